From an optimization exercise on the open Yosys and OpenROAD flow, aimed at small area; shortcuts taken in it are not production practice.
Where RTL was checked, it was by simulation tests only, not by an equivalence proof against the original.
Order is by start time. A run may have started before the one above it ended, and the first run may already hold edits.
The series may have gaps, and a smaller design here may also do less where the tests do not look.
For runs 2, 3, 7 to 12, 17, 19, 22 to 28, 30 to 34, 37 to 50, 52, 54 and 56 to 61, only the layout was checked, not whether the RTL still works.
In runs 6 to 17 and 19 to 61 the design's own scripts or RTL, not TritonCTS, make the clock network.
No driver is modelled on the clock port, so clock power and skew are understated where the tree is cut down; a real chip needs a root buffer or a tree.
Power figures rest on the tool's default switching activity, not on a simulated workload.

[flow/config.mk]
export PLATFORM = sky130hd
export DESIGN_NAME = FSM_LightStand
export DESIGN_NICKNAME = FSM_LightStand
export VERILOG_FILES = /design/flow/design.v
export SDC_FILE = /design/flow/constraint.sdc
export NUM_CORES = 4
export LEC_CHECK = 0
export CAP_MARGIN = 20
export CORE_MARGIN = 2
export CORE_UTILIZATION = 40
export SLEW_MARGIN = 20
[flow/constraint.sdc]
create_clock -name core_clock -period 10.0 [get_ports {i_clk}]
set_input_delay 2.0000 -clock core_clock [delete_from_list [all_inputs] [get_ports {i_clk}]]
set_output_delay 2.0000 -clock core_clock [all_outputs]
set_load 0.01 [all_outputs]
[flow/design.v]
`timescale 1ns / 1ps
module ClockDivider(
    input i_clk,
    input i_reset,
    output o_clk,
    output o_tick
    );
    reg r_clk;
    reg [5:0] r_counter;
    assign o_clk = r_clk;
    assign o_tick = (r_counter == 49) && !r_clk;
    always @(posedge i_clk or posedge i_reset) begin
        if(i_reset) begin
            r_clk <= 1'b0;
            r_counter <= 0;
        end
        else begin
            if(r_counter == 49) begin
                r_clk <= ~r_clk;
                r_counter <= 0;
            end
            else begin
                r_counter <= r_counter + 1;
            end
        end
    end
endmodule
`timescale 1ns / 1ps
module Counter(
    input i_clk,
    input i_reset,
    input i_en,
    output [9:0] o_counter
    );
    reg [9:0] r_counter;
    assign o_counter = r_counter;
    always @(posedge i_clk or posedge i_reset) begin
        if(i_reset) begin
            r_counter <= 0;
        end
        else if (i_en) begin
            if(r_counter == 999) begin
                r_counter <= 0;
            end
            else begin
                r_counter <= r_counter + 1;
            end
        end
    end
endmodule
`timescale 1ns / 1ps
module Comparator(
    input [9:0] i_counter,
    output o_light_0, o_light_1, o_light_2, o_light_3, o_light_4
    );
    assign o_light_0 = (i_counter < 0)   ? 1'b1 : 1'b0;
    assign o_light_1 = (i_counter < 100) ? 1'b1 : 1'b0;
    assign o_light_2 = (i_counter < 400) ? 1'b1 : 1'b0;
    assign o_light_3 = (i_counter < 700) ? 1'b1 : 1'b0;
    assign o_light_4 = (i_counter < 999) ? 1'b1 : 1'b0;
endmodule
`timescale 1ns / 1ps
module ButtonController(
    input i_clk,
    input i_reset,
    input i_button,
    output o_button
    );
    parameter   PUSHED = 1'b1,
                RELEASED = 1'b0,
                TRUE = 1'b1,
                FALSE = 1'b0;
    parameter   DEBOUNCE = 1_000_000;
    reg r_prevState; 
    reg r_button;
    reg [31:0] r_counter;
    assign o_button = r_button;
    always @(posedge i_clk or posedge i_reset) begin
        if(i_reset) begin
            r_prevState <= RELEASED;
            r_button <= FALSE;
            r_counter <= 0;
        end
        else begin
            if (i_button == PUSHED && r_prevState == RELEASED && r_counter < DEBOUNCE) begin
                r_counter <= r_counter + 1;
                r_button <= FALSE;
            end
            else if (i_button == PUSHED && r_prevState == RELEASED && r_counter == DEBOUNCE) begin
                r_counter <= 0;
                r_prevState <= PUSHED;
                r_button <= FALSE;
            end
            else if (i_button == RELEASED && r_prevState == PUSHED && r_counter < DEBOUNCE) begin
                r_counter <= r_counter + 1;
                r_button <= FALSE;
            end
            else if (i_button == RELEASED && r_prevState == PUSHED && r_counter == DEBOUNCE) begin
                r_counter <= 0;
                r_prevState <= RELEASED;
                r_button <= TRUE;
            end
            else begin
                r_button <= FALSE;
            end
        end
    end
endmodule
`timescale 1ns / 1ps
module FSM_Light(
    input i_clk,
    input i_reset,
    input [2:0] i_button,
    output [2:0] o_lightState
    );
    parameter   LIGHT_0 = 3'd0,
                LIGHT_1 = 3'd1,
                LIGHT_2 = 3'd2,
                LIGHT_3 = 3'd3,
                LIGHT_4 = 3'd4;
    reg [2:0] r_curState, r_nextState;
    reg [2:0] r_lightState;
    assign o_lightState = r_lightState;
    always @(posedge i_clk or posedge i_reset) begin
        if (i_reset)    r_curState <= LIGHT_0;
        else            r_curState <= r_nextState;
    end
    always @(r_curState, i_button) begin
        r_nextState <= LIGHT_0;
        case (r_curState)
            LIGHT_0 : begin
                if(i_button[0])         r_nextState <= LIGHT_1;
                else                    r_nextState <= LIGHT_0;
            end
            LIGHT_1 : begin
                if(i_button[0])         r_nextState <= LIGHT_2;
                else if(i_button[1])    r_nextState <= LIGHT_0;
                else if(i_button[2])    r_nextState <= LIGHT_0;
                else                    r_nextState <= LIGHT_1;
            end
            LIGHT_2 : begin
                if(i_button[0])         r_nextState <= LIGHT_3;
                else if(i_button[1])    r_nextState <= LIGHT_1;
                else if(i_button[2])    r_nextState <= LIGHT_0;
                else                    r_nextState <= LIGHT_2;
            end
            LIGHT_3 : begin
                if(i_button[0])         r_nextState <= LIGHT_4;
                else if(i_button[1])    r_nextState <= LIGHT_2;
                else if(i_button[2])    r_nextState <= LIGHT_0;
                else                    r_nextState <= LIGHT_3;
            end
            LIGHT_4 : begin
                if(i_button[1])         r_nextState <= LIGHT_3;
                else if(i_button[2])    r_nextState <= LIGHT_0;
                else                    r_nextState <= LIGHT_4;
            end
        endcase
    end
    always @(r_curState) begin
        r_lightState <= 3'b000;
        case(r_curState)
            LIGHT_0 : r_lightState <= 3'd0;
            LIGHT_1 : r_lightState <= 3'd1;
            LIGHT_2 : r_lightState <= 3'd2;
            LIGHT_3 : r_lightState <= 3'd3;
            LIGHT_4 : r_lightState <= 3'd4;
        endcase
    end
endmodule
`timescale 1ns / 1ps
module MUX(
    input [4:0] i_x,
    input [2:0] sel,
    output o_y
    );
    reg r_y;
    assign o_y = r_y;
    always @(*) begin
        r_y = 1'b0;
        case (sel)
            3'd0 : r_y = i_x[0];
            3'd1 : r_y = i_x[1];
            3'd2 : r_y = i_x[2];
            3'd3 : r_y = i_x[3];
            3'd4 : r_y = i_x[4];
        endcase
    end
endmodule
`timescale 1ns / 1ps
module FSM_LightStand(
    input i_clk,
    input i_reset,
    input [2:0] i_button,
    output o_pwm_light
    );
    wire w_clk;
    wire w_tick;
    ClockDivider clkdiv(
        .i_clk(i_clk),
        .i_reset(i_reset),
        .o_clk(w_clk),
        .o_tick(w_tick)
    );
    wire [9:0] w_counter;
    Counter count(
        .i_clk(i_clk),
        .i_reset(i_reset),
        .i_en(w_tick),
        .o_counter(w_counter)
    );
    wire [4:0] w_light;
    Comparator comp(
        .i_counter(w_counter),
        .o_light_0(w_light[0]),
        .o_light_1(w_light[1]), 
        .o_light_2(w_light[2]), 
        .o_light_3(w_light[3]), 
        .o_light_4(w_light[4])
    );
    wire [2:0] w_button;
    ButtonController UpBTN(
        .i_clk(i_clk),
        .i_reset(i_reset),
        .i_button(i_button[0]),
        .o_button(w_button[0])
    );
    ButtonController DownBTN(
        .i_clk(i_clk),
        .i_reset(i_reset),
        .i_button(i_button[1]),
        .o_button(w_button[1])
    );
    ButtonController OffBTN(
        .i_clk(i_clk),
        .i_reset(i_reset),
        .i_button(i_button[2]),
        .o_button(w_button[2])
    );
    wire [2:0] w_lightState;
    FSM_Light fsm_led(
        .i_clk(i_clk),
        .i_reset(i_reset),
        .i_button(w_button),
        .o_lightState(w_lightState)
    );
    MUX pwmsel(
        .i_x(w_light),
        .sel(w_lightState),
        .o_y(o_pwm_light)
    );
endmodule
[flow/run.sh]
#!/bin/bash
# synth_recipe.tcl (not shown) runs the flow's synth.tcl, then flattens the netlist and writes it again
# the make line also repeats each setting of config.mk as NAME=value (left out here)
make -C /OpenROAD-flow-scripts/flow DESIGN_CONFIG=/design/flow/config.mk WORK_HOME=/design/flow/orfs CLKGATE_MAP_FILE= SYNTH_SCRIPT=/design/flow/synth_recipe.tcl finish
==> results of run 1 <==
per-layer routing:
| metal | global-route usage [%] | vias up |
|---|---|---|
| met1 | 19.1 | 1904 |
| met4 | 7.54 | 0 |
| met2 | 23.3 | 47 |
| li1 | - | 1921 |
| met3 | 4.37 | 17 |
| met5 | 0 | - |
state kept, by name, summed over array words and instances (netlist names), 3 cells and up:
signal              flops
clkdiv.r_counter        6
count.r_counter        10
OffBTN.r_counter       32
UpBTN.r_counter        32
DownBTN.r_counter      32
fsm_led.r_curState      3
stage by stage:
step                instance area, sq um  hold WS (ns)  utilization [%]  power, W
floorplan                           5640         0.429                -  0.000654
global placement                    5770         0.365             41.7  0.000681
detailed placement                  5770         0.366             41.7  0.000687
CTS                                 6380         0.379             46.2   0.00132
global route                        6380         0.384             46.2   0.00136
finish                              6380         0.374             46.2   0.00130
power groups by stage:
stage	clock network (W)	logic (W)	registers, W
floorplan	0	0.0000811	0.000573
global placement	0	0.0000970	0.000584
detailed placement	0	0.000101	0.000585
CTS	0.000642	0.000102	0.000577
global route	0.000664	0.000113	0.000584
finish	0.000628	0.0000994	0.000577
worst reg2reg max path, delay by kind of cell (launching register included):
| kind | cells | cell delay [ns] |
|---|---|---|
| simple gates | 3 | 1.05 |
| mux | 1 | 0.32 |
| flops | 1 | 0.41 |
| compound gates | 1 | 0.42 |
logic make-up (layout without fill, tap and decap cells):
| logic type | after synthesis | after routing | share of synthesized area, % |
|---|---|---|---|
| xor+xnor | 47 | 47 | 7.29 |
| fa+ha+maj | 9 | 9 | 2.00 |
| compound gates | 69 | 69 | 8.25 |
| simple gates | 225 | 225 | 22.2 |
| flops | 122 | 122 | 54.1 |
| mux | 10 | 10 | 1.88 |
| buf+inv | 64 | 60 | 4.28 |
cell type report:
class,instances,area share (%)
clock buffer,18,6.88
clock inverter,14,2.71
inverter,22,1.33
multi-input combinational,360,36.8
sequential,122,47.8
tap,180,3.53
timing repair buffer,6,0.902
path summary, 6_finish.rpt:
| check | from | endpoint | slack [ns] |
|---|---|---|---|
| setup / recovery | count.r_counter[2]$_DFFE_PP0P_ | o_pwm_light | 5.57 |
| setup reg to reg | UpBTN.r_counter[11]$_DFFE_PP0P_ | UpBTN.r_counter[2]$_DFFE_PP0P_ | 7.67 |
| hold / removal | UpBTN.r_counter[30]$_DFFE_PP0P_ | UpBTN.r_counter[30]$_DFFE_PP0P_ | 0.37 |
| min in group asynchronous | i_reset | UpBTN.r_counter[1]$_DFFE_PP0P_ | 2.08 |
| max in group asynchronous | i_reset | DownBTN.r_counter[13]$_DFFE_PP0P_ | 6.69 |
| hold reg to reg | UpBTN.r_counter[30]$_DFFE_PP0P_ | UpBTN.r_counter[30]$_DFFE_PP0P_ | 0.37 |
cell usage in the layout (no fill, tap or decap), drive strengths merged, types with 6 or more instances in the layout:
cell,synthesis,layout
inv,22,23
xor2,24,24
nand2,40,40
clkbuf,41,18
nor3b,6,6
o21ai,21,21
dfrtp,122,122
nor2,38,38
nand4,25,25
nor4,17,17
a21oi,13,13
and4,10,10
xnor2,23,23
ha,9,9
nor3,14,14
clkinv,0,8
o31ai,6,6
and3,13,13
nand3,30,30
==> results.sh, run 1 <==
export IMPL_finalCritPeriodShare_pct=44.3
export IMPL_synthesis_nets=560
export IMPL_crit_required_ns=8.00
export IMPL_fin_cells=722
export IMPL_worstPathArrival_ns=2.43
export IMPL_min_period_ns=4.43
export IMPL_numClockSinks=122
export IMPL_synth_area_leaders="dfrtp_1 (54%), xor2_1 (3.7%), xnor2_1 (3.6%), nand4_1 (2.8%), clkbuf_1 (2.7%)"
export IMPL_fmax_ghz=0.226
export IMPL_worstPathCellList="o311ai_0 -> a21oi_1 -> nor3b_1 -> a21oi_1 -> o31ai_1 -> clkdlybuf4s50_1"
export IMPL_num_vias=3889
export IMPL_synth_cells=546
export IMPL_wl_met1_mm=4.78
export IMPL_wl_met2_mm=4.71
export IMPL_place_ws_ns=5.96
export IMPL_status="complete, no violations"
export IMPL_fin_setup_tns_ns=0
export IMPL_worst_setup_path_end_kind="output port"
export IMPL_cap_viol_max_count=0
export IMPL_crit_family="compound AO/OA/AOI/OAI gates"
export IMPL_internal_power_w=0.000975
export IMPL_hold_violations=0
export IMPL_path_common_cell="a21oi_1"
export IMPL_die_x_um=123
export IMPL_cts_resized=0
export IMPL_synth_async_reset_ratio_pct=100
export IMPL_clk_path_buf_depth=2
export IMPL_hp_class="flip-flop to flip-flop"
export IMPL_io_buffer_count=5
export IMPL_ys_seq_elements=122
export IMPL_synth_seq_area_share_pct=54.1
export IMPL_synth_area_leader_cell="dfrtp_1"
export IMPL_synth_common_cells="dfrtp_1 (122), clkbuf_1 (41), nand2_1 (40)"
export IMPL_place_congestion=0.859
export IMPL_drv_slew=0
export IMPL_hpwl_mm=6.77
export IMPL_setup_slack_ns=5.57
export IMPL_synth_most_common_cell="dfrtp_1"
export IMPL_syn_to_final_growth_pct=13.1
export IMPL_drt_wirelength_per_cell_um=13.9
export IMPL_worstRegToRegCells=5
export IMPL_cts_buffers=17
export IMPL_tritoncts="yes"
export IMPL_multiInputGateArea_sq_mm=0.00235
export IMPL_met3WireLength_um=304
export IMPL_netlist_area_leader_share_pct=54.1
export IMPL_syn_area_sq_mm=0.00564
export IMPL_ys_types=52
export IMPL_cts_setup_buffers=0
export IMPL_antenna_found_initial=0
export IMPL_crit_path_max_incr_delay_ns=0.58
export IMPL_io_pin_count=6
export IMPL_ctsHoldBuffers=0
export IMPL_synth_warnings=5
export IMPL_start_util_pct=40.8
export IMPL_clkPwrFrac_pct=48.1
export IMPL_die_area_sq_mm=0.0151
export IMPL_p_per_area_mw_per_mm2=204
export IMPL_regArea_sq_mm=0.00305
export IMPL_vias_per_cell=5.39
export IMPL_n_fill_cell=1241
export IMPL_worstSetupPathType="flip-flop to output port"
export IMPL_setup_viol=0
export IMPL_numPlacedInstances=690
export IMPL_path_clk_slew_ns=0.06
export IMPL_drive_gt1_share_pct=7.75
export IMPL_grt_pass1_vias=3762
export IMPL_cp_depth=6
export IMPL_post_route_drc_count=0
export IMPL_cp_slowest_cell="clkdlybuf4s50_1"
export IMPL_cp_max_fo=6
export IMPL_avgSynthCellArea_sq_um=10.3
export IMPL_slew_limit_headroom_pct=37.6
export IMPL_rows=43
export IMPL_core_area_sq_mm=0.0138
export IMPL_top_layer="met4"
export IMPL_grt_overflow_total=0
export IMPL_die_h_um=123
export IMPL_ir_worst_vdd_mv=0.129
export IMPL_first_pass_iters=4
export IMPL_finalWirelength_mm=10.0
export IMPL_skew_ns=0.00670
export IMPL_p_switching_w=0.000330
export IMPL_tightest_slew_ns=0.930
export IMPL_p_comb_share_pct=7.6
export IMPL_clk_latency_ns=0.42
export IMPL_gr_usage_all_layers_pct=15.0
export IMPL_antenna_cells=0
export IMPL_total_leakage_power_nw=2.88
export IMPL_hold_depth=0
export IMPL_grt_pass1_wl_mm=17.6
export IMPL_switching_share_pct=25.3
export IMPL_synth_top_flop_cell="dfrtp_1"
export IMPL_htree_num_levels=4
export IMPL_fin_nets=543
export IMPL_grt_max_degree=63
export IMPL_seq_power_share_pct=44.2
export IMPL_synth_edff_count=0
export IMPL_rsz0062_at_grt="false"
export IMPL_cts_root_buf="clkbuf_16"
export IMPL_detail_route_antenna_nets=0
export IMPL_critPathLaunchType="flip-flop"
export IMPL_drt_iter0_drc=276
export IMPL_crit_buf_inv=1
--- run 2: outline of the changes from run 1 ---
flow/design.v: 252 -> 189 lines; modules unchanged: 0
  ClockDivider: edited, 26 -> 18 lines, not shown
  Counter: edited, 22 -> 28 lines, not shown
  Comparator: edited, 10 -> 10 lines
  ButtonController: edited, 46 -> 25 lines, not shown
  FSM_Light: edited, 61 -> 19 lines, not shown
  MUX: edited, 18 -> 16 lines, not shown
  FSM_LightStand: edited, 62 -> 66 lines, shown in part
==> module Comparator as of run 2 <==
module Comparator(
    input [3:0] i_hi,
    input i_last,
    output o_light_1, o_light_2, o_light_3, o_light_4
    );
    assign o_light_1 = (i_hi == 4'd0);
    assign o_light_2 = (i_hi < 4'd4);
    assign o_light_3 = (i_hi < 4'd7);
    assign o_light_4 = ~i_last;
endmodule
==> module FSM_LightStand, changes in run 2, first 13 of 85 lines <==
@@ -4,59 +4,63 @@
     input [2:0] i_button,
     output o_pwm_light
     );
-    wire w_clk;
-    wire w_tick;
+    wire w_wrap, w_pre_last;
     ClockDivider clkdiv(
         .i_clk(i_clk),
         .i_reset(i_reset),
-        .o_clk(w_clk),
-        .o_tick(w_tick)
+        .o_wrap(w_wrap),
==> run 2 against run 1 <==
Against the previous run:
- die area down 36%
- critical endpoint is now fsm_led.r_level[3]$_DFFE_PP0P_
- clock power decreased by 56%
- largest cell class unchanged
- worst setup slack better by 1.0 ns
- sequential power grew 4.7%
- cell area fell by 37%
- sequential cell count is 35 lower
- final cell count fell by 48%
==> results.sh, run 2 <==
export IMPL_start_util_pct=41.1
export IMPL_crit_required_ns=10.22
export IMPL_hold_violations=0
export IMPL_drv_slew=0
export IMPL_rsz0062_at_grt="false"
export IMPL_grt_pass1_wl_mm=9.09
export IMPL_whs_endpoint="clkdiv.r_lo[8]$_DFF_PP1_"
export IMPL_netlist_area_leader_share_pct=37.1
export IMPL_synth_common_cells="mux2_2 (59), dfrtp_1 (53), dfstp_2 (34)"
export IMPL_detail_route_antenna_nets=0
export IMPL_fin_setup_tns_ns=0
export IMPL_synth_seq_area_share_pct=62.2
export IMPL_cts_root_buf="clkbuf_8"
export IMPL_critPathLaunchType="input port"
export IMPL_die_x_um=98.5
export IMPL_finalCritPeriodShare_pct=34.1
export IMPL_min_period_ns=3.41
export IMPL_synth_edff_count=0
export IMPL_hpwl_mm=3.33
export IMPL_rows=34
export IMPL_die_area_sq_mm=0.00970
export IMPL_fin_total_pwr_w=0.00107
export IMPL_place_congestion=0.710
export IMPL_skew_ns=0.00950
export IMPL_regArea_sq_mm=0.00222
export IMPL_grt_pass1_vias=1883
export IMPL_synth_cells=251
export IMPL_ctsHoldBuffers=0
export IMPL_cp_max_fo=4
export IMPL_num_vias=1907
export IMPL_core_area_sq_mm=0.00868
export IMPL_numPlacedInstances=357
export IMPL_cts_buffers=9
export IMPL_rr_startpoint="UpBTN.r_lfsr[12]$_DFFE_PP1N_"
export IMPL_cts_setup_buffers=0
export IMPL_status="complete, no violations"
export IMPL_grt_overflow_total=0
export IMPL_r2r_setup_slack_ns=7.95
export IMPL_numClockSinks=87
export IMPL_final_common_cell="mux2_2"
export IMPL_clk_path_buf_depth=2
export IMPL_htree_num_levels=3
export IMPL_synth_top_flop_cell="dfrtp_1"
export IMPL_n_fill_cell=825
export IMPL_endpoint="fsm_led.r_level[3]$_DFFE_PP0P_"
export IMPL_synth_warnings=5
export IMPL_antenna_cells=0
export IMPL_worst_setup_path_end_kind="flip-flop"
export IMPL_hold_depth=0
export IMPL_synth_most_common_cell="mux2_2"
export IMPL_fmax_ghz=0.293
export IMPL_syn_area_sq_mm=0.00357
export IMPL_ir_worst_vdd_mv=0.0968
export IMPL_hp_class="flip-flop to flip-flop"
export IMPL_clk_latency_ns=0.34
export IMPL_gr_usage_all_layers_pct=11.7
export IMPL_cts_resized=0
export IMPL_busiest_layer="met2"
export IMPL_vias_per_cell=5.11
export IMPL_ys_seq_elements=87
export IMPL_reg_largest_list="DownBTN.r_lfsr: 20 flops, OffBTN.r_lfsr: 20 flops, UpBTN.r_lfsr: 20 flops"
export IMPL_die_h_um=98.5
export IMPL_worstPathArrival_ns=3.63
export IMPL_grt_max_degree=60
export IMPL_fin_cells=373
export IMPL_holdWs_ns=0.367
export IMPL_synth_async_reset_ratio_pct=100
export IMPL_synthesis_nets=258
export IMPL_final_cell_mix="mux2_2 (59), dfrtp_1 (53), dfstp_2 (34)"
export IMPL_global_route_usage_met2_pct=16.9
export IMPL_tightest_slew_ns=0.731
==> run 2: cell types whose count changed in the layout (fill, tap and decap cells not counted), sizes merged, moves of 24 or more <==
| cell | previous run | this run |
|---|---|---|
| dfrtp | 122 | 53 |
| mux2 | 5 | 60 |
| dfstp | 0 | 34 |
| nand2 | 40 | 8 |
| nor2 | 38 | 10 |
| nand3 | 30 | 6 |
==> run 2: cell families (layout without fill, tap and decap cells) <==
group | Yosys count | after routing | share of synthesized area, %
fa+ha+maj | 2 | 2 | 0.701
flops | 87 | 87 | 62.2
xor+xnor | 7 | 7 | 1.72
simple gates | 59 | 59 | 10.6
mux | 60 | 60 | 18.9
buf+inv | 15 | 29 | 1.86
compound gates | 21 | 21 | 4.03
==> run 2: critical path: stages <==
cell and delay [ns]:
clkdlybuf4s50_1 0.51, and3b_1 0.27, nor4b_1 0.21, o2bb2a_1 0.31, a22oi_1 0.25, a21oi_2 0.08
==> run 2: metal layers <==
metal  routed length, um  share of wire (%)
met3                 173                3.3
met2                2330                 45
met4                  43               0.83
met5                   0                  0
met1                2630                 51
==> run 2: per-stage QoR <==
step | instance area, sq um | setup slack (ns)
after floorplan | 3570 | 5.81
after global placement | 3750 | 6.07
after detailed placement | 3750 | 6.05
after CTS | 3980 | 6.43
after global routing | 4020 | 6.52
final | 4020 | 6.59
==> run 2: report_power, final <==
group / switching, W / internal [W] / total (W)
Combinational: 0.0000620 / 0.000127 / 0.000189
Clock: 0.000115 / 0.000161 / 0.000276
Sequential: 0.0000887 / 0.000515 / 0.000604
==> run 2: layout make-up <==
| class | count | area share (%) |
|---|---|---|
| clock buffer | 13 | 4.21 |
| timing repair buffer | 6 | 1.43 |
| tap | 108 | 3.37 |
| clock inverter | 3 | 1.62 |
| multi-input combinational | 149 | 33.4 |
| inverter | 7 | 0.686 |
| sequential | 87 | 55.3 |
==> inputs of run 3 (changes only) <==
==> flow/flow/run.sh (new file) <==
#!/bin/bash
# Standard synthesis and layout, with three layout changes:
#  - CTS without dummy loads, with small clock buffers
#  - port buffers of the smallest buffer cell
#  - no cap/slew margins in repair
set -euo pipefail
bash standard.sh \
  "CTS_ARGS=-sink_clustering_enable -repair_clock_nets -dont_use_dummy_load -buf_list sky130_fd_sc_hd__clkbuf_4 -sink_clustering_size 20" \
  "BUFFER_PORTS_ARGS=-buffer_cell sky130_fd_sc_hd__buf_1" \
  CAP_MARGIN=0 SLEW_MARGIN=0 CORE_UTILIZATION=60 \
  finish > flow_run.log 2>&1
==> flow/standard.sh (new file) <==
#!/bin/bash
# synth_recipe.tcl (not shown) runs the flow's synth.tcl, then flattens the netlist and writes it again
# the make line also repeats each setting of config.mk as NAME=value (left out here)
make -C /OpenROAD-flow-scripts/flow DESIGN_CONFIG=/design/flow/config.mk WORK_HOME=/design/flow/orfs CLKGATE_MAP_FILE= SYNTH_SCRIPT=/design/flow/synth_recipe.tcl "${@:-finish}"
removed: flow/run.sh
==> run 3 against run 2 <==
Against the previous run:
- synthesized cell count unchanged
- sequential cell count unchanged
- utilization increased by 18 points
- die area is 32% lower
- critical path type unchanged
==> results.sh, run 3 <==
export IMPL_status="complete, no violations"
export IMPL_fmax_ghz=0.320
export IMPL_cp_depth=3
export IMPL_rows=28
export IMPL_grt_pass1_wl_mm=9.16
export IMPL_setup_slack_ns=6.88
export IMPL_fin_setup_tns_ns=0
export IMPL_synth_cells=251
export IMPL_fin_total_pwr_w=0.000933
export IMPL_antenna_cells=0
export IMPL_detail_route_antenna_nets=0
export IMPL_hpwl_mm=3.51
export IMPL_clk_latency_ns=0.41
export IMPL_endpoint="DownBTN.r_lfsr[2]$_DFFE_PP0N_"
export IMPL_grt_overflow_total=0
export IMPL_p_comb_share_pct=20.4
export IMPL_grt_pass1_vias=2041
export IMPL_vias_per_cell=5.80
export IMPL_cts_setup_buffers=0
export IMPL_synth_seq_area_share_pct=62.2
export IMPL_holdWs_ns=0.358
export IMPL_place_ws_ns=6.48
export IMPL_numPlacedInstances=325
export IMPL_place_congestion=0.828
export IMPL_final_cell_mix="mux2_2 (59), dfrtp_1 (53), dfstp_2 (34)"
export IMPL_met3WireLength_um=162
export IMPL_worst_setup_path_end_kind="flip-flop"
export IMPL_drv_slew=0
export IMPL_synth_async_reset_ratio_pct=100
export IMPL_syn_area_sq_mm=0.00357
export IMPL_power_leader="registers"
export IMPL_start_util_pct=61.0
export IMPL_skew_ns=0.0275
export IMPL_cts_resized=0
export IMPL_critPathLaunchType="input port"
export IMPL_ys_seq_elements=87
export IMPL_netlist_area_leader_share_pct=37.1
export IMPL_gr_usage_all_layers_pct=18.7
export IMPL_cp_slowest_cell="xnor2_2"
export IMPL_pg_seq_w=0.000605
export IMPL_finalCritPeriodShare_pct=31.2
export IMPL_ir_worst_vdd_mv=0.157
export IMPL_switching_share_pct=26.9
export IMPL_crit_path_max_incr_delay_ns=0.85
export IMPL_hold_violations=0
export IMPL_htree_num_levels=3
export IMPL_cts_buffers=9
export IMPL_r2r_setup_slack_ns=7.91
export IMPL_crit_buf_inv=1
export IMPL_die_x_um=81.1
export IMPL_worstPathArrival_ns=3.40
export IMPL_die_area_sq_mm=0.00658
export IMPL_min_period_ns=3.12
export IMPL_ctsHoldBuffers=0
export IMPL_rr_startpoint="UpBTN.r_lfsr[12]$_DFFE_PP1N_"
export IMPL_p_comb_w=0.000190
export IMPL_internal_power_w=0.000682
export IMPL_numClockSinks=87
export IMPL_reg_largest_list="DownBTN.r_lfsr: 20 flops, OffBTN.r_lfsr: 20 flops, UpBTN.r_lfsr: 20 flops"
export IMPL_postPlaceCellArea_sq_mm=0.00367
export IMPL_cp_max_fo=22
export IMPL_clkPwrFrac_pct=14.7
export IMPL_wl_met1_mm=2.28
export IMPL_grt_max_degree=88
export IMPL_fin_cells=334
export IMPL_final_common_cell="mux2_2"
export IMPL_crit_required_ns=10.28
export IMPL_synth_edff_count=0
export IMPL_top_layer="met4"
export IMPL_clk_power_w=0.000138
export IMPL_synth_top_flop_cell="dfrtp_1"
## run 3: cell count changes in the layout (fill, tap and decap cells not counted), sizes merged
cell           delta
clkdlybuf4s50     -5
clkinv            -1
buf               +6
clkbuf            -4
bufinv            -2
## run 3: cells by family (layout without fill, tap and decap cells)
| group | count (synthesis) | after routing | share of synthesized area, % |
|---|---|---|---|
| muxes | 60 | 60 | 18.9 |
| AOI/OAI and AO/OA | 21 | 21 | 4.03 |
| adders and majority gates | 2 | 2 | 0.701 |
| xor gates and xnor gates | 7 | 7 | 1.72 |
| buffers and inverters | 15 | 23 | 1.86 |
| DFF | 87 | 87 | 62.2 |
| and+or+nand+nor | 59 | 59 | 10.6 |
## run 3: per-layer routing
| metal | global-route usage, % | vias to the layer above |
|---|---|---|
| met5 | 0 | - |
| met3 | 6.67 | 9 |
| li1 | - | 917 |
| met1 | 22.9 | 990 |
| met2 | 30.7 | 20 |
| met4 | 7.12 | 0 |
## run 3: worst min path at each step
stage / startpoint / endpoint / slack [ns] / depth (start not counted)
6_report: clkdiv.r_lo[11]$_DFF_PP1_ / clkdiv.r_lo[12]$_DFF_PP1_ / 0.36 / 0
4_1_cts: clkdiv.r_lo[11]$_DFF_PP1_ / clkdiv.r_lo[12]$_DFF_PP1_ / 0.36 / 0
3_5_place_dp: clkdiv.r_lo[11]$_DFF_PP1_ / clkdiv.r_lo[12]$_DFF_PP1_ / 0.36 / 0
2_1_floorplan: clkdiv.r_lo[11]$_DFF_PP1_ / clkdiv.r_lo[12]$_DFF_PP1_ / 0.35 / 0
3_3_place_gp: clkdiv.r_lo[11]$_DFF_PP1_ / clkdiv.r_lo[12]$_DFF_PP1_ / 0.35 / 0
5_1_grt: clkdiv.r_lo[11]$_DFF_PP1_ / clkdiv.r_lo[12]$_DFF_PP1_ / 0.37 / 0
## run 3: final cells by class
cell class	instances	area, sq um
inverters	7	27.5
flip-flops and latches	87	2220
multi-input cells	149	1300
fillers	413	2110
clock buffers	9	67.6
well taps	75	93.8
repair buffers	7	33.8
==> inputs of run 4 (changes only) <==
--- a/flow/design.v
+++ b/flow/design.v
@@ -23,39 +23,28 @@
     input i_reset,
     input i_wrap,
     input i_pre_last,
-    output [3:0] o_hi,
-    output o_last
+    output [3:0] o_hi
     );
     reg [3:0] r_hi;
-    reg r_last;
     assign o_hi = r_hi;
-    assign o_last = r_last;
-    wire w_hi9 = r_hi[3] & r_hi[0];
+    wire w_hi9  = r_hi[3] & r_hi[0];    
+    wire w_hi10 = r_hi[3] & r_hi[1];
     always @(posedge i_clk or posedge i_reset) begin
-        if (i_reset) begin
+        if (i_reset)
             r_hi <= 4'd0;
-            r_last <= 1'b0;
-        end
-        else begin
-            if (i_wrap)
-                r_hi <= w_hi9 ? 4'd0 : r_hi + 4'd1;
-            if (i_wrap)
-                r_last <= 1'b0;
-            else if (i_pre_last & w_hi9)
-                r_last <= 1'b1;
-        end
+        else if (w_hi9 ? i_pre_last : i_wrap)
+            r_hi <= w_hi10 ? 4'd0 : r_hi + 4'd1;
     end
 endmodule
 `timescale 1ns / 1ps
 module Comparator(
     input [3:0] i_hi,
-    input i_last,
     output o_light_1, o_light_2, o_light_3, o_light_4
     );
     assign o_light_1 = (i_hi == 4'd0);
     assign o_light_2 = (i_hi < 4'd4);
     assign o_light_3 = (i_hi < 4'd7);
-    assign o_light_4 = ~i_last;
+    assign o_light_4 = ~(i_hi[3] & i_hi[1]);
 endmodule
 `timescale 1ns / 1ps
 module ButtonController(
@@ -135,19 +124,16 @@
         .o_pre_last(w_pre_last)
     );
     wire [3:0] w_hi;
-    wire w_last;
     Counter count(
         .i_clk(i_clk),
         .i_reset(i_reset),
         .i_wrap(w_wrap),
         .i_pre_last(w_pre_last),
-        .o_hi(w_hi),
-        .o_last(w_last)
+        .o_hi(w_hi)
     );
     wire [4:1] w_light;
     Comparator comp(
         .i_hi(w_hi),
-        .i_last(w_last),
         .o_light_1(w_light[1]),
         .o_light_2(w_light[2]),
         .o_light_3(w_light[3]),
==> flow/flow/run.sh (replaced) <==
#!/bin/bash
set -euo pipefail
bash standard.sh \
  "CTS_ARGS=-sink_clustering_enable -repair_clock_nets -dont_use_dummy_load -root_buf sky130_fd_sc_hd__clkbuf_16 -buf_list sky130_fd_sc_hd__clkbuf_16 -sink_clustering_size 100 -sink_clustering_max_diameter 500" \
  "BUFFER_PORTS_ARGS=-buffer_cell sky130_fd_sc_hd__buf_1" \
  CAP_MARGIN=0 SLEW_MARGIN=0 CORE_UTILIZATION=70 \
  finish > flow_run.log 2>&1
==> run 4 against run 3 <==
Against the previous run:
- area after synthesis barely moved
- register-to-register slack improved by 0.21 ns
- sequential share of layout area fell by 2.9 points
- largest power group unchanged
- cell area rose by 3.9%
- sequential power barely moved
- clock power rose by 94%
- combinational power barely moved
==> results.sh, run 4 <==
export IMPL_crit_required_ns=10.20
export IMPL_grt_pass1_vias=1961
export IMPL_fin_nets=270
export IMPL_cts_resized=0
export IMPL_antenna_found_initial=0
export IMPL_fin_total_pwr_w=0.00106
export IMPL_detail_route_antenna_nets=0
export IMPL_synth_top_flop_cell="dfrtp_1"
export IMPL_die_x_um=75.4
export IMPL_power_leader="registers"
export IMPL_status="complete, no violations"
export IMPL_worstPathCellList="buf_1 -> xnor2_2 -> mux2_2"
export IMPL_cts_buffers=9
export IMPL_synth_edff_count=0
export IMPL_final_common_cell="mux2_2"
export IMPL_place_congestion=0.810
export IMPL_min_period_ns=3.25
export IMPL_htree_num_levels=3
export IMPL_die_area_sq_mm=0.00569
export IMPL_clkPwrFrac_pct=25.2
export IMPL_final_cell_mix="mux2_2 (59), dfrtp_1 (52), dfstp_2 (34)"
export IMPL_setup_slack_ns=6.75
export IMPL_ctsHoldBuffers=0
export IMPL_antenna_cells=0
export IMPL_cts_setup_buffers=0
export IMPL_numPlacedInstances=319
export IMPL_postPlaceCellArea_sq_mm=0.00366
export IMPL_synth_async_reset_ratio_pct=100
export IMPL_crit_buf_inv=1
export IMPL_internal_power_w=0.000796
export IMPL_hold_violations=0
export IMPL_drv_slew=0
export IMPL_finalCritPeriodShare_pct=32.5
export IMPL_switching_share_pct=25.2
export IMPL_rows=25
export IMPL_n_fill_cell=274
export IMPL_grt_overflow_total=0
export IMPL_ir_worst_vdd_mv=0.208
export IMPL_holdWs_ns=0.355
export IMPL_p_comb_w=0.000189
export IMPL_fmax_ghz=0.308
export IMPL_fin_setup_tns_ns=0
export IMPL_ys_seq_elements=86
export IMPL_place_ws_ns=6.44
export IMPL_cts_root_buf="clkbuf_16"
export IMPL_clk_path_buf_depth=2
export IMPL_worst_setup_path_end_kind="flip-flop"
export IMPL_grt_max_degree=87
export IMPL_synth_seq_area_share_pct=61.5
export IMPL_critPathLaunchType="input port"
export IMPL_cp_max_fo=22
export IMPL_clk_latency_ns=0.33
export IMPL_p_comb_share_pct=17.7
export IMPL_gr_usage_all_layers_pct=21.9
export IMPL_synth_cells=254
export IMPL_netlist_area_leader_share_pct=36.5
export IMPL_vias_per_cell=6.05
export IMPL_cp_slowest_cell="xnor2_2"
export IMPL_drt_wirelength_per_cell_um=16.5
export IMPL_worstPathArrival_ns=3.44
export IMPL_seq_power_share_pct=57.1
export IMPL_grt_pass1_wl_mm=9.11
export IMPL_fin_cells=328
export IMPL_start_util_pct=74.1
export IMPL_hpwl_mm=3.27
export IMPL_crit_path_max_incr_delay_ns=0.89
export IMPL_synth_warnings=5
export IMPL_clk_power_w=0.000268
export IMPL_skew_ns=0.0175
export IMPL_reg_largest_list="DownBTN.r_lfsr: 20 flops, OffBTN.r_lfsr: 20 flops, UpBTN.r_lfsr: 20 flops"
export IMPL_numClockSinks=86
## run 4: cell count changes after synthesis, moves of 3 or more
cell      before  now
a21oi_1        3    7
a22oi_1        3    0
and4b_1        0    3
buf_2          2    6
clkbuf_1       3    0
nand3_1        5   10
nor4b_1        5    0
## run 4: worst register-to-register path: stages, from the launching register on
cell and delay (ns):
dfrtp_1 0.41, xnor2_2 0.92, mux2_2 0.43
## run 4: kinds of logic (layout without fill, tap and decap cells)
kind of cell / after synthesis / after routing / synth area share, %
buffers and inverters: 14 / 21 / 1.72
adders and majority gates: 2 / 2 / 0.701
and+or+nand+nor: 65 / 65 / 12.0
muxes: 59 / 59 / 18.6
AOI/OAI and AO/OA: 22 / 22 / 4.00
xor gates and xnor gates: 6 / 6 / 1.47
DFF: 86 / 86 / 61.5
## run 4: routing by layer
layer / routed length [um] / global-route usage (%)
met1: 2500 / 28.7
met2: 2660 / 34.5
met3: 154 / 6.75
met4: 92 / 8.77
met5: 0 / 0
## run 4: cell type report
cell class	count	area, sq um	share of cell area (%)
Sequential cell	86	2190	56.4
Inverter	6	23.8	0.611
Tap cell	67	83.8	2.16
Clock buffer	9	225	5.79
Timing Repair Buffer	6	26.3	0.675
Multi-Input combinational cell	154	1340	34.4
## run 4: final timing paths
check | to | startpoint | slack [ns] | cells past startpoint
min | clkdiv.r_lo[7]$_DFF_PP1_ | clkdiv.r_lo[6]$_DFF_PP1_ | 0.35 | 0
max in group asynchronous | DownBTN.r_lfsr[19]$_DFFE_PP0N_ | i_reset | 7.39 | 3
max | DownBTN.r_lfsr[19]$_DFFE_PP0N_ | i_button[1] | 6.75 | 3
min reg2reg | clkdiv.r_lo[7]$_DFF_PP1_ | clkdiv.r_lo[6]$_DFF_PP1_ | 0.35 | 0
min in group asynchronous | UpBTN.r_lfsr[2]$_DFFE_PP0N_ | i_reset | 1.97 | 3
max reg2reg | DownBTN.r_lfsr[19]$_DFFE_PP0N_ | DownBTN.r_prevState$_DFFE_PP0P_ | 8.12 | 2
==> inputs of run 5 (changes only) <==
==> flow/flow/run.sh (replaced) <==
#!/bin/bash
set -euo pipefail
bash standard.sh \
  "CTS_ARGS=-sink_clustering_enable -repair_clock_nets -dont_use_dummy_load -root_buf sky130_fd_sc_hd__clkbuf_8 -buf_list sky130_fd_sc_hd__clkbuf_8 -sink_clustering_size 50 -sink_clustering_max_diameter 300" \
  "BUFFER_PORTS_ARGS=-buffer_cell sky130_fd_sc_hd__buf_1" \
  CAP_MARGIN=0 SLEW_MARGIN=0 CORE_UTILIZATION=70 \
  finish > flow_run.log 2>&1
==> run 5 against run 4 <==
Against the previous run:
- still clean on timing, DRC and antenna
- combinational power about the same
- sequential power decreased by 0.8%
- sequential cell count unchanged
- global-route usage decreased by 1.3 points
- sequential share of layout area increased by 1.5 points
- die area unchanged
- final cell count unchanged
- via count decreased by 2.2%
- critical path depth unchanged
- clock power decreased by 33%
- synthesized cell count unchanged
- utilization decreased by 2.1 points
- highest routed layer unchanged
==> results.sh, run 5 <==
export IMPL_synth_most_common_cell="mux2_2"
export IMPL_crit_required_ns=10.22
export IMPL_rows=25
export IMPL_cp_max_fo=22
export IMPL_io_buffer_count=5
export IMPL_place_congestion=0.810
export IMPL_crit_buf_inv=1
export IMPL_place_ws_ns=6.44
export IMPL_synth_cells=254
export IMPL_worst_setup_path_end_kind="flip-flop"
export IMPL_synth_top_flop_cell="dfrtp_1"
export IMPL_synth_async_reset_ratio_pct=100
export IMPL_cts_resized=0
export IMPL_slew_limit_headroom_pct=25.4
export IMPL_syn_area_sq_mm=0.00357
export IMPL_numClockSinks=86
export IMPL_grt_overflow_total=0
export IMPL_cp_slowest_cell="xnor2_2"
export IMPL_clk_path_buf_depth=2
export IMPL_crit_path_max_incr_delay_ns=0.86
export IMPL_fin_nets=270
export IMPL_clk_latency_ns=0.35
export IMPL_cts_buffers=9
export IMPL_status="complete, no violations"
export IMPL_die_x_um=75.4
export IMPL_antenna_cells=0
export IMPL_drv_slew=0
export IMPL_cap_viol_max_count=0
export IMPL_design_area_sq_mm=0.00379
export IMPL_die_area_sq_mm=0.00569
export IMPL_antenna_found_initial=0
export IMPL_fmax_ghz=0.313
export IMPL_ir_worst_vdd_mv=0.192
export IMPL_ctsHoldBuffers=0
export IMPL_reg_largest_list="DownBTN.r_lfsr: 20 flops, OffBTN.r_lfsr: 20 flops, UpBTN.r_lfsr: 20 flops"
export IMPL_numPlacedInstances=319
export IMPL_hold_violations=0
export IMPL_final_cell_mix="mux2_2 (59), dfrtp_1 (52), dfstp_2 (34)"
export IMPL_synth_common_cells="mux2_2 (59), dfrtp_1 (52), dfstp_2 (34)"
export IMPL_netlist_area_leader_share_pct=36.5
export IMPL_drt_iter0_drc=113
export IMPL_final_common_cell="mux2_2"
export IMPL_finalCritPeriodShare_pct=31.9
export IMPL_synth_seq_area_share_pct=61.5
export IMPL_skew_ns=0.0253
export IMPL_synth_warnings=5
export IMPL_min_period_ns=3.19
export IMPL_gr_usage_all_layers_pct=20.6
export IMPL_worstSetupPathType="input port to flip-flop"
export IMPL_synth_area_leaders="dfrtp_1 (36%), dfstp_2 (25%), mux2_2 (19%), nand3_1 (1.4%), nor4bb_1 (1.4%)"
export IMPL_fin_cells=328
export IMPL_setup_viol=0
export IMPL_cts_setup_buffers=0
export IMPL_cts_root_buf="clkbuf_8"
export IMPL_setup_slack_ns=6.81
export IMPL_fin_setup_tns_ns=0
export IMPL_worstPathCellList="buf_1 -> xnor2_2 -> mux2_2"
export IMPL_synth_edff_count=0
export IMPL_worstPathArrival_ns=3.41
export IMPL_hpwl_mm=3.27
export IMPL_ys_seq_elements=86
export IMPL_grt_pass1_vias=1925
export IMPL_critPathLaunchType="input port"
export IMPL_vias_per_cell=5.92
export IMPL_postPlaceCellArea_sq_mm=0.00366
export IMPL_htree_num_levels=3
export IMPL_holdWs_ns=0.347
export IMPL_grt_max_degree=87
export IMPL_drt_wirelength_per_cell_um=15.1
export IMPL_grt_pass1_wl_mm=8.62
export IMPL_fin_total_pwr_w=0.000968
==> run 5: cells by family (layout without fill, tap and decap cells) <==
| group | count (synthesis) | in the layout | synth area share [%] |
|---|---|---|---|
| multiplexers | 59 | 59 | 18.6 |
| adder cells (fa/ha/maj) | 2 | 2 | 0.701 |
| flip-flops | 86 | 86 | 61.5 |
| AO/OA/AOI/OAI | 22 | 22 | 4.00 |
| AND/OR/NAND/NOR | 65 | 65 | 12.0 |
| XOR/XNOR | 6 | 6 | 1.47 |
| buffers and inverters | 14 | 21 | 1.72 |
==> run 5: path summary, 6_finish.rpt <==
| check | startpoint | end | slack [ns] | cells after the start |
|---|---|---|---|---|
| max | i_button[1] | DownBTN.r_lfsr[11]$_DFFE_PP0N_ | 6.81 | 3 |
| min | clkdiv.r_lo[6]$_DFF_PP1_ | clkdiv.r_lo[7]$_DFF_PP1_ | 0.35 | 0 |
| max reg2reg | OffBTN.r_prevState$_DFFE_PP0P_ | OffBTN.r_lfsr[19]$_DFFE_PP0N_ | 8.16 | 2 |
| min reg2reg | clkdiv.r_lo[6]$_DFF_PP1_ | clkdiv.r_lo[7]$_DFF_PP1_ | 0.35 | 0 |
| max in group asynchronous | i_reset | fsm_led.r_level[1]$_DFFE_PP0P_ | 7.41 | 3 |
| min in group asynchronous | i_reset | UpBTN.r_lfsr[2]$_DFFE_PP0N_ | 1.93 | 3 |
==> run 5: layer usage <==
metal / track usage (%) / up-vias / share of wire, %
met2: 31.9 / 27 / 47
met3: 7.14 / 4 / 3.6
li1: - / 946 / -
met1: 27.5 / 965 / 48
met5: 0 / - / 0
met4: 7.02 / 0 / 0.95
==> run 5: cell type report <==
type / instances / area, sq um
sequential: 86 / 2190
fill: 292 / 1030
clock buffer: 9 / 124
multi-input combinational: 154 / 1340
tap: 67 / 83.8
inverter: 6 / 23.8
timing repair buffer: 6 / 26.3
==> run 5: report_power, final <==
group          internal (W)  switching, W
Sequential         0.000512     0.0000901
Combinational      0.000125     0.0000615
Clock             0.0000804     0.0000988
Total              0.000717      0.000250
==> inputs of run 6 (changes only) <==
==> flow/flow/run.sh (replaced) <==
#!/bin/bash
# The standard synthesis and layout, with these layout changes:
#  - the clock tree is one level of 4 clock buffers clkbuf_8 (flow/pre_cts.tcl)
#  - port buffers are the smallest buffer cell
#  - repair_design aims at the library's cap and slew limits (no margin)
set -euo pipefail
export FLOW_CLK_BUF=sky130_fd_sc_hd__clkbuf_8
export FLOW_CLK_K=4
bash standard.sh \
  "PRE_CTS_TCL=$PWD/flow/pre_cts.tcl" \
  "BUFFER_PORTS_ARGS=-buffer_cell sky130_fd_sc_hd__buf_1" \
  CAP_MARGIN=0 SLEW_MARGIN=0 CORE_UTILIZATION=70  \
  finish > flow_run.log 2>&1
==> flow/flow/pre_cts.tcl (new file) <==
proc clock_tree_synthesis { args } {
  set block [ord::get_db_block]
  set net [$block findNet i_clk]
  set k $::env(FLOW_CLK_K)
  set pins {}
  set xs {}
  set ys {}
  foreach it [$net getITerms] {
    set b [[$it getInst] getBBox]
    lappend pins "[[$it getInst] getName]/[[$it getMTerm] getName]"
    lappend xs [expr { ([$b xMin] + [$b xMax]) / 2.0 }]
    lappend ys [expr { ([$b yMin] + [$b yMax]) / 2.0 }]
  }
  set n [llength $pins]
  # initial centres: sinks spread along the sorted x+y order
  set order [lsort -real -indices [lmap x $xs y $ys { expr { $x + 0.7 * $y } }]]
  set cx {}
  set cy {}
  for { set c 0 } { $c < $k } { incr c } {
    set i [lindex $order [expr { int(($c + 0.5) * $n / $k) }]]
    lappend cx [lindex $xs $i]
    lappend cy [lindex $ys $i]
  }
  # k-means with at most ceil(n/k) sinks per group: each round assigns
  # the sink-group pairs in order of distance, skipping full groups
  set cap [expr { ($n + $k - 1) / $k }]
  for { set iter 0 } { $iter < 30 } { incr iter } {
    set pairs {}
    set i 0
    foreach x $xs y $ys {
      for { set c 0 } { $c < $k } { incr c } {
        lappend pairs [list [expr { abs($x - [lindex $cx $c]) + abs($y - [lindex $cy $c]) }] $i $c]
      }
      incr i
    }
    set assign [lrepeat $n -1]
    set fill [lrepeat $k 0]
    foreach p [lsort -real -index 0 $pairs] {
      lassign $p d i c
      if { [lindex $assign $i] >= 0 || [lindex $fill $c] >= $cap } { continue }
      lset assign $i $c
      lset fill $c [expr { [lindex $fill $c] + 1 }]
    }
    set ncx {}
    set ncy {}
    for { set c 0 } { $c < $k } { incr c } {
      set sx 0.0
      set sy 0.0
      set m 0
      foreach a $assign x $xs y $ys {
        if { $a == $c } {
          set sx [expr { $sx + $x }]
          set sy [expr { $sy + $y }]
          incr m
        }
      }
      if { $m > 0 } {
        lappend ncx [expr { $sx / $m }]
        lappend ncy [expr { $sy / $m }]
      } else {
        lappend ncx [lindex $cx $c]
        lappend ncy [lindex $cy $c]
      }
    }
    set cx $ncx
    set cy $ncy
  }
  for { set c 0 } { $c < $k } { incr c } {
    set loads {}
    foreach a $assign p $pins {
      if { $a == $c } { lappend loads [get_pins $p] }
    }
    if { [llength $loads] == 0 } { continue }
    set x [ord::dbu_to_microns [expr { int([lindex $cx $c]) }]]
    set y [ord::dbu_to_microns [expr { int([lindex $cy $c]) }]]
    puts "clock buffer $c: [llength $loads] sinks at $x $y"
    insert_buffer -buffer_cell $::env(FLOW_CLK_BUF) -net i_clk -load_pins $loads \
      -location [list $x $y] -buffer_name clkbuf_$c -net_name clk_$c
  }
  set_propagated_clock [all_clocks]
}
==> run 6 against run 5 <==
Against the previous run:
- still clean on timing, DRC and antenna
- cell area fell by 1.8%
- clock power fell by 35%
- sequential cell count did not move
- fmax fell by 4.6%
- clock skew fell by 0.015 ns
- routed wire length fell by 4.4%
- register-to-register slack barely moved
- synthesized cell count did not move
- die area did not move
- combinational power barely moved
- worst setup slack got worse by 0.15 ns
- critical endpoint is now OffBTN.r_lfsr[10]$_DFFE_PP0N_
- largest cell class unchanged
- highest routed layer unchanged
==> results.sh, run 6 <==
export IMPL_status="complete, no violations"
export IMPL_seq_power_share_pct=66.5
export IMPL_p_switching_w=0.000230
export IMPL_gr_usage_all_layers_pct=17.9
export IMPL_worst_setup_path_end_kind="flip-flop"
export IMPL_grt_pass1_vias=1820
export IMPL_synth_seq_area_share_pct=61.5
export IMPL_synth_cells=254
export IMPL_crit_family="XOR/XNOR gates"
export IMPL_io_buffer_count=5
export IMPL_synth_area_leaders="dfrtp_1 (36%), dfstp_2 (25%), mux2_2 (19%), nand3_1 (1.4%), nor4bb_1 (1.4%)"
export IMPL_cp_slowest_cell="xnor2_2"
export IMPL_clkPwrFrac_pct=12.9
export IMPL_grt_pass1_wl_mm=8.22
export IMPL_worstSetupPathType="input port to flip-flop"
export IMPL_whs_endpoint="clkdiv.r_lo[13]$_DFF_PP1_"
export IMPL_cts_resized=0
export IMPL_n_fill_cell=299
export IMPL_final_common_cell="mux2_2"
export IMPL_critPathLaunchType="input port"
export IMPL_antenna_cells=0
export IMPL_hold_depth=0
export IMPL_clk_latency_ns=0.17
export IMPL_internal_power_w=0.000673
export IMPL_worstRegToRegCells=2
export IMPL_worstPathArrival_ns=3.41
export IMPL_endpoint="OffBTN.r_lfsr[10]$_DFFE_PP0N_"
export IMPL_switching_share_pct=25.5
export IMPL_grt_max_degree=87
export IMPL_syn_area_sq_mm=0.00357
export IMPL_worstPathCellList="buf_1 -> xnor2_2 -> mux2_2"
export IMPL_slew_limit_headroom_pct=25.9
export IMPL_die_area_sq_mm=0.00569
export IMPL_synth_top_flop_cell="dfrtp_1"
export IMPL_ctsHoldBuffers=0
export IMPL_finalCritPeriodShare_pct=33.5
export IMPL_cp_depth=3
export IMPL_vias_per_cell=5.92
export IMPL_drv_slew=0
export IMPL_place_congestion=0.810
export IMPL_synth_warnings=5
export IMPL_cts_setup_buffers=0
export IMPL_synth_common_cells="mux2_2 (59), dfrtp_1 (52), dfstp_2 (34)"
export IMPL_netlist_area_leader_share_pct=36.5
export IMPL_synth_edff_count=0
export IMPL_crit_path_max_incr_delay_ns=0.86
export IMPL_cap_viol_max_count=0
export IMPL_skew_ns=0.0108
export IMPL_rr_startpoint="OffBTN.r_prevState$_DFFE_PP0P_"
export IMPL_die_x_um=75.4
export IMPL_reg_largest_list="DownBTN.r_lfsr: 20 flops, OffBTN.r_lfsr: 20 flops, UpBTN.r_lfsr: 20 flops"
export IMPL_synthesis_nets=261
export IMPL_final_cell_mix="mux2_2 (59), dfrtp_1 (52), dfstp_2 (34)"
export IMPL_setup_viol=0
export IMPL_ir_worst_vdd_mv=0.184
export IMPL_rows=25
export IMPL_final_util_pct=77.2
export IMPL_reg2reg_to="OffBTN.r_lfsr[10]$_DFFE_PP0N_"
export IMPL_p_comb_share_pct=20.6
export IMPL_crit_required_ns=10.06
export IMPL_synth_async_reset_ratio_pct=100
export IMPL_fin_setup_tns_ns=0
export IMPL_fmax_ghz=0.299
export IMPL_crit_start="i_button[2]"
export IMPL_fin_nets=265
export IMPL_ys_seq_elements=86
export IMPL_antenna_found_initial=0
export IMPL_drt_wirelength_per_cell_um=14.6
export IMPL_hpwl_mm=3.27
export IMPL_crit_buf_inv=1
export IMPL_synth_most_common_cell="mux2_2"
==> run 6: cell counts after synthesis <==
No cell type changed its count.
==> run 6: cells by family (layout without fill, tap and decap cells) <==
family                   Yosys count  count (layout)  share of synthesized area (%)
flip-flops                        86              86                           61.5
AND/OR/NAND/NOR                   65              65                           12.0
multiplexers                      59              59                           18.6
AO/OA/AOI/OAI                     22              22                           4.00
buffers and inverters             14              16                           1.72
XOR/XNOR                           6               6                           1.47
adder cells (fa/ha/maj)            2               2                          0.701
==> run 6: area by class of cell, without the clock buffers <==
cell class                      instances  area (sq um)  area share (%)
Timing Repair Buffer                    6          26.3           0.706
Multi-Input combinational cell        154          1340            35.9
Inverter                                6          23.8           0.639
Sequential cell                        86          2190            59.0
Tap cell                               67          83.8            2.25
==> run 6: power by group through the flow <==
stage	logic, W	clock network (W)	registers [W]
floorplan	0.000167	0	0.000576
global placement	0.000179	0	0.000603
detailed placement	0.000189	0	0.000610
CTS	0.000189	0.000120	0.000603
global route	0.000206	0.000133	0.000622
finish	0.000186	0.000117	0.000601
==> run 6: metal layers <==
| metal | vias up | part of all wire, % | GRT usage, % |
|---|---|---|---|
| li1 | 936 | - | - |
| met5 | - | 0 | 0 |
| met4 | 0 | 1.2 | 1.75 |
| met2 | 12 | 46 | 30.2 |
| met1 | 958 | 51 | 27.0 |
| met3 | 7 | 1.8 | 1.32 |
==> run 6: per-stage QoR <==
step	worst slack [ns]	power, W	instances	cell area [sq um]	hold WS (ns)
final	6.65	0.000903	323	3720	0.374
after global routing	6.52	0.000961	323	3720	0.382
after CTS	6.63	0.000912	323	3720	0.374
after detailed placement	6.44	0.000799	319	3660	0.357
after global placement	6.47	0.000782	319	3660	0.355
after floorplan	5.83	0.000744	254	3570	0.354
--- run 7: outline of the changes from run 6 ---
flow/design.v: 175 -> 182 lines; modules unchanged: 4
  ClockDivider: edited, 18 -> 18 lines, not shown
  ButtonController: edited, 25 -> 25 lines, not shown
  FSM_Light: edited, 19 -> 26 lines, shown in part
==> module FSM_Light, changes in run 7, first 7 of 32 lines <==
@@ -4,16 +4,23 @@
     input [2:0] i_button,
     output [4:1] o_level
     );
-    reg [4:1] r_level;
-    assign o_level = r_level;
+    reg [2:0] r_level;
==> flow/flow/run.sh (replaced) <==
#!/bin/bash
# The standard synthesis and layout, with these layout changes:
#  - the clock tree is one level of 3 clock buffers clkbuf_16 (flow/pre_cts.tcl)
#  - port buffers are the smallest buffer cell
#  - repair_design aims at the library's cap and slew limits (no margin)
set -euo pipefail
export FLOW_CLK_BUF=sky130_fd_sc_hd__clkbuf_16
export FLOW_CLK_K=3
bash standard.sh \
  "PRE_CTS_TCL=$PWD/flow/pre_cts.tcl" \
  "BUFFER_PORTS_ARGS=-buffer_cell sky130_fd_sc_hd__buf_1" \
  CAP_MARGIN=0 SLEW_MARGIN=0 CORE_UTILIZATION=70  \
  finish > flow_run.log 2>&1
==> run 7 against run 6 <==
Against the previous run:
- clock power up 16%
- critical path depth is 1 higher
- sequential power barely moved
- highest routed layer unchanged
==> results.sh, run 7 <==
export IMPL_post_route_drc_count=0
export IMPL_reg2reg_to="OffBTN.r_prevState$_DFFE_PP0P_"
export IMPL_antenna_cells=0
export IMPL_gr_usage_all_layers_pct=20.1
export IMPL_core_area_sq_mm=0.00479
export IMPL_ys_seq_elements=85
export IMPL_io_pin_count=6
export IMPL_endpoint="OffBTN.r_lfsr[11]$_DFFE_PP0N_"
export IMPL_start_util_pct=73.8
export IMPL_grt_max_degree=86
export IMPL_setup_viol=0
export IMPL_ctsHoldBuffers=0
export IMPL_synth_cells=250
export IMPL_worst_setup_path_end_kind="flip-flop"
export IMPL_drv_slew=0
export IMPL_netlist_area_leader_share_pct=36.1
export IMPL_grt_pass1_wl_mm=9.02
export IMPL_hpwl_mm=3.68
export IMPL_fin_nets=265
export IMPL_grt_overflow_total=0
export IMPL_cts_resized=0
export IMPL_path_clk_slew_ns=0.11
export IMPL_skew_ns=0.0154
export IMPL_drt_iter0_drc=164
export IMPL_synth_area_leaders="dfrtp_1 (36%), dfstp_2 (25%), mux2_2 (19%), nor4b_1 (1.2%), xnor2_1 (1.2%)"
export IMPL_first_pass_iters=4
export IMPL_status="complete, no violations"
export IMPL_synth_area_leader_cell="dfrtp_1"
export IMPL_crit_required_ns=10.05
export IMPL_synthesis_nets=257
export IMPL_die_h_um=75.0
export IMPL_synth_async_reset_ratio_pct=100
export IMPL_worstPathArrival_ns=3.29
export IMPL_hp_class="flip-flop to flip-flop"
export IMPL_cp_max_fo=16
export IMPL_synth_top_flop_cell="dfrtp_1"
export IMPL_reg_largest_list="DownBTN.r_lfsr: 20 flops, OffBTN.r_lfsr: 20 flops, UpBTN.r_lfsr: 20 flops"
export IMPL_grt_pass1_vias=1958
export IMPL_final_common_cell="mux2_2"
export IMPL_die_area_sq_mm=0.00563
export IMPL_avgSynthCellArea_sq_um=14.1
export IMPL_rsz0062_at_grt="false"
export IMPL_synth_most_common_cell="mux2_2"
export IMPL_crit_start="i_button[2]"
export IMPL_whs_endpoint="clkdiv.r_lo[5]$_DFF_PP1_"
export IMPL_ys_types=45
export IMPL_drt_wirelength_per_cell_um=16.2
export IMPL_hold_violations=0
export IMPL_antenna_found_initial=0
export IMPL_n_fill_cell=289
export IMPL_io_buffer_count=5
export IMPL_fin_total_pwr_w=0.000913
export IMPL_critPathLaunchType="input port"
export IMPL_worstHoldStart="clkdiv.r_lo[4]$_DFF_PP1_"
export IMPL_min_period_ns=3.24
export IMPL_synth_seq_area_share_pct=61.4
export IMPL_rows=25
export IMPL_die_x_um=75.0
export IMPL_hold_depth=0
export IMPL_fmax_ghz=0.309
export IMPL_worstSetupPathType="input port to flip-flop"
export IMPL_synth_warnings=5
export IMPL_clk_latency_ns=0.17
export IMPL_tightest_slew_ns=0.993
export IMPL_rr_startpoint="OffBTN.r_lfsr[4]$_DFFE_PP1N_"
export IMPL_num_vias=1907
export IMPL_synth_edff_count=0
export IMPL_slew_limit_headroom_pct=33.8
export IMPL_worstRegToRegCells=4
export IMPL_finalCritPeriodShare_pct=32.4
export IMPL_total_leakage_power_nw=1.50
export IMPL_syn_area_sq_mm=0.00353
export IMPL_p_per_area_mw_per_mm2=246
export IMPL_drive_gt1_share_pct=41.0
export IMPL_final_cell_mix="mux2_2 (59), dfrtp_1 (51), dfstp_2 (34)"
export IMPL_syn_to_final_growth_pct=5.24
export IMPL_fin_setup_tns_ns=0
export IMPL_vias_per_cell=5.90
export IMPL_finalWirelength_mm=5.22
export IMPL_detail_route_antenna_nets=0
export IMPL_place_congestion=0.856
export IMPL_synth_common_cells="mux2_2 (59), dfrtp_1 (51), dfstp_2 (34)"
export IMPL_cts_setup_buffers=0
export IMPL_r2r_setup_slack_ns=7.92
export IMPL_ir_worst_vdd_mv=0.185
export IMPL_cap_viol_max_count=0
==> run 7: changes by cell type after synthesis, moves of 5 or more <==
cell / change
clkbuf_1: +6
nor4b_1: +5
nor4bb_1: -5
buf_2: -6
nand3_1: -5
==> run 7: area by class of cell, without the clock buffers <==
cell class | instances | area, sq um | share of cell area, %
sequential | 85 | 2170 | 58.4
timing repair buffer | 9 | 48.8 | 1.31
tap | 67 | 83.8 | 2.26
multi-input combinational | 153 | 1320 | 35.4
inverter | 6 | 22.5 | 0.606
==> run 7: power by group <==
| group | switching, W | total (W) | internal, W |
|---|---|---|---|
| Sequential | 0.0000931 | 0.000598 | 0.000505 |
| Combinational | 0.0000617 | 0.000179 | 0.000117 |
| Clock | 0.0000802 | 0.000136 | 0.0000554 |
| Total | 0.000235 | 0.000913 | 0.000678 |
==> run 7: through the flow <==
step                cells  util, %  area [sq um]  setup slack [ns]  hold slack [ns]
finish                323     77.6          3720              6.76            0.372
global route          323     77.6          3720              6.71            0.381
global placement      320     76.1          3640              6.70            0.354
CTS                   323     77.6          3720              6.77            0.374
detailed placement    320     76.1          3640              6.61            0.358
floorplan             250        -          3530              5.86            0.351
==> run 7: cells by family (layout without fill, tap and decap cells) <==
group                      after synthesis  count (layout)  synth area share (%)
muxes                                   61              61                  19.5
AOI/OAI and AO/OA                       20              20                  3.90
xor gates and xnor gates                 9               9                  2.23
buffers and inverters                   12              18                  1.28
DFF                                     85              85                  61.4
and+or+nand+nor                         61              61                  11.0
adders and majority gates                2               2                 0.709
==> run 7: layer usage <==
metal	global-route usage [%]	wire (um)	share of wire, %
met5	0	0	0
met4	2.18	55	1.1
met3	0.937	87	1.7
met2	34.3	2660	51
met1	30.0	2420	46
==> run 7: critical path: stages <==
cell and delay, ns:
buf_1 0.11, xnor2_1 0.47, buf_4 0.33, mux2_2 0.37
==> inputs of run 8 (changes only) <==
--- a/flow/design.v
+++ b/flow/design.v
@@ -5,13 +5,13 @@
     output o_wrap,
     output o_pre_last
     );
-    localparam [13:0] C_RESET = 14'b00111010110010;
-    localparam [13:0] C_9899  = 14'b00101010001010;
-    localparam [13:0] C_LAST  = 14'b11100011001110;
+    localparam [13:0] C_RESET = 14'b00010111100010;
+    localparam [13:0] C_9899  = 14'b11100110000000;
+    localparam [13:0] C_LAST  = 14'b01111010010101;
     reg [13:0] r_lo;
-    assign o_wrap     = &{r_lo[13], r_lo[12], r_lo[11], ~r_lo[10], r_lo[7], r_lo[6], ~r_lo[5], r_lo[3], r_lo[2], r_lo[1], ~r_lo[0]};
-    assign o_pre_last = &{~r_lo[12], r_lo[11], ~r_lo[10], r_lo[9], ~r_lo[8], r_lo[7], ~r_lo[6], ~r_lo[5], ~r_lo[4], r_lo[3], ~r_lo[2], ~r_lo[0]};
-    wire w_fb = ~(r_lo[13] ^ r_lo[1] ^ r_lo[3] ^ r_lo[12]) ^ o_wrap;
+    assign o_wrap     = &{~r_lo[13], r_lo[12], r_lo[11], r_lo[10], r_lo[9], r_lo[7], ~r_lo[6], ~r_lo[5], r_lo[4], ~r_lo[3], r_lo[2], r_lo[0]};
+    assign o_pre_last = &{r_lo[13], r_lo[11], ~r_lo[10], ~r_lo[9], r_lo[8], r_lo[7], ~r_lo[6], ~r_lo[5], ~r_lo[3], ~r_lo[2], ~r_lo[1]};
+    wire w_fb = ~(r_lo[13] ^ r_lo[0] ^ r_lo[5] ^ r_lo[7]) ^ o_wrap;
     always @(posedge i_clk or posedge i_reset) begin
         if (i_reset) r_lo <= C_RESET;
         else         r_lo <= {r_lo[12:0], w_fb};
==> run 8 against run 7 <==
Against the previous run:
- combinational power hardly changed
- critical path depth grew 2
- global-route usage up 0.61 points
- still clean on timing, DRC and antenna
- sequential cell count did not move
- via count rose by 2.0%
- routed wire length increased by 2.7%
- fmax fell by 5.7%
==> results.sh, run 8 <==
export IMPL_use_met3_pct=1.34
export IMPL_antenna_cells=0
export IMPL_switching_share_pct=25.8
export IMPL_rsz0062_at_grt="false"
export IMPL_worstPathCellList="buf_1 -> and4b_1 -> nand3_1 -> or2_2 -> a31oi_2 -> mux2_4"
export IMPL_synth_warnings=5
export IMPL_power_leader="registers"
export IMPL_hold_violations=0
export IMPL_die_x_um=75.1
export IMPL_synth_most_common_cell="mux2_2"
export IMPL_clkPwrFrac_pct=15.1
export IMPL_die_h_um=75.1
export IMPL_ys_seq_elements=85
export IMPL_seq_power_share_pct=65.5
export IMPL_path_clk_slew_ns=0.10
export IMPL_final_common_cell="mux2_2"
export IMPL_status="complete, no violations"
export IMPL_synthesis_nets=256
export IMPL_fin_setup_tns_ns=0
export IMPL_io_buffer_count=5
export IMPL_crit_buf_inv=1
export IMPL_multiInputGateArea_sq_mm=0.00135
export IMPL_detail_route_antenna_nets=0
export IMPL_netlist_area_leader_share_pct=36.7
export IMPL_numPlacedInstances=316
export IMPL_synth_edff_count=0
export IMPL_holdWs_ns=0.381
export IMPL_reg_largest_list="DownBTN.r_lfsr: 20 flops, OffBTN.r_lfsr: 20 flops, UpBTN.r_lfsr: 20 flops"
export IMPL_final_cell_mix="mux2_2 (60), dfrtp_1 (52), dfstp_2 (33)"
export IMPL_avgSynthCellArea_sq_um=14.2
export IMPL_cp_slowest_cell="or2_2"
export IMPL_vias_per_cell=6.10
export IMPL_syn_area_sq_mm=0.00354
export IMPL_fin_cells=319
export IMPL_synth_top_flop_cell="dfrtp_1"
export IMPL_grt_pass1_wl_mm=9.23
export IMPL_drive_gt1_share_pct=42.1
export IMPL_crit_required_ns=10.06
export IMPL_place_congestion=0.812
export IMPL_hp_class="flip-flop to flip-flop"
export IMPL_fmax_ghz=0.291
export IMPL_finalWirelength_mm=5.36
export IMPL_syn_to_final_growth_pct=5.23
export IMPL_drt_iter0_drc=76
export IMPL_cap_viol_max_count=0
export IMPL_hpwl_mm=3.66
export IMPL_start_util_pct=74.0
export IMPL_p_comb_w=0.000177
export IMPL_synth_seq_area_share_pct=61.2
export IMPL_skew_ns=0.0127
export IMPL_synth_area_leaders="dfrtp_1 (37%), dfstp_2 (24%), mux2_2 (19%), nor4b_1 (1.2%), xnor2_1 (1.2%)"
export IMPL_tightest_slew_ns=1.09
export IMPL_regArea_sq_mm=0.00217
export IMPL_worstSetupPathType="input port to flip-flop"
export IMPL_grt_pass1_vias=1978
export IMPL_internal_power_w=0.000677
export IMPL_drt_wirelength_per_cell_um=16.8
export IMPL_global_route_usage_met2_pct=34.6
export IMPL_gr_usage_all_layers_pct=20.7
export IMPL_fin_nets=261
export IMPL_ctsHoldBuffers=0
export IMPL_worstPathArrival_ns=3.49
export IMPL_cts_resized=0
export IMPL_post_route_drc_count=0
export IMPL_total_leakage_power_nw=1.48
export IMPL_rows=25
export IMPL_die_area_sq_mm=0.00565
export IMPL_busiest_layer="met2"
export IMPL_min_period_ns=3.43
export IMPL_drv_slew=0
export IMPL_p_comb_share_pct=19.4
## run 8: layout make-up, without the clock buffers
type | instances | area share (%)
Inverter | 7 | 0.705
Multi-Input combinational cell | 151 | 36.2
Sequential cell | 85 | 58.2
Tap cell | 67 | 2.25
Timing Repair Buffer | 6 | 0.705
## run 8: cells by family (layout without fill, tap and decap cells)
family	after synthesis	after routing	share of synthesized area, %
flip-flops	85	85	61.2
buffers and inverters	13	16	1.38
AO/OA/AOI/OAI	24	24	4.95
AND/OR/NAND/NOR	54	54	9.75
multiplexers	62	62	19.8
adder cells (fa/ha/maj)	2	2	0.706
XOR/XNOR	9	9	2.23
## run 8: worst register-to-register path: stages, from the launching register on
cell and delay, ns:
dfrtp_1 0.39, or4b_1 0.54, nor3_1 0.50, nand4_1 0.22
a31oi_2 0.31, mux2_4 0.33
## run 8: path summary, 6_finish.rpt
kind,endpoint,slack [ns],startpoint,cells past startpoint
min reg2reg,clkdiv.r_lo[7]$_DFF_PP1_,0.38,clkdiv.r_lo[6]$_DFF_PP1_,0
max in group asynchronous,OffBTN.r_lfsr[0]$_DFFE_PP0N_,7.28,i_reset,3
max,fsm_led.r_level[1]$_DFFE_PP0P_,6.57,i_button[0],6
min,clkdiv.r_lo[7]$_DFF_PP1_,0.38,clkdiv.r_lo[6]$_DFF_PP1_,0
max reg2reg,fsm_led.r_level[1]$_DFFE_PP0P_,7.60,DownBTN.r_lfsr[10]$_DFFE_PP0N_,5
min in group asynchronous,UpBTN.r_lfsr[19]$_DFFE_PP0N_,2.12,i_reset,3
## run 8: routing by layer
metal,share of wire [%],wire (um)
met5,0,0
met4,1.3,72
met3,2.7,146
met2,48,2590
met1,48,2560
## run 8: through the flow
stage | cell area [sq um] | setup WS, ns
after floorplan | 3540 | 5.86
final | 3730 | 6.57
after global placement | 3650 | 6.45
after global routing | 3730 | 6.52
after detailed placement | 3650 | 6.37
after CTS | 3730 | 6.57
--- run 9: outline of the changes from run 8 ---
flow/design.v: 182 -> 196 lines; modules unchanged: 3
  ClockDivider: edited, 18 -> 18 lines, shown in part
  Counter: edited, 18 -> 28 lines, not shown
  Comparator: edited, 9 -> 10 lines
  FSM_LightStand: edited, 63 -> 66 lines, not shown
==> module ClockDivider, changes in run 9, first 11 of 20 lines <==
@@ -4,13 +4,13 @@
     output o_wrap,
     output o_pre_last
     );
-    localparam [13:0] C_RESET = 14'b00010111100010;
-    localparam [13:0] C_9899  = 14'b11100110000000;
-    localparam [13:0] C_LAST  = 14'b01111010010101;
+    localparam [13:0] C_RESET = 14'b10101100110000;
+    localparam [13:0] C_9899  = 14'b00111000010011;
+    localparam [13:0] C_LAST  = 14'b11011001100011;
     reg [13:0] r_lo;
==> module Comparator as of run 9 <==
module Comparator(
    input [3:0] i_hi,
    input i_last,
    output o_light_1, o_light_2, o_light_3, o_light_4
    );
    assign o_light_1 = (i_hi == 4'd0);
    assign o_light_2 = (i_hi < 4'd4);
    assign o_light_3 = (i_hi < 4'd7);
    assign o_light_4 = ~i_last;
endmodule
==> run 9 against run 8 <==
Against the previous run:
- global-route usage grew 0.27 points
- sequential cell count rose by 1
- hold slack worse by 0.013 ns
- critical path depth down 3
- cell area rose by 0.20%
- fmax increased by 0.41%
- first-iteration DRC count is 30% lower
- combinational power is essentially flat
- synthesized cell count shrank 0.40%
- clock skew fell by 0.0052 ns
- critical path type unchanged
- critical endpoint is now DownBTN.r_lfsr[2]$_DFFE_PP0N_
- largest cell class unchanged
==> results.sh, run 9 <==
export IMPL_rows=25
export IMPL_post_route_drc_count=0
export IMPL_design_area_sq_mm=0.00373
export IMPL_avgSynthCellArea_sq_um=14.3
export IMPL_hold_depth=0
export IMPL_synth_compound_area_share_pct=4.09
export IMPL_worstRegToRegCells=4
export IMPL_synth_area_leaders="dfrtp_1 (37%), dfstp_2 (24%), mux2_2 (18%), xnor2_1 (2.0%), nor4b_1 (1.2%)"
export IMPL_worstPathArrival_ns=3.47
export IMPL_switching_share_pct=25.9
export IMPL_path_clk_slew_ns=0.10
export IMPL_numPlacedInstances=316
export IMPL_place_ws_ns=6.45
export IMPL_fmax_ghz=0.293
export IMPL_tightest_slew_ns=1.13
export IMPL_total_leakage_power_nw=1.50
export IMPL_holdWs_ns=0.368
export IMPL_gr_usage_all_layers_pct=20.9
export IMPL_grt_pass1_wl_mm=9.23
export IMPL_start_util_pct=73.7
export IMPL_fin_setup_tns_ns=0
export IMPL_hold_violations=0
export IMPL_cts_resized=0
export IMPL_cp_slowest_cell="xnor2_2"
export IMPL_worstSetupPathType="input port to flip-flop"
export IMPL_detail_route_antenna_nets=0
export IMPL_drv_slew=0
export IMPL_synth_most_common_cell="mux2_2"
export IMPL_ctsHoldBuffers=0
export IMPL_syn_area_sq_mm=0.00355
export IMPL_setup_slack_ns=6.58
export IMPL_fin_nets=261
export IMPL_ys_seq_elements=86
export IMPL_finalWirelength_mm=5.51
export IMPL_cap_viol_max_count=0
export IMPL_postPlaceCellArea_sq_mm=0.00366
export IMPL_netlist_area_leader_share_pct=37.4
export IMPL_min_period_ns=3.42
export IMPL_grt_pass1_vias=1964
export IMPL_place_congestion=0.768
export IMPL_internal_power_w=0.000681
export IMPL_vias_per_cell=5.96
export IMPL_status="complete, no violations"
export IMPL_synthSimpleGateAreaFrac_pct=10.2
export IMPL_synth_top_family_by_area="multiplexers"
export IMPL_synthesis_nets=255
export IMPL_rsz0062_at_grt="false"
export IMPL_die_area_sq_mm=0.00566
export IMPL_final_common_cell="mux2_2"
export IMPL_worstPathCellList="buf_1 -> xnor2_2 -> mux2_2"
export IMPL_synth_xor_area_share_pct=2.71
export IMPL_drive_gt1_share_pct=40.9
export IMPL_hpwl_mm=3.81
export IMPL_hp_class="flip-flop to flip-flop"
export IMPL_synth_edff_count=0
export IMPL_die_x_um=75.2
export IMPL_crit_required_ns=10.06
export IMPL_clkPwrFrac_pct=14.8
export IMPL_antenna_cells=0
export IMPL_final_cell_mix="mux2_2 (58), dfrtp_1 (53), dfstp_2 (33)"
export IMPL_synth_top_flop_cell="dfrtp_1"
export IMPL_reg_largest_list="DownBTN.r_lfsr: 20 flops, OffBTN.r_lfsr: 20 flops, UpBTN.r_lfsr: 20 flops"
export IMPL_seq_power_share_pct=65.6
export IMPL_synth_seq_area_share_pct=61.8
export IMPL_synth_warnings=5
export IMPL_p_comb_share_pct=19.6
export IMPL_synthAdderAreaFrac_pct=0.705
export IMPL_drt_wirelength_per_cell_um=17.3
export IMPL_io_buffer_count=5
export IMPL_muxShareOfSynthArea_pct=19.3
export IMPL_drt_iter0_drc=53
run 9: worst max-delay path, delay by kind of cell:
family                    cells  cell delay, ns
xor gates and xnor gates      1            0.89
muxes                         1            0.43
buffers and inverters         1            0.15
run 9: path summary, 6_finish.rpt:
path	startpoint	to	slack [ns]
worst max-delay path	i_button[1]	DownBTN.r_lfsr[2]$_DFFE_PP0N_	6.58
worst min-delay path	clkdiv.r_lo[2]$_DFF_PP0_	clkdiv.r_lo[3]$_DFF_PP0_	0.37
worst max register to register	OffBTN.r_lfsr[4]$_DFFE_PP1N_	OffBTN.r_prevState$_DFFE_PP0P_	7.89
worst min register to register	clkdiv.r_lo[2]$_DFF_PP0_	clkdiv.r_lo[3]$_DFF_PP0_	0.37
max in group asynchronous	i_reset	OffBTN.r_lfsr[0]$_DFFE_PP0N_	7.25
min in group asynchronous	i_reset	UpBTN.r_prevState$_DFFE_PP0P_	2.10
run 9: power by group through the flow:
stage	Combinational, W	Clock (W)	Sequential, W
floorplan	0.000156	0	0.000573
global placement	0.000166	0	0.000595
detailed placement	0.000181	0	0.000609
CTS	0.000183	0.000139	0.000605
global route	0.000199	0.000151	0.000624
finish	0.000180	0.000136	0.000602
run 9: final cells by class, without the clock buffers:
cell class / instances / area [sq um] / area share, %
Timing Repair Buffer: 7 / 33.8 / 0.905
Tap cell: 67 / 83.8 / 2.24
Inverter: 5 / 18.8 / 0.503
Sequential cell: 86 / 2190 / 58.7
Multi-Input combinational cell: 151 / 1330 / 35.6
run 9: routing by layer:
metal	routed length (um)	GRT usage, %	share of wire (%)	vias up
met5	0	0	0	-
met4	51	3.51	0.93	0
met3	131	1.87	2.4	8
met2	2950	38.6	54	26
met1	2370	27.7	43	966
li1	-	-	-	901
run 9: cell families after synthesis:
group | Yosys count
multiplexers | 61
adder cells (fa/ha/maj) | 2
XOR/XNOR | 11
flip-flops | 86
AND/OR/NAND/NOR | 56
AO/OA/AOI/OAI | 21
buffers and inverters | 11
--- run 10: outline of the changes from run 9 ---
flow/design.v: 196 -> 182 lines; modules unchanged: 3
  ClockDivider: edited, 18 -> 18 lines, shown in part
  Counter: edited, 28 -> 18 lines, not shown
  Comparator: edited, 10 -> 9 lines
  FSM_LightStand: edited, 66 -> 63 lines, not shown
==> module ClockDivider, changes in run 10, first 11 of 20 lines <==
@@ -4,13 +4,13 @@
     output o_wrap,
     output o_pre_last
     );
-    localparam [13:0] C_RESET = 14'b10101100110000;
-    localparam [13:0] C_9899  = 14'b00111000010011;
-    localparam [13:0] C_LAST  = 14'b11011001100011;
+    localparam [13:0] C_RESET = 14'b11101111000000;
+    localparam [13:0] C_9899  = 14'b00001011101111;
+    localparam [13:0] C_LAST  = 14'b00011011011001;
     reg [13:0] r_lo;
==> module Comparator as of run 10 <==
module Comparator(
    input [3:0] i_hi,
    output o_light_1, o_light_2, o_light_3, o_light_4
    );
    assign o_light_1 = (i_hi == 4'd0);
    assign o_light_2 = (i_hi < 4'd4);
    assign o_light_3 = (i_hi < 4'd7);
    assign o_light_4 = ~(i_hi[3] & i_hi[1]);
endmodule
==> run 10 against run 9 <==
Against the previous run:
- combinational power about the same
- clock skew up 0.0011 ns
- synthesized cell count is 2.4% higher
- still clean on timing, DRC and antenna
- final cell count is 1.6% higher
- power down 0.77%
- sequential power is 0.7% lower
- utilization is 0.13 points higher
- hold slack better by 0.0047 ns
- register-to-register slack got worse by 0.06 ns
- clock power about the same
- worst setup slack better by 0.040 ns
==> results.sh, run 10 <==
export IMPL_status="complete, no violations"
export IMPL_fin_total_pwr_w=0.000912
export IMPL_r2r_setup_slack_ns=7.83
export IMPL_hold_depth=0
export IMPL_start_util_pct=73.8
export IMPL_fin_setup_tns_ns=0
export IMPL_synth_seq_area_share_pct=61.0
export IMPL_synth_warnings=5
export IMPL_grt_pass1_vias=1905
export IMPL_hp_class="flip-flop to flip-flop"
export IMPL_grt_overflow_total=0
export IMPL_synthesis_nets=261
export IMPL_skew_ns=0.00857
export IMPL_clkPwrFrac_pct=14.8
export IMPL_place_ws_ns=6.43
export IMPL_drive_gt1_share_pct=42.0
export IMPL_design_area_sq_mm=0.00374
export IMPL_gr_usage_all_layers_pct=19.7
export IMPL_die_area_sq_mm=0.00566
export IMPL_cap_viol_max_count=0
export IMPL_crit_required_ns=10.06
export IMPL_ctsHoldBuffers=0
export IMPL_place_congestion=0.765
export IMPL_hpwl_mm=3.60
export IMPL_p_comb_share_pct=19.6
export IMPL_min_period_ns=3.38
export IMPL_post_route_drc_count=0
export IMPL_fmax_ghz=0.296
export IMPL_final_cell_mix="mux2_2 (60), dfrtp_1 (51), dfstp_2 (34)"
export IMPL_netlist_area_leader_share_pct=35.9
export IMPL_regArea_sq_mm=0.00217
export IMPL_critPathLaunchType="input port"
export IMPL_worstSetupPathType="input port to flip-flop"
export IMPL_path_clk_slew_ns=0.10
export IMPL_reg_largest_list="DownBTN.r_lfsr: 20 flops, OffBTN.r_lfsr: 20 flops, UpBTN.r_lfsr: 20 flops"
export IMPL_rsz0062_at_grt="false"
export IMPL_ys_seq_elements=85
export IMPL_synth_top_flop_cell="dfrtp_1"
export IMPL_synth_edff_count=0
export IMPL_pg_seq_w=0.000598
export IMPL_cts_resized=0
export IMPL_detail_route_antenna_nets=0
export IMPL_switching_share_pct=25.5
export IMPL_tightest_slew_ns=1.10
export IMPL_hold_violations=0
export IMPL_synth_area_leader_cell="dfrtp_1"
export IMPL_multiInputGateArea_sq_mm=0.00137
export IMPL_drv_slew=0
export IMPL_synth_most_common_cell="mux2_2"
export IMPL_drt_wirelength_per_cell_um=16.0
export IMPL_io_buffer_count=5
export IMPL_die_x_um=75.3
export IMPL_final_common_cell="mux2_2"
export IMPL_syn_area_sq_mm=0.00355
export IMPL_setup_slack_ns=6.62
export IMPL_avgSynthCellArea_sq_um=14.0
export IMPL_fin_nets=266
export IMPL_drt_iter0_drc=113
export IMPL_worstPathArrival_ns=3.44
export IMPL_clk_power_w=0.000135
export IMPL_internal_power_w=0.000679
export IMPL_rows=25
export IMPL_grt_pass1_wl_mm=8.78
export IMPL_p_comb_w=0.000178
export IMPL_setup_viol=0
export IMPL_postPlaceCellArea_sq_mm=0.00367
export IMPL_power_leader="registers"
export IMPL_synth_area_leaders="dfrtp_1 (36%), dfstp_2 (25%), mux2_2 (19%), nor4b_1 (1.5%), nand2_1 (1.4%)"
export IMPL_seq_power_share_pct=65.6
export IMPL_antenna_cells=0
export IMPL_total_leakage_power_nw=1.46
## run 10: stage by stage
step                      hold slack [ns]  utilization [%]  cells
final                               0.373             77.7    324
after global routing                0.380             77.7    324
after CTS                           0.374             77.7    324
after detailed placement            0.358             76.1    321
after global placement              0.357             76.1    321
after floorplan                     0.346                -    254
## run 10: cell type report, without the clock buffers
| type | count | share of cell area (%) |
|---|---|---|
| Multi-Input combinational cell | 159 | 36.6 |
| Tap cell | 67 | 2.24 |
| Timing Repair Buffer | 6 | 0.702 |
| Inverter | 4 | 0.435 |
| Sequential cell | 85 | 58.0 |
## run 10: layer usage
metal  global-route usage, %  wire length, um  up-vias
met5                       0                0        -
met4                    3.31              104        0
met3                   0.803               74        7
met2                    34.0             2600       11
met1                    28.8             2420      972
li1                        -                -      934
## run 10: worst max-delay path: stages
cell     delay (ns)
buf_1          0.13
xnor2_2        0.88
mux2_2         0.43
## run 10: kinds of logic (layout without fill, tap and decap cells)
| kind of cell | count (synthesis) | after routing | synth area share (%) |
|---|---|---|---|
| AOI/OAI and AO/OA | 18 | 18 | 3.84 |
| xor gates and xnor gates | 8 | 8 | 1.97 |
| adders and majority gates | 2 | 2 | 0.704 |
| buffers and inverters | 10 | 13 | 1.06 |
| DFF | 85 | 85 | 61.0 |
| muxes | 61 | 61 | 19.4 |
| and+or+nand+nor | 70 | 70 | 12.0 |
## run 10: path summary, 6_finish.rpt
check                                     startpoint                           end
max reg2reg                count.r_hi[3]$_DFFE_PP0P_     count.r_hi[3]$_DFFE_PP0P_
min                        clkdiv.r_lo[11]$_DFF_PP1_     clkdiv.r_lo[12]$_DFF_PP1_
min in group asynchronous                    i_reset   UpBTN.r_lfsr[1]$_DFFE_PP0N_
max                                      i_button[2]  OffBTN.r_lfsr[2]$_DFFE_PP0N_
max in group asynchronous                    i_reset      clkdiv.r_lo[4]$_DFF_PP0_
min reg2reg                clkdiv.r_lo[11]$_DFF_PP1_     clkdiv.r_lo[12]$_DFF_PP1_
--- run 11: outline of the changes from run 10 ---
flow/design.v: 182 -> 175 lines; modules unchanged: 4
  ClockDivider: edited, 18 -> 18 lines, not shown
  ButtonController: edited, 25 -> 25 lines, shown in part
  FSM_Light: edited, 26 -> 19 lines
==> module ButtonController, changes in run 11, first 10 of 18 lines <==
@@ -4,13 +4,13 @@
     input i_button,
     output o_release
     );
-    localparam [19:0] S_0   = 20'b01101011001000111000;
-    localparam [19:0] S_END = 20'b10110101100100011100;
+    localparam [19:0] S_0   = 20'b00111000100110101101;
+    localparam [19:0] S_END = 20'b00011100010011010110;
     reg r_prevState;
     reg [19:0] r_lfsr;
==> module FSM_Light as of run 11 <==
module FSM_Light(
    input i_clk,
    input i_reset,
    input [2:0] i_button,
    output [4:1] o_level
    );
    reg [4:1] r_level;
    assign o_level = r_level;
    always @(posedge i_clk or posedge i_reset) begin
        if (i_reset)
            r_level <= 4'b0000;
        else if (i_button[0])
            r_level <= {r_level[3:1], 1'b1};
        else if (i_button[1])
            r_level <= {1'b0, r_level[4:2]};
        else if (i_button[2])
            r_level <= 4'b0000;
    end
endmodule
==> run 11 against run 10 <==
Against the previous run:
- still clean on timing, DRC and antenna
- worst setup slack gained 0.081 ns
- sequential share of layout area rose by 0.78 points
- global-route usage down 0.31 points
- clock skew is 0.0012 ns lower
- critical endpoint is now fsm_led.r_level[2]$_DFFE_PP0P_
==> results.sh, run 11 <==
export IMPL_synth_most_common_cell="mux2_2"
export IMPL_holdWs_ns=0.369
export IMPL_post_route_drc_count=0
export IMPL_worstSetupPathType="input port to flip-flop"
export IMPL_setup_viol=0
export IMPL_crit_required_ns=10.05
export IMPL_drt_iter0_drc=64
export IMPL_hold_violations=0
export IMPL_worstPathArrival_ns=3.35
export IMPL_start_util_pct=73.8
export IMPL_gr_usage_all_layers_pct=19.4
export IMPL_rsz0062_at_grt="false"
export IMPL_critPathLaunchType="input port"
export IMPL_synth_edff_count=0
export IMPL_place_ws_ns=6.52
export IMPL_drt_wirelength_per_cell_um=16.9
export IMPL_worstPathCellList="buf_1 -> nor4b_1 -> mux2_2"
export IMPL_synth_area_leader_cell="dfrtp_1"
export IMPL_fin_nets=258
export IMPL_fin_cells=316
export IMPL_die_area_sq_mm=0.00566
export IMPL_cp_slowest_cell="nor4b_1"
export IMPL_path_clk_slew_ns=0.10
export IMPL_io_pin_count=6
export IMPL_place_congestion=0.769
export IMPL_total_leakage_power_nw=1.36
export IMPL_synth_common_cells="mux2_2 (65), dfrtp_1 (51), dfstp_2 (35)"
export IMPL_muxShareOfSynthArea_pct=20.6
export IMPL_cts_resized=0
export IMPL_grt_pass1_wl_mm=8.74
export IMPL_ctsHoldBuffers=0
export IMPL_synth_area_leaders="dfrtp_1 (36%), dfstp_2 (26%), mux2_2 (21%), xnor2_1 (2.2%), nor4b_1 (0.99%)"
export IMPL_postPlaceCellArea_sq_mm=0.00366
export IMPL_synth_top_family_by_area="multiplexers"
export IMPL_synth_warnings=5
export IMPL_rows=25
export IMPL_final_common_cell="mux2_2"
export IMPL_hp_class="flip-flop to flip-flop"
export IMPL_design_area_sq_mm=0.00374
export IMPL_cap_viol_max_count=0
export IMPL_die_x_um=75.3
export IMPL_status="complete, no violations"
export IMPL_worstHoldStart="clkdiv.r_lo[1]$_DFF_PP0_"
export IMPL_fmax_ghz=0.303
export IMPL_fin_total_pwr_w=0.000797
export IMPL_syn_area_sq_mm=0.00355
export IMPL_synthSimpleGateAreaFrac_pct=9.71
export IMPL_reg_largest_list="DownBTN.r_lfsr: 20 flops, OffBTN.r_lfsr: 20 flops, UpBTN.r_lfsr: 20 flops"
export IMPL_hpwl_mm=3.78
export IMPL_netlist_area_leader_share_pct=35.9
export IMPL_min_period_ns=3.30
export IMPL_multiInputGateArea_sq_mm=0.00132
export IMPL_crit_start="i_button[0]"
export IMPL_detail_route_antenna_nets=0
export IMPL_antenna_cells=0
export IMPL_synth_top_flop_cell="dfrtp_1"
export IMPL_fin_setup_tns_ns=0
export IMPL_synthAdderAreaFrac_pct=0.704
export IMPL_synthesis_nets=251
export IMPL_grt_pass1_vias=1943
export IMPL_synth_seq_area_share_pct=61.8
export IMPL_synth_compound_area_share_pct=3.10
export IMPL_regArea_sq_mm=0.00220
export IMPL_final_cell_mix="mux2_2 (65), dfrtp_1 (51), dfstp_2 (35)"
export IMPL_grt_overflow_total=0
export IMPL_drive_gt1_share_pct=45.0
export IMPL_setup_slack_ns=6.70
export IMPL_skew_ns=0.00742
export IMPL_crit_path_max_incr_delay_ns=0.81
export IMPL_final_util_pct=77.6
export IMPL_synth_xor_area_share_pct=2.96
run 11: changes by cell type in the layout (fill, tap and decap cells not counted), sizes merged, moves of 3 or more:
cell / before / now
buf: 6 / 9
mux2: 61 / 65
nand2: 14 / 9
nand3: 9 / 3
nor4bb: 0 / 3
o2111ai: 3 / 0
o21ai: 7 / 4
xnor2: 5 / 9
run 11: path summary, 6_finish.rpt:
check | to | slack (ns) | depth (start not counted)
max | fsm_led.r_level[2]$_DFFE_PP0P_ | 6.70 | 3
min | clkdiv.r_lo[2]$_DFF_PP0_ | 0.37 | 0
max reg2reg | fsm_led.r_level[2]$_DFFE_PP0P_ | 7.76 | 4
min reg2reg | clkdiv.r_lo[2]$_DFF_PP0_ | 0.37 | 0
max in group asynchronous | DownBTN.r_lfsr[6]$_DFFE_PP0N_ | 7.23 | 3
min in group asynchronous | OffBTN.r_lfsr[6]$_DFFE_PP0N_ | 2.11 | 3
run 11: cell type report, without the clock buffers:
| type | instances | area share, % |
|---|---|---|
| well taps | 67 | 2.24 |
| repair buffers | 9 | 1.31 |
| inverters | 4 | 0.402 |
| flip-flops and latches | 86 | 58.8 |
| multi-input cells | 147 | 35.3 |
run 11: layer usage:
| metal | vias to the layer above | GRT usage (%) | part of all wire [%] |
|---|---|---|---|
| met2 | 13 | 37.0 | 53 |
| met5 | - | 0 | 0 |
| met1 | 980 | 24.8 | 44 |
| li1 | 895 | - | - |
| met4 | 0 | 2.92 | 1.2 |
| met3 | 6 | 1.34 | 1.8 |
run 11: critical path, delay by kind of cell:
kind / cells / cell delay [ns]
and+or+nand+nor: 1 / 0.81
muxes: 1 / 0.41
buffers and inverters: 1 / 0.12
run 11: power breakdown:
group | total, W | internal [W] | switching, W | leakage [nW]
Combinational | 0.000133 | 0.0000875 | 0.0000455 | 0.386
Clock | 0.000135 | 0.0000554 | 0.0000800 | 0.0370
Sequential | 0.000528 | 0.000466 | 0.0000623 | 0.932
--- run 12: outline of the changes from run 11 ---
flow/design.v: 175 -> 198 lines; modules unchanged: 2
  ClockDivider: edited, 18 -> 18 lines, not shown
  Counter: edited, 18 -> 34 lines, not shown
  Comparator: edited, 9 -> 9 lines
  ButtonController: edited, 25 -> 25 lines, shown in part
  FSM_Light: edited, 19 -> 26 lines, not shown
==> module Comparator as of run 12 <==
module Comparator(
    input [3:0] i_hi,
    output o_light_1, o_light_2, o_light_3, o_light_4
    );
    assign o_light_1 = (i_hi == 4'b0000);
    assign o_light_2 = ~i_hi[3] & ~i_hi[2];
    assign o_light_3 = ~i_hi[3] & ~(i_hi[2] & ~i_hi[1] & ~i_hi[0]);
    assign o_light_4 = ~(i_hi[3] & i_hi[1]);
endmodule
==> module ButtonController, changes in run 12, first 9 of 18 lines <==
@@ -4,13 +4,13 @@
     input i_button,
     output o_release
     );
-    localparam [19:0] S_0   = 20'b00111000100110101101;
-    localparam [19:0] S_END = 20'b00011100010011010110;
+    localparam [19:0] S_0   = 20'b01101011001000111000;
+    localparam [19:0] S_END = 20'b10110101100100011100;
     reg r_prevState;
==> run 12 against run 11 <==
Against the previous run:
- still clean
- first-iteration DRC count down 9.4%
- clock skew about the same
- power up 16%
- fmax down 1.7%
- die area down 1.1%
- sequential cell count down 1
- via count down 0.63%
- final cell count up 1.3%
- global-route usage about the same
- cell area down 1.1%
- synthesized cell count up 2.0%
- register-to-register slack better by 0.10 ns
- critical path type unchanged
==> results.sh, run 12 <==
export IMPL_grt_overflow_total=0
export IMPL_total_leakage_power_nw=1.47
export IMPL_synth_edff_count=0
export IMPL_drive_gt1_share_pct=43.9
export IMPL_synth_seq_area_share_pct=61.8
export IMPL_cts_resized=0
export IMPL_global_route_usage_met2_pct=34.1
export IMPL_synth_most_common_cell="mux2_2"
export IMPL_n_fill_cell=270
export IMPL_grt_pass1_vias=1897
export IMPL_fmax_ghz=0.298
export IMPL_final_cell_mix="mux2_2 (60), dfrtp_1 (51), dfstp_2 (34)"
export IMPL_path_clk_slew_ns=0.09
export IMPL_final_common_cell="mux2_2"
export IMPL_fin_nets=261
export IMPL_final_util_pct=77.2
export IMPL_use_met3_pct=1.20
export IMPL_top_layer="met4"
export IMPL_worstPathArrival_ns=3.40
export IMPL_netlist_area_leader_share_pct=36.3
export IMPL_slew_limit_headroom_pct=28.4
export IMPL_place_ws_ns=6.48
export IMPL_synth_area_leader_cell="dfrtp_1"
export IMPL_hold_violations=0
export IMPL_gr_usage_all_layers_pct=19.4
export IMPL_antenna_cells=0
export IMPL_post_route_drc_count=0
export IMPL_met3WireLength_um=93
export IMPL_cap_viol_max_count=0
export IMPL_fin_cells=320
export IMPL_worstSetupPathType="input port to flip-flop"
export IMPL_reg_largest_list="DownBTN.r_lfsr: 20 flops, OffBTN.r_lfsr: 20 flops, UpBTN.r_lfsr: 20 flops"
export IMPL_place_congestion=0.807
export IMPL_skew_ns=0.00727
export IMPL_wl_met1_mm=2.45
export IMPL_die_x_um=74.8
export IMPL_synthesis_nets=255
export IMPL_setup_viol=0
export IMPL_die_area_sq_mm=0.00560
export IMPL_synth_area_leaders="dfrtp_1 (36%), dfstp_2 (25%), mux2_2 (19%), nand2_1 (1.8%), xnor2_1 (1.7%)"
export IMPL_fin_total_pwr_w=0.000924
export IMPL_busiest_layer="met2"
export IMPL_ctsHoldBuffers=0
export IMPL_fin_setup_tns_ns=0
export IMPL_holdWs_ns=0.372
export IMPL_status="complete, no violations"
export IMPL_antenna_found_initial=0
export IMPL_syn_area_sq_mm=0.00351
export IMPL_grtUsageMet1_pct=27.6
export IMPL_io_pin_count=6
export IMPL_crit_required_ns=10.05
export IMPL_min_period_ns=3.35
export IMPL_die_h_um=74.8
export IMPL_synth_common_cells="mux2_2 (60), dfrtp_1 (51), dfstp_2 (34)"
export IMPL_synth_warnings=5
export IMPL_critPathLaunchType="input port"
export IMPL_rows=25
export IMPL_hp_class="flip-flop to flip-flop"
export IMPL_wl_met2_mm=2.56
export IMPL_drt_wirelength_per_cell_um=16.1
export IMPL_postPlaceCellArea_sq_mm=0.00362
export IMPL_detail_route_antenna_nets=0
export IMPL_setup_slack_ns=6.65
export IMPL_start_util_pct=73.4
export IMPL_rsz0062_at_grt="false"
export IMPL_design_area_sq_mm=0.00369
export IMPL_hpwl_mm=3.63
export IMPL_synth_top_flop_cell="dfrtp_1"
export IMPL_avgSynthCellArea_sq_um=14.1
export IMPL_drt_iter0_drc=58
export IMPL_grt_pass1_wl_mm=8.71
-- run 12: cell count changes after synthesis, sizes merged, moves of 4 or more --
| cell | delta |
|---|---|
| buf | -5 |
| clkbuf | +5 |
| mux2 | -4 |
| nand2 | +8 |
| nor2 | +4 |
| nor3 | +4 |
-- run 12: logic make-up after synthesis --
logic type      Yosys count  synth area share, %
mux                      64                 20.5
buf+inv                  13                 1.39
xor+xnor                  9                 2.24
compound gates           19                 3.78
flops                    85                 61.8
fa+ha+maj                 1                0.356
simple gates             58                 9.94
-- run 12: worst max-delay path, stage by stage --
cell and delay, ns:
buf_1 0.12, xnor2_2 0.85, mux2_2 0.43
-- run 12: path summary, 6_finish.rpt --
| kind | start | to | slack (ns) | cells after the start |
|---|---|---|---|---|
| worst max-delay path | i_button[2] | OffBTN.r_lfsr[14]$_DFFE_PP0N_ | 6.65 | 3 |
| worst min-delay path | clkdiv.r_lo[11]$_DFF_PP1_ | clkdiv.r_lo[12]$_DFF_PP1_ | 0.37 | 0 |
| worst max register to register | UpBTN.r_lfsr[4]$_DFFE_PP1N_ | fsm_led.r_level[2]$_DFFE_PP0P_ | 7.86 | 6 |
| worst min register to register | clkdiv.r_lo[11]$_DFF_PP1_ | clkdiv.r_lo[12]$_DFF_PP1_ | 0.37 | 0 |
| max in group asynchronous | i_reset | clkdiv.r_lo[5]$_DFF_PP0_ | 7.27 | 3 |
| min in group asynchronous | i_reset | OffBTN.r_lfsr[16]$_DFFE_PP0N_ | 2.12 | 3 |
-- run 12: power breakdown --
part / internal [W] / switching (W)
clock network: 0.0000553 / 0.0000760
registers: 0.000507 / 0.0000933
logic: 0.000124 / 0.0000681
total: 0.000686 / 0.000237
-- run 12: cell type report, without the clock buffers --
cell class	count	area, sq um	share of cell area, %
Inverter	6	22.5	0.610
Multi-Input combinational cell	151	1300	35.2
Sequential cell	85	2170	58.7
Tap cell	67	83.8	2.27
Timing Repair Buffer	8	41.3	1.12
==> inputs of run 13 (changes only) <==
--- a/flow/design.v
+++ b/flow/design.v
@@ -5,13 +5,13 @@
     output o_wrap,
     output o_pre_last
     );
-    localparam [13:0] C_RESET = 14'b01101100010101;
-    localparam [13:0] C_9899  = 14'b10111110011110;
-    localparam [13:0] C_LAST  = 14'b00100010110011;
+    localparam [13:0] C_RESET = 14'b00111010110010;
+    localparam [13:0] C_9899  = 14'b00101010001010;
+    localparam [13:0] C_LAST  = 14'b11100011001110;
     reg [13:0] r_lo;
-    assign o_wrap     = &{~r_lo[13], ~r_lo[12], r_lo[11], ~r_lo[10], ~r_lo[8], r_lo[7], ~r_lo[6], r_lo[5], r_lo[4], ~r_lo[3], r_lo[1], r_lo[0]};
-    assign o_pre_last = &{r_lo[13], ~r_lo[12], r_lo[11], r_lo[10], r_lo[8], r_lo[7], ~r_lo[6], r_lo[4], r_lo[3], r_lo[2], ~r_lo[0]};
-    wire w_fb = ~(r_lo[13] ^ r_lo[0] ^ r_lo[3] ^ r_lo[7]) ^ o_wrap;
+    assign o_wrap     = &{r_lo[13], r_lo[12], r_lo[11], ~r_lo[10], r_lo[7], r_lo[6], ~r_lo[5], r_lo[3], r_lo[2], r_lo[1], ~r_lo[0]};
+    assign o_pre_last = &{~r_lo[12], r_lo[11], ~r_lo[10], r_lo[9], ~r_lo[8], r_lo[7], ~r_lo[6], ~r_lo[5], ~r_lo[4], r_lo[3], ~r_lo[2], ~r_lo[0]};
+    wire w_fb = ~(r_lo[13] ^ r_lo[1] ^ r_lo[3] ^ r_lo[12]) ^ o_wrap;
     always @(posedge i_clk or posedge i_reset) begin
         if (i_reset) r_lo <= C_RESET;
         else         r_lo <= {r_lo[12:0], w_fb};
@@ -95,24 +95,17 @@
     input [2:0] i_button,
     output [4:1] o_level
     );
-    reg [2:0] r_level;
-    wire w_top = r_level[2] & ~r_level[0];    
-    wire w_bot = ~r_level[1] & ~r_level[0];   
-    assign o_level[1] = r_level[1] | r_level[0];
-    assign o_level[2] = r_level[1];
-    assign o_level[3] = r_level[2];
-    assign o_level[4] = w_top;
+    reg [4:1] r_level;
+    assign o_level = r_level;
     always @(posedge i_clk or posedge i_reset) begin
         if (i_reset)
-            r_level <= 3'b000;
-        else if (i_button[0]) begin
-            if (!w_top) r_level <= {r_level[1:0], ~r_level[2]};
-        end
-        else if (i_button[1]) begin
-            if (!w_bot) r_level <= {~r_level[0], r_level[2:1]};
-        end
+            r_level <= 4'b0000;
+        else if (i_button[0])
+            r_level <= {r_level[3:1], 1'b1};
+        else if (i_button[1])
+            r_level <= {1'b0, r_level[4:2]};
         else if (i_button[2])
-            r_level <= 3'b000;
+            r_level <= 4'b0000;
     end
 endmodule
 `timescale 1ns / 1ps
==> run 13 against run 12 <==
Against the previous run:
- cell area decreased by 0.37%
- via count fell by 0.27%
- combinational power decreased by 3%
- final cell count is 0.94% lower
- first-iteration DRC count grew 52%
- global-route usage up 0.98 points
- critical path type is now input port to asynchronous set/reset pin
- critical endpoint is now UpBTN.r_lfsr[15]$_DFFE_PP1N_
- highest routed layer unchanged
==> results.sh, run 13 <==
export IMPL_detail_route_antenna_nets=0
export IMPL_hold_violations=0
export IMPL_slew_limit_headroom_pct=47.3
export IMPL_die_h_um=74.7
export IMPL_power_leader="registers"
export IMPL_worstPathArrival_ns=3.27
export IMPL_avgSynthCellArea_sq_um=14.3
export IMPL_fin_total_pwr_w=0.000923
export IMPL_clkPwrFrac_pct=14.8
export IMPL_die_x_um=74.7
export IMPL_synth_common_cells="mux2_2 (60), dfrtp_1 (52), dfstp_2 (34)"
export IMPL_p_comb_w=0.000187
export IMPL_postPlaceCellArea_sq_mm=0.00360
export IMPL_p_switching_w=0.000234
export IMPL_syn_area_sq_mm=0.00350
export IMPL_synth_top_flop_cell="dfrtp_1"
export IMPL_synthesis_nets=251
export IMPL_worstPathCellList="buf_1 -> inv_2 -> buf_4"
export IMPL_fin_cells=317
export IMPL_cts_resized=0
export IMPL_netlist_area_leader_share_pct=37.2
export IMPL_final_cell_mix="mux2_2 (60), dfrtp_1 (52), dfstp_2 (34)"
export IMPL_synth_area_leader_cell="dfrtp_1"
export IMPL_synthAdderAreaFrac_pct=0.358
export IMPL_p_comb_share_pct=20.2
export IMPL_status="complete, no violations"
export IMPL_switching_share_pct=25.3
export IMPL_grt_pass1_vias=1894
export IMPL_drive_gt1_share_pct=43.6
export IMPL_fmax_ghz=0.333
export IMPL_pg_seq_w=0.000600
export IMPL_synth_edff_count=0
export IMPL_synth_xor_area_share_pct=2.25
export IMPL_place_congestion=0.762
export IMPL_total_leakage_power_nw=1.45
export IMPL_synth_area_leaders="dfrtp_1 (37%), dfstp_2 (26%), mux2_2 (19%), xnor2_1 (2.0%), nand4b_1 (1.3%)"
export IMPL_gr_usage_all_layers_pct=20.4
export IMPL_crit_buf_inv=3
export IMPL_synth_compound_area_share_pct=4.04
export IMPL_reg_largest_list="DownBTN.r_lfsr: 20 flops, OffBTN.r_lfsr: 20 flops, UpBTN.r_lfsr: 20 flops"
export IMPL_cp_slowest_cell="buf_4"
export IMPL_antenna_cells=0
export IMPL_muxShareOfSynthArea_pct=19.6
export IMPL_drt_wirelength_per_cell_um=16.6
export IMPL_grt_pass1_wl_mm=8.94
export IMPL_path_clk_slew_ns=0.11
export IMPL_setup_viol=0
export IMPL_post_route_drc_count=0
export IMPL_drt_iter0_drc=88
export IMPL_synth_top_family_by_area="multiplexers"
export IMPL_ys_seq_elements=86
export IMPL_rsz0062_at_grt="false"
export IMPL_grt_overflow_total=0
export IMPL_rows=25
export IMPL_critPathLaunchType="input port"
export IMPL_crit_path_max_incr_delay_ns=0.59
export IMPL_die_area_sq_mm=0.00558
export IMPL_ctsHoldBuffers=0
export IMPL_crit_required_ns=10.27
export IMPL_seq_power_share_pct=65.0
export IMPL_synth_seq_area_share_pct=62.7
export IMPL_antenna_found_initial=0
export IMPL_internal_power_w=0.000689
export IMPL_numPlacedInstances=314
export IMPL_io_pin_count=6
export IMPL_synth_most_common_cell="mux2_2"
export IMPL_hpwl_mm=3.63
export IMPL_cap_viol_max_count=0
export IMPL_worstSetupPathType="input port to asynchronous set/reset pin"
export IMPL_fin_setup_tns_ns=0
export IMPL_synthSimpleGateAreaFrac_pct=9.62
==> run 13: cell count changes in the layout (fill, tap and decap cells not counted), moves of 3 or more <==
cell	change
a31oi_1	+3
nand2_1	-8
nand4_1	+3
nor2_1	-3
o21ai_0	+3
or4b_2	+3
==> run 13: through the flow <==
| step | worst slack, ns | utilization, % |
|---|---|---|
| floorplan | 5.83 | - |
| global placement | 6.81 | 75.3 |
| detailed placement | 6.74 | 75.3 |
| CTS | 6.93 | 76.9 |
| global route | 6.73 | 76.9 |
| finish | 7.00 | 76.9 |
==> run 13: routing by layer <==
| metal | up-vias | wire length, um | track usage [%] |
|---|---|---|---|
| li1 | 899 | - | - |
| met1 | 946 | 2400 | 28.6 |
| met3 | 12 | 122 | 1.87 |
| met5 | - | 0 | 0 |
| met4 | 0 | 113 | 4.37 |
| met2 | 20 | 2630 | 35.4 |
==> run 13: cell type report, without the clock buffers <==
class | instances | area, sq um
fill | 295 | 1110
inverter | 6 | 22.5
multi-input combinational | 146 | 1250
sequential | 86 | 2190
tap | 67 | 83.8
timing repair buffer | 9 | 48.8
==> run 13: path summary, 6_finish.rpt <==
kind,from,end,slack (ns),cells after the start
worst min-delay path,clkdiv.r_lo[9]$_DFF_PP1_,clkdiv.r_lo[10]$_DFF_PP1_,0.38,0
worst min register to register,clkdiv.r_lo[9]$_DFF_PP1_,clkdiv.r_lo[10]$_DFF_PP1_,0.38,0
worst max-delay path,i_reset,UpBTN.r_lfsr[15]$_DFFE_PP1N_,7.00,3
min in group asynchronous,i_reset,pwmsel.r_y$_DFF_PP0_,1.95,2
worst max register to register,OffBTN.r_lfsr[17]$_DFFE_PP1N_,fsm_led.r_level[3]$_DFFE_PP0P_,7.77,5
max in group core_clock,i_button[1],fsm_led.r_level[3]$_DFFE_PP0P_,7.02,4
==> run 13: worst register-to-register path, delay by kind of cell (launching register included) <==
family / cells / cell delay [ns]
AO/OA/AOI/OAI: 1 / 0.13
flip-flops: 1 / 0.54
AND/OR/NAND/NOR: 4 / 1.42
==> inputs of run 14 (changes only) <==
--- a/flow/flow/run.sh
+++ b/flow/flow/run.sh
@@ -9,5 +9,5 @@
 bash standard.sh \
   "PRE_CTS_TCL=$PWD/flow/pre_cts.tcl" \
   "BUFFER_PORTS_ARGS=-buffer_cell sky130_fd_sc_hd__buf_1" \
-  CAP_MARGIN=0 SLEW_MARGIN=0 CORE_UTILIZATION=70  \
+  CAP_MARGIN=0 SLEW_MARGIN=0 CORE_UTILIZATION=70 GPL_TIMING_DRIVEN=0  \
   finish > flow_run.log 2>&1
==> run 14 against run 13 <==
Against the previous run:
- fmax down 6.2%
- synthesized cell count unchanged
- worst setup slack worse by 0.20 ns
- area after synthesis unchanged
- die area unchanged
- clock power about the same
- routed wire length down 5.2%
- sequential share of layout area down 0.42 points
- global-route usage down 1.2 points
- first-iteration DRC count up 15%
- utilization up 0.55 points
==> results.sh, run 14 <==
export IMPL_status="complete, no violations"
export IMPL_reg_largest_list="DownBTN.r_lfsr: 20 flops, OffBTN.r_lfsr: 20 flops, UpBTN.r_lfsr: 20 flops"
export IMPL_cts_resized=0
export IMPL_place_congestion=0.767
export IMPL_min_period_ns=3.20
export IMPL_multi_input_area_share_pct=33.9
export IMPL_post_route_drc_count=0
export IMPL_synth_top_flop_cell="dfrtp_1"
export IMPL_antenna_found_initial=0
export IMPL_grt_overflow_total=0
export IMPL_synth_edff_count=0
export IMPL_inv_count=6
export IMPL_synth_common_cells="mux2_2 (60), dfrtp_1 (52), dfstp_2 (34)"
export IMPL_detail_route_antenna_nets=0
export IMPL_p_per_area_mw_per_mm2=249
export IMPL_synth_top_family_by_area="multiplexers"
export IMPL_ctsHoldBuffers=0
export IMPL_critPathLaunchType="input port"
export IMPL_worstPathArrival_ns=3.26
export IMPL_synthSimpleGateAreaFrac_pct=9.62
export IMPL_slew_limit_headroom_pct=61.6
export IMPL_regArea_sq_mm=0.00219
export IMPL_avgSynthCellArea_sq_um=14.3
export IMPL_drive_gt1_share_pct=41.7
export IMPL_rsz0062_at_grt="false"
export IMPL_drt_wirelength_per_cell_um=15.5
export IMPL_crit_required_ns=10.05
export IMPL_clk_latency_ns=0.16
export IMPL_final_cell_mix="mux2_2 (60), dfrtp_1 (52), dfstp_2 (34)"
export IMPL_dominant_cell_class="registers"
export IMPL_synth_xor_area_share_pct=2.25
export IMPL_synthAdderAreaFrac_pct=0.358
export IMPL_ys_seq_elements=86
export IMPL_worstSetupPathType="input port to flip-flop"
export IMPL_fin_total_pwr_w=0.000922
export IMPL_cp_slowest_cell="clkbuf_1"
export IMPL_cap_viol_max_count=0
export IMPL_total_leakage_power_nw=1.46
export IMPL_netlist_area_leader_share_pct=37.2
export IMPL_die_h_um=74.7
export IMPL_hp_class="flip-flop to flip-flop"
export IMPL_path_clk_slew_ns=0.10
export IMPL_io_pin_count=6
export IMPL_synthesis_nets=251
export IMPL_n_sequential_cell=86
export IMPL_drt_iter0_drc=101
export IMPL_multiInputGateArea_sq_mm=0.00125
export IMPL_crit_buf_inv=2
export IMPL_sh_seq_area_pct=59.2
export IMPL_hpwl_mm=3.36
export IMPL_antenna_cells=0
export IMPL_synth_area_leaders="dfrtp_1 (37%), dfstp_2 (26%), mux2_2 (19%), xnor2_1 (2.0%), nand4b_1 (1.3%)"
export IMPL_setup_viol=0
export IMPL_taps=67
export IMPL_multi_input_gates=146
export IMPL_n_fill_cell=305
export IMPL_muxShareOfSynthArea_pct=19.6
export IMPL_die_area_sq_mm=0.00558
export IMPL_fin_setup_tns_ns=0
export IMPL_worstPathCellList="buf_1 -> xnor2_1 -> clkbuf_1 -> mux2_2"
export IMPL_synth_most_common_cell="mux2_2"
export IMPL_synth_area_leader_cell="dfrtp_1"
export IMPL_synth_compound_area_share_pct=4.04
export IMPL_die_x_um=74.7
export IMPL_fmax_ghz=0.312
export IMPL_synth_seq_area_share_pct=62.7
export IMPL_grt_pass1_vias=1884
export IMPL_grt_pass1_wl_mm=8.58
export IMPL_rows=25
export IMPL_gr_usage_all_layers_pct=19.2
export IMPL_crit_path_max_incr_delay_ns=0.46
run 14: cell counts after synthesis:
No cell type changed its count.
run 14: where the power goes:
group | switching (W) | internal (W)
sequential | 0.0000896 | 0.000509
clock | 0.0000808 | 0.0000555
combinational | 0.0000624 | 0.000124
run 14: logic make-up (layout without fill, tap and decap cells):
family          Yosys count  count (layout)
flops                    86              86
buf+inv                  13              22
xor+xnor                  9               9
mux                      61              61
simple gates             54              54
fa+ha+maj                 1               1
compound gates           21              21
run 14: through the flow:
stage / setup WS (ns) / instance area, sq um / std cells / util, % / hold slack (ns)
detailed placement: 6.61 / 3630 / 318 / 75.9 / 0.355
floorplan: 5.83 / 3500 / 245 / - / 0.351
finish: 6.80 / 3710 / 321 / 77.4 / 0.368
global placement: 4.99 / 3600 / 317 / 75.2 / 0.352
global route: 6.71 / 3710 / 321 / 77.4 / 0.378
CTS: 6.78 / 3710 / 321 / 77.4 / 0.370
run 14: path summary, 6_finish.rpt:
path | start | depth (start not counted) | end | slack (ns)
min in group asynchronous | i_reset | 2 | pwmsel.r_y$_DFF_PP0_ | 1.86
max in group asynchronous | i_reset | 3 | DownBTN.r_lfsr[15]$_DFFE_PP1N_ | 7.51
min reg2reg | clkdiv.r_lo[9]$_DFF_PP1_ | 0 | clkdiv.r_lo[10]$_DFF_PP1_ | 0.37
max reg2reg | OffBTN.r_lfsr[17]$_DFFE_PP1N_ | 5 | fsm_led.r_level[1]$_DFFE_PP0P_ | 7.80
max | i_button[2] | 4 | OffBTN.r_lfsr[8]$_DFFE_PP0N_ | 6.80
min | clkdiv.r_lo[9]$_DFF_PP1_ | 0 | clkdiv.r_lo[10]$_DFF_PP1_ | 0.37
run 14: metal layers:
| layer | part of all wire [%] | vias to the layer above | global-route usage [%] |
|---|---|---|---|
| met4 | 1.4 | 0 | 2.78 |
| met3 | 1.4 | 7 | 1.20 |
| met5 | 0 | - | 0 |
| met2 | 48 | 10 | 34.0 |
| li1 | - | 909 | - |
| met1 | 49 | 947 | 27.3 |
==> inputs of run 15 (changes only) <==
--- a/flow/flow/run.sh
+++ b/flow/flow/run.sh
@@ -7,7 +7,7 @@
 export FLOW_CLK_BUF=sky130_fd_sc_hd__clkbuf_16
 export FLOW_CLK_K=3
 bash standard.sh \
-  "PRE_CTS_TCL=$PWD/flow/pre_cts.tcl" \
+  "PRE_CTS_TCL=$PWD/flow/pre_cts.tcl" "POST_CTS_TCL=$PWD/flow/post_cts.tcl" \
   "BUFFER_PORTS_ARGS=-buffer_cell sky130_fd_sc_hd__buf_1" \
-  CAP_MARGIN=0 SLEW_MARGIN=0 CORE_UTILIZATION=70 GPL_TIMING_DRIVEN=0  \
+  CAP_MARGIN=0 SLEW_MARGIN=0 CORE_UTILIZATION=70  \
   finish > flow_run.log 2>&1
==> flow/flow/post_cts.tcl (new file) <==
# After CTS and its timing repair: move each combinational cell and buffer
# to the smallest cell of the same function (same name but for the drive
# strength) that leaves no max-slew or max-capacitance violation and keeps
# setup and hold slack above a margin. Flip-flops and clock buffers keep
# their cells.
proc my_violations { } {
  set bad 0
  if { [sta::max_slew_violation_count] > 0 } { set bad 1 }
  if { [sta::max_capacitance_violation_count] > 0 } { set bad 1 }
  if { [worst_slack -max] < 1.0 } { set bad 1 }
  if { [worst_slack -min] < 0.1 } { set bad 1 }
  return $bad
}

proc my_downsize { } {
  estimate_parasitics -placement
  if { [my_violations] } {
    puts "my_downsize: violations before downsizing; skipped"
    return
  }
  set saved 0.0
  set n 0
  foreach inst [get_cells *] {
    set name [get_full_name $inst]
    set ref [get_property $inst ref_name]
    if { [string match clkbuf_* $name] } { continue }
    if { ![regexp {^(sky130_fd_sc_hd__[a-z0-9]+)_([0-9]+)$} $ref -> base size] } { continue }
    if { [regexp {__(df|sdf|edf|sedf|dl|tap|fill|decap|conb|diode)} $ref] } { continue }
    set cur_area [get_property [get_lib_cells $ref] area]
    set cands {}
    foreach lc [get_lib_cells ${base}_*] {
      set lname [get_name $lc]
      if { ![regexp {^sky130_fd_sc_hd__[a-z0-9]+_[0-9]+$} $lname] } { continue }
      if { [get_property $lc dont_use] } { continue }
      set a [get_property $lc area]
      if { $a < $cur_area - 1e-6 } { lappend cands [list $a $lname] }
    }
    foreach cand [lsort -real -index 0 $cands] {
      lassign $cand a lname
      replace_cell $inst $lname
      if { [my_violations] } {
        replace_cell $inst $ref
      } else {
        puts "my_downsize: $name $ref -> $lname"
        set saved [expr { $saved + $cur_area - $a }]
        incr n
        break
      }
    }
  }
  puts "my_downsize: $n cells, [format %.2f $saved] um2 saved"
}
my_downsize
==> run 15 against run 14 <==
Against the previous run:
- cell area shrank 1.5%
- utilization down 1.2 points
- largest cell class unchanged
- highest routed layer unchanged
- die area stayed put
- sequential share of layout area rose by 0.89 points
- combinational power about the same
- register-to-register slack worse by 0.47 ns
- synthesized cell count stayed put
- clock skew is 0.0075 ns higher
- hold slack improved by 0.0085 ns
- fmax is 6.9% lower
- first-iteration DRC count is 13% lower
- global-route usage is 1.2 points higher
- critical path type unchanged
==> results.sh, run 15 <==
export IMPL_top_layer="met4"
export IMPL_muxShareOfSynthArea_pct=19.6
export IMPL_wl_met1_mm=2.43
export IMPL_gr_usage_all_layers_pct=20.4
export IMPL_drive_gt1_share_pct=41.6
export IMPL_slew_limit_headroom_pct=31.0
export IMPL_use_met3_pct=1.87
export IMPL_crit_buf_inv=2
export IMPL_grt_max_degree=46
export IMPL_worstPathArrival_ns=3.49
export IMPL_setup_slack_ns=6.56
export IMPL_synth_common_cells="mux2_2 (60), dfrtp_1 (52), dfstp_2 (34)"
export IMPL_synth_top_family_by_area="multiplexers"
export IMPL_fin_setup_tns_ns=0
export IMPL_worstSetupPathType="input port to flip-flop"
export IMPL_grt_overflow_total=0
export IMPL_crit_path_max_incr_delay_ns=0.78
export IMPL_detail_route_antenna_nets=0
export IMPL_ys_seq_elements=86
export IMPL_clk_latency_ns=0.17
export IMPL_p_per_area_mw_per_mm2=253
export IMPL_drt_iter0_drc=88
export IMPL_synth_seq_area_share_pct=62.7
export IMPL_final_cell_mix="mux2_2 (60), dfrtp_1 (52), dfstp_2 (34)"
export IMPL_synth_area_leader_cell="dfrtp_1"
export IMPL_status="complete, no violations"
export IMPL_min_period_ns=3.44
export IMPL_reg_largest_list="DownBTN.r_lfsr: 20 flops, OffBTN.r_lfsr: 20 flops, UpBTN.r_lfsr: 20 flops"
export IMPL_worstPathCellList="buf_1 -> xnor2_1 -> buf_1 -> mux2_2"
export IMPL_synthSimpleGateAreaFrac_pct=9.62
export IMPL_synthesis_nets=251
export IMPL_wl_met2_mm=2.60
export IMPL_rows=25
export IMPL_drt_wirelength_per_cell_um=16.6
export IMPL_finalWirelength_mm=5.27
export IMPL_place_congestion=0.762
export IMPL_avgSynthCellArea_sq_um=14.3
export IMPL_grtUsageMet1_pct=28.6
export IMPL_synth_xor_area_share_pct=2.25
export IMPL_synth_area_leaders="dfrtp_1 (37%), dfstp_2 (26%), mux2_2 (19%), xnor2_1 (2.0%), nand4b_1 (1.3%)"
export IMPL_hp_class="flip-flop to flip-flop"
export IMPL_io_pin_count=6
export IMPL_global_route_usage_met2_pct=35.4
export IMPL_synth_compound_area_share_pct=4.04
export IMPL_netlist_area_leader_share_pct=37.2
export IMPL_path_clk_slew_ns=0.11
export IMPL_fmax_ghz=0.291
export IMPL_crit_required_ns=10.05
export IMPL_grt_pass1_vias=1901
export IMPL_synth_most_common_cell="mux2_2"
export IMPL_die_h_um=74.7
export IMPL_met3WireLength_um=130
export IMPL_total_leakage_power_nw=1.44
export IMPL_synthAdderAreaFrac_pct=0.358
export IMPL_grt_pass1_wl_mm=8.94
export IMPL_die_area_sq_mm=0.00558
export IMPL_antenna_found_initial=0
export IMPL_die_x_um=74.7
export IMPL_antenna_cells=0
export IMPL_rsz0062_at_grt="false"
export IMPL_final_common_cell="mux2_2"
export IMPL_cap_viol_max_count=0
export IMPL_cp_slowest_cell="buf_1"
export IMPL_synth_edff_count=0
export IMPL_post_route_drc_count=0
export IMPL_hpwl_mm=3.63
export IMPL_place_ws_ns=6.74
export IMPL_setup_viol=0
export IMPL_busiest_layer="met2"
export IMPL_critPathLaunchType="input port"
export IMPL_synth_top_flop_cell="dfrtp_1"
## run 15: cell counts after synthesis
Identical to the previous run, type by type.
## run 15: cell families (layout without fill, tap and decap cells)
logic type / after synthesis / count (layout)
AOI/OAI and AO/OA: 21 / 21
xor gates and xnor gates: 9 / 9
adders and majority gates: 1 / 1
DFF: 86 / 86
muxes: 61 / 61
and+or+nand+nor: 54 / 54
buffers and inverters: 13 / 18
## run 15: where the power goes
group	switching (W)	internal (W)	leakage, nW	total, W
Sequential	0.0000905	0.000509	0.999	0.000599
Combinational	0.0000624	0.000123	0.403	0.000186
Clock	0.0000812	0.0000555	0.0370	0.000137
## run 15: final cells by class, without the clock buffers
cell class	instances	area, sq um
Multi-Input combinational cell	146	1240
Inverter	6	22.5
Tap cell	67	83.8
Sequential cell	86	2190
Timing Repair Buffer	9	35.0
Fill cell	301	1130
## run 15: worst paths after layout
path | start | end | slack, ns | cells after the start
worst min-delay path | clkdiv.r_lo[10]$_DFF_PP1_ | clkdiv.r_lo[11]$_DFF_PP1_ | 0.38 | 0
min in group asynchronous | i_reset | pwmsel.r_y$_DFF_PP0_ | 1.95 | 2
worst max-delay path | i_button[2] | OffBTN.r_lfsr[6]$_DFFE_PP0N_ | 6.56 | 4
max in group asynchronous | i_reset | UpBTN.r_lfsr[0]$_DFFE_PP0N_ | 6.63 | 3
worst max register to register | clkdiv.r_lo[9]$_DFF_PP1_ | flip-flop | 7.33 | 5
worst min register to register | clkdiv.r_lo[10]$_DFF_PP1_ | clkdiv.r_lo[11]$_DFF_PP1_ | 0.38 | 0
## run 15: worst reg2reg max path, cell delays in order (launching register included)
cell and delay [ns]:
dfstp_2 0.55, or4b_1 0.41, or4_1 0.49, a21boi_0 0.65
o21ai_1 0.18, a32o_1 0.27
## run 15: stage by stage
stage                     area (sq um)  util, %  total power (W)  hold WS [ns]  instances
final                             3650     76.3         0.000922         0.377        317
after detailed placement          3600     75.3         0.000796         0.359        314
after global routing              3650     76.3         0.000977         0.379        317
after global placement            3600     75.3         0.000772         0.353        314
after floorplan                   3500        -         0.000738         0.351        245
==> inputs of run 16 (changes only) <==
--- a/flow/flow/run.sh
+++ b/flow/flow/run.sh
@@ -5,7 +5,8 @@
 #  - repair_design aims at the library's cap and slew limits (no margin)
 set -euo pipefail
 export FLOW_CLK_BUF=sky130_fd_sc_hd__clkbuf_16
-export FLOW_CLK_K=3
+export FLOW_CLK_K=4
+export FLOW_CLK_SLEW_PS=95
 bash standard.sh \
   "PRE_CTS_TCL=$PWD/flow/pre_cts.tcl" "POST_CTS_TCL=$PWD/flow/post_cts.tcl" \
   "BUFFER_PORTS_ARGS=-buffer_cell sky130_fd_sc_hd__buf_1" \
--- a/flow/flow/post_cts.tcl
+++ b/flow/flow/post_cts.tcl
@@ -51,3 +51,36 @@
   puts "my_downsize: $n cells, [format %.2f $saved] um2 saved"
 }
 my_downsize
+
+proc my_clk_pin_slew { buf } {
+  set worst 0.0
+  set net [get_nets -of_objects [get_pins [get_full_name $buf]/X]]
+  foreach pin [get_pins -of_objects $net -filter "direction == input"] {
+    foreach p {slew_max_rise slew_max_fall} {
+      set s [sta::time_ui_sta [get_property $pin $p]]
+      if { $s > $worst } { set worst $s }
+    }
+  }
+  return $worst
+}
+
+proc my_downsize_clock { } {
+  set limit [expr { $::env(FLOW_CLK_SLEW_PS) * 1e-12 }]
+  estimate_parasitics -placement
+  foreach buf [get_cells clkbuf_*] {
+    set ref [get_property $buf ref_name]
+    set s [my_clk_pin_slew $buf]
+    puts "my_downsize_clock: [get_full_name $buf] $ref slew [format %.1f [expr { $s * 1e12 }]] ps"
+    foreach cand {sky130_fd_sc_hd__clkbuf_4 sky130_fd_sc_hd__clkbuf_8} {
+      if { [get_property [get_lib_cells $cand] area] >= [get_property [get_lib_cells $ref] area] } { continue }
+      replace_cell $buf $cand
+      set s2 [my_clk_pin_slew $buf]
+      if { $s2 <= $limit && ![my_violations] } {
+        puts "my_downsize_clock: [get_full_name $buf] $ref -> $cand slew [format %.1f [expr { $s2 * 1e12 }]] ps"
+        break
+      }
+      replace_cell $buf $ref
+    }
+  }
+}
+if { [info exists ::env(FLOW_CLK_SLEW_PS)] } { my_downsize_clock }
==> run 16 against run 15 <==
Against the previous run:
- still clean on timing, DRC and antenna
- first-iteration DRC count is 30% higher
- power is 1.5% higher
- register-to-register slack worse by 0.02 ns
- critical endpoint is now OffBTN.r_lfsr[1]$_DFFE_PP0N_
==> results.sh, run 16 <==
export IMPL_p_switching_w=0.000231
export IMPL_syn_area_sq_mm=0.00350
export IMPL_synth_cells=245
export IMPL_synth_common_cells="mux2_2 (60), dfrtp_1 (52), dfstp_2 (34)"
export IMPL_setup_viol=0
export IMPL_path_clk_slew_ns=0.08
export IMPL_worst_setup_path_end_kind="flip-flop"
export IMPL_synth_async_reset_ratio_pct=100
export IMPL_critPathLaunchType="input port"
export IMPL_met3WireLength_um=127
export IMPL_final_cell_mix="mux2_2 (60), dfrtp_1 (52), dfstp_2 (34)"
export IMPL_final_common_cell="mux2_2"
export IMPL_worstSetupPathType="input port to flip-flop"
export IMPL_worstRegToRegCells=5
export IMPL_fin_cells=318
export IMPL_cp_max_fo=21
export IMPL_rsz0062_at_grt="false"
export IMPL_first_pass_iters=4
export IMPL_ir_worst_vdd_mv=0.185
export IMPL_drt_iter0_drc=114
export IMPL_numPlacedInstances=314
export IMPL_drt_wirelength_per_cell_um=16.7
export IMPL_finalWirelength_mm=5.31
export IMPL_fmax_ghz=0.287
export IMPL_detail_route_antenna_nets=0
export IMPL_power_leader="registers"
export IMPL_io_pin_count=6
export IMPL_status="complete, no violations"
export IMPL_fin_total_pwr_w=0.000936
export IMPL_syn_to_final_growth_pct=5.08
export IMPL_internal_power_w=0.000705
export IMPL_hpwl_mm=3.63
export IMPL_synth_warnings=5
export IMPL_finalCritPeriodShare_pct=34.9
export IMPL_core_area_sq_mm=0.00479
export IMPL_cap_viol_max_count=0
export IMPL_drive_gt1_share_pct=41.8
export IMPL_wl_met2_mm=2.66
export IMPL_die_h_um=74.7
export IMPL_drv_slew=0
export IMPL_gr_usage_all_layers_pct=20.3
export IMPL_switching_share_pct=24.6
export IMPL_place_congestion=0.762
export IMPL_ys_types=39
export IMPL_antenna_cells=0
export IMPL_reg_largest_list="DownBTN.r_lfsr: 20 flops, OffBTN.r_lfsr: 20 flops, UpBTN.r_lfsr: 20 flops"
export IMPL_grt_overflow_total=0
export IMPL_clkPwrFrac_pct=16.1
export IMPL_fin_setup_tns_ns=0
export IMPL_netlist_area_leader_share_pct=37.2
export IMPL_hold_violations=0
export IMPL_p_comb_share_pct=19.9
export IMPL_grt_max_degree=46
export IMPL_synth_top_flop_cell="dfrtp_1"
export IMPL_synth_seq_area_share_pct=62.7
export IMPL_p_comb_w=0.000186
export IMPL_hp_class="flip-flop to flip-flop"
export IMPL_p_per_area_mw_per_mm2=255
export IMPL_skew_ns=0.00723
export IMPL_slew_limit_headroom_pct=30.0
export IMPL_ys_seq_elements=86
export IMPL_final_util_pct=76.8
export IMPL_synth_area_leaders="dfrtp_1 (37%), dfstp_2 (26%), mux2_2 (19%), xnor2_1 (2.0%), nand4b_1 (1.3%)"
export IMPL_fin_nets=259
export IMPL_post_route_drc_count=0
export IMPL_die_area_sq_mm=0.00558
export IMPL_synth_most_common_cell="mux2_2"
export IMPL_design_area_sq_mm=0.00368
export IMPL_avgSynthCellArea_sq_um=14.3
export IMPL_pg_seq_w=0.000599
export IMPL_die_x_um=74.7
export IMPL_tightest_slew_ns=1.05
export IMPL_clk_power_w=0.000151
export IMPL_start_util_pct=73.1
export IMPL_total_leakage_power_nw=1.45
export IMPL_grt_pass1_vias=1924
export IMPL_num_vias=1914
export IMPL_grt_pass1_wl_mm=8.89
export IMPL_synth_area_leader_cell="dfrtp_1"
export IMPL_rows=25
export IMPL_top_layer="met4"
export IMPL_clk_latency_ns=0.15
export IMPL_worstPathArrival_ns=3.52
export IMPL_seq_power_share_pct=64.0
export IMPL_synth_edff_count=0
export IMPL_postPlaceCellArea_sq_mm=0.00360
export IMPL_antenna_found_initial=0
export IMPL_io_buffer_count=5
export IMPL_wl_met1_mm=2.40
export IMPL_hold_depth=0
export IMPL_crit_required_ns=10.03
export IMPL_min_period_ns=3.49
export IMPL_vias_per_cell=6.02
export IMPL_synthesis_nets=251
-- run 16: cell count changes in the layout (fill, tap and decap cells not counted) --
cell and change:
clkbuf_16 +1
-- run 16: metrics by stage --
stage | hold WS [ns] | worst slack (ns)
final | 0.373 | 6.51
after global routing | 0.377 | 6.23
after detailed placement | 0.359 | 6.74
after global placement | 0.353 | 6.81
after floorplan | 0.351 | 5.83
-- run 16: final cells by class, without the clock buffers --
class	instances	area, sq um
sequential	86	2190
multi-input combinational	146	1240
fill	289	1110
tap	67	83.8
timing repair buffer	9	35.0
inverter	6	22.5
-- run 16: metal layers --
metal / global-route usage [%] / up-vias
met4: 4.96 / 0
met1: 27.5 / 977
li1: - / 899
met5: 0 / -
met3: 2.01 / 12
met2: 36.0 / 26
-- run 16: cells by family (layout without fill, tap and decap cells) --
kind of cell	count (synthesis)	count (layout)	synth area share [%]
compound gates	21	21	4.04
xor+xnor	9	9	2.25
fa+ha+maj	1	1	0.358
buf+inv	13	19	1.39
flops	86	86	62.7
mux	61	61	19.6
simple gates	54	54	9.62
-- run 16: path summary, 6_finish.rpt --
kind,end,from,slack (ns)
hold reg to reg,clkdiv.r_lo[11]$_DFF_PP1_,clkdiv.r_lo[10]$_DFF_PP1_,0.37
max in group asynchronous,UpBTN.r_lfsr[14]$_DFFE_PP0N_,i_reset,6.59
min in group asynchronous,pwmsel.r_y$_DFF_PP0_,i_reset,1.99
setup reg to reg,flip-flop,clkdiv.r_lo[9]$_DFF_PP1_,7.31
setup / recovery,OffBTN.r_lfsr[1]$_DFFE_PP0N_,i_button[2],6.51
hold / removal,clkdiv.r_lo[11]$_DFF_PP1_,clkdiv.r_lo[10]$_DFF_PP1_,0.37
-- run 16: worst max-delay path, stage by stage --
cell	delay [ns]
buf_1	0.16
xnor2_1	0.13
buf_1	0.79
mux2_2	0.43
--- run 17: outline of the changes from run 16 ---
flow/design.v: 191 -> 198 lines; modules unchanged: 5
  ClockDivider: edited, 18 -> 18 lines, not shown
  FSM_Light: edited, 19 -> 26 lines, shown in part
==> module FSM_Light, changes in run 17, first 10 of 32 lines <==
@@ -4,16 +4,23 @@
     input [2:0] i_button,
     output [4:1] o_level
     );
-    reg [4:1] r_level;
-    assign o_level = r_level;
+    reg [2:0] r_level;
+    wire w_top = r_level[2] & ~r_level[0];    
+    wire w_bot = ~r_level[1] & ~r_level[0];   
+    assign o_level[1] = r_level[1] | r_level[0];
changed, not shown: flow/flow/post_cts.tcl
--- a/flow/flow/run.sh
+++ b/flow/flow/run.sh
@@ -5,8 +5,7 @@
 #  - repair_design aims at the library's cap and slew limits (no margin)
 set -euo pipefail
 export FLOW_CLK_BUF=sky130_fd_sc_hd__clkbuf_16
-export FLOW_CLK_K=4
-export FLOW_CLK_SLEW_PS=95
+export FLOW_CLK_K=3
 bash standard.sh \
   "PRE_CTS_TCL=$PWD/flow/pre_cts.tcl" "POST_CTS_TCL=$PWD/flow/post_cts.tcl" \
   "BUFFER_PORTS_ARGS=-buffer_cell sky130_fd_sc_hd__buf_1" \
==> run 17 against run 16 <==
Against the previous run:
- fmax increased by 1.2%
- power decreased by 1.6%
- register-to-register slack improved by 0.25 ns
- global-route usage decreased by 0.81 points
- final cell count increased by 0.63%
- via count decreased by 0.57%
- worst setup slack improved by 0.042 ns
- first-iteration DRC count decreased by 46%
- still clean on timing, DRC and antenna
- synthesized cell count increased by 1.6%
- clock skew increased by 0.0019 ns
- combinational power increased by 3%
- sequential power about the same
==> results.sh, run 17 <==
export IMPL_status="complete, no violations"
export IMPL_grt_max_degree=86
export IMPL_synth_edff_count=0
export IMPL_cap_viol_max_count=0
export IMPL_rsz0062_at_grt="false"
export IMPL_r2r_setup_slack_ns=7.56
export IMPL_setup_slack_ns=6.55
export IMPL_synth_warnings=5
export IMPL_syn_to_final_growth_pct=3.95
export IMPL_drive_gt1_share_pct=39.9
export IMPL_syn_area_sq_mm=0.00351
export IMPL_finalCritPeriodShare_pct=34.5
export IMPL_start_util_pct=73.4
export IMPL_fin_total_pwr_w=0.000921
export IMPL_place_ws_ns=6.48
export IMPL_hold_violations=0
export IMPL_synthesis_nets=255
export IMPL_vias_per_cell=5.95
export IMPL_core_area_sq_mm=0.00479
export IMPL_gr_usage_all_layers_pct=19.5
export IMPL_final_cell_mix="mux2_2 (60), dfrtp_1 (51), dfstp_2 (34)"
export IMPL_io_pin_count=6
export IMPL_drt_wirelength_per_cell_um=16.2
export IMPL_path_common_cell="buf_1"
export IMPL_holdWs_ns=0.373
export IMPL_ys_types=42
export IMPL_wl_met1_mm=2.40
export IMPL_grt_pass1_wl_mm=8.77
export IMPL_design_area_sq_mm=0.00365
export IMPL_fmax_ghz=0.290
export IMPL_antenna_cells=0
export IMPL_avgSynthCellArea_sq_um=14.1
export IMPL_worstPathCellList="buf_1 -> xor2_1 -> buf_1 -> mux2_2"
export IMPL_tightest_slew_ns=1.06
export IMPL_synth_area_leaders="dfrtp_1 (36%), dfstp_2 (25%), mux2_2 (19%), nand2_1 (1.8%), xnor2_1 (1.7%)"
export IMPL_worstHoldStart="clkdiv.r_lo[11]$_DFF_PP1_"
export IMPL_slew_limit_headroom_pct=29.1
export IMPL_ir_worst_vdd_mv=0.163
export IMPL_path_clk_slew_ns=0.10
export IMPL_crit_required_ns=10.05
export IMPL_hpwl_mm=3.63
export IMPL_die_h_um=74.8
export IMPL_p_per_area_mw_per_mm2=252
export IMPL_synth_area_leader_cell="dfrtp_1"
export IMPL_io_buffer_count=5
export IMPL_post_route_drc_count=0
export IMPL_ys_seq_elements=85
export IMPL_cp_slowest_cell="buf_1"
export IMPL_postPlaceCellArea_sq_mm=0.00362
export IMPL_rr_startpoint="UpBTN.r_lfsr[4]$_DFFE_PP1N_"
export IMPL_wl_met2_mm=2.57
export IMPL_synth_top_flop_cell="dfrtp_1"
export IMPL_drv_slew=0
export IMPL_synth_async_reset_ratio_pct=100
export IMPL_total_leakage_power_nw=1.45
export IMPL_place_congestion=0.807
export IMPL_synth_most_common_cell="mux2_2"
export IMPL_fin_nets=261
export IMPL_skew_ns=0.00913
export IMPL_finalWirelength_mm=5.19
export IMPL_grt_overflow_total=0
export IMPL_crit_start="i_button[1]"
export IMPL_netlist_area_leader_share_pct=36.3
export IMPL_synth_seq_area_share_pct=61.8
export IMPL_met3WireLength_um=158
export IMPL_num_vias=1903
export IMPL_antenna_found_initial=0
export IMPL_setup_viol=0
export IMPL_cp_max_fo=21
export IMPL_rows=25
export IMPL_worstPathArrival_ns=3.50
-- run 17: path summary, 6_finish.rpt --
path | cells after the start | endpoint
worst max-delay path | 4 | DownBTN.r_lfsr[8]$_DFFE_PP0N_
worst min-delay path | 0 | clkdiv.r_lo[12]$_DFF_PP1_
worst max register to register | 6 | fsm_led.r_level[2]$_DFFE_PP0P_
worst min register to register | 0 | clkdiv.r_lo[12]$_DFF_PP1_
max in group asynchronous | 3 | clkdiv.r_lo[5]$_DFF_PP0_
min in group asynchronous | 3 | OffBTN.r_lfsr[16]$_DFFE_PP0N_
-- run 17: layout make-up, without the clock buffers --
type | count | area (sq um)
Sequential cell | 85 | 2170
Multi-Input combinational cell | 151 | 1270
Fill cell | 282 | 1130
Tap cell | 67 | 83.8
Timing Repair Buffer | 8 | 33.8
Inverter | 6 | 22.5
-- run 17: logic make-up (layout without fill, tap and decap cells) --
logic type / count (synthesis) / in the layout / synth area share (%)
xor gates and xnor gates: 9 / 9 / 2.24
DFF: 85 / 85 / 61.8
adders and majority gates: 1 / 1 / 0.356
AOI/OAI and AO/OA: 19 / 19 / 3.78
and+or+nand+nor: 58 / 58 / 9.94
buffers and inverters: 13 / 17 / 1.39
muxes: 64 / 64 / 20.5
-- run 17: routing by layer --
metal  track usage [%]  vias up
li1                  -      904
met1              27.9      957
met2              33.9       35
met3              1.34        7
met4              3.37        0
met5                 0        -
-- run 17: metrics by stage --
| stage | cells | util [%] |
|---|---|---|
| 2_1_floorplan | 249 | - |
| 3_3_place_gp | 317 | 75.6 |
| 3_5_place_dp | 317 | 75.6 |
| 5_1_grt | 320 | 76.3 |
| 6_report | 320 | 76.3 |
-- run 17: power breakdown --
| part | internal (W) | switching [W] |
|---|---|---|
| Combinational | 0.000124 | 0.0000670 |
| Sequential | 0.000506 | 0.0000927 |
| Clock | 0.0000553 | 0.0000762 |
| Total | 0.000685 | 0.000236 |
-- run 17: critical path, delay by kind of cell --
kind / cells / cell delay (ns)
buffers and inverters: 2 / 0.91
xor gates and xnor gates: 1 / 0.16
muxes: 1 / 0.43
--- run 18: outline of the changes from run 17 ---
flow/design.v: 198 -> 191 lines; modules unchanged: 5
  ClockDivider: edited, 18 -> 18 lines, shown in part
  FSM_Light: edited, 26 -> 19 lines
==> module ClockDivider, changes in run 18, first 10 of 20 lines <==
@@ -4,13 +4,13 @@
     output o_wrap,
     output o_pre_last
     );
-    localparam [13:0] C_RESET = 14'b01101100010101;
-    localparam [13:0] C_9899  = 14'b10111110011110;
-    localparam [13:0] C_LAST  = 14'b00100010110011;
+    localparam [13:0] C_RESET = 14'b00111010110010;
+    localparam [13:0] C_9899  = 14'b00101010001010;
+    localparam [13:0] C_LAST  = 14'b11100011001110;
==> module FSM_Light as of run 18 <==
module FSM_Light(
    input i_clk,
    input i_reset,
    input [2:0] i_button,
    output [4:1] o_level
    );
    reg [4:1] r_level;
    assign o_level = r_level;
    always @(posedge i_clk or posedge i_reset) begin
        if (i_reset)
            r_level <= 4'b0000;
        else if (i_button[0])
            r_level <= {r_level[3:1], 1'b1};
        else if (i_button[1])
            r_level <= {1'b0, r_level[4:2]};
        else if (i_button[2])
            r_level <= 4'b0000;
    end
endmodule
changed, not shown: flow/flow/post_cts.tcl
==> run 18 against run 17 <==
Against the previous run:
- the run now fails in global routing (5_1_grt)
- area after synthesis down 0.39%
- synthesized cell count shrank 1.6%
==> results.sh, run 18 <==
export IMPL_syn_area_sq_mm=0.00350
export IMPL_start_util_pct=73.1
export IMPL_io_pin_count=6
export IMPL_ys_seq_elements=86
export IMPL_place_congestion=0.762
export IMPL_die_x_um=74.7
export IMPL_ys_types=39
export IMPL_synth_area_leader_cell="dfrtp_1"
export IMPL_netlist_area_leader_share_pct=37.2
export IMPL_synthesis_nets=251
export IMPL_synth_cells=245
export IMPL_firstError="[ERROR DRT-0073] No access point for load_slew21/A (sky130_fd_sc_hd__buf_2)."
export IMPL_synth_warnings=5
export IMPL_synth_async_reset_ratio_pct=100
export IMPL_synth_common_cells="mux2_2 (60), dfrtp_1 (52), dfstp_2 (34)"
export IMPL_stop_stage="global routing (5_1_grt)"
export IMPL_numPlacedInstances=314
export IMPL_synth_most_common_cell="mux2_2"
export IMPL_rows=25
export IMPL_synth_seq_area_share_pct=62.7
export IMPL_die_h_um=74.7
export IMPL_status="did not finish"
export IMPL_avgSynthCellArea_sq_um=14.3
export IMPL_hpwl_mm=3.63
export IMPL_synth_area_leaders="dfrtp_1 (37%), dfstp_2 (26%), mux2_2 (19%), xnor2_1 (2.0%), nand4b_1 (1.3%)"
export IMPL_io_buffer_count=5
export IMPL_synth_top_flop_cell="dfrtp_1"
export IMPL_synth_edff_count=0
## run 18: worst min path at each step
| stage | startpoint | end | slack [ns] | cells after the start |
|---|---|---|---|---|
| 2_1_floorplan | clkdiv.r_lo[8]$_DFF_PP0_ | clkdiv.r_lo[9]$_DFF_PP1_ | 0.35 | 0 |
| 3_3_place_gp | clkdiv.r_lo[9]$_DFF_PP1_ | clkdiv.r_lo[10]$_DFF_PP1_ | 0.35 | 0 |
| 3_5_place_dp | clkdiv.r_lo[4]$_DFF_PP1_ | clkdiv.r_lo[5]$_DFF_PP1_ | 0.36 | 0 |
## run 18: cells by family after synthesis
group                    share of synthesized area [%]
XOR/XNOR                                          2.25
multiplexers                                      19.6
flip-flops                                        62.7
AND/OR/NAND/NOR                                   9.62
buffers and inverters                             1.39
adder cells (fa/ha/maj)                          0.358
AO/OA/AOI/OAI                                     4.04
## run 18: power groups by stage
stage	Clock (W)	Combinational, W	Sequential, W
global placement	0	0.000177	0.000595
detailed placement	0	0.000189	0.000607
floorplan	0	0.000166	0.000572
## run 18: stage by stage
stage | instance area, sq um | setup slack, ns
3_5_place_dp | 3600 | 6.74
3_3_place_gp | 3600 | 6.81
2_1_floorplan | 3500 | 5.83
==> inputs of run 19 (changes only) <==
--- a/flow/design.v
+++ b/flow/design.v
@@ -69,13 +69,13 @@
     input i_button,
     output o_release
     );
-    localparam [19:0] S_0   = 20'b01101011001000111000;
-    localparam [19:0] S_END = 20'b10110101100100011100;
+    localparam [19:0] S_0   = 20'b00000001101011001000;
+    localparam [19:0] S_END = 20'b00000010110101100100;
     reg r_prevState;
     reg [19:0] r_lfsr;
     wire w_en   = i_button ^ r_prevState;
-    wire w_term = &{r_lfsr[19], ~r_lfsr[18], r_lfsr[17], r_lfsr[16], ~r_lfsr[15], r_lfsr[14], ~r_lfsr[13], r_lfsr[12], r_lfsr[11], ~r_lfsr[10], ~r_lfsr[9], r_lfsr[8], ~r_lfsr[7], ~r_lfsr[6], ~r_lfsr[5], r_lfsr[4], r_lfsr[3], r_lfsr[2], ~r_lfsr[1]};
-    wire w_fb   = ~(r_lfsr[19] ^ r_lfsr[2]) ^ w_term;
+    wire w_term = &{~r_lfsr[19], ~r_lfsr[18], ~r_lfsr[17], ~r_lfsr[16], ~r_lfsr[15], ~r_lfsr[14], ~r_lfsr[12], r_lfsr[11], r_lfsr[10], ~r_lfsr[9], r_lfsr[8], ~r_lfsr[7], r_lfsr[6], r_lfsr[5], ~r_lfsr[4], ~r_lfsr[3], r_lfsr[2], ~r_lfsr[1], ~r_lfsr[0]};
+    wire w_fb   = ~(r_lfsr[19] ^ r_lfsr[2]);
     assign o_release = w_en & w_term & r_prevState;
     always @(posedge i_clk or posedge i_reset) begin
         if (i_reset) begin
@@ -83,7 +83,7 @@
             r_lfsr <= S_0;
         end
         else if (w_en) begin
-            r_lfsr <= {r_lfsr[18:0], w_fb};
+            r_lfsr <= {r_lfsr[18:14], r_lfsr[13] ^ w_term, r_lfsr[12:0], w_fb};
             if (w_term) r_prevState <= ~r_prevState;
         end
     end
--- a/flow/flow/post_cts.tcl
+++ b/flow/flow/post_cts.tcl
@@ -50,29 +50,6 @@
   }
   puts "my_downsize: $n cells, [format %.2f $saved] um2 saved"
 }
-# Buffers that repair_design added inside the logic (not the port
-# buffers, not the clock buffers): remove each one whose removal leaves
-# no violation; put a buffer back with repair_design if one does.
-proc my_remove_buffers { } {
-  estimate_parasitics -placement
-  foreach inst [get_cells *] {
-    set name [get_full_name $inst]
-    set ref [get_property $inst ref_name]
-    if { ![regexp {__(buf|clkbuf)_[0-9]+$} $ref] } { continue }
-    if { [string match clkbuf_* $name] || [string match input* $name] || [string match output* $name] } { continue }
-    remove_buffers [list $inst]
-    estimate_parasitics -placement
-    if { [my_violations] } {
-      puts "my_remove_buffers: removing $name ($ref) left a violation; repair_design"
-      repair_design
-      estimate_parasitics -placement
-    } else {
-      puts "my_remove_buffers: removed $name ($ref)"
-    }
-  }
-}
-my_remove_buffers
-
 my_downsize
 
 proc my_clk_pin_slew { buf } {
@@ -107,3 +84,7 @@
   }
 }
 if { [info exists ::env(FLOW_CLK_SLEW_PS)] } { my_downsize_clock }
+
+# the cells changed in place; legalize again to be safe
+detailed_placement
+check_placement -verbose
==> run 19 against run 18 <==
Against the previous run:
- area after synthesis down 0.21%
- synthesized cell count up 2.4%
- now clean on timing, DRC and antenna
==> results.sh, run 19 <==
export IMPL_rsz0062_at_grt="false"
export IMPL_ir_worst_vdd_mv=0.165
export IMPL_synth_async_reset_ratio_pct=100
export IMPL_busiest_layer="met2"
export IMPL_rows=25
export IMPL_worst_setup_path_end_kind="flip-flop"
export IMPL_skew_ns=0.00770
export IMPL_fin_setup_tns_ns=0
export IMPL_avgSynthCellArea_sq_um=13.9
export IMPL_ys_seq_elements=86
export IMPL_vias_per_cell=5.76
export IMPL_grt_pass1_vias=1812
export IMPL_synth_top_flop_cell="dfrtp_1"
export IMPL_p_switching_w=0.000229
export IMPL_antenna_found_initial=0
export IMPL_worstPathArrival_ns=3.42
export IMPL_wl_met1_mm=2.43
export IMPL_critPathLaunchType="input port"
export IMPL_synth_common_cells="dfrtp_1 (61), mux2_2 (57), dfstp_2 (25)"
export IMPL_die_h_um=74.6
export IMPL_drive_gt1_share_pct=35.2
export IMPL_setup_slack_ns=6.64
export IMPL_p_comb_share_pct=19.2
export IMPL_cp_slowest_cell="xnor2_2"
export IMPL_synth_warnings=5
export IMPL_syn_area_sq_mm=0.00349
export IMPL_numPlacedInstances=317
export IMPL_die_x_um=74.6
export IMPL_num_vias=1844
export IMPL_synth_seq_area_share_pct=62.5
export IMPL_crit_path_max_incr_delay_ns=0.87
export IMPL_switching_share_pct=25.8
export IMPL_io_pin_count=6
export IMPL_cap_viol_max_count=0
export IMPL_gr_usage_all_layers_pct=19.3
export IMPL_synth_area_leader_cell="dfrtp_1"
export IMPL_reg_largest_list="DownBTN.r_lfsr: 20 flops, OffBTN.r_lfsr: 20 flops, UpBTN.r_lfsr: 20 flops"
export IMPL_fin_total_pwr_w=0.000891
export IMPL_synth_most_common_cell="dfrtp_1"
export IMPL_detail_route_antenna_nets=0
export IMPL_syn_to_final_growth_pct=4.77
export IMPL_holdWs_ns=0.378
export IMPL_final_cell_mix="dfrtp_1 (61), mux2_2 (57), dfstp_2 (25)"
export IMPL_netlist_area_leader_share_pct=43.7
export IMPL_p_per_area_mw_per_mm2=244
export IMPL_internal_power_w=0.000662
export IMPL_postPlaceCellArea_sq_mm=0.00360
export IMPL_place_congestion=0.825
export IMPL_clkPwrFrac_pct=15.4
export IMPL_final_util_pct=76.9
export IMPL_post_route_drc_count=0
export IMPL_final_common_cell="dfrtp_1"
export IMPL_fin_nets=261
export IMPL_crit_buf_inv=1
export IMPL_place_ws_ns=6.41
export IMPL_min_period_ns=3.36
export IMPL_met3WireLength_um=95
export IMPL_synth_area_leaders="dfrtp_1 (44%), dfstp_2 (19%), mux2_2 (18%), xnor2_1 (1.8%), o21ai_0 (1.4%)"
export IMPL_hpwl_mm=3.17
export IMPL_start_util_pct=73.4
export IMPL_tightest_slew_ns=1.12
export IMPL_global_route_usage_met2_pct=31.2
export IMPL_synth_edff_count=0
export IMPL_ys_types=36
export IMPL_io_buffer_count=5
export IMPL_synth_cells=251
export IMPL_seq_power_share_pct=65.4
export IMPL_drt_wirelength_per_cell_um=15.0
export IMPL_status="complete, no violations"
export IMPL_hold_violations=0
export IMPL_synthesis_nets=257
## run 19: changes by cell type after synthesis, moves of 3 or more
cell and change:
dfstp_2 -9, dfrtp_1 +9, mux2_2 -3, xor2_1 +4, o21ai_0 +3, or4b_2 -3
## run 19: kinds of logic (layout without fill, tap and decap cells)
family | count (synthesis) | in the layout | synth area share (%)
flops | 86 | 86 | 62.5
simple gates | 59 | 59 | 10.0
buf+inv | 12 | 14 | 1.29
mux | 58 | 58 | 18.7
xor+xnor | 12 | 12 | 3.01
compound gates | 23 | 23 | 4.09
fa+ha+maj | 1 | 1 | 0.358
## run 19: power groups by stage
stage,Combinational [W],Clock (W),Sequential [W]
3_3_place_gp,0.000166,0,0.000586
3_5_place_dp,0.000175,0,0.000590
5_1_grt,0.000193,0.000152,0.000605
6_report,0.000171,0.000138,0.000582
2_1_floorplan,0.000154,0,0.000560
## run 19: final timing paths
check,from,endpoint,slack (ns),cells after the start
hold reg to reg,clkdiv.r_lo[9]$_DFF_PP1_,clkdiv.r_lo[10]$_DFF_PP1_,0.38,0
hold / removal,clkdiv.r_lo[9]$_DFF_PP1_,clkdiv.r_lo[10]$_DFF_PP1_,0.38,0
setup reg to reg,clkdiv.r_lo[10]$_DFF_PP1_,flip-flop,7.84,5
max in group asynchronous,i_reset,UpBTN.r_lfsr[5]$_DFFE_PP0N_,7.25,3
setup / recovery,i_button[2],OffBTN.r_lfsr[8]$_DFFE_PP0N_,6.64,3
min in group asynchronous,i_reset,DownBTN.r_lfsr[14]$_DFFE_PP0N_,2.11,3
## run 19: final cells by class, without the clock buffers
| class | instances | area, sq um | share of cell area, % |
|---|---|---|---|
| Timing Repair Buffer | 6 | 26.3 | 0.718 |
| Inverter | 5 | 18.8 | 0.513 |
| Multi-Input combinational cell | 153 | 1270 | 34.7 |
| Sequential cell | 86 | 2180 | 59.7 |
| Tap cell | 67 | 83.8 | 2.29 |
==> inputs of run 20 (changes only) <==
--- a/flow/design.v
+++ b/flow/design.v
@@ -69,13 +69,13 @@
     input i_button,
     output o_release
     );
-    localparam [19:0] S_0   = 20'b00000001101011001000;
-    localparam [19:0] S_END = 20'b00000010110101100100;
+    localparam [19:0] S_0   = 20'b01101011001000111000;
+    localparam [19:0] S_END = 20'b10110101100100011100;
     reg r_prevState;
     reg [19:0] r_lfsr;
     wire w_en   = i_button ^ r_prevState;
-    wire w_term = &{~r_lfsr[19], ~r_lfsr[18], ~r_lfsr[17], ~r_lfsr[16], ~r_lfsr[15], ~r_lfsr[14], ~r_lfsr[12], r_lfsr[11], r_lfsr[10], ~r_lfsr[9], r_lfsr[8], ~r_lfsr[7], r_lfsr[6], r_lfsr[5], ~r_lfsr[4], ~r_lfsr[3], r_lfsr[2], ~r_lfsr[1], ~r_lfsr[0]};
-    wire w_fb   = ~(r_lfsr[19] ^ r_lfsr[2]);
+    wire w_term = &{r_lfsr[19], ~r_lfsr[18], r_lfsr[17], r_lfsr[16], ~r_lfsr[15], r_lfsr[14], ~r_lfsr[13], r_lfsr[12], r_lfsr[11], ~r_lfsr[10], ~r_lfsr[9], r_lfsr[8], ~r_lfsr[7], ~r_lfsr[6], ~r_lfsr[5], r_lfsr[4], r_lfsr[3], r_lfsr[2], ~r_lfsr[1]};
+    wire w_fb   = ~(r_lfsr[19] ^ r_lfsr[2]) ^ w_term;
     assign o_release = w_en & w_term & r_prevState;
     always @(posedge i_clk or posedge i_reset) begin
         if (i_reset) begin
@@ -83,7 +83,7 @@
             r_lfsr <= S_0;
         end
         else if (w_en) begin
-            r_lfsr <= {r_lfsr[18:14], r_lfsr[13] ^ w_term, r_lfsr[12:0], w_fb};
+            r_lfsr <= {r_lfsr[18:0], w_fb};
             if (w_term) r_prevState <= ~r_prevState;
         end
     end
--- a/flow/flow/run.sh
+++ b/flow/flow/run.sh
@@ -5,9 +5,10 @@
 #  - repair_design aims at the library's cap and slew limits (no margin)
 set -euo pipefail
 export FLOW_CLK_BUF=sky130_fd_sc_hd__clkbuf_16
-export FLOW_CLK_K=3
+export FLOW_CLK_K=4
+export FLOW_CLK_SLEW_PS=118
 bash standard.sh \
   "PRE_CTS_TCL=$PWD/flow/pre_cts.tcl" "POST_CTS_TCL=$PWD/flow/post_cts.tcl" \
   "BUFFER_PORTS_ARGS=-buffer_cell sky130_fd_sc_hd__buf_1" \
-  CAP_MARGIN=0 SLEW_MARGIN=0 CORE_UTILIZATION=70  \
+  CAP_MARGIN=0 SLEW_MARGIN=0 CORE_UTILIZATION=85  \
   finish > flow_run.log 2>&1
==> run 20 against run 19 <==
Against the previous run:
- still clean
- sequential cell count did not move
- routed wire length rose by 62%
- area after synthesis rose by 0.22%
- worst setup slack got worse by 0.16 ns
- sequential share of layout area rose by 0.43 points
- first-iteration DRC count rose to 3.1 times the previous value
- via count rose by 16%
- power rose by 11%
- utilization rose by 15 points
- combinational power rose by 25%
==> results.sh, run 20 <==
export IMPL_detail_route_antenna_nets=0
export IMPL_skew_ns=0.0124
export IMPL_rows=23
export IMPL_multi_input_area_share_pct=34.2
export IMPL_worstHoldStart="clkdiv.r_lo[4]$_DFF_PP1_"
export IMPL_ys_seq_elements=86
export IMPL_vias_per_cell=7.12
export IMPL_synth_cells=245
export IMPL_die_x_um=68.2
export IMPL_holdWs_ns=0.372
export IMPL_postPlaceCellArea_sq_mm=0.00358
export IMPL_p_per_area_mw_per_mm2=270
export IMPL_tightest_slew_ns=1.12
export IMPL_syn_area_sq_mm=0.00350
export IMPL_numPlacedInstances=296
export IMPL_synth_edff_count=0
export IMPL_start_util_pct=88.1
export IMPL_crit_path_max_incr_delay_ns=0.81
export IMPL_place_congestion=0.776
export IMPL_final_cell_mix="mux2_2 (60), dfrtp_1 (52), dfstp_2 (34)"
export IMPL_fin_nets=258
export IMPL_status="complete, no violations"
export IMPL_fin_total_pwr_w=0.000986
export IMPL_hpwl_mm=4.27
export IMPL_synth_top_flop_cell="dfrtp_1"
export IMPL_drt_wirelength_per_cell_um=25.9
export IMPL_synth_seq_area_share_pct=62.7
export IMPL_hold_violations=0
export IMPL_drive_gt1_share_pct=42.4
export IMPL_ys_types=39
export IMPL_n_sequential_cell=86
export IMPL_clkPwrFrac_pct=15.1
export IMPL_worstPathArrival_ns=3.56
export IMPL_hold_depth=0
export IMPL_r2r_setup_slack_ns=7.21
export IMPL_synth_area_leaders="dfrtp_1 (37%), dfstp_2 (26%), mux2_2 (19%), xnor2_1 (2.0%), nand4b_1 (1.3%)"
export IMPL_final_util_pct=91.9
export IMPL_ir_worst_vdd_mv=0.246
export IMPL_cp_slowest_cell="buf_1"
export IMPL_io_buffer_count=5
export IMPL_seq_power_share_pct=63.2
export IMPL_post_route_drc_count=0
export IMPL_dominant_cell_class="registers"
export IMPL_multi_input_gates=146
export IMPL_synthesis_nets=251
export IMPL_netlist_area_leader_share_pct=37.2
export IMPL_p_comb_share_pct=21.7
export IMPL_reg_largest_list="DownBTN.r_lfsr: 20 flops, OffBTN.r_lfsr: 20 flops, UpBTN.r_lfsr: 20 flops"
export IMPL_synth_area_leader_cell="dfrtp_1"
export IMPL_regArea_sq_mm=0.00219
export IMPL_crit_buf_inv=2
export IMPL_worstRegToRegCells=5
export IMPL_final_common_cell="mux2_2"
export IMPL_whs_endpoint="clkdiv.r_lo[5]$_DFF_PP1_"
export IMPL_cap_viol_max_count=0
export IMPL_taps=50
export IMPL_synth_most_common_cell="mux2_2"
export IMPL_place_ws_ns=6.44
export IMPL_critPathLaunchType="input port"
export IMPL_fin_setup_tns_ns=0
export IMPL_sh_seq_area_pct=60.1
export IMPL_num_vias=2135
export IMPL_synth_warnings=5
export IMPL_synth_async_reset_ratio_pct=100
export IMPL_io_pin_count=6
export IMPL_gr_usage_all_layers_pct=37.0
export IMPL_p_switching_w=0.000287
export IMPL_die_h_um=68.2
export IMPL_internal_power_w=0.000699
export IMPL_syn_to_final_growth_pct=4.33
export IMPL_avgSynthCellArea_sq_um=14.3
[run 20: cell types whose count changed in the layout (fill, tap and decap cells not counted), moves of 3 or more]
cell / delta
nor4_1: -3
o21ai_0: -4
dfrtp_1: -9
dfstp_2: +9
or4b_2: +3
mux2_2: +3
xor2_1: -4
xnor2_1: +3
[run 20: routing by layer]
metal	routed length, um	up-vias	global-route usage (%)
met1	2900	1084	46.5
met5	0	-	0
met4	270	0	11.3
met3	488	33	6.25
li1	-	891	-
met2	4100	127	66.0
[run 20: worst max path at each step]
stage | startpoint | to | slack [ns] | depth (start not counted)
6_report | i_button[1] | DownBTN.r_lfsr[1]$_DFFE_PP0N_ | 6.48 | 4
5_1_grt | i_button[1] | DownBTN.r_lfsr[1]$_DFFE_PP0N_ | 6.41 | 4
3_5_place_dp | i_button[0] | UpBTN.r_lfsr[16]$_DFFE_PP0N_ | 6.44 | 3
3_3_place_gp | i_button[0] | UpBTN.r_lfsr[10]$_DFFE_PP0N_ | 6.61 | 3
2_1_floorplan | i_reset | DownBTN.r_lfsr[0]$_DFFE_PP0N_ | 5.83 | 1
[run 20: power by group through the flow]
stage               Clock (W)  Combinational (W)  Sequential (W)
finish               0.000149           0.000214        0.000624
global route         0.000161           0.000229        0.000638
detailed placement          0           0.000198        0.000614
global placement            0           0.000174        0.000594
floorplan                   0           0.000166        0.000572
[run 20: kinds of logic (layout without fill, tap and decap cells)]
logic type                 Yosys count  count (layout)  synth area share, %
AOI/OAI and AO/OA                   21              21                 4.04
adders and majority gates            1               1                0.358
buffers and inverters               13              18                 1.39
muxes                               61              61                 19.6
DFF                                 86              86                 62.7
xor gates and xnor gates             9               9                 2.25
and+or+nand+nor                     54              54                 9.62
[run 20: worst register-to-register path, delay by kind of cell (launching register included)]
kind	cells	cell delay, ns
AND/OR/NAND/NOR	2	1.03
flip-flops	1	0.44
AO/OA/AOI/OAI	3	1.20
==> inputs of run 21 (changes only) <==
==> flow/flow/run.sh (replaced) <==
#!/bin/bash
# The standard synthesis and layout (standard.sh), with these changes
# to how the layout is made:
#  - clock tree: three clkbuf_16, each at the centre of an equal share of
#    the flip-flops, driven by the clock port (flow/pre_cts.tcl replaces
#    clock_tree_synthesis)
#  - after CTS, combinational cells and buffers go down to the smallest
#    drive strength that leaves no slew, cap or timing violation
#    (flow/post_cts.tcl)
#  - port buffers are buf_1; repair aims at the library's own cap and slew
#    limits; core utilization 70%
# ORFS writes each step's full log under orfs/logs/; this script's own
# output goes to flow_run.log.
set -euo pipefail
export FLOW_CLK_BUF=sky130_fd_sc_hd__clkbuf_16
export FLOW_CLK_K=3
bash standard.sh \
  "PRE_CTS_TCL=$PWD/flow/pre_cts.tcl" "POST_CTS_TCL=$PWD/flow/post_cts.tcl" \
  "BUFFER_PORTS_ARGS=-buffer_cell sky130_fd_sc_hd__buf_1" \
  CAP_MARGIN=0 SLEW_MARGIN=0 CORE_UTILIZATION=70 \
  finish > flow_run.log 2>&1
==> run 21 against run 20 <==
Against the previous run:
- hold slack improved by 0.0045 ns
- critical path depth unchanged
- cell area about the same
- routed wire length decreased by 32%
- utilization decreased by 16 points
- clock power decreased by 8%
- final cell count increased by 5.7%
- via count decreased by 11%
- combinational power decreased by 13%
- critical endpoint is now OffBTN.r_lfsr[6]$_DFFE_PP0N_
- highest routed layer unchanged
==> results.sh, run 21 <==
export IMPL_place_ws_ns=6.74
export IMPL_grt_pass1_vias=1901
export IMPL_gr_usage_all_layers_pct=20.4
export IMPL_synth_area_leaders="dfrtp_1 (37%), dfstp_2 (26%), mux2_2 (19%), xnor2_1 (2.0%), nand4b_1 (1.3%)"
export IMPL_ys_seq_elements=86
export IMPL_r2r_setup_slack_ns=7.33
export IMPL_cp_depth=4
export IMPL_synth_area_leader_cell="dfrtp_1"
export IMPL_synth_top_family_by_area="multiplexers"
export IMPL_internal_power_w=0.000688
export IMPL_start_util_pct=73.1
export IMPL_crit_path_max_incr_delay_ns=0.78
export IMPL_muxShareOfSynthArea_pct=19.6
export IMPL_io_buffer_count=5
export IMPL_p_comb_share_pct=20.2
export IMPL_place_congestion=0.762
export IMPL_synth_xor_area_share_pct=2.25
export IMPL_io_pin_count=6
export IMPL_netlist_area_leader_share_pct=37.2
export IMPL_switching_share_pct=25.4
export IMPL_crit_buf_inv=2
export IMPL_synth_warnings=5
export IMPL_tightest_slew_ns=1.03
export IMPL_finalCritPeriodShare_pct=34.4
export IMPL_final_util_pct=76.3
export IMPL_worstRegToRegCells=5
export IMPL_worst_setup_path_end_kind="flip-flop"
export IMPL_drv_slew=0
export IMPL_final_common_cell="mux2_2"
export IMPL_clkPwrFrac_pct=14.8
export IMPL_synth_edff_count=0
export IMPL_p_per_area_mw_per_mm2=253
export IMPL_synth_top_flop_cell="dfrtp_1"
export IMPL_crit_start="i_button[2]"
export IMPL_status="complete, no violations"
export IMPL_num_vias=1898
export IMPL_n_fill_cell=301
export IMPL_worstPathArrival_ns=3.49
export IMPL_syn_to_final_growth_pct=4.36
export IMPL_synth_async_reset_ratio_pct=100
export IMPL_fin_nets=258
export IMPL_crit_required_ns=10.05
export IMPL_critPathLaunchType="input port"
export IMPL_fin_setup_tns_ns=0
export IMPL_synthesis_nets=251
export IMPL_die_h_um=74.7
export IMPL_vias_per_cell=5.99
export IMPL_final_cell_mix="mux2_2 (60), dfrtp_1 (52), dfstp_2 (34)"
export IMPL_fmax_ghz=0.291
export IMPL_post_route_drc_count=0
export IMPL_drt_wirelength_per_cell_um=16.6
export IMPL_cap_viol_max_count=0
export IMPL_setup_slack_ns=6.56
export IMPL_synthSimpleGateAreaFrac_pct=9.62
export IMPL_endpoint="OffBTN.r_lfsr[6]$_DFFE_PP0N_"
export IMPL_synth_seq_area_share_pct=62.7
export IMPL_skew_ns=0.0141
export IMPL_synthAdderAreaFrac_pct=0.358
export IMPL_cp_slowest_cell="buf_1"
export IMPL_avgSynthCellArea_sq_um=14.3
export IMPL_synth_cells=245
export IMPL_ys_types=39
export IMPL_syn_area_sq_mm=0.00350
export IMPL_reg_largest_list="DownBTN.r_lfsr: 20 flops, OffBTN.r_lfsr: 20 flops, UpBTN.r_lfsr: 20 flops"
export IMPL_drive_gt1_share_pct=41.6
export IMPL_ir_worst_vdd_mv=0.205
export IMPL_detail_route_antenna_nets=0
export IMPL_rows=25
export IMPL_seq_power_share_pct=65.0
export IMPL_antenna_found_initial=0
export IMPL_hold_violations=0
## run 21: cell counts after synthesis
No cell type changed its count.
## run 21: cell type report, without the clock buffers
| cell class | count | area (sq um) | share of cell area [%] |
|---|---|---|---|
| flip-flops and latches | 86 | 2190 | 60.1 |
| multi-input cells | 146 | 1240 | 34.0 |
| well taps | 67 | 83.8 | 2.30 |
| repair buffers | 9 | 35.0 | 0.960 |
| inverters | 6 | 22.5 | 0.617 |
## run 21: through the flow
step	total power [W]	instance area, sq um	std cells	hold WS, ns
final	0.000922	3650	317	0.377
after detailed placement	0.000796	3600	314	0.359
after global placement	0.000772	3600	314	0.353
after global routing	0.000977	3650	317	0.379
after floorplan	0.000738	3500	245	0.351
## run 21: per-layer routing
metal	track usage [%]	share of wire, %
met5	0	0
met4	4.37	2.1
met3	1.87	2.5
met2	35.4	49
met1	28.6	46
## run 21: worst register-to-register path, cell delays in order, from the launching register on
cell and delay, ns:
dfstp_2 0.55, or4b_1 0.41, or4_1 0.49, a21boi_0 0.65, o21ai_1 0.18, a32o_1 0.27
## run 21: worst min path at each step
stage                         startpoint                   endpoint  depth (start not counted)
6_report       clkdiv.r_lo[10]$_DFF_PP1_  clkdiv.r_lo[11]$_DFF_PP1_                          0
5_1_grt        clkdiv.r_lo[10]$_DFF_PP1_  clkdiv.r_lo[11]$_DFF_PP1_                          0
3_5_place_dp    clkdiv.r_lo[4]$_DFF_PP1_   clkdiv.r_lo[5]$_DFF_PP1_                          0
2_1_floorplan   clkdiv.r_lo[8]$_DFF_PP0_   clkdiv.r_lo[9]$_DFF_PP1_                          0
3_3_place_gp    clkdiv.r_lo[9]$_DFF_PP1_  clkdiv.r_lo[10]$_DFF_PP1_                          0
## run 21: power groups by stage
stage	combinational [W]	sequential (W)	clock [W]
after floorplan	0.000166	0.000572	0
after global placement	0.000177	0.000595	0
after detailed placement	0.000189	0.000607	0
after global routing	0.000204	0.000621	0.000151
final	0.000186	0.000599	0.000137
==> inputs of run 22 (changes only) <==
--- a/flow/design.v
+++ b/flow/design.v
@@ -69,13 +69,13 @@
     input i_button,
     output o_release
     );
-    localparam [19:0] S_0   = 20'b01101011001000111000;
-    localparam [19:0] S_END = 20'b10110101100100011100;
+    localparam [19:0] S_0   = 20'b00000000110101100100;
+    localparam [19:0] S_END = 20'b10000001011010110010;
     reg r_prevState;
     reg [19:0] r_lfsr;
     wire w_en   = i_button ^ r_prevState;
-    wire w_term = &{r_lfsr[19], ~r_lfsr[18], r_lfsr[17], r_lfsr[16], ~r_lfsr[15], r_lfsr[14], ~r_lfsr[13], r_lfsr[12], r_lfsr[11], ~r_lfsr[10], ~r_lfsr[9], r_lfsr[8], ~r_lfsr[7], ~r_lfsr[6], ~r_lfsr[5], r_lfsr[4], r_lfsr[3], r_lfsr[2], ~r_lfsr[1]};
-    wire w_fb   = ~(r_lfsr[19] ^ r_lfsr[2]) ^ w_term;
+    wire w_term = &{r_lfsr[19], ~r_lfsr[18], ~r_lfsr[17], ~r_lfsr[16], ~r_lfsr[15], ~r_lfsr[14], ~r_lfsr[13], ~r_lfsr[11], r_lfsr[10], r_lfsr[9], ~r_lfsr[8], r_lfsr[7], ~r_lfsr[6], r_lfsr[5], r_lfsr[4], ~r_lfsr[3], ~r_lfsr[2], r_lfsr[1], ~r_lfsr[0]};
+    wire w_fb   = ~(r_lfsr[19] ^ r_lfsr[2]);
     assign o_release = w_en & w_term & r_prevState;
     always @(posedge i_clk or posedge i_reset) begin
         if (i_reset) begin
@@ -83,7 +83,7 @@
             r_lfsr <= S_0;
         end
         else if (w_en) begin
-            r_lfsr <= {r_lfsr[18:0], w_fb};
+            r_lfsr <= {r_lfsr[18:13], r_lfsr[12] ^ w_term, r_lfsr[11:0], w_fb};
             if (w_term) r_prevState <= ~r_prevState;
         end
     end
==> run 22 against run 21 <==
Against the previous run:
- still clean on timing, DRC and antenna
- critical path depth did not move
- critical path type unchanged
- routed wire length is 2.1% higher
- utilization grew 0.13 points
- first-iteration DRC count is 82% higher
- sequential power fell by 2%
- sequential cell count stayed put
- cell area increased by 0.17%
- clock power barely moved
- worst setup slack improved by 0.0076 ns
- clock skew down 0.00076 ns
- combinational power shrank 8%
==> results.sh, run 22 <==
export IMPL_status="complete, no violations"
export IMPL_busiest_layer="met2"
export IMPL_start_util_pct=73.5
export IMPL_path_common_cell="buf_1"
export IMPL_grt_max_degree=87
export IMPL_wl_met2_mm=2.69
export IMPL_syn_area_sq_mm=0.00352
export IMPL_final_cell_mix="dfrtp_1 (61), mux2_2 (57), dfstp_2 (25)"
export IMPL_crit_start="i_button[2]"
export IMPL_fmax_ghz=0.291
export IMPL_netlist_area_leader_share_pct=43.4
export IMPL_drv_slew=0
export IMPL_io_pin_count=6
export IMPL_num_vias=1914
export IMPL_rows=25
export IMPL_hold_violations=0
export IMPL_cp_slowest_cell="buf_1"
export IMPL_synth_cells=248
export IMPL_worst_setup_path_end_kind="flip-flop"
export IMPL_synth_edff_count=0
export IMPL_cap_viol_max_count=0
export IMPL_crit_required_ns=10.05
export IMPL_wl_met1_mm=2.49
export IMPL_reg_largest_list="DownBTN.r_lfsr: 20 flops, OffBTN.r_lfsr: 20 flops, UpBTN.r_lfsr: 20 flops"
export IMPL_synth_area_leader_cell="dfrtp_1"
export IMPL_finalWirelength_mm=5.38
export IMPL_final_common_cell="dfrtp_1"
export IMPL_worstPathArrival_ns=3.48
export IMPL_synth_top_flop_cell="dfrtp_1"
export IMPL_tightest_slew_ns=1.10
export IMPL_r2r_setup_slack_ns=7.84
export IMPL_drt_wirelength_per_cell_um=16.9
export IMPL_critPathLaunchType="input port"
export IMPL_place_congestion=0.765
export IMPL_detail_route_antenna_nets=0
export IMPL_fin_nets=259
export IMPL_fin_setup_tns_ns=0
export IMPL_drive_gt1_share_pct=35.5
export IMPL_synth_async_reset_ratio_pct=100
export IMPL_synth_area_leaders="dfrtp_1 (43%), dfstp_2 (19%), mux2_2 (18%), xnor2_1 (1.7%), o21ai_0 (1.4%)"
export IMPL_drt_iter0_drc=160
export IMPL_global_route_usage_met2_pct=36.6
export IMPL_post_route_drc_count=0
export IMPL_n_fill_cell=287
export IMPL_top_layer="met4"
export IMPL_met3WireLength_um=146
export IMPL_worstRegToRegCells=5
export IMPL_die_h_um=74.9
export IMPL_vias_per_cell=6.02
export IMPL_io_buffer_count=5
export IMPL_crit_path_max_incr_delay_ns=0.80
export IMPL_ys_types=38
export IMPL_synth_seq_area_share_pct=62.0
export IMPL_setup_slack_ns=6.57
export IMPL_grtUsageMet1_pct=30.8
export IMPL_gr_usage_all_layers_pct=21.2
export IMPL_grt_pass1_vias=1970
export IMPL_synthesis_nets=254
export IMPL_grt_overflow_total=0
export IMPL_skew_ns=0.0134
export IMPL_finalCritPeriodShare_pct=34.3
export IMPL_avgSynthCellArea_sq_um=14.2
export IMPL_synth_warnings=5
export IMPL_syn_to_final_growth_pct=3.91
export IMPL_endpoint="OffBTN.r_lfsr[14]$_DFFE_PP0N_"
export IMPL_ir_worst_vdd_mv=0.184
export IMPL_place_ws_ns=6.47
export IMPL_antenna_found_initial=0
export IMPL_ys_seq_elements=86
export IMPL_p_per_area_mw_per_mm2=246
export IMPL_use_met3_pct=1.74
-- run 22: through the flow --
stage               std cells  hold slack (ns)  instance area [sq um]  utilization, %  power [W]
global route              318            0.377                   3660            76.4   0.000955
floorplan                 248            0.351                   3520               -   0.000712
detailed placement        315            0.360                   3620            75.6   0.000767
finish                    318            0.376                   3660            76.4   0.000900
global placement          315            0.358                   3620            75.6   0.000740
-- run 22: report_power, final --
part	internal (W)	switching (W)
Sequential	0.000495	0.0000925
Combinational	0.000113	0.0000589
Clock	0.0000557	0.0000847
Total	0.000664	0.000236
-- run 22: kinds of logic after synthesis --
group                    Yosys count  synth area share (%)
XOR/XNOR                          12                  2.99
AO/OA/AOI/OAI                     23                  4.16
buffers and inverters             12                  1.49
flip-flops                        86                  62.0
multiplexers                      58                  18.5
AND/OR/NAND/NOR                   56                  10.5
adder cells (fa/ha/maj)            1                 0.355
-- run 22: worst min path at each step --
stage	startpoint	end	slack, ns	depth (start not counted)
after global placement	clkdiv.r_lo[10]$_DFF_PP1_	clkdiv.r_lo[11]$_DFF_PP1_	0.36	0
after floorplan	clkdiv.r_lo[4]$_DFF_PP1_	clkdiv.r_lo[5]$_DFF_PP1_	0.35	0
after global routing	clkdiv.r_lo[4]$_DFF_PP1_	clkdiv.r_lo[5]$_DFF_PP1_	0.38	0
after detailed placement	clkdiv.r_lo[10]$_DFF_PP1_	clkdiv.r_lo[11]$_DFF_PP1_	0.36	0
final	clkdiv.r_lo[4]$_DFF_PP1_	clkdiv.r_lo[5]$_DFF_PP1_	0.38	0
-- run 22: cell type report, without the clock buffers --
class | count | area [sq um] | area share [%]
flip-flops and latches | 86 | 2180 | 59.7
multi-input cells | 150 | 1270 | 34.6
well taps | 67 | 83.8 | 2.29
inverters | 5 | 18.8 | 0.513
repair buffers | 7 | 30.0 | 0.821
-- run 22: critical path: cells and delay by family --
family / cells / cell delay [ns]
multiplexers: 1 / 0.43
buffers and inverters: 2 / 0.90
XOR/XNOR: 1 / 0.15
==> inputs of run 23 (changes only) <==
--- a/flow/design.v
+++ b/flow/design.v
@@ -5,13 +5,13 @@
     output o_wrap,
     output o_pre_last
     );
-    localparam [13:0] C_RESET = 14'b00111010110010;
-    localparam [13:0] C_9899  = 14'b00101010001010;
-    localparam [13:0] C_LAST  = 14'b11100011001110;
+    localparam [13:0] C_RESET = 14'b11100100000010;
+    localparam [13:0] C_9899  = 14'b00001101111011;
+    localparam [13:0] C_LAST  = 14'b11101101101100;
     reg [13:0] r_lo;
-    assign o_wrap     = &{r_lo[13], r_lo[12], r_lo[11], ~r_lo[10], r_lo[7], r_lo[6], ~r_lo[5], r_lo[3], r_lo[2], r_lo[1], ~r_lo[0]};
-    assign o_pre_last = &{~r_lo[12], r_lo[11], ~r_lo[10], r_lo[9], ~r_lo[8], r_lo[7], ~r_lo[6], ~r_lo[5], ~r_lo[4], r_lo[3], ~r_lo[2], ~r_lo[0]};
-    wire w_fb = ~(r_lo[13] ^ r_lo[1] ^ r_lo[3] ^ r_lo[12]) ^ o_wrap;
+    assign o_wrap     = &{r_lo[13], r_lo[12], r_lo[11], ~r_lo[10], r_lo[9], r_lo[8], ~r_lo[7], r_lo[6], r_lo[5], ~r_lo[4], r_lo[2], ~r_lo[0]};
+    assign o_pre_last = &{~r_lo[13], ~r_lo[12], ~r_lo[11], ~r_lo[10], r_lo[9], r_lo[8], ~r_lo[7], r_lo[6], r_lo[5], r_lo[4], r_lo[3], ~r_lo[2]};
+    wire w_fb = ~(r_lo[13] ^ r_lo[2] ^ r_lo[9] ^ r_lo[10]) ^ o_wrap;
     always @(posedge i_clk or posedge i_reset) begin
         if (i_reset) r_lo <= C_RESET;
         else         r_lo <= {r_lo[12:0], w_fb};
@@ -69,12 +69,12 @@
     input i_button,
     output o_release
     );
-    localparam [19:0] S_0   = 20'b00000000110101100100;
-    localparam [19:0] S_END = 20'b10000001011010110010;
+    localparam [19:0] S_0   = 20'b00000001101011001000;
+    localparam [19:0] S_END = 20'b00000010110101100100;
     reg r_prevState;
     reg [19:0] r_lfsr;
     wire w_en   = i_button ^ r_prevState;
-    wire w_term = &{r_lfsr[19], ~r_lfsr[18], ~r_lfsr[17], ~r_lfsr[16], ~r_lfsr[15], ~r_lfsr[14], ~r_lfsr[13], ~r_lfsr[11], r_lfsr[10], r_lfsr[9], ~r_lfsr[8], r_lfsr[7], ~r_lfsr[6], r_lfsr[5], r_lfsr[4], ~r_lfsr[3], ~r_lfsr[2], r_lfsr[1], ~r_lfsr[0]};
+    wire w_term = &{~r_lfsr[19], ~r_lfsr[18], ~r_lfsr[17], ~r_lfsr[16], ~r_lfsr[15], ~r_lfsr[14], ~r_lfsr[12], r_lfsr[11], r_lfsr[10], ~r_lfsr[9], r_lfsr[8], ~r_lfsr[7], r_lfsr[6], r_lfsr[5], ~r_lfsr[4], ~r_lfsr[3], r_lfsr[2], ~r_lfsr[1], ~r_lfsr[0]};
     wire w_fb   = ~(r_lfsr[19] ^ r_lfsr[2]);
     assign o_release = w_en & w_term & r_prevState;
     always @(posedge i_clk or posedge i_reset) begin
@@ -83,7 +83,7 @@
             r_lfsr <= S_0;
         end
         else if (w_en) begin
-            r_lfsr <= {r_lfsr[18:13], r_lfsr[12] ^ w_term, r_lfsr[11:0], w_fb};
+            r_lfsr <= {r_lfsr[18:14], r_lfsr[13] ^ w_term, r_lfsr[12:0], w_fb};
             if (w_term) r_prevState <= ~r_prevState;
         end
     end
==> run 23 against run 22 <==
Against the previous run:
- final cell count is the same
- register-to-register slack improved by 0.06 ns
- largest power group unchanged
- via count is 2.5% lower
- critical path type unchanged
- sequential cell count is the same
- clock power fell by 4%
- area after synthesis increased by 0.14%
- largest cell class unchanged
==> results.sh, run 23 <==
export IMPL_fin_total_pwr_w=0.000898
export IMPL_worstPathArrival_ns=3.44
export IMPL_post_route_drc_count=0
export IMPL_synth_top_flop_cell="dfrtp_1"
export IMPL_worstSetupPathType="input port to flip-flop"
export IMPL_critPathLaunchType="input port"
export IMPL_finalCritPeriodShare_pct=33.9
export IMPL_die_x_um=75.0
export IMPL_worstRegToRegCells=5
export IMPL_ir_worst_vdd_mv=0.177
export IMPL_setup_viol=0
export IMPL_ys_seq_elements=86
export IMPL_synth_area_leaders="dfrtp_1 (45%), mux2_2 (18%), dfstp_2 (17%), xnor2_1 (1.5%), xor2_1 (1.5%)"
export IMPL_num_vias=1867
export IMPL_synth_area_leader_cell="dfrtp_1"
export IMPL_synth_seq_area_share_pct=61.9
export IMPL_start_util_pct=73.6
export IMPL_detail_route_antenna_nets=0
export IMPL_hold_violations=0
export IMPL_worst_setup_path_end_kind="flip-flop"
export IMPL_fin_setup_tns_ns=0
export IMPL_path_clk_slew_ns=0.10
export IMPL_avgSynthCellArea_sq_um=14.1
export IMPL_synth_async_reset_ratio_pct=100
export IMPL_first_pass_iters=4
export IMPL_io_buffer_count=5
export IMPL_place_congestion=0.741
export IMPL_crit_start="i_button[0]"
export IMPL_drive_gt1_share_pct=35.5
export IMPL_die_h_um=75.0
export IMPL_status="complete, no violations"
export IMPL_drv_slew=0
export IMPL_synthesis_nets=256
export IMPL_grt_pass1_wl_mm=9.04
export IMPL_final_cell_mix="dfrtp_1 (63), mux2_2 (57), dfstp_2 (23)"
export IMPL_skew_ns=0.0118
export IMPL_rsz0062_at_grt="false"
export IMPL_total_leakage_power_nw=1.49
export IMPL_p_per_area_mw_per_mm2=245
export IMPL_worstHoldStart="clkdiv.r_lo[0]$_DFF_PP0_"
export IMPL_slew_limit_headroom_pct=26.3
export IMPL_drt_iter0_drc=181
export IMPL_gr_usage_all_layers_pct=20.2
export IMPL_fin_nets=259
export IMPL_clk_latency_ns=0.17
export IMPL_syn_area_sq_mm=0.00352
export IMPL_drt_wirelength_per_cell_um=16.7
export IMPL_crit_required_ns=10.05
export IMPL_synth_edff_count=0
export IMPL_antenna_cells=0
export IMPL_syn_to_final_growth_pct=3.83
export IMPL_finalWirelength_mm=5.32
export IMPL_tightest_slew_ns=1.10
export IMPL_hp_class="flip-flop to flip-flop"
export IMPL_synth_most_common_cell="dfrtp_1"
export IMPL_synth_cells=250
export IMPL_antenna_found_initial=0
export IMPL_grt_pass1_vias=1928
export IMPL_netlist_area_leader_share_pct=44.7
export IMPL_cap_viol_max_count=0
export IMPL_synth_common_cells="dfrtp_1 (63), mux2_2 (57), dfstp_2 (23)"
export IMPL_ys_types=42
export IMPL_endpoint="UpBTN.r_lfsr[15]$_DFFE_PP0N_"
export IMPL_fmax_ghz=0.295
export IMPL_hpwl_mm=3.69
export IMPL_die_area_sq_mm=0.00562
export IMPL_min_period_ns=3.39
export IMPL_final_common_cell="dfrtp_1"
export IMPL_rr_startpoint="count.r_hi[3]$_DFFE_PP0P_"
export IMPL_rows=25
export IMPL_grt_overflow_total=0
export IMPL_reg_largest_list="DownBTN.r_lfsr: 20 flops, OffBTN.r_lfsr: 20 flops, UpBTN.r_lfsr: 20 flops"
export IMPL_vias_per_cell=5.87
export IMPL_core_area_sq_mm=0.00479
export IMPL_grt_max_degree=87
export IMPL_io_pin_count=6
export IMPL_synth_warnings=5
export IMPL_cp_max_fo=22
export IMPL_r2r_setup_slack_ns=7.90
[run 23: cells by family after synthesis]
family	count (synthesis)	synth area share, %
mux	58	18.5
fa+ha+maj	1	0.355
compound gates	25	4.76
flops	86	61.9
simple gates	54	10.0
xor+xnor	12	2.98
buf+inv	14	1.53
[run 23: worst min-delay path by stage]
stage                                            to  cells past startpoint
final                      clkdiv.r_lo[1]$_DFF_PP1_                      0
after global routing      clkdiv.r_lo[13]$_DFF_PP1_                      0
after detailed placement  clkdiv.r_lo[13]$_DFF_PP1_                      0
after global placement     clkdiv.r_lo[6]$_DFF_PP0_                      0
after floorplan            clkdiv.r_lo[4]$_DFF_PP0_                      0
[run 23: area by class of cell, without the clock buffers]
| cell class | count | area [sq um] |
|---|---|---|
| Sequential cell | 86 | 2180 |
| Tap cell | 67 | 83.8 |
| Multi-Input combinational cell | 150 | 1270 |
| Timing Repair Buffer | 6 | 26.3 |
| Fill cell | 300 | 1130 |
| Inverter | 6 | 22.5 |
[run 23: through the flow]
stage / utilization (%) / setup slack [ns] / std cells / hold slack, ns / area, sq um
global placement: 75.8 / 6.54 / 315 / 0.355 / 3630
finish: 76.5 / 6.61 / 318 / 0.386 / 3660
floorplan: - / 5.82 / 250 / 0.347 / 3520
detailed placement: 75.8 / 6.44 / 315 / 0.369 / 3630
global route: 76.5 / 6.48 / 318 / 0.395 / 3660
[run 23: per-layer routing]
| layer | global-route usage (%) | wire [um] |
|---|---|---|
| met5 | 0 | 0 |
| met4 | 1.98 | 53 |
| met3 | 1.61 | 93 |
| met2 | 35.2 | 2690 |
| met1 | 29.5 | 2490 |
[run 23: where the power goes]
part	internal, W	total [W]	switching, W
clock network	0.0000554	0.000135	0.0000795
logic	0.000115	0.000178	0.0000629
registers	0.000494	0.000585	0.0000913
[run 23: critical path, stage by stage]
cell and delay (ns):
buf_1 0.14, xnor2_2 0.87, mux2_2 0.42
--- run 24: outline of the changes from run 23 ---
flow/design.v: 191 -> 175 lines; modules unchanged: 3
  ClockDivider: edited, 18 -> 18 lines, not shown
  Counter: edited, 34 -> 18 lines, not shown
  Comparator: edited, 9 -> 9 lines
  ButtonController: edited, 25 -> 25 lines, shown in part
==> module Comparator as of run 24 <==
module Comparator(
    input [3:0] i_hi,
    output o_light_1, o_light_2, o_light_3, o_light_4
    );
    assign o_light_1 = (i_hi == 4'd0);
    assign o_light_2 = (i_hi < 4'd4);
    assign o_light_3 = (i_hi < 4'd7);
    assign o_light_4 = ~(i_hi[3] & i_hi[1]);
endmodule
==> module ButtonController, changes in run 24, first 11 of 25 lines <==
@@ -4,12 +4,12 @@
     input i_button,
     output o_release
     );
-    localparam [19:0] S_0   = 20'b00000001101011001000;
-    localparam [19:0] S_END = 20'b00000010110101100100;
+    localparam [19:0] S_0   = 20'b00000000110101100100;
+    localparam [19:0] S_END = 20'b10000001011010110010;
     reg r_prevState;
     reg [19:0] r_lfsr;
     wire w_en   = i_button ^ r_prevState;
==> run 24 against run 23 <==
Against the previous run:
- utilization rose by 0.42 points
- clock skew decreased by 0.0058 ns
- synthesized cell count is 1.2% lower
- power increased by 0.23%
- sequential share of layout area up 0.13 points
- clock power barely moved
- register-to-register slack got worse by 0.06 ns
- cell area is 0.10% lower
- critical path depth up 1
- sequential cell count did not move
- fmax is 2.7% lower
- largest cell class unchanged
- largest power group unchanged
==> results.sh, run 24 <==
export IMPL_status="complete, no violations"
export IMPL_drt_iter0_drc=101
export IMPL_core_area_sq_mm=0.00475
export IMPL_worst_setup_path_end_kind="flip-flop"
export IMPL_fin_total_pwr_w=0.000900
export IMPL_path_clk_slew_ns=0.10
export IMPL_synth_compound_area_share_pct=3.19
export IMPL_finalWirelength_mm=5.23
export IMPL_synth_top_family_by_area="multiplexers"
export IMPL_min_period_ns=3.48
export IMPL_multiInputGateArea_sq_mm=0.00126
export IMPL_postPlaceCellArea_sq_mm=0.00360
export IMPL_cap_viol_max_count=0
export IMPL_fin_nets=260
export IMPL_gr_usage_all_layers_pct=20.0
export IMPL_worstHoldStart="clkdiv.r_lo[4]$_DFF_PP1_"
export IMPL_hpwl_mm=3.71
export IMPL_io_pin_count=6
export IMPL_fin_cells=318
export IMPL_grt_overflow_total=0
export IMPL_ir_worst_vdd_mv=0.193
export IMPL_worstPathArrival_ns=3.53
export IMPL_ys_seq_elements=86
export IMPL_synth_most_common_cell="dfrtp_1"
export IMPL_vias_per_cell=5.92
export IMPL_cp_max_fo=22
export IMPL_final_common_cell="dfrtp_1"
export IMPL_syn_area_sq_mm=0.00350
export IMPL_detail_route_antenna_nets=0
export IMPL_ys_types=35
export IMPL_rr_startpoint="OffBTN.r_lfsr[14]$_DFFE_PP0N_"
export IMPL_synth_edff_count=0
export IMPL_syn_to_final_growth_pct=4.58
export IMPL_final_cell_mix="dfrtp_1 (61), mux2_2 (59), dfstp_2 (25)"
export IMPL_synthAdderAreaFrac_pct=0.716
export IMPL_p_per_area_mw_per_mm2=246
export IMPL_die_x_um=74.7
export IMPL_grt_pass1_wl_mm=8.85
export IMPL_reg_largest_list="DownBTN.r_lfsr: 20 flops, OffBTN.r_lfsr: 20 flops, UpBTN.r_lfsr: 20 flops"
export IMPL_synth_warnings=5
export IMPL_synth_cells=247
export IMPL_num_vias=1883
export IMPL_fmax_ghz=0.287
export IMPL_slew_limit_headroom_pct=26.7
export IMPL_rsz0062_at_grt="false"
export IMPL_tightest_slew_ns=1.09
export IMPL_drive_gt1_share_pct=35.9
export IMPL_synth_common_cells="dfrtp_1 (61), mux2_2 (59), dfstp_2 (25)"
export IMPL_design_area_sq_mm=0.00366
export IMPL_muxShareOfSynthArea_pct=19.3
export IMPL_numPlacedInstances=315
export IMPL_worstSetupPathType="input port to flip-flop"
export IMPL_die_h_um=74.7
export IMPL_hold_violations=0
export IMPL_netlist_area_leader_share_pct=43.7
export IMPL_synth_seq_area_share_pct=62.5
export IMPL_antenna_cells=0
export IMPL_place_congestion=0.800
export IMPL_final_util_pct=76.9
export IMPL_crit_start="i_button[1]"
export IMPL_grt_max_degree=66
export IMPL_regArea_sq_mm=0.00218
export IMPL_setup_viol=0
export IMPL_hp_class="flip-flop to flip-flop"
export IMPL_critPathLaunchType="input port"
export IMPL_synth_area_leader_cell="dfrtp_1"
export IMPL_fin_setup_tns_ns=0
export IMPL_post_route_drc_count=0
export IMPL_total_leakage_power_nw=1.49
export IMPL_synth_area_leaders="dfrtp_1 (44%), mux2_2 (19%), dfstp_2 (19%), nor4b_1 (1.5%), xnor2_1 (1.5%)"
export IMPL_n_fill_cell=275
run 24: critical path, cell delays in order:
cell	delay (ns)
buf_1	0.13
xor2_1	0.16
buf_1	0.80
mux2_2	0.43
run 24: per-stage QoR:
step | hold slack, ns | setup WS (ns)
2_1_floorplan | 0.351 | 5.82
3_3_place_gp | 0.355 | 6.55
3_5_place_dp | 0.358 | 6.46
5_1_grt | 0.381 | 6.44
6_report | 0.378 | 6.52
run 24: layer usage:
layer / GRT usage, % / up-vias / wire, um
li1: - / 897 / -
met1: 28.3 / 952 / 2350
met2: 36.1 / 26 / 2710
met3: 0.937 / 8 / 92
met4: 2.78 / 0 / 71
met5: 0 / - / 0
run 24: worst paths after layout:
path | depth (start not counted) | slack (ns) | end
hold / removal | 0 | 0.38 | clkdiv.r_lo[5]$_DFF_PP1_
hold reg to reg | 0 | 0.38 | clkdiv.r_lo[5]$_DFF_PP1_
setup / recovery | 4 | 6.52 | DownBTN.r_lfsr[7]$_DFFE_PP0N_
max in group asynchronous | 3 | 7.07 | DownBTN.r_lfsr[12]$_DFFE_PP0N_
setup reg to reg | 5 | 7.84 | fsm_led.r_level[2]$_DFFE_PP0P_
min in group asynchronous | 2 | 1.81 | OffBTN.r_prevState$_DFFE_PP0P_
run 24: cell type report, without the clock buffers:
class | count | area share [%]
Sequential cell | 86 | 59.7
Multi-Input combinational cell | 149 | 34.5
Tap cell | 67 | 2.29
Timing Repair Buffer | 8 | 0.924
Inverter | 5 | 0.513
run 24: where the power goes:
group / switching, W / total [W] / leakage [nW] / internal (W)
Combinational: 0.0000616 / 0.000177 / 0.444 / 0.000115
Sequential: 0.0000944 / 0.000590 / 1.01 / 0.000495
Clock: 0.0000780 / 0.000133 / 0.0370 / 0.0000553
Total: 0.000234 / 0.000900 / 1.49 / 0.000666
==> inputs of run 25 (changes only) <==
==> flow/design.v: back to that of run 7 <==
==> run 25 against run 24 <==
Against the previous run:
- clock power barely moved
- power rose by 0.74%
- clock skew barely moved
- utilization barely moved
- sequential cell count fell by 1
- die area rose by 0.94%
- cell area rose by 0.62%
- critical path type unchanged
- largest power group unchanged
==> results.sh, run 25 <==
export IMPL_worstPathArrival_ns=3.63
export IMPL_detail_route_antenna_nets=0
export IMPL_worstSetupPathType="input port to flip-flop"
export IMPL_path_clk_slew_ns=0.10
export IMPL_cp_slowest_cell="buf_1"
export IMPL_start_util_pct=73.8
export IMPL_r2r_setup_slack_ns=7.76
export IMPL_die_x_um=75.0
export IMPL_setup_viol=0
export IMPL_internal_power_w=0.000675
export IMPL_grt_pass1_wl_mm=9.05
export IMPL_synth_common_cells="mux2_2 (59), dfrtp_1 (51), dfstp_2 (34)"
export IMPL_vias_per_cell=5.90
export IMPL_final_util_pct=76.9
export IMPL_cap_viol_max_count=0
export IMPL_reg_largest_list="DownBTN.r_lfsr: 20 flops, OffBTN.r_lfsr: 20 flops, UpBTN.r_lfsr: 20 flops"
export IMPL_drive_gt1_share_pct=38.3
export IMPL_hpwl_mm=3.68
export IMPL_tightest_slew_ns=1.03
export IMPL_worstRegToRegCells=4
export IMPL_synth_cells=250
export IMPL_synth_warnings=5
export IMPL_ys_types=45
export IMPL_io_pin_count=6
export IMPL_p_switching_w=0.000231
export IMPL_final_common_cell="mux2_2"
export IMPL_ys_seq_elements=85
export IMPL_clkPwrFrac_pct=14.9
export IMPL_grt_max_degree=86
export IMPL_switching_share_pct=25.5
export IMPL_worst_setup_path_end_kind="flip-flop"
export IMPL_path_common_cell="buf_1"
export IMPL_place_congestion=0.856
export IMPL_design_area_sq_mm=0.00368
export IMPL_post_route_drc_count=0
export IMPL_worstPathCellList="buf_1 -> xnor2_1 -> buf_1 -> mux2_2"
export IMPL_p_per_area_mw_per_mm2=246
export IMPL_antenna_cells=0
export IMPL_gr_usage_all_layers_pct=20.1
export IMPL_critPathLaunchType="input port"
export IMPL_num_vias=1907
export IMPL_synth_seq_area_share_pct=61.4
export IMPL_postPlaceCellArea_sq_mm=0.00364
export IMPL_numPlacedInstances=320
export IMPL_min_period_ns=3.58
export IMPL_grt_overflow_total=0
export IMPL_cp_max_fo=16
export IMPL_fin_setup_tns_ns=0
export IMPL_hold_depth=0
export IMPL_synth_edff_count=0
export IMPL_finalWirelength_mm=5.23
export IMPL_hold_violations=0
export IMPL_crit_path_max_incr_delay_ns=0.64
export IMPL_core_area_sq_mm=0.00479
export IMPL_hp_class="flip-flop to flip-flop"
export IMPL_rr_startpoint="OffBTN.r_lfsr[4]$_DFFE_PP1N_"
export IMPL_reg2reg_to="OffBTN.r_prevState$_DFFE_PP0P_"
export IMPL_die_h_um=75.0
export IMPL_syn_area_sq_mm=0.00353
export IMPL_synth_most_common_cell="mux2_2"
export IMPL_seq_power_share_pct=65.9
export IMPL_fmax_ghz=0.279
export IMPL_endpoint="OffBTN.r_lfsr[11]$_DFFE_PP0N_"
export IMPL_fin_total_pwr_w=0.000907
export IMPL_synth_area_leader_cell="dfrtp_1"
export IMPL_final_cell_mix="mux2_2 (59), dfrtp_1 (51), dfstp_2 (34)"
export IMPL_status="complete, no violations"
export IMPL_drt_iter0_drc=167
export IMPL_fin_cells=323
export IMPL_total_leakage_power_nw=1.47
export IMPL_fin_nets=265
-- run 25: worst min-delay path by stage --
stage	from	endpoint	slack (ns)
after floorplan	clkdiv.r_lo[9]$_DFF_PP1_	clkdiv.r_lo[10]$_DFF_PP1_	0.35
after global placement	clkdiv.r_lo[9]$_DFF_PP1_	clkdiv.r_lo[10]$_DFF_PP1_	0.35
after detailed placement	clkdiv.r_lo[4]$_DFF_PP1_	clkdiv.r_lo[5]$_DFF_PP1_	0.36
after global routing	clkdiv.r_lo[10]$_DFF_PP1_	clkdiv.r_lo[11]$_DFF_PP1_	0.38
final	clkdiv.r_lo[9]$_DFF_PP1_	clkdiv.r_lo[10]$_DFF_PP1_	0.37
-- run 25: stage by stage --
stage	hold slack, ns	setup WS [ns]
after floorplan	0.351	5.86
after global placement	0.354	6.70
after detailed placement	0.358	6.61
after global routing	0.381	6.30
final	0.374	6.42
-- run 25: critical path, delay by kind of cell --
kind	cells	cell delay, ns
XOR/XNOR	1	0.46
buffers and inverters	2	0.75
multiplexers	1	0.42
-- run 25: layout make-up, without the clock buffers --
type / count / area [sq um]
sequential: 85 / 2170
multi-input combinational: 153 / 1290
fill: 295 / 1110
tap: 67 / 83.8
timing repair buffer: 9 / 37.5
inverter: 6 / 22.5
-- run 25: power groups by stage --
stage          Combinational [W]  Clock [W]  Sequential (W)
2_1_floorplan           0.000158          0        0.000569
3_3_place_gp            0.000169          0        0.000591
3_5_place_dp            0.000181          0        0.000605
5_1_grt                 0.000191   0.000152        0.000621
6_report                0.000174   0.000135        0.000597
-- run 25: cell families after synthesis --
kind of cell    Yosys count  synth area share [%]
buf+inv                  12                  1.28
compound gates           20                  3.90
simple gates             61                  11.0
xor+xnor                  9                  2.23
mux                      61                  19.5
fa+ha+maj                 2                 0.709
flops                    85                  61.4
-- run 25: routing by layer --
layer  up-vias  global-route usage, %  share of wire [%]
met1       965                   30.1                 46
li1        917                      -                  -
met5         -                      0                  0
met4         0                   1.98                1.3
met2        18                   34.5                 51
met3         7                  0.937                1.5
--- run 26: outline of the changes from run 25 ---
flow/design.v: 182 -> 196 lines; modules unchanged: 3
  ClockDivider: edited, 18 -> 18 lines, shown in part
  Counter: edited, 18 -> 28 lines, not shown
  Comparator: edited, 9 -> 10 lines
  FSM_LightStand: edited, 63 -> 66 lines, not shown
==> module ClockDivider, changes in run 26, first 11 of 20 lines <==
@@ -4,13 +4,13 @@
     output o_wrap,
     output o_pre_last
     );
-    localparam [13:0] C_RESET = 14'b00111010110010;
-    localparam [13:0] C_9899  = 14'b00101010001010;
-    localparam [13:0] C_LAST  = 14'b11100011001110;
+    localparam [13:0] C_RESET = 14'b11100100000010;
+    localparam [13:0] C_9899  = 14'b00001101111011;
+    localparam [13:0] C_LAST  = 14'b11101101101100;
     reg [13:0] r_lo;
==> module Comparator as of run 26 <==
module Comparator(
    input [3:0] i_hi,
    input i_last,
    output o_light_1, o_light_2, o_light_3, o_light_4
    );
    assign o_light_1 = (i_hi == 4'd0);
    assign o_light_2 = (i_hi < 4'd4);
    assign o_light_3 = (i_hi < 4'd7);
    assign o_light_4 = ~i_last;
endmodule
==> run 26 against run 25 <==
Against the previous run:
- still clean on timing, DRC and antenna
- cell area rose by 0.58%
- sequential share of layout area rose by 0.27 points
- final cell count unchanged
- utilization up 0.44 points
- sequential power is 1% higher
- power grew 1.3%
- synthesized cell count increased by 0.40%
- clock power hardly changed
- hold slack better by 0.0089 ns
- area after synthesis is 0.25% higher
- routed wire length shrank 2.7%
- worst setup slack lost 0.14 ns
- critical endpoint is now OffBTN.r_lfsr[10]$_DFFE_PP0N_
==> results.sh, run 26 <==
export IMPL_drive_gt1_share_pct=39.5
export IMPL_gr_usage_all_layers_pct=19.3
export IMPL_synth_seq_area_share_pct=61.9
export IMPL_finalCritPeriodShare_pct=37.2
export IMPL_worstPathArrival_ns=3.78
export IMPL_synth_cells=251
export IMPL_post_route_drc_count=0
export IMPL_rsz0062_at_grt="false"
export IMPL_crit_buf_inv=2
export IMPL_ys_types=34
export IMPL_final_util_pct=77.3
export IMPL_grt_pass1_vias=1959
export IMPL_holdWs_ns=0.383
export IMPL_die_x_um=75.1
export IMPL_die_area_sq_mm=0.00564
export IMPL_core_area_sq_mm=0.00479
export IMPL_final_common_cell="mux2_2"
export IMPL_start_util_pct=74.0
export IMPL_vias_per_cell=5.89
export IMPL_cp_slowest_cell="xnor2_1"
export IMPL_place_congestion=0.774
export IMPL_rows=25
export IMPL_hold_violations=0
export IMPL_grt_overflow_total=0
export IMPL_ys_seq_elements=86
export IMPL_fmax_ghz=0.269
export IMPL_avgSynthCellArea_sq_um=14.1
export IMPL_path_common_cell="buf_1"
export IMPL_synth_area_leaders="dfrtp_1 (38%), dfstp_2 (24%), mux2_2 (19%), xnor2_1 (1.5%), nand4_1 (1.4%)"
export IMPL_finalWirelength_mm=5.08
export IMPL_worst_setup_path_end_kind="flip-flop"
export IMPL_fin_setup_tns_ns=0
export IMPL_fin_nets=265
export IMPL_hpwl_mm=3.60
export IMPL_reg_largest_list="DownBTN.r_lfsr: 20 flops, OffBTN.r_lfsr: 20 flops, UpBTN.r_lfsr: 20 flops"
export IMPL_crit_required_ns=10.05
export IMPL_netlist_area_leader_share_pct=38.2
export IMPL_path_clk_slew_ns=0.10
export IMPL_p_per_area_mw_per_mm2=248
export IMPL_syn_to_final_growth_pct=4.52
export IMPL_synth_most_common_cell="mux2_2"
export IMPL_antenna_found_initial=0
export IMPL_clk_latency_ns=0.16
export IMPL_synth_async_reset_ratio_pct=100
export IMPL_fin_total_pwr_w=0.000918
export IMPL_tightest_slew_ns=1.19
export IMPL_syn_area_sq_mm=0.00354
export IMPL_slew_limit_headroom_pct=19.5
export IMPL_first_pass_iters=4
export IMPL_worstPathCellList="buf_1 -> xnor2_1 -> buf_1 -> mux2_2"
export IMPL_synth_edff_count=0
export IMPL_skew_ns=0.0103
export IMPL_crit_family="XOR/XNOR gates"
export IMPL_grt_max_degree=87
export IMPL_drt_wirelength_per_cell_um=15.7
export IMPL_antenna_cells=0
export IMPL_num_vias=1902
export IMPL_detail_route_antenna_nets=0
export IMPL_min_period_ns=3.72
export IMPL_n_fill_cell=309
export IMPL_drv_slew=0
export IMPL_synth_area_leader_cell="dfrtp_1"
export IMPL_crit_path_max_incr_delay_ns=0.76
export IMPL_place_ws_ns=6.28
export IMPL_synth_top_flop_cell="dfrtp_1"
export IMPL_die_h_um=75.1
export IMPL_cap_viol_max_count=0
export IMPL_io_buffer_count=5
export IMPL_grt_pass1_wl_mm=8.70
export IMPL_critPathLaunchType="input port"
export IMPL_synth_common_cells="mux2_2 (61), dfrtp_1 (54), dfstp_2 (32)"
export IMPL_drt_iter0_drc=107
export IMPL_cp_max_fo=11
export IMPL_worstSetupPathType="input port to flip-flop"
export IMPL_synthesis_nets=258
export IMPL_ir_worst_vdd_mv=0.205
export IMPL_io_pin_count=6
export IMPL_final_cell_mix="mux2_2 (61), dfrtp_1 (54), dfstp_2 (32)"
export IMPL_total_leakage_power_nw=1.48
export IMPL_status="complete, no violations"
export IMPL_synth_warnings=5
export IMPL_setup_slack_ns=6.28
export IMPL_setup_viol=0
export IMPL_hp_class="flip-flop to flip-flop"
[run 26: metrics by stage]
stage,instance area [sq um],instances
after floorplan,3540,251
after global placement,3650,320
after detailed placement,3650,320
after global routing,3700,323
final,3700,323
[run 26: cell families (layout without fill, tap and decap cells)]
logic type	Yosys count	in the layout	synth area share [%]
mux	61	61	19.4
flops	86	86	61.9
buf+inv	12	17	1.27
compound gates	17	17	3.04
xor+xnor	10	10	2.47
fa+ha+maj	2	2	0.707
simple gates	63	63	11.2
[run 26: routing by layer]
metal / vias up / part of all wire [%] / global-route usage [%]
li1: 917 / - / -
met1: 967 / 47 / 27.0
met2: 14 / 50 / 34.3
met3: 4 / 1.9 / 1.61
met4: 0 / 0.81 / 2.18
met5: - / 0 / 0
[run 26: worst paths after layout]
path                                                 from                            end  slack [ns]  depth (start not counted)
worst min register to register  clkdiv.r_lo[11]$_DFF_PP1_      clkdiv.r_lo[12]$_DFF_PP1_        0.38                          0
worst min-delay path            clkdiv.r_lo[11]$_DFF_PP1_      clkdiv.r_lo[12]$_DFF_PP1_        0.38                          0
worst max register to register   clkdiv.r_lo[8]$_DFF_PP1_      count.r_hi[3]$_DFFE_PP0P_        7.53                          5
max in group asynchronous                         i_reset       clkdiv.r_lo[4]$_DFF_PP0_        7.26                          3
min in group asynchronous                         i_reset   UpBTN.r_lfsr[19]$_DFFE_PP0N_        2.12                          3
worst max-delay path                          i_button[2]  OffBTN.r_lfsr[10]$_DFFE_PP0N_        6.28                          4
[run 26: report_power, final]
group | internal (W) | total [W] | switching (W)
Sequential | 0.000510 | 0.000604 | 0.0000939
Clock | 0.0000554 | 0.000134 | 0.0000788
Combinational | 0.000118 | 0.000180 | 0.0000623
[run 26: cell type report, without the clock buffers]
| class | instances | area, sq um | share of cell area [%] |
|---|---|---|---|
| flip-flops and latches | 86 | 2190 | 59.2 |
| multi-input cells | 153 | 1290 | 34.9 |
| repair buffers | 8 | 33.8 | 0.913 |
| inverters | 6 | 22.5 | 0.609 |
| well taps | 67 | 83.8 | 2.27 |
--- run 27: outline of the changes from run 26 ---
flow/design.v: 196 -> 175 lines; modules unchanged: 1
  ClockDivider: edited, 18 -> 18 lines, not shown
  Counter: edited, 28 -> 18 lines, not shown
  Comparator: edited, 10 -> 9 lines
  ButtonController: edited, 25 -> 25 lines, shown in part
  FSM_Light: edited, 26 -> 19 lines, not shown
  FSM_LightStand: edited, 66 -> 63 lines, not shown
==> module Comparator as of run 27 <==
module Comparator(
    input [3:0] i_hi,
    output o_light_1, o_light_2, o_light_3, o_light_4
    );
    assign o_light_1 = (i_hi == 4'd0);
    assign o_light_2 = (i_hi < 4'd4);
    assign o_light_3 = (i_hi < 4'd7);
    assign o_light_4 = ~(i_hi[3] & i_hi[1]);
endmodule
==> module ButtonController, changes in run 27, first 10 of 27 lines <==
@@ -4,13 +4,13 @@
     input i_button,
     output o_release
     );
-    localparam [19:0] S_0   = 20'b01101011001000111000;
-    localparam [19:0] S_END = 20'b10110101100100011100;
+    localparam [19:0] S_0   = 20'b00000001101011001000;
+    localparam [19:0] S_END = 20'b00000010110101100100;
     reg r_prevState;
     reg [19:0] r_lfsr;
==> run 27 against run 26 <==
Against the previous run:
- global-route usage up 0.76 points
- fmax up 1.4%
- register-to-register slack worse by 0.09 ns
- clock skew down 0.0041 ns
- clock power about the same
- power down 3.8%
- worst setup slack better by 0.053 ns
- sequential power down 3%
- area after synthesis down 0.21%
- utilization down 0.73 points
- sequential share of layout area up 0.33 points
- critical path type unchanged
- largest cell class unchanged
- largest power group unchanged
- highest routed layer unchanged
==> results.sh, run 27 <==
export IMPL_final_cell_mix="dfrtp_1 (61), mux2_1 (36), dfstp_2 (25)"
export IMPL_finalWirelength_mm=5.20
export IMPL_fin_nets=259
export IMPL_status="complete, no violations"
export IMPL_rr_startpoint="UpBTN.r_lfsr[6]$_DFFE_PP1N_"
export IMPL_avgSynthCellArea_sq_um=14.3
export IMPL_grt_pass1_wl_mm=9.02
export IMPL_wl_met1_mm=2.56
export IMPL_crit_start="i_button[1]"
export IMPL_synth_async_reset_ratio_pct=100
export IMPL_netlist_area_leader_share_pct=43.2
export IMPL_global_route_usage_met2_pct=35.2
export IMPL_min_period_ns=3.67
export IMPL_vias_per_cell=5.85
export IMPL_top_layer="met4"
export IMPL_use_met3_pct=1.20
export IMPL_met3WireLength_um=82
export IMPL_hpwl_mm=3.63
export IMPL_syn_area_sq_mm=0.00353
export IMPL_setup_viol=0
export IMPL_total_leakage_power_nw=1.49
export IMPL_wl_met2_mm=2.52
export IMPL_slew_limit_headroom_pct=24.7
export IMPL_grt_max_degree=87
export IMPL_ir_worst_vdd_mv=0.225
export IMPL_start_util_pct=73.8
export IMPL_crit_required_ns=10.06
export IMPL_synth_common_cells="dfrtp_1 (61), mux2_1 (36), dfstp_2 (25)"
export IMPL_syn_to_final_growth_pct=3.75
export IMPL_antenna_found_initial=0
export IMPL_die_h_um=75.0
export IMPL_drive_gt1_share_pct=22.0
export IMPL_core_area_sq_mm=0.00479
export IMPL_grtUsageMet1_pct=29.1
export IMPL_clk_latency_ns=0.16
export IMPL_grt_overflow_total=0
export IMPL_synth_cells=247
export IMPL_busiest_layer="met2"
export IMPL_worst_setup_path_end_kind="flip-flop"
export IMPL_ys_types=37
export IMPL_die_area_sq_mm=0.00563
export IMPL_finalCritPeriodShare_pct=36.7
export IMPL_synth_most_common_cell="dfrtp_1"
export IMPL_io_pin_count=6
export IMPL_final_util_pct=76.6
export IMPL_synth_edff_count=0
export IMPL_fin_cells=317
export IMPL_hp_class="flip-flop to flip-flop"
export IMPL_drv_slew=0
export IMPL_gr_usage_all_layers_pct=20.0
export IMPL_num_vias=1856
export IMPL_path_clk_slew_ns=0.10
export IMPL_cap_viol_max_count=0
export IMPL_worstHoldStart="clkdiv.r_lo[10]$_DFF_PP1_"
export IMPL_drt_iter0_drc=135
export IMPL_numPlacedInstances=314
export IMPL_first_pass_iters=4
export IMPL_rsz0062_at_grt="false"
export IMPL_reg_largest_list="DownBTN.r_lfsr: 20 flops, OffBTN.r_lfsr: 20 flops, UpBTN.r_lfsr: 20 flops"
export IMPL_antenna_cells=0
export IMPL_synthesis_nets=254
export IMPL_post_route_drc_count=0
export IMPL_die_x_um=75.0
export IMPL_cp_max_fo=22
export IMPL_rows=25
export IMPL_grt_pass1_vias=1942
export IMPL_fin_setup_tns_ns=0
export IMPL_worstSetupPathType="input port to flip-flop"
export IMPL_synth_seq_area_share_pct=61.8
export IMPL_synth_warnings=5
export IMPL_critPathLaunchType="input port"
export IMPL_ys_seq_elements=86
export IMPL_final_common_cell="dfrtp_1"
export IMPL_tightest_slew_ns=1.12
export IMPL_place_congestion=0.759
export IMPL_synth_area_leaders="dfrtp_1 (43%), dfstp_2 (19%), mux2_1 (11%), mux2_2 (7.7%), xnor2_1 (1.5%)"
export IMPL_io_buffer_count=5
export IMPL_fmax_ghz=0.273
export IMPL_synth_top_flop_cell="dfrtp_1"
export IMPL_detail_route_antenna_nets=0
export IMPL_synth_area_leader_cell="dfrtp_1"
export IMPL_p_per_area_mw_per_mm2=241
export IMPL_hold_violations=0
export IMPL_worstPathArrival_ns=3.72
export IMPL_drt_wirelength_per_cell_um=16.4
export IMPL_skew_ns=0.00626
[run 27: cell count changes in the layout (fill, tap and decap cells not counted), moves of 4 or more]
cell,previous run,this run
mux2_1,0,36
nand4_1,8,4
mux2_2,61,24
dfstp_2,32,25
dfrtp_1,54,61
o21ai_1,0,4
[run 27: worst paths after layout]
kind	end	slack (ns)	cells after the start
min in group asynchronous	UpBTN.r_prevState$_DFFE_PP0P_	2.12	3
hold / removal	clkdiv.r_lo[11]$_DFF_PP1_	0.37	0
setup reg to reg	fsm_led.r_level[2]$_DFFE_PP0P_	7.44	5
max in group asynchronous	OffBTN.r_lfsr[19]$_DFFE_PP0N_	7.24	3
hold reg to reg	clkdiv.r_lo[11]$_DFF_PP1_	0.37	0
setup / recovery	DownBTN.r_lfsr[13]$_DFFE_PP0N_	6.33	4
[run 27: logic make-up after synthesis]
family          after synthesis  synth area share, %
xor+xnor                     12                 2.98
compound gates               18                 3.22
buf+inv                      11                 1.17
mux                          61                 19.4
flops                        86                 61.8
fa+ha+maj                     2                0.708
simple gates                 57                 10.7
[run 27: power by group]
part	switching, W	internal, W
clock network	0.0000815	0.0000555
logic	0.0000602	0.0000989
registers	0.0000934	0.000494
[run 27: final cells by class, without the clock buffers]
cell class                      count  area [sq um]
Sequential cell                    86          2180
Multi-Input combinational cell    150          1280
Fill cell                         285          1120
Tap cell                           67          83.8
Timing Repair Buffer                7          30.0
Inverter                            4          15.0
[run 27: stage by stage]
step	hold slack (ns)	power, W	cell area, sq um	setup WS, ns
after detailed placement	0.359	0.000764	3640	6.43
after global placement	0.355	0.000739	3640	6.53
final	0.374	0.000883	3660	6.33
after global routing	0.382	0.000939	3660	6.26
after floorplan	0.351	0.000707	3530	5.82
[run 27: worst max-delay path: stages]
cell	delay (ns)
buf_1	0.21
xor2_1	0.24
buf_1	0.83
mux2_2	0.43
--- run 28: outline of the changes from run 27 ---
flow/design.v: 175 -> 189 lines; modules unchanged: 2
  ClockDivider: edited, 18 -> 18 lines, not shown
  Counter: edited, 18 -> 28 lines, not shown
  Comparator: edited, 9 -> 10 lines
  ButtonController: edited, 25 -> 25 lines, shown in part
  FSM_LightStand: edited, 63 -> 66 lines, not shown
==> module Comparator as of run 28 <==
module Comparator(
    input [3:0] i_hi,
    input i_last,
    output o_light_1, o_light_2, o_light_3, o_light_4
    );
    assign o_light_1 = (i_hi == 4'd0);
    assign o_light_2 = (i_hi < 4'd4);
    assign o_light_3 = (i_hi < 4'd7);
    assign o_light_4 = ~i_last;
endmodule
==> module ButtonController, changes in run 28, first 11 of 25 lines <==
@@ -4,12 +4,12 @@
     input i_button,
     output o_release
     );
-    localparam [19:0] S_0   = 20'b00000001101011001000;
-    localparam [19:0] S_END = 20'b00000010110101100100;
+    localparam [19:0] S_0   = 20'b00000000110101100100;
+    localparam [19:0] S_END = 20'b10000001011010110010;
     reg r_prevState;
     reg [19:0] r_lfsr;
     wire w_en   = i_button ^ r_prevState;
==> run 28 against run 27 <==
Against the previous run:
- routed wire length up 3.0%
- area after synthesis up 0.11%
- worst setup slack better by 0.17 ns
- sequential power up 0.7%
- synthesized cell count down 0.40%
==> results.sh, run 28 <==
export IMPL_status="complete, no violations"
export IMPL_final_common_cell="dfrtp_1"
export IMPL_die_h_um=75.1
export IMPL_ys_seq_elements=87
export IMPL_netlist_area_leader_share_pct=44.6
export IMPL_path_common_cell="buf_1"
export IMPL_total_leakage_power_nw=1.49
export IMPL_rsz0062_at_grt="false"
export IMPL_setup_viol=0
export IMPL_worstHoldStart="clkdiv.r_lo[6]$_DFF_PP1_"
export IMPL_ir_worst_vdd_mv=0.224
export IMPL_synth_warnings=5
export IMPL_crit_path_max_incr_delay_ns=0.82
export IMPL_worstRegToRegCells=5
export IMPL_reg2reg_to="fsm_led.r_level[2]$_DFFE_PP0P_"
export IMPL_fin_nets=259
export IMPL_finalWirelength_mm=5.36
export IMPL_die_area_sq_mm=0.00564
export IMPL_first_pass_iters=4
export IMPL_worst_setup_path_end_kind="flip-flop"
export IMPL_cap_viol_max_count=0
export IMPL_avgSynthCellArea_sq_um=14.4
export IMPL_drt_wirelength_per_cell_um=16.9
export IMPL_drv_slew=0
export IMPL_hp_class="flip-flop to flip-flop"
export IMPL_path_clk_slew_ns=0.11
export IMPL_hold_violations=0
export IMPL_core_area_sq_mm=0.00479
export IMPL_endpoint="DownBTN.r_lfsr[16]$_DFFE_PP0N_"
export IMPL_antenna_cells=0
export IMPL_reg_largest_list="DownBTN.r_lfsr: 20 flops, OffBTN.r_lfsr: 20 flops, UpBTN.r_lfsr: 20 flops"
export IMPL_fmax_ghz=0.286
export IMPL_ys_types=41
export IMPL_crit_required_ns=10.06
export IMPL_synth_async_reset_ratio_pct=100
export IMPL_grt_pass1_wl_mm=8.99
export IMPL_rows=25
export IMPL_n_fill_cell=291
export IMPL_skew_ns=0.0124
export IMPL_synth_area_leader_cell="dfrtp_1"
export IMPL_synth_edff_count=0
export IMPL_holdWs_ns=0.365
export IMPL_syn_to_final_growth_pct=3.82
export IMPL_post_route_drc_count=0
export IMPL_antenna_found_initial=0
export IMPL_drt_iter0_drc=112
export IMPL_synthesis_nets=253
export IMPL_clk_latency_ns=0.17
export IMPL_finalCritPeriodShare_pct=35.0
export IMPL_p_per_area_mw_per_mm2=246
export IMPL_synth_cells=246
export IMPL_synth_area_leaders="dfrtp_1 (45%), dfstp_2 (18%), mux2_2 (17%), xnor2_1 (1.7%), mux2_1 (1.6%)"
export IMPL_hpwl_mm=3.61
export IMPL_io_pin_count=6
export IMPL_final_cell_mix="dfrtp_1 (63), mux2_2 (52), dfstp_2 (24)"
export IMPL_io_buffer_count=5
export IMPL_grt_overflow_total=0
export IMPL_cp_slowest_cell="buf_1"
export IMPL_die_x_um=75.1
export IMPL_r2r_setup_slack_ns=7.69
export IMPL_whs_endpoint="clkdiv.r_lo[7]$_DFF_PP1_"
export IMPL_vias_per_cell=5.91
export IMPL_grt_max_degree=88
export IMPL_slew_limit_headroom_pct=24.6
export IMPL_start_util_pct=73.9
export IMPL_synth_most_common_cell="dfrtp_1"
export IMPL_gr_usage_all_layers_pct=20.0
export IMPL_worstPathCellList="buf_1 -> xor2_1 -> buf_1 -> mux2_2"
export IMPL_num_vias=1872
export IMPL_rr_startpoint="UpBTN.r_lfsr[5]$_DFFE_PP1N_"
export IMPL_hold_depth=0
export IMPL_worstSetupPathType="input port to flip-flop"
export IMPL_synth_seq_area_share_pct=62.4
export IMPL_detail_route_antenna_nets=0
export IMPL_min_period_ns=3.50
export IMPL_worstPathArrival_ns=3.55
export IMPL_place_congestion=0.785
export IMPL_cp_max_fo=22
export IMPL_synth_common_cells="dfrtp_1 (63), mux2_2 (52), dfstp_2 (24)"
export IMPL_tightest_slew_ns=1.12
export IMPL_syn_area_sq_mm=0.00354
export IMPL_fin_setup_tns_ns=0
export IMPL_drive_gt1_share_pct=33.6
export IMPL_critPathLaunchType="input port"
export IMPL_synth_top_flop_cell="dfrtp_1"
export IMPL_grt_pass1_vias=1999
export IMPL_crit_start="i_button[1]"
[run 28: cell families (layout without fill, tap and decap cells)]
logic type / count (synthesis) / after routing / synth area share [%]
DFF: 87 / 87 / 62.4
muxes: 58 / 58 / 18.6
and+or+nand+nor: 56 / 56 / 10.8
AOI/OAI and AO/OA: 18 / 18 / 3.01
xor gates and xnor gates: 13 / 13 / 3.22
buffers and inverters: 12 / 16 / 1.27
adders and majority gates: 2 / 2 / 0.708
[run 28: metal layers]
layer	routed length, um	global-route usage (%)	vias to the layer above
met5	0	0	-
met4	70	2.58	0
met3	128	1.61	9
met2	2700	36.0	26
met1	2460	27.7	953
li1	-	-	884
[run 28: per-stage QoR]
step	setup WS, ns	std cells	total power [W]	cell area [sq um]	util [%]
finish	6.50	317	0.000903	3670	76.7
global route	6.39	317	0.000957	3670	76.7
detailed placement	6.43	314	0.000781	3650	76.2
floorplan	5.79	246	0.000723	3540	-
global placement	6.55	314	0.000756	3650	76.2
[run 28: power breakdown]
part / switching (W) / total [W] / internal [W] / leakage, nW
Clock: 0.0000827 / 0.000138 / 0.0000556 / 0.0370
Combinational: 0.0000601 / 0.000174 / 0.000114 / 0.434
Sequential: 0.0000920 / 0.000591 / 0.000499 / 1.02
Total: 0.000235 / 0.000903 / 0.000668 / 1.49
[run 28: cell type report, without the clock buffers]
type	count	area, sq um	area share, %
Inverter	6	22.5	0.613
Multi-Input combinational cell	147	1250	34.1
Sequential cell	87	2210	60.1
Tap cell	67	83.8	2.28
Timing Repair Buffer	7	30.0	0.818
[run 28: worst max-delay path, delay by kind of cell]
kind / cells / cell delay (ns)
buffers and inverters: 2 / 0.96
muxes: 1 / 0.43
xor gates and xnor gates: 1 / 0.16
==> inputs of run 29 (changes only) <==
==> flow/design.v: back to that of run 13 <==
--- a/flow/flow/run.sh
+++ b/flow/flow/run.sh
@@ -12,7 +12,7 @@
 # ORFS writes each step's full log under orfs/logs/; this script's own
 # output goes to flow_run.log.
 set -euo pipefail
-export FLOW_CLK_BUF=sky130_fd_sc_hd__clkbuf_16
+export FLOW_CLK_BUF=sky130_fd_sc_hd__buf_12
 export FLOW_CLK_K=3
 bash standard.sh \
   "PRE_CTS_TCL=$PWD/flow/pre_cts.tcl" "POST_CTS_TCL=$PWD/flow/post_cts.tcl" \
==> run 29 against run 28 <==
Against the previous run:
- via count rose by 0.80%
- utilization fell by 0.73 points
- combinational power rose by 7%
- fmax rose by 0.88%
- sequential power rose by 1%
- routed wire length fell by 3.2%
- highest routed layer unchanged
- critical path type unchanged
- sequential cell count fell by 1
- worst setup slack improved by 0.030 ns
- clock power fell by 5%
==> results.sh, run 29 <==
export IMPL_synth_area_leaders="dfrtp_1 (37%), dfstp_2 (26%), mux2_2 (19%), xnor2_1 (2.0%), nand4b_1 (1.3%)"
export IMPL_gr_usage_all_layers_pct=20.1
export IMPL_final_util_pct=76.0
export IMPL_design_area_sq_mm=0.00364
export IMPL_vias_per_cell=5.95
export IMPL_fmax_ghz=0.289
export IMPL_io_pin_count=6
export IMPL_switching_share_pct=25.6
export IMPL_rsz0062_at_grt="false"
export IMPL_fin_cells=317
export IMPL_cap_viol_max_count=0
export IMPL_synth_seq_area_share_pct=62.7
export IMPL_synthesis_nets=251
export IMPL_die_area_sq_mm=0.00558
export IMPL_pg_seq_w=0.000599
export IMPL_drv_slew=0
export IMPL_first_pass_iters=4
export IMPL_io_buffer_count=5
export IMPL_avgSynthCellArea_sq_um=14.3
export IMPL_cp_max_fo=21
export IMPL_ys_types=39
export IMPL_netlist_area_leader_share_pct=37.2
export IMPL_finalWirelength_mm=5.19
export IMPL_drt_wirelength_per_cell_um=16.4
export IMPL_hpwl_mm=3.63
export IMPL_clk_power_w=0.000131
export IMPL_syn_area_sq_mm=0.00350
export IMPL_p_comb_w=0.000186
export IMPL_synth_async_reset_ratio_pct=100
export IMPL_clk_latency_ns=0.14
export IMPL_hold_depth=0
export IMPL_whs_endpoint="clkdiv.r_lo[11]$_DFF_PP1_"
export IMPL_worst_setup_path_end_kind="flip-flop"
export IMPL_grt_max_degree=46
export IMPL_hold_violations=0
export IMPL_clkPwrFrac_pct=14.3
export IMPL_path_clk_slew_ns=0.11
export IMPL_die_h_um=74.7
export IMPL_synth_top_flop_cell="dfrtp_1"
export IMPL_num_vias=1887
export IMPL_start_util_pct=73.1
export IMPL_antenna_cells=0
export IMPL_final_common_cell="mux2_2"
export IMPL_final_cell_mix="mux2_2 (60), dfrtp_1 (52), dfstp_2 (34)"
export IMPL_grt_pass1_vias=1868
export IMPL_finalCritPeriodShare_pct=34.7
export IMPL_crit_required_ns=10.03
export IMPL_numPlacedInstances=314
export IMPL_post_route_drc_count=0
export IMPL_p_per_area_mw_per_mm2=252
export IMPL_synth_warnings=5
export IMPL_worstHoldStart="clkdiv.r_lo[10]$_DFF_PP1_"
export IMPL_grt_overflow_total=0
export IMPL_total_leakage_power_nw=1.43
export IMPL_seq_power_share_pct=65.4
export IMPL_setup_viol=0
export IMPL_r2r_setup_slack_ns=7.33
export IMPL_worstRegToRegCells=5
export IMPL_syn_to_final_growth_pct=3.93
export IMPL_worstSetupPathType="input port to flip-flop"
export IMPL_slew_limit_headroom_pct=30.7
export IMPL_postPlaceCellArea_sq_mm=0.00360
export IMPL_min_period_ns=3.47
export IMPL_die_x_um=74.7
export IMPL_fin_nets=258
export IMPL_synth_common_cells="mux2_2 (60), dfrtp_1 (52), dfstp_2 (34)"
export IMPL_rows=25
export IMPL_drt_iter0_drc=94
export IMPL_skew_ns=0.0114
export IMPL_status="complete, no violations"
export IMPL_synth_edff_count=0
run 29: worst max path at each step:
stage	slack, ns	end	cells past startpoint	start
2_1_floorplan	5.83	DownBTN.r_lfsr[0]$_DFFE_PP0N_	1	i_reset
3_5_place_dp	6.74	UpBTN.r_lfsr[18]$_DFFE_PP1N_	3	i_reset
6_report	6.53	OffBTN.r_lfsr[19]$_DFFE_PP0N_	4	i_button[2]
3_3_place_gp	6.81	UpBTN.r_lfsr[3]$_DFFE_PP1N_	3	i_reset
5_1_grt	6.24	UpBTN.r_lfsr[14]$_DFFE_PP0N_	3	i_reset
run 29: critical path, cell delays in order:
cell and delay, ns:
buf_1 0.15, xnor2_1 0.13, buf_1 0.78, mux2_2 0.42
run 29: cells by family (layout without fill, tap and decap cells):
group	Yosys count	in the layout	synth area share [%]
flip-flops	86	86	62.7
multiplexers	61	61	19.6
AND/OR/NAND/NOR	54	54	9.62
AO/OA/AOI/OAI	21	21	4.04
buffers and inverters	13	18	1.39
XOR/XNOR	9	9	2.25
adder cells (fa/ha/maj)	1	1	0.358
run 29: layout make-up, without the clock buffers:
cell class / instances / area, sq um
Fill cell: 304 / 1150
Inverter: 6 / 22.5
Multi-Input combinational cell: 146 / 1240
Sequential cell: 86 / 2190
Tap cell: 67 / 83.8
Timing Repair Buffer: 9 / 35.0
run 29: stage by stage:
| step | total power, W | worst slack [ns] |
|---|---|---|
| final | 0.000917 | 6.53 |
| after global routing | 0.000971 | 6.24 |
| after detailed placement | 0.000796 | 6.74 |
| after global placement | 0.000772 | 6.81 |
| after floorplan | 0.000738 | 5.83 |
run 29: metal layers:
| layer | part of all wire, % | global-route usage [%] | wire length (um) |
|---|---|---|---|
| met4 | 1.6 | 2.38 | 85 |
| met1 | 47 | 29.3 | 2440 |
| met2 | 49 | 34.8 | 2540 |
| met3 | 2.3 | 1.61 | 121 |
| met5 | 0 | 0 | 0 |
--- run 30: outline of the changes from run 29 ---
flow/design.v: 191 -> 175 lines; modules unchanged: 3
  ClockDivider: edited, 18 -> 18 lines, not shown
  Counter: edited, 34 -> 18 lines, not shown
  Comparator: edited, 9 -> 9 lines, not shown
  ButtonController: edited, 25 -> 25 lines, shown in part
==> module ButtonController, changes in run 30, first 7 of 27 lines <==
@@ -4,13 +4,13 @@
     input i_button,
     output o_release
     );
-    localparam [19:0] S_0   = 20'b01101011001000111000;
-    localparam [19:0] S_END = 20'b10110101100100011100;
+    localparam [19:0] S_0   = 20'b00000000110101100100;
--- a/flow/flow/run.sh
+++ b/flow/flow/run.sh
@@ -12,7 +12,7 @@
 # ORFS writes each step's full log under orfs/logs/; this script's own
 # output goes to flow_run.log.
 set -euo pipefail
-export FLOW_CLK_BUF=sky130_fd_sc_hd__buf_12
+export FLOW_CLK_BUF=sky130_fd_sc_hd__clkbuf_16
 export FLOW_CLK_K=3
 bash standard.sh \
   "PRE_CTS_TCL=$PWD/flow/pre_cts.tcl" "POST_CTS_TCL=$PWD/flow/post_cts.tcl" \
==> run 30 against run 29 <==
Against the previous run:
- clock power increased by 5%
- routed wire length is 1.5% higher
- synthesized cell count is 2.0% higher
- sequential power down 1%
- critical endpoint is now DownBTN.r_lfsr[16]$_DFFE_PP0N_
- largest power group unchanged
==> results.sh, run 30 <==
export IMPL_antenna_cells=0
export IMPL_ys_types=43
export IMPL_path_clk_slew_ns=0.10
export IMPL_inv_count=6
export IMPL_drt_iter0_drc=112
export IMPL_synth_area_leaders="dfrtp_1 (45%), mux2_2 (18%), dfstp_2 (17%), xor2_1 (2.0%), nand2_1 (1.2%)"
export IMPL_multiInputGateArea_sq_mm=0.00127
export IMPL_clkPwrFrac_pct=15.0
export IMPL_gr_usage_all_layers_pct=20.0
export IMPL_worstPathCellList="buf_1 -> xor2_1 -> buf_1 -> mux2_2"
export IMPL_rsz0062_at_grt="false"
export IMPL_path_common_cell="buf_1"
export IMPL_synthesis_nets=257
export IMPL_num_vias=1890
export IMPL_io_buffer_count=5
export IMPL_setup_viol=0
export IMPL_final_common_cell="dfrtp_1"
export IMPL_cap_viol_max_count=0
export IMPL_final_util_pct=76.6
export IMPL_synth_top_flop_cell="dfrtp_1"
export IMPL_hpwl_mm=3.66
export IMPL_slew_limit_headroom_pct=25.6
export IMPL_total_leakage_power_nw=1.49
export IMPL_cp_max_fo=22
export IMPL_cp_slowest_cell="buf_1"
export IMPL_switching_share_pct=26.4
export IMPL_avgSynthCellArea_sq_um=14.2
export IMPL_fin_nets=263
export IMPL_final_cell_mix="dfrtp_1 (63), mux2_2 (56), dfstp_2 (23)"
export IMPL_die_h_um=75.1
export IMPL_skew_ns=0.00544
export IMPL_die_x_um=75.1
export IMPL_cp_depth=4
export IMPL_crit_family="buffers and inverters"
export IMPL_synth_async_reset_ratio_pct=100
export IMPL_crit_path_max_incr_delay_ns=0.82
export IMPL_synth_warnings=5
export IMPL_finalWirelength_mm=5.27
export IMPL_fmax_ghz=0.286
export IMPL_worstSetupPathType="input port to flip-flop"
export IMPL_grt_overflow_total=0
export IMPL_hold_violations=0
export IMPL_netlist_area_leader_share_pct=44.5
export IMPL_p_per_area_mw_per_mm2=249
export IMPL_multi_input_gates=152
export IMPL_n_fill_cell=296
export IMPL_syn_area_sq_mm=0.00354
export IMPL_multi_input_area_share_pct=34.7
export IMPL_crit_start="i_button[1]"
export IMPL_drt_wirelength_per_cell_um=16.4
export IMPL_dominant_cell_class="registers"
export IMPL_vias_per_cell=5.89
export IMPL_finalCritPeriodShare_pct=35.0
export IMPL_worst_setup_path_end_kind="flip-flop"
export IMPL_io_pin_count=6
export IMPL_post_route_drc_count=0
export IMPL_n_sequential_cell=86
export IMPL_grt_pass1_vias=1951
export IMPL_start_util_pct=74.0
export IMPL_crit_required_ns=10.06
export IMPL_endpoint="DownBTN.r_lfsr[16]$_DFFE_PP0N_"
export IMPL_grtUsageMet1_pct=27.8
export IMPL_rows=25
export IMPL_seq_power_share_pct=64.9
export IMPL_clk_latency_ns=0.16
export IMPL_status="complete, no violations"
export IMPL_crit_buf_inv=2
export IMPL_first_pass_iters=4
export IMPL_r2r_setup_slack_ns=7.84
export IMPL_sh_seq_area_pct=59.5
export IMPL_taps=67
## run 30: through the flow
stage	hold WS [ns]	setup slack (ns)	area (sq um)	total power, W	std cells
after floorplan	0.331	5.82	3540	0.000728	250
after global placement	0.345	6.52	3650	0.000759	318
after detailed placement	0.342	6.45	3650	0.000788	318
after global routing	0.377	6.36	3670	0.000965	321
final	0.360	6.50	3670	0.000911	321
## run 30: power by group through the flow
stage / registers, W / clock network, W / logic [W]
global route: 0.000611 / 0.000152 / 0.000201
global placement: 0.000585 / 0 / 0.000174
detailed placement: 0.000599 / 0 / 0.000189
floorplan: 0.000564 / 0 / 0.000164
finish: 0.000591 / 0.000137 / 0.000183
## run 30: worst min-delay path by stage
stage                                   from                  endpoint  depth (start not counted)
finish              clkdiv.r_lo[1]$_DFF_PP0_  clkdiv.r_lo[2]$_DFF_PP0_                          0
detailed placement  clkdiv.r_lo[1]$_DFF_PP0_  clkdiv.r_lo[2]$_DFF_PP0_                          0
global route        clkdiv.r_lo[1]$_DFF_PP0_  clkdiv.r_lo[2]$_DFF_PP0_                          0
global placement    clkdiv.r_lo[1]$_DFF_PP0_  clkdiv.r_lo[2]$_DFF_PP0_                          0
floorplan           clkdiv.r_lo[1]$_DFF_PP0_  clkdiv.r_lo[2]$_DFF_PP0_                          0
## run 30: logic make-up after synthesis
| kind of cell | count (synthesis) | synth area share (%) |
|---|---|---|
| simple gates | 59 | 11.1 |
| xor+xnor | 12 | 2.97 |
| buf+inv | 12 | 1.34 |
| flops | 86 | 61.6 |
| compound gates | 21 | 3.67 |
| fa+ha+maj | 2 | 0.706 |
| mux | 58 | 18.6 |
## run 30: worst register-to-register path, stage by stage, from the launching register on
cell and delay, ns:
dfrtp_1 0.39, or4_1 0.53, nor3_1 0.29, nand4b_1 0.34, or2_0 0.33, a31oi_1 0.20
## run 30: layer usage
layer  up-vias  wire [um]
met5         -          0
met1       966       2400
met3         4         83
met2        17       2730
li1        903          -
met4         0         47
==> inputs of run 31 (changes only) <==
--- a/flow/design.v
+++ b/flow/design.v
@@ -5,13 +5,13 @@
     output o_wrap,
     output o_pre_last
     );
-    localparam [13:0] C_RESET = 14'b10010100001001;
-    localparam [13:0] C_9899  = 14'b11010011110000;
-    localparam [13:0] C_LAST  = 14'b01101100101011;
+    localparam [13:0] C_RESET = 14'b10000101101001;
+    localparam [13:0] C_9899  = 14'b11100001101001;
+    localparam [13:0] C_LAST  = 14'b01010100101111;
     reg [13:0] r_lo;
-    assign o_wrap     = &{~r_lo[13], r_lo[12], r_lo[11], ~r_lo[10], r_lo[9], r_lo[8], ~r_lo[7], ~r_lo[6], r_lo[5], ~r_lo[4], r_lo[3], ~r_lo[2]};
-    assign o_pre_last = &{r_lo[13], r_lo[12], ~r_lo[11], r_lo[10], ~r_lo[9], ~r_lo[8], r_lo[7], r_lo[6], r_lo[5], r_lo[4], ~r_lo[3], ~r_lo[2]};
-    wire w_fb = ~(r_lo[13] ^ r_lo[2] ^ r_lo[7] ^ r_lo[12]) ^ o_wrap;
+    assign o_wrap     = &{~r_lo[13], r_lo[12], ~r_lo[11], r_lo[10], ~r_lo[7], ~r_lo[6], r_lo[5], ~r_lo[4], r_lo[3], r_lo[2], r_lo[1], r_lo[0]};
+    assign o_pre_last = &{r_lo[13], r_lo[12], r_lo[11], ~r_lo[10], ~r_lo[9], ~r_lo[8], r_lo[5], ~r_lo[4], r_lo[3], ~r_lo[2], ~r_lo[1], r_lo[0]};
+    wire w_fb = ~(r_lo[13] ^ r_lo[5] ^ r_lo[7] ^ r_lo[12]) ^ o_wrap;
     always @(posedge i_clk or posedge i_reset) begin
         if (i_reset) r_lo <= C_RESET;
         else         r_lo <= {r_lo[12:0], w_fb};
@@ -26,14 +26,30 @@
     output [3:0] o_hi
     );
     reg [3:0] r_hi;
+    reg [3:0] w_next;
     assign o_hi = r_hi;
-    wire w_hi9  = r_hi[3] & r_hi[0];    
+    wire w_hi9  = r_hi[3] & r_hi[0] & ~r_hi[1];
     wire w_hi10 = r_hi[3] & r_hi[1];
+    always @(*) begin
+        case (r_hi)
+            4'b0000: w_next = 4'b0001;
+            4'b0001: w_next = 4'b0011;
+            4'b0011: w_next = 4'b0010;
+            4'b0010: w_next = 4'b0110;
+            4'b0110: w_next = 4'b0111;
+            4'b0111: w_next = 4'b0101;
+            4'b0101: w_next = 4'b0100;
+            4'b0100: w_next = 4'b1100;
+            4'b1100: w_next = 4'b1101;
+            4'b1101: w_next = 4'b1111;
+            default: w_next = 4'b0000;
+        endcase
+    end
     always @(posedge i_clk or posedge i_reset) begin
         if (i_reset)
-            r_hi <= 4'd0;
+            r_hi <= 4'b0000;
         else if (w_hi9 ? i_pre_last : i_wrap)
-            r_hi <= w_hi10 ? 4'd0 : r_hi + 4'd1;
+            r_hi <= w_next;
     end
 endmodule
 `timescale 1ns / 1ps
@@ -41,9 +57,9 @@
     input [3:0] i_hi,
     output o_light_1, o_light_2, o_light_3, o_light_4
     );
-    assign o_light_1 = (i_hi == 4'd0);
-    assign o_light_2 = (i_hi < 4'd4);
-    assign o_light_3 = (i_hi < 4'd7);
+    assign o_light_1 = (i_hi == 4'b0000);
+    assign o_light_2 = ~i_hi[3] & ~i_hi[2];
+    assign o_light_3 = ~i_hi[3] & ~(i_hi[2] & ~i_hi[1] & ~i_hi[0]);
     assign o_light_4 = ~(i_hi[3] & i_hi[1]);
 endmodule
 `timescale 1ns / 1ps
==> run 31 against run 30 <==
Against the previous run:
- routed wire length decreased by 0.53%
- synthesized cell count unchanged
- sequential power down 0.8%
- final cell count decreased by 0.62%
- largest cell class unchanged
==> results.sh, run 31 <==
export IMPL_postPlaceCellArea_sq_mm=0.00363
export IMPL_ys_types=41
export IMPL_drive_gt1_share_pct=34.9
export IMPL_status="complete, no violations"
export IMPL_post_route_drc_count=0
export IMPL_design_area_sq_mm=0.00367
export IMPL_cp_max_fo=22
export IMPL_netlist_area_leader_share_pct=44.0
export IMPL_reg_largest_list="DownBTN.r_lfsr: 20 flops, OffBTN.r_lfsr: 20 flops, UpBTN.r_lfsr: 20 flops"
export IMPL_worstSetupPathType="input port to flip-flop"
export IMPL_grt_pass1_vias=1934
export IMPL_cap_viol_max_count=0
export IMPL_core_area_sq_mm=0.00479
export IMPL_synth_cells=250
export IMPL_detail_route_antenna_nets=0
export IMPL_fin_nets=260
export IMPL_fmax_ghz=0.295
export IMPL_place_congestion=0.781
export IMPL_numPlacedInstances=316
export IMPL_worstPathArrival_ns=3.44
export IMPL_grt_overflow_total=0
export IMPL_rsz0062_at_grt="false"
export IMPL_worst_setup_path_end_kind="flip-flop"
export IMPL_syn_to_final_growth_pct=4.15
export IMPL_ir_worst_vdd_mv=0.157
export IMPL_fin_total_pwr_w=0.000890
export IMPL_fin_cells=319
export IMPL_synth_async_reset_ratio_pct=100
export IMPL_synth_warnings=5
export IMPL_drt_wirelength_per_cell_um=16.4
export IMPL_avgSynthCellArea_sq_um=14.1
export IMPL_grt_max_degree=87
export IMPL_start_util_pct=73.7
export IMPL_die_x_um=75.0
export IMPL_antenna_found_initial=0
export IMPL_synthesis_nets=256
export IMPL_rr_startpoint="UpBTN.r_prevState$_DFFE_PP0P_"
export IMPL_die_h_um=75.0
export IMPL_tightest_slew_ns=1.15
export IMPL_r2r_setup_slack_ns=8.11
export IMPL_hpwl_mm=3.55
export IMPL_synth_most_common_cell="dfrtp_1"
export IMPL_num_vias=1906
export IMPL_gr_usage_all_layers_pct=19.6
export IMPL_fin_setup_tns_ns=0
export IMPL_die_area_sq_mm=0.00562
export IMPL_total_leakage_power_nw=1.54
export IMPL_drv_slew=0
export IMPL_ys_seq_elements=86
export IMPL_io_buffer_count=5
export IMPL_final_cell_mix="dfrtp_1 (62), mux2_2 (56), dfstp_2 (24)"
export IMPL_critPathLaunchType="input port"
export IMPL_finalWirelength_mm=5.24
export IMPL_grt_pass1_wl_mm=8.88
export IMPL_synth_area_leaders="dfrtp_1 (44%), dfstp_2 (18%), mux2_2 (18%), xnor2_1 (2.0%), nor4bb_1 (1.4%)"
export IMPL_p_per_area_mw_per_mm2=242
export IMPL_setup_viol=0
export IMPL_endpoint="UpBTN.r_lfsr[9]$_DFFE_PP0N_"
export IMPL_reg2reg_to="UpBTN.r_lfsr[9]$_DFFE_PP0N_"
export IMPL_slew_limit_headroom_pct=22.7
export IMPL_clk_latency_ns=0.16
export IMPL_antenna_cells=0
export IMPL_final_common_cell="dfrtp_1"
export IMPL_crit_required_ns=10.05
export IMPL_crit_start="i_button[0]"
export IMPL_path_clk_slew_ns=0.10
export IMPL_synth_seq_area_share_pct=61.9
export IMPL_synth_area_leader_cell="dfrtp_1"
export IMPL_hold_depth=0
export IMPL_synth_top_flop_cell="dfrtp_1"
export IMPL_io_pin_count=6
export IMPL_worstRegToRegCells=2
export IMPL_min_period_ns=3.39
export IMPL_rows=25
export IMPL_hold_violations=0
export IMPL_drt_iter0_drc=83
export IMPL_finalCritPeriodShare_pct=33.9
export IMPL_whs_endpoint="clkdiv.r_lo[5]$_DFF_PP1_"
export IMPL_skew_ns=0.00848
export IMPL_synth_common_cells="dfrtp_1 (62), mux2_2 (56), dfstp_2 (24)"
export IMPL_worstHoldStart="clkdiv.r_lo[4]$_DFF_PP0_"
export IMPL_vias_per_cell=5.97
export IMPL_first_pass_iters=6
export IMPL_synth_edff_count=0
export IMPL_syn_area_sq_mm=0.00353
export IMPL_hp_class="flip-flop to flip-flop"
-- run 31: kinds of logic (layout without fill, tap and decap cells) --
group	count (synthesis)	after routing	share of synthesized area (%)
and+or+nand+nor	58	58	10.9
DFF	86	86	61.9
buffers and inverters	12	14	1.42
muxes	58	58	18.5
AOI/OAI and AO/OA	23	23	4.01
xor gates and xnor gates	12	12	2.98
adders and majority gates	1	1	0.355
-- run 31: worst max-delay path, stage by stage --
cell     delay, ns
buf_1         0.12
xnor2_2       0.89
mux2_2        0.43
-- run 31: layer usage --
| layer | track usage [%] | wire [um] | up-vias |
|---|---|---|---|
| met5 | 0 | 0 | - |
| met4 | 1.98 | 46 | 0 |
| met3 | 1.20 | 132 | 3 |
| met2 | 33.7 | 2470 | 31 |
| met1 | 29.1 | 2590 | 961 |
| li1 | - | - | 911 |
-- run 31: power by group --
part           internal (W)  leakage (nW)  switching (W)
Clock             0.0000554        0.0370      0.0000803
Combinational      0.000112         0.476      0.0000561
Sequential         0.000494          1.03      0.0000917
Total              0.000662          1.54       0.000228
-- run 31: per-stage QoR --
stage | utilization [%] | hold slack, ns | setup slack, ns
finish | 76.8 | 0.398 | 6.61
global route | 76.8 | 0.403 | 6.50
detailed placement | 75.8 | 0.373 | 6.40
global placement | 75.8 | 0.360 | 6.55
floorplan | - | 0.348 | 5.82
-- run 31: cell type report, without the clock buffers --
type                       count  area [sq um]
multi-input combinational    152          1290
sequential                    86          2180
timing repair buffer           6          26.3
inverter                       5          18.8
tap                           67          83.8
fill                         300          1110
==> inputs of run 32 (changes only) <==
--- a/flow/design.v
+++ b/flow/design.v
@@ -5,13 +5,13 @@
     output o_wrap,
     output o_pre_last
     );
-    localparam [13:0] C_RESET = 14'b10000101101001;
-    localparam [13:0] C_9899  = 14'b11100001101001;
-    localparam [13:0] C_LAST  = 14'b01010100101111;
+    localparam [13:0] C_RESET = 14'b11100100000010;
+    localparam [13:0] C_9899  = 14'b00001101111011;
+    localparam [13:0] C_LAST  = 14'b11101101101100;
     reg [13:0] r_lo;
-    assign o_wrap     = &{~r_lo[13], r_lo[12], ~r_lo[11], r_lo[10], ~r_lo[7], ~r_lo[6], r_lo[5], ~r_lo[4], r_lo[3], r_lo[2], r_lo[1], r_lo[0]};
-    assign o_pre_last = &{r_lo[13], r_lo[12], r_lo[11], ~r_lo[10], ~r_lo[9], ~r_lo[8], r_lo[5], ~r_lo[4], r_lo[3], ~r_lo[2], ~r_lo[1], r_lo[0]};
-    wire w_fb = ~(r_lo[13] ^ r_lo[5] ^ r_lo[7] ^ r_lo[12]) ^ o_wrap;
+    assign o_wrap     = &{r_lo[13], r_lo[12], r_lo[11], ~r_lo[10], r_lo[9], r_lo[8], ~r_lo[7], r_lo[6], r_lo[5], ~r_lo[4], r_lo[2], ~r_lo[0]};
+    assign o_pre_last = &{~r_lo[13], ~r_lo[12], ~r_lo[11], ~r_lo[10], r_lo[9], r_lo[8], ~r_lo[7], r_lo[6], r_lo[5], r_lo[4], r_lo[3], ~r_lo[2]};
+    wire w_fb = ~(r_lo[13] ^ r_lo[2] ^ r_lo[9] ^ r_lo[10]) ^ o_wrap;
     always @(posedge i_clk or posedge i_reset) begin
         if (i_reset) r_lo <= C_RESET;
         else         r_lo <= {r_lo[12:0], w_fb};
==> run 32 against run 31 <==
Against the previous run:
- area after synthesis rose by 0.21%
- highest routed layer unchanged
- critical endpoint is now OffBTN.r_lfsr[12]$_DFFE_PP0N_
- power rose by 0.71%
- still clean
- sequential cell count did not move
==> results.sh, run 32 <==
export IMPL_slew_limit_headroom_pct=27.3
export IMPL_rr_startpoint="DownBTN.r_lfsr[5]$_DFFE_PP1N_"
export IMPL_fin_total_pwr_w=0.000896
export IMPL_io_pin_count=6
export IMPL_tightest_slew_ns=1.08
export IMPL_drv_slew=0
export IMPL_crit_required_ns=10.05
export IMPL_rows=25
export IMPL_grt_max_degree=87
export IMPL_crit_start="i_button[2]"
export IMPL_holdWs_ns=0.383
export IMPL_gr_usage_all_layers_pct=19.6
export IMPL_design_area_sq_mm=0.00367
export IMPL_postPlaceCellArea_sq_mm=0.00363
export IMPL_hpwl_mm=3.66
export IMPL_worstRegToRegCells=4
export IMPL_reg2reg_to="DownBTN.r_prevState$_DFFE_PP0P_"
export IMPL_critPathLaunchType="input port"
export IMPL_start_util_pct=73.9
export IMPL_netlist_area_leader_share_pct=44.6
export IMPL_setup_viol=0
export IMPL_reg_largest_list="DownBTN.r_lfsr: 20 flops, OffBTN.r_lfsr: 20 flops, UpBTN.r_lfsr: 20 flops"
export IMPL_antenna_found_initial=0
export IMPL_setup_slack_ns=6.59
export IMPL_io_buffer_count=5
export IMPL_grt_overflow_total=0
export IMPL_syn_to_final_growth_pct=3.82
export IMPL_hold_depth=0
export IMPL_die_area_sq_mm=0.00563
export IMPL_drt_iter0_drc=100
export IMPL_drive_gt1_share_pct=35.2
export IMPL_synth_edff_count=0
export IMPL_fin_setup_tns_ns=0
export IMPL_avgSynthCellArea_sq_um=14.1
export IMPL_antenna_cells=0
export IMPL_grt_pass1_wl_mm=8.71
export IMPL_place_ws_ns=6.42
export IMPL_ys_types=45
export IMPL_whs_endpoint="clkdiv.r_lo[12]$_DFF_PP1_"
export IMPL_die_h_um=75.1
export IMPL_cp_max_fo=22
export IMPL_drt_wirelength_per_cell_um=16.2
export IMPL_first_pass_iters=4
export IMPL_grt_pass1_vias=1892
export IMPL_place_congestion=0.831
export IMPL_worstPathArrival_ns=3.46
export IMPL_rsz0062_at_grt="false"
export IMPL_fmax_ghz=0.293
export IMPL_worstHoldStart="clkdiv.r_lo[11]$_DFF_PP1_"
export IMPL_synthesis_nets=257
export IMPL_path_clk_slew_ns=0.10
export IMPL_final_common_cell="dfrtp_1"
export IMPL_finalWirelength_mm=5.19
export IMPL_total_leakage_power_nw=1.50
export IMPL_p_per_area_mw_per_mm2=244
export IMPL_synth_cells=251
export IMPL_synth_seq_area_share_pct=61.7
export IMPL_clk_latency_ns=0.16
export IMPL_hp_class="flip-flop to flip-flop"
export IMPL_syn_area_sq_mm=0.00353
export IMPL_synth_common_cells="dfrtp_1 (63), mux2_2 (57), dfstp_2 (23)"
export IMPL_worstSetupPathType="input port to flip-flop"
export IMPL_final_cell_mix="dfrtp_1 (63), mux2_2 (57), dfstp_2 (23)"
export IMPL_fin_nets=261
export IMPL_num_vias=1894
export IMPL_ys_seq_elements=86
export IMPL_skew_ns=0.00725
export IMPL_die_x_um=75.1
export IMPL_synth_warnings=5
export IMPL_synth_area_leader_cell="dfrtp_1"
export IMPL_synth_async_reset_ratio_pct=100
export IMPL_post_route_drc_count=0
export IMPL_hold_violations=0
export IMPL_worst_setup_path_end_kind="flip-flop"
export IMPL_core_area_sq_mm=0.00479
export IMPL_cap_viol_max_count=0
export IMPL_ir_worst_vdd_mv=0.175
export IMPL_min_period_ns=3.41
export IMPL_synth_top_flop_cell="dfrtp_1"
export IMPL_vias_per_cell=5.92
export IMPL_synth_most_common_cell="dfrtp_1"
export IMPL_status="complete, no violations"
export IMPL_detail_route_antenna_nets=0
export IMPL_r2r_setup_slack_ns=7.91
export IMPL_synth_area_leaders="dfrtp_1 (45%), mux2_2 (18%), dfstp_2 (17%), xnor2_1 (1.7%), xor2_1 (1.2%)"
export IMPL_finalCritPeriodShare_pct=34.1
[run 32: layout make-up, without the clock buffers]
type	count	area, sq um
Sequential cell	86	2180
Multi-Input combinational cell	152	1280
Fill cell	298	1120
Tap cell	67	83.8
Timing Repair Buffer	7	30.0
Inverter	5	18.8
[run 32: logic make-up after synthesis]
logic type | after synthesis | synth area share (%)
buffers and inverters | 13 | 1.70
xor gates and xnor gates | 12 | 2.97
adders and majority gates | 1 | 0.354
muxes | 58 | 18.4
and+or+nand+nor | 57 | 10.2
AOI/OAI and AO/OA | 24 | 4.67
DFF | 86 | 61.7
[run 32: layer usage]
metal  global-route usage [%]  vias to the layer above  share of wire, %
li1                         -                      902                 -
met1                     27.1                      969                47
met2                     35.4                       16                50
met3                     1.07                        7               1.8
met4                     2.98                        0               1.4
met5                        0                        -                 0
[run 32: power breakdown]
group / switching, W / total, W / internal, W
clock: 0.0000805 / 0.000136 / 0.0000555
sequential: 0.0000918 / 0.000587 / 0.000495
combinational: 0.0000603 / 0.000173 / 0.000113
total: 0.000233 / 0.000896 / 0.000663
[run 32: worst max-delay path: stages]
cell and delay (ns):
buf_1 0.14, xnor2_1 0.13, buf_1 0.77, mux2_2 0.42
[run 32: metrics by stage]
step	utilization (%)	instances
after floorplan	-	251
after global placement	75.8	317
after detailed placement	75.8	317
after global routing	76.7	320
final	76.7	320
[run 32: how the worst max path moves through the flow]
stage | slack, ns | end | cells after the start
final | 6.59 | OffBTN.r_lfsr[12]$_DFFE_PP0N_ | 4
after floorplan | 5.82 | DownBTN.r_lfsr[0]$_DFFE_PP0N_ | 1
after detailed placement | 6.42 | UpBTN.r_lfsr[12]$_DFFE_PP0N_ | 3
after global routing | 6.46 | OffBTN.r_lfsr[7]$_DFFE_PP0N_ | 4
after global placement | 6.54 | DownBTN.r_lfsr[4]$_DFFE_PP0N_ | 3
==> inputs of run 33 (changes only) <==
--- a/flow/design.v
+++ b/flow/design.v
@@ -5,13 +5,13 @@
     output o_wrap,
     output o_pre_last
     );
-    localparam [13:0] C_RESET = 14'b11100100000010;
-    localparam [13:0] C_9899  = 14'b00001101111011;
-    localparam [13:0] C_LAST  = 14'b11101101101100;
+    localparam [13:0] C_RESET = 14'b10000001011110;
+    localparam [13:0] C_9899  = 14'b01100000111101;
+    localparam [13:0] C_LAST  = 14'b01100110100010;
     reg [13:0] r_lo;
-    assign o_wrap     = &{r_lo[13], r_lo[12], r_lo[11], ~r_lo[10], r_lo[9], r_lo[8], ~r_lo[7], r_lo[6], r_lo[5], ~r_lo[4], r_lo[2], ~r_lo[0]};
-    assign o_pre_last = &{~r_lo[13], ~r_lo[12], ~r_lo[11], ~r_lo[10], r_lo[9], r_lo[8], ~r_lo[7], r_lo[6], r_lo[5], r_lo[4], r_lo[3], ~r_lo[2]};
-    wire w_fb = ~(r_lo[13] ^ r_lo[2] ^ r_lo[9] ^ r_lo[10]) ^ o_wrap;
+    assign o_wrap     = &{~r_lo[13], r_lo[12], r_lo[11], ~r_lo[10], ~r_lo[9], r_lo[8], r_lo[7], ~r_lo[6], r_lo[5], ~r_lo[3], r_lo[1], ~r_lo[0]};
+    assign o_pre_last = &{~r_lo[13], r_lo[12], r_lo[11], ~r_lo[10], ~r_lo[9], ~r_lo[8], ~r_lo[7], ~r_lo[6], r_lo[5], r_lo[4], r_lo[3], ~r_lo[1]};
+    wire w_fb = ~(r_lo[13] ^ r_lo[5] ^ r_lo[9] ^ r_lo[12]) ^ o_wrap;
     always @(posedge i_clk or posedge i_reset) begin
         if (i_reset) r_lo <= C_RESET;
         else         r_lo <= {r_lo[12:0], w_fb};
==> run 33 against run 32 <==
Against the previous run:
- still clean on timing, DRC and antenna
- area after synthesis grew 0.21%
- fmax grew 1.3%
- synthesized cell count grew 0.80%
- global-route usage shrank 0.92 points
- hold slack lost 0.020 ns
- cell area grew 0.14%
- critical path depth shrank 1
- final cell count grew 0.94%
- clock skew grew 0.0025 ns
- via count shrank 1.9%
- highest routed layer unchanged
==> results.sh, run 33 <==
export IMPL_status="complete, no violations"
export IMPL_holdWs_ns=0.363
export IMPL_rows=25
export IMPL_crit_required_ns=10.05
export IMPL_die_area_sq_mm=0.00565
export IMPL_drive_gt1_share_pct=33.6
export IMPL_reg_largest_list="DownBTN.r_lfsr: 20 flops, OffBTN.r_lfsr: 20 flops, UpBTN.r_lfsr: 20 flops"
export IMPL_muxShareOfSynthArea_pct=18.4
export IMPL_crit_buf_inv=1
export IMPL_final_util_pct=76.8
export IMPL_netlist_area_leader_share_pct=43.8
export IMPL_min_period_ns=3.37
export IMPL_regArea_sq_mm=0.00218
export IMPL_synth_warnings=5
export IMPL_worstPathArrival_ns=3.42
export IMPL_synth_seq_area_share_pct=61.6
export IMPL_cp_slowest_cell="xnor2_2"
export IMPL_hp_class="flip-flop to flip-flop"
export IMPL_die_x_um=75.1
export IMPL_rsz0062_at_grt="false"
export IMPL_grt_max_degree=87
export IMPL_path_clk_slew_ns=0.10
export IMPL_slew_limit_headroom_pct=25.2
export IMPL_ys_seq_elements=86
export IMPL_core_area_sq_mm=0.00479
export IMPL_skew_ns=0.00972
export IMPL_num_vias=1858
export IMPL_n_fill_cell=305
export IMPL_synthSimpleGateAreaFrac_pct=11.5
export IMPL_multiInputGateArea_sq_mm=0.00128
export IMPL_setup_viol=0
export IMPL_final_cell_mix="dfrtp_1 (62), mux2_2 (55), dfstp_2 (24)"
export IMPL_grt_pass1_vias=1866
export IMPL_worst_setup_path_end_kind="flip-flop"
export IMPL_antenna_found_initial=0
export IMPL_syn_to_final_growth_pct=3.74
export IMPL_grt_pass1_wl_mm=8.44
export IMPL_synth_async_reset_ratio_pct=100
export IMPL_first_pass_iters=4
export IMPL_die_h_um=75.1
export IMPL_detail_route_antenna_nets=0
export IMPL_synthAdderAreaFrac_pct=0.353
export IMPL_clk_latency_ns=0.16
export IMPL_cp_max_fo=22
export IMPL_synth_xor_area_share_pct=2.72
export IMPL_synth_cells=253
export IMPL_synth_area_leaders="dfrtp_1 (44%), dfstp_2 (18%), mux2_2 (17%), xor2_1 (1.7%), o21ai_0 (1.6%)"
export IMPL_synth_top_family_by_area="multiplexers"
export IMPL_design_area_sq_mm=0.00367
export IMPL_fmax_ghz=0.297
export IMPL_finalCritPeriodShare_pct=33.7
export IMPL_synth_edff_count=0
export IMPL_worstSetupPathType="input port to flip-flop"
export IMPL_critPathLaunchType="input port"
export IMPL_antenna_cells=0
export IMPL_ir_worst_vdd_mv=0.202
export IMPL_cap_viol_max_count=0
export IMPL_crit_family="XOR/XNOR gates"
export IMPL_synthesis_nets=259
export IMPL_fin_cells=323
export IMPL_hold_violations=0
export IMPL_synth_most_common_cell="dfrtp_1"
export IMPL_tightest_slew_ns=1.12
export IMPL_finalWirelength_mm=4.88
export IMPL_grt_overflow_total=0
export IMPL_fin_nets=264
export IMPL_io_pin_count=6
export IMPL_final_common_cell="dfrtp_1"
export IMPL_worstPathCellList="buf_1 -> xnor2_2 -> mux2_2"
export IMPL_avgSynthCellArea_sq_um=14.0
export IMPL_fin_setup_tns_ns=0
## run 33: cell types whose count changed after synthesis, sizes merged, moves of 2 or more
cell	previous run	this run
a31oi	5	3
and4b	0	2
nor2	6	8
nor3	2	4
nand3	7	4
a21oi	3	1
nand4b	1	4
nand2	11	14
xor2	5	7
xnor2	7	4
nor4bb	2	0
o21ai	10	15
## run 33: final cells by class, without the clock buffers
type                    count  area share, %
inverters                   6          0.613
multi-input cells         155           35.0
flip-flops and latches     86           59.4
well taps                  67           2.28
repair buffers              6          0.715
## run 33: report_power, final
part           leakage, nW  total [W]  internal (W)  switching (W)
registers             1.02   0.000585      0.000497      0.0000885
clock network       0.0370   0.000138     0.0000555      0.0000821
logic                0.446   0.000178      0.000118      0.0000608
## run 33: path summary, 6_finish.rpt
path / cells after the start / slack (ns) / start / end
worst max-delay path: 3 / 6.63 / i_button[2] / OffBTN.r_lfsr[19]$_DFFE_PP0N_
worst min-delay path: 0 / 0.36 / clkdiv.r_lo[2]$_DFF_PP1_ / clkdiv.r_lo[3]$_DFF_PP1_
worst max register to register: 5 / 7.87 / DownBTN.r_lfsr[8]$_DFFE_PP1N_ / fsm_led.r_level[2]$_DFFE_PP0P_
worst min register to register: 0 / 0.36 / clkdiv.r_lo[2]$_DFF_PP1_ / clkdiv.r_lo[3]$_DFF_PP1_
max in group asynchronous: 3 / 7.23 / i_reset / DownBTN.r_lfsr[1]$_DFFE_PP0N_
min in group asynchronous: 3 / 2.10 / i_reset / OffBTN.r_lfsr[7]$_DFFE_PP0N_
## run 33: per-layer routing
metal  vias to the layer above  global-route usage [%]  part of all wire [%]
met2                        11                    31.0                    46
met5                         -                       0                     0
met4                         0                    2.53                   1.4
met3                         7                    1.07                   1.2
li1                        923                       -                     -
met1                       917                    28.5                    52
## run 33: kinds of logic after synthesis
logic type               after synthesis
adder cells (fa/ha/maj)                1
buffers and inverters                 12
AO/OA/AOI/OAI                         25
flip-flops                            86
AND/OR/NAND/NOR                       60
multiplexers                          58
XOR/XNOR                              11
--- run 34: outline of the changes from run 33 ---
flow/design.v: 191 -> 189 lines; modules unchanged: 3
  ClockDivider: edited, 18 -> 18 lines, shown in part
  Counter: edited, 34 -> 28 lines, not shown
  Comparator: edited, 9 -> 10 lines
  FSM_LightStand: edited, 63 -> 66 lines, not shown
==> module ClockDivider, changes in run 34, first 11 of 20 lines <==
@@ -4,13 +4,13 @@
     output o_wrap,
     output o_pre_last
     );
-    localparam [13:0] C_RESET = 14'b10000001011110;
-    localparam [13:0] C_9899  = 14'b01100000111101;
-    localparam [13:0] C_LAST  = 14'b01100110100010;
+    localparam [13:0] C_RESET = 14'b10000101101001;
+    localparam [13:0] C_9899  = 14'b11100001101001;
+    localparam [13:0] C_LAST  = 14'b01010100101111;
     reg [13:0] r_lo;
==> module Comparator as of run 34 <==
module Comparator(
    input [3:0] i_hi,
    input i_last,
    output o_light_1, o_light_2, o_light_3, o_light_4
    );
    assign o_light_1 = (i_hi == 4'd0);
    assign o_light_2 = (i_hi < 4'd4);
    assign o_light_3 = (i_hi < 4'd7);
    assign o_light_4 = ~i_last;
endmodule
==> run 34 against run 33 <==
Against the previous run:
- critical path depth rose by 2
- via count decreased by 0.86%
- power rose by 0.17%
- worst setup slack got worse by 0.12 ns
- utilization is 0.052 points lower
- register-to-register slack got worse by 0.22 ns
- clock skew rose by 0.0017 ns
- synthesized cell count shrank 3.6%
- sequential share of layout area is 0.72 points higher
- cell area barely moved
- clock power barely moved
- routed wire length rose by 9.2%
- critical path type unchanged
- critical endpoint is now fsm_led.r_level[2]$_DFFE_PP0P_
==> results.sh, run 34 <==
export IMPL_status="complete, no violations"
export IMPL_met3WireLength_um=78
export IMPL_worstPathArrival_ns=3.55
export IMPL_top_layer="met4"
export IMPL_fin_setup_tns_ns=0
export IMPL_finalCritPeriodShare_pct=34.9
export IMPL_core_area_sq_mm=0.00479
export IMPL_synthesis_nets=251
export IMPL_netlist_area_leader_share_pct=44.8
export IMPL_ys_seq_elements=87
export IMPL_io_pin_count=6
export IMPL_final_util_pct=76.7
export IMPL_die_x_um=74.9
export IMPL_hp_class="flip-flop to flip-flop"
export IMPL_drive_gt1_share_pct=36.3
export IMPL_antenna_cells=0
export IMPL_synth_cells=244
export IMPL_antenna_found_initial=0
export IMPL_fin_cells=315
export IMPL_slew_limit_headroom_pct=18.1
export IMPL_num_vias=1842
export IMPL_holdWs_ns=0.389
export IMPL_wl_met1_mm=2.37
export IMPL_min_period_ns=3.49
export IMPL_setup_viol=0
export IMPL_fin_nets=257
export IMPL_critPathLaunchType="input port"
export IMPL_die_area_sq_mm=0.00561
export IMPL_grt_pass1_wl_mm=9.07
export IMPL_skew_ns=0.0114
export IMPL_synth_common_cells="dfrtp_1 (63), mux2_2 (60), dfstp_2 (24)"
export IMPL_crit_family="simple AND/OR/NAND/NOR gates"
export IMPL_rsz0062_at_grt="false"
export IMPL_synth_edff_count=0
export IMPL_grt_pass1_vias=2016
export IMPL_finalWirelength_mm=5.33
export IMPL_synth_async_reset_ratio_pct=100
export IMPL_crit_buf_inv=1
export IMPL_cp_max_fo=4
export IMPL_hold_violations=0
export IMPL_worstPathCellList="buf_1 -> or4b_1 -> or3_1 -> a32o_1 -> mux2_2"
export IMPL_final_cell_mix="dfrtp_1 (63), mux2_2 (60), dfstp_2 (24)"
export IMPL_syn_to_final_growth_pct=4.37
export IMPL_p_per_area_mw_per_mm2=246
export IMPL_synth_warnings=5
export IMPL_crit_required_ns=10.06
export IMPL_cap_viol_max_count=0
export IMPL_worst_setup_path_end_kind="flip-flop"
export IMPL_tightest_slew_ns=1.22
export IMPL_synth_seq_area_share_pct=62.7
export IMPL_synth_most_common_cell="dfrtp_1"
export IMPL_die_h_um=74.9
export IMPL_clk_latency_ns=0.17
export IMPL_drv_slew=0
export IMPL_reg_largest_list="DownBTN.r_lfsr: 20 flops, OffBTN.r_lfsr: 20 flops, UpBTN.r_lfsr: 20 flops"
export IMPL_avgSynthCellArea_sq_um=14.4
export IMPL_design_area_sq_mm=0.00367
export IMPL_ir_worst_vdd_mv=0.150
export IMPL_cp_slowest_cell="or4b_1"
export IMPL_grt_max_degree=88
export IMPL_final_common_cell="dfrtp_1"
export IMPL_first_pass_iters=4
export IMPL_rows=25
export IMPL_detail_route_antenna_nets=0
export IMPL_path_clk_slew_ns=0.10
export IMPL_fmax_ghz=0.287
export IMPL_wl_met2_mm=2.80
export IMPL_drt_iter0_drc=123
export IMPL_synth_area_leaders="dfrtp_1 (45%), mux2_2 (19%), dfstp_2 (18%), xnor2_1 (1.7%), xor2_1 (1.5%)"
export IMPL_grt_overflow_total=0
export IMPL_worstSetupPathType="input port to flip-flop"
## run 34: cell count changes after synthesis, sizes merged, moves of 3 or more
cell,previous run,this run
nand2,14,9
mux2,57,60
or3,0,3
nand4b,4,1
o21ai,15,8
xnor2,4,7
nor4bb,0,4
## run 34: power by group
group / internal [W] / total (W) / switching (W)
combinational: 0.000115 / 0.000174 / 0.0000594
sequential: 0.000499 / 0.000590 / 0.0000912
clock: 0.0000556 / 0.000138 / 0.0000827
## run 34: cell type report, without the clock buffers
type                    count  area (sq um)
flip-flops and latches     87          2210
multi-input cells         146          1260
fillers                   299          1110
well taps                  67          83.8
repair buffers              7          30.0
inverters                   5          18.8
## run 34: path summary, 6_finish.rpt
kind / depth (start not counted) / startpoint / slack (ns) / endpoint
min in group asynchronous: 3 / i_reset / 2.12 / UpBTN.r_lfsr[3]$_DFFE_PP0N_
max in group asynchronous: 3 / i_reset / 7.24 / clkdiv.r_lo[7]$_DFF_PP0_
hold / removal: 0 / clkdiv.r_lo[9]$_DFF_PP0_ / 0.39 / clkdiv.r_lo[10]$_DFF_PP0_
setup / recovery: 5 / i_button[2] / 6.51 / fsm_led.r_level[2]$_DFFE_PP0P_
hold reg to reg: 0 / clkdiv.r_lo[9]$_DFF_PP0_ / 0.39 / clkdiv.r_lo[10]$_DFF_PP0_
setup reg to reg: 5 / clkdiv.r_lo[13]$_DFF_PP1_ / 7.65 / count.r_hi[2]$_DFFE_PP0P_
## run 34: cells by family (layout without fill, tap and decap cells)
family / Yosys count / in the layout / share of synthesized area [%]
adder cells (fa/ha/maj): 2 / 2 / 0.711
buffers and inverters: 11 / 15 / 1.17
XOR/XNOR: 13 / 13 / 3.24
flip-flops: 87 / 87 / 62.7
multiplexers: 60 / 60 / 19.2
AND/OR/NAND/NOR: 55 / 55 / 10.1
AO/OA/AOI/OAI: 16 / 16 / 2.81
## run 34: metal layers
layer	track usage, %	up-vias
li1	-	883
met1	26.8	935
met2	38.2	13
met3	1.47	11
met4	3.57	0
met5	0	-
==> inputs of run 35 (changes only) <==
==> flow/design.v: back to that of run 13 <==
--- a/flow/flow/run.sh
+++ b/flow/flow/run.sh
@@ -1,7 +1,7 @@
 #!/bin/bash
 # The standard synthesis and layout (standard.sh), with these changes
 # to how the layout is made:
-#  - clock tree: three clkbuf_16, each at the centre of an equal share of
+#  - clock tree: three buf_12, each at the centre of an equal share of
 #    the flip-flops, driven by the clock port (flow/pre_cts.tcl replaces
 #    clock_tree_synthesis)
 #  - after CTS, combinational cells and buffers go down to the smallest
@@ -12,7 +12,7 @@
 # ORFS writes each step's full log under orfs/logs/; this script's own
 # output goes to flow_run.log.
 set -euo pipefail
-export FLOW_CLK_BUF=sky130_fd_sc_hd__clkbuf_16
+export FLOW_CLK_BUF=sky130_fd_sc_hd__buf_12
 export FLOW_CLK_K=3
 bash standard.sh \
   "PRE_CTS_TCL=$PWD/flow/pre_cts.tcl" "POST_CTS_TCL=$PWD/flow/post_cts.tcl" \
==> run 35 against run 34 <==
Against the previous run:
- clock power decreased by 5%
- highest routed layer unchanged
- critical endpoint is now OffBTN.r_lfsr[19]$_DFFE_PP0N_
- fmax grew 0.66%
- power up 1.5%
- via count is 2.4% higher
- sequential power rose by 2%
==> results.sh, run 35 <==
export IMPL_status="complete, no violations"
export IMPL_grt_overflow_total=0
export IMPL_reg_largest_list="DownBTN.r_lfsr: 20 flops, OffBTN.r_lfsr: 20 flops, UpBTN.r_lfsr: 20 flops"
export IMPL_crit_required_ns=10.03
export IMPL_synth_async_reset_ratio_pct=100
export IMPL_synthAdderAreaFrac_pct=0.358
export IMPL_antenna_found_initial=0
export IMPL_regArea_sq_mm=0.00219
export IMPL_synth_common_cells="mux2_2 (60), dfrtp_1 (52), dfstp_2 (34)"
export IMPL_rows=25
export IMPL_drive_gt1_share_pct=41.6
export IMPL_finalCritPeriodShare_pct=34.7
export IMPL_synthSimpleGateAreaFrac_pct=9.62
export IMPL_die_h_um=74.7
export IMPL_min_period_ns=3.47
export IMPL_antenna_cells=0
export IMPL_fin_setup_tns_ns=0
export IMPL_synth_cells=245
export IMPL_cp_max_fo=21
export IMPL_cp_slowest_cell="buf_1"
export IMPL_r2r_setup_slack_ns=7.33
export IMPL_setup_viol=0
export IMPL_synth_area_leaders="dfrtp_1 (37%), dfstp_2 (26%), mux2_2 (19%), xnor2_1 (2.0%), nand4b_1 (1.3%)"
export IMPL_ir_worst_vdd_mv=0.202
export IMPL_finalWirelength_mm=5.19
export IMPL_avgSynthCellArea_sq_um=14.3
export IMPL_hold_violations=0
export IMPL_design_area_sq_mm=0.00364
export IMPL_drv_slew=0
export IMPL_clk_latency_ns=0.14
export IMPL_final_common_cell="mux2_2"
export IMPL_final_cell_mix="mux2_2 (60), dfrtp_1 (52), dfstp_2 (34)"
export IMPL_grt_pass1_vias=1868
export IMPL_io_pin_count=6
export IMPL_ys_seq_elements=86
export IMPL_worstSetupPathType="input port to flip-flop"
export IMPL_worstPathCellList="buf_1 -> xnor2_1 -> buf_1 -> mux2_2"
export IMPL_crit_buf_inv=2
export IMPL_n_fill_cell=304
export IMPL_num_vias=1887
export IMPL_fin_nets=258
export IMPL_slew_limit_headroom_pct=30.7
export IMPL_drt_iter0_drc=94
export IMPL_synth_compound_area_share_pct=4.04
export IMPL_first_pass_iters=4
export IMPL_synth_top_family_by_area="multiplexers"
export IMPL_synthesis_nets=251
export IMPL_netlist_area_leader_share_pct=37.2
export IMPL_grt_max_degree=46
export IMPL_synth_most_common_cell="mux2_2"
export IMPL_core_area_sq_mm=0.00479
export IMPL_rsz0062_at_grt="false"
export IMPL_tightest_slew_ns=1.04
export IMPL_synth_edff_count=0
export IMPL_crit_family="buffers and inverters"
export IMPL_p_per_area_mw_per_mm2=252
export IMPL_skew_ns=0.0114
export IMPL_worst_setup_path_end_kind="flip-flop"
export IMPL_worstPathArrival_ns=3.49
export IMPL_hp_class="flip-flop to flip-flop"
export IMPL_fmax_ghz=0.289
export IMPL_syn_to_final_growth_pct=3.93
export IMPL_path_common_cell="buf_1"
export IMPL_multiInputGateArea_sq_mm=0.00124
export IMPL_muxShareOfSynthArea_pct=19.6
export IMPL_die_x_um=74.7
export IMPL_synth_warnings=5
export IMPL_cap_viol_max_count=0
export IMPL_grt_pass1_wl_mm=8.84
export IMPL_detail_route_antenna_nets=0
export IMPL_critPathLaunchType="input port"
[run 35: cell count changes after synthesis, moves of 2 or more]
cell / change
nor4bb_1: -4
or2_2: +2
nor4_1: -3
dfstp_2: +10
nor2_1: -2
a31oi_1: +4
nand4b_1: +4
xor2_1: -5
dfrtp_1: -11
or4b_2: +3
nand4_1: +2
and4b_1: -2
[run 35: cell type report, without the clock buffers]
cell class	count	share of cell area [%]
Multi-Input combinational cell	146	34.1
Tap cell	67	2.31
Sequential cell	86	60.4
Timing Repair Buffer	9	0.964
Inverter	6	0.619
[run 35: path summary, 6_finish.rpt]
kind	from	depth (start not counted)	end
worst max register to register	clkdiv.r_lo[9]$_DFF_PP1_	5	flip-flop
max in group asynchronous	i_reset	3	UpBTN.r_lfsr[6]$_DFFE_PP0N_
worst min-delay path	clkdiv.r_lo[10]$_DFF_PP1_	0	clkdiv.r_lo[11]$_DFF_PP1_
worst max-delay path	i_button[2]	4	OffBTN.r_lfsr[19]$_DFFE_PP0N_
worst min register to register	clkdiv.r_lo[10]$_DFF_PP1_	0	clkdiv.r_lo[11]$_DFF_PP1_
min in group asynchronous	i_reset	2	UpBTN.r_lfsr[16]$_DFFE_PP0N_
[run 35: report_power, final]
part | switching (W) | internal (W) | leakage (nW)
clock network | 0.0000825 | 0.0000490 | 0.0282
registers | 0.0000903 | 0.000509 | 0.999
logic | 0.0000623 | 0.000123 | 0.403
total | 0.000235 | 0.000682 | 1.43
[run 35: per-layer routing]
metal	part of all wire (%)	vias up	track usage, %
met1	47	947	29.3
met2	49	29	34.8
met4	1.6	0	2.38
li1	-	902	-
met5	0	-	0
met3	2.3	9	1.61
[run 35: stage by stage]
step	util, %	hold slack (ns)	std cells	total power, W	setup WS, ns
floorplan	-	0.351	245	0.000738	5.83
global placement	75.3	0.353	314	0.000772	6.81
detailed placement	75.3	0.359	314	0.000796	6.74
global route	76.0	0.382	317	0.000971	6.24
finish	76.0	0.378	317	0.000917	6.53
==> inputs of run 36 (changes only) <==
--- a/flow/flow/run.sh
+++ b/flow/flow/run.sh
@@ -17,5 +17,5 @@
 bash standard.sh \
   "PRE_CTS_TCL=$PWD/flow/pre_cts.tcl" "POST_CTS_TCL=$PWD/flow/post_cts.tcl" \
   "BUFFER_PORTS_ARGS=-buffer_cell sky130_fd_sc_hd__buf_1" \
-  CAP_MARGIN=0 SLEW_MARGIN=0 CORE_UTILIZATION=70 \
+  CAP_MARGIN=0 SLEW_MARGIN=0 CORE_UTILIZATION=80 \
   finish > flow_run.log 2>&1
==> run 36 against run 35 <==
Against the previous run:
- power is 0.91% higher
- global-route usage is 3.9 points higher
- cell area is 0.45% lower
- worst setup slack hardly changed
- area after synthesis stayed put
- final cell count is 4.7% lower
- clock skew hardly changed
- critical endpoint is now UpBTN.r_lfsr[14]$_DFFE_PP0N_
- utilization is 8.3 points higher
==> results.sh, run 36 <==
export IMPL_status="complete, no violations"
export IMPL_internal_power_w=0.000682
export IMPL_synth_area_leaders="dfrtp_1 (37%), dfstp_2 (26%), mux2_2 (19%), xnor2_1 (2.0%), nand4b_1 (1.3%)"
export IMPL_clk_power_w=0.000133
export IMPL_crit_buf_inv=2
export IMPL_finalCritPeriodShare_pct=34.7
export IMPL_drt_iter0_drc=145
export IMPL_avgSynthCellArea_sq_um=14.3
export IMPL_num_vias=1922
export IMPL_grtUsageMet1_pct=33.9
export IMPL_top_layer="met4"
export IMPL_wl_met2_mm=2.86
export IMPL_p_per_area_mw_per_mm2=256
export IMPL_min_period_ns=3.47
export IMPL_synth_common_cells="mux2_2 (60), dfrtp_1 (52), dfstp_2 (34)"
export IMPL_p_comb_w=0.000189
export IMPL_finalWirelength_mm=5.47
export IMPL_hold_violations=0
export IMPL_ir_worst_vdd_mv=0.166
export IMPL_hp_class="flip-flop to flip-flop"
export IMPL_synthesis_nets=251
export IMPL_clkPwrFrac_pct=14.4
export IMPL_final_cell_mix="mux2_2 (60), dfrtp_1 (52), dfstp_2 (34)"
export IMPL_multiInputGateArea_sq_mm=0.00124
export IMPL_crit_required_ns=10.02
export IMPL_grt_overflow_total=0
export IMPL_grt_pass1_wl_mm=9.63
export IMPL_busiest_layer="met2"
export IMPL_cp_slowest_cell="buf_1"
export IMPL_syn_area_sq_mm=0.00350
export IMPL_cap_viol_max_count=0
export IMPL_die_x_um=70.1
export IMPL_syn_to_final_growth_pct=3.47
export IMPL_critPathLaunchType="input port"
export IMPL_drive_gt1_share_pct=41.6
export IMPL_fin_nets=258
export IMPL_antenna_found_initial=0
export IMPL_clk_latency_ns=0.14
export IMPL_synth_most_common_cell="mux2_2"
export IMPL_power_leader="registers"
export IMPL_synth_cells=245
export IMPL_regArea_sq_mm=0.00219
export IMPL_met3WireLength_um=171
export IMPL_ys_seq_elements=86
export IMPL_worstSetupPathType="input port to flip-flop"
export IMPL_synth_async_reset_ratio_pct=100
export IMPL_cp_max_fo=21
export IMPL_worst_setup_path_end_kind="flip-flop"
export IMPL_slew_limit_headroom_pct=30.2
export IMPL_grt_pass1_vias=2011
export IMPL_grt_max_degree=87
export IMPL_p_comb_share_pct=20.5
export IMPL_worstPathArrival_ns=3.49
export IMPL_detail_route_antenna_nets=0
export IMPL_wl_met1_mm=2.30
export IMPL_tightest_slew_ns=1.05
export IMPL_core_area_sq_mm=0.00429
export IMPL_path_common_cell="buf_1"
export IMPL_seq_power_share_pct=65.2
export IMPL_setup_viol=0
export IMPL_netlist_area_leader_share_pct=37.2
export IMPL_reg_largest_list="DownBTN.r_lfsr: 20 flops, OffBTN.r_lfsr: 20 flops, UpBTN.r_lfsr: 20 flops"
export IMPL_drt_wirelength_per_cell_um=18.1
export IMPL_crit_family="buffers and inverters"
export IMPL_global_route_usage_met2_pct=42.1
export IMPL_fin_setup_tns_ns=0
export IMPL_die_h_um=70.1
export IMPL_pg_seq_w=0.000603
export IMPL_drv_slew=0
export IMPL_final_common_cell="mux2_2"
export IMPL_fmax_ghz=0.289
==> run 36: cell count changes in the layout (fill, tap and decap cells not counted) <==
cell and change:
buf_2 -1, buf_4 +1
==> run 36: worst register-to-register path, delay by kind of cell (launching register included) <==
kind / cells / cell delay, ns
AOI/OAI and AO/OA: 3 / 1.18
and+or+nand+nor: 2 / 0.91
DFF: 1 / 0.54
==> run 36: cell families after synthesis <==
group,count (synthesis),share of synthesized area (%)
fa+ha+maj,1,0.358
buf+inv,13,1.39
mux,61,19.6
simple gates,54,9.62
compound gates,21,4.04
xor+xnor,9,2.25
flops,86,62.7
==> run 36: area by class of cell, without the clock buffers <==
type | count | share of cell area, %
flip-flops and latches | 86 | 60.6
multi-input cells | 146 | 34.3
well taps | 52 | 1.80
repair buffers | 9 | 1.04
inverters | 6 | 0.622
==> run 36: worst paths after layout <==
kind / startpoint / end / slack [ns] / cells past startpoint
worst max register to register: clkdiv.r_lo[9]$_DFF_PP1_ / flip-flop / 7.28 / 5
worst max-delay path: i_button[0] / UpBTN.r_lfsr[14]$_DFFE_PP0N_ / 6.53 / 4
max in group asynchronous: i_reset / clkdiv.r_lo[3]$_DFF_PP0_ / 7.25 / 3
worst min register to register: clkdiv.r_lo[9]$_DFF_PP1_ / clkdiv.r_lo[10]$_DFF_PP1_ / 0.37 / 0
worst min-delay path: clkdiv.r_lo[9]$_DFF_PP1_ / clkdiv.r_lo[10]$_DFF_PP1_ / 0.37 / 0
min in group asynchronous: i_reset / UpBTN.r_lfsr[1]$_DFFE_PP0N_ / 2.14 / 3
==> run 36: metrics by stage <==
stage                     setup slack [ns]  cells  total power, W  utilization (%)  instance area (sq um)
after global routing                  6.42    302        0.000976             84.3                   3620
after global placement                7.00    299        0.000771             83.5                   3590
after floorplan                       5.83    245        0.000738                -                   3500
after detailed placement              6.93    299        0.000802             83.5                   3590
final                                 6.53    302        0.000925             84.3                   3620
--- run 37: outline of the changes from run 36 ---
flow/design.v: 191 -> 175 lines; modules unchanged: 3
  ClockDivider: edited, 18 -> 18 lines, not shown
  Counter: edited, 34 -> 18 lines, not shown
  Comparator: edited, 9 -> 9 lines, not shown
  ButtonController: edited, 25 -> 25 lines, not shown
==> flow/flow/run.sh (replaced) <==
#!/bin/bash
# The standard synthesis and layout (standard.sh), with these changes
# to how the layout is made:
#  - clock tree: three clkbuf_16, each at the centre of an equal share of
#    the flip-flops, driven by the clock port (flow/pre_cts.tcl replaces
#    clock_tree_synthesis)
#  - after CTS, combinational cells and buffers go down to the smallest
#    drive strength that leaves no slew, cap or timing violation
#    (flow/post_cts.tcl)
#  - port buffers are buf_1; repair aims at the library's own cap and slew
#    limits; core utilization 70%
# ORFS writes each step's full log under orfs/logs/; this script's own
# output goes to flow_run.log.
set -euo pipefail
export FLOW_CLK_BUF=sky130_fd_sc_hd__clkbuf_16
export FLOW_CLK_K=3
bash standard.sh \
  "PRE_CTS_TCL=$PWD/flow/pre_cts.tcl" "POST_CTS_TCL=$PWD/flow/post_cts.tcl" \
  "BUFFER_PORTS_ARGS=-buffer_cell sky130_fd_sc_hd__buf_1" \
  CAP_MARGIN=0 SLEW_MARGIN=0 CORE_UTILIZATION=70 \
  finish > flow_run.log 2>&1
==> run 37 against run 36 <==
Against the previous run:
- still clean on timing, DRC and antenna
- sequential share of layout area decreased by 1.2 points
- clock power about the same
- fmax decreased by 3.0%
- hold slack improved by 0.013 ns
- critical path depth unchanged
- cell area increased by 1.5%
- combinational power decreased by 14%
- utilization decreased by 7.6 points
- first-iteration DRC count decreased by 19%
- area after synthesis increased by 1.2%
- clock skew decreased by 0.0068 ns
- power decreased by 3.8%
- critical path type unchanged
- critical endpoint is now DownBTN.r_lfsr[17]$_DFFE_PP0N_
- largest power group unchanged
==> results.sh, run 37 <==
export IMPL_status="complete, no violations"
export IMPL_finalWirelength_mm=5.52
export IMPL_postPlaceCellArea_sq_mm=0.00365
export IMPL_fin_nets=259
export IMPL_detail_route_antenna_nets=0
export IMPL_hp_class="flip-flop to flip-flop"
export IMPL_antenna_found_initial=0
export IMPL_ir_worst_vdd_mv=0.177
export IMPL_grtUsageMet1_pct=30.2
export IMPL_ys_types=40
export IMPL_crit_required_ns=10.05
export IMPL_cp_slowest_cell="buf_1"
export IMPL_syn_area_sq_mm=0.00354
export IMPL_final_common_cell="dfrtp_1"
export IMPL_design_area_sq_mm=0.00367
export IMPL_fin_setup_tns_ns=0
export IMPL_die_h_um=75.1
export IMPL_critPathLaunchType="input port"
export IMPL_worstPathArrival_ns=3.63
export IMPL_wl_met2_mm=2.77
export IMPL_core_area_sq_mm=0.00479
export IMPL_p_per_area_mw_per_mm2=242
export IMPL_grt_pass1_wl_mm=9.32
export IMPL_final_cell_mix="dfrtp_1 (63), mux2_1 (37), dfstp_2 (23), mux2_2 (23), nand2_1 (12)"
export IMPL_path_common_cell="buf_1"
export IMPL_drt_iter0_drc=118
export IMPL_die_x_um=75.1
export IMPL_tightest_slew_ns=1.15
export IMPL_setup_slack_ns=6.43
export IMPL_grt_pass1_vias=1958
export IMPL_busiest_layer="met2"
export IMPL_place_ws_ns=6.41
export IMPL_fin_total_pwr_w=0.000890
export IMPL_slew_limit_headroom_pct=22.6
export IMPL_met3WireLength_um=98
export IMPL_fmax_ghz=0.280
export IMPL_hold_violations=0
export IMPL_io_buffer_count=5
export IMPL_reg_largest_list="DownBTN.r_lfsr: 20 flops, OffBTN.r_lfsr: 20 flops, UpBTN.r_lfsr: 20 flops"
export IMPL_global_route_usage_met2_pct=36.5
export IMPL_wl_met1_mm=2.61
export IMPL_top_layer="met4"
export IMPL_worst_setup_path_end_kind="flip-flop"
export IMPL_num_vias=1918
export IMPL_setup_viol=0
export IMPL_min_period_ns=3.57
export IMPL_gr_usage_all_layers_pct=20.9
export IMPL_synth_common_cells="dfrtp_1 (63), mux2_1 (37), dfstp_2 (23), mux2_2 (23), nand2_1 (12)"
export IMPL_synthesis_nets=254
export IMPL_finalCritPeriodShare_pct=35.7
export IMPL_path_clk_slew_ns=0.10
export IMPL_grt_max_degree=87
export IMPL_final_util_pct=76.7
export IMPL_clk_latency_ns=0.16
export IMPL_drv_slew=0
export IMPL_synth_cells=247
export IMPL_total_leakage_power_nw=1.49
export IMPL_avgSynthCellArea_sq_um=14.3
export IMPL_synth_async_reset_ratio_pct=100
export IMPL_worstSetupPathType="input port to flip-flop"
export IMPL_synth_most_common_cell="dfrtp_1"
export IMPL_drive_gt1_share_pct=20.8
export IMPL_synth_area_leaders="dfrtp_1 (45%), dfstp_2 (17%), mux2_1 (12%), mux2_2 (7.3%), xnor2_1 (1.5%)"
export IMPL_netlist_area_leader_share_pct=44.5
export IMPL_drt_wirelength_per_cell_um=17.4
export IMPL_post_route_drc_count=0
export IMPL_ys_seq_elements=86
export IMPL_syn_to_final_growth_pct=3.75
export IMPL_cp_max_fo=22
export IMPL_cap_viol_max_count=0
export IMPL_grt_overflow_total=0
-- run 37: area by class of cell, without the clock buffers --
type | count | area [sq um]
flip-flops and latches | 86 | 2180
multi-input cells | 150 | 1290
fillers | 289 | 1110
well taps | 67 | 83.8
repair buffers | 7 | 30.0
inverters | 4 | 15.0
-- run 37: power breakdown --
part,switching [W],total [W],internal (W)
Sequential,0.0000981,0.000592,0.000494
Clock,0.0000809,0.000136,0.0000555
Combinational,0.0000631,0.000162,0.0000985
-- run 37: critical path, delay by kind of cell --
family | cells | cell delay (ns)
buffers and inverters | 2 | 1.04
muxes | 1 | 0.43
xor gates and xnor gates | 1 | 0.16
-- run 37: stage by stage --
step                cells  hold slack [ns]
floorplan             247            0.347
global placement      314            0.353
detailed placement    314            0.366
global route          317            0.393
finish                317            0.384
-- run 37: path summary, 6_finish.rpt --
path	cells after the start	start	end	slack, ns
max	4	i_button[1]	DownBTN.r_lfsr[17]$_DFFE_PP0N_	6.43
min	0	clkdiv.r_lo[6]$_DFF_PP0_	clkdiv.r_lo[7]$_DFF_PP0_	0.38
max reg2reg	5	UpBTN.r_lfsr[6]$_DFFE_PP1N_	fsm_led.r_level[2]$_DFFE_PP0P_	7.29
min reg2reg	0	clkdiv.r_lo[6]$_DFF_PP0_	clkdiv.r_lo[7]$_DFF_PP0_	0.38
max in group asynchronous	3	i_reset	count.r_hi[0]$_DFFE_PP0P_	7.27
min in group asynchronous	3	i_reset	UpBTN.r_prevState$_DFFE_PP0P_	2.11
-- run 37: kinds of logic after synthesis --
| kind of cell | synth area share [%] |
|---|---|
| AO/OA/AOI/OAI | 3.54 |
| XOR/XNOR | 2.97 |
| adder cells (fa/ha/maj) | 0.707 |
| buffers and inverters | 1.17 |
| flip-flops | 61.6 |
| multiplexers | 19.4 |
| AND/OR/NAND/NOR | 10.6 |
--- run 38: outline of the changes from run 37 ---
flow/design.v: 175 -> 189 lines; modules unchanged: 3
  ClockDivider: edited, 18 -> 18 lines, shown in part
  Counter: edited, 18 -> 28 lines, not shown
  Comparator: edited, 9 -> 10 lines
  FSM_LightStand: edited, 63 -> 66 lines, not shown
==> module ClockDivider, changes in run 38, first 11 of 20 lines <==
@@ -4,13 +4,13 @@
     output o_wrap,
     output o_pre_last
     );
-    localparam [13:0] C_RESET = 14'b11100100000010;
-    localparam [13:0] C_9899  = 14'b00001101111011;
-    localparam [13:0] C_LAST  = 14'b11101101101100;
+    localparam [13:0] C_RESET = 14'b10000101101001;
+    localparam [13:0] C_9899  = 14'b11100001101001;
+    localparam [13:0] C_LAST  = 14'b01010100101111;
     reg [13:0] r_lo;
==> module Comparator as of run 38 <==
module Comparator(
    input [3:0] i_hi,
    input i_last,
    output o_light_1, o_light_2, o_light_3, o_light_4
    );
    assign o_light_1 = (i_hi == 4'd0);
    assign o_light_2 = (i_hi < 4'd4);
    assign o_light_3 = (i_hi < 4'd7);
    assign o_light_4 = ~i_last;
endmodule
==> run 38 against run 37 <==
Against the previous run:
- cell area rose by 0.17%
- first-iteration DRC count rose by 66%
- global-route usage fell by 0.18 points
- hold slack improved by 0.0065 ns
- area after synthesis rose by 0.60%
- largest power group unchanged
==> results.sh, run 38 <==
export IMPL_grt_overflow_total=0
export IMPL_fin_setup_tns_ns=0
export IMPL_setup_slack_ns=6.54
export IMPL_syn_to_final_growth_pct=3.30
export IMPL_tightest_slew_ns=1.14
export IMPL_fmax_ghz=0.289
export IMPL_crit_buf_inv=2
export IMPL_synth_async_reset_ratio_pct=100
export IMPL_reg2reg_to="fsm_led.r_level[1]$_DFFE_PP0P_"
export IMPL_syn_area_sq_mm=0.00356
export IMPL_final_common_cell="dfrtp_1"
export IMPL_worstPathArrival_ns=3.51
export IMPL_finalCritPeriodShare_pct=34.6
export IMPL_finalWirelength_mm=5.41
export IMPL_io_buffer_count=5
export IMPL_worstHoldStart="clkdiv.r_lo[5]$_DFF_PP1_"
export IMPL_p_per_area_mw_per_mm2=246
export IMPL_holdWs_ns=0.390
export IMPL_postPlaceCellArea_sq_mm=0.00367
export IMPL_rr_startpoint="DownBTN.r_lfsr[15]$_DFFE_PP0N_"
export IMPL_die_h_um=75.3
export IMPL_clk_latency_ns=0.17
export IMPL_crit_family="buffers and inverters"
export IMPL_place_ws_ns=6.42
export IMPL_path_common_cell="buf_1"
export IMPL_min_period_ns=3.46
export IMPL_slew_limit_headroom_pct=23.9
export IMPL_r2r_setup_slack_ns=7.77
export IMPL_fin_nets=262
export IMPL_path_clk_slew_ns=0.11
export IMPL_drv_slew=0
export IMPL_synth_most_common_cell="dfrtp_1"
export IMPL_ys_seq_elements=87
export IMPL_grt_pass1_wl_mm=9.23
export IMPL_worstSetupPathType="input port to flip-flop"
export IMPL_hp_class="flip-flop to flip-flop"
export IMPL_worstRegToRegCells=5
export IMPL_gr_usage_all_layers_pct=20.7
export IMPL_grt_pass1_vias=2006
export IMPL_netlist_area_leader_share_pct=44.3
export IMPL_worstPathCellList="buf_1 -> xor2_1 -> buf_1 -> mux2_2"
export IMPL_detail_route_antenna_nets=0
export IMPL_cp_slowest_cell="buf_1"
export IMPL_num_vias=1902
export IMPL_core_area_sq_mm=0.00482
export IMPL_critPathLaunchType="input port"
export IMPL_final_cell_mix="dfrtp_1 (63), mux2_2 (56), dfstp_2 (24)"
export IMPL_synthesis_nets=256
export IMPL_grt_max_degree=88
export IMPL_hold_depth=0
export IMPL_total_leakage_power_nw=1.52
export IMPL_drt_wirelength_per_cell_um=16.9
export IMPL_cap_viol_max_count=0
export IMPL_reg_largest_list="DownBTN.r_lfsr: 20 flops, OffBTN.r_lfsr: 20 flops, UpBTN.r_lfsr: 20 flops"
export IMPL_drive_gt1_share_pct=35.2
export IMPL_whs_endpoint="clkdiv.r_lo[6]$_DFF_PP1_"
export IMPL_drt_iter0_drc=196
export IMPL_worst_setup_path_end_kind="flip-flop"
export IMPL_synth_common_cells="dfrtp_1 (63), mux2_2 (56), dfstp_2 (24)"
export IMPL_avgSynthCellArea_sq_um=14.3
export IMPL_final_util_pct=76.4
export IMPL_design_area_sq_mm=0.00368
export IMPL_die_x_um=75.3
export IMPL_synth_area_leaders="dfrtp_1 (44%), dfstp_2 (18%), mux2_2 (18%), xnor2_1 (2.0%), nand2_1 (1.3%)"
export IMPL_status="complete, no violations"
export IMPL_cp_max_fo=22
export IMPL_post_route_drc_count=0
export IMPL_antenna_found_initial=0
export IMPL_setup_viol=0
export IMPL_crit_required_ns=10.05
export IMPL_synth_cells=249
[run 38: changes by cell type after synthesis, sizes merged, moves of 3 or more]
cell	delta
mux2	-3
nor4	+3
a31oi	+3
buf	+4
clkbuf	-5
a21oi	-3
[run 38: report_power, final]
| part | leakage, nW | internal (W) | switching [W] |
|---|---|---|---|
| combinational | 0.460 | 0.000113 | 0.0000640 |
| sequential | 1.02 | 0.000498 | 0.0000936 |
| clock | 0.0370 | 0.0000555 | 0.0000822 |
| total | 1.52 | 0.000667 | 0.000240 |
[run 38: area by class of cell, without the clock buffers]
cell class,count,area (sq um)
Sequential cell,87,2210
Tap cell,67,83.8
Timing Repair Buffer,7,30.0
Fill cell,309,1140
Multi-Input combinational cell,150,1260
Inverter,6,22.5
[run 38: kinds of logic after synthesis]
family / count (synthesis) / share of synthesized area, %
buf+inv: 12 / 1.41
xor+xnor: 13 / 3.20
simple gates: 60 / 11.7
compound gates: 18 / 3.02
flops: 87 / 62.0
fa+ha+maj: 2 / 0.703
mux: 57 / 18.0
[run 38: through the flow]
| stage | instances | power, W |
|---|---|---|
| 3_5_place_dp | 317 | 0.000781 |
| 5_1_grt | 320 | 0.000959 |
| 6_report | 320 | 0.000907 |
| 2_1_floorplan | 249 | 0.000720 |
| 3_3_place_gp | 317 | 0.000749 |
[run 38: worst max-delay path by stage]
stage	start	endpoint	slack (ns)	depth (start not counted)
global route	i_button[1]	DownBTN.r_lfsr[1]$_DFFE_PP0N_	6.46	4
finish	i_button[1]	DownBTN.r_lfsr[5]$_DFFE_PP0N_	6.54	4
floorplan	i_reset	DownBTN.r_lfsr[0]$_DFFE_PP0N_	5.79	1
detailed placement	i_button[2]	OffBTN.r_lfsr[5]$_DFFE_PP0N_	6.42	3
global placement	i_button[2]	OffBTN.r_lfsr[4]$_DFFE_PP0N_	6.50	3
[run 38: per-layer routing]
layer	vias to the layer above	wire length, um	GRT usage, %
li1	895	-	-
met1	981	2440	28.6
met3	10	116	1.59
met5	-	0	0
met4	0	90	3.90
met2	16	2760	36.8
--- run 39: outline of the changes from run 38 ---
flow/design.v: 189 -> 194 lines; modules unchanged: 1
  ClockDivider: edited, 18 -> 18 lines, not shown
  Counter: edited, 28 -> 34 lines, not shown
  Comparator: edited, 10 -> 9 lines, not shown
  FSM_Light: edited, 19 -> 22 lines, not shown
  MUX: edited, 16 -> 16 lines, not shown
  FSM_LightStand: edited, 66 -> 63 lines, not shown
--- a/flow/flow/run.sh
+++ b/flow/flow/run.sh
@@ -1,7 +1,7 @@
 #!/bin/bash
 # The standard synthesis and layout (standard.sh), with these changes
 # to how the layout is made:
-#  - clock tree: three clkbuf_16, each at the centre of an equal share of
+#  - clock tree: three buf_12, each at the centre of an equal share of
 #    the flip-flops, driven by the clock port (flow/pre_cts.tcl replaces
 #    clock_tree_synthesis)
 #  - after CTS, combinational cells and buffers go down to the smallest
@@ -12,7 +12,7 @@
 # ORFS writes each step's full log under orfs/logs/; this script's own
 # output goes to flow_run.log.
 set -euo pipefail
-export FLOW_CLK_BUF=sky130_fd_sc_hd__clkbuf_16
+export FLOW_CLK_BUF=sky130_fd_sc_hd__buf_12
 export FLOW_CLK_K=3
 bash standard.sh \
   "PRE_CTS_TCL=$PWD/flow/pre_cts.tcl" "POST_CTS_TCL=$PWD/flow/post_cts.tcl" \
==> run 39 against run 38 <==
Against the previous run:
- still clean on timing, DRC and antenna
- hold slack worse by 0.012 ns
- critical path depth did not move
- final cell count grew 0.63%
- via count rose by 5.3%
- worst setup slack got worse by 0.28 ns
- clock power decreased by 5%
- cell area decreased by 1.0%
- sequential power barely moved
- critical endpoint is now OffBTN.r_lfsr[1]$_DFFE_PP0N_
==> results.sh, run 39 <==
export IMPL_hold_depth=0
export IMPL_setup_viol=0
export IMPL_path_clk_slew_ns=0.11
export IMPL_grt_max_degree=87
export IMPL_gr_usage_all_layers_pct=21.5
export IMPL_grt_overflow_total=0
export IMPL_avgSynthCellArea_sq_um=14.0
export IMPL_crit_required_ns=10.03
export IMPL_seq_power_share_pct=66.0
export IMPL_ys_seq_elements=86
export IMPL_cap_viol_max_count=0
export IMPL_synth_async_reset_ratio_pct=100
export IMPL_clkPwrFrac_pct=14.7
export IMPL_syn_area_sq_mm=0.00351
export IMPL_antenna_found_initial=0
export IMPL_slew_limit_headroom_pct=24.9
export IMPL_grt_pass1_vias=2066
export IMPL_die_x_um=74.8
export IMPL_internal_power_w=0.000654
export IMPL_n_fill_cell=325
export IMPL_core_area_sq_mm=0.00479
export IMPL_crit_buf_inv=2
export IMPL_drt_iter0_drc=154
export IMPL_multiInputGateArea_sq_mm=0.00127
export IMPL_holdWs_ns=0.378
export IMPL_p_comb_share_pct=19.3
export IMPL_clk_latency_ns=0.14
export IMPL_design_area_sq_mm=0.00364
export IMPL_path_common_cell="buf_1"
export IMPL_synth_common_cells="dfrtp_1 (61), mux2_2 (57), dfstp_2 (25)"
export IMPL_switching_share_pct=26.7
export IMPL_fmax_ghz=0.267
export IMPL_setup_slack_ns=6.26
export IMPL_numPlacedInstances=319
export IMPL_hp_class="flip-flop to flip-flop"
export IMPL_p_per_area_mw_per_mm2=245
export IMPL_final_cell_mix="dfrtp_1 (61), mux2_2 (57), dfstp_2 (25)"
export IMPL_hold_violations=0
export IMPL_status="complete, no violations"
export IMPL_post_route_drc_count=0
export IMPL_drive_gt1_share_pct=34.5
export IMPL_place_ws_ns=6.29
export IMPL_syn_to_final_growth_pct=3.71
export IMPL_synthesis_nets=257
export IMPL_grt_pass1_wl_mm=9.55
export IMPL_synth_area_leaders="dfrtp_1 (43%), dfstp_2 (19%), mux2_2 (18%), nand4_1 (1.2%), xnor2_1 (1.2%)"
export IMPL_critPathLaunchType="input port"
export IMPL_final_common_cell="dfrtp_1"
export IMPL_worstRegToRegCells=3
export IMPL_total_leakage_power_nw=1.48
export IMPL_final_util_pct=76.1
export IMPL_worstPathCellList="buf_1 -> xnor2_1 -> buf_1 -> mux2_2"
export IMPL_tightest_slew_ns=1.12
export IMPL_finalCritPeriodShare_pct=37.4
export IMPL_reg_largest_list="DownBTN.r_lfsr: 20 flops, OffBTN.r_lfsr: 20 flops, UpBTN.r_lfsr: 20 flops"
export IMPL_finalWirelength_mm=5.61
export IMPL_p_switching_w=0.000238
export IMPL_cp_max_fo=12
export IMPL_worstPathArrival_ns=3.77
export IMPL_synth_most_common_cell="dfrtp_1"
export IMPL_fin_setup_tns_ns=0
export IMPL_postPlaceCellArea_sq_mm=0.00361
export IMPL_fin_total_pwr_w=0.000892
export IMPL_num_vias=2003
export IMPL_crit_family="XOR/XNOR gates"
export IMPL_worstSetupPathType="input port to flip-flop"
export IMPL_first_pass_iters=4
export IMPL_detail_route_antenna_nets=0
export IMPL_min_period_ns=3.74
export IMPL_netlist_area_leader_share_pct=43.5
export IMPL_fin_cells=322
run 39: changes by cell type in the layout (fill, tap and decap cells not counted), sizes merged, moves of 3 or more:
cell	delta
nand2b	+5
a21oi	+5
xnor2	-3
nand4	+4
buf	+4
clkbuf	-3
nor4b	-3
run 39: worst paths after layout:
check | startpoint | endpoint | slack (ns)
max | i_button[2] | OffBTN.r_lfsr[1]$_DFFE_PP0N_ | 6.26
min reg2reg | clkdiv.r_lo[11]$_DFF_PP1_ | clkdiv.r_lo[12]$_DFF_PP1_ | 0.38
max in group asynchronous | i_reset | UpBTN.r_lfsr[18]$_DFFE_PP0N_ | 7.24
min in group asynchronous | i_reset | count.r_hi[0]$_DFFE_PP0P_ | 2.15
max reg2reg | OffBTN.r_prevState$_DFFE_PP0P_ | OffBTN.r_lfsr[1]$_DFFE_PP0N_ | 7.79
min | clkdiv.r_lo[11]$_DFF_PP1_ | clkdiv.r_lo[12]$_DFF_PP1_ | 0.38
run 39: area by class of cell, without the clock buffers:
cell class,count,area share [%]
inverters,3,0.309
multi-input cells,155,34.8
flip-flops and latches,86,60.0
well taps,67,2.30
repair buffers,8,0.928
run 39: cells by family (layout without fill, tap and decap cells):
group           Yosys count  in the layout  share of synthesized area, %
compound gates           23             23                          4.31
xor+xnor                 10             10                          2.49
fa+ha+maj                 1              1                         0.356
buf+inv                  10             14                          1.18
flops                    86             86                          62.2
mux                      58             58                          18.6
simple gates             63             63                          10.9
run 39: power by group through the flow:
| stage | sequential [W] | clock (W) | combinational, W |
|---|---|---|---|
| floorplan | 0.000561 | 0 | 0.000149 |
| global placement | 0.000580 | 0 | 0.000160 |
| detailed placement | 0.000597 | 0 | 0.000175 |
| global route | 0.000610 | 0.000143 | 0.000190 |
| finish | 0.000589 | 0.000131 | 0.000172 |
run 39: metal layers:
layer	GRT usage [%]	share of wire, %	up-vias
li1	-	-	925
met1	28.2	43	1036
met2	39.7	53	32
met3	1.20	1.9	10
met4	4.76	1.9	0
met5	0	0	-
--- run 40: outline of the changes from run 39 ---
flow/design.v: 194 -> 178 lines; modules unchanged: 3
  ClockDivider: edited, 18 -> 18 lines, not shown
  Counter: edited, 34 -> 18 lines, not shown
  Comparator: edited, 9 -> 9 lines
  ButtonController: edited, 25 -> 25 lines, shown in part
==> module Comparator as of run 40 <==
module Comparator(
    input [3:0] i_hi,
    output o_light_1, o_light_2, o_light_3, o_light_4
    );
    assign o_light_1 = (i_hi == 4'd0);
    assign o_light_2 = (i_hi < 4'd4);
    assign o_light_3 = (i_hi < 4'd7);
    assign o_light_4 = ~(i_hi[3] & i_hi[1]);
endmodule
==> module ButtonController, changes in run 40, first 11 of 25 lines <==
@@ -4,12 +4,12 @@
     input i_button,
     output o_release
     );
-    localparam [19:0] S_0   = 20'b00000001101011001000;
-    localparam [19:0] S_END = 20'b00000010110101100100;
+    localparam [19:0] S_0   = 20'b00000000110101100100;
+    localparam [19:0] S_END = 20'b10000001011010110010;
     reg r_prevState;
     reg [19:0] r_lfsr;
     wire w_en   = i_button ^ r_prevState;
==> run 40 against run 39 <==
Against the previous run:
- critical path type unchanged
- routed wire length shrank 7.5%
- first-iteration DRC count shrank 54%
- via count shrank 6.8%
- clock skew shrank 0.0039 ns
- clock power is essentially flat
- highest routed layer unchanged
- power shrank 0.25%
- fmax grew 2.2%
- largest cell class unchanged
- sequential power is essentially flat
- largest power group unchanged
- final cell count shrank 2.2%
- die area grew 0.17%
- still clean on timing, DRC and antenna
==> results.sh, run 40 <==
export IMPL_drive_gt1_share_pct=34.7
export IMPL_io_pin_count=6
export IMPL_worst_setup_path_end_kind="flip-flop"
export IMPL_tightest_slew_ns=1.10
export IMPL_critPathLaunchType="input port"
export IMPL_fin_nets=257
export IMPL_hp_class="flip-flop to flip-flop"
export IMPL_antenna_found_initial=0
export IMPL_synth_cells=244
export IMPL_worstRegToRegCells=5
export IMPL_setup_viol=0
export IMPL_path_clk_slew_ns=0.10
export IMPL_worstHoldStart="clkdiv.r_lo[1]$_DFF_PP0_"
export IMPL_syn_to_final_growth_pct=3.13
export IMPL_place_congestion=0.794
export IMPL_synth_edff_count=0
export IMPL_synth_area_leaders="dfrtp_1 (45%), mux2_2 (18%), dfstp_2 (17%), xnor2_1 (1.7%), nand2_1 (1.6%)"
export IMPL_worstSetupPathType="input port to flip-flop"
export IMPL_final_util_pct=75.8
export IMPL_hold_depth=0
export IMPL_grt_max_degree=87
export IMPL_numPlacedInstances=312
export IMPL_hpwl_mm=3.64
export IMPL_netlist_area_leader_share_pct=44.8
export IMPL_hold_violations=0
export IMPL_rsz0062_at_grt="false"
export IMPL_cp_max_fo=15
export IMPL_reg_largest_list="DownBTN.r_lfsr: 20 flops, OffBTN.r_lfsr: 20 flops, UpBTN.r_lfsr: 20 flops"
export IMPL_ys_seq_elements=86
export IMPL_p_per_area_mw_per_mm2=245
export IMPL_skew_ns=0.00701
export IMPL_clk_latency_ns=0.14
export IMPL_worstPathArrival_ns=3.69
export IMPL_drv_slew=0
export IMPL_drt_iter0_drc=71
export IMPL_slew_limit_headroom_pct=26.3
export IMPL_synthesis_nets=251
export IMPL_synth_async_reset_ratio_pct=100
export IMPL_synth_area_leader_cell="dfrtp_1"
export IMPL_reg2reg_to="fsm_led.r_level[1]$_DFF_PP0_"
export IMPL_core_area_sq_mm=0.00479
export IMPL_n_fill_cell=313
export IMPL_drt_wirelength_per_cell_um=16.5
export IMPL_grt_pass1_wl_mm=8.66
export IMPL_ys_types=41
export IMPL_rr_startpoint="DownBTN.r_lfsr[10]$_DFFE_PP1N_"
export IMPL_post_route_drc_count=0
export IMPL_synth_warnings=5
export IMPL_rows=25
export IMPL_synth_seq_area_share_pct=62.0
export IMPL_io_buffer_count=5
export IMPL_regArea_sq_mm=0.00218
export IMPL_ir_worst_vdd_mv=0.167
export IMPL_grt_overflow_total=0
export IMPL_fin_total_pwr_w=0.000890
export IMPL_whs_endpoint="clkdiv.r_lo[2]$_DFF_PP0_"
export IMPL_status="complete, no violations"
export IMPL_num_vias=1866
export IMPL_synth_most_common_cell="dfrtp_1"
export IMPL_detail_route_antenna_nets=0
export IMPL_grt_pass1_vias=1895
export IMPL_syn_area_sq_mm=0.00352
export IMPL_finalCritPeriodShare_pct=36.6
export IMPL_endpoint="DownBTN.r_lfsr[18]$_DFFE_PP0N_"
export IMPL_die_x_um=74.9
export IMPL_synth_top_flop_cell="dfrtp_1"
export IMPL_r2r_setup_slack_ns=7.61
export IMPL_finalWirelength_mm=5.19
export IMPL_first_pass_iters=4
export IMPL_die_h_um=74.9
export IMPL_antenna_cells=0
export IMPL_avgSynthCellArea_sq_um=14.4
export IMPL_synth_common_cells="dfrtp_1 (63), mux2_2 (57), dfstp_2 (23)"
export IMPL_die_area_sq_mm=0.00561
export IMPL_crit_required_ns=10.03
export IMPL_fin_cells=315
export IMPL_cap_viol_max_count=0
export IMPL_vias_per_cell=5.92
export IMPL_min_period_ns=3.66
export IMPL_fin_setup_tns_ns=0
export IMPL_final_cell_mix="dfrtp_1 (63), mux2_2 (57), dfstp_2 (23)"
export IMPL_crit_start="i_button[1]"
export IMPL_start_util_pct=73.5
export IMPL_gr_usage_all_layers_pct=19.3
export IMPL_final_common_cell="dfrtp_1"
export IMPL_total_leakage_power_nw=1.51
export IMPL_fmax_ghz=0.273
export IMPL_multiInputGateArea_sq_mm=0.00126
run 40: per-layer routing:
metal / up-vias / routed length [um] / GRT usage [%]
met5: - / 0 / 0
met4: 0 / 75 / 4.17
met3: 7 / 93 / 1.47
met2: 19 / 2560 / 31.9
met1: 953 / 2460 / 28.6
li1: 887 / - / -
run 40: worst max-delay path, stage by stage:
cell and delay [ns]:
buf_1 0.13, xor2_1 0.52, buf_1 0.62, mux2_2 0.42
run 40: cell families (layout without fill, tap and decap cells):
| family | count (synthesis) | after routing | share of synthesized area, % |
|---|---|---|---|
| buffers and inverters | 10 | 14 | 1.21 |
| adder cells (fa/ha/maj) | 2 | 2 | 0.711 |
| XOR/XNOR | 13 | 13 | 3.24 |
| AND/OR/NAND/NOR | 55 | 55 | 10.4 |
| AO/OA/AOI/OAI | 20 | 20 | 3.95 |
| multiplexers | 58 | 58 | 18.5 |
| flip-flops | 86 | 86 | 62.0 |
run 40: layout make-up, without the clock buffers:
type | count | area share (%)
inverters | 3 | 0.310
multi-input cells | 148 | 34.7
well taps | 67 | 2.31
flip-flops and latches | 86 | 60.1
repair buffers | 8 | 0.931
run 40: per-stage QoR:
step | hold slack [ns] | instance area (sq um) | setup WS (ns)
2_1_floorplan | 0.331 | 3520 | 5.82
5_1_grt | 0.384 | 3630 | 6.14
6_report | 0.376 | 3630 | 6.34
3_3_place_gp | 0.344 | 3620 | 6.55
3_5_place_dp | 0.343 | 3620 | 6.45
run 40: power breakdown:
part / switching [W] / internal, W / total [W]
combinational: 0.0000596 / 0.000112 / 0.000172
sequential: 0.0000942 / 0.000495 / 0.000590
clock: 0.0000792 / 0.0000490 / 0.000128
total: 0.000233 / 0.000656 / 0.000890
--- run 41: outline of the changes from run 40 ---
flow/design.v: 178 -> 192 lines; modules unchanged: 2
  ClockDivider: edited, 18 -> 18 lines, shown in part
  Counter: edited, 18 -> 28 lines, not shown
  Comparator: edited, 9 -> 10 lines, not shown
  MUX: edited, 16 -> 16 lines
  FSM_LightStand: edited, 63 -> 66 lines, not shown
==> module ClockDivider, changes in run 41, first 10 of 20 lines <==
@@ -4,13 +4,13 @@
     output o_wrap,
     output o_pre_last
     );
-    localparam [13:0] C_RESET = 14'b10010010110000;
-    localparam [13:0] C_9899  = 14'b10100001011011;
-    localparam [13:0] C_LAST  = 14'b01111111111101;
+    localparam [13:0] C_RESET = 14'b10000001011110;
+    localparam [13:0] C_9899  = 14'b01100000111101;
+    localparam [13:0] C_LAST  = 14'b01100110100010;
==> module MUX, changes in run 41 <==
@@ -11,6 +11,6 @@
         if (i_reset)
             r_y <= 1'b0;
         else
-            r_y <= |(i_level & i_x);
+            r_y <= i_level[1] & (i_x[1] | (i_level[2] & (i_x[2] | (i_level[3] & (i_x[3] | (i_level[4] & i_x[4]))))));
     end
 endmodule
==> run 41 against run 40 <==
Against the previous run:
- worst setup slack improved by 0.16 ns
- utilization increased by 0.31 points
- sequential share of layout area increased by 0.47 points
- die area decreased by 0.17%
- highest routed layer unchanged
- sequential cell count increased by 1
- clock power increased by 4%
- combinational power decreased by 4%
- register-to-register slack got worse by 0.37 ns
==> results.sh, run 41 <==
export IMPL_synth_edff_count=0
export IMPL_synth_async_reset_ratio_pct=100
export IMPL_synth_warnings=5
export IMPL_worstPathArrival_ns=3.53
export IMPL_grt_max_degree=88
export IMPL_antenna_found_initial=0
export IMPL_post_route_drc_count=0
export IMPL_setup_viol=0
export IMPL_syn_area_sq_mm=0.00351
export IMPL_p_comb_share_pct=18.6
export IMPL_ys_types=38
export IMPL_syn_to_final_growth_pct=3.74
export IMPL_p_per_area_mw_per_mm2=244
export IMPL_synth_cells=244
export IMPL_power_leader="registers"
export IMPL_synth_seq_area_share_pct=62.9
export IMPL_crit_start="i_button[1]"
export IMPL_synthesis_nets=251
export IMPL_pg_seq_w=0.000590
export IMPL_crit_path_max_incr_delay_ns=0.79
export IMPL_endpoint="DownBTN.r_lfsr[1]$_DFFE_PP0N_"
export IMPL_reg2reg_to="fsm_led.r_level[4]$_DFF_PP0_"
export IMPL_num_vias=1826
export IMPL_reg_largest_list="DownBTN.r_lfsr: 20 flops, OffBTN.r_lfsr: 20 flops, UpBTN.r_lfsr: 20 flops"
export IMPL_crit_required_ns=10.03
export IMPL_hp_class="flip-flop to flip-flop"
export IMPL_drv_slew=0
export IMPL_grt_pass1_wl_mm=8.65
export IMPL_rows=25
export IMPL_tightest_slew_ns=1.10
export IMPL_p_switching_w=0.000231
export IMPL_cp_slowest_cell="buf_1"
export IMPL_synth_area_leader_cell="dfrtp_1"
export IMPL_worstPathCellList="buf_1 -> xor2_1 -> buf_1 -> mux2_2"
export IMPL_avgSynthCellArea_sq_um=14.4
export IMPL_seq_power_share_pct=66.5
export IMPL_drt_iter0_drc=156
export IMPL_die_x_um=74.8
export IMPL_vias_per_cell=5.82
export IMPL_cp_max_fo=22
export IMPL_clk_power_w=0.000133
export IMPL_critPathLaunchType="input port"
export IMPL_status="complete, no violations"
export IMPL_grt_pass1_vias=1847
export IMPL_hpwl_mm=3.49
export IMPL_postPlaceCellArea_sq_mm=0.00362
export IMPL_fin_nets=256
export IMPL_worstSetupPathType="input port to flip-flop"
export IMPL_slew_limit_headroom_pct=26.3
export IMPL_r2r_setup_slack_ns=7.24
export IMPL_hold_violations=0
export IMPL_die_area_sq_mm=0.00560
export IMPL_die_h_um=74.8
export IMPL_total_leakage_power_nw=1.50
export IMPL_grt_overflow_total=0
export IMPL_path_clk_slew_ns=0.11
export IMPL_rr_startpoint="UpBTN.r_lfsr[0]$_DFFE_PP0N_"
export IMPL_worst_setup_path_end_kind="flip-flop"
export IMPL_ir_worst_vdd_mv=0.200
export IMPL_skew_ns=0.0131
export IMPL_design_area_sq_mm=0.00364
export IMPL_crit_buf_inv=2
export IMPL_cp_depth=4
export IMPL_first_pass_iters=4
export IMPL_place_congestion=0.809
export IMPL_holdWs_ns=0.370
export IMPL_synth_top_flop_cell="dfrtp_1"
export IMPL_io_buffer_count=5
export IMPL_synth_area_leaders="dfrtp_1 (45%), dfstp_2 (18%), mux2_2 (18%), xnor2_1 (2.0%), xor2_1 (1.2%)"
export IMPL_place_ws_ns=6.42
export IMPL_detail_route_antenna_nets=0
==> run 41: changes by cell type in the layout (fill, tap and decap cells not counted), moves of 2 or more <==
cell / before / now
mux2_2: 57 / 55
nor3_1: 5 / 2
mux2_1: 0 / 3
o21ai_1: 0 / 2
nor2_1: 5 / 9
inv_1: 2 / 4
and3_1: 0 / 2
and4b_1: 2 / 0
nand2_1: 15 / 8
==> run 41: worst min path at each step <==
stage	startpoint	endpoint	slack, ns	cells past startpoint
after global routing	clkdiv.r_lo[2]$_DFF_PP1_	clkdiv.r_lo[3]$_DFF_PP1_	0.37	0
after floorplan	clkdiv.r_lo[2]$_DFF_PP1_	clkdiv.r_lo[3]$_DFF_PP1_	0.35	0
after global placement	clkdiv.r_lo[2]$_DFF_PP1_	clkdiv.r_lo[3]$_DFF_PP1_	0.35	0
final	clkdiv.r_lo[2]$_DFF_PP1_	clkdiv.r_lo[3]$_DFF_PP1_	0.37	0
after detailed placement	clkdiv.r_lo[2]$_DFF_PP1_	clkdiv.r_lo[3]$_DFF_PP1_	0.35	0
==> run 41: final cells by class, without the clock buffers <==
class | instances | area (sq um)
Timing Repair Buffer | 7 | 30.0
Sequential cell | 87 | 2210
Tap cell | 67 | 83.8
Fill cell | 302 | 1140
Multi-Input combinational cell | 145 | 1240
Inverter | 5 | 18.8
==> run 41: per-layer routing <==
layer	vias up	part of all wire, %	track usage (%)	wire length, um
met5	-	0	0	0
met4	0	1.5	2.78	78
met3	5	1.6	0.937	82
met2	15	47	31.8	2420
met1	916	49	29.7	2530
li1	890	-	-	-
==> run 41: metrics by stage <==
stage | std cells | total power [W]
after floorplan | 244 | 0.000711
after global placement | 311 | 0.000743
after detailed placement | 311 | 0.000768
after global routing | 314 | 0.000943
final | 314 | 0.000888
==> run 41: logic make-up after synthesis <==
| kind of cell | share of synthesized area (%) |
|---|---|
| DFF | 62.9 |
| muxes | 18.6 |
| and+or+nand+nor | 9.02 |
| AOI/OAI and AO/OA | 4.28 |
| xor gates and xnor gates | 3.24 |
| buffers and inverters | 1.28 |
| adders and majority gates | 0.713 |
--- run 42: outline of the changes from run 41 ---
flow/design.v: 192 -> 194 lines; modules unchanged: 2
  ClockDivider: edited, 18 -> 18 lines, not shown
  Counter: edited, 28 -> 34 lines, not shown
  Comparator: edited, 10 -> 9 lines
  ButtonController: edited, 25 -> 25 lines, shown in part
  FSM_LightStand: edited, 66 -> 63 lines, not shown
==> module Comparator as of run 42 <==
module Comparator(
    input [3:0] i_hi,
    output o_light_1, o_light_2, o_light_3, o_light_4
    );
    assign o_light_1 = (i_hi == 4'b0000);
    assign o_light_2 = ~i_hi[3] & ~i_hi[2];
    assign o_light_3 = ~i_hi[3] & ~(i_hi[2] & ~i_hi[1] & ~i_hi[0]);
    assign o_light_4 = ~(i_hi[3] & i_hi[1]);
endmodule
==> module ButtonController, changes in run 42, first 9 of 25 lines <==
@@ -4,12 +4,12 @@
     input i_button,
     output o_release
     );
-    localparam [19:0] S_0   = 20'b00000000110101100100;
-    localparam [19:0] S_END = 20'b10000001011010110010;
+    localparam [19:0] S_0   = 20'b00000001101011001000;
+    localparam [19:0] S_END = 20'b00000010110101100100;
     reg r_prevState;
==> run 42 against run 41 <==
Against the previous run:
- power barely moved
- area after synthesis is 0.53% higher
- die area is 0.51% higher
- clock power about the same
- final cell count increased by 1.9%
- sequential share of layout area fell by 0.75 points
- sequential cell count down 1
- clock skew fell by 0.0026 ns
- via count up 5.6%
- synthesized cell count grew 2.5%
- combinational power is essentially flat
- first-iteration DRC count down 26%
- largest cell class unchanged
- largest power group unchanged
==> results.sh, run 42 <==
export IMPL_status="complete, no violations"
export IMPL_n_fill_cell=291
export IMPL_synth_seq_area_share_pct=61.8
export IMPL_path_clk_slew_ns=0.10
export IMPL_grt_overflow_total=0
export IMPL_setup_viol=0
export IMPL_avgSynthCellArea_sq_um=14.1
export IMPL_hold_depth=0
export IMPL_synth_top_family_by_area="multiplexers"
export IMPL_reg_largest_list="DownBTN.r_lfsr: 20 flops, OffBTN.r_lfsr: 20 flops, UpBTN.r_lfsr: 20 flops"
export IMPL_post_route_drc_count=0
export IMPL_fin_setup_tns_ns=0
export IMPL_slew_limit_headroom_pct=23.8
export IMPL_whs_endpoint="clkdiv.r_lo[2]$_DFF_PP1_"
export IMPL_place_congestion=0.775
export IMPL_critPathLaunchType="input port"
export IMPL_num_vias=1929
export IMPL_synth_top_flop_cell="dfrtp_1"
export IMPL_syn_area_sq_mm=0.00353
export IMPL_grt_max_degree=87
export IMPL_worstHoldStart="clkdiv.r_lo[1]$_DFF_PP1_"
export IMPL_r2r_setup_slack_ns=7.69
export IMPL_muxShareOfSynthArea_pct=18.1
export IMPL_synth_async_reset_ratio_pct=100
export IMPL_ys_types=41
export IMPL_synth_area_leader_cell="dfrtp_1"
export IMPL_hold_violations=0
export IMPL_fin_nets=261
export IMPL_cp_max_fo=22
export IMPL_skew_ns=0.0105
export IMPL_detail_route_antenna_nets=0
export IMPL_rows=25
export IMPL_ir_worst_vdd_mv=0.185
export IMPL_numPlacedInstances=317
export IMPL_drt_iter0_drc=116
export IMPL_syn_to_final_growth_pct=3.30
export IMPL_io_buffer_count=5
export IMPL_synthesis_nets=256
export IMPL_fin_cells=320
export IMPL_die_h_um=75.0
export IMPL_reg2reg_to="fsm_led.r_level[1]$_DFF_PP0_"
export IMPL_finalWirelength_mm=5.32
export IMPL_die_x_um=75.0
export IMPL_vias_per_cell=6.03
export IMPL_synth_xor_area_share_pct=3.23
export IMPL_synth_warnings=5
export IMPL_tightest_slew_ns=1.14
export IMPL_total_leakage_power_nw=1.49
export IMPL_design_area_sq_mm=0.00365
export IMPL_synth_area_leaders="dfrtp_1 (44%), dfstp_2 (18%), mux2_2 (18%), xnor2_1 (2.2%), o21ai_0 (1.6%)"
export IMPL_p_per_area_mw_per_mm2=243
export IMPL_rr_startpoint="DownBTN.r_lfsr[19]$_DFFE_PP0N_"
export IMPL_hp_class="flip-flop to flip-flop"
export IMPL_worstSetupPathType="input port to flip-flop"
export IMPL_first_pass_iters=4
export IMPL_antenna_found_initial=0
export IMPL_synth_cells=250
export IMPL_synth_edff_count=0
export IMPL_synth_compound_area_share_pct=4.86
export IMPL_grt_pass1_vias=2034
export IMPL_worst_setup_path_end_kind="flip-flop"
export IMPL_crit_required_ns=10.03
export IMPL_die_area_sq_mm=0.00563
export IMPL_grt_pass1_wl_mm=9.36
export IMPL_hpwl_mm=3.64
export IMPL_cap_viol_max_count=0
export IMPL_worstPathArrival_ns=3.50
export IMPL_synthAdderAreaFrac_pct=0.354
export IMPL_synthSimpleGateAreaFrac_pct=10.1
export IMPL_gr_usage_all_layers_pct=20.8
export IMPL_postPlaceCellArea_sq_mm=0.00363
[run 42: per-stage QoR]
step | util (%) | total power (W) | hold slack, ns | worst slack (ns)
floorplan | - | 0.000711 | 0.354 | 5.82
global placement | 75.9 | 0.000742 | 0.367 | 6.56
detailed placement | 75.9 | 0.000767 | 0.362 | 6.45
global route | 76.2 | 0.000942 | 0.387 | 6.43
finish | 76.2 | 0.000887 | 0.381 | 6.53
[run 42: report_power, final]
| part | internal [W] | switching, W |
|---|---|---|
| Sequential | 0.000494 | 0.0000940 |
| Clock | 0.0000490 | 0.0000834 |
| Combinational | 0.000110 | 0.0000570 |
| Total | 0.000653 | 0.000234 |
[run 42: logic make-up (layout without fill, tap and decap cells)]
group / after synthesis / in the layout
flip-flops: 86 / 86
multiplexers: 57 / 57
buffers and inverters: 13 / 16
AND/OR/NAND/NOR: 53 / 53
AO/OA/AOI/OAI: 27 / 27
XOR/XNOR: 13 / 13
adder cells (fa/ha/maj): 1 / 1
[run 42: final cells by class, without the clock buffers]
class | instances | area (sq um) | area share, %
Tap cell | 67 | 83.8 | 2.30
Sequential cell | 86 | 2180 | 59.8
Inverter | 6 | 22.5 | 0.618
Timing Repair Buffer | 7 | 30.0 | 0.824
Multi-Input combinational cell | 151 | 1270 | 34.8
[run 42: critical path: stages]
cell    delay (ns)
buf_1         0.14
xor2_1        0.15
buf_1         0.79
mux2_2        0.42
[run 42: worst max-delay path by stage]
stage / from / cells after the start / end
6_report: i_button[1] / 4 / DownBTN.r_lfsr[15]$_DFFE_PP0N_
3_3_place_gp: i_button[2] / 3 / OffBTN.r_lfsr[8]$_DFFE_PP0N_
3_5_place_dp: i_button[2] / 3 / OffBTN.r_lfsr[15]$_DFFE_PP0N_
2_1_floorplan: i_reset / 1 / DownBTN.r_lfsr[0]$_DFFE_PP0N_
5_1_grt: i_button[1] / 4 / DownBTN.r_lfsr[2]$_DFFE_PP0N_
[run 42: per-layer routing]
metal	GRT usage [%]	share of wire (%)
met5	0	0
met2	36.9	49
met3	1.20	2.4
met4	3.37	1.7
met1	29.3	47
--- run 43: outline of the changes from run 42 ---
flow/design.v: 194 -> 178 lines; modules unchanged: 3
  ClockDivider: edited, 18 -> 18 lines, shown in part
  Counter: edited, 34 -> 18 lines, not shown
  Comparator: edited, 9 -> 9 lines
  MUX: edited, 16 -> 16 lines, not shown
==> module ClockDivider, changes in run 43, first 11 of 20 lines <==
@@ -4,13 +4,13 @@
     output o_wrap,
     output o_pre_last
     );
-    localparam [13:0] C_RESET = 14'b01001000100111;
-    localparam [13:0] C_9899  = 14'b00110101111100;
-    localparam [13:0] C_LAST  = 14'b11001010110111;
+    localparam [13:0] C_RESET = 14'b10010010110000;
+    localparam [13:0] C_9899  = 14'b10100001011011;
+    localparam [13:0] C_LAST  = 14'b01111111111101;
     reg [13:0] r_lo;
==> module Comparator as of run 43 <==
module Comparator(
    input [3:0] i_hi,
    output o_light_1, o_light_2, o_light_3, o_light_4
    );
    assign o_light_1 = (i_hi == 4'd0);
    assign o_light_2 = (i_hi < 4'd4);
    assign o_light_3 = (i_hi < 4'd7);
    assign o_light_4 = ~(i_hi[3] & i_hi[1]);
endmodule
==> run 43 against run 42 <==
Against the previous run:
- still clean
- utilization is 0.052 points lower
- power is 0.25% higher
- first-iteration DRC count fell by 10%
- register-to-register slack got worse by 0.02 ns
- worst setup slack lost 0.035 ns
- die area fell by 0.31%
- critical endpoint is now OffBTN.r_lfsr[2]$_DFFE_PP0N_
==> results.sh, run 43 <==
export IMPL_setup_viol=0
export IMPL_synth_area_leader_cell="dfrtp_1"
export IMPL_grt_pass1_vias=1873
export IMPL_synth_top_flop_cell="dfrtp_1"
export IMPL_setup_slack_ns=6.49
export IMPL_wl_met1_mm=2.39
export IMPL_avgSynthCellArea_sq_um=14.4
export IMPL_fin_setup_tns_ns=0
export IMPL_p_per_area_mw_per_mm2=244
export IMPL_worst_setup_path_end_kind="flip-flop"
export IMPL_synth_seq_area_share_pct=62.0
export IMPL_path_clk_slew_ns=0.10
export IMPL_wl_met2_mm=2.59
export IMPL_place_ws_ns=6.83
export IMPL_p_switching_w=0.000233
export IMPL_status="complete, no violations"
export IMPL_switching_share_pct=26.1
export IMPL_met3WireLength_um=79
export IMPL_holdWs_ns=0.368
export IMPL_hp_class="flip-flop to flip-flop"
export IMPL_ys_types=37
export IMPL_numPlacedInstances=315
export IMPL_clkPwrFrac_pct=14.5
export IMPL_fin_total_pwr_w=0.000889
export IMPL_crit_required_ns=10.02
export IMPL_ir_worst_vdd_mv=0.164
export IMPL_p_comb_share_pct=19.8
export IMPL_synthesis_nets=252
export IMPL_antenna_found_initial=0
export IMPL_die_x_um=74.9
export IMPL_cap_viol_max_count=0
export IMPL_syn_to_final_growth_pct=3.56
export IMPL_n_fill_cell=308
export IMPL_fin_cells=318
export IMPL_num_vias=1877
export IMPL_place_congestion=0.797
export IMPL_slew_limit_headroom_pct=31.0
export IMPL_hold_violations=0
export IMPL_skew_ns=0.00837
export IMPL_final_util_pct=76.1
export IMPL_synth_edff_count=0
export IMPL_synth_area_leaders="dfrtp_1 (45%), mux2_2 (18%), dfstp_2 (17%), xnor2_1 (1.7%), nor4b_1 (1.5%)"
export IMPL_gr_usage_all_layers_pct=19.5
export IMPL_worstPathArrival_ns=3.53
export IMPL_critPathLaunchType="input port"
export IMPL_hpwl_mm=3.57
export IMPL_use_met3_pct=1.20
export IMPL_grtUsageMet1_pct=27.5
export IMPL_postPlaceCellArea_sq_mm=0.00363
export IMPL_post_route_drc_count=0
export IMPL_grt_max_degree=87
export IMPL_worstSetupPathType="input port to flip-flop"
export IMPL_fin_nets=260
export IMPL_syn_area_sq_mm=0.00352
export IMPL_first_pass_iters=4
export IMPL_io_buffer_count=5
export IMPL_detail_route_antenna_nets=0
export IMPL_tightest_slew_ns=1.03
export IMPL_top_layer="met4"
export IMPL_grt_overflow_total=0
export IMPL_regArea_sq_mm=0.00218
export IMPL_synth_warnings=5
export IMPL_rows=25
export IMPL_busiest_layer="met2"
export IMPL_die_area_sq_mm=0.00561
export IMPL_internal_power_w=0.000657
export IMPL_finalWirelength_mm=5.15
export IMPL_total_leakage_power_nw=1.50
export IMPL_seq_power_share_pct=65.7
export IMPL_vias_per_cell=5.90
export IMPL_die_h_um=74.9
run 43: path summary, 6_finish.rpt:
path | startpoint | to | slack [ns] | cells after the start
setup / recovery | i_button[2] | OffBTN.r_lfsr[2]$_DFFE_PP0N_ | 6.49 | 4
hold / removal | clkdiv.r_lo[1]$_DFF_PP0_ | clkdiv.r_lo[2]$_DFF_PP0_ | 0.37 | 0
setup reg to reg | DownBTN.r_lfsr[4]$_DFFE_PP0N_ | fsm_led.r_level[1]$_DFF_PP0_ | 7.67 | 5
hold reg to reg | clkdiv.r_lo[1]$_DFF_PP0_ | clkdiv.r_lo[2]$_DFF_PP0_ | 0.37 | 0
max in group asynchronous | i_reset | OffBTN.r_lfsr[19]$_DFFE_PP0N_ | 7.23 | 3
min in group asynchronous | i_reset | DownBTN.r_lfsr[5]$_DFFE_PP0N_ | 2.13 | 3
run 43: cell families (layout without fill, tap and decap cells):
kind of cell	Yosys count	after routing	synth area share [%]
multiplexers	58	58	18.5
flip-flops	86	86	62.0
buffers and inverters	9	15	0.996
AND/OR/NAND/NOR	60	60	11.2
AO/OA/AOI/OAI	17	17	3.38
adder cells (fa/ha/maj)	2	2	0.711
XOR/XNOR	13	13	3.24
run 43: power groups by stage:
stage / clock (W) / sequential, W / combinational (W)
after global routing: 0.000144 / 0.000606 / 0.000194
after detailed placement: 0 / 0.000595 / 0.000181
after global placement: 0 / 0.000583 / 0.000167
after floorplan: 0 / 0.000563 / 0.000155
final: 0.000129 / 0.000584 / 0.000176
run 43: worst max-delay path, cell delays in order:
cell and delay (ns):
buf_1 0.17, xnor2_1 0.15, buf_1 0.78, mux2_2 0.43
run 43: area by class of cell, without the clock buffers:
type                            instances  share of cell area [%]
Sequential cell                        86                    59.9
Multi-Input combinational cell        150                    34.9
Tap cell                               67                    2.30
Timing Repair Buffer                    9                    1.03
Inverter                                3                   0.309
--- run 44: outline of the changes from run 43 ---
flow/design.v: 178 -> 192 lines; modules unchanged: 3
  ClockDivider: edited, 18 -> 18 lines, shown in part
  Counter: edited, 18 -> 28 lines, not shown
  Comparator: edited, 9 -> 10 lines
  FSM_LightStand: edited, 63 -> 66 lines, not shown
==> module ClockDivider, changes in run 44, first 11 of 20 lines <==
@@ -4,13 +4,13 @@
     output o_wrap,
     output o_pre_last
     );
-    localparam [13:0] C_RESET = 14'b10010010110000;
-    localparam [13:0] C_9899  = 14'b10100001011011;
-    localparam [13:0] C_LAST  = 14'b01111111111101;
+    localparam [13:0] C_RESET = 14'b10001100100100;
+    localparam [13:0] C_9899  = 14'b10101110101011;
+    localparam [13:0] C_LAST  = 14'b11100011001101;
     reg [13:0] r_lo;
==> module Comparator as of run 44 <==
module Comparator(
    input [3:0] i_hi,
    input i_last,
    output o_light_1, o_light_2, o_light_3, o_light_4
    );
    assign o_light_1 = (i_hi == 4'd0);
    assign o_light_2 = (i_hi < 4'd4);
    assign o_light_3 = (i_hi < 4'd7);
    assign o_light_4 = ~i_last;
endmodule
==> run 44 against run 43 <==
Against the previous run:
- still clean
- register-to-register slack got worse by 0.12 ns
- hold slack improved by 0.021 ns
- critical path depth did not move
- sequential share of layout area up 0.69 points
- clock power barely moved
- combinational power down 2%
- final cell count up 0.31%
- global-route usage increased by 0.31 points
- worst setup slack got worse by 0.24 ns
- fmax decreased by 6.3%
- first-iteration DRC count fell by 38%
- routed wire length is 0.41% higher
- critical endpoint is now UpBTN.r_lfsr[17]$_DFFE_PP0N_
- largest power group unchanged
==> results.sh, run 44 <==
export IMPL_finalCritPeriodShare_pct=37.5
export IMPL_internal_power_w=0.000658
export IMPL_seq_power_share_pct=66.4
export IMPL_fin_nets=261
export IMPL_clkPwrFrac_pct=14.4
export IMPL_skew_ns=0.0110
export IMPL_worst_setup_path_end_kind="flip-flop"
export IMPL_slew_limit_headroom_pct=27.2
export IMPL_hold_violations=0
export IMPL_num_vias=1866
export IMPL_critPathLaunchType="input port"
export IMPL_fin_setup_tns_ns=0
export IMPL_die_h_um=74.9
export IMPL_worstSetupPathType="input port to flip-flop"
export IMPL_post_route_drc_count=0
export IMPL_rr_startpoint="DownBTN.r_lfsr[1]$_DFFE_PP0N_"
export IMPL_worstRegToRegCells=5
export IMPL_grt_max_degree=88
export IMPL_n_fill_cell=308
export IMPL_avgSynthCellArea_sq_um=14.3
export IMPL_crit_start="i_button[0]"
export IMPL_die_x_um=74.9
export IMPL_detail_route_antenna_nets=0
export IMPL_io_buffer_count=5
export IMPL_power_leader="registers"
export IMPL_synth_seq_area_share_pct=62.6
export IMPL_final_util_pct=76.1
export IMPL_crit_path_max_incr_delay_ns=0.71
export IMPL_min_period_ns=3.75
export IMPL_tightest_slew_ns=1.08
export IMPL_worstPathCellList="buf_1 -> xnor2_1 -> buf_1 -> mux2_2"
export IMPL_synth_edff_count=0
export IMPL_p_comb_share_pct=19.3
export IMPL_path_common_cell="buf_1"
export IMPL_antenna_found_initial=0
export IMPL_die_area_sq_mm=0.00562
export IMPL_drive_gt1_share_pct=34.1
export IMPL_worstPathArrival_ns=3.77
export IMPL_rows=25
export IMPL_synth_area_leaders="dfrtp_1 (45%), mux2_2 (19%), dfstp_2 (17%), xnor2_1 (2.2%), nor2_1 (1.4%)"
export IMPL_reg2reg_to="fsm_led.r_level[3]$_DFF_PP0_"
export IMPL_r2r_setup_slack_ns=7.55
export IMPL_total_leakage_power_nw=1.49
export IMPL_synth_top_flop_cell="dfrtp_1"
export IMPL_cp_max_fo=12
export IMPL_hp_class="flip-flop to flip-flop"
export IMPL_synth_warnings=5
export IMPL_ir_worst_vdd_mv=0.229
export IMPL_synth_area_leader_cell="dfrtp_1"
export IMPL_clk_power_w=0.000128
export IMPL_ys_types=32
export IMPL_switching_share_pct=26.2
export IMPL_crit_required_ns=10.02
export IMPL_synthesis_nets=254
export IMPL_fmax_ghz=0.267
export IMPL_p_per_area_mw_per_mm2=245
export IMPL_status="complete, no violations"
export IMPL_endpoint="UpBTN.r_lfsr[17]$_DFFE_PP0N_"
export IMPL_syn_area_sq_mm=0.00352
export IMPL_vias_per_cell=5.85
export IMPL_cp_slowest_cell="xnor2_1"
export IMPL_syn_to_final_growth_pct=3.45
export IMPL_grt_pass1_vias=1943
export IMPL_hpwl_mm=3.62
export IMPL_cap_viol_max_count=0
export IMPL_gr_usage_all_layers_pct=19.8
export IMPL_setup_viol=0
export IMPL_grt_overflow_total=0
export IMPL_p_comb_w=0.000172
export IMPL_p_switching_w=0.000233
export IMPL_first_pass_iters=4
[run 44: logic make-up (layout without fill, tap and decap cells)]
family	Yosys count	in the layout	synth area share, %
flops	87	87	62.6
mux	58	58	18.5
simple gates	56	56	10.1
compound gates	17	17	3.13
xor+xnor	14	14	3.48
buf+inv	13	18	1.39
fa+ha+maj	2	2	0.710
[run 44: routing by layer]
metal | global-route usage, % | vias up | share of wire (%)
li1 | - | 894 | -
met1 | 26.2 | 956 | 45
met2 | 36.7 | 9 | 53
met3 | 2.01 | 7 | 2.0
met4 | 1.98 | 0 | 0.93
met5 | 0 | - | 0
[run 44: metrics by stage]
step           cells  worst slack, ns  hold WS [ns]  cell area [sq um]  power [W]
5_1_grt          319             6.09         0.403               3640   0.000945
3_3_place_gp     316             6.43         0.358               3630   0.000751
6_report         319             6.25         0.389               3640   0.000891
2_1_floorplan    247             5.79         0.354               3520   0.000718
3_5_place_dp     316             6.32         0.364               3630   0.000776
[run 44: cell type report, without the clock buffers]
class / count / area [sq um] / share of cell area [%]
Sequential cell: 87 / 2210 / 60.5
Multi-Input combinational cell: 147 / 1230 / 33.9
Tap cell: 67 / 83.8 / 2.30
Timing Repair Buffer: 9 / 37.5 / 1.03
Inverter: 6 / 22.5 / 0.618
[run 44: worst min-delay path by stage]
stage                                          from                   endpoint  slack (ns)  cells after the start
after floorplan            clkdiv.r_lo[0]$_DFF_PP0_   clkdiv.r_lo[1]$_DFF_PP0_        0.35                      0
after global routing       clkdiv.r_lo[7]$_DFF_PP0_   clkdiv.r_lo[8]$_DFF_PP1_        0.40                      0
final                     clkdiv.r_lo[11]$_DFF_PP0_  clkdiv.r_lo[12]$_DFF_PP0_        0.39                      0
after detailed placement  clkdiv.r_lo[11]$_DFF_PP0_  clkdiv.r_lo[12]$_DFF_PP0_        0.36                      0
after global placement    clkdiv.r_lo[11]$_DFF_PP0_  clkdiv.r_lo[12]$_DFF_PP0_        0.36                      0
[run 44: worst max-delay path: cells and delay by family]
kind	cells	cell delay, ns
xor+xnor	1	0.71
buf+inv	2	0.64
mux	1	0.41
==> inputs of run 45 (changes only) <==
--- a/flow/design.v
+++ b/flow/design.v
@@ -5,13 +5,13 @@
     output o_wrap,
     output o_pre_last
     );
-    localparam [13:0] C_RESET = 14'b10001100100100;
-    localparam [13:0] C_9899  = 14'b10101110101011;
-    localparam [13:0] C_LAST  = 14'b11100011001101;
+    localparam [13:0] C_RESET = 14'b10010010110000;
+    localparam [13:0] C_9899  = 14'b10100001011011;
+    localparam [13:0] C_LAST  = 14'b01111111111101;
     reg [13:0] r_lo;
-    assign o_wrap     = &{r_lo[12], r_lo[11], ~r_lo[10], ~r_lo[9], ~r_lo[8], r_lo[6], ~r_lo[5], ~r_lo[4], r_lo[3], r_lo[2], ~r_lo[1], r_lo[0]};
-    assign o_pre_last = &{r_lo[13], ~r_lo[12], r_lo[11], ~r_lo[10], r_lo[9], r_lo[8], r_lo[7], ~r_lo[6], r_lo[5], ~r_lo[4], r_lo[3], r_lo[0]};
-    wire w_fb = ~(r_lo[13] ^ r_lo[4] ^ r_lo[5] ^ r_lo[8]) ^ o_wrap;
+    assign o_wrap     = &{~r_lo[13], r_lo[12], r_lo[11], r_lo[10], r_lo[9], r_lo[8], r_lo[7], r_lo[6], r_lo[5], r_lo[3], r_lo[2], r_lo[0]};
+    assign o_pre_last = &{r_lo[13], ~r_lo[12], r_lo[11], ~r_lo[10], ~r_lo[8], ~r_lo[7], r_lo[6], ~r_lo[5], r_lo[4], r_lo[3], ~r_lo[2], r_lo[0]};
+    wire w_fb = ~(r_lo[13] ^ r_lo[4] ^ r_lo[10] ^ r_lo[11]) ^ o_wrap;
     always @(posedge i_clk or posedge i_reset) begin
         if (i_reset) r_lo <= C_RESET;
         else         r_lo <= {r_lo[12:0], w_fb};
@@ -64,13 +64,13 @@
     input i_button,
     output o_release
     );
-    localparam [19:0] S_0   = 20'b00000001101011001000;
-    localparam [19:0] S_END = 20'b00000010110101100100;
+    localparam [19:0] S_0   = 20'b01101011001000111000;
+    localparam [19:0] S_END = 20'b10110101100100011100;
     reg r_prevState;
     reg [19:0] r_lfsr;
     wire w_en   = i_button ^ r_prevState;
-    wire w_term = &{~r_lfsr[19], ~r_lfsr[18], ~r_lfsr[17], ~r_lfsr[16], ~r_lfsr[15], ~r_lfsr[14], ~r_lfsr[12], r_lfsr[11], r_lfsr[10], ~r_lfsr[9], r_lfsr[8], ~r_lfsr[7], r_lfsr[6], r_lfsr[5], ~r_lfsr[4], ~r_lfsr[3], r_lfsr[2], ~r_lfsr[1], ~r_lfsr[0]};
-    wire w_fb   = ~(r_lfsr[19] ^ r_lfsr[2]);
+    wire w_term = &{r_lfsr[19], ~r_lfsr[18], r_lfsr[17], r_lfsr[16], ~r_lfsr[15], r_lfsr[14], ~r_lfsr[13], r_lfsr[12], r_lfsr[11], ~r_lfsr[10], ~r_lfsr[9], r_lfsr[8], ~r_lfsr[7], ~r_lfsr[6], ~r_lfsr[5], r_lfsr[4], r_lfsr[3], r_lfsr[2], ~r_lfsr[1]};
+    wire w_fb   = ~(r_lfsr[19] ^ r_lfsr[2]) ^ w_term;
     assign o_release = w_en & w_term & r_prevState;
     always @(posedge i_clk or posedge i_reset) begin
         if (i_reset) begin
@@ -78,7 +78,7 @@
             r_lfsr <= S_0;
         end
         else if (w_en) begin
-            r_lfsr <= {r_lfsr[18:14], r_lfsr[13] ^ w_term, r_lfsr[12:0], w_fb};
+            r_lfsr <= {r_lfsr[18:0], w_fb};
             if (w_term) r_prevState <= ~r_prevState;
         end
     end
==> run 45 against run 44 <==
Against the previous run:
- final cell count fell by 3.4%
- cell area about the same
- combinational power is essentially flat
- clock skew up 0.0072 ns
- sequential share of layout area rose by 0.29 points
- power increased by 1.8%
- critical path depth stayed put
- largest cell class unchanged
- highest routed layer unchanged
==> results.sh, run 45 <==
export IMPL_die_h_um=75.1
export IMPL_synth_seq_area_share_pct=62.6
export IMPL_p_per_area_mw_per_mm2=249
export IMPL_antenna_cells=0
export IMPL_hp_class="flip-flop to flip-flop"
export IMPL_grt_pass1_wl_mm=9.21
export IMPL_grtUsageMet1_pct=28.4
export IMPL_status="complete, no violations"
export IMPL_r2r_setup_slack_ns=7.49
export IMPL_global_route_usage_met2_pct=36.1
export IMPL_fin_nets=250
export IMPL_top_layer="met4"
export IMPL_num_vias=1849
export IMPL_core_area_sq_mm=0.00479
export IMPL_skew_ns=0.0182
export IMPL_cap_viol_max_count=0
export IMPL_fmax_ghz=0.260
export IMPL_antenna_found_initial=0
export IMPL_setup_slack_ns=6.15
export IMPL_netlist_area_leader_share_pct=38.9
export IMPL_synth_top_flop_cell="dfrtp_1"
export IMPL_wl_met1_mm=2.41
export IMPL_io_pin_count=6
export IMPL_cp_max_fo=11
export IMPL_met3WireLength_um=100
export IMPL_place_ws_ns=6.23
export IMPL_use_met3_pct=1.47
export IMPL_regArea_sq_mm=0.00222
export IMPL_synth_async_reset_ratio_pct=100
export IMPL_min_period_ns=3.85
export IMPL_grt_overflow_total=0
export IMPL_final_common_cell="mux2_2"
export IMPL_slew_limit_headroom_pct=21.8
export IMPL_synth_common_cells="mux2_2 (61), dfrtp_1 (55), dfstp_2 (32)"
export IMPL_crit_required_ns=10.03
export IMPL_syn_area_sq_mm=0.00354
export IMPL_multiInputGateArea_sq_mm=0.00122
export IMPL_finalWirelength_mm=5.31
export IMPL_hold_violations=0
export IMPL_grt_max_degree=88
export IMPL_synthesis_nets=242
export IMPL_synth_cells=235
export IMPL_worst_setup_path_end_kind="flip-flop"
export IMPL_vias_per_cell=6.00
export IMPL_design_area_sq_mm=0.00364
export IMPL_fin_setup_tns_ns=0
export IMPL_rsz0062_at_grt="false"
export IMPL_synth_warnings=5
export IMPL_wl_met2_mm=2.72
export IMPL_clk_latency_ns=0.15
export IMPL_drt_iter0_drc=132
export IMPL_rows=25
export IMPL_setup_viol=0
export IMPL_place_congestion=0.761
export IMPL_ir_worst_vdd_mv=0.203
export IMPL_drt_wirelength_per_cell_um=17.2
export IMPL_first_pass_iters=4
export IMPL_syn_to_final_growth_pct=2.97
export IMPL_tightest_slew_ns=1.16
export IMPL_die_area_sq_mm=0.00564
export IMPL_critPathLaunchType="input port"
export IMPL_final_cell_mix="mux2_2 (61), dfrtp_1 (55), dfstp_2 (32)"
export IMPL_total_leakage_power_nw=1.50
export IMPL_finalCritPeriodShare_pct=38.5
export IMPL_io_buffer_count=5
export IMPL_worstPathArrival_ns=3.88
export IMPL_detail_route_antenna_nets=0
export IMPL_n_fill_cell=298
export IMPL_grt_pass1_vias=1993
export IMPL_die_x_um=75.1
export IMPL_hpwl_mm=3.67
export IMPL_busiest_layer="met2"
export IMPL_post_route_drc_count=0
export IMPL_avgSynthCellArea_sq_um=15.1
export IMPL_worstSetupPathType="input port to flip-flop"
export IMPL_synth_most_common_cell="mux2_2"
export IMPL_gr_usage_all_layers_pct=20.4
export IMPL_synth_area_leader_cell="dfrtp_1"
export IMPL_path_clk_slew_ns=0.12
export IMPL_ys_seq_elements=87
export IMPL_drv_slew=0
export IMPL_synth_area_leaders="dfrtp_1 (39%), dfstp_2 (24%), mux2_2 (19%), xnor2_1 (1.7%), nand4_1 (1.4%)"
export IMPL_fin_total_pwr_w=0.000907
export IMPL_ys_types=39
export IMPL_postPlaceCellArea_sq_mm=0.00365
export IMPL_reg_largest_list="DownBTN.r_lfsr: 20 flops, OffBTN.r_lfsr: 20 flops, UpBTN.r_lfsr: 20 flops"
export IMPL_start_util_pct=74.0
export IMPL_drive_gt1_share_pct=40.7
export IMPL_synth_edff_count=0
## run 45: changes by cell type in the layout (fill, tap and decap cells not counted), sizes merged, moves of 4 or more
cell / before / now
dfrtp: 64 / 55
dfstp: 23 / 32
nor2: 13 / 4
nand2: 10 / 5
a21oi: 4 / 0
o21ai: 6 / 2
## run 45: path summary, 6_finish.rpt
check / depth (start not counted) / to / from
setup / recovery: 4 / DownBTN.r_lfsr[19]$_DFFE_PP0N_ / i_button[1]
hold / removal: 0 / clkdiv.r_lo[2]$_DFF_PP0_ / clkdiv.r_lo[1]$_DFF_PP0_
setup reg to reg: 5 / fsm_led.r_level[2]$_DFF_PP0_ / DownBTN.r_lfsr[1]$_DFFE_PP0N_
hold reg to reg: 0 / clkdiv.r_lo[2]$_DFF_PP0_ / clkdiv.r_lo[1]$_DFF_PP0_
max in group asynchronous: 3 / UpBTN.r_lfsr[11]$_DFFE_PP0N_ / i_reset
min in group asynchronous: 3 / UpBTN.r_lfsr[2]$_DFFE_PP0N_ / i_reset
## run 45: kinds of logic after synthesis
family / share of synthesized area, %
flip-flops: 62.6
multiplexers: 19.4
AND/OR/NAND/NOR: 9.26
AO/OA/AOI/OAI: 3.78
buffers and inverters: 1.48
XOR/XNOR: 2.72
adder cells (fa/ha/maj): 0.707
## run 45: per-stage QoR
step	hold WS (ns)	util [%]	instances
2_1_floorplan	0.331	-	235
3_3_place_gp	0.337	76.3	305
3_5_place_dp	0.338	76.3	305
5_1_grt	0.381	76.2	308
6_report	0.369	76.2	308
## run 45: cell type report, without the clock buffers
type	instances	area share, %
multi-input combinational	134	33.4
inverter	8	0.824
tap	67	2.30
sequential	87	60.8
timing repair buffer	9	1.03
## run 45: power breakdown
group / leakage (nW) / internal, W / switching [W]
Sequential: 1.01 / 0.000512 / 0.0000917
Clock: 0.0282 / 0.0000490 / 0.0000836
Combinational: 0.466 / 0.000112 / 0.0000588
Total: 1.50 / 0.000673 / 0.000234
## run 45: critical path, stage by stage
cell and delay (ns):
buf_1 0.11, xnor2_1 0.85, buf_1 0.52, mux2_2 0.40
==> inputs of run 46 (changes only) <==
--- a/flow/design.v
+++ b/flow/design.v
@@ -5,13 +5,13 @@
     output o_wrap,
     output o_pre_last
     );
-    localparam [13:0] C_RESET = 14'b10010010110000;
-    localparam [13:0] C_9899  = 14'b10100001011011;
-    localparam [13:0] C_LAST  = 14'b01111111111101;
+    localparam [13:0] C_RESET = 14'b11100100000010;
+    localparam [13:0] C_9899  = 14'b00001101111011;
+    localparam [13:0] C_LAST  = 14'b11101101101100;
     reg [13:0] r_lo;
-    assign o_wrap     = &{~r_lo[13], r_lo[12], r_lo[11], r_lo[10], r_lo[9], r_lo[8], r_lo[7], r_lo[6], r_lo[5], r_lo[3], r_lo[2], r_lo[0]};
-    assign o_pre_last = &{r_lo[13], ~r_lo[12], r_lo[11], ~r_lo[10], ~r_lo[8], ~r_lo[7], r_lo[6], ~r_lo[5], r_lo[4], r_lo[3], ~r_lo[2], r_lo[0]};
-    wire w_fb = ~(r_lo[13] ^ r_lo[4] ^ r_lo[10] ^ r_lo[11]) ^ o_wrap;
+    assign o_wrap     = &{r_lo[13], r_lo[12], r_lo[11], ~r_lo[10], r_lo[9], r_lo[8], ~r_lo[7], r_lo[6], r_lo[5], ~r_lo[4], r_lo[2], ~r_lo[0]};
+    assign o_pre_last = &{~r_lo[13], ~r_lo[12], ~r_lo[11], ~r_lo[10], r_lo[9], r_lo[8], ~r_lo[7], r_lo[6], r_lo[5], r_lo[4], r_lo[3], ~r_lo[2]};
+    wire w_fb = ~(r_lo[13] ^ r_lo[2] ^ r_lo[9] ^ r_lo[10]) ^ o_wrap;
     always @(posedge i_clk or posedge i_reset) begin
         if (i_reset) r_lo <= C_RESET;
         else         r_lo <= {r_lo[12:0], w_fb};
@@ -64,13 +64,13 @@
     input i_button,
     output o_release
     );
-    localparam [19:0] S_0   = 20'b01101011001000111000;
-    localparam [19:0] S_END = 20'b10110101100100011100;
+    localparam [19:0] S_0   = 20'b00000000110101100100;
+    localparam [19:0] S_END = 20'b10000001011010110010;
     reg r_prevState;
     reg [19:0] r_lfsr;
     wire w_en   = i_button ^ r_prevState;
-    wire w_term = &{r_lfsr[19], ~r_lfsr[18], r_lfsr[17], r_lfsr[16], ~r_lfsr[15], r_lfsr[14], ~r_lfsr[13], r_lfsr[12], r_lfsr[11], ~r_lfsr[10], ~r_lfsr[9], r_lfsr[8], ~r_lfsr[7], ~r_lfsr[6], ~r_lfsr[5], r_lfsr[4], r_lfsr[3], r_lfsr[2], ~r_lfsr[1]};
-    wire w_fb   = ~(r_lfsr[19] ^ r_lfsr[2]) ^ w_term;
+    wire w_term = &{r_lfsr[19], ~r_lfsr[18], ~r_lfsr[17], ~r_lfsr[16], ~r_lfsr[15], ~r_lfsr[14], ~r_lfsr[13], ~r_lfsr[11], r_lfsr[10], r_lfsr[9], ~r_lfsr[8], r_lfsr[7], ~r_lfsr[6], r_lfsr[5], r_lfsr[4], ~r_lfsr[3], ~r_lfsr[2], r_lfsr[1], ~r_lfsr[0]};
+    wire w_fb   = ~(r_lfsr[19] ^ r_lfsr[2]);
     assign o_release = w_en & w_term & r_prevState;
     always @(posedge i_clk or posedge i_reset) begin
         if (i_reset) begin
@@ -78,7 +78,7 @@
             r_lfsr <= S_0;
         end
         else if (w_en) begin
-            r_lfsr <= {r_lfsr[18:0], w_fb};
+            r_lfsr <= {r_lfsr[18:13], r_lfsr[12] ^ w_term, r_lfsr[11:0], w_fb};
             if (w_term) r_prevState <= ~r_prevState;
         end
     end
==> run 46 against run 45 <==
Against the previous run:
- register-to-register slack worse by 0.15 ns
- area after synthesis increased by 0.25%
- sequential share of layout area fell by 0.37 points
- clock power about the same
- worst setup slack improved by 0.26 ns
- die area grew 0.23%
- final cell count rose by 1.9%
- routed wire length decreased by 0.38%
- fmax grew 7.3%
==> results.sh, run 46 <==
export IMPL_status="complete, no violations"
export IMPL_synth_compound_area_share_pct=4.69
export IMPL_hp_class="flip-flop to flip-flop"
export IMPL_synthAdderAreaFrac_pct=0.705
export IMPL_synth_area_leader_cell="dfrtp_1"
export IMPL_total_leakage_power_nw=1.49
export IMPL_worstSetupPathType="input port to asynchronous set/reset pin"
export IMPL_drv_slew=0
export IMPL_seq_power_share_pct=66.4
export IMPL_n_fill_cell=309
export IMPL_internal_power_w=0.000658
export IMPL_drt_wirelength_per_cell_um=16.9
export IMPL_fin_total_pwr_w=0.000889
export IMPL_slew_limit_headroom_pct=19.8
export IMPL_ir_worst_vdd_mv=0.191
export IMPL_die_h_um=75.2
export IMPL_p_per_area_mw_per_mm2=244
export IMPL_first_pass_iters=4
export IMPL_pg_seq_w=0.000590
export IMPL_avgSynthCellArea_sq_um=14.5
export IMPL_crit_buf_inv=3
export IMPL_place_congestion=0.812
export IMPL_synth_top_flop_cell="dfrtp_1"
export IMPL_synth_seq_area_share_pct=62.2
export IMPL_p_comb_w=0.000168
export IMPL_clk_latency_ns=0.14
export IMPL_worstPathArrival_ns=3.67
export IMPL_worst_setup_path_end_kind="asynchronous set/reset pin"
export IMPL_ys_types=40
export IMPL_synth_top_family_by_area="multiplexers"
export IMPL_rsz0062_at_grt="false"
export IMPL_fmax_ghz=0.279
export IMPL_crit_path_max_incr_delay_ns=1.01
export IMPL_synthesis_nets=251
export IMPL_cp_slowest_cell="buf_2"
export IMPL_r2r_setup_slack_ns=7.34
export IMPL_grt_pass1_vias=1916
export IMPL_antenna_found_initial=0
export IMPL_setup_viol=0
export IMPL_crit_required_ns=10.08
export IMPL_drt_iter0_drc=210
export IMPL_syn_area_sq_mm=0.00355
export IMPL_cap_viol_max_count=0
export IMPL_grt_max_degree=57
export IMPL_num_vias=1875
export IMPL_gr_usage_all_layers_pct=20.4
export IMPL_synthSimpleGateAreaFrac_pct=9.56
export IMPL_finalWirelength_mm=5.29
export IMPL_multiInputGateArea_sq_mm=0.00125
export IMPL_p_switching_w=0.000231
export IMPL_skew_ns=0.0162
export IMPL_syn_to_final_growth_pct=2.82
export IMPL_synth_area_leaders="dfrtp_1 (45%), mux2_2 (18%), dfstp_2 (17%), xnor2_1 (2.0%), nand2_1 (1.3%)"
export IMPL_cp_max_fo=56
export IMPL_hpwl_mm=3.66
export IMPL_synth_xor_area_share_pct=3.21
export IMPL_antenna_cells=0
export IMPL_p_comb_share_pct=18.9
export IMPL_post_route_drc_count=0
export IMPL_grt_pass1_wl_mm=9.11
export IMPL_path_clk_slew_ns=0.10
export IMPL_grt_overflow_total=0
export IMPL_tightest_slew_ns=1.19
export IMPL_start_util_pct=73.7
export IMPL_finalCritPeriodShare_pct=35.8
export IMPL_worstPathCellList="buf_1 -> clkinv_1 -> buf_2"
export IMPL_hold_violations=0
export IMPL_min_period_ns=3.58
export IMPL_synth_async_reset_ratio_pct=100
export IMPL_detail_route_antenna_nets=0
export IMPL_muxShareOfSynthArea_pct=18.1
## run 46: cell types whose count changed after synthesis, moves of 3 or more
cell	before	now
a21oi_1	0	3
o21ai_0	2	6
nand4b_1	1	4
nand4_1	8	3
a22o_1	0	3
mux2_2	61	57
dfstp_2	32	23
a2111oi_0	3	0
dfrtp_1	55	64
o31ai_1	3	0
nand2_1	5	12
## run 46: kinds of logic (layout without fill, tap and decap cells)
family / after synthesis / in the layout
buffers and inverters: 13 / 16
DFF: 87 / 87
muxes: 57 / 57
xor gates and xnor gates: 13 / 13
adders and majority gates: 2 / 2
and+or+nand+nor: 48 / 48
AOI/OAI and AO/OA: 24 / 24
## run 46: cell type report, without the clock buffers
| class | count | share of cell area [%] |
|---|---|---|
| sequential | 87 | 60.5 |
| timing repair buffer | 7 | 0.754 |
| multi-input combinational | 144 | 34.2 |
| inverter | 6 | 0.617 |
| tap | 67 | 2.30 |
## run 46: through the flow
stage	utilization, %	cell area, sq um	worst slack, ns	hold slack (ns)
global placement	75.7	3650	6.54	0.352
finish	75.7	3650	6.42	0.382
floorplan	-	3550	5.79	0.346
global route	75.7	3650	6.02	0.386
detailed placement	75.7	3650	6.41	0.357
## run 46: path summary, 6_finish.rpt
check	start	to	depth (start not counted)
min in group asynchronous	i_reset	OffBTN.r_lfsr[9]$_DFFE_PP0N_	2
worst max-delay path	i_reset	DownBTN.r_lfsr[18]$_DFFE_PP0N_	3
max in group core_clock	i_button[0]	fsm_led.r_level[3]$_DFF_PP0_	4
worst min register to register	clkdiv.r_lo[12]$_DFF_PP1_	clkdiv.r_lo[13]$_DFF_PP1_	0
worst min-delay path	clkdiv.r_lo[12]$_DFF_PP1_	clkdiv.r_lo[13]$_DFF_PP1_	0
worst max register to register	UpBTN.r_lfsr[10]$_DFFE_PP1N_	fsm_led.r_level[3]$_DFF_PP0_	5
## run 46: routing by layer
layer  track usage, %  share of wire [%]  wire, um
met5                0                  0         0
met4             2.34                1.4        72
met3             1.47                2.5       131
met2             34.8                 50      2620
met1             30.4                 47      2470
--- run 47: outline of the changes from run 46 ---
flow/design.v: 192 -> 180 lines; modules unchanged: 1
  ClockDivider: edited, 18 -> 18 lines, not shown
  Counter: edited, 28 -> 18 lines, not shown
  Comparator: edited, 10 -> 9 lines
  ButtonController: edited, 25 -> 25 lines, shown in part
  FSM_Light: edited, 22 -> 24 lines, not shown
  FSM_LightStand: edited, 66 -> 63 lines, not shown
==> module Comparator as of run 47 <==
module Comparator(
    input [3:0] i_hi,
    output o_light_1, o_light_2, o_light_3, o_light_4
    );
    assign o_light_1 = (i_hi == 4'd0);
    assign o_light_2 = (i_hi < 4'd4);
    assign o_light_3 = (i_hi < 4'd7);
    assign o_light_4 = ~(i_hi[3] & i_hi[1]);
endmodule
==> module ButtonController, changes in run 47, first 10 of 25 lines <==
@@ -4,12 +4,12 @@
     input i_button,
     output o_release
     );
-    localparam [19:0] S_0   = 20'b00000000110101100100;
-    localparam [19:0] S_END = 20'b10000001011010110010;
+    localparam [19:0] S_0   = 20'b00000001101011001000;
+    localparam [19:0] S_END = 20'b00000010110101100100;
     reg r_prevState;
     reg [19:0] r_lfsr;
==> run 47 against run 46 <==
Against the previous run:
- still clean on timing, DRC and antenna
- sequential cell count decreased by 2
- utilization decreased by 0.13 points
- sequential power decreased by 0.8%
- worst setup slack improved by 0.071 ns
- power decreased by 1.3%
- highest routed layer unchanged
==> results.sh, run 47 <==
export IMPL_status="complete, no violations"
export IMPL_reg2reg_to="fsm_led.r_level[1]$_DFF_PP0_"
export IMPL_internal_power_w=0.000647
export IMPL_rr_startpoint="UpBTN.r_lfsr[11]$_DFFE_PP1N_"
export IMPL_gr_usage_all_layers_pct=20.7
export IMPL_worst_setup_path_end_kind="flip-flop"
export IMPL_antenna_cells=0
export IMPL_grt_pass1_vias=1939
export IMPL_r2r_setup_slack_ns=7.59
export IMPL_holdWs_ns=0.374
export IMPL_fin_total_pwr_w=0.000878
export IMPL_slew_limit_headroom_pct=24.1
export IMPL_rows=25
export IMPL_detail_route_antenna_nets=0
export IMPL_avgSynthCellArea_sq_um=14.3
export IMPL_whs_endpoint="clkdiv.r_lo[5]$_DFF_PP1_"
export IMPL_synth_top_flop_cell="dfrtp_1"
export IMPL_finalWirelength_mm=5.34
export IMPL_seq_power_share_pct=66.7
export IMPL_worstHoldStart="clkdiv.r_lo[4]$_DFF_PP1_"
export IMPL_io_pin_count=6
export IMPL_skew_ns=0.00929
export IMPL_syn_area_sq_mm=0.00353
export IMPL_setup_viol=0
export IMPL_worstRegToRegCells=5
export IMPL_synth_area_leader_cell="dfrtp_1"
export IMPL_clk_latency_ns=0.14
export IMPL_pg_seq_w=0.000585
export IMPL_grt_pass1_wl_mm=9.18
export IMPL_p_comb_share_pct=19.0
export IMPL_cap_viol_max_count=0
export IMPL_die_h_um=75.1
export IMPL_antenna_found_initial=0
export IMPL_busiest_layer="met2"
export IMPL_first_pass_iters=4
export IMPL_total_leakage_power_nw=1.47
export IMPL_grt_max_degree=86
export IMPL_post_route_drc_count=0
export IMPL_use_met3_pct=0.937
export IMPL_start_util_pct=73.9
export IMPL_synth_area_leaders="dfrtp_1 (42%), dfstp_2 (19%), mux2_2 (16%), mux2_1 (2.2%), nor4b_4 (2.0%)"
export IMPL_rsz0062_at_grt="false"
export IMPL_cp_max_fo=22
export IMPL_p_comb_w=0.000167
export IMPL_tightest_slew_ns=1.13
export IMPL_hold_depth=0
export IMPL_fmax_ghz=0.285
export IMPL_hold_violations=0
export IMPL_synthesis_nets=255
export IMPL_synth_async_reset_ratio_pct=100
export IMPL_p_per_area_mw_per_mm2=243
export IMPL_global_route_usage_met2_pct=36.8
export IMPL_place_congestion=0.754
export IMPL_grt_overflow_total=0
export IMPL_n_fill_cell=305
export IMPL_drt_wirelength_per_cell_um=16.7
export IMPL_num_vias=1889
export IMPL_grtUsageMet1_pct=29.0
export IMPL_worstPathArrival_ns=3.54
export IMPL_drv_slew=0
export IMPL_crit_required_ns=10.03
export IMPL_min_period_ns=3.51
export IMPL_p_switching_w=0.000231
export IMPL_hpwl_mm=3.81
export IMPL_ir_worst_vdd_mv=0.237
export IMPL_synth_seq_area_share_pct=61.1
export IMPL_worstSetupPathType="input port to flip-flop"
export IMPL_ys_types=42
export IMPL_hp_class="flip-flop to flip-flop"
export IMPL_finalCritPeriodShare_pct=35.1
export IMPL_drt_iter0_drc=95
-- run 47: changes by cell type after synthesis, moves of 3 or more --
cell      previous run  this run
buf_2                0         4
nand2_1             12         9
nand4b_1             4         0
nand3_1              0         4
a211oi_1             3         0
clkbuf_1             6         2
mux2_2              57        51
nor2_1               5        12
mux2_1               0         7
dfrtp_1             64        60
-- run 47: worst max-delay path, stage by stage --
cell and delay, ns:
buf_1 0.13, xor2_1 0.15, buf_1 0.82, mux2_2 0.43
-- run 47: cell families after synthesis --
family	count (synthesis)	synth area share (%)
AO/OA/AOI/OAI	21	3.72
XOR/XNOR	12	2.97
multiplexers	60	19.0
flip-flops	85	61.1
adder cells (fa/ha/maj)	2	0.708
AND/OR/NAND/NOR	54	10.9
buffers and inverters	14	1.63
-- run 47: worst max path at each step --
stage / cells past startpoint / startpoint / slack, ns / endpoint
3_5_place_dp: 3 / i_button[0] / 6.41 / UpBTN.r_lfsr[19]$_DFFE_PP0N_
3_3_place_gp: 3 / i_button[0] / 6.54 / UpBTN.r_lfsr[8]$_DFFE_PP0N_
6_report: 4 / i_button[1] / 6.49 / DownBTN.r_lfsr[16]$_DFFE_PP0N_
2_1_floorplan: 1 / i_reset / 5.85 / DownBTN.r_lfsr[0]$_DFFE_PP0N_
5_1_grt: 4 / i_button[1] / 6.40 / DownBTN.r_lfsr[2]$_DFFE_PP0N_
-- run 47: area by class of cell, without the clock buffers --
cell class	instances	area, sq um	area share, %
Inverter	8	30.0	0.830
Multi-Input combinational cell	149	1260	34.7
Sequential cell	85	2160	59.6
Tap cell	67	83.8	2.32
Timing Repair Buffer	7	30.0	0.830
-- run 47: layer usage --
| layer | wire [um] | share of wire (%) |
|---|---|---|
| met1 | 2410 | 45 |
| met2 | 2720 | 51 |
| met3 | 86 | 1.6 |
| met4 | 114 | 2.1 |
| met5 | 0 | 0 |
-- run 47: stage by stage --
stage	area (sq um)	setup WS (ns)	util, %
after global placement	3640	6.54	76.1
after global routing	3620	6.40	75.6
after detailed placement	3640	6.41	76.1
final	3620	6.49	75.6
after floorplan	3530	5.85	-
==> inputs of run 48 (changes only) <==
--- a/flow/design.v
+++ b/flow/design.v
@@ -26,14 +26,30 @@
     output [3:0] o_hi
     );
     reg [3:0] r_hi;
+    reg [3:0] w_next;
     assign o_hi = r_hi;
-    wire w_hi9  = r_hi[3] & r_hi[0];    
+    wire w_hi9  = r_hi[3] & r_hi[0] & ~r_hi[1];
     wire w_hi10 = r_hi[3] & r_hi[1];
+    always @(*) begin
+        case (r_hi)
+            4'b0000: w_next = 4'b0001;
+            4'b0001: w_next = 4'b0011;
+            4'b0011: w_next = 4'b0010;
+            4'b0010: w_next = 4'b0110;
+            4'b0110: w_next = 4'b0111;
+            4'b0111: w_next = 4'b0101;
+            4'b0101: w_next = 4'b0100;
+            4'b0100: w_next = 4'b1100;
+            4'b1100: w_next = 4'b1101;
+            4'b1101: w_next = 4'b1111;
+            default: w_next = 4'b0000;
+        endcase
+    end
     always @(posedge i_clk or posedge i_reset) begin
         if (i_reset)
-            r_hi <= 4'd0;
+            r_hi <= 4'b0000;
         else if (w_hi9 ? i_pre_last : i_wrap)
-            r_hi <= w_hi10 ? 4'd0 : r_hi + 4'd1;
+            r_hi <= w_next;
     end
 endmodule
 `timescale 1ns / 1ps
@@ -41,9 +57,9 @@
     input [3:0] i_hi,
     output o_light_1, o_light_2, o_light_3, o_light_4
     );
-    assign o_light_1 = (i_hi == 4'd0);
-    assign o_light_2 = (i_hi < 4'd4);
-    assign o_light_3 = (i_hi < 4'd7);
+    assign o_light_1 = (i_hi == 4'b0000);
+    assign o_light_2 = ~i_hi[3] & ~i_hi[2];
+    assign o_light_3 = ~i_hi[3] & ~(i_hi[2] & ~i_hi[1] & ~i_hi[0]);
     assign o_light_4 = ~(i_hi[3] & i_hi[1]);
 endmodule
 `timescale 1ns / 1ps
@@ -53,12 +69,12 @@
     input i_button,
     output o_release
     );
-    localparam [19:0] S_0   = 20'b00000001101011001000;
-    localparam [19:0] S_END = 20'b00000010110101100100;
+    localparam [19:0] S_0   = 20'b00000000110101100100;
+    localparam [19:0] S_END = 20'b10000001011010110010;
     reg r_prevState;
     reg [19:0] r_lfsr;
     wire w_en   = i_button ^ r_prevState;
-    wire w_term = &{~r_lfsr[19], ~r_lfsr[18], ~r_lfsr[17], ~r_lfsr[16], ~r_lfsr[15], ~r_lfsr[14], ~r_lfsr[12], r_lfsr[11], r_lfsr[10], ~r_lfsr[9], r_lfsr[8], ~r_lfsr[7], r_lfsr[6], r_lfsr[5], ~r_lfsr[4], ~r_lfsr[3], r_lfsr[2], ~r_lfsr[1], ~r_lfsr[0]};
+    wire w_term = &{r_lfsr[19], ~r_lfsr[18], ~r_lfsr[17], ~r_lfsr[16], ~r_lfsr[15], ~r_lfsr[14], ~r_lfsr[13], ~r_lfsr[11], r_lfsr[10], r_lfsr[9], ~r_lfsr[8], r_lfsr[7], ~r_lfsr[6], r_lfsr[5], r_lfsr[4], ~r_lfsr[3], ~r_lfsr[2], r_lfsr[1], ~r_lfsr[0]};
     wire w_fb   = ~(r_lfsr[19] ^ r_lfsr[2]);
     assign o_release = w_en & w_term & r_prevState;
     always @(posedge i_clk or posedge i_reset) begin
@@ -67,7 +83,7 @@
             r_lfsr <= S_0;
         end
         else if (w_en) begin
-            r_lfsr <= {r_lfsr[18:14], r_lfsr[13] ^ w_term, r_lfsr[12:0], w_fb};
+            r_lfsr <= {r_lfsr[18:13], r_lfsr[12] ^ w_term, r_lfsr[11:0], w_fb};
             if (w_term) r_prevState <= ~r_prevState;
         end
     end
==> run 48 against run 47 <==
Against the previous run:
- still clean
- largest power group unchanged
- first-iteration DRC count increased by 18%
- register-to-register slack improved by 0.33 ns
- routed wire length decreased by 4.5%
- worst setup slack got worse by 0.0091 ns
- sequential cell count unchanged
- via count increased by 0.21%
- clock skew about the same
- sequential share of layout area increased by 0.10 points
==> results.sh, run 48 <==
export IMPL_use_met3_pct=1.36
export IMPL_worstSetupPathType="input port to flip-flop"
export IMPL_rsz0062_at_grt="false"
export IMPL_skew_ns=0.00900
export IMPL_min_period_ns=3.52
export IMPL_grt_pass1_vias=1936
export IMPL_core_area_sq_mm=0.00475
export IMPL_rr_startpoint="count.r_hi[3]$_DFFE_PP0P_"
export IMPL_tightest_slew_ns=1.14
export IMPL_busiest_layer="met2"
export IMPL_path_clk_slew_ns=0.11
export IMPL_worstPathArrival_ns=3.54
export IMPL_holdWs_ns=0.371
export IMPL_worstHoldStart="clkdiv.r_lo[4]$_DFF_PP1_"
export IMPL_hp_class="flip-flop to flip-flop"
export IMPL_cp_max_fo=22
export IMPL_met3WireLength_um=112
export IMPL_clk_latency_ns=0.14
export IMPL_total_leakage_power_nw=1.47
export IMPL_avgSynthCellArea_sq_um=14.0
export IMPL_first_pass_iters=4
export IMPL_post_route_drc_count=0
export IMPL_wl_met2_mm=2.51
export IMPL_num_vias=1893
export IMPL_synth_seq_area_share_pct=62.1
export IMPL_final_util_pct=76.0
export IMPL_design_area_sq_mm=0.00361
export IMPL_synth_async_reset_ratio_pct=100
export IMPL_grt_pass1_wl_mm=8.70
export IMPL_top_layer="met4"
export IMPL_postPlaceCellArea_sq_mm=0.00358
export IMPL_io_pin_count=6
export IMPL_fmax_ghz=0.284
export IMPL_gr_usage_all_layers_pct=19.5
export IMPL_p_per_area_mw_per_mm2=246
export IMPL_synth_top_flop_cell="dfrtp_1"
export IMPL_hold_violations=0
export IMPL_grt_overflow_total=0
export IMPL_grt_max_degree=86
export IMPL_ys_types=40
export IMPL_start_util_pct=73.1
export IMPL_n_fill_cell=306
export IMPL_slew_limit_headroom_pct=23.8
export IMPL_antenna_found_initial=0
export IMPL_synth_area_leader_cell="dfrtp_1"
export IMPL_status="complete, no violations"
export IMPL_rows=25
export IMPL_place_congestion=0.767
export IMPL_ir_worst_vdd_mv=0.179
export IMPL_finalWirelength_mm=5.09
export IMPL_drive_gt1_share_pct=36.3
export IMPL_final_common_cell="dfrtp_1"
export IMPL_wl_met1_mm=2.41
export IMPL_grtUsageMet1_pct=28.1
export IMPL_crit_start="i_button[1]"
export IMPL_hpwl_mm=3.54
export IMPL_synth_area_leaders="dfrtp_1 (43%), dfstp_2 (19%), mux2_2 (18%), xnor2_1 (1.5%), xor2_1 (1.5%)"
export IMPL_cap_viol_max_count=0
export IMPL_crit_required_ns=10.02
export IMPL_worst_setup_path_end_kind="flip-flop"
export IMPL_detail_route_antenna_nets=0
export IMPL_fin_total_pwr_w=0.000889
export IMPL_drt_wirelength_per_cell_um=16.0
export IMPL_drt_iter0_drc=112
export IMPL_setup_viol=0
export IMPL_drv_slew=0
export IMPL_die_h_um=74.5
export IMPL_global_route_usage_met2_pct=34.0
export IMPL_synthesis_nets=254
export IMPL_finalCritPeriodShare_pct=35.2
export IMPL_antenna_cells=0
==> run 48: cell count changes in the layout (fill, tap and decap cells not counted), sizes merged, moves of 2 or more <==
cell    delta
inv        -3
nor4b      -7
and2       -2
nor4       +3
nor3       +3
nor2       -2
nand2b     +2
a21oi      +2
==> run 48: critical path, cell delays in order <==
cell    delay [ns]
buf_1         0.13
xor2_1        0.17
buf_1         0.81
mux2_2        0.43
==> run 48: area by class of cell, without the clock buffers <==
| type | count | area [sq um] | area share (%) |
|---|---|---|---|
| Sequential cell | 85 | 2160 | 59.8 |
| Multi-Input combinational cell | 151 | 1260 | 34.9 |
| Inverter | 5 | 18.8 | 0.520 |
| Timing Repair Buffer | 7 | 30.0 | 0.831 |
| Tap cell | 67 | 83.8 | 2.32 |
==> run 48: logic make-up (layout without fill, tap and decap cells) <==
family / count (synthesis) / in the layout / share of synthesized area [%]
buffers and inverters: 12 / 15 / 1.48
AND/OR/NAND/NOR: 54 / 54 / 9.28
multiplexers: 59 / 59 / 19.0
adder cells (fa/ha/maj): 1 / 1 / 0.360
XOR/XNOR: 12 / 12 / 3.02
flip-flops: 85 / 85 / 62.1
AO/OA/AOI/OAI: 25 / 25 / 4.75
==> run 48: report_power, final <==
part	internal (W)	switching, W
registers	0.000492	0.0000927
clock network	0.0000490	0.0000781
logic	0.000115	0.0000632
==> run 48: final timing paths <==
path                                                       end  slack (ns)  cells after the start
min in group asynchronous         fsm_led.r_level[1]$_DFF_PP0_        2.15                      3
max in group asynchronous       DownBTN.r_lfsr[19]$_DFFE_PP0N_        7.22                      3
worst max register to register                       flip-flop        7.92                      5
worst min-delay path                  clkdiv.r_lo[5]$_DFF_PP1_        0.37                      0
worst min register to register        clkdiv.r_lo[5]$_DFF_PP1_        0.37                      0
worst max-delay path             DownBTN.r_lfsr[1]$_DFFE_PP0N_        6.48                      4
==> run 48: per-stage QoR <==
step / worst slack (ns) / std cells
floorplan: 5.85 / 248
global placement: 6.54 / 315
finish: 6.48 / 318
detailed placement: 6.43 / 315
global route: 6.38 / 318
--- run 49: outline of the changes from run 48 ---
flow/design.v: 196 -> 180 lines; modules unchanged: 3
  ClockDivider: edited, 18 -> 18 lines, not shown
  Counter: edited, 34 -> 18 lines, not shown
  Comparator: edited, 9 -> 9 lines
  ButtonController: edited, 25 -> 25 lines, shown in part
==> module Comparator as of run 49 <==
module Comparator(
    input [3:0] i_hi,
    output o_light_1, o_light_2, o_light_3, o_light_4
    );
    assign o_light_1 = (i_hi == 4'd0);
    assign o_light_2 = (i_hi < 4'd4);
    assign o_light_3 = (i_hi < 4'd7);
    assign o_light_4 = ~(i_hi[3] & i_hi[1]);
endmodule
==> module ButtonController, changes in run 49, first 11 of 25 lines <==
@@ -4,12 +4,12 @@
     input i_button,
     output o_release
     );
-    localparam [19:0] S_0   = 20'b00000000110101100100;
-    localparam [19:0] S_END = 20'b10000001011010110010;
+    localparam [19:0] S_0   = 20'b00000001101011001000;
+    localparam [19:0] S_END = 20'b00000010110101100100;
     reg r_prevState;
     reg [19:0] r_lfsr;
     wire w_en   = i_button ^ r_prevState;
==> run 49 against run 48 <==
Against the previous run:
- register-to-register slack got worse by 0.32 ns
- power decreased by 11%
- synthesized cell count grew 16%
- die area up 0.71%
- final cell count increased by 12%
- combinational power fell by 24%
- critical path type unchanged
- critical endpoint is now OffBTN.r_lfsr[13]$_DFFE_PP0N_
- largest cell class unchanged
- largest power group unchanged
==> results.sh, run 49 <==
export IMPL_top_layer="met4"
export IMPL_synth_top_flop_cell="dfrtp_1"
export IMPL_crit_required_ns=10.03
export IMPL_p_per_area_mw_per_mm2=219
export IMPL_tightest_slew_ns=1.14
export IMPL_hp_class="flip-flop to flip-flop"
export IMPL_finalCritPeriodShare_pct=34.0
export IMPL_wl_met2_mm=2.42
export IMPL_grt_overflow_total=0
export IMPL_total_leakage_power_nw=1.57
export IMPL_drive_gt1_share_pct=23.8
export IMPL_antenna_cells=0
export IMPL_fin_cells=357
export IMPL_status="complete, no violations"
export IMPL_post_route_drc_count=0
export IMPL_synthesis_nets=294
export IMPL_met3WireLength_um=103
export IMPL_worstPathArrival_ns=3.42
export IMPL_wl_met1_mm=2.52
export IMPL_worstPathCellList="buf_1 -> xnor2_2 -> mux2_2"
export IMPL_holdWs_ns=0.367
export IMPL_drt_iter0_drc=80
export IMPL_finalWirelength_mm=5.09
export IMPL_avgSynthCellArea_sq_um=12.2
export IMPL_fin_total_pwr_w=0.000795
export IMPL_rsz0062_at_grt="false"
export IMPL_global_route_usage_met2_pct=33.4
export IMPL_busiest_layer="met2"
export IMPL_path_clk_slew_ns=0.10
export IMPL_synth_seq_area_share_pct=61.6
export IMPL_worst_setup_path_end_kind="flip-flop"
export IMPL_numPlacedInstances=354
export IMPL_synth_area_leader_cell="dfrtp_1"
export IMPL_gr_usage_all_layers_pct=19.6
export IMPL_hpwl_mm=3.45
export IMPL_fmax_ghz=0.294
export IMPL_antenna_found_initial=0
export IMPL_num_vias=2036
export IMPL_core_area_sq_mm=0.00479
export IMPL_drv_slew=0
export IMPL_first_pass_iters=4
export IMPL_grt_pass1_wl_mm=8.84
export IMPL_crit_path_max_incr_delay_ns=0.88
export IMPL_skew_ns=0.00536
export IMPL_synth_async_reset_ratio_pct=100
export IMPL_grt_max_degree=86
export IMPL_slew_limit_headroom_pct=23.6
export IMPL_final_util_pct=75.9
export IMPL_ys_seq_elements=85
export IMPL_rows=25
export IMPL_clk_latency_ns=0.14
export IMPL_cp_slowest_cell="xnor2_2"
export IMPL_synth_area_leaders="dfrtp_1 (44%), dfstp_2 (18%), mux2_2 (13%), nand2_1 (7.4%), xnor2_1 (1.7%)"
export IMPL_cp_max_fo=22
export IMPL_cap_viol_max_count=0
export IMPL_place_congestion=0.727
export IMPL_multiInputGateArea_sq_mm=0.00128
export IMPL_start_util_pct=73.2
export IMPL_grtUsageMet1_pct=29.5
export IMPL_ys_types=40
export IMPL_die_h_um=74.7
export IMPL_detail_route_antenna_nets=0
export IMPL_worstSetupPathType="input port to flip-flop"
export IMPL_io_pin_count=6
export IMPL_n_fill_cell=311
export IMPL_hold_violations=0
export IMPL_drt_wirelength_per_cell_um=14.3
export IMPL_use_met3_pct=1.34
export IMPL_regArea_sq_mm=0.00216
export IMPL_grt_pass1_vias=1957
export IMPL_min_period_ns=3.40
run 49: cell count changes after synthesis, sizes merged, moves of 2 or more:
cell    change
nand4       -3
nand2      +61
o31ai       +2
buf         -3
mux2       -18
nor3        -2
clkbuf      +4
mux2i       -2
nor4b       +6
a21oi       -3
nor3b       +2
nor2        -4
o21ai       +5
run 49: logic make-up after synthesis:
kind of cell / after synthesis / share of synthesized area (%)
simple gates: 111 / 16.2
flops: 85 / 61.6
mux: 39 / 12.5
compound gates: 26 / 4.57
xor+xnor: 12 / 3.00
buf+inv: 12 / 1.36
fa+ha+maj: 2 / 0.714
run 49: through the flow:
stage	area (sq um)	setup slack (ns)
after floorplan	3500	5.85
after global placement	3610	6.45
after detailed placement	3610	6.44
after global routing	3630	6.52
final	3630	6.60
run 49: where the power goes:
group | total (W) | switching [W] | internal, W
Clock | 0.000128 | 0.0000792 | 0.0000490
Sequential | 0.000532 | 0.0000728 | 0.000459
Combinational | 0.000135 | 0.0000521 | 0.0000830
Total | 0.000795 | 0.000204 | 0.000591
run 49: cell type report, without the clock buffers:
class	instances	share of cell area [%]
flip-flops and latches	85	59.4
multi-input cells	190	35.3
well taps	67	2.31
repair buffers	8	0.930
inverters	4	0.414
run 49: worst paths after layout:
check | from | endpoint | slack (ns) | cells after the start
worst max-delay path | i_button[2] | OffBTN.r_lfsr[13]$_DFFE_PP0N_ | 6.60 | 3
worst min-delay path | clkdiv.r_lo[2]$_DFF_PP1_ | clkdiv.r_lo[3]$_DFF_PP1_ | 0.37 | 0
worst max register to register | UpBTN.r_lfsr[11]$_DFFE_PP1N_ | fsm_led.r_level[0]$_DFF_PP0_ | 7.60 | 5
worst min register to register | clkdiv.r_lo[2]$_DFF_PP1_ | clkdiv.r_lo[3]$_DFF_PP1_ | 0.37 | 0
max in group asynchronous | i_reset | fsm_led.r_level[2]$_DFF_PP0_ | 7.22 | 3
min in group asynchronous | i_reset | UpBTN.r_lfsr[10]$_DFFE_PP0N_ | 2.13 | 3
--- run 50: outline of the changes from run 49 ---
flow/design.v: 180 -> 196 lines; modules unchanged: 3
  ClockDivider: edited, 18 -> 18 lines, not shown
  Counter: edited, 18 -> 34 lines, not shown
  Comparator: edited, 9 -> 9 lines
  ButtonController: edited, 25 -> 25 lines, shown in part
==> module Comparator as of run 50 <==
module Comparator(
    input [3:0] i_hi,
    output o_light_1, o_light_2, o_light_3, o_light_4
    );
    assign o_light_1 = (i_hi == 4'b0000);
    assign o_light_2 = ~i_hi[3] & ~i_hi[2];
    assign o_light_3 = ~i_hi[3] & ~(i_hi[2] & ~i_hi[1] & ~i_hi[0]);
    assign o_light_4 = ~(i_hi[3] & i_hi[1]);
endmodule
==> module ButtonController, changes in run 50, first 10 of 25 lines <==
@@ -4,12 +4,12 @@
     input i_button,
     output o_release
     );
-    localparam [19:0] S_0   = 20'b00000001101011001000;
-    localparam [19:0] S_END = 20'b00000010110101100100;
+    localparam [19:0] S_0   = 20'b00000000110101100100;
+    localparam [19:0] S_END = 20'b10000001011010110010;
     reg r_prevState;
     reg [19:0] r_lfsr;
==> run 50 against run 49 <==
Against the previous run:
- worst setup slack lost 0.11 ns
- fmax decreased by 3.1%
- cell area unchanged
- sequential power rose by about 10%
- first-iteration DRC count up 31%
- area after synthesis shrank 0.11%
- still clean
- final cell count fell by 11%
- clock power hardly changed
- die area shrank 0.11%
- via count down 6.4%
- utilization is the same
==> results.sh, run 50 <==
export IMPL_hold_violations=0
export IMPL_setup_slack_ns=6.50
export IMPL_postPlaceCellArea_sq_mm=0.00360
export IMPL_min_period_ns=3.50
export IMPL_holdWs_ns=0.382
export IMPL_final_util_pct=75.9
export IMPL_drv_slew=0
export IMPL_finalCritPeriodShare_pct=35.0
export IMPL_first_pass_iters=4
export IMPL_rows=25
export IMPL_fin_total_pwr_w=0.000892
export IMPL_grt_pass1_vias=1990
export IMPL_seq_power_share_pct=65.7
export IMPL_internal_power_w=0.000654
export IMPL_post_route_drc_count=0
export IMPL_worst_setup_path_end_kind="flip-flop"
export IMPL_p_switching_w=0.000237
export IMPL_synth_top_flop_cell="dfrtp_1"
export IMPL_finalWirelength_mm=5.36
export IMPL_start_util_pct=73.1
export IMPL_synth_area_leader_cell="dfrtp_1"
export IMPL_switching_share_pct=26.6
export IMPL_numPlacedInstances=314
export IMPL_drive_gt1_share_pct=36.0
export IMPL_synth_async_reset_ratio_pct=100
export IMPL_ys_seq_elements=85
export IMPL_tightest_slew_ns=1.09
export IMPL_p_comb_w=0.000178
export IMPL_synth_seq_area_share_pct=61.6
export IMPL_num_vias=1906
export IMPL_core_area_sq_mm=0.00479
export IMPL_detail_route_antenna_nets=0
export IMPL_path_clk_slew_ns=0.10
export IMPL_crit_path_max_incr_delay_ns=0.82
export IMPL_die_h_um=74.7
export IMPL_cp_max_fo=22
export IMPL_grt_max_degree=86
export IMPL_path_common_cell="buf_1"
export IMPL_design_area_sq_mm=0.00363
export IMPL_grt_pass1_wl_mm=9.26
export IMPL_power_leader="registers"
export IMPL_worstPathCellList="buf_1 -> xor2_1 -> buf_1 -> mux2_2"
export IMPL_clk_latency_ns=0.14
export IMPL_worstSetupPathType="input port to flip-flop"
export IMPL_hpwl_mm=3.76
export IMPL_place_congestion=0.729
export IMPL_clkPwrFrac_pct=14.3
export IMPL_worstPathArrival_ns=3.53
export IMPL_p_per_area_mw_per_mm2=246
export IMPL_avgSynthCellArea_sq_um=14.2
export IMPL_grt_overflow_total=0
export IMPL_pg_seq_w=0.000586
export IMPL_skew_ns=0.00350
export IMPL_cp_slowest_cell="buf_1"
export IMPL_fmax_ghz=0.285
export IMPL_hp_class="flip-flop to flip-flop"
export IMPL_crit_required_ns=10.03
export IMPL_io_pin_count=6
export IMPL_rsz0062_at_grt="false"
export IMPL_fin_cells=317
export IMPL_cap_viol_max_count=0
export IMPL_io_buffer_count=5
export IMPL_synth_area_leaders="dfrtp_1 (44%), mux2_2 (18%), dfstp_2 (18%), xnor2_1 (2.0%), xor2_1 (1.3%)"
export IMPL_antenna_cells=0
export IMPL_gr_usage_all_layers_pct=20.8
export IMPL_slew_limit_headroom_pct=26.8
export IMPL_synthesis_nets=253
export IMPL_clk_power_w=0.000127
export IMPL_place_ws_ns=6.44
export IMPL_status="complete, no violations"
export IMPL_p_comb_share_pct=20.0
-- run 50: changes by cell type in the layout (fill, tap and decap cells not counted), sizes merged, moves of 3 or more --
cell,delta
nor4b,-7
nor4,-3
o21ai,-6
nand2,-61
nor2,+3
mux2,+18
-- run 50: critical path: cells and delay by family --
family / cells / cell delay (ns)
buffers and inverters: 2 / 0.94
multiplexers: 1 / 0.43
XOR/XNOR: 1 / 0.15
-- run 50: cells by family after synthesis --
logic type | count (synthesis) | synth area share (%)
flip-flops | 85 | 61.6
AO/OA/AOI/OAI | 25 | 4.79
adder cells (fa/ha/maj) | 1 | 0.357
buffers and inverters | 11 | 1.22
AND/OR/NAND/NOR | 53 | 9.83
XOR/XNOR | 13 | 3.25
multiplexers | 59 | 18.9
-- run 50: final timing paths --
check,start,endpoint,slack (ns),cells after the start
hold reg to reg,clkdiv.r_lo[4]$_DFF_PP1_,clkdiv.r_lo[5]$_DFF_PP1_,0.38,0
min in group asynchronous,i_reset,OffBTN.r_lfsr[3]$_DFFE_PP0N_,2.14,3
setup / recovery,i_button[1],DownBTN.r_lfsr[1]$_DFFE_PP0N_,6.50,4
setup reg to reg,clkdiv.r_lo[11]$_DFF_PP1_,flip-flop,7.40,5
max in group asynchronous,i_reset,clkdiv.r_lo[1]$_DFF_PP0_,7.23,3
hold / removal,clkdiv.r_lo[4]$_DFF_PP1_,clkdiv.r_lo[5]$_DFF_PP1_,0.38,0
-- run 50: routing by layer --
| layer | share of wire [%] | up-vias | track usage (%) |
|---|---|---|---|
| met2 | 52 | 21 | 38.8 |
| met1 | 44 | 980 | 27.6 |
| met5 | 0 | - | 0 |
| met3 | 2.2 | 8 | 1.47 |
| li1 | - | 897 | - |
| met4 | 1.5 | 0 | 2.58 |
-- run 50: layout make-up, without the clock buffers --
cell class	instances	area (sq um)
fill	302	1150
inverter	4	15.0
multi-input combinational	151	1280
sequential	85	2160
tap	67	83.8
timing repair buffer	7	30.0
--- run 51: outline of the changes from run 50 ---
flow/design.v: 196 -> 191 lines; modules unchanged: 3
  ClockDivider: edited, 18 -> 18 lines, not shown
  ButtonController: edited, 25 -> 25 lines, shown in part
  FSM_Light: edited, 24 -> 19 lines, not shown
  MUX: edited, 16 -> 16 lines
==> module ButtonController, changes in run 51, first 11 of 27 lines <==
@@ -4,13 +4,13 @@
     input i_button,
     output o_release
     );
-    localparam [19:0] S_0   = 20'b00000000110101100100;
-    localparam [19:0] S_END = 20'b10000001011010110010;
+    localparam [19:0] S_0   = 20'b01101011001000111000;
+    localparam [19:0] S_END = 20'b10110101100100011100;
     reg r_prevState;
     reg [19:0] r_lfsr;
     wire w_en   = i_button ^ r_prevState;
==> module MUX, changes in run 51 <==
@@ -11,6 +11,6 @@
         if (i_reset)
             r_y <= 1'b0;
         else
-            r_y <= |(i_level & i_x);
+            r_y <= i_level[1] & (i_x[1] | (i_level[2] & (i_x[2] | (i_level[3] & (i_x[3] | (i_level[4] & i_x[4]))))));
     end
 endmodule
==> run 51 against run 50 <==
Against the previous run:
- highest routed layer unchanged
- sequential cell count is 1 higher
- cell area up 1.7%
- area after synthesis grew 1.6%
- sequential power increased by 3.8%
- worst setup slack lost 0.12 ns
- power increased by 2.5%
- first-iteration DRC count rose by 26%
- critical path depth did not move
- utilization up 0.81 points
- sequential share of layout area barely moved
- combinational power about the same
- final cell count is 0.63% higher
==> results.sh, run 51 <==
export IMPL_status="complete, no violations"
export IMPL_whs_endpoint="clkdiv.r_lo[5]$_DFF_PP1_"
export IMPL_grtUsageMet1_pct=30.3
export IMPL_clk_latency_ns=0.14
export IMPL_io_pin_count=6
export IMPL_synthesis_nets=254
export IMPL_first_pass_iters=4
export IMPL_top_layer="met4"
export IMPL_met3WireLength_um=99
export IMPL_place_congestion=0.780
export IMPL_tightest_slew_ns=1.11
export IMPL_numPlacedInstances=316
export IMPL_synth_seq_area_share_pct=61.7
export IMPL_cp_max_fo=17
export IMPL_worst_setup_path_end_kind="flip-flop"
export IMPL_antenna_cells=0
export IMPL_worstPathArrival_ns=3.65
export IMPL_post_route_drc_count=0
export IMPL_place_ws_ns=6.45
export IMPL_finalWirelength_mm=5.64
export IMPL_skew_ns=0.0107
export IMPL_path_clk_slew_ns=0.11
export IMPL_holdWs_ns=0.372
export IMPL_num_vias=1925
export IMPL_min_period_ns=3.62
export IMPL_drive_gt1_share_pct=40.9
export IMPL_synth_top_flop_cell="dfrtp_1"
export IMPL_wl_met2_mm=2.84
export IMPL_cap_viol_max_count=0
export IMPL_p_per_area_mw_per_mm2=247
export IMPL_grt_max_degree=87
export IMPL_hp_class="flip-flop to flip-flop"
export IMPL_finalCritPeriodShare_pct=36.2
export IMPL_hold_depth=0
export IMPL_worstSetupPathType="input port to flip-flop"
export IMPL_setup_slack_ns=6.38
export IMPL_rsz0062_at_grt="false"
export IMPL_final_util_pct=76.7
export IMPL_rows=25
export IMPL_path_common_cell="buf_1"
export IMPL_fin_total_pwr_w=0.000914
export IMPL_global_route_usage_met2_pct=38.1
export IMPL_grt_overflow_total=0
export IMPL_drv_slew=0
export IMPL_r2r_setup_slack_ns=7.32
export IMPL_rr_startpoint="clkdiv.r_lo[9]$_DFF_PP1_"
export IMPL_hpwl_mm=3.92
export IMPL_n_fill_cell=316
export IMPL_worstRegToRegCells=5
export IMPL_worstHoldStart="clkdiv.r_lo[4]$_DFF_PP1_"
export IMPL_crit_buf_inv=2
export IMPL_crit_required_ns=10.02
export IMPL_regArea_sq_mm=0.00219
export IMPL_crit_path_max_incr_delay_ns=0.72
export IMPL_fmax_ghz=0.276
export IMPL_detail_route_antenna_nets=0
export IMPL_die_h_um=75.3
export IMPL_hold_violations=0
export IMPL_busiest_layer="met2"
export IMPL_slew_limit_headroom_pct=25.7
export IMPL_grt_pass1_vias=1965
export IMPL_multiInputGateArea_sq_mm=0.00129
export IMPL_worstPathCellList="buf_1 -> xnor2_1 -> buf_1 -> mux2_2"
export IMPL_avgSynthCellArea_sq_um=14.3
export IMPL_fin_cells=319
export IMPL_use_met3_pct=1.34
export IMPL_io_buffer_count=5
export IMPL_design_area_sq_mm=0.00369
export IMPL_synth_area_leaders="dfrtp_1 (37%), dfstp_2 (25%), mux2_2 (19%), nor4bb_1 (1.4%), xnor2_1 (1.2%)"
export IMPL_synth_async_reset_ratio_pct=100
export IMPL_ys_seq_elements=86
==> run 51: cell types whose count changed after synthesis, sizes merged, moves of 2 or more <==
| cell | delta |
|---|---|
| dfstp | +10 |
| inv | +3 |
| xnor2 | -3 |
| nand3 | -3 |
| and4b | -2 |
| nor4bb | +3 |
| dfrtp | -9 |
| mux2 | +3 |
| nor3 | -3 |
| nand4 | +2 |
| a21oi | -3 |
| nand2 | -2 |
| o31ai | +2 |
| a211oi | +2 |
==> run 51: power breakdown <==
part           internal, W  switching [W]  leakage [nW]  total (W)
registers         0.000509      0.0000992         0.985   0.000608
logic             0.000118      0.0000588         0.459   0.000177
clock network    0.0000490      0.0000802        0.0282   0.000129
total             0.000676       0.000238          1.47   0.000914
==> run 51: how the worst max path moves through the flow <==
| stage | startpoint | endpoint | slack, ns | depth (start not counted) |
|---|---|---|---|---|
| final | i_button[1] | DownBTN.r_lfsr[16]$_DFFE_PP0N_ | 6.38 | 4 |
| after floorplan | i_reset | DownBTN.r_lfsr[0]$_DFFE_PP0N_ | 5.83 | 1 |
| after global routing | i_button[1] | DownBTN.r_lfsr[16]$_DFFE_PP0N_ | 6.31 | 4 |
| after detailed placement | i_button[1] | fsm_led.r_level[2]$_DFFE_PP0P_ | 6.45 | 5 |
| after global placement | i_button[1] | fsm_led.r_level[2]$_DFFE_PP0P_ | 6.54 | 5 |
==> run 51: layout make-up, without the clock buffers <==
class	count	area share (%)
Multi-Input combinational cell	148	35.1
Timing Repair Buffer	8	0.915
Sequential cell	86	59.4
Tap cell	67	2.27
Inverter	7	0.711
==> run 51: cell families (layout without fill, tap and decap cells) <==
| family | Yosys count | after routing | share of synthesized area (%) |
|---|---|---|---|
| buffers and inverters | 14 | 18 | 1.48 |
| AND/OR/NAND/NOR | 52 | 52 | 9.92 |
| multiplexers | 61 | 61 | 19.3 |
| AO/OA/AOI/OAI | 25 | 25 | 5.03 |
| XOR/XNOR | 9 | 9 | 2.22 |
| flip-flops | 86 | 86 | 61.7 |
| adder cells (fa/ha/maj) | 1 | 1 | 0.352 |
--- run 52: outline of the changes from run 51 ---
flow/design.v: 191 -> 181 lines; modules unchanged: 1
  ClockDivider: edited, 18 -> 18 lines, not shown
  Counter: edited, 34 -> 18 lines, not shown
  Comparator: edited, 9 -> 9 lines
  ButtonController: edited, 25 -> 25 lines, shown in part
  FSM_Light: edited, 19 -> 25 lines, not shown
  MUX: edited, 16 -> 16 lines, not shown
==> module Comparator as of run 52 <==
module Comparator(
    input [3:0] i_hi,
    output o_light_1, o_light_2, o_light_3, o_light_4
    );
    assign o_light_1 = (i_hi == 4'd0);
    assign o_light_2 = (i_hi < 4'd4);
    assign o_light_3 = (i_hi < 4'd7);
    assign o_light_4 = ~(i_hi[3] & i_hi[1]);
endmodule
==> module ButtonController, changes in run 52, first 10 of 27 lines <==
@@ -4,13 +4,13 @@
     input i_button,
     output o_release
     );
-    localparam [19:0] S_0   = 20'b01101011001000111000;
-    localparam [19:0] S_END = 20'b10110101100100011100;
+    localparam [19:0] S_0   = 20'b00000000110101100100;
+    localparam [19:0] S_END = 20'b10000001011010110010;
     reg r_prevState;
     reg [19:0] r_lfsr;
==> run 52 against run 51 <==
Against the previous run:
- first-iteration DRC count up 5.3%
- largest power group unchanged
- critical path depth down 1
- highest routed layer unchanged
- sequential share of layout area down 0.17 points
- sequential power down 12%
- global-route usage down 2.7 points
- clock power about the same
- combinational power down 25%
- sequential cell count down 1
- synthesized cell count up 17%
- hold slack worse by 0.0031 ns
- die area down 1.2%
- cell area down 1.5%
==> results.sh, run 52 <==
export IMPL_hold_violations=0
export IMPL_fin_setup_tns_ns=0
export IMPL_drive_gt1_share_pct=23.5
export IMPL_slew_limit_headroom_pct=24.8
export IMPL_worstSetupPathType="input port to flip-flop"
export IMPL_io_buffer_count=5
export IMPL_drv_slew=0
export IMPL_synth_area_leader_cell="dfrtp_1"
export IMPL_detail_route_antenna_nets=0
export IMPL_worstPathArrival_ns=3.43
export IMPL_first_pass_iters=4
export IMPL_finalCritPeriodShare_pct=33.9
export IMPL_multiInputGateArea_sq_mm=0.00129
export IMPL_synth_area_leaders="dfrtp_1 (44%), dfstp_2 (17%), mux2_2 (12%), nand2_1 (7.6%), xnor2_1 (2.0%)"
export IMPL_rows=25
export IMPL_start_util_pct=73.4
export IMPL_final_util_pct=76.0
export IMPL_setup_slack_ns=6.61
export IMPL_post_route_drc_count=0
export IMPL_synth_edff_count=0
export IMPL_avgSynthCellArea_sq_um=12.1
export IMPL_synthAdderAreaFrac_pct=0.713
export IMPL_grt_overflow_total=0
export IMPL_skew_ns=0.00831
export IMPL_num_vias=2000
export IMPL_hpwl_mm=3.41
export IMPL_cap_viol_max_count=0
export IMPL_status="complete, no violations"
export IMPL_ys_seq_elements=85
export IMPL_synth_top_family_by_area="simple AND/OR/NAND/NOR gates"
export IMPL_finalWirelength_mm=5.07
export IMPL_synth_compound_area_share_pct=3.46
export IMPL_regArea_sq_mm=0.00216
export IMPL_place_congestion=0.816
export IMPL_place_ws_ns=6.43
export IMPL_synthSimpleGateAreaFrac_pct=16.6
export IMPL_crit_family="XOR/XNOR gates"
export IMPL_synth_xor_area_share_pct=3.24
export IMPL_path_clk_slew_ns=0.11
export IMPL_synth_seq_area_share_pct=61.4
export IMPL_synth_top_flop_cell="dfrtp_1"
export IMPL_crit_buf_inv=1
export IMPL_cp_max_fo=22
export IMPL_io_pin_count=6
export IMPL_hp_class="flip-flop to flip-flop"
export IMPL_setup_viol=0
export IMPL_die_area_sq_mm=0.00560
export IMPL_muxShareOfSynthArea_pct=13.3
export IMPL_worst_setup_path_end_kind="flip-flop"
export IMPL_antenna_cells=0
export IMPL_grt_max_degree=86
export IMPL_clk_latency_ns=0.14
export IMPL_drt_wirelength_per_cell_um=14.0
export IMPL_min_period_ns=3.39
export IMPL_rsz0062_at_grt="false"
export IMPL_die_x_um=74.8
export IMPL_tightest_slew_ns=1.12
export IMPL_n_fill_cell=333
export IMPL_crit_path_max_incr_delay_ns=0.87
export IMPL_netlist_area_leader_share_pct=44.2
export IMPL_die_h_um=74.8
export IMPL_p_per_area_mw_per_mm2=219
export IMPL_fmax_ghz=0.295
export IMPL_grt_pass1_vias=1923
export IMPL_design_area_sq_mm=0.00364
export IMPL_total_leakage_power_nw=1.60
export IMPL_reg_largest_list="DownBTN.r_lfsr: 20 flops, OffBTN.r_lfsr: 20 flops, UpBTN.r_lfsr: 20 flops"
export IMPL_worstPathCellList="buf_1 -> xnor2_2 -> mux2_2"
export IMPL_crit_required_ns=10.04
export IMPL_synth_async_reset_ratio_pct=100
export IMPL_synthesis_nets=298
run 52: cell count changes in the layout (fill, tap and decap cells not counted), moves of 4 or more:
cell / change
dfrtp_1: +10
mux2_2: -22
nor4bb_1: -4
o21ai_0: +6
nand2_1: +66
dfstp_2: -11
run 52: area by class of cell, without the clock buffers:
class | count | area share, %
inverters | 5 | 0.516
repair buffers | 8 | 0.928
flip-flops and latches | 85 | 59.3
multi-input cells | 193 | 35.4
well taps | 67 | 2.30
run 52: per-stage QoR:
step,instances,hold slack [ns],total power [W]
global route,361,0.382,0.000843
finish,361,0.369,0.000798
floorplan,291,0.331,0.000633
global placement,358,0.338,0.000664
detailed placement,358,0.337,0.000677
run 52: where the power goes:
part           switching [W]  total [W]  leakage (nW)  internal (W)
Clock              0.0000826   0.000132        0.0282     0.0000490
Sequential         0.0000738   0.000534          1.01      0.000460
Combinational      0.0000499   0.000133         0.563     0.0000831
run 52: metal layers:
| metal | wire length [um] | vias to the layer above | global-route usage (%) | share of wire [%] |
|---|---|---|---|---|
| met5 | 0 | - | 0 | 0 |
| met1 | 2610 | 992 | 29.3 | 51 |
| met3 | 65 | 4 | 0.937 | 1.3 |
| li1 | - | 996 | - | - |
| met2 | 2370 | 8 | 31.2 | 47 |
| met4 | 25 | 0 | 1.39 | 0.49 |
run 52: path summary, 6_finish.rpt:
check | from | endpoint | slack, ns | depth (start not counted)
max | i_button[0] | UpBTN.r_lfsr[16]$_DFFE_PP0N_ | 6.61 | 3
min | clkdiv.r_lo[1]$_DFF_PP0_ | clkdiv.r_lo[2]$_DFF_PP0_ | 0.37 | 0
max reg2reg | DownBTN.r_lfsr[8]$_DFFE_PP1N_ | fsm_led.r_level[2]$_DFF_PP0_ | 7.57 | 5
min reg2reg | clkdiv.r_lo[1]$_DFF_PP0_ | clkdiv.r_lo[2]$_DFF_PP0_ | 0.37 | 0
max in group asynchronous | i_reset | fsm_led.r_level[0]$_DFF_PP0_ | 7.24 | 3
min in group asynchronous | i_reset | OffBTN.r_prevState$_DFFE_PP0P_ | 2.15 | 3
==> inputs of run 53 (changes only) <==
--- a/flow/design.v
+++ b/flow/design.v
@@ -5,13 +5,13 @@
     output o_wrap,
     output o_pre_last
     );
-    localparam [13:0] C_RESET = 14'b10010100001001;
-    localparam [13:0] C_9899  = 14'b11010011110000;
-    localparam [13:0] C_LAST  = 14'b01101100101011;
+    localparam [13:0] C_RESET = 14'b10101100110000;
+    localparam [13:0] C_9899  = 14'b00111000010011;
+    localparam [13:0] C_LAST  = 14'b11011001100011;
     reg [13:0] r_lo;
-    assign o_wrap     = &{~r_lo[13], r_lo[12], r_lo[11], ~r_lo[10], r_lo[9], r_lo[8], ~r_lo[7], ~r_lo[6], r_lo[5], ~r_lo[4], r_lo[3], ~r_lo[2]};
-    assign o_pre_last = &{r_lo[13], r_lo[12], ~r_lo[11], r_lo[10], ~r_lo[9], ~r_lo[8], r_lo[7], r_lo[6], r_lo[5], r_lo[4], ~r_lo[3], ~r_lo[2]};
-    wire w_fb = ~(r_lo[13] ^ r_lo[2] ^ r_lo[7] ^ r_lo[12]) ^ o_wrap;
+    assign o_wrap     = &{r_lo[13], r_lo[12], ~r_lo[11], r_lo[10], r_lo[9], ~r_lo[8], ~r_lo[7], r_lo[6], r_lo[5], ~r_lo[3], r_lo[1]};
+    assign o_pre_last = &{~r_lo[13], ~r_lo[12], r_lo[11], r_lo[10], r_lo[9], ~r_lo[8], ~r_lo[7], ~r_lo[6], ~r_lo[5], ~r_lo[3], r_lo[1], r_lo[0]};
+    wire w_fb = ~(r_lo[13] ^ r_lo[4] ^ r_lo[7] ^ r_lo[8]) ^ o_wrap;
     always @(posedge i_clk or posedge i_reset) begin
         if (i_reset) r_lo <= C_RESET;
         else         r_lo <= {r_lo[12:0], w_fb};
==> run 53 against run 52 <==
Against the previous run:
- fmax fell by 4.0%
- synthesized cell count fell by 15%
- clock skew rose by 0.0066 ns
- combinational power rose by 26%
- global-route usage rose by 1.6 points
- hold slack improved by 0.00093 ns
- power rose by 10%
- first-iteration DRC count fell by 6.5%
- highest routed layer unchanged
- area after synthesis fell by 0.89%
- routed wire length rose by 4.2%
- largest cell class unchanged
==> results.sh, run 53 <==
export IMPL_total_leakage_power_nw=1.47
export IMPL_fin_setup_tns_ns=0
export IMPL_drive_gt1_share_pct=37.2
export IMPL_status="complete, no violations"
export IMPL_start_util_pct=73.2
export IMPL_finalWirelength_mm=5.28
export IMPL_antenna_cells=0
export IMPL_rsz0062_at_grt="false"
export IMPL_worst_setup_path_end_kind="flip-flop"
export IMPL_avgSynthCellArea_sq_um=14.1
export IMPL_drv_slew=0
export IMPL_critPathLaunchType="input port"
export IMPL_grt_pass1_vias=1911
export IMPL_crit_required_ns=10.03
export IMPL_path_clk_slew_ns=0.11
export IMPL_synth_compound_area_share_pct=3.31
export IMPL_multiInputGateArea_sq_mm=0.00127
export IMPL_cp_max_fo=6
export IMPL_die_h_um=74.5
export IMPL_clk_latency_ns=0.14
export IMPL_tightest_slew_ns=1.13
export IMPL_synthesis_nets=253
export IMPL_synthAdderAreaFrac_pct=0.719
export IMPL_netlist_area_leader_share_pct=43.9
export IMPL_worstPathCellList="buf_1 -> or3b_2 -> nor4_1 -> or4b_2 -> nand2_1"
export IMPL_synth_area_leaders="dfrtp_1 (44%), mux2_2 (18%), dfstp_2 (18%), xnor2_1 (2.3%), o21ai_0 (1.3%)"
export IMPL_crit_buf_inv=1
export IMPL_die_x_um=74.5
export IMPL_antenna_found_initial=0
export IMPL_hpwl_mm=3.68
export IMPL_crit_path_max_incr_delay_ns=0.66
export IMPL_finalCritPeriodShare_pct=35.4
export IMPL_skew_ns=0.0149
export IMPL_min_period_ns=3.54
export IMPL_slew_limit_headroom_pct=24.4
export IMPL_num_vias=1888
export IMPL_setup_viol=0
export IMPL_crit_family="simple AND/OR/NAND/NOR gates"
export IMPL_grt_max_degree=86
export IMPL_post_route_drc_count=0
export IMPL_synth_async_reset_ratio_pct=100
export IMPL_muxShareOfSynthArea_pct=18.9
export IMPL_final_common_cell="dfrtp_1"
export IMPL_detail_route_antenna_nets=0
export IMPL_n_fill_cell=297
export IMPL_synth_seq_area_share_pct=62.0
export IMPL_synth_edff_count=0
export IMPL_synth_warnings=5
export IMPL_rows=25
export IMPL_reg_largest_list="DownBTN.r_lfsr: 20 flops, OffBTN.r_lfsr: 20 flops, UpBTN.r_lfsr: 20 flops"
export IMPL_hold_violations=0
export IMPL_regArea_sq_mm=0.00216
export IMPL_io_buffer_count=5
export IMPL_synth_xor_area_share_pct=3.27
export IMPL_synth_area_leader_cell="dfrtp_1"
export IMPL_synth_top_flop_cell="dfrtp_1"
export IMPL_fmax_ghz=0.283
export IMPL_worstSetupPathType="input port to flip-flop"
export IMPL_io_pin_count=6
export IMPL_first_pass_iters=4
export IMPL_grt_overflow_total=0
export IMPL_hp_class="flip-flop to flip-flop"
export IMPL_final_util_pct=76.1
export IMPL_p_per_area_mw_per_mm2=243
export IMPL_die_area_sq_mm=0.00555
export IMPL_ys_seq_elements=85
export IMPL_worstPathArrival_ns=3.57
export IMPL_synthSimpleGateAreaFrac_pct=10.8
export IMPL_synth_top_family_by_area="multiplexers"
export IMPL_place_congestion=0.804
export IMPL_drt_wirelength_per_cell_um=16.7
## run 53: logic make-up after synthesis
| family | Yosys count |
|---|---|
| flops | 85 |
| mux | 58 |
| xor+xnor | 13 |
| fa+ha+maj | 2 |
| simple gates | 60 |
| compound gates | 18 |
| buf+inv | 10 |
## run 53: final timing paths
kind | start | to | slack, ns | cells past startpoint
worst max register to register | clkdiv.r_lo[11]$_DFF_PP1_ | count.r_hi[3]$_DFFE_PP0P_ | 7.40 | 5
worst min register to register | clkdiv.r_lo[2]$_DFF_PP0_ | clkdiv.r_lo[3]$_DFF_PP0_ | 0.37 | 0
max in group asynchronous | i_reset | clkdiv.r_lo[1]$_DFF_PP0_ | 7.25 | 3
min in group asynchronous | i_reset | UpBTN.r_lfsr[0]$_DFFE_PP0N_ | 2.14 | 3
worst max-delay path | i_button[0] | fsm_led.r_level[2]$_DFF_PP0_ | 6.46 | 5
worst min-delay path | clkdiv.r_lo[2]$_DFF_PP0_ | clkdiv.r_lo[3]$_DFF_PP0_ | 0.37 | 0
## run 53: layout make-up, without the clock buffers
class | count | area share, %
inverters | 4 | 0.415
multi-input cells | 151 | 35.2
repair buffers | 7 | 0.830
well taps | 67 | 2.32
flip-flops and latches | 85 | 59.6
## run 53: per-layer routing
metal	track usage [%]	wire, um	vias up
met5	0	0	-
met4	2.98	64	0
met3	1.76	143	7
met2	35.0	2600	25
met1	29.5	2470	967
li1	-	-	889
## run 53: through the flow
step           hold slack [ns]  total power (W)  instance area, sq um  cells  setup slack (ns)
2_1_floorplan            0.331         0.000703                  3480    246              5.85
3_3_place_gp             0.344         0.000735                  3590    314              6.46
3_5_place_dp             0.336         0.000762                  3590    314              6.31
5_1_grt                  0.384         0.000933                  3620    317              6.39
6_report                 0.370         0.000879                  3620    317              6.46
## run 53: report_power, final
part	switching [W]	internal, W	total, W
registers	0.0000941	0.000491	0.000585
clock network	0.0000772	0.0000490	0.000126
logic	0.0000591	0.000109	0.000168
==> inputs of run 54 (changes only) <==
--- a/flow/design.v
+++ b/flow/design.v
@@ -5,13 +5,13 @@
     output o_wrap,
     output o_pre_last
     );
-    localparam [13:0] C_RESET = 14'b10101100110000;
-    localparam [13:0] C_9899  = 14'b00111000010011;
-    localparam [13:0] C_LAST  = 14'b11011001100011;
+    localparam [13:0] C_RESET = 14'b10000001011110;
+    localparam [13:0] C_9899  = 14'b01100000111101;
+    localparam [13:0] C_LAST  = 14'b01100110100010;
     reg [13:0] r_lo;
-    assign o_wrap     = &{r_lo[13], r_lo[12], ~r_lo[11], r_lo[10], r_lo[9], ~r_lo[8], ~r_lo[7], r_lo[6], r_lo[5], ~r_lo[3], r_lo[1]};
-    assign o_pre_last = &{~r_lo[13], ~r_lo[12], r_lo[11], r_lo[10], r_lo[9], ~r_lo[8], ~r_lo[7], ~r_lo[6], ~r_lo[5], ~r_lo[3], r_lo[1], r_lo[0]};
-    wire w_fb = ~(r_lo[13] ^ r_lo[4] ^ r_lo[7] ^ r_lo[8]) ^ o_wrap;
+    assign o_wrap     = &{~r_lo[13], r_lo[12], r_lo[11], ~r_lo[10], ~r_lo[9], r_lo[8], r_lo[7], ~r_lo[6], r_lo[5], ~r_lo[3], r_lo[1], ~r_lo[0]};
+    assign o_pre_last = &{~r_lo[13], r_lo[12], r_lo[11], ~r_lo[10], ~r_lo[9], ~r_lo[8], ~r_lo[7], ~r_lo[6], r_lo[5], r_lo[4], r_lo[3], ~r_lo[1]};
+    wire w_fb = ~(r_lo[13] ^ r_lo[5] ^ r_lo[9] ^ r_lo[12]) ^ o_wrap;
     always @(posedge i_clk or posedge i_reset) begin
         if (i_reset) r_lo <= C_RESET;
         else         r_lo <= {r_lo[12:0], w_fb};
==> run 54 against run 53 <==
Against the previous run:
- routed wire length down 2.7%
- sequential cell count unchanged
- sequential power about the same
- power down 0.57%
- via count up 0.79%
- hold slack worse by 0.0054 ns
- first-iteration DRC count down 6.2%
==> results.sh, run 54 <==
export IMPL_crit_required_ns=10.02
export IMPL_synth_area_leaders="dfrtp_1 (44%), dfstp_2 (18%), mux2_2 (18%), nand2_1 (1.5%), xnor2_1 (1.5%)"
export IMPL_antenna_cells=0
export IMPL_syn_to_final_growth_pct=3.80
export IMPL_cp_slowest_cell="buf_1"
export IMPL_use_met3_pct=1.20
export IMPL_worstPathCellList="buf_1 -> xor2_1 -> buf_1 -> mux2_2"
export IMPL_clk_latency_ns=0.14
export IMPL_post_route_drc_count=0
export IMPL_start_util_pct=73.4
export IMPL_core_area_sq_mm=0.00475
export IMPL_worstSetupPathType="input port to flip-flop"
export IMPL_busiest_layer="met2"
export IMPL_detail_route_antenna_nets=0
export IMPL_total_leakage_power_nw=1.48
export IMPL_ir_worst_vdd_mv=0.191
export IMPL_ys_types=41
export IMPL_syn_area_sq_mm=0.00349
export IMPL_global_route_usage_met2_pct=34.1
export IMPL_setup_viol=0
export IMPL_hpwl_mm=3.61
export IMPL_synth_warnings=5
export IMPL_drt_wirelength_per_cell_um=16.1
export IMPL_avgSynthCellArea_sq_um=14.1
export IMPL_synth_common_cells="dfrtp_1 (61), mux2_2 (56), dfstp_2 (24)"
export IMPL_crit_path_max_incr_delay_ns=0.81
export IMPL_cap_viol_max_count=0
export IMPL_worstPathArrival_ns=3.53
export IMPL_path_common_cell="buf_1"
export IMPL_p_per_area_mw_per_mm2=241
export IMPL_holdWs_ns=0.364
export IMPL_synth_top_flop_cell="dfrtp_1"
export IMPL_final_common_cell="dfrtp_1"
export IMPL_final_cell_mix="dfrtp_1 (61), mux2_2 (56), dfstp_2 (24)"
export IMPL_hold_violations=0
export IMPL_finalWirelength_mm=5.14
export IMPL_grt_pass1_vias=1921
export IMPL_ys_seq_elements=85
export IMPL_synth_edff_count=0
export IMPL_postPlaceCellArea_sq_mm=0.00360
export IMPL_drt_iter0_drc=122
export IMPL_slew_limit_headroom_pct=24.8
export IMPL_num_vias=1903
export IMPL_die_h_um=74.6
export IMPL_synth_cells=248
export IMPL_rows=25
export IMPL_netlist_area_leader_share_pct=43.7
export IMPL_grt_overflow_total=0
export IMPL_io_pin_count=6
export IMPL_cp_max_fo=22
export IMPL_synth_async_reset_ratio_pct=100
export IMPL_vias_per_cell=5.97
export IMPL_die_area_sq_mm=0.00557
export IMPL_finalCritPeriodShare_pct=35.0
export IMPL_grt_max_degree=86
export IMPL_rsz0062_at_grt="false"
export IMPL_fin_nets=261
export IMPL_gr_usage_all_layers_pct=19.6
export IMPL_die_x_um=74.6
export IMPL_grt_pass1_wl_mm=8.77
export IMPL_synth_area_leader_cell="dfrtp_1"
export IMPL_fin_setup_tns_ns=0
export IMPL_reg_largest_list="DownBTN.r_lfsr: 20 flops, OffBTN.r_lfsr: 20 flops, UpBTN.r_lfsr: 20 flops"
export IMPL_final_util_pct=76.2
export IMPL_path_clk_slew_ns=0.10
export IMPL_place_congestion=0.775
export IMPL_critPathLaunchType="input port"
export IMPL_synth_most_common_cell="dfrtp_1"
export IMPL_antenna_found_initial=0
export IMPL_status="complete, no violations"
export IMPL_drv_slew=0
export IMPL_worst_setup_path_end_kind="flip-flop"
export IMPL_r2r_setup_slack_ns=7.70
export IMPL_design_area_sq_mm=0.00362
export IMPL_fin_total_pwr_w=0.000874
export IMPL_synth_seq_area_share_pct=61.8
export IMPL_first_pass_iters=4
export IMPL_hp_class="flip-flop to flip-flop"
export IMPL_skew_ns=0.00849
export IMPL_min_period_ns=3.50
export IMPL_io_buffer_count=5
export IMPL_synthesis_nets=255
export IMPL_tightest_slew_ns=1.12
export IMPL_fmax_ghz=0.286
export IMPL_drive_gt1_share_pct=36.1
export IMPL_grtUsageMet1_pct=27.9
-- run 54: routing by layer --
layer | vias to the layer above | share of wire [%]
met5 | - | 0
met4 | 0 | 2.2
met3 | 9 | 1.6
met2 | 18 | 51
met1 | 969 | 45
li1 | 907 | -
-- run 54: path summary, 6_finish.rpt --
path                                                    from                        endpoint  depth (start not counted)
worst max-delay path                             i_button[1]  DownBTN.r_lfsr[16]$_DFFE_PP0N_                          4
worst min-delay path                clkdiv.r_lo[2]$_DFF_PP1_        clkdiv.r_lo[3]$_DFF_PP1_                          0
worst max register to register  UpBTN.r_lfsr[10]$_DFFE_PP1N_    fsm_led.r_level[1]$_DFF_PP0_                          5
worst min register to register      clkdiv.r_lo[2]$_DFF_PP1_        clkdiv.r_lo[3]$_DFF_PP1_                          0
max in group asynchronous                            i_reset    OffBTN.r_lfsr[1]$_DFFE_PP0N_                          3
min in group asynchronous                            i_reset       clkdiv.r_lo[11]$_DFF_PP0_                          3
-- run 54: power breakdown --
group	leakage, nW	internal, W	switching (W)
clock	0.0282	0.0000489	0.0000765
combinational	0.458	0.000109	0.0000567
sequential	0.995	0.000491	0.0000922
-- run 54: logic make-up after synthesis --
group | count (synthesis) | synth area share, %
compound gates | 25 | 4.19
xor+xnor | 11 | 2.76
fa+ha+maj | 2 | 0.716
buf+inv | 9 | 0.967
flops | 85 | 61.8
mux | 57 | 18.4
simple gates | 59 | 11.2
-- run 54: area by class of cell, without the clock buffers --
class | count | area [sq um]
fill | 296 | 1130
inverter | 3 | 11.3
multi-input combinational | 154 | 1280
sequential | 85 | 2160
tap | 67 | 83.8
timing repair buffer | 7 | 30.0
-- run 54: worst max-delay path, delay by kind of cell --
family | cells | cell delay [ns]
buf+inv | 2 | 0.94
xor+xnor | 1 | 0.16
mux | 1 | 0.42
-- run 54: metrics by stage --
step                setup WS (ns)  cells
floorplan                    5.85    248
global placement             6.56    316
detailed placement           6.48    316
global route                 6.42    319
finish                       6.50    319
==> inputs of run 55 (changes only) <==
--- a/flow/design.v
+++ b/flow/design.v
@@ -5,13 +5,13 @@
     output o_wrap,
     output o_pre_last
     );
-    localparam [13:0] C_RESET = 14'b10000001011110;
-    localparam [13:0] C_9899  = 14'b01100000111101;
-    localparam [13:0] C_LAST  = 14'b01100110100010;
+    localparam [13:0] C_RESET = 14'b00111010110010;
+    localparam [13:0] C_9899  = 14'b00101010001010;
+    localparam [13:0] C_LAST  = 14'b11100011001110;
     reg [13:0] r_lo;
-    assign o_wrap     = &{~r_lo[13], r_lo[12], r_lo[11], ~r_lo[10], ~r_lo[9], r_lo[8], r_lo[7], ~r_lo[6], r_lo[5], ~r_lo[3], r_lo[1], ~r_lo[0]};
-    assign o_pre_last = &{~r_lo[13], r_lo[12], r_lo[11], ~r_lo[10], ~r_lo[9], ~r_lo[8], ~r_lo[7], ~r_lo[6], r_lo[5], r_lo[4], r_lo[3], ~r_lo[1]};
-    wire w_fb = ~(r_lo[13] ^ r_lo[5] ^ r_lo[9] ^ r_lo[12]) ^ o_wrap;
+    assign o_wrap     = &{r_lo[13], r_lo[12], r_lo[11], ~r_lo[10], r_lo[7], r_lo[6], ~r_lo[5], r_lo[3], r_lo[2], r_lo[1], ~r_lo[0]};
+    assign o_pre_last = &{~r_lo[12], r_lo[11], ~r_lo[10], r_lo[9], ~r_lo[8], r_lo[7], ~r_lo[6], ~r_lo[5], ~r_lo[4], r_lo[3], ~r_lo[2], ~r_lo[0]};
+    wire w_fb = ~(r_lo[13] ^ r_lo[1] ^ r_lo[3] ^ r_lo[12]) ^ o_wrap;
     always @(posedge i_clk or posedge i_reset) begin
         if (i_reset) r_lo <= C_RESET;
         else         r_lo <= {r_lo[12:0], w_fb};
==> run 55 against run 54 <==
Against the previous run:
- sequential power is essentially flat
- clock skew grew 0.0029 ns
- hold slack gained 0.0012 ns
- routed wire length grew 2.1%
- power grew 1.1%
- area after synthesis shrank 0.25%
- global-route usage grew 0.82 points
- register-to-register slack lost 0.14 ns
- clock power grew 6%
- sequential cell count is the same
- critical path type unchanged
==> results.sh, run 55 <==
export IMPL_antenna_cells=0
export IMPL_die_x_um=74.5
export IMPL_post_route_drc_count=0
export IMPL_drt_iter0_drc=168
export IMPL_skew_ns=0.0114
export IMPL_synth_most_common_cell="dfrtp_1"
export IMPL_hold_violations=0
export IMPL_synth_seq_area_share_pct=62.0
export IMPL_finalCritPeriodShare_pct=35.2
export IMPL_finalWirelength_mm=5.25
export IMPL_final_cell_mix="dfrtp_1 (60), mux2_2 (57), dfstp_2 (25)"
export IMPL_synth_cells=245
export IMPL_r2r_setup_slack_ns=7.56
export IMPL_worstHoldStart="clkdiv.r_lo[4]$_DFF_PP1_"
export IMPL_fin_nets=260
export IMPL_clk_latency_ns=0.14
export IMPL_cp_depth=5
export IMPL_die_h_um=74.5
export IMPL_holdWs_ns=0.365
export IMPL_synthesis_nets=252
export IMPL_netlist_area_leader_share_pct=43.1
export IMPL_synth_async_reset_ratio_pct=100
export IMPL_synth_area_leader_cell="dfrtp_1"
export IMPL_gr_usage_all_layers_pct=20.4
export IMPL_drv_slew=0
export IMPL_grt_pass1_vias=1942
export IMPL_tightest_slew_ns=1.07
export IMPL_path_clk_slew_ns=0.11
export IMPL_status="complete, no violations"
export IMPL_grt_overflow_total=0
export IMPL_synth_top_flop_cell="dfrtp_1"
export IMPL_setup_viol=0
export IMPL_worstSetupPathType="input port to flip-flop"
export IMPL_worstRegToRegCells=5
export IMPL_cp_slowest_cell="or4b_2"
export IMPL_hpwl_mm=3.66
export IMPL_core_area_sq_mm=0.00475
export IMPL_reg_largest_list="DownBTN.r_lfsr: 20 flops, OffBTN.r_lfsr: 20 flops, UpBTN.r_lfsr: 20 flops"
export IMPL_first_pass_iters=4
export IMPL_reg2reg_to="count.r_hi[3]$_DFFE_PP0P_"
export IMPL_p_per_area_mw_per_mm2=245
export IMPL_die_area_sq_mm=0.00556
export IMPL_syn_area_sq_mm=0.00348
export IMPL_whs_endpoint="clkdiv.r_lo[5]$_DFF_PP1_"
export IMPL_rows=25
export IMPL_antenna_found_initial=0
export IMPL_ys_seq_elements=85
export IMPL_cap_viol_max_count=0
export IMPL_fin_setup_tns_ns=0
export IMPL_worstPathArrival_ns=3.51
export IMPL_synth_area_leaders="dfrtp_1 (43%), dfstp_2 (19%), mux2_2 (18%), xnor2_1 (1.5%), xor2_1 (1.5%)"
export IMPL_slew_limit_headroom_pct=28.9
export IMPL_num_vias=1866
export IMPL_worstPathCellList="buf_1 -> or4b_2 -> nor3_1 -> or3b_2 -> a22oi_1"
export IMPL_min_period_ns=3.52
export IMPL_drive_gt1_share_pct=36.7
export IMPL_ys_types=39
export IMPL_worst_setup_path_end_kind="flip-flop"
export IMPL_rsz0062_at_grt="false"
export IMPL_total_leakage_power_nw=1.47
export IMPL_grt_max_degree=86
export IMPL_grt_pass1_wl_mm=8.97
export IMPL_hold_depth=0
export IMPL_crit_buf_inv=1
export IMPL_syn_to_final_growth_pct=3.45
export IMPL_cp_max_fo=6
export IMPL_synth_common_cells="dfrtp_1 (60), mux2_2 (57), dfstp_2 (25)"
export IMPL_drt_wirelength_per_cell_um=16.5
export IMPL_crit_required_ns=9.99
export IMPL_synth_warnings=5
export IMPL_hp_class="flip-flop to flip-flop"
## run 55: stage by stage
stage	power [W]	instances	cell area [sq um]	utilization (%)	setup slack (ns)
after floorplan	0.000704	245	3480	-	5.85
after global placement	0.000736	315	3590	75.6	6.64
after detailed placement	0.000762	315	3590	75.6	6.54
after global routing	0.000936	318	3600	75.8	6.30
final	0.000883	318	3600	75.8	6.48
## run 55: layout make-up, without the clock buffers
| class | count | area [sq um] |
|---|---|---|
| Sequential cell | 85 | 2160 |
| Multi-Input combinational cell | 151 | 1250 |
| Fill cell | 317 | 1150 |
| Tap cell | 67 | 83.8 |
| Timing Repair Buffer | 9 | 37.5 |
| Inverter | 3 | 11.3 |
## run 55: kinds of logic (layout without fill, tap and decap cells)
family                     count (synthesis)  after routing  share of synthesized area (%)
AOI/OAI and AO/OA                         19             19                           3.45
buffers and inverters                      9             15                          0.970
muxes                                     58             58                           18.9
DFF                                       85             85                           62.0
and+or+nand+nor                           60             60                           11.0
xor gates and xnor gates                  12             12                           3.02
adders and majority gates                  2              2                          0.718
## run 55: routing by layer
| layer | track usage, % | vias up | part of all wire (%) |
|---|---|---|---|
| met1 | 29.4 | 947 | 46 |
| met5 | 0 | - | 0 |
| met2 | 35.7 | 20 | 51 |
| li1 | - | 895 | - |
| met3 | 1.36 | 4 | 2.0 |
| met4 | 2.38 | 0 | 0.69 |
## run 55: worst max-delay path by stage
stage / start / endpoint / slack [ns]
detailed placement: i_button[1] / fsm_led.r_level[1]$_DFF_PP0_ / 6.54
finish: i_button[1] / fsm_led.r_level[0]$_DFF_PP0_ / 6.48
floorplan: i_reset / DownBTN.r_lfsr[0]$_DFFE_PP0N_ / 5.85
global placement: i_button[1] / fsm_led.r_level[0]$_DFF_PP0_ / 6.64
global route: i_button[0] / fsm_led.r_level[1]$_DFF_PP0_ / 6.30
## run 55: power by group
group	switching, W	internal, W
clock	0.0000842	0.0000490
sequential	0.0000939	0.000491
combinational	0.0000572	0.000109
==> inputs of run 56 (changes only) <==
--- a/flow/design.v
+++ b/flow/design.v
@@ -26,14 +26,30 @@
     output [3:0] o_hi
     );
     reg [3:0] r_hi;
+    reg [3:0] w_next;
     assign o_hi = r_hi;
-    wire w_hi9  = r_hi[3] & r_hi[0];    
+    wire w_hi9  = r_hi[3] & r_hi[0] & ~r_hi[1];
     wire w_hi10 = r_hi[3] & r_hi[1];
+    always @(*) begin
+        case (r_hi)
+            4'b0000: w_next = 4'b0001;
+            4'b0001: w_next = 4'b0011;
+            4'b0011: w_next = 4'b0010;
+            4'b0010: w_next = 4'b0110;
+            4'b0110: w_next = 4'b0111;
+            4'b0111: w_next = 4'b0101;
+            4'b0101: w_next = 4'b0100;
+            4'b0100: w_next = 4'b1100;
+            4'b1100: w_next = 4'b1101;
+            4'b1101: w_next = 4'b1111;
+            default: w_next = 4'b0000;
+        endcase
+    end
     always @(posedge i_clk or posedge i_reset) begin
         if (i_reset)
-            r_hi <= 4'd0;
+            r_hi <= 4'b0000;
         else if (w_hi9 ? i_pre_last : i_wrap)
-            r_hi <= w_hi10 ? 4'd0 : r_hi + 4'd1;
+            r_hi <= w_next;
     end
 endmodule
 `timescale 1ns / 1ps
@@ -41,9 +57,9 @@
     input [3:0] i_hi,
     output o_light_1, o_light_2, o_light_3, o_light_4
     );
-    assign o_light_1 = (i_hi == 4'd0);
-    assign o_light_2 = (i_hi < 4'd4);
-    assign o_light_3 = (i_hi < 4'd7);
+    assign o_light_1 = (i_hi == 4'b0000);
+    assign o_light_2 = ~i_hi[3] & ~i_hi[2];
+    assign o_light_3 = ~i_hi[3] & ~(i_hi[2] & ~i_hi[1] & ~i_hi[0]);
     assign o_light_4 = ~(i_hi[3] & i_hi[1]);
 endmodule
 `timescale 1ns / 1ps
@@ -53,12 +69,12 @@
     input i_button,
     output o_release
     );
-    localparam [19:0] S_0   = 20'b00000000110101100100;
-    localparam [19:0] S_END = 20'b10000001011010110010;
+    localparam [19:0] S_0   = 20'b00000001101011001000;
+    localparam [19:0] S_END = 20'b00000010110101100100;
     reg r_prevState;
     reg [19:0] r_lfsr;
     wire w_en   = i_button ^ r_prevState;
-    wire w_term = &{r_lfsr[19], ~r_lfsr[18], ~r_lfsr[17], ~r_lfsr[16], ~r_lfsr[15], ~r_lfsr[14], ~r_lfsr[13], ~r_lfsr[11], r_lfsr[10], r_lfsr[9], ~r_lfsr[8], r_lfsr[7], ~r_lfsr[6], r_lfsr[5], r_lfsr[4], ~r_lfsr[3], ~r_lfsr[2], r_lfsr[1], ~r_lfsr[0]};
+    wire w_term = &{~r_lfsr[19], ~r_lfsr[18], ~r_lfsr[17], ~r_lfsr[16], ~r_lfsr[15], ~r_lfsr[14], ~r_lfsr[12], r_lfsr[11], r_lfsr[10], ~r_lfsr[9], r_lfsr[8], ~r_lfsr[7], r_lfsr[6], r_lfsr[5], ~r_lfsr[4], ~r_lfsr[3], r_lfsr[2], ~r_lfsr[1], ~r_lfsr[0]};
     wire w_fb   = ~(r_lfsr[19] ^ r_lfsr[2]);
     assign o_release = w_en & w_term & r_prevState;
     always @(posedge i_clk or posedge i_reset) begin
@@ -67,7 +83,7 @@
             r_lfsr <= S_0;
         end
         else if (w_en) begin
-            r_lfsr <= {r_lfsr[18:13], r_lfsr[12] ^ w_term, r_lfsr[11:0], w_fb};
+            r_lfsr <= {r_lfsr[18:14], r_lfsr[13] ^ w_term, r_lfsr[12:0], w_fb};
             if (w_term) r_prevState <= ~r_prevState;
         end
     end
==> run 56 against run 55 <==
Against the previous run:
- via count is 3.6% higher
- clock skew is 0.0055 ns lower
- cell area is 0.59% higher
- register-to-register slack better by 0.34 ns
- global-route usage hardly changed
- power hardly changed
- synthesized cell count is 2.0% higher
- fmax is 0.87% lower
- highest routed layer unchanged
==> results.sh, run 56 <==
export IMPL_worstSetupPathType="input port to flip-flop"
export IMPL_netlist_area_leader_share_pct=42.8
export IMPL_antenna_found_initial=0
export IMPL_synth_xor_area_share_pct=2.99
export IMPL_gr_usage_all_layers_pct=20.3
export IMPL_drt_iter0_drc=112
export IMPL_rows=25
export IMPL_grt_max_degree=86
export IMPL_p_comb_share_pct=19.3
export IMPL_postPlaceCellArea_sq_mm=0.00361
export IMPL_total_leakage_power_nw=1.46
export IMPL_pg_seq_w=0.000582
export IMPL_grt_pass1_wl_mm=9.18
export IMPL_holdWs_ns=0.373
export IMPL_synth_top_flop_cell="dfrtp_1"
export IMPL_switching_share_pct=26.2
export IMPL_design_area_sq_mm=0.00362
export IMPL_synth_area_leader_cell="dfrtp_1"
export IMPL_top_layer="met4"
export IMPL_finalCritPeriodShare_pct=35.5
export IMPL_synth_most_common_cell="dfrtp_1"
export IMPL_hold_violations=0
export IMPL_synth_common_cells="dfrtp_1 (60), mux2_2 (56), dfstp_2 (25)"
export IMPL_synth_top_family_by_area="multiplexers"
export IMPL_num_vias=1933
export IMPL_p_per_area_mw_per_mm2=244
export IMPL_worst_setup_path_end_kind="flip-flop"
export IMPL_worstPathArrival_ns=3.58
export IMPL_synth_async_reset_ratio_pct=100
export IMPL_clkPwrFrac_pct=14.8
export IMPL_hold_depth=0
export IMPL_synth_seq_area_share_pct=61.5
export IMPL_min_period_ns=3.55
export IMPL_fin_nets=261
export IMPL_internal_power_w=0.000652
export IMPL_final_cell_mix="dfrtp_1 (60), mux2_2 (56), dfstp_2 (25)"
export IMPL_synth_cells=250
export IMPL_synth_warnings=5
export IMPL_wl_met2_mm=2.56
export IMPL_synthesis_nets=256
export IMPL_drv_slew=0
export IMPL_cp_max_fo=22
export IMPL_status="complete, no violations"
export IMPL_path_clk_slew_ns=0.11
export IMPL_crit_required_ns=10.03
export IMPL_grt_overflow_total=0
export IMPL_met3WireLength_um=129
export IMPL_die_x_um=74.8
export IMPL_worstRegToRegCells=5
export IMPL_p_comb_w=0.000171
export IMPL_power_leader="registers"
export IMPL_slew_limit_headroom_pct=24.6
export IMPL_wl_met1_mm=2.52
export IMPL_grt_pass1_vias=2003
export IMPL_syn_to_final_growth_pct=3.24
export IMPL_skew_ns=0.00586
export IMPL_io_pin_count=6
export IMPL_ys_types=40
export IMPL_finalWirelength_mm=5.32
export IMPL_synthAdderAreaFrac_pct=0.356
export IMPL_drive_gt1_share_pct=34.8
export IMPL_hpwl_mm=3.68
export IMPL_start_util_pct=73.4
export IMPL_ys_seq_elements=85
export IMPL_tightest_slew_ns=1.13
export IMPL_seq_power_share_pct=65.9
export IMPL_clk_power_w=0.000130
export IMPL_vias_per_cell=6.04
export IMPL_p_switching_w=0.000232
export IMPL_cap_viol_max_count=0
export IMPL_setup_viol=0
[run 56: cell count changes after synthesis, moves of 3 or more]
cell     previous run  this run
or3b_2              3         0
a31oi_1             0         3
nand2_1            12         8
inv_1               3         8
nand4_1             6         2
nor2_1              6        10
[run 56: critical path: stages]
cell    delay, ns
buf_1        0.16
xor2_1       0.18
buf_1        0.82
mux2_2       0.43
[run 56: cell type report, without the clock buffers]
cell class / count / area [sq um]
flip-flops and latches: 85 / 2160
multi-input cells: 150 / 1260
fillers: 312 / 1160
well taps: 67 / 83.8
repair buffers: 7 / 30.0
inverters: 8 / 30.0
[run 56: per-layer routing]
layer  vias to the layer above  global-route usage [%]
met1                       993                    29.1
met2                        17                    34.6
met4                         0                    3.97
met5                         -                       0
li1                        912                       -
met3                        11                    1.87
[run 56: through the flow]
step	utilization [%]	power (W)	std cells	setup slack [ns]
after global placement	75.4	0.000740	317	6.52
after detailed placement	75.4	0.000763	317	6.45
after global routing	75.7	0.000937	320	6.36
after floorplan	-	0.000708	250	5.85
final	75.7	0.000883	320	6.45
[run 56: cells by family (layout without fill, tap and decap cells)]
group                      Yosys count  after routing
DFF                                 85             85
xor gates and xnor gates            12             12
adders and majority gates            1              1
muxes                               58             58
AOI/OAI and AO/OA                   26             26
and+or+nand+nor                     53             53
buffers and inverters               15             18
[run 56: final timing paths]
check | startpoint | end | slack [ns]
min in group asynchronous | i_reset | OffBTN.r_lfsr[5]$_DFFE_PP0N_ | 2.16
min | clkdiv.r_lo[9]$_DFF_PP1_ | clkdiv.r_lo[10]$_DFF_PP1_ | 0.37
max | i_button[1] | DownBTN.r_lfsr[17]$_DFFE_PP0N_ | 6.45
max reg2reg | count.r_hi[3]$_DFFE_PP0P_ | count.r_hi[3]$_DFFE_PP0P_ | 7.90
min reg2reg | clkdiv.r_lo[9]$_DFF_PP1_ | clkdiv.r_lo[10]$_DFF_PP1_ | 0.37
max in group asynchronous | i_reset | asynchronous set/reset pin | 7.24
==> inputs of run 57 (changes only) <==
--- a/flow/design.v
+++ b/flow/design.v
@@ -5,13 +5,13 @@
     output o_wrap,
     output o_pre_last
     );
-    localparam [13:0] C_RESET = 14'b00111010110010;
-    localparam [13:0] C_9899  = 14'b00101010001010;
-    localparam [13:0] C_LAST  = 14'b11100011001110;
+    localparam [13:0] C_RESET = 14'b10000101101001;
+    localparam [13:0] C_9899  = 14'b11100001101001;
+    localparam [13:0] C_LAST  = 14'b01010100101111;
     reg [13:0] r_lo;
-    assign o_wrap     = &{r_lo[13], r_lo[12], r_lo[11], ~r_lo[10], r_lo[7], r_lo[6], ~r_lo[5], r_lo[3], r_lo[2], r_lo[1], ~r_lo[0]};
-    assign o_pre_last = &{~r_lo[12], r_lo[11], ~r_lo[10], r_lo[9], ~r_lo[8], r_lo[7], ~r_lo[6], ~r_lo[5], ~r_lo[4], r_lo[3], ~r_lo[2], ~r_lo[0]};
-    wire w_fb = ~(r_lo[13] ^ r_lo[1] ^ r_lo[3] ^ r_lo[12]) ^ o_wrap;
+    assign o_wrap     = &{~r_lo[13], r_lo[12], ~r_lo[11], r_lo[10], ~r_lo[7], ~r_lo[6], r_lo[5], ~r_lo[4], r_lo[3], r_lo[2], r_lo[1], r_lo[0]};
+    assign o_pre_last = &{r_lo[13], r_lo[12], r_lo[11], ~r_lo[10], ~r_lo[9], ~r_lo[8], r_lo[5], ~r_lo[4], r_lo[3], ~r_lo[2], ~r_lo[1], r_lo[0]};
+    wire w_fb = ~(r_lo[13] ^ r_lo[5] ^ r_lo[7] ^ r_lo[12]) ^ o_wrap;
     always @(posedge i_clk or posedge i_reset) begin
         if (i_reset) r_lo <= C_RESET;
         else         r_lo <= {r_lo[12:0], w_fb};
==> run 57 against run 56 <==
Against the previous run:
- combinational power barely moved
- still clean on timing, DRC and antenna
- sequential cell count did not move
- register-to-register slack got worse by 0.46 ns
==> results.sh, run 57 <==
export IMPL_hold_violations=0
export IMPL_path_clk_slew_ns=0.10
export IMPL_design_area_sq_mm=0.00362
export IMPL_worstPathArrival_ns=3.74
export IMPL_fin_total_pwr_w=0.000876
export IMPL_fin_nets=258
export IMPL_grt_pass1_vias=1901
export IMPL_critPathLaunchType="input port"
export IMPL_slew_limit_headroom_pct=26.2
export IMPL_hold_depth=0
export IMPL_die_x_um=74.6
export IMPL_grt_pass1_wl_mm=8.52
export IMPL_postPlaceCellArea_sq_mm=0.00359
export IMPL_min_period_ns=3.71
export IMPL_setup_viol=0
export IMPL_antenna_found_initial=0
export IMPL_p_per_area_mw_per_mm2=242
export IMPL_final_common_cell="dfrtp_1"
export IMPL_status="complete, no violations"
export IMPL_total_leakage_power_nw=1.47
export IMPL_netlist_area_leader_share_pct=43.8
export IMPL_die_h_um=74.6
export IMPL_cp_max_fo=7
export IMPL_worstHoldStart="clkdiv.r_lo[9]$_DFF_PP0_"
export IMPL_syn_to_final_growth_pct=3.95
export IMPL_synth_most_common_cell="dfrtp_1"
export IMPL_final_util_pct=76.2
export IMPL_r2r_setup_slack_ns=7.44
export IMPL_finalWirelength_mm=5.00
export IMPL_synthesis_nets=252
export IMPL_hpwl_mm=3.51
export IMPL_crit_buf_inv=1
export IMPL_vias_per_cell=5.95
export IMPL_synth_area_leader_cell="dfrtp_1"
export IMPL_synth_seq_area_share_pct=61.9
export IMPL_synth_top_flop_cell="dfrtp_1"
export IMPL_tightest_slew_ns=1.10
export IMPL_reg2reg_to="fsm_led.r_level[1]$_DFF_PP0_"
export IMPL_ys_seq_elements=85
export IMPL_rr_startpoint="UpBTN.r_lfsr[6]$_DFFE_PP1N_"
export IMPL_synth_area_leaders="dfrtp_1 (44%), mux2_2 (18%), dfstp_2 (18%), xnor2_1 (1.8%), nor4bb_1 (1.4%)"
export IMPL_worstRegToRegCells=5
export IMPL_synth_async_reset_ratio_pct=100
export IMPL_ys_types=42
export IMPL_grt_max_degree=86
export IMPL_holdWs_ns=0.382
export IMPL_crit_required_ns=10.02
export IMPL_drive_gt1_share_pct=34.8
export IMPL_start_util_pct=73.3
export IMPL_drt_iter0_drc=73
export IMPL_cap_viol_max_count=0
export IMPL_drv_slew=0
export IMPL_whs_endpoint="clkdiv.r_lo[10]$_DFF_PP0_"
export IMPL_num_vias=1887
export IMPL_grt_overflow_total=0
export IMPL_multiInputGateArea_sq_mm=0.00127
export IMPL_io_pin_count=6
export IMPL_worstSetupPathType="input port to flip-flop"
export IMPL_skew_ns=0.0124
export IMPL_worstPathCellList="buf_1 -> nand2b_1 -> nor4_1 -> and3b_1 -> a221o_1"
export IMPL_synth_cells=246
export IMPL_crit_path_max_incr_delay_ns=0.93
export IMPL_finalCritPeriodShare_pct=37.1
export IMPL_cp_slowest_cell="nor4_1"
export IMPL_rows=25
export IMPL_rsz0062_at_grt="false"
export IMPL_regArea_sq_mm=0.00216
export IMPL_synth_warnings=5
export IMPL_fin_setup_tns_ns=0
export IMPL_crit_family="simple AND/OR/NAND/NOR gates"
export IMPL_synth_common_cells="dfrtp_1 (61), mux2_2 (57), dfstp_2 (24)"
run 57: cell count changes in the layout (fill, tap and decap cells not counted), moves of 2 or more:
cell and delta:
and3_1 -2, o21ai_0 -4, nand4b_1 -2, nor4bb_1 +4, a21o_1 +2, nor3_1 +4, nand3_1 -3, inv_1 -4
a32oi_1 -2, nor2b_1 +2
run 57: per-stage QoR:
step	cells	setup WS, ns
after floorplan	246	5.85
after global placement	314	6.47
after detailed placement	314	6.26
after global routing	317	6.22
final	317	6.29
run 57: cell families (layout without fill, tap and decap cells):
logic type,after synthesis,after routing,synth area share (%)
buffers and inverters,11,15,1.18
DFF,85,85,61.9
muxes,59,59,19.0
adders and majority gates,1,1,0.359
and+or+nand+nor,53,53,9.69
AOI/OAI and AO/OA,25,25,4.92
xor gates and xnor gates,12,12,3.01
run 57: area by class of cell, without the clock buffers:
| class | count | area share [%] |
|---|---|---|
| Inverter | 4 | 0.414 |
| Sequential cell | 85 | 59.5 |
| Timing Repair Buffer | 8 | 0.932 |
| Tap cell | 67 | 2.31 |
| Multi-Input combinational cell | 150 | 35.2 |
run 57: metal layers:
layer / share of wire, % / GRT usage (%) / vias to the layer above
met5: 0 / 0 / -
met4: 0.94 / 2.18 / 0
met3: 1.5 / 1.22 / 4
met2: 51 / 34.1 / 13
met1: 47 / 26.4 / 972
li1: - / - / 898
run 57: worst max path at each step:
stage                            from                            end  slack [ns]  cells past startpoint
final                     i_button[0]   fsm_led.r_level[1]$_DFF_PP0_        6.29                      5
after global routing      i_button[0]   fsm_led.r_level[1]$_DFF_PP0_        6.22                      5
after detailed placement  i_button[1]   fsm_led.r_level[1]$_DFF_PP0_        6.26                      5
after global placement    i_button[1]   fsm_led.r_level[1]$_DFF_PP0_        6.47                      5
after floorplan               i_reset  DownBTN.r_lfsr[0]$_DFFE_PP0N_        5.85                      1
run 57: power breakdown:
group	total, W	switching, W	internal [W]
Sequential	0.000581	0.0000910	0.000490
Clock	0.000125	0.0000765	0.0000489
Combinational	0.000169	0.0000564	0.000113
Total	0.000876	0.000224	0.000652
==> inputs of run 58 (changes only) <==
--- a/flow/design.v
+++ b/flow/design.v
@@ -5,13 +5,13 @@
     output o_wrap,
     output o_pre_last
     );
-    localparam [13:0] C_RESET = 14'b10000101101001;
-    localparam [13:0] C_9899  = 14'b11100001101001;
-    localparam [13:0] C_LAST  = 14'b01010100101111;
+    localparam [13:0] C_RESET = 14'b11100100000010;
+    localparam [13:0] C_9899  = 14'b00001101111011;
+    localparam [13:0] C_LAST  = 14'b11101101101100;
     reg [13:0] r_lo;
-    assign o_wrap     = &{~r_lo[13], r_lo[12], ~r_lo[11], r_lo[10], ~r_lo[7], ~r_lo[6], r_lo[5], ~r_lo[4], r_lo[3], r_lo[2], r_lo[1], r_lo[0]};
-    assign o_pre_last = &{r_lo[13], r_lo[12], r_lo[11], ~r_lo[10], ~r_lo[9], ~r_lo[8], r_lo[5], ~r_lo[4], r_lo[3], ~r_lo[2], ~r_lo[1], r_lo[0]};
-    wire w_fb = ~(r_lo[13] ^ r_lo[5] ^ r_lo[7] ^ r_lo[12]) ^ o_wrap;
+    assign o_wrap     = &{r_lo[13], r_lo[12], r_lo[11], ~r_lo[10], r_lo[9], r_lo[8], ~r_lo[7], r_lo[6], r_lo[5], ~r_lo[4], r_lo[2], ~r_lo[0]};
+    assign o_pre_last = &{~r_lo[13], ~r_lo[12], ~r_lo[11], ~r_lo[10], r_lo[9], r_lo[8], ~r_lo[7], r_lo[6], r_lo[5], r_lo[4], r_lo[3], ~r_lo[2]};
+    wire w_fb = ~(r_lo[13] ^ r_lo[2] ^ r_lo[9] ^ r_lo[10]) ^ o_wrap;
     always @(posedge i_clk or posedge i_reset) begin
         if (i_reset) r_lo <= C_RESET;
         else         r_lo <= {r_lo[12:0], w_fb};
@@ -26,30 +26,14 @@
     output [3:0] o_hi
     );
     reg [3:0] r_hi;
-    reg [3:0] w_next;
     assign o_hi = r_hi;
-    wire w_hi9  = r_hi[3] & r_hi[0] & ~r_hi[1];
+    wire w_hi9  = r_hi[3] & r_hi[0];    
     wire w_hi10 = r_hi[3] & r_hi[1];
-    always @(*) begin
-        case (r_hi)
-            4'b0000: w_next = 4'b0001;
-            4'b0001: w_next = 4'b0011;
-            4'b0011: w_next = 4'b0010;
-            4'b0010: w_next = 4'b0110;
-            4'b0110: w_next = 4'b0111;
-            4'b0111: w_next = 4'b0101;
-            4'b0101: w_next = 4'b0100;
-            4'b0100: w_next = 4'b1100;
-            4'b1100: w_next = 4'b1101;
-            4'b1101: w_next = 4'b1111;
-            default: w_next = 4'b0000;
-        endcase
-    end
     always @(posedge i_clk or posedge i_reset) begin
         if (i_reset)
-            r_hi <= 4'b0000;
+            r_hi <= 4'd0;
         else if (w_hi9 ? i_pre_last : i_wrap)
-            r_hi <= w_next;
+            r_hi <= w_hi10 ? 4'd0 : r_hi + 4'd1;
     end
 endmodule
 `timescale 1ns / 1ps
@@ -57,9 +41,9 @@
     input [3:0] i_hi,
     output o_light_1, o_light_2, o_light_3, o_light_4
     );
-    assign o_light_1 = (i_hi == 4'b0000);
-    assign o_light_2 = ~i_hi[3] & ~i_hi[2];
-    assign o_light_3 = ~i_hi[3] & ~(i_hi[2] & ~i_hi[1] & ~i_hi[0]);
+    assign o_light_1 = (i_hi == 4'd0);
+    assign o_light_2 = (i_hi < 4'd4);
+    assign o_light_3 = (i_hi < 4'd7);
     assign o_light_4 = ~(i_hi[3] & i_hi[1]);
 endmodule
 `timescale 1ns / 1ps
==> run 58 against run 57 <==
Against the previous run:
- via count fell by 2.2%
- still clean on timing, DRC and antenna
- clock power increased by 4%
- utilization decreased by 0.37 points
- register-to-register slack improved by 0.30 ns
- largest cell class unchanged
- highest routed layer unchanged
==> results.sh, run 58 <==
export IMPL_status="complete, no violations"
export IMPL_synth_area_leaders="dfrtp_1 (44%), mux2_2 (19%), dfstp_2 (17%), xnor2_1 (2.0%), nand2_1 (1.8%)"
export IMPL_p_per_area_mw_per_mm2=243
export IMPL_syn_to_final_growth_pct=3.72
export IMPL_synth_seq_area_share_pct=61.6
export IMPL_drt_iter0_drc=120
export IMPL_p_comb_share_pct=19.4
export IMPL_worstPathArrival_ns=3.52
export IMPL_rsz0062_at_grt="false"
export IMPL_synthAdderAreaFrac_pct=0.715
export IMPL_p_switching_w=0.000234
export IMPL_ir_worst_vdd_mv=0.184
export IMPL_cp_max_fo=6
export IMPL_synth_top_family_by_area="multiplexers"
export IMPL_num_vias=1845
export IMPL_synth_async_reset_ratio_pct=100
export IMPL_power_leader="registers"
export IMPL_muxShareOfSynthArea_pct=18.7
export IMPL_setup_viol=0
export IMPL_numPlacedInstances=314
export IMPL_ys_types=34
export IMPL_synthSimpleGateAreaFrac_pct=11.3
export IMPL_internal_power_w=0.000649
export IMPL_crit_required_ns=10.04
export IMPL_ys_seq_elements=85
export IMPL_synth_common_cells="dfrtp_1 (62), mux2_2 (58), dfstp_2 (23)"
export IMPL_drv_slew=0
export IMPL_synth_warnings=5
export IMPL_hpwl_mm=3.65
export IMPL_clk_power_w=0.000130
export IMPL_finalWirelength_mm=5.25
export IMPL_synth_most_common_cell="dfrtp_1"
export IMPL_final_common_cell="dfrtp_1"
export IMPL_worstSetupPathType="input port to flip-flop"
export IMPL_synth_cells=247
export IMPL_clkPwrFrac_pct=14.8
export IMPL_fin_setup_tns_ns=0
export IMPL_slew_limit_headroom_pct=27.6
export IMPL_setup_slack_ns=6.52
export IMPL_grt_pass1_vias=1919
export IMPL_holdWs_ns=0.380
export IMPL_final_util_pct=75.9
export IMPL_die_x_um=74.7
export IMPL_min_period_ns=3.48
export IMPL_seq_power_share_pct=65.9
export IMPL_synth_top_flop_cell="dfrtp_1"
export IMPL_io_pin_count=6
export IMPL_fin_cells=317
export IMPL_grt_pass1_wl_mm=9.05
export IMPL_grt_max_degree=86
export IMPL_netlist_area_leader_share_pct=44.3
export IMPL_synth_xor_area_share_pct=3.00
export IMPL_start_util_pct=73.2
export IMPL_pg_seq_w=0.000582
export IMPL_die_h_um=74.7
export IMPL_p_comb_w=0.000171
export IMPL_postPlaceCellArea_sq_mm=0.00361
export IMPL_fin_total_pwr_w=0.000883
export IMPL_design_area_sq_mm=0.00363
export IMPL_total_leakage_power_nw=1.49
export IMPL_tightest_slew_ns=1.08
export IMPL_grt_overflow_total=0
export IMPL_path_clk_slew_ns=0.11
export IMPL_switching_share_pct=26.5
export IMPL_synth_area_leader_cell="dfrtp_1"
export IMPL_synth_compound_area_share_pct=3.75
export IMPL_fin_nets=259
export IMPL_synthesis_nets=254
export IMPL_skew_ns=0.00504
export IMPL_vias_per_cell=5.82
export IMPL_rows=25
[run 58: cell count changes after synthesis, sizes merged, moves of 3 or more]
cell,delta
nand2,+9
nor2,-6
o21ai,+6
a31oi,-3
nor3,-3
nor4b,-3
or3b,+3
[run 58: path summary, 6_finish.rpt]
| check | startpoint | slack, ns | endpoint | cells past startpoint |
|---|---|---|---|---|
| worst max register to register | UpBTN.r_lfsr[11]$_DFFE_PP1N_ | 7.74 | fsm_led.r_level[2]$_DFF_PP0_ | 5 |
| worst min-delay path | clkdiv.r_lo[12]$_DFF_PP1_ | 0.38 | clkdiv.r_lo[13]$_DFF_PP1_ | 0 |
| max in group asynchronous | i_reset | 7.23 | OffBTN.r_lfsr[0]$_DFFE_PP0N_ | 3 |
| worst max-delay path | i_button[0] | 6.52 | fsm_led.r_level[2]$_DFF_PP0_ | 5 |
| worst min register to register | clkdiv.r_lo[12]$_DFF_PP1_ | 0.38 | clkdiv.r_lo[13]$_DFF_PP1_ | 0 |
| min in group asynchronous | i_reset | 2.15 | UpBTN.r_lfsr[1]$_DFFE_PP0N_ | 3 |
[run 58: worst max-delay path, cell delays in order]
cell and delay, ns:
buf_1 0.12, or3b_2 0.47, nor4_1 0.63, or4b_2 0.25
nand2_1 0.05
[run 58: logic make-up (layout without fill, tap and decap cells)]
family / Yosys count / after routing
AOI/OAI and AO/OA: 23 / 23
xor gates and xnor gates: 12 / 12
adders and majority gates: 2 / 2
buffers and inverters: 9 / 12
DFF: 85 / 85
muxes: 58 / 58
and+or+nand+nor: 58 / 58
[run 58: final cells by class, without the clock buffers]
cell class / instances / area (sq um)
Fill cell: 312 / 1150
Inverter: 3 / 11.3
Multi-Input combinational cell: 153 / 1290
Sequential cell: 85 / 2160
Tap cell: 67 / 83.8
Timing Repair Buffer: 6 / 26.3
[run 58: per-layer routing]
metal  share of wire [%]  GRT usage (%)
met5                   0              0
met4                 1.0           1.98
met3                 2.4           1.34
met2                  51           36.8
met1                  45           28.7
==> inputs of run 59 (changes only) <==
--- a/flow/design.v
+++ b/flow/design.v
@@ -5,13 +5,13 @@
     output o_wrap,
     output o_pre_last
     );
-    localparam [13:0] C_RESET = 14'b11100100000010;
-    localparam [13:0] C_9899  = 14'b00001101111011;
-    localparam [13:0] C_LAST  = 14'b11101101101100;
+    localparam [13:0] C_RESET = 14'b10000001011110;
+    localparam [13:0] C_9899  = 14'b01100000111101;
+    localparam [13:0] C_LAST  = 14'b01100110100010;
     reg [13:0] r_lo;
-    assign o_wrap     = &{r_lo[13], r_lo[12], r_lo[11], ~r_lo[10], r_lo[9], r_lo[8], ~r_lo[7], r_lo[6], r_lo[5], ~r_lo[4], r_lo[2], ~r_lo[0]};
-    assign o_pre_last = &{~r_lo[13], ~r_lo[12], ~r_lo[11], ~r_lo[10], r_lo[9], r_lo[8], ~r_lo[7], r_lo[6], r_lo[5], r_lo[4], r_lo[3], ~r_lo[2]};
-    wire w_fb = ~(r_lo[13] ^ r_lo[2] ^ r_lo[9] ^ r_lo[10]) ^ o_wrap;
+    assign o_wrap     = &{~r_lo[13], r_lo[12], r_lo[11], ~r_lo[10], ~r_lo[9], r_lo[8], r_lo[7], ~r_lo[6], r_lo[5], ~r_lo[3], r_lo[1], ~r_lo[0]};
+    assign o_pre_last = &{~r_lo[13], r_lo[12], r_lo[11], ~r_lo[10], ~r_lo[9], ~r_lo[8], ~r_lo[7], ~r_lo[6], r_lo[5], r_lo[4], r_lo[3], ~r_lo[1]};
+    wire w_fb = ~(r_lo[13] ^ r_lo[5] ^ r_lo[9] ^ r_lo[12]) ^ o_wrap;
     always @(posedge i_clk or posedge i_reset) begin
         if (i_reset) r_lo <= C_RESET;
         else         r_lo <= {r_lo[12:0], w_fb};
==> run 59 against run 58 <==
Against the previous run:
- cell area did not move
- combinational power barely moved
- sequential cell count did not move
- worst setup slack got worse by 0.027 ns
- largest cell class unchanged
- sequential share of layout area barely moved
- sequential power rose by 0.7%
- clock skew barely moved
- hold slack got worse by 0.016 ns
- die area did not move
- power rose by 0.27%
- global-route usage fell by 0.88 points
==> results.sh, run 59 <==
export IMPL_min_period_ns=3.51
export IMPL_rows=25
export IMPL_worstRegToRegCells=5
export IMPL_crit_required_ns=9.99
export IMPL_num_vias=1889
export IMPL_clk_latency_ns=0.14
export IMPL_fin_cells=318
export IMPL_hpwl_mm=3.62
export IMPL_die_h_um=74.7
export IMPL_total_leakage_power_nw=1.51
export IMPL_synth_async_reset_ratio_pct=100
export IMPL_antenna_found_initial=0
export IMPL_ys_types=39
export IMPL_rr_startpoint="UpBTN.r_lfsr[11]$_DFFE_PP1N_"
export IMPL_skew_ns=0.00502
export IMPL_grt_max_degree=86
export IMPL_slew_limit_headroom_pct=24.5
export IMPL_drv_slew=0
export IMPL_worstPathArrival_ns=3.50
export IMPL_finalWirelength_mm=5.29
export IMPL_path_clk_slew_ns=0.11
export IMPL_crit_family="simple AND/OR/NAND/NOR gates"
export IMPL_final_util_pct=75.9
export IMPL_setup_viol=0
export IMPL_syn_to_final_growth_pct=3.72
export IMPL_worstHoldStart="clkdiv.r_lo[2]$_DFF_PP1_"
export IMPL_hold_depth=0
export IMPL_synth_common_cells="dfrtp_1 (61), mux2_2 (57), dfstp_2 (24)"
export IMPL_netlist_area_leader_share_pct=43.6
export IMPL_start_util_pct=73.2
export IMPL_status="complete, no violations"
export IMPL_tightest_slew_ns=1.13
export IMPL_cp_slowest_cell="or4b_2"
export IMPL_worstSetupPathType="input port to flip-flop"
export IMPL_reg2reg_to="fsm_led.r_level[2]$_DFF_PP0_"
export IMPL_synth_warnings=5
export IMPL_fin_total_pwr_w=0.000886
export IMPL_ir_worst_vdd_mv=0.180
export IMPL_grt_overflow_total=0
export IMPL_drt_iter0_drc=86
export IMPL_design_area_sq_mm=0.00363
export IMPL_fin_nets=260
export IMPL_worstPathCellList="buf_1 -> or4b_2 -> nor3_1 -> or3b_2 -> a22oi_1"
export IMPL_p_per_area_mw_per_mm2=244
export IMPL_rsz0062_at_grt="false"
export IMPL_grt_pass1_wl_mm=8.81
export IMPL_vias_per_cell=5.94
export IMPL_postPlaceCellArea_sq_mm=0.00361
export IMPL_synth_seq_area_share_pct=61.6
export IMPL_setup_slack_ns=6.49
export IMPL_fin_setup_tns_ns=0
export IMPL_die_x_um=74.7
export IMPL_synth_cells=248
export IMPL_io_pin_count=6
export IMPL_final_common_cell="dfrtp_1"
export IMPL_synth_top_flop_cell="dfrtp_1"
export IMPL_holdWs_ns=0.364
export IMPL_cp_max_fo=6
export IMPL_synth_most_common_cell="dfrtp_1"
export IMPL_numPlacedInstances=315
export IMPL_crit_path_max_incr_delay_ns=0.64
export IMPL_grt_pass1_vias=1924
export IMPL_synth_area_leaders="dfrtp_1 (44%), mux2_2 (18%), dfstp_2 (18%), xnor2_1 (1.8%), nand2_1 (1.7%)"
export IMPL_ys_seq_elements=85
export IMPL_avgSynthCellArea_sq_um=14.1
export IMPL_synthesis_nets=255
export IMPL_synth_area_leader_cell="dfrtp_1"
export IMPL_whs_endpoint="clkdiv.r_lo[3]$_DFF_PP1_"
export IMPL_die_area_sq_mm=0.00558
export IMPL_crit_buf_inv=1
export IMPL_r2r_setup_slack_ns=7.75
run 59: changes by cell type after synthesis, moves of 2 or more:
| cell | delta |
|---|---|
| nand4bb_1 | -2 |
| nor4b_1 | +2 |
| nor3_1 | +2 |
| or4_1 | -2 |
run 59: metal layers:
layer | vias to the layer above | part of all wire [%] | global-route usage [%]
met5 | - | 0 | 0
met1 | 976 | 46 | 27.2
met3 | 5 | 1.2 | 1.07
li1 | 899 | - | -
met4 | 0 | 1.3 | 2.38
met2 | 9 | 51 | 35.3
run 59: cell type report, without the clock buffers:
| cell class | count | area (sq um) |
|---|---|---|
| sequential | 85 | 2160 |
| multi-input combinational | 154 | 1290 |
| fill | 318 | 1150 |
| tap | 67 | 83.8 |
| timing repair buffer | 6 | 26.3 |
| inverter | 3 | 11.3 |
run 59: worst reg2reg max path, delay by kind of cell (launching register included):
| kind | cells | cell delay (ns) |
|---|---|---|
| DFF | 1 | 0.55 |
| and+or+nand+nor | 5 | 1.59 |
run 59: how the worst max path moves through the flow:
stage,start,to,slack (ns),cells after the start
final,i_button[1],fsm_led.r_level[0]$_DFF_PP0_,6.49,5
after global routing,i_button[0],fsm_led.r_level[1]$_DFF_PP0_,6.32,5
after detailed placement,i_button[1],DownBTN.r_lfsr[4]$_DFFE_PP0N_,6.45,3
after global placement,i_button[2],OffBTN.r_lfsr[1]$_DFFE_PP0N_,6.56,3
after floorplan,i_reset,DownBTN.r_lfsr[0]$_DFFE_PP0N_,5.85,1
run 59: kinds of logic after synthesis:
logic type	Yosys count	synth area share [%]
flops	85	61.6
simple gates	59	11.4
mux	57	18.3
compound gates	25	4.18
xor+xnor	11	2.75
buf+inv	9	0.965
fa+ha+maj	2	0.715
run 59: where the power goes:
part           leakage, nW  total (W)  switching, W  internal (W)
Clock               0.0282   0.000130     0.0000810     0.0000490
Sequential            1.01   0.000586     0.0000957      0.000490
Combinational        0.475   0.000170     0.0000599      0.000110
--- run 60: outline of the changes from run 59 ---
flow/design.v: 181 -> 178 lines; modules unchanged: 4
  ClockDivider: edited, 18 -> 18 lines, not shown
  ButtonController: edited, 25 -> 25 lines, shown in part
  FSM_Light: edited, 25 -> 22 lines, not shown
==> module ButtonController, changes in run 60, first 12 of 25 lines <==
@@ -4,12 +4,12 @@
     input i_button,
     output o_release
     );
-    localparam [19:0] S_0   = 20'b00000001101011001000;
-    localparam [19:0] S_END = 20'b00000010110101100100;
+    localparam [19:0] S_0   = 20'b00000000110101100100;
+    localparam [19:0] S_END = 20'b10000001011010110010;
     reg r_prevState;
     reg [19:0] r_lfsr;
     wire w_en   = i_button ^ r_prevState;
-    wire w_term = &{~r_lfsr[19], ~r_lfsr[18], ~r_lfsr[17], ~r_lfsr[16], ~r_lfsr[15], ~r_lfsr[14], ~r_lfsr[12], r_lfsr[11], r_lfsr[10], ~r_lfsr[9], r_lfsr[8], ~r_lfsr[7], r_lfsr[6], r_lfsr[5], ~r_lfsr[4], ~r_lfsr[3], r_lfsr[2], ~r_lfsr[1], ~r_lfsr[0]};
==> run 60 against run 59 <==
Against the previous run:
- area after synthesis is 2.6% higher
- combinational power hardly changed
- critical path type unchanged
- worst setup slack better by 0.052 ns
- cell area is 1.8% higher
- die area is 2.5% higher
- sequential share of layout area is 0.31 points lower
- clock skew is 0.0071 ns higher
- hold slack better by 0.0093 ns
- global-route usage is 0.096 points lower
==> results.sh, run 60 <==
export IMPL_die_x_um=75.6
export IMPL_worstPathCellList="buf_1 -> xor2_1 -> buf_1 -> mux2_2"
export IMPL_crit_path_max_incr_delay_ns=0.78
export IMPL_detail_route_antenna_nets=0
export IMPL_fin_total_pwr_w=0.000900
export IMPL_syn_to_final_growth_pct=2.86
export IMPL_seq_power_share_pct=66.4
export IMPL_grt_pass1_wl_mm=8.83
export IMPL_synth_async_reset_ratio_pct=100
export IMPL_holdWs_ns=0.373
export IMPL_crit_buf_inv=2
export IMPL_drt_iter0_drc=97
export IMPL_status="complete, no violations"
export IMPL_final_util_pct=73.3
export IMPL_fin_setup_tns_ns=0
export IMPL_cp_slowest_cell="buf_1"
export IMPL_grt_pass1_vias=1914
export IMPL_min_period_ns=3.46
export IMPL_ir_worst_vdd_mv=0.166
export IMPL_clk_latency_ns=0.14
export IMPL_netlist_area_leader_share_pct=42.5
export IMPL_cp_max_fo=22
export IMPL_num_vias=1882
export IMPL_synthesis_nets=258
export IMPL_numPlacedInstances=322
export IMPL_rows=26
export IMPL_fin_cells=325
export IMPL_wl_met2_mm=2.47
export IMPL_setup_slack_ns=6.54
export IMPL_postPlaceCellArea_sq_mm=0.00370
export IMPL_synth_area_leader_cell="dfrtp_1"
export IMPL_final_common_cell="dfrtp_1"
export IMPL_wl_met1_mm=2.54
export IMPL_finalWirelength_mm=5.17
export IMPL_antenna_found_initial=0
export IMPL_setup_viol=0
export IMPL_hpwl_mm=3.48
export IMPL_design_area_sq_mm=0.00369
export IMPL_vias_per_cell=5.79
export IMPL_slew_limit_headroom_pct=26.0
export IMPL_grt_max_degree=87
export IMPL_finalCritPeriodShare_pct=34.6
export IMPL_ys_seq_elements=86
export IMPL_drv_slew=0
export IMPL_reg_largest_list="DownBTN.r_lfsr: 20 flops, OffBTN.r_lfsr: 20 flops, UpBTN.r_lfsr: 20 flops"
export IMPL_top_layer="met4"
export IMPL_p_switching_w=0.000242
export IMPL_fin_nets=264
export IMPL_synth_top_flop_cell="dfrtp_1"
export IMPL_io_pin_count=6
export IMPL_grt_overflow_total=0
export IMPL_worstSetupPathType="input port to flip-flop"
export IMPL_die_h_um=75.6
export IMPL_internal_power_w=0.000657
export IMPL_met3WireLength_um=91
export IMPL_crit_family="buffers and inverters"
export IMPL_skew_ns=0.0121
export IMPL_total_leakage_power_nw=1.49
export IMPL_switching_share_pct=26.9
export IMPL_p_comb_share_pct=18.9
export IMPL_clkPwrFrac_pct=14.7
export IMPL_avgSynthCellArea_sq_um=14.3
export IMPL_synth_area_leaders="dfrtp_1 (42%), dfstp_2 (18%), mux2_2 (18%), xnor2_1 (1.7%), nor4b_1 (1.5%)"
export IMPL_start_util_pct=71.2
export IMPL_rsz0062_at_grt="false"
export IMPL_p_per_area_mw_per_mm2=244
export IMPL_ys_types=41
export IMPL_synth_common_cells="dfrtp_1 (61), mux2_2 (58), dfstp_2 (25)"
export IMPL_synth_seq_area_share_pct=60.8
export IMPL_synth_most_common_cell="dfrtp_1"
export IMPL_synth_cells=251
==> run 60: power by group through the flow <==
stage | Clock (W) | Combinational (W) | Sequential [W]
final | 0.000132 | 0.000170 | 0.000597
after global routing | 0.000148 | 0.000187 | 0.000619
after detailed placement | 0 | 0.000176 | 0.000609
after global placement | 0 | 0.000166 | 0.000603
after floorplan | 0 | 0.000156 | 0.000573
==> run 60: area by class of cell, without the clock buffers <==
cell class,count,area [sq um]
multi-input cells,155,1320
well taps,70,87.6
flip-flops and latches,86,2180
fillers,354,1350
repair buffers,7,30.0
inverters,4,15.0
==> run 60: cells by family after synthesis <==
| family | count (synthesis) | synth area share [%] |
|---|---|---|
| fa+ha+maj | 2 | 0.697 |
| compound gates | 17 | 3.52 |
| flops | 86 | 60.8 |
| mux | 58 | 18.2 |
| simple gates | 66 | 12.6 |
| xor+xnor | 12 | 2.93 |
| buf+inv | 10 | 1.25 |
==> run 60: layer usage <==
layer / up-vias / GRT usage, %
met5: - / 0
met2: 12 / 33.5
met3: 5 / 1.06
li1: 922 / -
met1: 943 / 28.5
met4: 0 / 2.53
==> run 60: path summary, 6_finish.rpt <==
path / slack, ns / to / from / cells past startpoint
setup / recovery: 6.54 / DownBTN.r_lfsr[18]$_DFFE_PP0N_ / i_button[1] / 4
hold / removal: 0.37 / clkdiv.r_lo[11]$_DFF_PP1_ / clkdiv.r_lo[10]$_DFF_PP1_ / 0
setup reg to reg: 7.97 / OffBTN.r_prevState$_DFFE_PP0P_ / OffBTN.r_lfsr[10]$_DFFE_PP1N_ / 4
hold reg to reg: 0.37 / clkdiv.r_lo[11]$_DFF_PP1_ / clkdiv.r_lo[10]$_DFF_PP1_ / 0
max in group asynchronous: 7.21 / DownBTN.r_lfsr[15]$_DFFE_PP0N_ / i_reset / 3
min in group asynchronous: 2.14 / OffBTN.r_lfsr[1]$_DFFE_PP0N_ / i_reset / 3
==> inputs of run 61 (changes only) <==
--- a/flow/design.v
+++ b/flow/design.v
@@ -26,14 +26,30 @@
     output [3:0] o_hi
     );
     reg [3:0] r_hi;
+    reg [3:0] w_next;
     assign o_hi = r_hi;
-    wire w_hi9  = r_hi[3] & r_hi[0];    
+    wire w_hi9  = r_hi[3] & r_hi[0] & ~r_hi[1];
     wire w_hi10 = r_hi[3] & r_hi[1];
+    always @(*) begin
+        case (r_hi)
+            4'b0000: w_next = 4'b0001;
+            4'b0001: w_next = 4'b0011;
+            4'b0011: w_next = 4'b0010;
+            4'b0010: w_next = 4'b0110;
+            4'b0110: w_next = 4'b0111;
+            4'b0111: w_next = 4'b0101;
+            4'b0101: w_next = 4'b0100;
+            4'b0100: w_next = 4'b1100;
+            4'b1100: w_next = 4'b1101;
+            4'b1101: w_next = 4'b1111;
+            default: w_next = 4'b0000;
+        endcase
+    end
     always @(posedge i_clk or posedge i_reset) begin
         if (i_reset)
-            r_hi <= 4'd0;
+            r_hi <= 4'b0000;
         else if (w_hi9 ? i_pre_last : i_wrap)
-            r_hi <= w_hi10 ? 4'd0 : r_hi + 4'd1;
+            r_hi <= w_next;
     end
 endmodule
 `timescale 1ns / 1ps
@@ -41,9 +57,9 @@
     input [3:0] i_hi,
     output o_light_1, o_light_2, o_light_3, o_light_4
     );
-    assign o_light_1 = (i_hi == 4'd0);
-    assign o_light_2 = (i_hi < 4'd4);
-    assign o_light_3 = (i_hi < 4'd7);
+    assign o_light_1 = (i_hi == 4'b0000);
+    assign o_light_2 = ~i_hi[3] & ~i_hi[2];
+    assign o_light_3 = ~i_hi[3] & ~(i_hi[2] & ~i_hi[1] & ~i_hi[0]);
     assign o_light_4 = ~(i_hi[3] & i_hi[1]);
 endmodule
 `timescale 1ns / 1ps
@@ -79,19 +95,22 @@
     input [2:0] i_button,
     output [4:1] o_level
     );
-    reg [4:1] r_level;
-    assign o_level = r_level;
-    wire w_up   = i_button[0] & ~r_level[4];
-    wire w_down = i_button[1];
+    reg [2:0] r_level;
+    wire w_top  = r_level[2] & ~r_level[0];    
+    wire w_up   = i_button[0] & ~w_top;
+    wire w_down = i_button[1] & ~w_up;
     wire w_hold = ~(w_up | i_button[1] | i_button[2]);
+    assign o_level[1] = r_level[1] | r_level[0];
+    assign o_level[2] = r_level[1];
+    assign o_level[3] = r_level[2];
+    assign o_level[4] = r_level[2] & ~r_level[0];
     always @(posedge i_clk or posedge i_reset) begin
         if (i_reset)
-            r_level <= 4'b0000;
+            r_level <= 3'b000;
         else begin
-            r_level[1] <= w_up | (w_down & r_level[2]) | (w_hold & r_level[1]);
-            r_level[2] <= (w_up & r_level[1]) | (w_down & r_level[3]) | (w_hold & r_level[2]);
-            r_level[3] <= (w_up & r_level[2]) | (w_down & r_level[4]) | (w_hold & r_level[3]);
-            r_level[4] <= (w_up & r_level[3]) | (w_hold & r_level[4]);
+            r_level[0] <= (w_up & ~r_level[2]) | (w_down & r_level[1]) | (w_hold & r_level[0]);
+            r_level[1] <= (w_up & (r_level[1] | r_level[0])) | (w_down & r_level[2]) | (w_hold & r_level[1]);
+            r_level[2] <= (w_up & r_level[1]) | (w_down & r_level[2] & ~r_level[0]) | (w_hold & r_level[2]);
         end
     end
 endmodule
==> run 61 against run 60 <==
Against the previous run:
- fmax fell by 0.91%
- largest cell class unchanged
- first-iteration DRC count increased by 30%
- final cell count is 1.5% lower
- area after synthesis decreased by 2.8%
- largest power group unchanged
- die area fell by 2.6%
- clock power about the same
- cell area fell by 1.3%
- power is 0.85% lower
- sequential power fell by 3%
- register-to-register slack worse by 0.24 ns
- critical endpoint is now DownBTN.r_lfsr[1]$_DFFE_PP0N_
==> results.sh, run 61 <==
export IMPL_worstSetupPathType="input port to flip-flop"
export IMPL_finalWirelength_mm=5.50
export IMPL_synthSimpleGateAreaFrac_pct=10.2
export IMPL_synthesis_nets=256
export IMPL_synth_seq_area_share_pct=61.8
export IMPL_die_x_um=74.6
export IMPL_antenna_found_initial=0
export IMPL_grt_max_degree=86
export IMPL_status="complete, no violations"
export IMPL_p_per_area_mw_per_mm2=245
export IMPL_die_h_um=74.6
export IMPL_total_leakage_power_nw=1.49
export IMPL_fin_cells=320
export IMPL_skew_ns=0.00707
export IMPL_design_area_sq_mm=0.00365
export IMPL_ir_worst_vdd_mv=0.229
export IMPL_grt_pass1_vias=1995
export IMPL_num_vias=1948
export IMPL_multiInputGateArea_sq_mm=0.00130
export IMPL_setup_slack_ns=6.51
export IMPL_fin_total_pwr_w=0.000892
export IMPL_synth_async_reset_ratio_pct=100
export IMPL_final_util_pct=76.7
export IMPL_vias_per_cell=6.09
export IMPL_synth_top_flop_cell="dfrtp_1"
export IMPL_syn_to_final_growth_pct=4.44
export IMPL_postPlaceCellArea_sq_mm=0.00360
export IMPL_rsz0062_at_grt="false"
export IMPL_use_met3_pct=2.14
export IMPL_global_route_usage_met2_pct=35.2
export IMPL_synthAdderAreaFrac_pct=0.358
export IMPL_busiest_layer="met2"
export IMPL_slew_limit_headroom_pct=25.1
export IMPL_avgSynthCellArea_sq_um=14.0
export IMPL_min_period_ns=3.49
export IMPL_die_area_sq_mm=0.00557
export IMPL_final_common_cell="dfrtp_1"
export IMPL_synth_top_family_by_area="multiplexers"
export IMPL_cp_max_fo=22
export IMPL_synth_most_common_cell="dfrtp_1"
export IMPL_regArea_sq_mm=0.00216
export IMPL_muxShareOfSynthArea_pct=18.7
export IMPL_n_fill_cell=303
export IMPL_reg_largest_list="DownBTN.r_lfsr: 20 flops, OffBTN.r_lfsr: 20 flops, UpBTN.r_lfsr: 20 flops"
export IMPL_grt_overflow_total=0
export IMPL_rows=25
export IMPL_synth_common_cells="dfrtp_1 (60), mux2_2 (57), dfstp_2 (25)"
export IMPL_critPathLaunchType="input port"
export IMPL_start_util_pct=73.5
export IMPL_ys_seq_elements=85
export IMPL_finalCritPeriodShare_pct=34.9
export IMPL_synth_area_leaders="dfrtp_1 (43%), dfstp_2 (19%), mux2_2 (18%), xnor2_1 (1.5%), xor2_1 (1.5%)"
export IMPL_synth_xor_area_share_pct=3.01
export IMPL_grtUsageMet1_pct=30.6
export IMPL_synth_area_leader_cell="dfrtp_1"
export IMPL_detail_route_antenna_nets=0
export IMPL_grt_pass1_wl_mm=9.27
export IMPL_hpwl_mm=3.82
export IMPL_clk_latency_ns=0.14
export IMPL_syn_area_sq_mm=0.00349
export IMPL_setup_viol=0
export IMPL_hp_class="flip-flop to flip-flop"
export IMPL_drv_slew=0
export IMPL_synth_cells=250
export IMPL_fin_setup_tns_ns=0
export IMPL_synth_compound_area_share_pct=4.69
export IMPL_fin_nets=261
export IMPL_netlist_area_leader_share_pct=43.0
export IMPL_ys_types=41
export IMPL_numPlacedInstances=317
export IMPL_drt_iter0_drc=126
-- run 61: cell count changes after synthesis, moves of 3 or more --
cell / delta
a21oi_1: +3
nand2b_1: +3
clkbuf_1: +7
nand3_1: -5
buf_2: -6
a221o_1: -3
nor4b_1: -4
-- run 61: path summary, 6_finish.rpt --
kind	slack (ns)	end	depth (start not counted)	from
worst max register to register	7.73	fsm_led.r_level[1]$_DFF_PP0_	5	DownBTN.r_lfsr[8]$_DFFE_PP1N_
worst min register to register	0.38	clkdiv.r_lo[5]$_DFF_PP1_	0	clkdiv.r_lo[4]$_DFF_PP1_
worst max-delay path	6.51	DownBTN.r_lfsr[1]$_DFFE_PP0N_	4	i_button[1]
worst min-delay path	0.38	clkdiv.r_lo[5]$_DFF_PP1_	0	clkdiv.r_lo[4]$_DFF_PP1_
max in group asynchronous	7.23	clkdiv.r_lo[12]$_DFF_PP0_	3	i_reset
min in group asynchronous	2.13	OffBTN.r_lfsr[4]$_DFFE_PP0N_	3	i_reset
-- run 61: cell type report, without the clock buffers --
type	count	area share [%]
Multi-Input combinational cell	153	35.6
Tap cell	67	2.30
Sequential cell	85	59.2
Timing Repair Buffer	7	0.823
Inverter	5	0.514
-- run 61: power by group --
part           total, W  switching (W)  leakage, nW  internal (W)
Sequential     0.000582      0.0000905        0.998      0.000491
Combinational  0.000180      0.0000662        0.465      0.000113
Clock          0.000131      0.0000818       0.0282     0.0000490
-- run 61: critical path: stages --
cell and delay [ns]:
buf_1 0.13, xor2_1 0.15, buf_1 0.80, mux2_2 0.43
-- run 61: cell families (layout without fill, tap and decap cells) --
| kind of cell | Yosys count | in the layout |
|---|---|---|
| flops | 85 | 85 |
| xor+xnor | 12 | 12 |
| mux | 58 | 58 |
| fa+ha+maj | 1 | 1 |
| simple gates | 57 | 57 |
| compound gates | 25 | 25 |
| buf+inv | 12 | 15 |
-- run 61: routing by layer --
metal / up-vias / wire length [um]
met4: 0 / 74
met5: - / 0
li1: 919 / -
met2: 36 / 2710
met1: 988 / 2580
met3: 5 / 145

## what the ideal ports hide
How much do the figures lean on ideal ports? The routed layouts below were timed once more, with nothing changed but the port constraints. Step 1 assumes that a clkbuf_16 drives the clock port and a buf_2 every other input. Step 2 times the ports against the registers' clock, not the clock port: input delays grow and output delays shrink by t, the midpoint of the rising clock arrivals with the driver on. Three values: ideal, step 1, step 2; two values: the first two.
| run | t (ns) | setup WS [ns] | slew at the worst register clock pin (ns) |
|---|---|---|---|
| run 1 | 0.461 | 5.571 / 5.526 / 5.965 | 0.06 / 0.06 |
| run 2 | 0.368 | 6.589 / 6.598 / 6.230 | 0.09 / 0.09 |
| run 3 | 0.428 | 6.879 / 6.885 / 6.457 | 0.12 / 0.12 |
| run 4 | 0.355 | 6.754 / 6.767 / 6.412 | 0.06 / 0.06 |
| run 5 | 0.365 | 6.807 / 6.816 / 6.451 | 0.08 / 0.08 |
| run 6 | 0.225 | 6.653 / 6.691 / 6.466 | 0.12 / 0.12 |
| run 7 | 0.221 | 6.764 / 6.801 / 6.581 | 0.11 / 0.11 |
| run 8 | 0.225 | 6.569 / 6.609 / 6.384 | 0.11 / 0.11 |
| run 9 | 0.213 | 6.584 / 6.615 / 6.402 | 0.10 / 0.10 |
| run 10 | 0.221 | 6.623 / 6.666 / 6.445 | 0.10 / 0.10 |
| run 11 | 0.224 | 6.704 / 6.745 / 6.522 | 0.10 / 0.10 |
| run 12 | 0.216 | 6.647 / 6.688 / 6.472 | 0.10 / 0.10 |
| run 13 | 0.224 | 6.996 / 7.039 / 6.816 | 0.11 / 0.11 |
| run 14 | 0.223 | 6.798 / 6.836 / 6.613 | 0.10 / 0.10 |
| run 15 | 0.224 | 6.561 / 6.604 / 6.380 | 0.11 / 0.11 |
| run 16 | 0.217 | 6.513 / 6.566 / 6.348 | 0.08 / 0.08 |
| run 17 | 0.217 | 6.555 / 6.589 / 6.372 | 0.10 / 0.10 |
| run 19 | 0.218 | 6.636 / 6.671 / 6.453 | 0.10 / 0.10 |
| run 20 | 0.224 | 6.479 / 6.495 / 6.271 | 0.11 / 0.11 |
| run 21 | 0.224 | 6.561 / 6.604 / 6.380 | 0.11 / 0.11 |
| run 22 | 0.225 | 6.569 / 6.602 / 6.377 | 0.11 / 0.11 |
| run 23 | 0.224 | 6.610 / 6.655 / 6.431 | 0.11 / 0.11 |
| run 24 | 0.218 | 6.516 / 6.538 / 6.319 | 0.10 / 0.10 |
| run 25 | 0.219 | 6.421 / 6.457 / 6.238 | 0.10 / 0.10 |
| run 26 | 0.214 | 6.278 / 6.306 / 6.092 | 0.10 / 0.10 |
| run 27 | 0.217 | 6.331 / 6.366 / 6.148 | 0.10 / 0.10 |
| run 28 | 0.221 | 6.504 / 6.533 / 6.312 | 0.11 / 0.11 |
| run 29 | 0.203 | 6.535 / 6.580 / 6.377 | 0.11 / 0.11 |
| run 30 | 0.222 | 6.498 / 6.536 / 6.314 | 0.10 / 0.10 |
| run 31 | 0.220 | 6.608 / 6.648 / 6.428 | 0.10 / 0.10 |
| run 32 | 0.219 | 6.588 / 6.621 / 6.402 | 0.10 / 0.10 |
| run 33 | 0.221 | 6.632 / 6.672 / 6.452 | 0.10 / 0.10 |
| run 34 | 0.221 | 6.512 / 6.548 / 6.327 | 0.11 / 0.11 |
| run 35 | 0.203 | 6.535 / 6.580 / 6.377 | 0.11 / 0.11 |
| run 36 | 0.202 | 6.534 / 6.572 / 6.370 | 0.11 / 0.11 |
| run 37 | 0.220 | 6.426 / 6.460 / 6.240 | 0.10 / 0.10 |
| run 38 | 0.223 | 6.537 / 6.571 / 6.348 | 0.11 / 0.11 |
| run 39 | 0.198 | 6.256 / 6.293 / 6.095 | 0.11 / 0.11 |
| run 40 | 0.197 | 6.335 / 6.370 / 6.173 | 0.10 / 0.10 |
| run 41 | 0.207 | 6.499 / 6.546 / 6.340 | 0.11 / 0.11 |
| run 42 | 0.207 | 6.526 / 6.571 / 6.364 | 0.11 / 0.11 |
| run 43 | 0.200 | 6.491 / 6.535 / 6.335 | 0.11 / 0.11 |
| run 44 | 0.200 | 6.254 / 6.300 / 6.101 | 0.11 / 0.11 |
| run 45 | 0.203 | 6.155 / 6.199 / 5.996 | 0.12 / 0.12 |
| run 46 | 0.204 | 6.418 / 6.461 / 6.257 | 0.11 / 0.11 |
| run 47 | 0.204 | 6.488 / 6.534 / 6.330 | 0.11 / 0.11 |
| run 48 | 0.195 | 6.479 / 6.515 / 6.320 | 0.11 / 0.11 |
| run 49 | 0.202 | 6.604 / 6.652 / 6.450 | 0.10 / 0.10 |
| run 50 | 0.197 | 6.497 / 6.536 / 6.339 | 0.10 / 0.10 |
| run 51 | 0.204 | 6.379 / 6.424 / 6.220 | 0.11 / 0.11 |
| run 52 | 0.198 | 6.608 / 6.647 / 6.450 | 0.11 / 0.11 |
| run 53 | 0.197 | 6.465 / 6.496 / 6.300 | 0.11 / 0.11 |
| run 54 | 0.201 | 6.498 / 6.542 / 6.341 | 0.10 / 0.10 |
| run 55 | 0.201 | 6.484 / 6.527 / 6.326 | 0.11 / 0.11 |
| run 56 | 0.203 | 6.453 / 6.483 / 6.280 | 0.11 / 0.11 |
| run 57 | 0.197 | 6.288 / 6.331 / 6.134 | 0.11 / 0.11 |
| run 58 | 0.202 | 6.519 / 6.562 / 6.360 | 0.11 / 0.11 |
| run 59 | 0.203 | 6.491 / 6.539 / 6.336 | 0.11 / 0.11 |
| run 60 | 0.205 | 6.543 / 6.588 / 6.383 | 0.11 / 0.11 |
| run 61 | 0.202 | 6.512 / 6.549 / 6.348 | 0.11 / 0.11 |
After both steps setup and hold are still met in every run listed. The setup slack of run 3, which loses most, moves by +0.006 ns with the drivers and by -0.422 ns with both steps. Setup slack includes reset recovery checks.
